This design comes from an exercise in tuning for small area, a short achievable clock period and few clock cycles per item on the open sky130 flow, not from production work. RTL that was checked went through simulation tests only; none was proved equivalent to the original. Runs are listed by start time; runs that overlapped did not see each other's results, and the first one shown may already differ from the original design. Some runs may be left out. An edit can pass the tests and still lose a function that they never use. For runs 9, 10, 12, 14, 16, 17, 22 to 24, 29, 38, 40 and 43, only the layout was checked, not whether the RTL still works.

## flow/config.mk

```make
export PLATFORM = sky130hd
export DESIGN_NAME = dotproduct
export DESIGN_NICKNAME = dotproduct
export VERILOG_FILES = /design/flow/design.v
export SDC_FILE = /design/flow/constraint.sdc
export NUM_CORES = 4
export LEC_CHECK = 0
export CAP_MARGIN = 20
export CORE_MARGIN = 2
export CORE_UTILIZATION = 40
export SLEW_MARGIN = 20
```

## flow/constraint.sdc

```tcl
create_clock -name core_clock -period 15.0 [get_ports {clk_i}]
set_input_delay 3.0000 -clock core_clock [delete_from_list [all_inputs] [get_ports {clk_i}]]
set_output_delay 3.0000 -clock core_clock [all_outputs]
set_load 0.01 [all_outputs]
```

## flow/design.v

```verilog
module dotproduct (
    input  logic         clk_i,
    input  logic         rst_ni,    
    input  logic         start_i,
    input  logic [7:0]   nnz_i,
    input  logic [31:0]  a0_i, a1_i, a2_i, a3_i, a4_i,
                         a5_i, a6_i, a7_i, a8_i, a9_i,
    input  logic [31:0]  b0_i, b1_i, b2_i, b3_i, b4_i,
                         b5_i, b6_i, b7_i, b8_i, b9_i,
    input  logic [31:0]  c_i,
    output logic [63:0]  result_o,
    output logic         busy_o,
    output logic         result_valid_o,
    output logic [31:0]  cycle_count_o
);
    typedef enum logic [1:0] {
        IDLE,
        COMPUTE,
        DONE
    } state_t;
    state_t state;
    logic signed [63:0] acc;
    logic signed [63:0] result_reg;
    logic        [3:0]  idx;
    logic [31:0] cycle_cnt;
    logic [31:0] cycle_cnt_reg;
    logic start_d;
    wire start_pulse;
    logic signed [63:0] acc_next;
    logic signed [31:0] a [0:9];
    logic signed [31:0] b [0:9];
    always_comb begin
        a[0]=a0_i; b[0]=b0_i;
        a[1]=a1_i; b[1]=b1_i;
        a[2]=a2_i; b[2]=b2_i;
        a[3]=a3_i; b[3]=b3_i;
        a[4]=a4_i; b[4]=b4_i;
        a[5]=a5_i; b[5]=b5_i;
        a[6]=a6_i; b[6]=b6_i;
        a[7]=a7_i; b[7]=b7_i;
        a[8]=a8_i; b[8]=b8_i;
        a[9]=a9_i; b[9]=b9_i;
    end
    always_ff @(posedge clk_i or negedge rst_ni) begin
        if (!rst_ni)
            start_d <= 1'b0;
        else
            start_d <= start_i;
    end
    assign start_pulse = start_i & ~start_d;
    assign acc_next = acc + ($signed(a[idx]) * $signed(b[idx]));
    always_ff @(posedge clk_i or negedge rst_ni) begin
        if (!rst_ni) begin
            state          <= IDLE;
            acc            <= 64'sd0;
            result_reg     <= 64'sd0;
            idx            <= 4'd0;
            busy_o         <= 1'b0;
            result_valid_o <= 1'b0;
            cycle_cnt      <= 32'd0;
            cycle_cnt_reg  <= 32'd0;
        end else begin
            if (start_pulse)
                result_valid_o <= 1'b0;
            case (state)
                IDLE: begin
                    busy_o    <= 1'b0;
                    idx       <= 4'd0;
                    cycle_cnt <= 32'd0;
                    if (start_pulse && nnz_i != 0) begin
                        acc    <= 64'sd0;
                        state  <= COMPUTE;
                        busy_o <= 1'b1;
                    end
                end
                COMPUTE: begin
                    busy_o <= 1'b1;
                    acc <= acc_next;
                    cycle_cnt <= cycle_cnt + 1;
                    if (idx == nnz_i - 1) begin
                        result_reg     <= acc_next + $signed(c_i);
                        cycle_cnt_reg  <= cycle_cnt + 1;  
                        state          <= DONE;
                        result_valid_o <= 1'b1;
                    end else begin
                        idx <= idx + 1;
                    end
                end
                DONE: begin
                    busy_o <= 1'b0;
                    if (start_pulse && nnz_i != 0) begin
                        acc            <= 64'sd0;
                        idx            <= 4'd0;
                        cycle_cnt      <= 32'd0;
                        state          <= COMPUTE;
                        busy_o         <= 1'b1;
                        result_valid_o <= 1'b0;
                    end
                end
            endcase
        end
    end
    assign result_o       = result_reg;
    assign cycle_count_o  = cycle_cnt_reg;
endmodule
```

## flow/run.sh

```bash
#!/bin/bash
# synth_recipe.tcl (not shown) runs the flow's synth.tcl, then flattens the netlist and writes it again
# the make line also repeats each setting of config.mk as NAME=value (left out here)
make -C /OpenROAD-flow-scripts/flow DESIGN_CONFIG=/design/flow/config.mk WORK_HOME=/design/flow/orfs CLKGATE_MAP_FILE= SYNTH_SCRIPT=/design/flow/synth_recipe.tcl finish
```

==> results of run 1 <==
worst max-delay path: cells and delay by family:
family,cells,cell delay [ns]
compound gates,15,3.21
buf+inv,12,2.20
simple gates,7,1.52
fa+ha+maj,10,4.53
xor+xnor,1,0.13
stage by stage:
step	hold slack, ns	utilization	std cells
after floorplan	0.450	-	6177
after global placement	0.464	0.485	8695
after detailed placement	0.470	0.485	8697
after CTS	0.484	0.490	8738
after global routing	0.510	0.491	8775
final	0.480	0.491	8783
layout by cell type (no fill, tap or decap), types with 24 or more instances in the layout:
master / netlist / layout
fa_1: 1211 / 1211
nand4_1: 70 / 70
ha_1: 296 / 296
o21ai_0: 172 / 172
nand2_1: 969 / 967
buf_4: 0 / 273
nand3_1: 60 / 60
xor2_1: 69 / 69
o31ai_1: 25 / 25
a21oi_1: 141 / 140
and4_1: 54 / 53
clkdlybuf4s50_1: 0 / 779
xnor2_1: 100 / 100
a222oi_1: 39 / 39
and2_1: 43 / 36
dfrtp_1: 201 / 201
diode_2: 0 / 45
inv_1: 1268 / 1268
a22o_1: 110 / 110
a21boi_0: 25 / 24
a221oi_1: 76 / 73
a22oi_1: 80 / 80
a21o_1: 69 / 69
clkbuf_16: 0 / 25
nor2_1: 501 / 499
synth_stat cells, types with 76 or more instances:
master | count | share of area
a21oi_1 | 141 | 0.013
nand2_1 | 969 | 0.066
inv_1 | 1268 | 0.087
ha_1 | 296 | 0.068
dfrtp_1 | 201 | 0.092
a22oi_1 | 80 | 0.011
clkbuf_1 | 194 | 0.013
a221oi_1 | 76 | 0.012
o21ai_0 | 172 | 0.016
xnor2_1 | 100 | 0.016
a22o_1 | 110 | 0.018
nor2_1 | 501 | 0.034
buf_2 | 114 | 0.010
fa_1 | 1211 | 0.44
final cells by class:
class / count / area (um^2)
multi-input cells: 4383 / 43700
diodes: 45 / 113
inverters: 1268 / 4760
clock inverters: 10 / 77.6
clock buffers: 31 / 658
fillers: 13200 / 69000
well taps: 1781 / 2230
repair buffers: 1064 / 10100
flip-flops and latches: 201 / 5030
worst paths after layout:
| check | start | to | slack, ns | depth (start not counted) |
|---|---|---|---|---|
| setup / recovery | a6_i[15] | result_reg[61]$_DFFE_PN0P_ | 0.82 | 45 |
| hold / removal | result_reg[14]$_DFFE_PN0P_ | result_reg[14]$_DFFE_PN0P_ | 0.48 | 2 |
| setup reg to reg | idx[1]$_DFFE_PN0P_ | result_reg[61]$_DFFE_PN0P_ | 1.98 | 46 |
| hold reg to reg | result_reg[14]$_DFFE_PN0P_ | result_reg[14]$_DFFE_PN0P_ | 0.48 | 2 |
| max in group asynchronous | rst_ni | cycle_cnt[7]$_DFFE_PN0P_ | 11.06 | 2 |
| min in group asynchronous | rst_ni | result_reg[61]$_DFFE_PN0P_ | 2.49 | 1 |
routing by layer:
layer  GRT usage  share of wire  vias to the layer above
met5           0        0.00040                        -
met3      0.0797          0.090                      506
li1            -              -                    20800
met2       0.593           0.43                     2561
met1       0.532           0.40                    25400
met4       0.231          0.072                       16
kinds of logic after synthesis:
| group | after synthesis | synth area share |
|---|---|---|
| fa+ha+maj | 1507 | 0.510 |
| xor+xnor | 171 | 0.0277 |
| simple gates | 1807 | 0.141 |
| compound gates | 888 | 0.115 |
| buf+inv | 1593 | 0.112 |
| flops | 201 | 0.0918 |
| mux | 10 | 0.00199 |
==> summary.txt, run 1 <==
Outcome
The flow ran to the end and the layout has no timing, DRC or antenna violations.

Setup path
STA classifies the critical path endpoint as a flop. The category of the most critical setup path is in -> reg. Along the worst path, the maximum fanout reaches 11. The startpoint type of the worst setup path is an input pin. For this run, the slowest stage of the critical path takes 0.74 ns. The critical path data arrival time is 14.61 ns. The required time of the critical path is 15.43 ns. The cell that appears most often on the critical path is fa_1. The standard cell with the maximum stage delay on the critical path is nand4_1.

Drt
The average via count per standard cell is 5.61. The number of DRC violations after detailed routing is 0. The detailed router finished its first iteration with 5003 violations. The average detailed-routed wire length per instance is 31.3 um. The total length of routed wires is 275 mm. The routed layout has 49.3k vias. The number of nets with antenna violations after routing is 0. The pre-antenna-repair detailed-routing pass consisted of 7 iterations.

Placement
The placer congestion estimate is 1.05. Summed over all nets, the half-perimeter wirelength after detailed placement is 238 mm. The post-place instance area is 0.0658 mm^2.

The port buffer count is 780. The worst setup timing slack at the placement stage is 0.527 ns.

Clock network
The number of clock buffers added by TritonCTS is 24. TritonCTS built the clock tree. The CTS H-tree depth is 1. The cts-stage hold buffer count is 0. Clock latency on the worst-skew pair, taken at its later pin, is 0.55 ns.

The total setup buffers inserted after CTS is 0. Once the clock tree was built, the resizer swapped 0 gates to a different size. After clock tree synthesis, the clock-pin slew on the worst setup and hold paths is 0.07 ns. The clock passes through at most 3 buffers. The tree is rooted in a clkbuf_16. For this design, the sink count on the clock tree is 201.

Timing
Of the available clock period, the critical path in the final layout requires 0.945. Setup violations remaining at the end of the flow were counted as 0. The final number of hold-violating endpoints is 0.

The clock period could shrink to 14.18 ns. Measured against its own limit, the worst slew margin works out to 0.254. For the pin with the worst max-slew slack, the measured transition is 1.12 ns.

Between clock sinks in the finished design, the worst skew comes to 0.0224 ns. Setup repair after global routing left no endpoint under its margin. The worst-case setup margin in the final layout is 0.819 ns. The final number of max-transition violations is 0. Setup total negative slack on the finished layout was measured at 0 ns. The highest clock frequency the design can meet is 70.5 MHz.

Floorplanning
The die footprint is 0.140 mm^2. The standard-cell row count is 135. Measured along the y axis, the die boundary spans 374 um. The boundary pin count is 781. For this configuration, the core starts out at a cell density of 0.404. The core region is 0.136 mm^2. The horizontal die dimension is 374 um.

Global routing
The wire length of the first global-routing pass is 390 mm. The leftover overflow at the end of global routing is 0. Entering global routing, the biggest net connects 119 pins. The number of global-route vias before repair was 51.2k. Across every metal layer, demand over resource in global routing totals 0.396. The number of antenna violations at the first check in global routing is 90.

Synthesis
The synthesized area per cell is 8.87 um^2. The sequential share of the synthesized area is 0.0918. The synthesized design contains 0 enable-type register cells.

In the synthesized netlist, the number of instances is 6177. Yosys mapped the design onto 85 distinct sky130hd cell types. The number of warnings printed during yosys synthesis is 3.

The summed instance area of the synthesized netlist is 0.0548 mm^2. Among all flip-flop cells after synthesis, the most frequent one is dfrtp_1. The share of flip-flops with an asynchronous set or reset after synthesis is 1.00. The count of state elements after synthesis is 201.

Cells and area
The share of final-layout standard cells stronger than drive strength 1 is 0.0561. The final design instance area without fill is 0.0666 mm^2. The area growth from synthesis to layout is 21.7%. The layout net count is 9132.

Run
The tool flagged a number of max-cap violations equal to 0.

Worst hold path
The path type of the worst min-delay path is reg -> reg.
Testbench counts, summed over its fixed seeds: cycles 15,638, items 2,400.
Power of run 1 is not shown: default switching activity piles up to over one toggle a cycle in this logic, so the estimate is an artifact.
## Run 2: large edit since run 1, in outline
flow/design.v: 105 -> 1612 lines; modules unchanged: 0
  dotproduct: edited, 105 -> 1612 lines, shown in part
==> module dotproduct, changes in run 2, first 58 of 1687 lines <==
@@ -1,5 +1,5 @@
 module dotproduct (
     input  logic         clk_i,
-    input  logic         rst_ni,    
+    input  logic         rst_ni,
     input  logic         start_i,
     input  logic [7:0]   nnz_i,
@@ -14,92 +14,1599 @@
     output logic [31:0]  cycle_count_o
 );
-    typedef enum logic [1:0] {
-        IDLE,
-        COMPUTE,
-        DONE
-    } state_t;
-    state_t state;
-    logic signed [63:0] acc;
-    logic signed [63:0] result_reg;
-    logic        [3:0]  idx;
-    logic [31:0] cycle_cnt;
-    logic [31:0] cycle_cnt_reg;
-    logic start_d;
-    wire start_pulse;
-    logic signed [63:0] acc_next;
-    logic signed [31:0] a [0:9];
-    logic signed [31:0] b [0:9];
+    logic        fvalid;      
+    logic        fetching;    
+    logic        flast;       
+    logic        valid_q;
+    logic [3:0]  cnt_q;       
+    logic [3:0]  idx;         
+    logic        ch;          
+    logic [31:0] M;           
+    logic [16:0] Q;           
+    logic        sh;          
+    logic [63:0] acc;
+    wire start_ok = start_i & ~fvalid;
+    wire go       = start_ok | fetching;
+    logic [31:0] A, B;
     always_comb begin
-        a[0]=a0_i; b[0]=b0_i;
-        a[1]=a1_i; b[1]=b1_i;
-        a[2]=a2_i; b[2]=b2_i;
-        a[3]=a3_i; b[3]=b3_i;
-        a[4]=a4_i; b[4]=b4_i;
-        a[5]=a5_i; b[5]=b5_i;
-        a[6]=a6_i; b[6]=b6_i;
-        a[7]=a7_i; b[7]=b7_i;
-        a[8]=a8_i; b[8]=b8_i;
-        a[9]=a9_i; b[9]=b9_i;
+        case (idx)
+            4'd0: begin A = a0_i; B = b0_i; end
+            4'd1: begin A = a1_i; B = b1_i; end
+            4'd2: begin A = a2_i; B = b2_i; end
+            4'd3: begin A = a3_i; B = b3_i; end
+            4'd4: begin A = a4_i; B = b4_i; end
+            4'd5: begin A = a5_i; B = b5_i; end
==> summary.txt, run 2 <==
Drt
The violation count after the first detailed-route iteration came to 4557 (-8.9%). The average via count per standard cell is 6.36 (+13%). The number of DRC violations after detailed routing is 0 (unchanged). The total vias in the final route is 35.9k (-27%). The number of nets with antenna violations after routing is 0 (unchanged). The average detailed-routed wire length per instance was 30.6 um (-2.2%). The total length of routed wires is 173 mm (-37%).

The number of detailed-routing iterations run before antenna repair is 8 (+1).

Floorplanning
The standard-cell row count is 100 (-26%). The core region area is 0.0747 mm^2 (-45%). The starting density of the core is 0.405 (+0.00130).

The vertical die dimension came to 279 um (-25%). The horizontal die dimension is 279 um (-25%). The boundary pin count came to 781 (unchanged). The die footprint came to 0.0779 mm^2 (-44%).

Synthesis
The number of warnings printed during yosys synthesis was 1 (-2). In the synthesized netlist the dominant register cell turns out to be dfxtp_1. The commonest cells after synthesis are a21oi_1, nand2_1, nor2_1. The number of flops mapped to enable cells by yosys is 0 (unchanged).

The sequential share of the synthesized area is 0.0860 (-0.00583). The synthesized instance count is 4225 (-32%). The leading area contributor after synthesis is fa_1. The portion of synthesized cell area occupied by the leading cell type was 0.159 (-0.283). After synthesis, the cell types taking the most area are fa_1, dfxtp_1, a21oi_1, nand2_1, a221oi_1.

The synthesized area per cell is 7.16 um^2 (-19%). The summed instance area of the synthesized netlist is 0.0303 mm^2 (-45%). The share of flip-flops with an asynchronous set or reset after synthesis is 0.0945 (-0.906). The count of cell types in the netlist came to 88 (+3.5%). The count of state elements after synthesis is 127 (-37%).

Global routing
The number of antenna violations at the first check in global routing came to 64 (-29%). The largest net degree at the start of global routing is 93 (-22%). The leftover overflow at the end of global routing was 0 (unchanged).

The wire length of the first global-routing pass is 244 mm (-37%). The number of global-route vias before repair is 34.1k (-33%). The global-route total usage across every layer came to 0.432 (+0.0360).

Clock network
The TritonCTS sink count is 127 (-37%). The cts-stage hold buffer count is 0 (unchanged). The CTS H-tree depth is 4 (+3). The count of cells resized by post-cts repair came to 0 (unchanged). The maximum count of clock buffers along a single path is 2 (-1).

The total setup buffers inserted after CTS is 0 (unchanged). The total CTS buffers is 17 (-29%). The register clock-pin slew on the reported worst setup and hold paths is 0.08 ns (about the same). The CTS tree is built. The insertion delay to the later sink of the worst-skew pair is 0.52 ns (-0.03 ns). The cell sitting at the root of the clock tree is a clkbuf_16.

Cells and area
The fill cell total of the finished layout is 7424 (-44%). Leaving out fill and tap cells, the most frequent cells in the layout are clkdlybuf4s50_1, nand2_1, a21oi_1. The number of flip-flops in the largest register is 64. The share of final-layout standard cells stronger than drive strength 1 is 0.0566 (+0.000590). The layout net count is 5649 (-38%). The most frequent standard cell in the layout excluding fill and tap cells is clkdlybuf4s50_1. The area growth from synthesis to layout is 27.4%. The area occupied by registers was 0.00264 mm^2 (-48%). The multi-input gate area in the final layout was 0.0248 mm^2 (-43%). Counting flops per register, the top entry is acc.

Timing
The post-layout minimum cycle time is 8.97 ns (-5.22 ns). The final number of setup-violating endpoints was 0 (unchanged). The final number of max-transition violations was 0 (unchanged). The slew at the pin closest to its max-slew limit is 1.25 ns (+0.137 ns).

The total negative setup slack came to 0 ns (unchanged). The largest clock skew in the final design came to 0.0359 ns (+0.0135 ns). The relative slew slack was 0.157 (-0.0968). The final number of hold-violating endpoints is 0 (unchanged). The post-route clock period utilization was 0.598 (-0.348).

The highest clock frequency the design can meet is 112 MHz (+58%). Setup repair after global routing left no endpoint under its margin.

Setup path
The category of the most critical setup path is reg -> reg. The worst setup path is captured at a flop. The standard cell with the maximum stage delay on the critical path is and2_0. The worst setup path is launched from a flop.

The most common cell type on the critical path is fa_1. The maximum fanout encountered on the critical timing path is 32 (+21). The critical path's top delay family is compound AO/OA/AOI/OAI gates. The required time of the critical path came to 15.32 ns (-0.11 ns). The critical path data arrival time is 9.29 ns (-5.32 ns).

The delay of the slowest cell on the worst path is 1.04 ns (+0.30 ns). The buffer and inverter count on the worst path came to 2 (-10).

Placement
The port buffer count is 752 (-3.6%). The detailed placer's ending HPWL came to 135 mm (-43%). The placer congestion estimate was 0.973 (-7.2%).

Worst hold path
The path type of the worst min-delay path is reg -> reg.

Run
The max-capacitance violation count is 0 (unchanged).

Outcome
The flow ran to the end and the layout has no timing, DRC or antenna violations.
run 2: cell count changes in the layout (fill, tap and decap cells not counted), sizes merged, moves of 113 or more:
cell	before	now
a21oi	144	452
a221oi	78	191
buf	284	102
dfrtp	201	12
dfxtp	0	115
fa	1211	241
ha	296	113
inv	1268	239
nand2	969	452
o22ai	2	185
run 2: kinds of logic after synthesis:
logic type,share of synthesized area
and+or+nand+nor,0.173
xor gates and xnor gates,0.0327
other,0.000124
muxes,0.0497
DFF,0.0860
buffers and inverters,0.102
AOI/OAI and AO/OA,0.324
adders and majority gates,0.233
run 2: final cells by class:
| class | count | share of cell area |
|---|---|---|
| Inverter | 238 | 0.0232 |
| Multi-Input combinational cell | 3373 | 0.644 |
| Clock inverter | 12 | 0.00279 |
| Sequential cell | 127 | 0.0684 |
| Tap cell | 969 | 0.0315 |
| Antenna cell | 44 | 0.00286 |
| Timing Repair Buffer | 855 | 0.215 |
| Clock buffer | 20 | 0.0121 |
run 2: worst paths after layout:
kind	startpoint	endpoint	slack, ns	cells after the start
min	flast$_DFF_P_	valid_q$_DFFE_PN0P_	0.47	2
min in group asynchronous	rst_ni	idx[1]$_DFFE_PN0P_	2.94	1
max	Q[2]$_SDFF_PP0_	acc[58]$_DFF_P_	6.03	25
min reg2reg	flast$_DFF_P_	valid_q$_DFFE_PN0P_	0.47	2
max reg2reg	Q[2]$_SDFF_PP0_	acc[58]$_DFF_P_	6.03	25
max in group asynchronous	rst_ni	idx[2]$_DFFE_PN0P_	11.49	1
run 2: routing by layer:
layer  wire [um]  up-vias  track usage
met5         193        -            0
met4       14700       30        0.326
met3       18800      420        0.128
met2       73800     2238        0.643
met1       65100    17200        0.524
li1            -    16000            -
run 2: metrics by stage:
stage | util | hold slack, ns | cells | setup WS (ns) | cell area (um^2)
after global routing | 0.515 | 0.509 | 5620 | 5.68 | 38500
after floorplan | - | 0.441 | 4252 | 8.06 | 30400
after global placement | 0.506 | 0.453 | 5561 | 6.25 | 37800
after CTS | 0.514 | 0.470 | 5593 | 6.35 | 38400
after detailed placement | 0.506 | 0.455 | 5561 | 6.39 | 37800
final | 0.516 | 0.468 | 5638 | 6.03 | 38500
run 2: worst register-to-register path, stage by stage (launching register included):
cell and delay, ns:
dfxtp_2 0.77, and2_0 1.04, nand2_1 0.12, a21oi_1 0.16, nor2_1 0.05, a221oi_1 0.46, fa_1 0.53, fa_1 0.49
inv_1 0.05, fa_1 0.48, inv_1 0.05, fa_1 0.50, nor2_1 0.05, a21oi_1 0.21, fa_1 0.45, ha_1 0.44
nand2_1 0.10, o21ai_0 0.35, a32oi_1 0.20, nor3_1 0.24, a21oi_1 0.14, o21ai_0 0.54, a31oi_1 0.45, o21ai_0 0.54
mux2i_1 0.27, nand4_1 0.11
Testbench counts for the RTL of run 2, summed over its fixed seeds: cycles 18,851, items 2,400.
Power of run 2 is left out for the same reason.
==> run 3, diff against run 2 <==
--- a/flow/design.v
+++ b/flow/design.v
@@ -22,5 +22,5 @@
     logic        ch;          
     logic [31:0] M;           
-    logic [16:0] Q;           
+    logic [7:0]  bneg, bone, btwo;    
     logic        sh;          
     logic [63:0] acc;
@@ -44,8 +44,7 @@
     wire nA = (A[31:15] == {17{A[31]}});    
     wire nB = (B[31:15] == {17{B[31]}});
-    wire swap = nA & ~nB;                    
-    wire two  = ~nA & ~nB;                   
-    wire [31:0] X  = swap ? B : A;
-    wire [16:0] Qn = ch ? B[31:15] : (swap ? {A[15:0], 1'b0} : {B[15:0], 1'b0});
+    wire two  = ~nA & ~nB;
+    wire [31:0] X  = nB ? A : B;
+    wire [16:0] Qn = ch ? A[31:15] : (nB ? {B[15:0], 1'b0} : {A[15:0], 1'b0});
     wire last_chunk = ~two | ch;
     wire last_elem  = ({4'd0, idx} + 8'd1 == nnz_i);
@@ -53,5 +52,10 @@
     always_ff @(posedge clk_i) begin
         M     <= X;
-        Q     <= go ? Qn : 17'd0;    
+        for (int i = 0; i < 8; i++) begin
+            bneg[i] <= go & Qn[2*i+2];
+            bone[i] <= go & (Qn[2*i] ^ Qn[2*i+1]);
+            btwo[i] <= go & ((Qn[2*i+2] & ~Qn[2*i+1] & ~Qn[2*i]) |
+                             (~Qn[2*i+2] & Qn[2*i+1] & Qn[2*i]));
+        end
         sh    <= ch;
         flast <= last_job;
@@ -84,12 +88,4 @@
         end
     end
-    logic [7:0] bneg, bone, btwo;
-    always_comb begin
-        for (int i = 0; i < 8; i++) begin
-            bneg[i] = Q[2*i+2];
-            bone[i] = Q[2*i] ^ Q[2*i+1];
-            btwo[i] = (Q[2*i+2] & ~Q[2*i+1] & ~Q[2*i]) | (~Q[2*i+2] & Q[2*i+1] & Q[2*i]);
-        end
-    end
     wire [33:0] Xe  = {M[31], M[31], M};
     wire [33:0] Xe2 = {M[31], M, 1'b0};
@@ -104,4 +100,6 @@
     assign pp7 = (({34{bone[7]}} & Xe) | ({34{btwo[7]}} & Xe2)) ^ {34{bneg[7]}};
     wire nsh = ~sh;
+    wire s0v = ~sh;
+    wire s1v = sh;
     wire [63:0] fsum, fcar;
     wire ps1;
@@ -819,36 +817,4 @@
     wire fs713;
     wire fc714;
-    wire fs715;
-    wire fc716;
-    wire fs717;
-    wire fc718;
-    wire fs719;
-    wire fc720;
-    wire fs721;
-    wire fc722;
-    wire fs723;
-    wire fc724;
-    wire fs725;
-    wire fc726;
-    wire fs727;
-    wire fc728;
-    wire fs729;
-    wire fc730;
-    wire fs731;
-    wire fc732;
-    wire fs733;
-    wire fc734;
-    wire fs735;
-    wire fc736;
-    wire fs737;
-    wire fc738;
-    wire fs739;
-    wire fc740;
-    wire fs741;
-    wire fc742;
-    wire fs743;
-    wire fc744;
-    wire fs745;
-    wire fc746;
     assign ps1 = pp0[10] ^ pp1[8];
     assign pc2 = pp0[10] & pp1[8];
@@ -1310,293 +1276,261 @@
     assign pc458 = (~pp6[33] & pp7[31]) | (~pp6[33] & pc370) | (pp7[31] & pc370);
     assign ps459 = ~pp7[32];
-    assign ms460 = (~sh & pp0[0]);
-    assign ms461 = (~sh & pp0[1]);
-    assign ms462 = (~sh & ps371);
-    assign ms463 = (~sh & ps373);
-    assign ms464 = (~sh & ps375);
-    assign ms465 = (~sh & ps377);
-    assign ms466 = (~sh & ps379);
-    assign ms467 = (~sh & ps381);
-    assign ms468 = (~sh & ps383);
-    assign ms469 = (~sh & ps385);
-    assign ms470 = (~sh & ps387);
-    assign ms471 = (~sh & ps389);
-    assign ms472 = (~sh & ps391);
-    assign ms473 = (~sh & ps393);
-    assign ms474 = (~sh & ps395);
-    assign ms475 = (~sh & ps397);
-    assign ms476 = (sh ? pp0[0] : ps399);
-    assign ms477 = (sh ? pp0[1] : ps401);
-    assign ms478 = (sh ? ps371 : ps403);
-    assign ms479 = (sh ? ps373 : ps405);
-    assign ms480 = (sh ? ps375 : ps407);
-    assign ms481 = (sh ? ps377 : ps409);
-    assign ms482 = (sh ? ps379 : ps411);
-    assign ms483 = (sh ? ps381 : ps413);
-    assign ms484 = (sh ? ps383 : ps415);
-    assign ms485 = (sh ? ps385 : ps417);
-    assign ms486 = (sh ? ps387 : ps419);
-    assign ms487 = (sh ? ps389 : ps421);
-    assign ms488 = (sh ? ps391 : ps423);
-    assign ms489 = (sh ? ps393 : ps425);
-    assign ms490 = (sh ? ps395 : ps427);
-    assign ms491 = (sh ? ps397 : ps429);
-    assign ms492 = (sh ? ps399 : ps431);
-    assign ms493 = (sh ? ps401 : ps433);
-    assign ms494 = (sh ? ps403 : ps435);
-    assign ms495 = (sh ? ps405 : ps437);
-    assign ms496 = (sh ? ps407 : ps439);
-    assign ms497 = (sh ? ps409 : ps441);
-    assign ms498 = (sh ? ps411 : ps443);
-    assign ms499 = (sh ? ps413 : ps445);
-    assign ms500 = (sh ? ps415 : ps447);
-    assign ms501 = (sh ? ps417 : ps449);
-    assign ms502 = (sh ? ps419 : ps451);
-    assign ms503 = (sh ? ps421 : ps453);
-    assign ms504 = (sh ? ps423 : ps455);
-    assign ms505 = (sh ? ps425 : ps457);
-    assign ms506 = (sh ? ps427 : ps459);
-    assign ms507 = (sh ? ps429 : ~pp7[33]);
-    assign ms508 = (sh & ps431);
-    assign ms509 = (sh & ps433);
-    assign ms510 = (sh & ps435);
-    assign ms511 = (sh & ps437);
-    assign ms512 = (sh & ps439);
-    assign ms513 = (sh & ps441);
-    assign ms514 = (sh & ps443);
-    assign ms515 = (sh & ps445);
-    assign ms516 = (sh & ps447);
-    assign ms517 = (sh & ps449);
-    assign ms518 = (sh & ps451);
-    assign ms519 = (sh & ps453);
-    assign ms520 = (sh & ps455);
-    assign ms521 = (sh & ps457);
-    assign ms522 = (sh & ps459);
-    assign ms523 = (sh & ~pp7[33]);
-    assign mc524 = (~sh & bneg[0]);
-    assign mc525 = (~sh & bneg[1]);
-    assign mc526 = (~sh & pc372);
-    assign mc527 = (~sh & pc374);
-    assign mc528 = (~sh & pc376);
-    assign mc529 = (~sh & pc378);
-    assign mc530 = (~sh & pc380);
-    assign mc531 = (~sh & pc382);
-    assign mc532 = (~sh & pc384);
-    assign mc533 = (~sh & pc386);
-    assign mc534 = (~sh & pc388);
-    assign mc535 = (~sh & pc390);
-    assign mc536 = (~sh & pc392);
-    assign mc537 = (~sh & pc394);
-    assign mc538 = (~sh & pc396);
-    assign mc539 = (sh ? bneg[0] : pc398);
-    assign mc540 = (~sh & pc400);
-    assign mc541 = (sh ? bneg[1] : pc402);
-    assign mc542 = (sh ? pc372 : pc404);
-    assign mc543 = (sh ? pc374 : pc406);
-    assign mc544 = (sh ? pc376 : pc408);
-    assign mc545 = (sh ? pc378 : pc410);
-    assign mc546 = (sh ? pc380 : pc412);
-    assign mc547 = (sh ? pc382 : pc414);
-    assign mc548 = (sh ? pc384 : pc416);
-    assign mc549 = (sh ? pc386 : pc418);
-    assign mc550 = (sh ? pc388 : pc420);
-    assign mc551 = (sh ? pc390 : pc422);
-    assign mc552 = (sh ? pc392 : pc424);
-    assign mc553 = (sh ? pc394 : pc426);
-    assign mc554 = (sh ? pc396 : pc428);
-    assign mc555 = (sh ? pc398 : pc430);
-    assign mc556 = (sh ? pc400 : pc432);
-    assign mc557 = (sh ? pc402 : pc434);
-    assign mc558 = (sh ? pc404 : pc436);
-    assign mc559 = (sh ? pc406 : pc438);
-    assign mc560 = (sh ? pc408 : pc440);
-    assign mc561 = (sh ? pc410 : pc442);
-    assign mc562 = (sh ? pc412 : pc444);
-    assign mc563 = (sh ? pc414 : pc446);
-    assign mc564 = (sh ? pc416 : pc448);
-    assign mc565 = (sh ? pc418 : pc450);
-    assign mc566 = (sh ? pc420 : pc452);
-    assign mc567 = (sh ? pc422 : pc454);
-    assign mc568 = (sh ? pc424 : pc456);
-    assign mc569 = (sh ? pc426 : pc458);
-    assign mc570 = (sh ? pc428 : pp7[32]);
-    assign mc571 = (sh & pc430);
-    assign mc572 = (sh & pc432);
-    assign mc573 = (sh & pc434);
-    assign mc574 = (sh & pc436);
-    assign mc575 = (sh & pc438);
-    assign mc576 = (sh & pc440);
-    assign mc577 = (sh & pc442);
-    assign mc578 = (sh & pc444);
-    assign mc579 = (sh & pc446);
-    assign mc580 = (sh & pc448);
-    assign mc581 = (sh & pc450);
-    assign mc582 = (sh & pc452);
-    assign mc583 = (sh & pc454);
-    assign mc584 = (sh & pc456);
-    assign mc585 = (sh & pc458);
-    assign mc586 = (sh & pp7[32]);
-    assign fs587 = acc[48] ^ ms508;
-    assign fc588 = acc[48] & ms508;
-    assign fs589 = acc[49] ^ ms509 ^ mc572;
-    assign fc590 = (acc[49] & ms509) | (acc[49] & mc572) | (ms509 & mc572);
-    assign fs591 = acc[50] ^ ms510 ^ mc573;
-    assign fc592 = (acc[50] & ms510) | (acc[50] & mc573) | (ms510 & mc573);
-    assign fs593 = acc[51] ^ ms511 ^ mc574;
-    assign fc594 = (acc[51] & ms511) | (acc[51] & mc574) | (ms511 & mc574);
-    assign fs595 = acc[52] ^ ms512 ^ mc575;
-    assign fc596 = (acc[52] & ms512) | (acc[52] & mc575) | (ms512 & mc575);
-    assign fs597 = acc[53] ^ ms513 ^ mc576;
-    assign fc598 = (acc[53] & ms513) | (acc[53] & mc576) | (ms513 & mc576);
-    assign fs599 = acc[54] ^ ms514 ^ mc577;
-    assign fc600 = (acc[54] & ms514) | (acc[54] & mc577) | (ms514 & mc577);
-    assign fs601 = acc[55] ^ ms515 ^ mc578;
-    assign fc602 = (acc[55] & ms515) | (acc[55] & mc578) | (ms515 & mc578);
-    assign fs603 = acc[56] ^ ms516 ^ mc579;
-    assign fc604 = (acc[56] & ms516) | (acc[56] & mc579) | (ms516 & mc579);
-    assign fs605 = acc[57] ^ ms517 ^ mc580;
-    assign fc606 = (acc[57] & ms517) | (acc[57] & mc580) | (ms517 & mc580);
-    assign fs607 = acc[58] ^ ms518 ^ mc581;
-    assign fc608 = (acc[58] & ms518) | (acc[58] & mc581) | (ms518 & mc581);
-    assign fs609 = acc[59] ^ ms519 ^ mc582;
-    assign fc610 = (acc[59] & ms519) | (acc[59] & mc582) | (ms519 & mc582);
-    assign fs611 = acc[60] ^ ms520 ^ mc583;
-    assign fc612 = (acc[60] & ms520) | (acc[60] & mc583) | (ms520 & mc583);
-    assign fs613 = acc[61] ^ ms521 ^ mc584;
-    assign fc614 = (acc[61] & ms521) | (acc[61] & mc584) | (ms521 & mc584);
-    assign fs615 = acc[62] ^ ms522 ^ mc585;
-    assign fc616 = (acc[62] & ms522) | (acc[62] & mc585) | (ms522 & mc585);
-    assign fs617 = acc[63] ^ ms523 ^ mc586;
-    assign fc618 = (acc[63] & ms523) | (acc[63] & mc586) | (ms523 & mc586);
-    assign fs619 = acc[0] ^ ms460;
-    assign fc620 = acc[0] & ms460;
-    assign fs621 = acc[1] ^ ms461;
-    assign fc622 = acc[1] & ms461;
-    assign fs623 = acc[2] ^ ms462 ^ mc525;
-    assign fc624 = (acc[2] & ms462) | (acc[2] & mc525) | (ms462 & mc525);
-    assign fs625 = acc[3] ^ ms463 ^ mc526;
-    assign fc626 = (acc[3] & ms463) | (acc[3] & mc526) | (ms463 & mc526);
-    assign fs627 = acc[4] ^ ms464 ^ mc527;
-    assign fc628 = (acc[4] & ms464) | (acc[4] & mc527) | (ms464 & mc527);
-    assign fs629 = acc[5] ^ ms465 ^ mc528;
-    assign fc630 = (acc[5] & ms465) | (acc[5] & mc528) | (ms465 & mc528);
-    assign fs631 = acc[6] ^ ms466 ^ mc529;
-    assign fc632 = (acc[6] & ms466) | (acc[6] & mc529) | (ms466 & mc529);
-    assign fs633 = acc[7] ^ ms467 ^ mc530;
-    assign fc634 = (acc[7] & ms467) | (acc[7] & mc530) | (ms467 & mc530);
-    assign fs635 = acc[8] ^ ms468 ^ mc531;
-    assign fc636 = (acc[8] & ms468) | (acc[8] & mc531) | (ms468 & mc531);
-    assign fs637 = acc[9] ^ ms469 ^ mc532;
-    assign fc638 = (acc[9] & ms469) | (acc[9] & mc532) | (ms469 & mc532);
-    assign fs639 = acc[10] ^ ms470 ^ mc533;
-    assign fc640 = (acc[10] & ms470) | (acc[10] & mc533) | (ms470 & mc533);
-    assign fs641 = acc[11] ^ ms471 ^ mc534;
-    assign fc642 = (acc[11] & ms471) | (acc[11] & mc534) | (ms471 & mc534);
-    assign fs643 = acc[12] ^ ms472 ^ mc535;
-    assign fc644 = (acc[12] & ms472) | (acc[12] & mc535) | (ms472 & mc535);
-    assign fs645 = acc[13] ^ ms473 ^ mc536;
-    assign fc646 = (acc[13] & ms473) | (acc[13] & mc536) | (ms473 & mc536);
-    assign fs647 = acc[14] ^ ms474 ^ mc537;
-    assign fc648 = (acc[14] & ms474) | (acc[14] & mc537) | (ms474 & mc537);
-    assign fs649 = acc[15] ^ ms475 ^ mc538;
-    assign fc650 = (acc[15] & ms475) | (acc[15] & mc538) | (ms475 & mc538);
-    assign fs651 = acc[16] ^ ms476 ^ mc539;
-    assign fc652 = (acc[16] & ms476) | (acc[16] & mc539) | (ms476 & mc539);
-    assign fs653 = acc[17] ^ ms477 ^ mc540;
-    assign fc654 = (acc[17] & ms477) | (acc[17] & mc540) | (ms477 & mc540);
-    assign fs655 = acc[18] ^ ms478 ^ mc541;
-    assign fc656 = (acc[18] & ms478) | (acc[18] & mc541) | (ms478 & mc541);
-    assign fs657 = acc[19] ^ ms479 ^ mc542;
-    assign fc658 = (acc[19] & ms479) | (acc[19] & mc542) | (ms479 & mc542);
-    assign fs659 = acc[20] ^ ms480 ^ mc543;
-    assign fc660 = (acc[20] & ms480) | (acc[20] & mc543) | (ms480 & mc543);
-    assign fs661 = acc[21] ^ ms481 ^ mc544;
-    assign fc662 = (acc[21] & ms481) | (acc[21] & mc544) | (ms481 & mc544);
-    assign fs663 = acc[22] ^ ms482 ^ mc545;
-    assign fc664 = (acc[22] & ms482) | (acc[22] & mc545) | (ms482 & mc545);
-    assign fs665 = acc[23] ^ ms483 ^ mc546;
-    assign fc666 = (acc[23] & ms483) | (acc[23] & mc546) | (ms483 & mc546);
-    assign fs667 = acc[24] ^ ms484 ^ mc547;
-    assign fc668 = (acc[24] & ms484) | (acc[24] & mc547) | (ms484 & mc547);
-    assign fs669 = acc[25] ^ ms485 ^ mc548;
-    assign fc670 = (acc[25] & ms485) | (acc[25] & mc548) | (ms485 & mc548);
-    assign fs671 = acc[26] ^ ms486 ^ mc549;
-    assign fc672 = (acc[26] & ms486) | (acc[26] & mc549) | (ms486 & mc549);
-    assign fs673 = acc[27] ^ ms487 ^ mc550;
-    assign fc674 = (acc[27] & ms487) | (acc[27] & mc550) | (ms487 & mc550);
-    assign fs675 = acc[28] ^ ms488 ^ mc551;
-    assign fc676 = (acc[28] & ms488) | (acc[28] & mc551) | (ms488 & mc551);
-    assign fs677 = acc[29] ^ ms489 ^ mc552;
-    assign fc678 = (acc[29] & ms489) | (acc[29] & mc552) | (ms489 & mc552);
-    assign fs679 = acc[30] ^ ms490 ^ mc553;
-    assign fc680 = (acc[30] & ms490) | (acc[30] & mc553) | (ms490 & mc553);
-    assign fs681 = acc[31] ^ ms491 ^ mc554;
-    assign fc682 = (acc[31] & ms491) | (acc[31] & mc554) | (ms491 & mc554);
-    assign fs683 = acc[32] ^ ms492 ^ mc555;
-    assign fc684 = (acc[32] & ms492) | (acc[32] & mc555) | (ms492 & mc555);
-    assign fs685 = acc[33] ^ ms493 ^ mc556;
-    assign fc686 = (acc[33] & ms493) | (acc[33] & mc556) | (ms493 & mc556);
-    assign fs687 = acc[34] ^ ms494 ^ mc557;
-    assign fc688 = (acc[34] & ms494) | (acc[34] & mc557) | (ms494 & mc557);
-    assign fs689 = acc[35] ^ ms495 ^ mc558;
-    assign fc690 = (acc[35] & ms495) | (acc[35] & mc558) | (ms495 & mc558);
-    assign fs691 = acc[36] ^ ms496 ^ mc559;
-    assign fc692 = (acc[36] & ms496) | (acc[36] & mc559) | (ms496 & mc559);
-    assign fs693 = acc[37] ^ ms497 ^ mc560;
-    assign fc694 = (acc[37] & ms497) | (acc[37] & mc560) | (ms497 & mc560);
-    assign fs695 = acc[38] ^ ms498 ^ mc561;
-    assign fc696 = (acc[38] & ms498) | (acc[38] & mc561) | (ms498 & mc561);
-    assign fs697 = acc[39] ^ ms499 ^ mc562;
-    assign fc698 = (acc[39] & ms499) | (acc[39] & mc562) | (ms499 & mc562);
-    assign fs699 = acc[40] ^ ms500 ^ mc563;
-    assign fc700 = (acc[40] & ms500) | (acc[40] & mc563) | (ms500 & mc563);
-    assign fs701 = acc[41] ^ ms501 ^ mc564;
-    assign fc702 = (acc[41] & ms501) | (acc[41] & mc564) | (ms501 & mc564);
-    assign fs703 = acc[42] ^ ms502 ^ mc565;
-    assign fc704 = (acc[42] & ms502) | (acc[42] & mc565) | (ms502 & mc565);
-    assign fs705 = acc[43] ^ ms503 ^ mc566;
-    assign fc706 = (acc[43] & ms503) | (acc[43] & mc566) | (ms503 & mc566);
-    assign fs707 = acc[44] ^ ms504 ^ mc567;
-    assign fc708 = (acc[44] & ms504) | (acc[44] & mc567) | (ms504 & mc567);
-    assign fs709 = acc[45] ^ ms505 ^ mc568;
-    assign fc710 = (acc[45] & ms505) | (acc[45] & mc568) | (ms505 & mc568);
-    assign fs711 = acc[46] ^ ms506 ^ mc569;
-    assign fc712 = (acc[46] & ms506) | (acc[46] & mc569) | (ms506 & mc569);
-    assign fs713 = acc[47] ^ ms507 ^ mc570;
-    assign fc714 = (acc[47] & ms507) | (acc[47] & mc570) | (ms507 & mc570);
-    assign fs715 = fs587 ^ mc571 ^ nsh;
-    assign fc716 = (fs587 & mc571) | (fs587 & nsh) | (mc571 & nsh);
-    assign fs717 = fs589 ^ nsh ^ fc588;
-    assign fc718 = (fs589 & nsh) | (fs589 & fc588) | (nsh & fc588);
-    assign fs719 = fs591 ^ nsh ^ fc590;
-    assign fc720 = (fs591 & nsh) | (fs591 & fc590) | (nsh & fc590);
-    assign fs721 = fs593 ^ nsh ^ fc592;
-    assign fc722 = (fs593 & nsh) | (fs593 & fc592) | (nsh & fc592);
-    assign fs723 = fs595 ^ nsh ^ fc594;
-    assign fc724 = (fs595 & nsh) | (fs595 & fc594) | (nsh & fc594);
-    assign fs725 = fs597 ^ nsh ^ fc596;
-    assign fc726 = (fs597 & nsh) | (fs597 & fc596) | (nsh & fc596);
-    assign fs727 = fs599 ^ nsh ^ fc598;
-    assign fc728 = (fs599 & nsh) | (fs599 & fc598) | (nsh & fc598);
-    assign fs729 = fs601 ^ nsh ^ fc600;
-    assign fc730 = (fs601 & nsh) | (fs601 & fc600) | (nsh & fc600);
-    assign fs731 = fs603 ^ nsh ^ fc602;
-    assign fc732 = (fs603 & nsh) | (fs603 & fc602) | (nsh & fc602);
-    assign fs733 = fs605 ^ nsh ^ fc604;
-    assign fc734 = (fs605 & nsh) | (fs605 & fc604) | (nsh & fc604);
-    assign fs735 = fs607 ^ nsh ^ fc606;
-    assign fc736 = (fs607 & nsh) | (fs607 & fc606) | (nsh & fc606);
-    assign fs737 = fs609 ^ nsh ^ fc608;
-    assign fc738 = (fs609 & nsh) | (fs609 & fc608) | (nsh & fc608);
-    assign fs739 = fs611 ^ nsh ^ fc610;
-    assign fc740 = (fs611 & nsh) | (fs611 & fc610) | (nsh & fc610);
-    assign fs741 = fs613 ^ nsh ^ fc612;
-    assign fc742 = (fs613 & nsh) | (fs613 & fc612) | (nsh & fc612);
-    assign fs743 = fs615 ^ nsh ^ fc614;
-    assign fc744 = (fs615 & nsh) | (fs615 & fc614) | (nsh & fc614);
-    assign fs745 = fs617 ^ nsh ^ fc616;
-    assign fc746 = (fs617 & nsh) | (fs617 & fc616) | (nsh & fc616);
-    assign fsum = {fs745, fs743, fs741, fs739, fs737, fs735, fs733, fs731, fs729, fs727, fs725, fs723, fs721, fs719, fs717, fs715, fs713, fs711, fs709, fs707, fs705, fs703, fs701, fs699, fs697, fs695, fs693, fs691, fs689, fs687, fs685, fs683, fs681, fs679, fs677, fs675, fs673, fs671, fs669, fs667, fs665, fs663, fs661, fs659, fs657, fs655, fs653, fs651, fs649, fs647, fs645, fs643, fs641, fs639, fs637, fs635, fs633, fs631, fs629, fs627, fs625, fs623, fs621, fs619};
-    assign fcar = {fc744, fc742, fc740, fc738, fc736, fc734, fc732, fc730, fc728, fc726, fc724, fc722, fc720, fc718, fc716, fc714, fc712, fc710, fc708, fc706, fc704, fc702, fc700, fc698, fc696, fc694, fc692, fc690, fc688, fc686, fc684, fc682, fc680, fc678, fc676, fc674, fc672, fc670, fc668, fc666, fc664, fc662, fc660, fc658, fc656, fc654, fc652, fc650, fc648, fc646, fc644, fc642, fc640, fc638, fc636, fc634, fc632, fc630, fc628, fc626, fc624, fc622, fc620, mc524};
+    assign ms460 = (s0v & pp0[0]);
+    assign ms461 = (s0v & pp0[1]);
+    assign ms462 = (s0v & ps371);
+    assign ms463 = (s0v & ps373);
+    assign ms464 = (s0v & ps375);
+    assign ms465 = (s0v & ps377);
+    assign ms466 = (s0v & ps379);
+    assign ms467 = (s0v & ps381);
+    assign ms468 = (s0v & ps383);
+    assign ms469 = (s0v & ps385);
+    assign ms470 = (s0v & ps387);
+    assign ms471 = (s0v & ps389);
+    assign ms472 = (s0v & ps391);
+    assign ms473 = (s0v & ps393);
+    assign ms474 = (s0v & ps395);
+    assign ms475 = (s0v & ps397);
+    assign ms476 = ((s1v & pp0[0]) | (s0v & ps399));
+    assign ms477 = ((s1v & pp0[1]) | (s0v & ps401));
+    assign ms478 = ((s1v & ps371) | (s0v & ps403));
+    assign ms479 = ((s1v & ps373) | (s0v & ps405));
+    assign ms480 = ((s1v & ps375) | (s0v & ps407));
+    assign ms481 = ((s1v & ps377) | (s0v & ps409));
+    assign ms482 = ((s1v & ps379) | (s0v & ps411));
+    assign ms483 = ((s1v & ps381) | (s0v & ps413));
+    assign ms484 = ((s1v & ps383) | (s0v & ps415));
+    assign ms485 = ((s1v & ps385) | (s0v & ps417));
+    assign ms486 = ((s1v & ps387) | (s0v & ps419));
+    assign ms487 = ((s1v & ps389) | (s0v & ps421));
+    assign ms488 = ((s1v & ps391) | (s0v & ps423));
+    assign ms489 = ((s1v & ps393) | (s0v & ps425));
+    assign ms490 = ((s1v & ps395) | (s0v & ps427));
+    assign ms491 = ((s1v & ps397) | (s0v & ps429));
+    assign ms492 = ((s1v & ps399) | (s0v & ps431));
+    assign ms493 = ((s1v & ps401) | (s0v & ps433));
+    assign ms494 = ((s1v & ps403) | (s0v & ps435));
+    assign ms495 = ((s1v & ps405) | (s0v & ps437));
+    assign ms496 = ((s1v & ps407) | (s0v & ps439));
+    assign ms497 = ((s1v & ps409) | (s0v & ps441));
+    assign ms498 = ((s1v & ps411) | (s0v & ps443));
+    assign ms499 = ((s1v & ps413) | (s0v & ps445));
+    assign ms500 = ((s1v & ps415) | (s0v & ps447));
+    assign ms501 = ((s1v & ps417) | (s0v & ps449));
+    assign ms502 = ((s1v & ps419) | (s0v & ps451));
+    assign ms503 = ((s1v & ps421) | (s0v & ps453));
+    assign ms504 = ((s1v & ps423) | (s0v & ps455));
+    assign ms505 = ((s1v & ps425) | (s0v & ps457));
+    assign ms506 = ((s1v & ps427) | (s0v & ps459));
+    assign ms507 = ((s1v & ps429) | (s0v & ~pp7[33]));
+    assign ms508 = ((s1v & ps431) | (s0v & 1));
+    assign ms509 = ((s1v & ps433) | (s0v & 1));
+    assign ms510 = ((s1v & ps435) | (s0v & 1));
+    assign ms511 = ((s1v & ps437) | (s0v & 1));
+    assign ms512 = ((s1v & ps439) | (s0v & 1));
+    assign ms513 = ((s1v & ps441) | (s0v & 1));
+    assign ms514 = ((s1v & ps443) | (s0v & 1));
+    assign ms515 = ((s1v & ps445) | (s0v & 1));
+    assign ms516 = ((s1v & ps447) | (s0v & 1));
+    assign ms517 = ((s1v & ps449) | (s0v & 1));
+    assign ms518 = ((s1v & ps451) | (s0v & 1));
+    assign ms519 = ((s1v & ps453) | (s0v & 1));
+    assign ms520 = ((s1v & ps455) | (s0v & 1));
+    assign ms521 = ((s1v & ps457) | (s0v & 1));
+    assign ms522 = ((s1v & ps459) | (s0v & 1));
+    assign ms523 = ((s1v & ~pp7[33]) | (s0v & 1));
+    assign mc524 = (s0v & bneg[0]);
+    assign mc525 = (s0v & bneg[1]);
+    assign mc526 = (s0v & pc372);
+    assign mc527 = (s0v & pc374);
+    assign mc528 = (s0v & pc376);
+    assign mc529 = (s0v & pc378);
+    assign mc530 = (s0v & pc380);
+    assign mc531 = (s0v & pc382);
+    assign mc532 = (s0v & pc384);
+    assign mc533 = (s0v & pc386);
+    assign mc534 = (s0v & pc388);
+    assign mc535 = (s0v & pc390);
+    assign mc536 = (s0v & pc392);
+    assign mc537 = (s0v & pc394);
+    assign mc538 = (s0v & pc396);
+    assign mc539 = ((s1v & bneg[0]) | (s0v & pc398));
+    assign mc540 = (s0v & pc400);
+    assign mc541 = ((s1v & bneg[1]) | (s0v & pc402));
+    assign mc542 = ((s1v & pc372) | (s0v & pc404));
+    assign mc543 = ((s1v & pc374) | (s0v & pc406));
+    assign mc544 = ((s1v & pc376) | (s0v & pc408));
+    assign mc545 = ((s1v & pc378) | (s0v & pc410));
+    assign mc546 = ((s1v & pc380) | (s0v & pc412));
+    assign mc547 = ((s1v & pc382) | (s0v & pc414));
+    assign mc548 = ((s1v & pc384) | (s0v & pc416));
+    assign mc549 = ((s1v & pc386) | (s0v & pc418));
+    assign mc550 = ((s1v & pc388) | (s0v & pc420));
+    assign mc551 = ((s1v & pc390) | (s0v & pc422));
+    assign mc552 = ((s1v & pc392) | (s0v & pc424));
+    assign mc553 = ((s1v & pc394) | (s0v & pc426));
+    assign mc554 = ((s1v & pc396) | (s0v & pc428));
+    assign mc555 = ((s1v & pc398) | (s0v & pc430));
+    assign mc556 = ((s1v & pc400) | (s0v & pc432));
+    assign mc557 = ((s1v & pc402) | (s0v & pc434));
+    assign mc558 = ((s1v & pc404) | (s0v & pc436));
+    assign mc559 = ((s1v & pc406) | (s0v & pc438));
+    assign mc560 = ((s1v & pc408) | (s0v & pc440));
+    assign mc561 = ((s1v & pc410) | (s0v & pc442));
+    assign mc562 = ((s1v & pc412) | (s0v & pc444));
+    assign mc563 = ((s1v & pc414) | (s0v & pc446));
+    assign mc564 = ((s1v & pc416) | (s0v & pc448));
+    assign mc565 = ((s1v & pc418) | (s0v & pc450));
+    assign mc566 = ((s1v & pc420) | (s0v & pc452));
+    assign mc567 = ((s1v & pc422) | (s0v & pc454));
+    assign mc568 = ((s1v & pc424) | (s0v & pc456));
+    assign mc569 = ((s1v & pc426) | (s0v & pc458));
+    assign mc570 = ((s1v & pc428) | (s0v & pp7[32]));
+    assign mc571 = (s1v & pc430);
+    assign mc572 = (s1v & pc432);
+    assign mc573 = (s1v & pc434);
+    assign mc574 = (s1v & pc436);
+    assign mc575 = (s1v & pc438);
+    assign mc576 = (s1v & pc440);
+    assign mc577 = (s1v & pc442);
+    assign mc578 = (s1v & pc444);
+    assign mc579 = (s1v & pc446);
+    assign mc580 = (s1v & pc448);
+    assign mc581 = (s1v & pc450);
+    assign mc582 = (s1v & pc452);
+    assign mc583 = (s1v & pc454);
+    assign mc584 = (s1v & pc456);
+    assign mc585 = (s1v & pc458);
+    assign mc586 = (s1v & pp7[32]);
+    assign fs587 = acc[0] ^ ms460;
+    assign fc588 = acc[0] & ms460;
+    assign fs589 = acc[1] ^ ms461;
+    assign fc590 = acc[1] & ms461;
+    assign fs591 = acc[2] ^ ms462 ^ mc525;
+    assign fc592 = (acc[2] & ms462) | (acc[2] & mc525) | (ms462 & mc525);
+    assign fs593 = acc[3] ^ ms463 ^ mc526;
+    assign fc594 = (acc[3] & ms463) | (acc[3] & mc526) | (ms463 & mc526);
+    assign fs595 = acc[4] ^ ms464 ^ mc527;
+    assign fc596 = (acc[4] & ms464) | (acc[4] & mc527) | (ms464 & mc527);
+    assign fs597 = acc[5] ^ ms465 ^ mc528;
+    assign fc598 = (acc[5] & ms465) | (acc[5] & mc528) | (ms465 & mc528);
+    assign fs599 = acc[6] ^ ms466 ^ mc529;
+    assign fc600 = (acc[6] & ms466) | (acc[6] & mc529) | (ms466 & mc529);
+    assign fs601 = acc[7] ^ ms467 ^ mc530;
+    assign fc602 = (acc[7] & ms467) | (acc[7] & mc530) | (ms467 & mc530);
+    assign fs603 = acc[8] ^ ms468 ^ mc531;
+    assign fc604 = (acc[8] & ms468) | (acc[8] & mc531) | (ms468 & mc531);
+    assign fs605 = acc[9] ^ ms469 ^ mc532;
+    assign fc606 = (acc[9] & ms469) | (acc[9] & mc532) | (ms469 & mc532);
+    assign fs607 = acc[10] ^ ms470 ^ mc533;
+    assign fc608 = (acc[10] & ms470) | (acc[10] & mc533) | (ms470 & mc533);
+    assign fs609 = acc[11] ^ ms471 ^ mc534;
+    assign fc610 = (acc[11] & ms471) | (acc[11] & mc534) | (ms471 & mc534);
+    assign fs611 = acc[12] ^ ms472 ^ mc535;
+    assign fc612 = (acc[12] & ms472) | (acc[12] & mc535) | (ms472 & mc535);
+    assign fs613 = acc[13] ^ ms473 ^ mc536;
+    assign fc614 = (acc[13] & ms473) | (acc[13] & mc536) | (ms473 & mc536);
+    assign fs615 = acc[14] ^ ms474 ^ mc537;
+    assign fc616 = (acc[14] & ms474) | (acc[14] & mc537) | (ms474 & mc537);
+    assign fs617 = acc[15] ^ ms475 ^ mc538;
+    assign fc618 = (acc[15] & ms475) | (acc[15] & mc538) | (ms475 & mc538);
+    assign fs619 = acc[16] ^ ms476 ^ mc539;
+    assign fc620 = (acc[16] & ms476) | (acc[16] & mc539) | (ms476 & mc539);
+    assign fs621 = acc[17] ^ ms477 ^ mc540;
+    assign fc622 = (acc[17] & ms477) | (acc[17] & mc540) | (ms477 & mc540);
+    assign fs623 = acc[18] ^ ms478 ^ mc541;
+    assign fc624 = (acc[18] & ms478) | (acc[18] & mc541) | (ms478 & mc541);
+    assign fs625 = acc[19] ^ ms479 ^ mc542;
+    assign fc626 = (acc[19] & ms479) | (acc[19] & mc542) | (ms479 & mc542);
+    assign fs627 = acc[20] ^ ms480 ^ mc543;
+    assign fc628 = (acc[20] & ms480) | (acc[20] & mc543) | (ms480 & mc543);
+    assign fs629 = acc[21] ^ ms481 ^ mc544;
+    assign fc630 = (acc[21] & ms481) | (acc[21] & mc544) | (ms481 & mc544);
+    assign fs631 = acc[22] ^ ms482 ^ mc545;
+    assign fc632 = (acc[22] & ms482) | (acc[22] & mc545) | (ms482 & mc545);
+    assign fs633 = acc[23] ^ ms483 ^ mc546;
+    assign fc634 = (acc[23] & ms483) | (acc[23] & mc546) | (ms483 & mc546);
+    assign fs635 = acc[24] ^ ms484 ^ mc547;
+    assign fc636 = (acc[24] & ms484) | (acc[24] & mc547) | (ms484 & mc547);
+    assign fs637 = acc[25] ^ ms485 ^ mc548;
+    assign fc638 = (acc[25] & ms485) | (acc[25] & mc548) | (ms485 & mc548);
+    assign fs639 = acc[26] ^ ms486 ^ mc549;
+    assign fc640 = (acc[26] & ms486) | (acc[26] & mc549) | (ms486 & mc549);
+    assign fs641 = acc[27] ^ ms487 ^ mc550;
+    assign fc642 = (acc[27] & ms487) | (acc[27] & mc550) | (ms487 & mc550);
+    assign fs643 = acc[28] ^ ms488 ^ mc551;
+    assign fc644 = (acc[28] & ms488) | (acc[28] & mc551) | (ms488 & mc551);
+    assign fs645 = acc[29] ^ ms489 ^ mc552;
+    assign fc646 = (acc[29] & ms489) | (acc[29] & mc552) | (ms489 & mc552);
+    assign fs647 = acc[30] ^ ms490 ^ mc553;
+    assign fc648 = (acc[30] & ms490) | (acc[30] & mc553) | (ms490 & mc553);
+    assign fs649 = acc[31] ^ ms491 ^ mc554;
+    assign fc650 = (acc[31] & ms491) | (acc[31] & mc554) | (ms491 & mc554);
+    assign fs651 = acc[32] ^ ms492 ^ mc555;
+    assign fc652 = (acc[32] & ms492) | (acc[32] & mc555) | (ms492 & mc555);
+    assign fs653 = acc[33] ^ ms493 ^ mc556;
+    assign fc654 = (acc[33] & ms493) | (acc[33] & mc556) | (ms493 & mc556);
+    assign fs655 = acc[34] ^ ms494 ^ mc557;
+    assign fc656 = (acc[34] & ms494) | (acc[34] & mc557) | (ms494 & mc557);
+    assign fs657 = acc[35] ^ ms495 ^ mc558;
+    assign fc658 = (acc[35] & ms495) | (acc[35] & mc558) | (ms495 & mc558);
+    assign fs659 = acc[36] ^ ms496 ^ mc559;
+    assign fc660 = (acc[36] & ms496) | (acc[36] & mc559) | (ms496 & mc559);
+    assign fs661 = acc[37] ^ ms497 ^ mc560;
+    assign fc662 = (acc[37] & ms497) | (acc[37] & mc560) | (ms497 & mc560);
+    assign fs663 = acc[38] ^ ms498 ^ mc561;
+    assign fc664 = (acc[38] & ms498) | (acc[38] & mc561) | (ms498 & mc561);
+    assign fs665 = acc[39] ^ ms499 ^ mc562;
+    assign fc666 = (acc[39] & ms499) | (acc[39] & mc562) | (ms499 & mc562);
+    assign fs667 = acc[40] ^ ms500 ^ mc563;
+    assign fc668 = (acc[40] & ms500) | (acc[40] & mc563) | (ms500 & mc563);
+    assign fs669 = acc[41] ^ ms501 ^ mc564;
+    assign fc670 = (acc[41] & ms501) | (acc[41] & mc564) | (ms501 & mc564);
+    assign fs671 = acc[42] ^ ms502 ^ mc565;
+    assign fc672 = (acc[42] & ms502) | (acc[42] & mc565) | (ms502 & mc565);
+    assign fs673 = acc[43] ^ ms503 ^ mc566;
+    assign fc674 = (acc[43] & ms503) | (acc[43] & mc566) | (ms503 & mc566);
+    assign fs675 = acc[44] ^ ms504 ^ mc567;
+    assign fc676 = (acc[44] & ms504) | (acc[44] & mc567) | (ms504 & mc567);
+    assign fs677 = acc[45] ^ ms505 ^ mc568;
+    assign fc678 = (acc[45] & ms505) | (acc[45] & mc568) | (ms505 & mc568);
+    assign fs679 = acc[46] ^ ms506 ^ mc569;
+    assign fc680 = (acc[46] & ms506) | (acc[46] & mc569) | (ms506 & mc569);
+    assign fs681 = acc[47] ^ ms507 ^ mc570;
+    assign fc682 = (acc[47] & ms507) | (acc[47] & mc570) | (ms507 & mc570);
+    assign fs683 = acc[48] ^ ms508 ^ mc571;
+    assign fc684 = (acc[48] & ms508) | (acc[48] & mc571) | (ms508 & mc571);
+    assign fs685 = acc[49] ^ ms509 ^ mc572;
+    assign fc686 = (acc[49] & ms509) | (acc[49] & mc572) | (ms509 & mc572);
+    assign fs687 = acc[50] ^ ms510 ^ mc573;
+    assign fc688 = (acc[50] & ms510) | (acc[50] & mc573) | (ms510 & mc573);
+    assign fs689 = acc[51] ^ ms511 ^ mc574;
+    assign fc690 = (acc[51] & ms511) | (acc[51] & mc574) | (ms511 & mc574);
+    assign fs691 = acc[52] ^ ms512 ^ mc575;
+    assign fc692 = (acc[52] & ms512) | (acc[52] & mc575) | (ms512 & mc575);
+    assign fs693 = acc[53] ^ ms513 ^ mc576;
+    assign fc694 = (acc[53] & ms513) | (acc[53] & mc576) | (ms513 & mc576);
+    assign fs695 = acc[54] ^ ms514 ^ mc577;
+    assign fc696 = (acc[54] & ms514) | (acc[54] & mc577) | (ms514 & mc577);
+    assign fs697 = acc[55] ^ ms515 ^ mc578;
+    assign fc698 = (acc[55] & ms515) | (acc[55] & mc578) | (ms515 & mc578);
+    assign fs699 = acc[56] ^ ms516 ^ mc579;
+    assign fc700 = (acc[56] & ms516) | (acc[56] & mc579) | (ms516 & mc579);
+    assign fs701 = acc[57] ^ ms517 ^ mc580;
+    assign fc702 = (acc[57] & ms517) | (acc[57] & mc580) | (ms517 & mc580);
+    assign fs703 = acc[58] ^ ms518 ^ mc581;
+    assign fc704 = (acc[58] & ms518) | (acc[58] & mc581) | (ms518 & mc581);
+    assign fs705 = acc[59] ^ ms519 ^ mc582;
+    assign fc706 = (acc[59] & ms519) | (acc[59] & mc582) | (ms519 & mc582);
+    assign fs707 = acc[60] ^ ms520 ^ mc583;
+    assign fc708 = (acc[60] & ms520) | (acc[60] & mc583) | (ms520 & mc583);
+    assign fs709 = acc[61] ^ ms521 ^ mc584;
+    assign fc710 = (acc[61] & ms521) | (acc[61] & mc584) | (ms521 & mc584);
+    assign fs711 = acc[62] ^ ms522 ^ mc585;
+    assign fc712 = (acc[62] & ms522) | (acc[62] & mc585) | (ms522 & mc585);
+    assign fs713 = acc[63] ^ ms523 ^ mc586;
+    assign fc714 = (acc[63] & ms523) | (acc[63] & mc586) | (ms523 & mc586);
+    assign fsum = {fs713, fs711, fs709, fs707, fs705, fs703, fs701, fs699, fs697, fs695, fs693, fs691, fs689, fs687, fs685, fs683, fs681, fs679, fs677, fs675, fs673, fs671, fs669, fs667, fs665, fs663, fs661, fs659, fs657, fs655, fs653, fs651, fs649, fs647, fs645, fs643, fs641, fs639, fs637, fs635, fs633, fs631, fs629, fs627, fs625, fs623, fs621, fs619, fs617, fs615, fs613, fs611, fs609, fs607, fs605, fs603, fs601, fs599, fs597, fs595, fs593, fs591, fs589, fs587};
+    assign fcar = {fc712, fc710, fc708, fc706, fc704, fc702, fc700, fc698, fc696, fc694, fc692, fc690, fc688, fc686, fc684, fc682, fc680, fc678, fc676, fc674, fc672, fc670, fc668, fc666, fc664, fc662, fc660, fc658, fc656, fc654, fc652, fc650, fc648, fc646, fc644, fc642, fc640, fc638, fc636, fc634, fc632, fc630, fc628, fc626, fc624, fc622, fc620, fc618, fc616, fc614, fc612, fc610, fc608, fc606, fc604, fc602, fc600, fc598, fc596, fc594, fc592, fc590, fc588, mc524};
     wire [63:0] acc_next = fsum + fcar;
     always_ff @(posedge clk_i) begin
--- a/flow/config.mk
+++ b/flow/config.mk
@@ -6,4 +6,5 @@
 export NUM_CORES = 4
 export LEC_CHECK = 0
+export ABC_AREA = 1
 export CAP_MARGIN = 20
 export CORE_MARGIN = 2
==> summary.txt, run 3 <==
Timing
The final number of max-transition violations came to 0 (unchanged). The relative slew slack is 0.185 (+0.0280). The final number of hold-violating endpoints is 0 (unchanged). The total negative setup slack is 0 ns (unchanged). The slew at the pin closest to its max-slew limit came to 1.22 ns (-0.0304 ns). The post-route clock period utilization is 0.460 (-0.138). The post-layout minimum cycle time was 6.90 ns (-2.07 ns). The post-route worst hold slack is 0.495 ns (+0.0271 ns). The highest clock frequency the design can meet is 145 MHz (+30%). The final number of setup-violating endpoints was 0 (unchanged). Setup repair after global routing left no endpoint under its margin. The largest clock skew in the final design is 0.0257 ns (-0.0102 ns).

Floorplanning
The standard-cell row count is 93 (-7.0%). The horizontal die dimension came to 259 um (-7.0%). The boundary pin count is 781 (unchanged).

The vertical die dimension was 259 um (-7.0%). The core region area is 0.0645 mm^2 (-14%). The die footprint is 0.0673 mm^2 (-14%).

The starting density of the core is 0.405 (about the same).

Global routing
The global-route total usage across every layer was 0.438 (+0.00605). The largest net degree at the start of global routing is 108 (+16%). The number of antenna violations at the first check in global routing was 31 (-52%). The number of global-route vias before repair is 30.5k (-11%). The leftover overflow at the end of global routing is 0 (unchanged).

The wire length of the first global-routing pass came to 212 mm (-13%).

Setup path
The endpoint identified for the worst register-to-register timing path is acc[56]$_DFF_P_. The critical path data arrival time is 7.33 ns (-1.96 ns). The number of cell instances on the worst register-to-register path is 24 (-4.0%). The startpoint of the worst-slack reg-to-reg timing path is bneg[4]$_DFF_P_. The required time of the critical path is 15.43 ns (+0.11 ns).

The signal on the critical path passes through buf_4, clkinv_1, xor2_1, fa_1, fa_1, inv_1, fa_1, nand2_1, nand2_1, fa_1, ha_1, nand2_1, nor2_1, inv_1, nor2_1, inv_1, nor4_1, nand3_1, nand3_1, a21o_1, a21oi_1, nand2_1, nand2_1, o21ai_0. The delay of the slowest cell on the worst path came to 0.70 ns (-0.34 ns). The largest individual stage delay along the critical path comes from the cell xor2_1. The maximum fanout encountered on the critical timing path is 30 (-6.3%). The most numerous cell type found on the critical path is nand2_1. The slack of the worst reg-to-reg path is 8.10 ns (+2.07 ns).

STA classifies the critical path startpoint as a flop. The category of the most critical setup path is reg -> reg. The kind of end point of the critical path is a flop.

Synthesis
The most frequently used cell type in the post-synthesis netlist is nand2_1. The main combinational cell family by area after synthesis is simple AND/OR/NAND/NOR gates. The count of state elements after synthesis is 134 (+5.5%). The most used flip-flop cell after synthesis is dfxtp_1. The share of cell area taken by muxes after synthesis is 0.00575 (-0.0440).

Yosys attributes the largest share of cell area to fa_1, nand2_1, xor2_1, dfxtp_1, inv_1. The sequential share of the synthesized area is 0.105 (+0.0190). The adder-cell area share of the yosys netlist is 0.238 (+0.00561). The synthesized area per cell is 6.69 um^2 (-6.6%). The post-synthesis compound-gate area fraction came to 0.185 (-0.139). The share of synthesized cell area in and, or, nand and nor gates came to 0.239 (+0.0666). Summed over all instances, the cell type with the most area after synthesis is fa_1. The number of flops mapped to enable cells by yosys is 0 (unchanged).

The xor and xnor fraction of the mapped netlist area is 0.0983 (+0.0656). The portion of synthesized cell area occupied by the leading cell type is 0.186 (+0.0261). The share of flip-flops with an asynchronous set or reset after synthesis is 0.0896 (-0.00494).

After synthesis, the most frequently instantiated cells are nand2_1, inv_1, nor2_1. The synthesized instance count is 3905 (-7.6%). The number of warnings printed during yosys synthesis is 1 (unchanged). The summed instance area of the synthesized netlist is 0.0261 mm^2 (-14%). The count of cell types in the netlist was 56 (-36%).

Clock network
The CTS tree is built. The maximum count of clock buffers along a single path came to 2 (unchanged). In this run the clock root is driven by a clkbuf_16. The CTS H-tree depth is 4 (unchanged).

The total CTS buffers is 17 (unchanged). The cts-stage hold buffer count came to 0 (unchanged). The insertion delay to the later sink of the worst-skew pair is 0.51 ns (about the same). The total setup buffers inserted after CTS is 0 (unchanged). The TritonCTS sink count is 134 (+5.5%). The register clock-pin slew on the reported worst setup and hold paths is 0.07 ns (about the same). The count of cells resized by post-cts repair was 0 (unchanged).

Placement
The port buffer count is 752 (unchanged). The detailed placer's ending HPWL was 122 mm (-9.8%). The placer congestion estimate came to 1.06 (+9.1%).

Cells and area
In the layout the commonest cells are nand2_1, clkdlybuf4s50_1, inv_1. From synthesis to final layout, the design area changed by 32.7%. The number of flip-flops in the largest register was 64 (unchanged). The most frequent standard cell in the layout excluding fill and tap cells is nand2_1. The share of final-layout standard cells stronger than drive strength 1 was 0.0386 (-0.0181). The register with the most flip-flops is acc. The layout net count is 5536 (-2.0%).

Worst hold path
The worst hold path belongs to the class reg -> reg. The worst hold path startpoint is cnt_q[2]$_DFFE_PN0P_. The number of cells traversed by the worst hold path is 2 (unchanged).

For hold timing, the worst endpoint is cnt_q[2]$_DFFE_PN0P_.

Drt
The number of nets with antenna violations after routing was 0 (unchanged). The total length of routed wires is 150 mm (-13%). The violation count after the first detailed-route iteration is 3896 (-15%). The number of detailed-routing iterations run before antenna repair is 6 (-2). The number of DRC violations after detailed routing is 0 (unchanged). The total vias in the final route is 31.0k (-14%). The average detailed-routed wire length per instance is 27.8 um (-9.0%). The average via count per standard cell is 5.75 (-9.6%).

Outcome
The run finished with no timing, DRC or antenna violations.

Run
The max-capacitance violation count is 0 (unchanged).
run 3: worst max path at each step:
stage	startpoint	end	slack, ns	depth (start not counted)
final	bneg[4]$_DFF_P_	acc[56]$_DFF_P_	8.10	24
after global routing	bneg[4]$_DFF_P_	acc[61]$_DFF_P_	7.79	25
after CTS	bone[6]$_DFF_P_	acc[61]$_DFF_P_	8.08	25
after detailed placement	bone[6]$_DFF_P_	acc[61]$_DFF_P_	8.14	25
after global placement	bone[6]$_DFF_P_	acc[61]$_DFF_P_	8.10	25
after floorplan	bneg[4]$_DFF_P_	acc[51]$_DFF_P_	9.06	25
run 3: final cells by class:
cell class | count | area [um^2]
Fill cell | 6559 | 29800
Multi-Input combinational cell | 2989 | 20200
Timing Repair Buffer | 808 | 7960
Sequential cell | 134 | 2750
Inverter | 551 | 2070
Tap cell | 855 | 1070
Clock buffer | 19 | 433
Clock inverter | 12 | 155
Antenna cell | 19 | 47.5
run 3: worst max-delay path: cells and delay by family (launching register included):
family	cells	cell delay, ns
DFF	1	0.32
buffers and inverters	5	1.13
adders and majority gates	5	2.47
xor gates and xnor gates	1	0.70
and+or+nand+nor	10	1.71
AOI/OAI and AO/OA	3	0.43
run 3: logic make-up after synthesis:
logic type / Yosys count
xor+xnor: 293
buf+inv: 809
mux: 15
compound gates: 795
simple gates: 1506
other cells: 1
fa+ha+maj: 352
flops: 134
run 3: through the flow:
stage	instances	utilization	setup WS (ns)	area, um^2
finish	5387	0.538	8.10	34700
global route	5386	0.538	7.79	34700
detailed placement	5336	0.527	8.14	34000
floorplan	3932	-	9.06	26200
CTS	5367	0.536	8.08	34600
global placement	5334	0.527	8.10	34000
run 3: per-layer routing:
layer | part of all wire | GRT usage
met1 | 0.39 | 0.547
met2 | 0.42 | 0.648
met5 | 0.00080 | 0
met3 | 0.13 | 0.165
met4 | 0.061 | 0.240
Testbench counts for the RTL of run 3, summed over its fixed seeds: cycles 18,851, items 2,400.
Power of run 3 is left out for the same reason.
==> run 4, diff against run 3 <==
==> flow/flow/run.sh (new file) <==
#!/bin/bash
set -o pipefail
export BUFFER_PORTS_ARGS="-buffer_cell sky130_fd_sc_hd__buf_1"
bash standard.sh finish > standard.log 2>&1
==> flow/standard.sh (new file) <==
#!/bin/bash
# synth_recipe.tcl (not shown) runs the flow's synth.tcl, then flattens the netlist and writes it again
# the make line also repeats each setting of config.mk as NAME=value (left out here)
make -C /OpenROAD-flow-scripts/flow DESIGN_CONFIG=/design/flow/config.mk WORK_HOME=/design/flow/orfs CLKGATE_MAP_FILE= SYNTH_SCRIPT=/design/flow/synth_recipe.tcl "${@:-finish}"
removed: flow/run.sh
==> summary.txt, run 4 <==
Global routing
The leftover overflow at the end of global routing is 0 (unchanged). The number of global-route vias before repair was 30.0k (-1.6%). The number of antenna violations at the first check in global routing is 34 (+9.7%). The largest net degree at the start of global routing came to 95 (-12%). The global-route total usage across every layer is 0.446 (+0.00847). The wire length of the first global-routing pass is 213 mm (+0.82%).

Synthesis
The count of state elements after synthesis is 134 (unchanged). The number of flops mapped to enable cells by yosys was 0 (unchanged). The synthesized instance count is 3905 (unchanged). The sequential share of the synthesized area is 0.105 (unchanged). The leading area contributor after synthesis is fa_1. The count of cell types in the netlist is 56 (unchanged). The portion of synthesized cell area occupied by the leading cell type is 0.186 (unchanged). The synthesized area per cell is 6.69 um^2 (unchanged). The share of flip-flops with an asynchronous set or reset after synthesis is 0.0896 (unchanged). The dominant register cell in the synthesized netlist is dfxtp_1. Ranked by instance count, the synthesized netlist is headed by nand2_1, inv_1, nor2_1.

The summed instance area of the synthesized netlist is 0.0261 mm^2 (unchanged). The number of warnings printed during yosys synthesis is 1 (unchanged). In the post-synthesis netlist, the biggest area contributors are fa_1, nand2_1, xor2_1, dfxtp_1, inv_1. The most frequently used cell type in the post-synthesis netlist is nand2_1.

Setup path
By instance count, the cell type seen most on the critical path is fa_1. The maximum fanout encountered on the critical timing path came to 20 (-33%). The beginning of the critical path is bone[2]$_DFF_P_. The delay of the slowest cell on the worst path is 0.52 ns (-0.18 ns). The critical path data arrival time is 7.35 ns (+0.02 ns). The endpoint identified for the worst register-to-register timing path is acc[42]$_DFF_P_.

The number of cell instances on the worst register-to-register path is 25 (+4.2%). The kind of end point of the critical path is a flop. The required time of the critical path is 15.36 ns (-0.07 ns).

The startpoint type of the worst setup path is a flop. The worst setup path is of the reg -> reg kind. The number of cells on the critical path came to 25 (+4.2%).

In this run the worst setup path terminates at acc[42]$_DFF_P_. The largest individual stage delay along the critical path comes from the cell fa_1. The worst register-to-register path begins at bone[2]$_DFF_P_. The slack of the worst reg-to-reg path is 8.01 ns (-0.09 ns). The buffer and inverter count on the worst path is 5 (unchanged). The kind of cell with the highest combined delay along the critical path is adder cells.

Cells and area
The number of flip-flops in the largest register is 64 (unchanged). The final design instance area without fill is 0.0300 mm^2 (-14%). In the layout the commonest cells are nand2_1, buf_1, inv_1.

The share of final-layout standard cells stronger than drive strength 1 came to 0.0394 (+0.000860). The most frequent standard cell in the layout excluding fill and tap cells is nand2_1. The layout net count is 5538 (+0.036%). Compared with the post-synthesis result, the final layout area differs by 14.7%. More flip-flops sit in one register than any other, and that register is acc. The final cell count without fillers is 5391 (+0.074%).

Worst hold path
In this run the most critical hold path is launched from cnt_q[2]$_DFFE_PN0P_. The tightest min-delay check is of the reg -> reg type.

Floorplanning
The starting density of the core was 0.405 (unchanged). The boundary pin count is 781 (unchanged). The die footprint came to 0.0673 mm^2 (unchanged). The standard-cell row count is 93 (unchanged).

The horizontal die dimension was 259 um (unchanged). The core region area is 0.0645 mm^2 (unchanged). The vertical die dimension is 259 um (unchanged).

Clock network
The insertion delay to the later sink of the worst-skew pair is 0.50 ns (about the same). The register clock-pin slew on the reported worst setup and hold paths is 0.07 ns (about the same). The CTS H-tree depth is 4 (unchanged). The CTS tree is built. The maximum count of clock buffers along a single path came to 2 (unchanged). The count of cells resized by post-cts repair is 0 (unchanged). The TritonCTS sink count is 134 (unchanged).

The tree is rooted in a clkbuf_16. The total setup buffers inserted after CTS was 0 (unchanged). The cts-stage hold buffer count came to 0 (unchanged).

The total CTS buffers came to 17 (unchanged).

Drt
The number of DRC violations after detailed routing is 0 (unchanged). The number of nets with antenna violations after routing is 0 (unchanged). The total length of routed wires is 153 mm (+2.1%). The average via count per standard cell was 5.78 (+0.51%). The violation count after the first detailed-route iteration was 3755 (-3.6%).

The total vias in the final route is 31.2k (+0.59%). The average detailed-routed wire length per instance is 28.4 um (+2.0%). The number of detailed-routing iterations run before antenna repair is 7 (+1).

Placement
The total instance count after detailed placement is 5339 (+0.056%). The post-place instance area is 0.0293 mm^2 (-14%). The placer congestion estimate is 1.04 (-2.0%).

The port buffer count is 752 (unchanged). The detailed placer's ending HPWL is 124 mm (+1.6%).

Timing
The largest clock skew in the final design is 0.0203 ns (-0.00539 ns). The final number of setup-violating endpoints is 0 (unchanged). The post-layout minimum cycle time came to 6.99 ns (+0.0921 ns). The slew at the pin closest to its max-slew limit is 1.32 ns (+0.0938 ns). The relative slew slack came to 0.113 (-0.0718). Setup repair after global routing left no endpoint under its margin.

The final number of max-transition violations came to 0 (unchanged). The post-route clock period utilization came to 0.466 (+0.00614). The total negative setup slack is 0 ns (unchanged). The highest clock frequency the design can meet is 143 MHz (-1.3%). The final number of hold-violating endpoints is 0 (unchanged).

Run
The max-capacitance violation count is 0 (unchanged).

Outcome
The run finished with no timing, DRC or antenna violations.
[run 4: worst min-delay path by stage]
stage | endpoint | slack (ns) | cells after the start
final | cnt_q[2]$_DFFE_PN0P_ | 0.48 | 2
after global routing | cnt_q[1]$_DFFE_PN0P_ | 0.52 | 2
after CTS | cnt_q[2]$_DFFE_PN0P_ | 0.48 | 2
after detailed placement | cnt_q[2]$_DFFE_PN0P_ | 0.47 | 2
after global placement | cnt_q[2]$_DFFE_PN0P_ | 0.46 | 2
after floorplan | sh$_DFF_P_ | 0.35 | 0
[run 4: cell type report]
type                       instances  area [um^2]
fill                            7216        34500
multi-input combinational       2989        20200
timing repair buffer             810         3260
sequential                       134         2750
inverter                         551         2070
tap                              855         1070
clock buffer                      20          478
clock inverter                    12          109
antenna                           20         50.0
[run 4: kinds of logic (layout without fill, tap and decap cells)]
kind of cell / count (synthesis) / after routing / synth area share
xor gates and xnor gates: 293 / 293 / 0.0983
other: 1 / 48 / 0.000144
adders and majority gates: 352 / 352 / 0.238
DFF: 134 / 134 / 0.105
AOI/OAI and AO/OA: 795 / 795 / 0.185
and+or+nand+nor: 1506 / 1506 / 0.239
muxes: 15 / 15 / 0.00575
buffers and inverters: 809 / 1393 / 0.128
[run 4: worst min-delay path, cell delays in order, from the launching register on]
cell and delay (ns):
dfrtp_1 0.34, nand2_1 0.05, nand2_1 0.06
[run 4: stage by stage]
stage	hold slack (ns)	setup slack [ns]	utilization
floorplan	0.345	9.06	-
global placement	0.462	8.22	0.455
detailed placement	0.468	8.24	0.455
CTS	0.482	8.21	0.464
global route	0.520	7.62	0.465
finish	0.483	8.01	0.465
[run 4: metal layers]
metal,share of wire,track usage
met4,0.059,0.233
met5,0.00071,0
met2,0.42,0.662
met3,0.13,0.168
met1,0.38,0.561
Power of run 4 is left out for the same reason.
==> run 5, diff against run 4 <==
==> flow/flow/run.sh (replaced) <==
#!/bin/bash
set -o pipefail
export BUFFER_PORTS_ARGS="-buffer_cell sky130_fd_sc_hd__buf_1"
bash standard.sh SETUP_SLACK_MARGIN=8 finish > standard.log 2>&1
==> summary.txt, run 5 <==
Placement
The placer congestion estimate is 1.04 (unchanged). The total instance count after detailed placement came to 5339 (unchanged). The detailed placer's ending HPWL was 124 mm (unchanged).

The port buffer count is 752 (unchanged).

Timing
The post-route clock period utilization is 0.448 (-0.0185). Setup repair after global routing left no endpoint under its margin. The final number of max-transition violations is 0 (unchanged).

The final number of hold-violating endpoints was 0 (unchanged). The slew at the pin closest to its max-slew limit came to 1.36 ns (+0.0475 ns). The highest clock frequency the design can meet is 149 MHz (+4.1%). The post-layout minimum cycle time is 6.71 ns (-0.277 ns).

The largest clock skew in the final design came to 0.0227 ns (+0.00236 ns). The final number of setup-violating endpoints is 0 (unchanged). The total negative setup slack was 0 ns (unchanged). The relative slew slack is 0.0813 (-0.0320).

Global routing
The global-route total usage across every layer came to 0.446 (unchanged). The leftover overflow at the end of global routing was 0 (unchanged). The number of global-route vias before repair is 30.0k (unchanged). The largest net degree at the start of global routing was 95 (unchanged). The wire length of the first global-routing pass came to 213 mm (unchanged). The number of antenna violations at the first check in global routing is 34 (unchanged).

Setup path
The maximum fanout encountered on the critical timing path is 17 (-15%). The required time of the critical path is 15.35 ns (about the same). The kind of end point of the critical path is a flop. The category of the most critical setup path is reg -> reg.

The critical path data arrival time is 7.06 ns (-0.29 ns). STA classifies the critical path startpoint as a flop.

Synthesis
By area the synthesized netlist is led by fa_1, nand2_1, xor2_1, dfxtp_1, inv_1. The synthesized area per cell was 6.69 um^2 (unchanged). The most frequently used cell type in the post-synthesis netlist is nand2_1.

The sequential share of the synthesized area is 0.105 (unchanged). The share of flip-flops with an asynchronous set or reset after synthesis is 0.0896 (unchanged). The summed instance area of the synthesized netlist is 0.0261 mm^2 (unchanged).

The count of cell types in the netlist is 56 (unchanged). The synthesized instance count is 3905 (unchanged). The count of state elements after synthesis is 134 (unchanged).

The leading area contributor after synthesis is fa_1. The number of warnings printed during yosys synthesis is 1 (unchanged). The dominant register cell in the synthesized netlist is dfxtp_1. The commonest cells after synthesis are nand2_1, inv_1, nor2_1. The portion of synthesized cell area occupied by the leading cell type came to 0.186 (unchanged). The number of flops mapped to enable cells by yosys is 0 (unchanged).

Floorplanning
The vertical die dimension is 259 um (unchanged). The die footprint is 0.0673 mm^2 (unchanged). The horizontal die dimension is 259 um (unchanged). The standard-cell row count is 93 (unchanged). The core region area is 0.0645 mm^2 (unchanged).

The boundary pin count is 781 (unchanged). The starting density of the core is 0.405 (unchanged).

Drt
The violation count after the first detailed-route iteration was 3844 (+2.4%). The number of nets with antenna violations after routing was 0 (unchanged). The number of detailed-routing iterations run before antenna repair is 6 (-1). The total vias in the final route is 31.3k (+0.54%). The average via count per standard cell was 5.80 (+0.35%).

The total length of routed wires is 153 mm (about the same). The average detailed-routed wire length per instance is 28.4 um (-0.12%). The number of DRC violations after detailed routing is 0 (unchanged).

Cells and area
The share of final-layout standard cells stronger than drive strength 1 came to 0.0422 (+0.00280). Leaving out fill and tap cells, the most frequent cell in the layout is nand2_1. More flip-flops sit in one register than any other, and that register is acc. The number of flip-flops in the largest register was 64 (unchanged). The area growth from synthesis to layout is 15.1%. The final cell count without fillers is 5401 (+0.19%).

The layout net count is 5546 (+0.14%). The final core utilization is 0.466 (+0.00145). The library cells used most frequently in the layout, excluding fill and tap cells, are nand2_1, buf_1, inv_1.

Outcome
The flow ran to the end and the layout has no timing, DRC or antenna violations.

Clock network
The register clock-pin slew on the reported worst setup and hold paths is 0.07 ns (about the same). The maximum count of clock buffers along a single path is 2 (unchanged). The insertion delay to the later sink of the worst-skew pair was 0.50 ns (about the same).

The tree is rooted in a clkbuf_16. The TritonCTS sink count was 134 (unchanged). The CTS H-tree depth came to 4 (unchanged). The CTS tree is built. The total CTS buffers is 17 (unchanged).

Worst hold path
The worst hold path belongs to the class reg -> reg.

Run
The max-capacitance violation count was 0 (unchanged).
## run 5: stage by stage
step | area [um^2] | setup WS [ns] | hold WS [ns]
2_1_floorplan | 26200 | 9.06 | 0.345
4_1_cts | 29900 | 8.21 | 0.482
3_3_place_gp | 29300 | 8.22 | 0.462
3_5_place_dp | 29300 | 8.24 | 0.468
5_1_grt | 30000 | 8.00 | 0.520
6_report | 30100 | 8.29 | 0.483
## run 5: cell type report
type | count | area, um^2
antenna | 22 | 55.1
fill | 7205 | 34400
clock buffer | 20 | 478
timing repair buffer | 818 | 3330
inverter | 551 | 2090
sequential | 134 | 2750
clock inverter | 12 | 109
multi-input combinational | 2989 | 20200
tap | 855 | 1070
## run 5: routing by layer
metal,global-route usage,routed length (um)
met5,0,95
met4,0.233,9150
met2,0.662,64800
met3,0.168,20300
met1,0.561,58900
## run 5: kinds of logic after synthesis
kind of cell | synth area share
buffers and inverters | 0.128
multiplexers | 0.00575
AND/OR/NAND/NOR | 0.239
other | 0.000144
flip-flops | 0.105
AO/OA/AOI/OAI | 0.185
XOR/XNOR | 0.0983
adder cells (fa/ha/maj) | 0.238
## run 5: what timing repair did
action,4_1_cts,5_1_grt
gates resized for setup,0,8
endpoints found under the hold margin,0,0
hold buffers,0,0
setup buffers,0,8
endpoints found under the setup margin,0,16
## run 5: worst max-delay path, cell delays in order (launching register included)
cell	delay [ns]
dfxtp_1	0.36
clkinvlp_4	0.31
buf_4	0.34
a21oi_1	0.20
xor2_1	0.25
inv_1	0.09
fa_1	0.46
fa_1	0.50
inv_1	0.05
fa_1	0.48
inv_1	0.06
fa_1	0.50
inv_1	0.09
o21ai_0	0.22
fa_1	0.46
ha_1	0.39
a21oi_1	0.15
inv_1	0.07
a31oi_1	0.20
o21ai_0	0.17
a31oi_1	0.18
nand3_1	0.27
a21o_1	0.27
a21oi_1	0.25
nand2_1	0.09
nand2_1	0.06
o21ai_0	0.07
## run 5: worst paths after layout
check	from	end	slack, ns	depth (start not counted)
max in group asynchronous	rst_ni	cnt_q[1]$_DFFE_PN0P_	11.67	1
worst min-delay path	cnt_q[2]$_DFFE_PN0P_	cnt_q[2]$_DFFE_PN0P_	0.48	2
worst max register to register	btwo[0]$_DFF_P_	acc[56]$_DFF_P_	8.29	26
min in group asynchronous	rst_ni	valid_q$_DFFE_PN0P_	2.69	1
worst min register to register	cnt_q[2]$_DFFE_PN0P_	cnt_q[2]$_DFFE_PN0P_	0.48	2
worst max-delay path	btwo[0]$_DFF_P_	acc[56]$_DFF_P_	8.29	26
Power of run 5 is left out for the same reason.
==> run 6, diff against run 5 <==
==> flow/flow/run.sh (replaced) <==
#!/bin/bash
set -o pipefail
export BUFFER_PORTS_ARGS="-buffer_cell sky130_fd_sc_hd__buf_1"
bash standard.sh SETUP_SLACK_MARGIN=9.5 finish > standard.log 2>&1
==> summary.txt, run 6 <==
Outcome
The run finished with no timing, DRC or antenna violations.

Drt
The total length of routed wires was 159 mm (+3.9%). The average via count per standard cell is 5.86 (+1.0%). The total vias in the final route is 32.7k (+4.5%). The number of detailed-routing iterations run before antenna repair came to 6 (unchanged).

The number of DRC violations after detailed routing is 0 (unchanged). The number of nets with antenna violations after routing is 0 (unchanged). The average detailed-routed wire length per instance came to 28.5 um (+0.49%). The violation count after the first detailed-route iteration is 3988 (+3.7%).

Placement
The placer congestion estimate is 1.09 (+4.5%). The detailed placer's ending HPWL was 126 mm (+1.2%). The port buffer count came to 752 (unchanged).

Cells and area
In the layout the commonest cells are nand2_1, buf_1, inv_1. The number of flip-flops in the largest register is 64 (unchanged). The area occupied by registers is 0.00279 mm^2 (+1.5%).

The area growth from synthesis to layout is 33.5%. The layout net count came to 5738 (+3.5%). acc holds more flip-flops than any other register.

The multi-input gate area in the final layout is 0.0226 mm^2 (+12%). The fill cell total of the finished layout is 6529 (-9.4%). The share of final-layout standard cells stronger than drive strength 1 is 0.182 (+0.140). The library cell used most frequently in the layout, excluding fill and tap cells, is nand2_1.

Timing
The largest clock skew in the final design is 0.0237 ns (+0.00104 ns). The final number of setup-violating endpoints was 0 (unchanged). The final number of max-transition violations is 0 (unchanged). The total negative setup slack is 0 ns (unchanged).

The relative slew slack is 0.175 (+0.0936). The highest clock frequency the design can meet is 167 MHz (+12%). The slew at the pin closest to its max-slew limit is 1.24 ns (-0.126 ns).

The final number of hold-violating endpoints came to 0 (unchanged). Setup repair after global routing could not meet its margin everywhere. The post-route clock period utilization came to 0.400 (-0.0473).

The post-layout minimum cycle time came to 6.01 ns (-0.709 ns).

Clock network
The register clock-pin slew on the reported worst setup and hold paths is 0.07 ns (about the same). The insertion delay to the later sink of the worst-skew pair came to 0.51 ns (about the same). The CTS H-tree depth came to 4 (unchanged). The root buffer cell is clkbuf_16.

The TritonCTS sink count came to 134 (unchanged). The maximum count of clock buffers along a single path came to 2 (unchanged). The cts-stage hold buffer count came to 0 (unchanged). The CTS tree is built. The total CTS buffers is 17 (unchanged).

Synthesis
The post-synthesis compound-gate area fraction was 0.185 (unchanged). The sequential share of the synthesized area is 0.105 (unchanged). The number of flops mapped to enable cells by yosys came to 0 (unchanged). The share of cell area taken by muxes after synthesis is 0.00575 (unchanged). fa_1 takes more of the synthesized area than any other cell. The main combinational cell family by area after synthesis is simple AND/OR/NAND/NOR gates.

The number of warnings printed during yosys synthesis is 1 (unchanged). Yosys attributes the largest share of cell area to fa_1, nand2_1, xor2_1, dfxtp_1, inv_1. After synthesis, the most frequently instantiated cells are nand2_1, inv_1, nor2_1. Yosys instantiated no cell more often than nand2_1. The share of synthesized cell area in and, or, nand and nor gates is 0.239 (unchanged). The share of flip-flops with an asynchronous set or reset after synthesis is 0.0896 (unchanged).

For this run, the leading register cell type out of synthesis is dfxtp_1. The adder-cell area share of the yosys netlist is 0.238 (unchanged). The portion of synthesized cell area occupied by the leading cell type is 0.186 (unchanged). The count of cell types in the netlist is 56 (unchanged). The synthesized instance count was 3905 (unchanged). The xor and xnor fraction of the mapped netlist area is 0.0983 (unchanged). The synthesized area per cell is 6.69 um^2 (unchanged). The summed instance area of the synthesized netlist is 0.0261 mm^2 (unchanged). The count of state elements after synthesis came to 134 (unchanged).

Worst hold path
The number of cells traversed by the worst hold path is 2 (unchanged). The worst hold path startpoint is cnt_q[3]$_DFFE_PN0P_. The path type of the worst min-delay path is reg -> reg.

Floorplanning
The starting density of the core was 0.405 (unchanged). The boundary pin count is 781 (unchanged). The vertical die dimension is 259 um (unchanged). The standard-cell row count is 93 (unchanged). The core region area is 0.0645 mm^2 (unchanged). The die footprint was 0.0673 mm^2 (unchanged). The horizontal die dimension was 259 um (unchanged).

Run
The max-capacitance violation count is 0 (unchanged).

Setup path
The number of cell instances on the worst register-to-register path is 24 (-7.7%). The most common cell type on the critical path is fa_1. The delay of the slowest cell on the worst path is 0.59 ns (+0.09 ns).

The category of the most critical setup path is reg -> reg. For this design, the slowest cell found on the critical path is fa_1. The critical path data arrival time is 6.38 ns (-0.68 ns).

The startpoint identified for the worst register-to-register timing path is M[7]$_DFF_P_. STA classifies the critical path startpoint as a flop. The required time of the critical path is 15.37 ns (+0.02 ns). The maximum fanout encountered on the critical timing path is 5 (-12).

Walking the worst path, the cells encountered are clkinvlp_4, o22ai_1, xor2_1, fa_1, fa_1, inv_1, fa_1, inv_1, fa_1, nand2_1, nand2_2, fa_1, ha_4, a21oi_4, inv_2, a31oi_4, o21a_1, inv_2, a21oi_4, nand3_4, a31o_4, or2_2, nand3_1, nand2_1. The critical path starts at M[7]$_DFF_P_. STA classifies the critical path endpoint as a flop.

Global routing
The global-route total usage across every layer was 0.458 (+0.0114). The largest net degree at the start of global routing is 77 (-19%). The number of antenna violations at the first check in global routing is 28 (-18%). The wire length of the first global-routing pass came to 219 mm (+2.9%). The leftover overflow at the end of global routing came to 0 (unchanged). The number of global-route vias before repair is 31.2k (+4.0%).
run 6: final timing paths:
kind | endpoint | slack, ns
min reg2reg | cnt_q[3]$_DFFE_PN0P_ | 0.50
max reg2reg | acc[51]$_DFF_P_ | 8.99
max | acc[51]$_DFF_P_ | 8.99
min in group asynchronous | valid_q$_DFFE_PN0P_ | 2.47
max in group asynchronous | ch$_DFFE_PN0P_ | 12.28
min | cnt_q[3]$_DFFE_PN0P_ | 0.50
run 6: cell type report:
class	instances	area share
clock buffer	18	0.0123
tap	855	0.0307
antenna	15	0.00108
clock inverter	14	0.00546
timing repair buffer	1005	0.157
multi-input combinational	2989	0.649
sequential	134	0.0800
inverter	551	0.0639
timing repair inverter	5	0.00108
run 6: layer usage:
metal  global-route usage  wire length, um  up-vias
li1                     -                -    14300
met1                0.576            60700    15800
met2                0.666            66200     2208
met3                0.175            21500      450
met4                0.260            10800       16
met5                    0               97        -
run 6: metrics by stage:
| step | hold WS (ns) | utilization | instance area (um^2) | instances | worst slack (ns) |
|---|---|---|---|---|---|
| 5_1_grt | 0.543 | 0.541 | 34800 | 5583 | 8.82 |
| 4_1_cts | 0.496 | 0.514 | 33100 | 5511 | 9.11 |
| 3_5_place_dp | 0.474 | 0.455 | 29300 | 5334 | 7.92 |
| 6_report | 0.499 | 0.541 | 34900 | 5586 | 8.99 |
| 3_3_place_gp | 0.480 | 0.455 | 29300 | 5333 | 7.72 |
| 2_1_floorplan | 0.345 | - | 26300 | 3932 | 9.49 |
run 6: timing repair:
item	CTS	global route
pin swaps	113	125
hold endpoints to repair	0	0
setup buffers	139	56
setup endpoints to repair	96	73
gates cloned	6	3
resized for setup	455	300
run 6: worst max-delay path, delay by kind of cell, from the launching register on:
kind | cells | cell delay (ns)
DFF | 1 | 0.40
adders and majority gates | 6 | 2.80
xor gates and xnor gates | 1 | 0.24
buffers and inverters | 5 | 0.46
AOI/OAI and AO/OA | 6 | 1.16
and+or+nand+nor | 6 | 0.81
run 6: kinds of logic (layout without fill, tap and decap cells):
group           after synthesis  count (layout)
simple gates               1506            1506
flops                       134             134
xor+xnor                    293             293
compound gates              795             795
fa+ha+maj                   352             352
mux                          15              15
other cells                   1              43
buf+inv                     809            1593
Power of run 6 is left out for the same reason.
==> run 7, diff against run 6 <==
--- a/flow/design.v
+++ b/flow/design.v
@@ -19,5 +19,5 @@
     logic        valid_q;
     logic [3:0]  cnt_q;       
-    logic [3:0]  idx;         
+    logic [9:0]  sel;         
     logic        ch;          
     logic [31:0] M;           
@@ -29,16 +29,16 @@
     logic [31:0] A, B;
     always_comb begin
-        case (idx)
-            4'd0: begin A = a0_i; B = b0_i; end
-            4'd1: begin A = a1_i; B = b1_i; end
-            4'd2: begin A = a2_i; B = b2_i; end
-            4'd3: begin A = a3_i; B = b3_i; end
-            4'd4: begin A = a4_i; B = b4_i; end
-            4'd5: begin A = a5_i; B = b5_i; end
-            4'd6: begin A = a6_i; B = b6_i; end
-            4'd7: begin A = a7_i; B = b7_i; end
-            4'd8: begin A = a8_i; B = b8_i; end
-            default: begin A = a9_i; B = b9_i; end
-        endcase
+        A = ({32{sel[0]}} & a0_i) | ({32{sel[1]}} & a1_i) | ({32{sel[2]}} & a2_i) |
+            ({32{sel[3]}} & a3_i) | ({32{sel[4]}} & a4_i) | ({32{sel[5]}} & a5_i) |
+            ({32{sel[6]}} & a6_i) | ({32{sel[7]}} & a7_i) | ({32{sel[8]}} & a8_i) |
+            ({32{sel[9]}} & a9_i);
+        B = ({32{sel[0]}} & b0_i) | ({32{sel[1]}} & b1_i) | ({32{sel[2]}} & b2_i) |
+            ({32{sel[3]}} & b3_i) | ({32{sel[4]}} & b4_i) | ({32{sel[5]}} & b5_i) |
+            ({32{sel[6]}} & b6_i) | ({32{sel[7]}} & b7_i) | ({32{sel[8]}} & b8_i) |
+            ({32{sel[9]}} & b9_i);
+    end
+    logic [9:0] lastsel;
+    always_comb begin
+        for (int k = 0; k < 10; k++) lastsel[k] = (nnz_i == 8'(k + 1));
     end
     wire nA = (A[31:15] == {17{A[31]}});    
@@ -48,5 +48,5 @@
     wire [16:0] Qn = ch ? A[31:15] : (nB ? {B[15:0], 1'b0} : {A[15:0], 1'b0});
     wire last_chunk = ~two | ch;
-    wire last_elem  = ({4'd0, idx} + 8'd1 == nnz_i);
+    wire last_elem  = |(sel & lastsel);
     wire last_job   = last_chunk & last_elem;
     always_ff @(posedge clk_i) begin
@@ -67,5 +67,5 @@
             valid_q  <= 1'b0;
             cnt_q    <= 4'd0;
-            idx      <= 4'd0;
+            sel      <= 10'd1;
             ch       <= 1'b0;
         end else begin
@@ -75,5 +75,5 @@
                 if (last_chunk) begin
                     ch  <= 1'b0;
-                    idx <= last_elem ? 4'd0 : idx + 4'd1;
+                    sel <= last_elem ? 10'd1 : {sel[8:0], 1'b0};
                 end else begin
                     ch  <= 1'b1;
@@ -1533,12 +1533,32 @@
     assign fsum = {fs713, fs711, fs709, fs707, fs705, fs703, fs701, fs699, fs697, fs695, fs693, fs691, fs689, fs687, fs685, fs683, fs681, fs679, fs677, fs675, fs673, fs671, fs669, fs667, fs665, fs663, fs661, fs659, fs657, fs655, fs653, fs651, fs649, fs647, fs645, fs643, fs641, fs639, fs637, fs635, fs633, fs631, fs629, fs627, fs625, fs623, fs621, fs619, fs617, fs615, fs613, fs611, fs609, fs607, fs605, fs603, fs601, fs599, fs597, fs595, fs593, fs591, fs589, fs587};
     assign fcar = {fc712, fc710, fc708, fc706, fc704, fc702, fc700, fc698, fc696, fc694, fc692, fc690, fc688, fc686, fc684, fc682, fc680, fc678, fc676, fc674, fc672, fc670, fc668, fc666, fc664, fc662, fc660, fc658, fc656, fc654, fc652, fc650, fc648, fc646, fc644, fc642, fc640, fc638, fc636, fc634, fc632, fc630, fc628, fc626, fc624, fc622, fc620, fc618, fc616, fc614, fc612, fc610, fc608, fc606, fc604, fc602, fc600, fc598, fc596, fc594, fc592, fc590, fc588, mc524};
-    wire [63:0] acc_next = fsum + fcar;
+    localparam int BW = 8;
+    localparam int NB = 64 / BW;
+    logic [NB-2:0] bc;
+    logic [63:0]   bcw;
+    logic [63:0]   acc_next;
+    logic [NB-2:0] bc_next;
+    always_comb begin
+        bcw = 64'd0;
+        for (int k = 1; k < NB; k++) bcw[k*BW] = bc[k-1];
+    end
+    assign {bc_next[0], acc_next[BW-1:0]} = {1'b0, fsum[BW-1:0]} + {1'b0, fcar[BW-1:0]};
+    for (genvar k = 1; k < NB; k++) begin : g_blk
+        wire [BW+1:0] t = {1'b0, fsum[k*BW +: BW], 1'b1} + {1'b0, fcar[k*BW +: BW], bc[k-1]};
+        assign acc_next[k*BW +: BW] = t[BW:1];
+        if (k < NB - 1) begin : g_co
+            assign bc_next[k] = t[BW+1];
+        end
+    end
     always_ff @(posedge clk_i) begin
-        if (start_ok)
+        if (start_ok) begin
             acc <= {{32{c_i[31]}}, c_i};
-        else
+            bc  <= '0;
+        end else begin
             acc <= acc_next;
+            bc  <= bc_next;
+        end
     end
-    assign result_o       = acc;
+    assign result_o       = acc + bcw;
     assign busy_o         = fvalid;
     assign result_valid_o = valid_q;
==> flow/flow/run.sh (replaced) <==
#!/bin/bash
set -o pipefail
export BUFFER_PORTS_ARGS="-buffer_cell sky130_fd_sc_hd__buf_1"
bash standard.sh  finish > standard.log 2>&1
==> summary.txt, run 7 <==
Drt
The total vias in the final route is 30.2k (-7.6%). The violation count after the first detailed-route iteration came to 3605 (-9.6%). The total met3 wirelength after detailed routing is 14.2 mm (-34%).

The average detailed-routed wire length per instance is 26.1 um (-8.3%). The highest routing layer actually used is met5. The wire length on met1 is 57.9 mm (-4.6%). The total length of routed wires is 142 mm (-11%). The met2 wirelength from detailed routing was 61.9 mm (-6.5%).

The number of detailed-routing iterations run before antenna repair was 6 (unchanged). The number of nets with antenna violations after routing is 0 (unchanged). The average via count per standard cell was 5.55 (-5.3%). The number of DRC violations after detailed routing is 0 (unchanged).

Timing
The post-layout minimum cycle time came to 6.45 ns (+0.446 ns). The relative slew slack is 0.293 (+0.118). Setup repair after global routing left no endpoint under its margin. The worst-case setup margin in the final layout is 8.55 ns (-0.446 ns). The final number of setup-violating endpoints is 0 (unchanged). The post-route clock period utilization is 0.430 (+0.0297). The final number of hold-violating endpoints was 0 (unchanged). The slew at the pin closest to its max-slew limit is 1.06 ns (-0.179 ns). The largest clock skew in the final design was 0.00939 ns (-0.0143 ns).

The highest clock frequency the design can meet came to 155 MHz (-6.9%). The total negative setup slack came to 0 ns (unchanged). The final number of max-transition violations is 0 (unchanged).

Setup path
The buffer and inverter count on the worst path is 2 (-3). The maximum fanout encountered on the critical timing path came to 5 (unchanged). The standard cell with the maximum stage delay on the critical path is o21ai_0.

Grouping stages by cell kind, the critical path spends the most delay in compound AO/OA/AOI/OAI gates. The critical path data arrival time came to 3.45 ns (-2.93 ns). The required time of the critical path is 12.00 ns (-3.37 ns).

The critical path goes through ha_1, ha_1, nand2_1, nor2_1, nand2_1, o21ai_2, inv_1, o21ai_0, nand3_1, o2111ai_1, nand4_1, xor2_1, buf_1. The delay of the slowest cell on the worst path is 0.50 ns (-0.09 ns). The critical path is of the reg -> out type.

The startpoint type of the worst setup path is a flop. The kind of end point of the critical path is a primary output.

Synthesis
The sequential share of the synthesized area was 0.113 (+0.00833). The synthesized design spends more area on one cell type than any other, namely fa_1. The portion of synthesized cell area occupied by the leading cell type is 0.188 (+0.00220). The most frequently used cell type in the post-synthesis netlist is nand2_1. The synthesized instance count is 3984 (+2.0%). The number of warnings printed during yosys synthesis is 1 (unchanged). For this run, the leading register cell type out of synthesis is dfxtp_1. The number of flops mapped to enable cells by yosys is 0 (unchanged).

The count of state elements after synthesis is 147 (+9.7%). The summed instance area of the synthesized netlist is 0.0268 mm^2 (+2.5%). The commonest cells after synthesis are nand2_1, inv_1, xor2_1. The count of cell types in the netlist came to 55 (-1.8%). The synthesized area per cell is 6.72 um^2 (+0.47%). By area the synthesized netlist is led by fa_1, nand2_1, xor2_1, dfxtp_1, inv_1.

The share of flip-flops with an asynchronous set or reset after synthesis came to 0.122 (+0.0329).

Floorplanning
The core region area is 0.0660 mm^2 (+2.4%). The starting density of the core was 0.406 (+0.000589). The standard-cell row count is 94 (+1.1%). The horizontal die dimension came to 263 um (+1.2%). The vertical die dimension is 263 um (+1.2%). The die footprint is 0.0690 mm^2 (+2.5%).

The boundary pin count came to 781 (unchanged).

Placement
The detailed placer's ending HPWL is 116 mm (-7.9%). The worst setup timing slack at the placement stage came to 8.68 ns (+0.764 ns). The placer congestion estimate came to 1.01 (-7.4%). The port buffer count was 752 (unchanged).

Global routing
The wire length of the first global-routing pass came to 202 mm (-7.9%). The global-route total usage across every layer is 0.403 (-0.0549). The leftover overflow at the end of global routing is 0 (unchanged).

The largest net degree at the start of global routing was 95 (+23%). The number of global-route vias before repair is 29.1k (-6.8%). The number of antenna violations at the first check in global routing was 23 (-18%).

Cells and area
The number of flip-flops in the largest register is 64 (unchanged). The share of final-layout standard cells stronger than drive strength 1 was 0.0311 (-0.151). The layout net count is 5605 (-2.3%).

The register with the most flip-flops is acc. The library cell used most frequently in the layout, excluding fill and tap cells, is nand2_1. In the layout the commonest cells are nand2_1, buf_1, inv_1. The multi-input gate area in the final layout came to 0.0205 mm^2 (-9.5%). From synthesis to final layout, the design area changed by 13.4%. The area occupied by registers is 0.00307 mm^2 (+10%). The fill cell total of the finished layout is 7322 (+12%).

Clock network
The CTS tree is built. The maximum count of clock buffers along a single path was 2 (unchanged). The root buffer cell is clkbuf_16. The total CTS buffers was 17 (unchanged). The count of cells resized by post-cts repair was 0 (-100%).

The cts-stage hold buffer count was 0 (unchanged). The register clock-pin slew on the reported worst setup and hold paths was 0.07 ns (about the same). The insertion delay to the later sink of the worst-skew pair is 0.49 ns (-0.02 ns).

The total setup buffers inserted after CTS came to 0 (-100%). The TritonCTS sink count was 147 (+9.7%). The CTS H-tree depth is 4 (unchanged).

Run
The max-capacitance violation count is 0 (unchanged).

Outcome
The flow ran to the end and the layout has no timing, DRC or antenna violations.

Worst hold path
The path type of the worst min-delay path is reg -> reg.
==> run 7: cell count changes in the layout (fill, tap and decap cells not counted), moves of 53 or more <==
| cell | previous run | this run |
|---|---|---|
| nand2_1 | 859 | 1157 |
| buf_4 | 175 | 49 |
| nand3_1 | 140 | 208 |
| a221oi_1 | 67 | 0 |
| xor2_1 | 266 | 323 |
| o22ai_1 | 199 | 252 |
==> run 7: final timing paths <==
check / cells after the start / slack [ns] / startpoint / end
setup / recovery: 13 / 8.55 / bc[0]$_SDFF_PP0_ / result_o[62]
hold / removal: 2 / 0.50 / cnt_q[1]$_DFFE_PN0P_ / cnt_q[1]$_DFFE_PN0P_
setup reg to reg: 26 / 8.82 / bneg[2]$_DFF_P_ / acc[63]$_DFF_P_
hold reg to reg: 2 / 0.50 / cnt_q[1]$_DFFE_PN0P_ / cnt_q[1]$_DFFE_PN0P_
max in group asynchronous: 2 / 12.23 / rst_ni / sel[0]$_DFFE_PN1P_
min in group asynchronous: 2 / 2.48 / rst_ni / cnt_q[0]$_DFFE_PN0P_
==> run 7: per-stage QoR <==
stage,area (um^2),cells,hold slack [ns],util
after floorplan,26900,4011,0.345,-
after global placement,29700,5402,0.475,0.451
after detailed placement,29700,5402,0.483,0.451
after CTS,30300,5434,0.500,0.459
after global routing,30300,5446,0.525,0.460
final,30300,5450,0.496,0.460
==> run 7: kinds of logic (layout without fill, tap and decap cells) <==
group | count (synthesis) | after routing | share of synthesized area
mux | 4 | 4 | 0.00150
xor+xnor | 340 | 340 | 0.111
buf+inv | 787 | 1346 | 0.126
simple gates | 1738 | 1738 | 0.266
fa+ha+maj | 365 | 365 | 0.241
compound gates | 602 | 602 | 0.141
other cells | 1 | 44 | 0.000140
flops | 147 | 147 | 0.113
==> run 7: area by class of cell <==
cell class / instances / share of cell area
Tap cell: 864 / 0.0356
Sequential cell: 147 / 0.101
Timing Repair Buffer: 801 / 0.105
Multi-Input combinational cell: 3077 / 0.675
Clock buffer: 18 / 0.0145
Inverter: 513 / 0.0635
Clock inverter: 14 / 0.00429
Antenna cell: 16 / 0.00132
==> run 7: worst register-to-register path: cells and delay by family (launching register included) <==
family          cells  cell delay [ns]
xor+xnor            2             0.81
buf+inv             5             0.96
simple gates        9             1.09
fa+ha+maj           5             2.06
flops               1             0.33
compound gates      5             0.81
==> run 7: per-layer routing <==
metal,vias up,track usage
li1,13800,-
met1,14200,0.524
met2,1821,0.620
met3,305,0.0896
met4,10,0.220
met5,-,0
Testbench counts for the RTL of run 7, summed over its fixed seeds: cycles 18,851, items 2,400.
Power of run 7 is not shown: the default activity estimate is doubtful for this run.
==> run 8, diff against run 7 <==
==> flow/flow/run.sh (replaced) <==
#!/bin/bash
set -o pipefail
export BUFFER_PORTS_ARGS="-buffer_cell sky130_fd_sc_hd__buf_1"
bash standard.sh SETUP_SLACK_MARGIN=8.5 finish > standard.log 2>&1
==> summary.txt, run 8 <==
Outcome
The flow ran to the end and the layout has no timing, DRC or antenna violations.

Global routing
The number of antenna violations at the first check in global routing is 23 (unchanged). The global-route total usage across every layer is 0.403 (unchanged). The number of global-route vias before repair was 29.1k (unchanged). The leftover overflow at the end of global routing is 0 (unchanged). The largest net degree at the start of global routing is 95 (unchanged). The wire length of the first global-routing pass is 202 mm (unchanged).

Cells and area
Leaving out fill and tap cells, the most frequent cell in the layout is nand2_1. The number of flip-flops in the largest register is 64 (unchanged). The area growth from synthesis to layout is 13.4% (about the same). More flip-flops sit in one register than any other, and that register is acc. In the layout the commonest cells are nand2_1, buf_1, inv_1. The share of final-layout standard cells stronger than drive strength 1 is 0.0315 (+0.000438). The layout net count is 5605 (unchanged). The final cell count without fillers was 5450 (unchanged).

Worst hold path
The worst hold path startpoint is cnt_q[1]$_DFFE_PN0P_. The path type of the worst min-delay path is reg -> reg.

Timing
The final number of hold-violating endpoints is 0 (unchanged). The highest clock frequency the design can meet is 159 MHz (+2.4%). The largest clock skew in the final design is 0.0109 ns (+0.00156 ns). The total negative setup slack is 0 ns (unchanged). Setup repair after global routing left no endpoint under its margin. The relative slew slack is 0.283 (-0.00983). The slew at the pin closest to its max-slew limit is 1.07 ns (+0.0147 ns). The post-layout minimum cycle time was 6.30 ns (-0.150 ns).

The final number of max-transition violations is 0 (unchanged). The final number of setup-violating endpoints is 0 (unchanged). The post-route clock period utilization is 0.420 (-0.00999).

Clock network
The TritonCTS sink count is 147 (unchanged). The total setup buffers inserted after CTS was 0 (unchanged). The root buffer cell is clkbuf_16. The cts-stage hold buffer count was 0 (unchanged). The CTS tree is built.

The insertion delay to the later sink of the worst-skew pair is 0.49 ns (about the same). The register clock-pin slew on the reported worst setup and hold paths is 0.07 ns (about the same). The CTS H-tree depth is 4 (unchanged). The count of cells resized by post-cts repair was 0 (unchanged).

The maximum count of clock buffers along a single path is 2 (unchanged). The total CTS buffers came to 17 (unchanged).

Setup path
The slack of the worst reg-to-reg path came to 8.83 ns (about the same). The worst setup path is captured at a primary output. The capture point of the critical path is result_o[62]. The startpoint type of the worst setup path is a flop.

The startpoint identified for the worst register-to-register timing path is bneg[2]$_DFF_P_. By startpoint and endpoint, the worst setup path is classified as reg -> out. The required time of the critical path came to 12.00 ns (about the same). The maximum fanout encountered on the critical timing path came to 5 (unchanged). The most critical setup path has its startpoint at bc[0]$_SDFF_PP0_. The critical path data arrival time is 3.30 ns (-0.15 ns).

The number of cell instances on the worst register-to-register path is 26 (unchanged). The end of the worst register-to-register path is acc[63]$_DFF_P_.

Drt
The number of DRC violations after detailed routing is 0 (unchanged). The number of nets with antenna violations after routing was 0 (unchanged). The average detailed-routed wire length per instance is 26.1 um (-0.12%).

The number of detailed-routing iterations run before antenna repair is 6 (unchanged). The average via count per standard cell is 5.55 (about the same). The total vias in the final route came to 30.2k (+0.060%). The total length of routed wires is 142 mm (-0.12%). The violation count after the first detailed-route iteration is 3481 (-3.4%).

Synthesis
The summed instance area of the synthesized netlist is 0.0268 mm^2 (unchanged). The count of state elements after synthesis was 147 (unchanged). The count of cell types in the netlist came to 55 (unchanged). The synthesized area per cell came to 6.72 um^2 (unchanged).

The share of flip-flops with an asynchronous set or reset after synthesis came to 0.122 (unchanged). The biggest area contributor in the post-synthesis netlist is fa_1. Sorting the synthesized cells by area gives the leading types as fa_1, nand2_1, xor2_1, dfxtp_1, inv_1. The dominant register cell in the synthesized netlist is dfxtp_1. The number of flops mapped to enable cells by yosys is 0 (unchanged).

In the post-synthesis netlist, the cell with the most instances is nand2_1. The commonest cells after synthesis are nand2_1, inv_1, xor2_1. The synthesized instance count is 3984 (unchanged). The portion of synthesized cell area occupied by the leading cell type is 0.188 (unchanged). The sequential share of the synthesized area is 0.113 (unchanged). The number of warnings printed during yosys synthesis was 1 (unchanged).

Placement
The placer congestion estimate was 1.01 (unchanged). The detailed placer's ending HPWL is 116 mm (unchanged). The port buffer count came to 752 (unchanged). The total instance count after detailed placement is 5402 (unchanged).

Floorplanning
The die footprint is 0.0690 mm^2 (unchanged). The core region area is 0.0660 mm^2 (unchanged). The starting density of the core is 0.406 (unchanged). The boundary pin count is 781 (unchanged).

The horizontal die dimension is 263 um (unchanged). The vertical die dimension was 263 um (unchanged). The standard-cell row count is 94 (unchanged).

Run
The max-capacitance violation count is 0 (unchanged).
## run 8: cell types whose count changed in the layout (fill, tap and decap cells not counted)
cell     change
o31ai_1      -1
o21ai_0      -1
nor2_2       +1
o21ai_1      +1
nor2_1       -1
o31ai_2      +1
## run 8: layer usage
layer	global-route usage	vias to the layer above	share of wire
met1	0.524	14300	0.40
li1	-	13800	-
met4	0.220	10	0.059
met2	0.620	1841	0.43
met5	0	-	0.00046
met3	0.0896	298	0.10
## run 8: how the worst min path moves through the flow
stage / to / cells past startpoint / slack (ns)
5_1_grt: cnt_q[3]$_DFFE_PN0P_ / 2 / 0.52
4_1_cts: cnt_q[1]$_DFFE_PN0P_ / 2 / 0.50
3_5_place_dp: cnt_q[1]$_DFFE_PN0P_ / 2 / 0.48
2_1_floorplan: sh$_DFF_P_ / 0 / 0.35
6_report: cnt_q[1]$_DFFE_PN0P_ / 2 / 0.50
3_3_place_gp: cnt_q[0]$_DFFE_PN0P_ / 2 / 0.47
## run 8: layout make-up
class	count	area, um^2
antenna	16	40.0
clock buffer	18	439
clock inverter	14	130
fill	7321	35600
inverter	513	1930
multi-input combinational	3077	20500
sequential	147	3070
tap	864	1080
timing repair buffer	801	3190
## run 8: through the flow
stage	cell area (um^2)	utilization	hold slack (ns)	setup WS [ns]
global placement	29700	0.451	0.475	8.70
global route	30300	0.460	0.525	8.51
floorplan	26900	-	0.345	9.49
CTS	30300	0.459	0.500	8.52
detailed placement	29700	0.451	0.483	8.68
finish	30400	0.460	0.499	8.70
## run 8: logic make-up after synthesis
family,count (synthesis),share of synthesized area
fa+ha+maj,365,0.241
compound gates,602,0.141
buf+inv,787,0.126
xor+xnor,340,0.111
mux,4,0.00150
flops,147,0.113
other cells,1,0.000140
simple gates,1738,0.266
## run 8: worst max-delay path: stages, from the launching register on
cell and delay [ns]:
dfxtp_1 0.39, ha_1 0.19, ha_1 0.19, nand2_1 0.06, nor2_1 0.19, nand2_1 0.13
o21ai_2 0.34, inv_1 0.12, o21ai_1 0.36, nand3_1 0.13, o2111ai_1 0.19, nand4_1 0.16
xor2_1 0.15, buf_1 0.20
Power of run 8 is not shown: the default activity estimate is doubtful for this run.
==> run 9, diff against run 8 <==
--- a/flow/design.v
+++ b/flow/design.v
@@ -20,5 +20,7 @@
     logic [3:0]  cnt_q;       
     logic [9:0]  sel;         
-    logic        ch;          
+    logic        pend;        
+    logic        plast;       
+    logic [16:0] P;           
     logic [31:0] M;           
     logic [7:0]  bneg, bone, btwo;    
@@ -26,5 +28,6 @@
     logic [63:0] acc;
     wire start_ok = start_i & ~fvalid;
-    wire go       = start_ok | fetching;
+    wire issue0   = start_ok | (fetching & ~pend);    
+    wire go       = issue0 | pend;                     
     logic [31:0] A, B;
     always_comb begin
@@ -45,11 +48,11 @@
     wire nB = (B[31:15] == {17{B[31]}});
     wire two  = ~nA & ~nB;
-    wire [31:0] X  = nB ? A : B;
-    wire [16:0] Qn = ch ? A[31:15] : (nB ? {B[15:0], 1'b0} : {A[15:0], 1'b0});
-    wire last_chunk = ~two | ch;
+    wire [31:0] X  = pend ? M : (nB ? A : B);
+    wire [16:0] Qn = pend ? P : (nB ? {B[15:0], 1'b0} : {A[15:0], 1'b0});
     wire last_elem  = |(sel & lastsel);
-    wire last_job   = last_chunk & last_elem;
     always_ff @(posedge clk_i) begin
         M     <= X;
+        P     <= A[31:15];
+        plast <= last_elem;
         for (int i = 0; i < 8; i++) begin
             bneg[i] <= go & Qn[2*i+2];
@@ -58,6 +61,6 @@
                              (~Qn[2*i+2] & Qn[2*i+1] & Qn[2*i]));
         end
-        sh    <= ch;
-        flast <= last_job;
+        sh    <= pend;
+        flast <= pend ? plast : (last_elem & ~two);
     end
     always_ff @(posedge clk_i or negedge rst_ni) begin
@@ -65,18 +68,14 @@
             fvalid   <= 1'b0;
             fetching <= 1'b0;
+            pend     <= 1'b0;
             valid_q  <= 1'b0;
             cnt_q    <= 4'd0;
             sel      <= 10'd1;
-            ch       <= 1'b0;
         end else begin
             fvalid   <= go;
-            fetching <= go & ~last_job;
-            if (go) begin
-                if (last_chunk) begin
-                    ch  <= 1'b0;
-                    sel <= last_elem ? 10'd1 : {sel[8:0], 1'b0};
-                end else begin
-                    ch  <= 1'b1;
-                end
+            pend     <= issue0 & two;
+            if (issue0) begin
+                fetching <= ~last_elem;
+                sel      <= last_elem ? 10'd1 : {sel[8:0], 1'b0};
             end
             if (start_ok) begin
@@ -1533,5 +1532,5 @@
     assign fsum = {fs713, fs711, fs709, fs707, fs705, fs703, fs701, fs699, fs697, fs695, fs693, fs691, fs689, fs687, fs685, fs683, fs681, fs679, fs677, fs675, fs673, fs671, fs669, fs667, fs665, fs663, fs661, fs659, fs657, fs655, fs653, fs651, fs649, fs647, fs645, fs643, fs641, fs639, fs637, fs635, fs633, fs631, fs629, fs627, fs625, fs623, fs621, fs619, fs617, fs615, fs613, fs611, fs609, fs607, fs605, fs603, fs601, fs599, fs597, fs595, fs593, fs591, fs589, fs587};
     assign fcar = {fc712, fc710, fc708, fc706, fc704, fc702, fc700, fc698, fc696, fc694, fc692, fc690, fc688, fc686, fc684, fc682, fc680, fc678, fc676, fc674, fc672, fc670, fc668, fc666, fc664, fc662, fc660, fc658, fc656, fc654, fc652, fc650, fc648, fc646, fc644, fc642, fc640, fc638, fc636, fc634, fc632, fc630, fc628, fc626, fc624, fc622, fc620, fc618, fc616, fc614, fc612, fc610, fc608, fc606, fc604, fc602, fc600, fc598, fc596, fc594, fc592, fc590, fc588, mc524};
-    localparam int BW = 8;
+    localparam int BW = 16;
     localparam int NB = 64 / BW;
     logic [NB-2:0] bc;
==> summary.txt, run 9 <==
Setup path
The standard cell with the maximum stage delay on the critical path is fa_1. Grouping stages by cell kind, the critical path spends the most delay in adder cells. STA classifies the critical path endpoint as a flop. The slack of the worst reg-to-reg path was 8.80 ns (-0.03 ns). The required time of the critical path is 15.35 ns (+3.35 ns). The maximum fanout encountered on the critical timing path came to 16 (+11). The startpoint of the worst-slack reg-to-reg timing path is M[15]$_DFFE_PN_. Traced cell by cell, the critical path runs through clkinvlp_4, o22ai_1, xor2_1, fa_1, fa_1, inv_1, fa_1, inv_1, fa_1, mux2i_1, fa_1, inv_1, ha_1, nand2_1, o21ai_1, a21oi_1, o21ai_1, a21boi_0, o21ai_1, nand2_1, nand2_1, nand2_1, nand2_1, o21ai_1. The delay of the slowest cell on the worst path is 0.58 ns (+0.19 ns).

The critical path data arrival time is 6.55 ns (+3.25 ns). The buffer and inverter count on the worst path is 4 (+2). The end of the worst register-to-register path is acc[45]$_DFF_P_.

The number of cell instances on the worst register-to-register path is 24 (-7.7%). STA classifies the critical path startpoint as a flop. The category of the most critical setup path is reg -> reg.

Timing
Setup repair after global routing left no endpoint under its margin. The final number of setup-violating endpoints is 0 (unchanged). The highest clock frequency the design can meet is 161 MHz (+1.6%). The final number of hold-violating endpoints came to 0 (unchanged). The post-route clock period utilization is 0.413 (-0.00665). The final number of max-transition violations is 0 (unchanged). The post-layout minimum cycle time is 6.20 ns (-0.0997 ns). The total negative setup slack is 0 ns (unchanged). The relative slew slack is 0.247 (-0.0358). The slew at the pin closest to its max-slew limit is 1.12 ns (+0.0454 ns).

The largest clock skew in the final design is 0.0191 ns (+0.00819 ns).

Cells and area
In the layout the commonest cells are nand2_1, buf_1, inv_1. The layout net count came to 5383 (-4.0%). The number of flip-flops in the largest register is 64 (unchanged).

The area growth from synthesis to layout is 14.9%. The library cell used most frequently in the layout, excluding fill and tap cells, is nand2_1. The share of final-layout standard cells stronger than drive strength 1 was 0.0503 (+0.0187). The final core utilization is 0.463 (+0.00344). The register with the most flip-flops is acc.

Synthesis
The most frequently used cell type in the post-synthesis netlist is nand2_1. The sequential share of the synthesized area is 0.137 (+0.0236). Yosys attributes the largest share of cell area to fa_1, nand2_1, xor2_1, dfxtp_1, inv_1. The summed instance area of the synthesized netlist came to 0.0265 mm^2 (-0.88%). The number of warnings printed during yosys synthesis is 1 (unchanged).

By area, the combinational part of the netlist is dominated by adder cells. The count of state elements after synthesis was 161 (+9.5%). The adder-cell area share of the yosys netlist is 0.237 (-0.00390).

The share of synthesized cell area in and, or, nand and nor gates is 0.231 (-0.0348). The count of cell types in the netlist is 56 (+1.8%). The portion of synthesized cell area occupied by the leading cell type came to 0.185 (-0.00286).

Sorting the synthesized cells by how often they occur yields nand2_1, inv_1, xor2_1. The synthesized instance count was 3753 (-5.8%). The number of flops mapped to enable cells by yosys is 32 (+32).

The xor and xnor fraction of the mapped netlist area came to 0.111 (about the same). The post-synthesis compound-gate area fraction was 0.167 (+0.0263). The synthesized area per cell is 7.07 um^2 (+5.2%). The share of cell area taken by muxes after synthesis is 0.00113 (-0.000364). The share of flip-flops with an asynchronous set or reset after synthesis is 0.112 (-0.0106). The leading area contributor after synthesis is fa_1.

The most used flip-flop cell after synthesis is dfxtp_1.

Drt
The average via count per standard cell is 5.60 (+0.94%). The total length of routed wires is 135 mm (-5.5%). The number of detailed-routing iterations run before antenna repair is 6 (unchanged). The total vias in the final route is 29.3k (-3.1%). The average detailed-routed wire length per instance came to 25.7 um (-1.6%).

The number of nets with antenna violations after routing was 0 (unchanged). The violation count after the first detailed-route iteration is 3327 (-4.4%). The number of DRC violations after detailed routing is 0 (unchanged).

Floorplanning
The boundary pin count is 781 (unchanged). The standard-cell row count is 94 (unchanged). The horizontal die dimension is 262 um (-0.43%). The vertical die dimension came to 262 um (-0.43%). The core region area is 0.0657 mm^2 (-0.36%).

The die footprint came to 0.0684 mm^2 (-0.87%). The starting density of the core is 0.404 (-0.00213).

Placement
The detailed placer's ending HPWL was 109 mm (-6.1%). The placer congestion estimate was 1.01 (about the same). The port buffer count is 752 (unchanged).

Clock network
The total CTS buffers is 17 (unchanged). The TritonCTS sink count came to 161 (+9.5%). The cts-stage hold buffer count is 0 (unchanged).

The tree is rooted in a clkbuf_16. The CTS tree is built. The CTS H-tree depth is 4 (unchanged).

The insertion delay to the later sink of the worst-skew pair is 0.50 ns (about the same). The maximum count of clock buffers along a single path is 2 (unchanged). The register clock-pin slew on the reported worst setup and hold paths is 0.09 ns (+0.02 ns).

Worst hold path
The min-delay analysis places its worst path in the category reg -> reg. The worst hold path begins at fetching$_DFFE_PN0P_. The number of cells traversed by the worst hold path is 2 (unchanged).

For hold timing, the worst endpoint is fetching$_DFFE_PN0P_.

Run
The max-capacitance violation count came to 0 (unchanged).

Global routing
The leftover overflow at the end of global routing is 0 (unchanged). The wire length of the first global-routing pass is 189 mm (-6.4%). The global-route total usage across every layer is 0.383 (-0.0195).

The number of global-route vias before repair came to 27.4k (-5.7%). The number of antenna violations at the first check in global routing is 14 (-39%). The largest net degree at the start of global routing is 78 (-18%).

Outcome
The run finished with no timing, DRC or antenna violations.
run 9: cell count changes after synthesis, sizes merged, moves of 18 or more:
| cell | change |
|---|---|
| a221oi | +35 |
| nand4 | -22 |
| dfxtp | -18 |
| xor2 | -19 |
| edfxtp | +32 |
| a31oi | +18 |
| a22o | +29 |
| or2 | +22 |
| nand3 | -33 |
| nor2 | -40 |
| nand2 | -202 |
| inv | -46 |
run 9: layer usage:
| layer | vias to the layer above | share of wire | GRT usage |
|---|---|---|---|
| li1 | 13400 | - | - |
| met1 | 14000 | 0.40 | 0.502 |
| met3 | 269 | 0.094 | 0.0823 |
| met4 | 6 | 0.051 | 0.175 |
| met2 | 1686 | 0.45 | 0.604 |
| met5 | - | 0.00025 | 0 |
run 9: layout make-up:
cell class / instances / area [um^2]
diodes: 11 / 27.5
clock buffers: 17 / 425
clock inverters: 15 / 208
fillers: 7057 / 35300
inverters: 468 / 1830
multi-input cells: 2884 / 20000
flip-flops and latches: 161 / 3650
well taps: 864 / 1080
repair buffers: 813 / 3290
run 9: worst max path at each step:
stage | startpoint | endpoint | slack [ns] | depth (start not counted)
floorplan | bneg[4]$_DFF_P_ | acc[60]$_DFF_P_ | 9.21 | 26
global route | M[21]$_DFFE_PN_ | acc[60]$_DFF_P_ | 8.50 | 25
detailed placement | bone[2]$_DFF_P_ | acc[60]$_DFF_P_ | 8.64 | 26
CTS | bone[2]$_DFF_P_ | acc[60]$_DFF_P_ | 8.62 | 26
global placement | bone[5]$_DFF_P_ | acc[60]$_DFF_P_ | 8.50 | 25
finish | M[15]$_DFFE_PN_ | acc[45]$_DFF_P_ | 8.80 | 24
run 9: through the flow:
stage	setup slack (ns)	cell area, um^2	hold WS [ns]	cells
after floorplan	9.21	26600	0.403	3780
after global placement	8.50	29600	0.470	5178
after detailed placement	8.64	29600	0.469	5178
after CTS	8.62	30300	0.486	5210
after global routing	8.50	30500	0.524	5228
final	8.80	30500	0.484	5233
run 9: logic make-up (layout without fill, tap and decap cells):
kind of cell               Yosys count  in the layout
and+or+nand+nor                   1461           1461
buffers and inverters              735           1313
muxes                                3              3
xor gates and xnor gates           337            337
other                                1             39
adders and majority gates          356            356
DFF                                161            161
AOI/OAI and AO/OA                  699            699
run 9: repair_timing:
action | CTS | global route
setup endpoints to repair | 0 | 13
gates resized for setup | 0 | 22
setup buffers | 0 | 12
run 9: tightest hold or removal path, cell delays in order, from the launching register on:
cell and delay [ns]:
dfrtp_1 0.34, nand2_1 0.05, nand2_1 0.06
Power of run 9 is left out: the tool's default activity adds up to more than one toggle a clock period on the data nets, which glitch-free logic cannot reach.
==> run 10, diff against run 9 <==
--- a/flow/design.v
+++ b/flow/design.v
@@ -1532,5 +1532,5 @@
     assign fsum = {fs713, fs711, fs709, fs707, fs705, fs703, fs701, fs699, fs697, fs695, fs693, fs691, fs689, fs687, fs685, fs683, fs681, fs679, fs677, fs675, fs673, fs671, fs669, fs667, fs665, fs663, fs661, fs659, fs657, fs655, fs653, fs651, fs649, fs647, fs645, fs643, fs641, fs639, fs637, fs635, fs633, fs631, fs629, fs627, fs625, fs623, fs621, fs619, fs617, fs615, fs613, fs611, fs609, fs607, fs605, fs603, fs601, fs599, fs597, fs595, fs593, fs591, fs589, fs587};
     assign fcar = {fc712, fc710, fc708, fc706, fc704, fc702, fc700, fc698, fc696, fc694, fc692, fc690, fc688, fc686, fc684, fc682, fc680, fc678, fc676, fc674, fc672, fc670, fc668, fc666, fc664, fc662, fc660, fc658, fc656, fc654, fc652, fc650, fc648, fc646, fc644, fc642, fc640, fc638, fc636, fc634, fc632, fc630, fc628, fc626, fc624, fc622, fc620, fc618, fc616, fc614, fc612, fc610, fc608, fc606, fc604, fc602, fc600, fc598, fc596, fc594, fc592, fc590, fc588, mc524};
-    localparam int BW = 16;
+    localparam int BW = 8;
     localparam int NB = 64 / BW;
     logic [NB-2:0] bc;
==> summary.txt, run 10 <==
Outcome
The flow ran to the end and the layout has no timing, DRC or antenna violations.

Timing
The post-route worst hold slack is 0.441 ns (-0.0439 ns). Setup repair after global routing could not meet its margin everywhere. The highest clock frequency the design can meet is 159 MHz (-1.2%). The final number of hold-violating endpoints came to 0 (unchanged). The slew at the pin closest to its max-slew limit is 1.03 ns (-0.0900 ns).

The post-layout minimum cycle time is 6.27 ns (+0.0731 ns). The total negative setup slack is 0 ns (unchanged). The final number of setup-violating endpoints came to 0 (unchanged).

The worst-case setup margin in the final layout was 8.73 ns (-0.0731 ns). The relative slew slack came to 0.312 (+0.0655). The largest clock skew in the final design came to 0.0125 ns (-0.00663 ns).

The final number of max-transition violations is 0 (unchanged). The post-route clock period utilization is 0.418 (+0.00487).

Synthesis
The sequential share of the synthesized area is 0.139 (+0.00218). The number of warnings printed during yosys synthesis is 1 (unchanged). Among all flip-flop cells after synthesis, the most frequent one is dfxtp_1.

After synthesis, the cell types taking the most area are fa_1, nand2_1, xor2_1, dfxtp_1, inv_1. The share of flip-flops with an asynchronous set or reset after synthesis came to 0.109 (-0.00271). The number of flops mapped to enable cells by yosys is 32 (unchanged). Of all cell types, the one taking the most synthesized area is fa_1. The summed instance area of the synthesized netlist is 0.0267 mm^2 (+0.60%). The count of state elements after synthesis is 165 (+2.5%). The synthesized area per cell is 7.08 um^2 (+0.12%). The count of cell types in the netlist came to 57 (+1.8%). The synthesized instance count came to 3771 (+0.48%). The most frequently used cell type in the post-synthesis netlist is nand2_1.

Sorting the synthesized cells by how often they occur yields nand2_1, inv_1, xor2_1. The portion of synthesized cell area occupied by the leading cell type came to 0.188 (+0.00339).

Setup path
The critical path data arrival time was 3.27 ns (-3.28 ns). The maximum fanout encountered on the critical timing path was 4 (-12). The number of cell instances on the worst register-to-register path is 22 (-8.3%). By startpoint and endpoint, the worst setup path is classified as reg -> out. The kind of end point of the critical path is a primary output.

The worst setup path is launched from a flop. The required time of the critical path is 12.00 ns (-3.35 ns).

Drt
The number of detailed-routing iterations run before antenna repair is 6 (unchanged). The number of nets with antenna violations after routing is 0 (unchanged). The total vias in the final route came to 29.1k (-0.90%).

The total length of routed wires is 132 mm (-1.7%). The violation count after the first detailed-route iteration is 2954 (-11%). The average detailed-routed wire length per instance is 25.2 um (-1.8%). The average via count per standard cell is 5.54 (-1.1%). The number of DRC violations after detailed routing is 0 (unchanged).

Cells and area
The layout net count is 5407 (+0.45%). The share of final-layout standard cells stronger than drive strength 1 is 0.0421 (-0.00817). The multi-input gate area in the final layout was 0.0199 mm^2 (-0.31%). In the layout the commonest cells are nand2_1, buf_1, inv_1. Leaving out fill and tap cells, the most frequent cell in the layout is nand2_1. The final core utilization is 0.464 (about the same). The area occupied by registers is 0.00373 mm^2 (+2.2%). The area growth from synthesis to layout is 14.4%. The number of flip-flops in the largest register is 64 (unchanged). The fill cell total of the finished layout is 7040 (-0.24%).

The register with the most flip-flops is acc.

Floorplanning
The starting density of the core is 0.405 (+0.00171). The boundary pin count is 781 (unchanged). The vertical die dimension was 262 um (+0.30%). The horizontal die dimension is 262 um (+0.30%). The standard-cell row count is 94 (unchanged). The core region area came to 0.0659 mm^2 (+0.18%). The die footprint is 0.0688 mm^2 (+0.60%).

Global routing
The number of global-route vias before repair is 27.6k (+0.59%). The leftover overflow at the end of global routing was 0 (unchanged). The number of antenna violations at the first check in global routing is 8 (-6).

The wire length of the first global-routing pass came to 188 mm (-0.39%). The largest net degree at the start of global routing is 85 (+9.0%). The global-route total usage across every layer is 0.370 (-0.0131).

Worst hold path
The path type of the worst min-delay path is reg -> reg. The number of cells traversed by the worst hold path is 2 (unchanged).

Clock network
The register clock-pin slew on the reported worst setup and hold paths is 0.08 ns (about the same). The insertion delay to the later sink of the worst-skew pair is 0.50 ns (about the same). The cts-stage hold buffer count was 0 (unchanged). The TritonCTS sink count is 165 (+2.5%).

The tree is rooted in a clkbuf_16. The maximum count of clock buffers along a single path is 2 (unchanged). The total setup buffers inserted after CTS is 0 (unchanged). The total CTS buffers is 17 (unchanged).

The CTS tree is built. The CTS H-tree depth is 4 (unchanged). The count of cells resized by post-cts repair was 0 (unchanged).

Placement
The worst setup timing slack at the placement stage came to 8.83 ns (+0.185 ns). The placer congestion estimate came to 1.02 (+1.7%). The port buffer count came to 752 (unchanged). The detailed placer's ending HPWL is 108 mm (-0.81%).

Run
The max-capacitance violation count is 0 (unchanged).
## run 10: stage by stage
step                cell area [um^2]  instances
floorplan                      26800       3798
global placement               29800       5199
detailed placement             29800       5200
CTS                            30500       5232
global route                   30500       5240
finish                         30500       5243
## run 10: kinds of logic (layout without fill, tap and decap cells)
family / count (synthesis) / count (layout) / synth area share
xor gates and xnor gates: 331 / 331 / 0.109
and+or+nand+nor: 1464 / 1464 / 0.226
AOI/OAI and AO/OA: 671 / 671 / 0.163
adders and majority gates: 365 / 365 / 0.242
buffers and inverters: 771 / 1345 / 0.120
other: 1 / 35 / 0.000141
muxes: 3 / 3 / 0.00113
DFF: 165 / 165 / 0.139
## run 10: routing by layer
metal,vias to the layer above,GRT usage,share of wire
met3,237,0.0662,0.091
met4,6,0.139,0.043
met2,1591,0.599,0.46
met1,13900,0.492,0.41
met5,-,0,0.00030
li1,13300,-,-
## run 10: path summary, 6_finish.rpt
kind | start | to | slack, ns
worst max-delay path | bc[0]$_SDFF_PP0_ | result_o[48] | 8.73
worst min-delay path | plast$_DFF_P_ | flast$_DFF_P_ | 0.44
worst max register to register | bone[3]$_DFF_P_ | acc[22]$_DFF_P_ | 8.79
worst min register to register | plast$_DFF_P_ | flast$_DFF_P_ | 0.44
max in group asynchronous | rst_ni | sel[0]$_DFFE_PN1P_ | 12.03
min in group asynchronous | rst_ni | valid_q$_DFFE_PN0P_ | 2.42
## run 10: critical path, stage by stage (launching register included)
cell and delay [ns]:
dfxtp_1 0.42, ha_1 0.21, ha_1 0.19, nand2_1 0.07, nor2_2 0.16, nand2_2 0.11, o21ai_4 0.22, nand2_2 0.13
o21ai_4 0.20, nand2_2 0.07, nand2_2 0.14, inv_2 0.05, o21ai_2 0.19, nand4_1 0.13, xor2_1 0.30, buf_1 0.19
## run 10: area by class of cell
cell class	instances	share of cell area
clock buffers	17	0.0139
multi-input cells	2862	0.652
well taps	864	0.0354
clock inverters	15	0.00692
inverters	512	0.0638
flip-flops and latches	165	0.122
repair inverters	3	0.000656
repair buffers	798	0.105
diodes	7	0.000574
Power of run 10 is left out for the same reason.
==> run 11, diff against run 10 <==
--- a/flow/design.v
+++ b/flow/design.v
@@ -20,7 +20,5 @@
     logic [3:0]  cnt_q;       
     logic [9:0]  sel;         
-    logic        pend;        
-    logic        plast;       
-    logic [16:0] P;           
+    logic        ch;          
     logic [31:0] M;           
     logic [7:0]  bneg, bone, btwo;    
@@ -28,6 +26,5 @@
     logic [63:0] acc;
     wire start_ok = start_i & ~fvalid;
-    wire issue0   = start_ok | (fetching & ~pend);    
-    wire go       = issue0 | pend;                     
+    wire go       = start_ok | fetching;
     logic [31:0] A, B;
     always_comb begin
@@ -48,11 +45,11 @@
     wire nB = (B[31:15] == {17{B[31]}});
     wire two  = ~nA & ~nB;
-    wire [31:0] X  = pend ? M : (nB ? A : B);
-    wire [16:0] Qn = pend ? P : (nB ? {B[15:0], 1'b0} : {A[15:0], 1'b0});
+    wire [31:0] X  = nB ? A : B;
+    wire [16:0] Qn = ch ? A[31:15] : (nB ? {B[15:0], 1'b0} : {A[15:0], 1'b0});
+    wire last_chunk = ~two | ch;
     wire last_elem  = |(sel & lastsel);
+    wire last_job   = last_chunk & last_elem;
     always_ff @(posedge clk_i) begin
         M     <= X;
-        P     <= A[31:15];
-        plast <= last_elem;
         for (int i = 0; i < 8; i++) begin
             bneg[i] <= go & Qn[2*i+2];
@@ -61,6 +58,6 @@
                              (~Qn[2*i+2] & Qn[2*i+1] & Qn[2*i]));
         end
-        sh    <= pend;
-        flast <= pend ? plast : (last_elem & ~two);
+        sh    <= ch;
+        flast <= last_job;
     end
     always_ff @(posedge clk_i or negedge rst_ni) begin
@@ -68,14 +65,18 @@
             fvalid   <= 1'b0;
             fetching <= 1'b0;
-            pend     <= 1'b0;
             valid_q  <= 1'b0;
             cnt_q    <= 4'd0;
             sel      <= 10'd1;
+            ch       <= 1'b0;
         end else begin
             fvalid   <= go;
-            pend     <= issue0 & two;
-            if (issue0) begin
-                fetching <= ~last_elem;
-                sel      <= last_elem ? 10'd1 : {sel[8:0], 1'b0};
+            fetching <= go & ~last_job;
+            if (go) begin
+                if (last_chunk) begin
+                    ch  <= 1'b0;
+                    sel <= last_elem ? 10'd1 : {sel[8:0], 1'b0};
+                end else begin
+                    ch  <= 1'b1;
+                end
             end
             if (start_ok) begin
--- a/flow/config.mk
+++ b/flow/config.mk
@@ -9,4 +9,5 @@
 export CAP_MARGIN = 20
 export CORE_MARGIN = 2
-export CORE_UTILIZATION = 40
+export CORE_UTILIZATION = 65
+export PLACE_DENSITY = 0.75
 export SLEW_MARGIN = 20
==> summary.txt, run 11 <==
Outcome
The run stopped with a tool error. The flow halted during 3_2_place_iop. The tool reported: "[ERROR PPL-0024] Number of IO pins (781) exceeds maximum number of available positions (742). Increase the die perimeter from 827.68um to 1062.16um".

Synthesis
The summed instance area of the synthesized netlist is 0.0268 mm^2 (+0.28%). The sequential share of the synthesized area is 0.113 (-0.0258). Sorting the synthesized cells by how often they occur yields nand2_1, inv_1, xor2_1. The synthesized area per cell came to 6.72 um^2 (-5.1%).

Yosys instantiated no cell more often than nand2_1. Ranked by total cell area, the synthesized netlist is headed by fa_1, nand2_1, xor2_1, dfxtp_1, inv_1. The synthesized instance count came to 3984 (+5.6%).

The count of cell types in the netlist is 55 (-3.5%). The number of flops mapped to enable cells by yosys is 0 (-100%). The count of state elements after synthesis came to 147 (-11%). For this run, the leading register cell type out of synthesis is dfxtp_1. The portion of synthesized cell area occupied by the leading cell type is 0.188 (-0.000528). The number of warnings printed during yosys synthesis is 1 (unchanged). The share of flip-flops with an asynchronous set or reset after synthesis was 0.122 (+0.0134). The leading area contributor after synthesis is fa_1.

Floorplanning
The horizontal die dimension is 207 um (-21%). The starting density of the core was 0.657 (+0.252). The standard-cell row count was 74 (-21%). The vertical die dimension is 207 um (-21%).
-- run 11: cell types whose count changed after synthesis, sizes merged, moves of 27 or more --
cell / delta
nand2: +179
nand3: +62
a221oi: -36
a22o: -35
edfxtp: -32
nor2: +29
nand4: +27
-- run 11: cells by family after synthesis --
logic type	count (synthesis)	share of synthesized area
AOI/OAI and AO/OA	602	0.141
other	1	0.000140
and+or+nand+nor	1738	0.266
buffers and inverters	787	0.126
adders and majority gates	365	0.241
xor gates and xnor gates	340	0.111
DFF	147	0.113
muxes	4	0.00150
Testbench counts for the RTL of run 11, summed over its fixed seeds: cycles 18,851, items 2,400.
==> run 12, diff against run 11 <==
--- a/flow/design.v
+++ b/flow/design.v
@@ -20,5 +20,7 @@
     logic [3:0]  cnt_q;       
     logic [9:0]  sel;         
-    logic        ch;          
+    logic        pend;        
+    logic        plast;       
+    logic [16:0] P;           
     logic [31:0] M;           
     logic [7:0]  bneg, bone, btwo;    
@@ -26,5 +28,6 @@
     logic [63:0] acc;
     wire start_ok = start_i & ~fvalid;
-    wire go       = start_ok | fetching;
+    wire issue0   = start_ok | (fetching & ~pend);    
+    wire go       = issue0 | pend;                     
     logic [31:0] A, B;
     always_comb begin
@@ -45,11 +48,11 @@
     wire nB = (B[31:15] == {17{B[31]}});
     wire two  = ~nA & ~nB;
-    wire [31:0] X  = nB ? A : B;
-    wire [16:0] Qn = ch ? A[31:15] : (nB ? {B[15:0], 1'b0} : {A[15:0], 1'b0});
-    wire last_chunk = ~two | ch;
+    wire [31:0] X  = pend ? M : (nB ? A : B);
+    wire [16:0] Qn = pend ? P : (nB ? {B[15:0], 1'b0} : {A[15:0], 1'b0});
     wire last_elem  = |(sel & lastsel);
-    wire last_job   = last_chunk & last_elem;
     always_ff @(posedge clk_i) begin
         M     <= X;
+        P     <= A[31:15];
+        plast <= last_elem;
         for (int i = 0; i < 8; i++) begin
             bneg[i] <= go & Qn[2*i+2];
@@ -58,6 +61,6 @@
                              (~Qn[2*i+2] & Qn[2*i+1] & Qn[2*i]));
         end
-        sh    <= ch;
-        flast <= last_job;
+        sh    <= pend;
+        flast <= pend ? plast : (last_elem & ~two);
     end
     always_ff @(posedge clk_i or negedge rst_ni) begin
@@ -65,18 +68,14 @@
             fvalid   <= 1'b0;
             fetching <= 1'b0;
+            pend     <= 1'b0;
             valid_q  <= 1'b0;
             cnt_q    <= 4'd0;
             sel      <= 10'd1;
-            ch       <= 1'b0;
         end else begin
             fvalid   <= go;
-            fetching <= go & ~last_job;
-            if (go) begin
-                if (last_chunk) begin
-                    ch  <= 1'b0;
-                    sel <= last_elem ? 10'd1 : {sel[8:0], 1'b0};
-                end else begin
-                    ch  <= 1'b1;
-                end
+            pend     <= issue0 & two;
+            if (issue0) begin
+                fetching <= ~last_elem;
+                sel      <= last_elem ? 10'd1 : {sel[8:0], 1'b0};
             end
             if (start_ok) begin
@@ -1533,32 +1532,12 @@
     assign fsum = {fs713, fs711, fs709, fs707, fs705, fs703, fs701, fs699, fs697, fs695, fs693, fs691, fs689, fs687, fs685, fs683, fs681, fs679, fs677, fs675, fs673, fs671, fs669, fs667, fs665, fs663, fs661, fs659, fs657, fs655, fs653, fs651, fs649, fs647, fs645, fs643, fs641, fs639, fs637, fs635, fs633, fs631, fs629, fs627, fs625, fs623, fs621, fs619, fs617, fs615, fs613, fs611, fs609, fs607, fs605, fs603, fs601, fs599, fs597, fs595, fs593, fs591, fs589, fs587};
     assign fcar = {fc712, fc710, fc708, fc706, fc704, fc702, fc700, fc698, fc696, fc694, fc692, fc690, fc688, fc686, fc684, fc682, fc680, fc678, fc676, fc674, fc672, fc670, fc668, fc666, fc664, fc662, fc660, fc658, fc656, fc654, fc652, fc650, fc648, fc646, fc644, fc642, fc640, fc638, fc636, fc634, fc632, fc630, fc628, fc626, fc624, fc622, fc620, fc618, fc616, fc614, fc612, fc610, fc608, fc606, fc604, fc602, fc600, fc598, fc596, fc594, fc592, fc590, fc588, mc524};
-    localparam int BW = 8;
-    localparam int NB = 64 / BW;
-    logic [NB-2:0] bc;
-    logic [63:0]   bcw;
-    logic [63:0]   acc_next;
-    logic [NB-2:0] bc_next;
-    always_comb begin
-        bcw = 64'd0;
-        for (int k = 1; k < NB; k++) bcw[k*BW] = bc[k-1];
-    end
-    assign {bc_next[0], acc_next[BW-1:0]} = {1'b0, fsum[BW-1:0]} + {1'b0, fcar[BW-1:0]};
-    for (genvar k = 1; k < NB; k++) begin : g_blk
-        wire [BW+1:0] t = {1'b0, fsum[k*BW +: BW], 1'b1} + {1'b0, fcar[k*BW +: BW], bc[k-1]};
-        assign acc_next[k*BW +: BW] = t[BW:1];
-        if (k < NB - 1) begin : g_co
-            assign bc_next[k] = t[BW+1];
-        end
-    end
+    wire [63:0] acc_next = fsum + fcar;
     always_ff @(posedge clk_i) begin
-        if (start_ok) begin
+        if (start_ok)
             acc <= {{32{c_i[31]}}, c_i};
-            bc  <= '0;
-        end else begin
+        else
             acc <= acc_next;
-            bc  <= bc_next;
-        end
     end
-    assign result_o       = acc + bcw;
+    assign result_o       = acc;
     assign busy_o         = fvalid;
     assign result_valid_o = valid_q;
==> summary.txt, run 12 <==
Floorplanning
The starting density of the core is 0.654 (-0.00268). The horizontal die dimension is 209 um (+0.91%). The standard-cell row count was 75 (+1.4%). The vertical die dimension was 209 um (+0.91%).

Synthesis
By count the netlist is led by nand2_1, inv_1, nor2_1, xor2_1, o22ai_1. The share of cell area taken by muxes after synthesis was 0.000734 (-0.000762). The count of state elements after synthesis is 158 (+7.5%). The synthesized area per cell came to 6.76 um^2 (+0.62%). The main combinational cell family by area after synthesis is simple AND/OR/NAND/NOR gates. The share of synthesized cell area in and, or, nand and nor gates came to 0.257 (-0.00953). The share of flip-flops with an asynchronous set or reset after synthesis is 0.114 (-0.00852).

The number of flops mapped to enable cells by yosys is 32 (+32). nand2_1 is the most common cell in the netlist. The sequential share of the synthesized area is 0.131 (+0.0178). The adder-cell area share of the yosys netlist is 0.226 (-0.0147). The count of cell types in the netlist is 52 (-5.5%). The biggest area contributor in the post-synthesis netlist is fa_1. The dominant register cell in the synthesized netlist is dfxtp_1. The post-synthesis compound-gate area fraction was 0.172 (+0.0311). The xor and xnor fraction of the mapped netlist area is 0.0896 (-0.0216). Sorting the synthesized cells by area gives the leading types as fa_1, nand2_1, xor2_1, dfxtp_1, inv_1. The number of warnings printed during yosys synthesis is 1 (unchanged). The synthesized instance count is 4033 (+1.2%). The summed instance area of the synthesized netlist is 0.0273 mm^2 (+1.9%). The portion of synthesized cell area occupied by the leading cell type came to 0.178 (-0.0100).

Outcome
The tool reported: "[ERROR PPL-0024] Number of IO pins (781) exceeds maximum number of available positions (750). Increase the die perimeter from 835.18um to 1062.16um". The run stopped with a tool error. It got as far as 3_2_place_iop and failed there.
## run 12: cell families after synthesis
kind of cell | Yosys count
xor+xnor | 279
buf+inv | 832
fa+ha+maj | 348
flops | 158
simple gates | 1657
mux | 2
compound gates | 756
other cells | 1
==> run 13, diff against run 12 <==
==> flow/design.v: back to that of run 7 <==
--- a/flow/config.mk
+++ b/flow/config.mk
@@ -9,5 +9,5 @@
 export CAP_MARGIN = 20
 export CORE_MARGIN = 2
-export CORE_UTILIZATION = 65
-export PLACE_DENSITY = 0.75
+export CORE_UTILIZATION = 40
+export PLACE_DENSITY = 0.8
 export SLEW_MARGIN = 20
==> summary.txt, run 13 <==
Setup path
The required time of the critical path is 15.29 ns. The startpoint of the worst-slack reg-to-reg timing path is btwo[3]$_DFF_P_. The startpoint type of the worst setup path is a flop. The capture point of the critical path is acc[63]$_DFF_P_. The slack of the worst reg-to-reg path is 8.72 ns.

The end of the worst register-to-register path is acc[63]$_DFF_P_. Data arrives at the worst endpoint at 6.57 ns. The category of the most critical setup path is reg -> reg. The beginning of the critical path is btwo[3]$_DFF_P_. In this run the worst path has a maximum fanout of 3. The number of cell instances on the worst register-to-register path is 25. The worst setup path is captured at a flop.

Run
The tool flagged a number of max-cap violations equal to 0.

Floorplanning
The region available for standard cell placement spans 0.0660 mm^2. The standard-cell row count was 94 (+25%). The boundary pin count is 781. The die covers 0.0690 mm^2. The vertical die dimension was 263 um (+26%). The horizontal die dimension is 263 um (+26%). The starting density of the core came to 0.406 (-0.249).

Clock network
The insertion delay to the later sink of the worst-skew pair is 0.47 ns. CTS built an H-tree with a depth of 4. The tree is rooted in a clkbuf_16. The CTS tree is built. In this run, CTS created clock tree buffers numbering 17. The clock net in this run drives a total of 147 sinks. The total setup buffers inserted after CTS is 0.

The maximum count of clock buffers along a single path is 2. The register clock-pin slew on the reported worst setup and hold paths is 0.06 ns.

Drt
Using the TritonRoute via totals, the vias-per-cell ratio works out to 5.69. The detailed router placed 31.0k vias in this run. In this run the remaining antenna-violating nets after routing total 0. The first detailed-routing pass took 8 iterations. The total length of routed wires is 135 mm. The average detailed-routed wire length per instance is 24.7 um. The violation count after the first detailed-route iteration is 4148. The number of DRC violations after detailed routing is 0.

Synthesis
The leading area contributor after synthesis is fa_1. The sequential share of the synthesized area is 0.113 (-0.0178). The dominant register cell in the synthesized netlist is dfxtp_1. The share of synthesized cell area in and, or, nand and nor gates was 0.266 (+0.00953).

The share of cell area taken by muxes after synthesis came to 0.00150 (+0.000762). The number of flops mapped to enable cells by yosys was 0 (-100%). The synthesized instance count is 3984 (-1.2%). The post-synthesis compound-gate area fraction is 0.141 (-0.0311). The adder-cell area share of the yosys netlist is 0.241 (+0.0147). Yosys attributes the largest share of cell area to fa_1, nand2_1, xor2_1, dfxtp_1, inv_1. The main combinational cell family by area after synthesis is simple AND/OR/NAND/NOR gates. The share of flip-flops with an asynchronous set or reset after synthesis is 0.122 (+0.00852). The summed instance area of the synthesized netlist is 0.0268 mm^2 (-1.8%).

The synthesized area per cell is 6.72 um^2 (-0.61%). The count of cell types in the netlist is 55 (+5.8%). The count of state elements after synthesis came to 147 (-7.0%). The number of warnings printed during yosys synthesis is 1 (unchanged). The most frequently used cell type in the post-synthesis netlist is nand2_1. In the synthesized netlist, the cells that appear most often are nand2_1, inv_1, xor2_1. The xor and xnor fraction of the mapped netlist area is 0.111 (+0.0216). The portion of synthesized cell area occupied by the leading cell type was 0.188 (+0.0100).

Timing
The highest clock frequency the design can meet is 159 MHz. Clock skew on the completed layout was measured at 0.0132 ns. The final number of setup-violating endpoints is 0. Setup repair after global routing left no endpoint under its margin. The relative slew slack is 0.221. Dividing the final minimum period by the clock period gives 0.418. The total negative setup slack is 0 ns. Hold timing on the final database bottoms out at a slack of 0.519 ns. The post-layout minimum cycle time is 6.28 ns. The final number of hold-violating endpoints came to 0. At the pin with the least slew margin, the transition time is 1.16 ns.

The final number of max-transition violations is 0.

Global routing
The number of antenna violations at the first check in global routing is 28. The first global-routing pass estimated 194 mm of wire. The global-route total usage across every layer is 0.378. The number of global-route vias before repair came to 29.1k. Global routing finished with a remaining overflow of 0. Entering global routing, the biggest net connects 95 pins.

Placement
The post-place instance area is 0.0297 mm^2. The port buffer count is 752. The detailed placer's ending HPWL is 108 mm. After detailed placement, the design holds a cell count of 5400. The placer congestion estimate is 1.03.

Cells and area
Compared with the post-synthesis result, the final layout area differs by 13.5%. The register with the most flip-flops in the layout has 64 of them. In the layout the commonest cells are nand2_1, buf_1, inv_1. The final design instance area without fill is 0.0304 mm^2. Leaving out fill and tap cells, the most frequent cell in the layout is nand2_1. The register with the most flip-flops is acc. The share of final-layout standard cells stronger than drive strength 1 is 0.0313. At the end of the flow, the number of nets in the layout was 5604.

The fill cell total of the finished layout is 6982. The finished layout holds 5450 standard cells, fillers aside.

Worst hold path
The path type of the worst min-delay path is reg -> reg.

Outcome
The run finished with no timing, DRC or antenna violations.
-- run 13: final cells by class --
type / count / area [um^2] / area share
antenna: 17 / 42.5 / 0.00140
timing repair buffer: 799 / 3180 / 0.105
clock inverter: 9 / 103 / 0.00338
timing repair inverter: 1 / 7.51 / 0.000247
clock buffer: 23 / 488 / 0.0161
multi-input combinational: 3077 / 20500 / 0.674
inverter: 513 / 1930 / 0.0635
tap: 864 / 1080 / 0.0356
sequential: 147 / 3070 / 0.101
-- run 13: kinds of logic after synthesis --
group,Yosys count
and+or+nand+nor,1738
buffers and inverters,787
AOI/OAI and AO/OA,602
adders and majority gates,365
xor gates and xnor gates,340
DFF,147
muxes,4
other,1
-- run 13: through the flow --
stage	setup WS (ns)	util
2_1_floorplan	9.49	-
3_3_place_gp	8.56	0.450
3_5_place_dp	8.55	0.450
4_1_cts	8.55	0.459
5_1_grt	8.51	0.460
6_report	8.72	0.460
-- run 13: how the worst min path moves through the flow --
stage	startpoint	slack [ns]	to	cells past startpoint
after detailed placement	cnt_q[3]$_DFFE_PN0P_	0.50	cnt_q[3]$_DFFE_PN0P_	2
final	cnt_q[3]$_DFFE_PN0P_	0.52	cnt_q[3]$_DFFE_PN0P_	2
after global placement	cnt_q[2]$_DFFE_PN0P_	0.47	cnt_q[2]$_DFFE_PN0P_	2
after CTS	cnt_q[3]$_DFFE_PN0P_	0.51	cnt_q[3]$_DFFE_PN0P_	2
after global routing	valid_q$_DFFE_PN0P_	0.54	valid_q$_DFFE_PN0P_	2
after floorplan	ch$_DFFE_PN0P_	0.35	sh$_DFF_P_	0
-- run 13: routing by layer --
layer,share of wire,wire [um],vias to the layer above,GRT usage
met5,0.00024,33,-,0
met4,0.055,7390,6,0.176
met3,0.12,15600,411,0.0876
met2,0.45,60500,2328,0.605
met1,0.38,51400,14400,0.481
li1,-,-,13900,-
-- run 13: worst max-delay path: stages (launching register included) --
cell and delay, ns:
dfxtp_1 0.40, o21ai_0 0.93, xor2_1 0.32, ha_1 0.21
inv_1 0.05, fa_1 0.53, inv_1 0.05, fa_1 0.50
inv_1 0.05, fa_1 0.45, or2_2 0.35, fa_1 0.51
inv_1 0.06, fa_1 0.38, nand2_1 0.08, inv_1 0.05
o21ai_0 0.16, nand2_1 0.09, nand2_1 0.09, nand2_1 0.06
a21oi_1 0.17, nor2_1 0.08, o21ai_0 0.23, nand2_1 0.07
o21ai_0 0.14, o21ai_0 0.08
-- run 13: what timing repair did --
item | 4_1_cts | 5_1_grt
hold buffers | 0 | 0
endpoints found under the setup margin | 0 | 6
gates resized for setup | 0 | 4
Testbench counts for the RTL of run 13, summed over its fixed seeds: cycles 18,851, items 2,400.
Power of run 13 is not shown: the default activity estimate is doubtful for this run.
==> run 14, diff against run 13 <==
==> flow/design.v: back to that of run 12 <==
==> summary.txt, run 14 <==
Synthesis
The synthesized area per cell is 6.76 um^2 (+0.62%). Of all cell types, the one taking the most synthesized area is fa_1. The summed instance area of the synthesized netlist was 0.0273 mm^2 (+1.9%).

The count of cell types in the netlist is 52 (-5.5%). By area the synthesized netlist is led by fa_1, nand2_1, xor2_1, dfxtp_1, inv_1. The share of flip-flops with an asynchronous set or reset after synthesis is 0.114 (-0.00852). The portion of synthesized cell area occupied by the leading cell type was 0.178 (-0.0100). The synthesized instance count is 4033 (+1.2%). The number of warnings printed during yosys synthesis is 1 (unchanged). The count of state elements after synthesis is 158 (+7.5%). The dominant register cell in the synthesized netlist is dfxtp_1. The number of flops mapped to enable cells by yosys came to 32 (+32).

By instance count, the leading cell after synthesis is nand2_1. The sequential share of the synthesized area is 0.131 (+0.0178). Ranked by instance count, the synthesized netlist is headed by nand2_1, inv_1, nor2_1, xor2_1, o22ai_1.

Drt
The total vias in the final route is 32.9k (+6.1%). The average detailed-routed wire length per instance was 25.8 um (+4.3%). The total length of routed wires is 144 mm (+7.1%). The number of DRC violations after detailed routing was 0 (unchanged). The violation count after the first detailed-route iteration is 4677 (+13%).

The average via count per standard cell was 5.89 (+3.4%). The number of detailed-routing iterations run before antenna repair is 7 (-1). The number of nets with antenna violations after routing is 0 (unchanged).

Cells and area
acc holds more flip-flops than any other register. The share of final-layout standard cells stronger than drive strength 1 came to 0.0695 (+0.0382). The top cell types in the final layout, fill and taps aside, are nand2_1, buf_1, inv_1.

The area growth from synthesis to layout is 18.1%. The number of flip-flops in the largest register is 64 (unchanged). Leaving out fill and tap cells, the most frequent cell in the layout is nand2_1. The layout net count is 5735 (+2.3%). The final core utilization is 0.479 (+0.0183).

Setup path
The kind of cell with the highest combined delay along the critical path is adder cells. The buffer and inverter count on the worst path was 5 (unchanged). STA classifies the critical path startpoint as a flop. The standard cell with the maximum stage delay on the critical path is fa_1. The required time of the critical path is 15.33 ns (+0.04 ns). The maximum fanout encountered on the critical timing path came to 16 (+13). The critical path is of the reg -> reg type. The critical path data arrival time is 6.72 ns (+0.15 ns). The startpoint of the worst-slack reg-to-reg timing path is M[29]$_DFFE_PN_. STA classifies the critical path endpoint as a flop.

The beginning of the critical path is M[29]$_DFFE_PN_. The delay of the slowest cell on the worst path is 0.58 ns (-0.35 ns).

Clock network
The insertion delay to the later sink of the worst-skew pair is 0.51 ns (+0.04 ns). The register clock-pin slew on the reported worst setup and hold paths was 0.07 ns (about the same). The CTS tree is built. The CTS H-tree depth came to 4 (unchanged). The TritonCTS sink count is 158 (+7.5%). The cts-stage hold buffer count is 0 (unchanged). The maximum count of clock buffers along a single path came to 2 (unchanged). The total CTS buffers was 17 (unchanged).

The root buffer cell is clkbuf_16.

Global routing
The number of antenna violations at the first check in global routing came to 10 (-64%). The largest net degree at the start of global routing was 77 (-19%). The wire length of the first global-routing pass is 202 mm (+4.4%). The leftover overflow at the end of global routing is 0 (unchanged). The global-route total usage across every layer is 0.393 (+0.0152). The number of global-route vias before repair is 30.3k (+4.1%).

Timing
The final number of max-transition violations came to 0 (unchanged). The worst-case setup margin in the final layout is 8.61 ns (-0.113 ns). The post-route clock period utilization is 0.426 (+0.00752). The largest clock skew in the final design is 0.0196 ns (+0.00641 ns). The final number of setup-violating endpoints is 0 (unchanged). The highest clock frequency the design can meet was 157 MHz (-1.8%). Setup repair after global routing could not meet its margin everywhere. The slew at the pin closest to its max-slew limit was 1.17 ns (+0.0116 ns).

The post-layout minimum cycle time was 6.39 ns (+0.113 ns). The total negative setup slack is 0 ns (unchanged). The relative slew slack was 0.217 (-0.00430). The final number of hold-violating endpoints was 0 (unchanged). The post-route worst hold slack is 0.447 ns (-0.0716 ns).

Floorplanning
The die footprint is 0.0703 mm^2 (+1.8%). The core region area is 0.0673 mm^2 (+2.0%). The starting density of the core is 0.405 (-0.000432). The boundary pin count was 781 (unchanged). The horizontal die dimension is 265 um (+0.91%). The vertical die dimension is 265 um (+0.91%).

The standard-cell row count was 95 (+1.1%).

Placement
The port buffer count is 752 (unchanged). The worst setup timing slack at the placement stage is 8.18 ns (-0.376 ns). The placer congestion estimate is 1.09 (+5.4%). The detailed placer's ending HPWL came to 116 mm (+7.1%).

Outcome
The run finished with no timing, DRC or antenna violations.

Worst hold path
The worst hold path begins at plast$_DFF_P_. The min-delay analysis places its worst path in the category reg -> reg.

Run
The max-capacitance violation count is 0 (unchanged).
## run 14: per-layer routing
metal	wire length [um]	GRT usage	vias up
li1	-	-	14400
met1	53800	0.506	15400
met5	287	0.0222	-
met4	9060	0.193	18
met3	17900	0.107	539
met2	63300	0.605	2595
## run 14: tightest hold or removal path: cells and delay by family, from the launching register on
family / cells / cell delay (ns)
simple gates: 2 / 0.10
flops: 1 / 0.31
## run 14: per-stage QoR
step | std cells | area, um^2
floorplan | 4060 | 27400
global placement | 5475 | 30400
detailed placement | 5475 | 30400
CTS | 5524 | 31300
global route | 5591 | 32200
finish | 5593 | 32200
## run 14: logic make-up (layout without fill, tap and decap cells)
kind of cell	Yosys count	after routing	synth area share
AOI/OAI and AO/OA	756	756	0.172
xor gates and xnor gates	279	279	0.0896
adders and majority gates	348	348	0.226
buffers and inverters	832	1489	0.124
DFF	158	158	0.131
muxes	2	2	0.000734
other	1	31	0.000138
and+or+nand+nor	1657	1657	0.257
## run 14: what timing repair did
action	CTS	global route
resized for setup	13	62
setup endpoints to repair	41	45
hold endpoints to repair	0	0
pin swaps	0	0
cloned	4	1
buffers inserted	13	65
## run 14: layout make-up
cell class	instances	area, um^2
repair buffers	874	4060
flip-flops and latches	158	3590
inverters	578	2300
fillers	6862	35100
clock inverters	12	136
clock buffers	20	489
repair inverters	5	35.0
multi-input cells	3070	20500
well taps	873	1090
diodes	3	7.51
## run 14: worst paths after layout
path                                            end  slack, ns  depth (start not counted)
worst max register to register      acc[50]$_DFF_P_       8.61                         25
worst min-delay path                  flast$_DFF_P_       0.45                          2
max in group asynchronous        sel[0]$_DFFE_PN1P_      12.16                          2
worst min register to register        flast$_DFF_P_       0.45                          2
min in group asynchronous       valid_q$_DFFE_PN0P_       2.52                          2
worst max-delay path                acc[50]$_DFF_P_       8.61                         25
Power of run 14 is left out: the tool's default activity adds up to more than one toggle a clock period on the data nets, which glitch-free logic cannot reach.
==> run 15, diff against run 14 <==
==> flow/design.v: back to that of run 7 <==
==> flow/flow/run.sh (replaced) <==
#!/bin/bash
set -o pipefail
export BUFFER_PORTS_ARGS="-buffer_cell sky130_fd_sc_hd__buf_1"
bash standard.sh SETUP_SLACK_MARGIN=9.5 finish > standard.log 2>&1
--- a/flow/config.mk
+++ b/flow/config.mk
@@ -10,4 +10,3 @@
 export CORE_MARGIN = 2
 export CORE_UTILIZATION = 40
-export PLACE_DENSITY = 0.8
 export SLEW_MARGIN = 20
==> summary.txt, run 15 <==
Placement
The post-place instance area is 0.0297 mm^2 (-2.4%). The detailed placer's ending HPWL is 118 mm (+1.8%). The placer congestion estimate was 1.02 (-6.4%). The total instance count after detailed placement is 5396 (-1.4%).

The port buffer count came to 752 (unchanged).

Timing
The final number of max-transition violations was 0 (unchanged). The final number of setup-violating endpoints is 0 (unchanged). The final number of hold-violating endpoints is 0 (unchanged). The relative slew slack is 0.222 (+0.00493). The slew at the pin closest to its max-slew limit is 1.16 ns (-0.00735 ns). The post-layout minimum cycle time is 5.57 ns (-0.817 ns). The total negative setup slack was 0 ns (unchanged). The largest clock skew in the final design is 0.0300 ns (+0.0103 ns). The post-route clock period utilization is 0.371 (-0.0545). Setup repair after global routing could not meet its margin everywhere. The highest clock frequency the design can meet was 179 MHz (+15%).

Drt
The number of DRC violations after detailed routing was 0 (unchanged). The average detailed-routed wire length per instance is 26.6 um (+3.2%). The violation count after the first detailed-route iteration is 3755 (-20%). The total vias in the final route is 31.7k (-3.8%).

The number of detailed-routing iterations run before antenna repair was 7 (unchanged). The total length of routed wires is 150 mm (+3.8%). The number of nets with antenna violations after routing came to 0 (unchanged). The average via count per standard cell is 5.63 (-4.4%).

Setup path
The startpoint of the worst-slack reg-to-reg timing path is M[24]$_DFF_P_. The critical path is of the reg -> out type. The kind of end point of the critical path is a primary output. The end of the worst register-to-register path is acc[55]$_DFF_P_. The slack of the worst reg-to-reg path came to 9.46 ns (+0.85 ns).

The maximum fanout encountered on the critical timing path is 4 (-12). The number of cell instances on the worst register-to-register path was 24 (-4.0%). The critical path data arrival time is 2.57 ns (-4.15 ns). The required time of the critical path was 12.00 ns (-3.33 ns). The worst setup path is launched from a flop.

Worst hold path
For hold timing, the worst endpoint is cnt_q[3]$_DFFE_PN0P_. The worst hold path startpoint is cnt_q[3]$_DFFE_PN0P_. The worst hold path belongs to the class reg -> reg. The number of cells traversed by the worst hold path is 2 (unchanged).

Synthesis
The number of warnings printed during yosys synthesis is 1 (unchanged). The count of cell types in the netlist is 55 (+5.8%). Sorting the synthesized cells by how often they occur yields nand2_1, inv_1, xor2_1. The portion of synthesized cell area occupied by the leading cell type is 0.188 (+0.0100).

The synthesized area per cell is 6.72 um^2 (-0.61%). By instance count, the leading cell after synthesis is nand2_1. The synthesized instance count is 3984 (-1.2%). The dominant register cell in the synthesized netlist is dfxtp_1. The count of state elements after synthesis came to 147 (-7.0%). Sorting the synthesized cells by area gives the leading types as fa_1, nand2_1, xor2_1, dfxtp_1, inv_1. Of all cell types, the one taking the most synthesized area is fa_1. The sequential share of the synthesized area is 0.113 (-0.0178). The summed instance area of the synthesized netlist is 0.0268 mm^2 (-1.8%). The share of flip-flops with an asynchronous set or reset after synthesis is 0.122 (+0.00852). The number of flops mapped to enable cells by yosys is 0 (-100%).

Clock network
The cts-stage hold buffer count is 0 (unchanged). The maximum count of clock buffers along a single path was 2 (unchanged). The total CTS buffers is 17 (unchanged).

The insertion delay to the later sink of the worst-skew pair was 0.50 ns (about the same). The CTS tree is built. The register clock-pin slew on the reported worst setup and hold paths is 0.08 ns (about the same). The CTS H-tree depth is 4 (unchanged). The root buffer cell is clkbuf_16. The TritonCTS sink count came to 147 (-7.0%).

Cells and area
The number of flip-flops in the largest register is 64 (unchanged). The layout net count came to 5782 (+0.82%). The library cell used most frequently in the layout, excluding fill and tap cells, is nand2_1.

In the layout the commonest cells are nand2_1, buf_1, inv_1. Counting flops per register, the top entry is acc. The multi-input gate area in the final layout is 0.0219 mm^2 (+6.7%).

The area growth from synthesis to layout is 26.2%. The final design instance area without fill was 0.0338 mm^2 (+4.9%). The final core utilization is 0.512 (+0.0333). The share of final-layout standard cells stronger than drive strength 1 is 0.138 (+0.0684). The area occupied by registers is 0.00315 mm^2 (-12%). The fill cell total of the finished layout is 6946 (+1.2%). The final cell count without fillers came to 5627 (+0.61%).

Floorplanning
The boundary pin count is 781 (unchanged). The starting density of the core came to 0.406 (+0.000432). The vertical die dimension is 263 um (-0.90%). The horizontal die dimension is 263 um (-0.90%). The die footprint is 0.0690 mm^2 (-1.8%). The standard-cell row count is 94 (-1.1%).

The core region area is 0.0660 mm^2 (-1.9%).

Global routing
The number of global-route vias before repair is 30.3k (-0.23%). The number of antenna violations at the first check in global routing is 19 (+9). The global-route total usage across every layer was 0.417 (+0.0243).

The largest net degree at the start of global routing came to 97 (+26%). The leftover overflow at the end of global routing was 0 (unchanged). The wire length of the first global-routing pass came to 210 mm (+4.0%).

Outcome
The flow ran to the end and the layout has no timing, DRC or antenna violations.

Run
The max-capacitance violation count is 0 (unchanged).
run 15: final cells by class:
class,count,share of cell area
clock inverter,14,0.00415
timing repair buffer,976,0.148
inverter,513,0.0612
multi-input combinational,3078,0.647
sequential,147,0.0934
timing repair inverter,1,0.000222
antenna,16,0.00119
tap,864,0.0320
clock buffer,18,0.0127
run 15: critical path: stages (launching register included):
cell and delay [ns]:
dfxtp_2 0.36, ha_4 0.15, ha_4 0.14, nand2_4 0.05, nor2_4 0.09, nand2_2 0.08
o21ai_4 0.22, inv_2 0.10, buf_6 0.13, nor2_4 0.14, a21oi_2 0.11, o21ai_1 0.18
xor2_1 0.16, buf_2 0.16
run 15: per-layer routing:
layer | up-vias | GRT usage | wire length [um]
met5 | - | 0 | 13
met4 | 2 | 0.244 | 10600
met3 | 405 | 0.115 | 16100
met2 | 2012 | 0.639 | 64400
met1 | 15000 | 0.526 | 58700
li1 | 14200 | - | -
run 15: how the worst max path moves through the flow:
stage / startpoint / endpoint / slack, ns / depth (start not counted)
after floorplan: btwo[4]$_DFF_P_ / acc[39]$_DFF_P_ / 9.61 / 24
after global placement: b9_i[25] / sel[7]$_DFFE_PN0P_ / 8.72 / 15
after detailed placement: b9_i[25] / sel[1]$_DFFE_PN0P_ / 8.72 / 15
after CTS: bc[0]$_SDFF_PP0_ / result_o[62] / 9.38 / 13
after global routing: M[24]$_DFF_P_ / acc[55]$_DFF_P_ / 9.19 / 25
final: bc[0]$_SDFF_PP0_ / result_o[44] / 9.43 / 13
run 15: timing repair:
item                                    CTS  global route
endpoints found under the setup margin   89            76
endpoints found under the hold margin     0             0
gates cloned                              1             2
pin swaps                                25           105
resized for setup                       200           312
setup buffers                           130            50
run 15: kinds of logic (layout without fill, tap and decap cells):
group           Yosys count  after routing  share of synthesized area
flops                   147            147                      0.113
other cells               1             44                   0.000140
simple gates           1738           1739                      0.266
buf+inv                 787           1522                      0.126
mux                       4              4                    0.00150
xor+xnor                340            340                      0.111
compound gates          602            602                      0.141
fa+ha+maj               365            365                      0.241
run 15: stage by stage:
step / hold WS, ns / setup WS, ns
after floorplan: 0.345 / 9.61
after global placement: 0.467 / 8.72
after detailed placement: 0.476 / 8.72
after CTS: 0.493 / 9.38
after global routing: 0.517 / 9.19
final: 0.495 / 9.43
Testbench counts for the RTL of run 15, summed over its fixed seeds: cycles 18,851, items 2,400.
Power of run 15 is not shown: the default activity estimate is doubtful for this run.
==> run 16, diff against run 15 <==
--- a/flow/design.v
+++ b/flow/design.v
@@ -20,5 +20,7 @@
     logic [3:0]  cnt_q;       
     logic [9:0]  sel;         
-    logic        ch;          
+    logic        pend;        
+    logic        plast;       
+    logic [16:0] P;           
     logic [31:0] M;           
     logic [7:0]  bneg, bone, btwo;    
@@ -26,5 +28,6 @@
     logic [63:0] acc;
     wire start_ok = start_i & ~fvalid;
-    wire go       = start_ok | fetching;
+    wire issue0   = start_ok | (fetching & ~pend);    
+    wire go       = issue0 | pend;                     
     logic [31:0] A, B;
     always_comb begin
@@ -45,11 +48,11 @@
     wire nB = (B[31:15] == {17{B[31]}});
     wire two  = ~nA & ~nB;
-    wire [31:0] X  = nB ? A : B;
-    wire [16:0] Qn = ch ? A[31:15] : (nB ? {B[15:0], 1'b0} : {A[15:0], 1'b0});
-    wire last_chunk = ~two | ch;
+    wire [31:0] X  = pend ? M : (nB ? A : B);
+    wire [16:0] Qn = pend ? P : (nB ? {B[15:0], 1'b0} : {A[15:0], 1'b0});
     wire last_elem  = |(sel & lastsel);
-    wire last_job   = last_chunk & last_elem;
     always_ff @(posedge clk_i) begin
         M     <= X;
+        P     <= A[31:15];
+        plast <= last_elem;
         for (int i = 0; i < 8; i++) begin
             bneg[i] <= go & Qn[2*i+2];
@@ -58,6 +61,6 @@
                              (~Qn[2*i+2] & Qn[2*i+1] & Qn[2*i]));
         end
-        sh    <= ch;
-        flast <= last_job;
+        sh    <= pend;
+        flast <= pend ? plast : (last_elem & ~two);
     end
     always_ff @(posedge clk_i or negedge rst_ni) begin
@@ -65,18 +68,14 @@
             fvalid   <= 1'b0;
             fetching <= 1'b0;
+            pend     <= 1'b0;
             valid_q  <= 1'b0;
             cnt_q    <= 4'd0;
             sel      <= 10'd1;
-            ch       <= 1'b0;
         end else begin
             fvalid   <= go;
-            fetching <= go & ~last_job;
-            if (go) begin
-                if (last_chunk) begin
-                    ch  <= 1'b0;
-                    sel <= last_elem ? 10'd1 : {sel[8:0], 1'b0};
-                end else begin
-                    ch  <= 1'b1;
-                end
+            pend     <= issue0 & two;
+            if (issue0) begin
+                fetching <= ~last_elem;
+                sel      <= last_elem ? 10'd1 : {sel[8:0], 1'b0};
             end
             if (start_ok) begin
==> flow/flow/run.sh (replaced) <==
#!/bin/bash
set -o pipefail
export BUFFER_PORTS_ARGS="-buffer_cell sky130_fd_sc_hd__buf_1"
bash standard.sh SETUP_SLACK_MARGIN=9.0 finish > standard.log 2>&1
==> summary.txt, run 16 <==
Placement
The post-place instance area is 0.0298 mm^2 (+0.40%). The worst setup timing slack at the placement stage was 8.83 ns (+0.113 ns). The placer congestion estimate is 1.02 (+0.88%). The detailed placer's ending HPWL is 108 mm (-8.6%).

The port buffer count was 752 (unchanged).

Floorplanning
The vertical die dimension is 262 um (-0.14%). The core region area was 0.0659 mm^2 (-0.18%). The die footprint is 0.0688 mm^2 (-0.27%). The starting density of the core was 0.405 (-0.000415). The horizontal die dimension is 262 um (-0.14%). The boundary pin count is 781 (unchanged). The standard-cell row count was 94 (unchanged).

Synthesis
The count of cell types in the netlist is 57 (+3.6%). The number of flops mapped to enable cells by yosys came to 32 (+32). The synthesized instance count is 3771 (-5.3%). The count of state elements after synthesis is 165 (+12%). By area, the combinational part of the netlist is dominated by adder cells. The share of cell area taken by muxes after synthesis is 0.00113 (-0.000371).

The dominant register cell in the synthesized netlist is dfxtp_1. The sequential share of the synthesized area is 0.139 (+0.0258). Ranked by total cell area, the synthesized netlist is headed by fa_1, nand2_1, xor2_1, dfxtp_1, inv_1.

The synthesized area per cell is 7.08 um^2 (+5.4%). The most frequently used cell type in the post-synthesis netlist is nand2_1. The share of synthesized cell area in and, or, nand and nor gates was 0.226 (-0.0396). The share of flip-flops with an asynchronous set or reset after synthesis was 0.109 (-0.0134).

The adder-cell area share of the yosys netlist is 0.242 (+0.000678). The summed instance area of the synthesized netlist was 0.0267 mm^2 (-0.28%). The post-synthesis compound-gate area fraction is 0.163 (+0.0226). The portion of synthesized cell area occupied by the leading cell type is 0.188 (+0.000528). The largest total area in the synthesized netlist belongs to fa_1.

The number of warnings printed during yosys synthesis was 1 (unchanged). The xor and xnor fraction of the mapped netlist area is 0.109 (-0.00264). The commonest cells after synthesis are nand2_1, inv_1, xor2_1.

Global routing
The global-route total usage across every layer is 0.374 (-0.0436). The largest net degree at the start of global routing is 85 (-12%). The number of global-route vias before repair is 27.8k (-8.2%). The wire length of the first global-routing pass is 190 mm (-9.6%). The number of antenna violations at the first check in global routing is 8 (-11). The leftover overflow at the end of global routing came to 0 (unchanged).

Drt
The number of detailed-routing iterations run before antenna repair came to 9 (+2). The average via count per standard cell is 5.54 (-1.5%). The total length of routed wires was 135 mm (-9.6%). The average detailed-routed wire length per instance is 25.1 um (-5.8%). The total vias in the final route is 30.0k (-5.4%). The number of DRC violations after detailed routing is 0 (unchanged). The number of nets with antenna violations after routing came to 0 (unchanged). The violation count after the first detailed-route iteration came to 3466 (-7.7%).

Run
The max-capacitance violation count is 0 (unchanged).

Setup path
The worst setup path is captured at a primary output. STA classifies the critical path startpoint as a flop. The category of the most critical setup path is reg -> out. The required time of the critical path is 12.00 ns (about the same). The critical path data arrival time is 2.92 ns (+0.35 ns). The maximum fanout encountered on the critical timing path is 4 (unchanged).

Cells and area
The area growth from synthesis to layout is 21.1%. The library cell used most frequently in the layout, excluding fill and tap cells, is nand2_1. The final core utilization came to 0.491 (-0.0211). The area occupied by registers is 0.00375 mm^2 (+19%). The final design instance area without fill is 0.0323 mm^2 (-4.3%). The share of final-layout standard cells stronger than drive strength 1 came to 0.0922 (-0.0458). The multi-input gate area in the final layout is 0.0201 mm^2 (-8.2%). In the layout the commonest cells are nand2_1, buf_1, inv_1. The layout net count was 5568 (-3.7%). The number of flip-flops in the largest register was 64 (unchanged). The register with the most flip-flops is acc. The fill cell total of the finished layout was 6862 (-1.2%).

Timing
The slew at the pin closest to its max-slew limit is 1.05 ns (-0.106 ns). The worst-case setup margin in the final layout was 9.08 ns (-0.349 ns). The final number of max-transition violations was 0 (unchanged).

The total negative setup slack is 0 ns (unchanged). The post-layout minimum cycle time is 5.92 ns (+0.349 ns). The relative slew slack is 0.295 (+0.0737). The post-route clock period utilization is 0.395 (+0.0233). The largest clock skew in the final design is 0.0128 ns (-0.0172 ns). The final number of setup-violating endpoints is 0 (unchanged). The highest clock frequency the design can meet is 169 MHz (-5.9%).

The final number of hold-violating endpoints was 0 (unchanged). Setup repair after global routing could not meet its margin everywhere.

Clock network
The maximum count of clock buffers along a single path is 2 (unchanged). The root buffer cell is clkbuf_16. The CTS H-tree depth is 4 (unchanged).

The total CTS buffers is 17 (unchanged). The register clock-pin slew on the reported worst setup and hold paths came to 0.08 ns (about the same). The cts-stage hold buffer count is 0 (unchanged). TritonCTS built the clock tree. The TritonCTS sink count is 165 (+12%). The insertion delay to the later sink of the worst-skew pair was 0.50 ns (about the same).

Worst hold path
The path type of the worst min-delay path is reg -> reg.

Outcome
The flow ran to the end and the layout has no timing, DRC or antenna violations.
run 16: changes by cell type in the layout (fill, tap and decap cells not counted), moves of 22 or more:
cell | before | now
nand2_1 | 1136 | 963
nand3_1 | 199 | 143
dfxtp_2 | 51 | 3
o22ai_1 | 210 | 255
o21ai_1 | 56 | 13
o21ai_0 | 93 | 135
a221oi_1 | 0 | 36
dfxtp_1 | 70 | 106
a22o_1 | 38 | 73
edfxtp_1 | 0 | 32
o22ai_2 | 33 | 4
nand4_1 | 56 | 29
fa_1 | 226 | 248
fa_2 | 25 | 3
run 16: cell families (layout without fill, tap and decap cells):
family                     Yosys count  in the layout
other                                1             35
and+or+nand+nor                   1464           1464
DFF                                165            165
buffers and inverters              771           1506
adders and majority gates          365            365
muxes                                3              3
xor gates and xnor gates           331            331
AOI/OAI and AO/OA                  671            671
run 16: repair_timing:
item | 4_1_cts | 5_1_grt
gates resized for setup | 27 | 109
pin swaps | 5 | 15
buffers inserted | 5 | 151
cloned | 6 | 3
endpoints found under the setup margin | 20 | 30
run 16: cell type report:
type / count / area share
Antenna cell: 7 / 0.000542
Clock buffer: 17 / 0.0132
Clock inverter: 15 / 0.00654
Inverter: 512 / 0.0640
Multi-Input combinational cell: 2862 / 0.621
Sequential cell: 165 / 0.116
Tap cell: 864 / 0.0334
Timing Repair Buffer: 953 / 0.143
Timing Repair inverter: 9 / 0.00193
run 16: path summary, 6_finish.rpt:
path / startpoint / endpoint / slack [ns] / cells past startpoint
max: bc[0]$_SDFF_PP0_ / result_o[48] / 9.08 / 15
min: plast$_DFF_P_ / flast$_DFF_P_ / 0.44 / 2
max reg2reg: M[26]$_DFFE_PN_ / acc[39]$_DFF_P_ / 9.22 / 24
min reg2reg: plast$_DFF_P_ / flast$_DFF_P_ / 0.44 / 2
max in group asynchronous: rst_ni / sel[0]$_DFFE_PN1P_ / 12.02 / 2
min in group asynchronous: rst_ni / valid_q$_DFFE_PN0P_ / 2.42 / 1
run 16: routing by layer:
layer	up-vias	track usage	wire, um
met5	-	0	39
met2	1813	0.603	61300
met1	14200	0.492	54000
met3	321	0.0738	13400
met4	6	0.142	6700
li1	13700	-	-
run 16: metrics by stage:
step           instances  hold WS [ns]
6_report            5404         0.444
5_1_grt             5401         0.470
4_1_cts             5243         0.446
3_5_place_dp        5200         0.421
3_3_place_gp        5199         0.413
2_1_floorplan       3798         0.403
run 16: critical path, stage by stage, from the launching register on:
cell     delay [ns]
dfxtp_4        0.37
ha_2           0.21
ha_2           0.19
nand2_1        0.06
nor2_2         0.12
nand2_2        0.09
o21ai_4        0.19
nand2_4        0.09
o21ai_4        0.16
nand2_2        0.08
nand2_4        0.07
inv_2          0.05
o21ai_4        0.15
nand4_1        0.16
xor2_2         0.24
buf_2          0.17
Power of run 16 is left out: the tool's default activity adds up to more than one toggle a clock period on the data nets, which glitch-free logic cannot reach.
==> run 17, diff against run 16 <==
==> flow/flow/run.sh (replaced) <==
#!/bin/bash
set -o pipefail
export BUFFER_PORTS_ARGS="-buffer_cell sky130_fd_sc_hd__buf_1"
bash standard.sh SETUP_SLACK_MARGIN=9.25 finish > standard.log 2>&1
==> summary.txt, run 17 <==
Drt
The number of DRC violations after detailed routing came to 0 (unchanged). The number of nets with antenna violations after routing came to 0 (unchanged). The average detailed-routed wire length per instance came to 25.3 um (+0.71%). The average via count per standard cell is 5.56 (+0.23%). The number of detailed-routing iterations run before antenna repair is 8 (-1). The total vias in the final route is 30.2k (+0.91%). The violation count after the first detailed-route iteration is 3420 (-1.3%). The total length of routed wires is 137 mm (+1.4%).

Clock network
The root buffer cell is clkbuf_16. The cts-stage hold buffer count is 0 (unchanged). The TritonCTS sink count is 165 (unchanged).

The total CTS buffers came to 17 (unchanged). The insertion delay to the later sink of the worst-skew pair came to 0.50 ns (about the same). The CTS H-tree depth is 4 (unchanged). The maximum count of clock buffers along a single path is 2 (unchanged). The CTS tree is built. The register clock-pin slew on the reported worst setup and hold paths was 0.08 ns (about the same).

Setup path
The startpoint of the worst-slack reg-to-reg timing path is bone[3]$_DFF_P_. The maximum fanout encountered on the critical timing path was 4 (unchanged). The standard cell with the maximum stage delay on the critical path is dfxtp_4. The category of the most critical setup path is reg -> out. The startpoint type of the worst setup path is a flop. The worst setup path is captured at a primary output. The beginning of the critical path is bc[0]$_SDFF_PP0_. The required time of the critical path is 12.00 ns (about the same). The number of cell instances on the worst register-to-register path was 24 (unchanged). The worst register-to-register path ends at acc[23]$_DFF_P_. The critical path data arrival time was 2.89 ns (-0.03 ns). Walking the worst path, the cells encountered are ha_4, ha_4, nand2_4, nor2_4, nand2_2, o21ai_4, nand2_4, o21ai_4, nand2_2, nand2_4, inv_2, o21ai_4, nand4_1, xor2_2, buf_2. The slack of the worst reg-to-reg path is 9.30 ns (+0.08 ns). The delay of the slowest cell on the worst path is 0.38 ns (about the same).

Cells and area
Ranked by flip-flop count, first place goes to acc. The final cell count without fillers is 5441 (+0.68%). The share of final-layout standard cells stronger than drive strength 1 is 0.124 (+0.0319).

The number of flip-flops in the largest register is 64 (unchanged). Relative to the synthesized area, the layout overhead comes to 25.0%. The layout net count is 5604 (+0.65%).

The library cell used most frequently in the layout, excluding fill and tap cells, is nand2_1. The final core utilization is 0.507 (+0.0157). The fill cell total of the finished layout is 6707 (-2.3%). The library cells used most frequently in the layout, excluding fill and tap cells, are nand2_1, buf_1, inv_1.

Placement
The worst setup timing slack at the placement stage is 8.83 ns (unchanged). The detailed placer's ending HPWL was 108 mm (unchanged). The total instance count after detailed placement is 5200 (unchanged). The placer congestion estimate is 1.02 (unchanged). The port buffer count is 752 (unchanged).

Timing
The worst-case setup margin in the final layout came to 9.11 ns (+0.0284 ns). The largest clock skew in the final design was 0.0148 ns (+0.00204 ns). The highest clock frequency the design can meet came to 170 MHz (+0.48%). The final number of setup-violating endpoints is 0 (unchanged). The post-route clock period utilization was 0.393 (-0.00189). Setup repair after global routing could not meet its margin everywhere. The post-layout minimum cycle time is 5.89 ns (-0.0284 ns). The total negative setup slack is 0 ns (unchanged). The relative slew slack came to 0.282 (-0.0133).

The final number of hold-violating endpoints is 0 (unchanged). The slew at the pin closest to its max-slew limit is 1.07 ns (+0.0200 ns). The final number of max-transition violations is 0 (unchanged).

Synthesis
Ranked by instance count, the synthesized netlist is headed by nand2_1, inv_1, xor2_1. The number of warnings printed during yosys synthesis is 1 (unchanged). The most frequently used cell type in the post-synthesis netlist is nand2_1. The largest total area in the synthesized netlist belongs to fa_1.

The summed instance area of the synthesized netlist came to 0.0267 mm^2 (unchanged). The synthesized area per cell came to 7.08 um^2 (unchanged). Yosys attributes the largest share of cell area to fa_1, nand2_1, xor2_1, dfxtp_1, inv_1.

The portion of synthesized cell area occupied by the leading cell type came to 0.188 (unchanged). The count of cell types in the netlist was 57 (unchanged). The share of flip-flops with an asynchronous set or reset after synthesis is 0.109 (unchanged). The number of flops mapped to enable cells by yosys was 32 (unchanged). The most used flip-flop cell after synthesis is dfxtp_1. The synthesized instance count is 3771 (unchanged). The sequential share of the synthesized area is 0.139 (unchanged). The count of state elements after synthesis came to 165 (unchanged).

Global routing
The global-route total usage across every layer is 0.378 (+0.00427). The number of antenna violations at the first check in global routing is 8 (unchanged). The leftover overflow at the end of global routing is 0 (unchanged).

The largest net degree at the start of global routing is 85 (unchanged). The wire length of the first global-routing pass is 192 mm (+1.2%). The number of global-route vias before repair is 28.2k (+1.6%).

Floorplanning
The starting density of the core came to 0.405 (unchanged). The horizontal die dimension is 262 um (unchanged). The boundary pin count is 781 (unchanged). The die footprint came to 0.0688 mm^2 (unchanged). The vertical die dimension was 262 um (unchanged). The standard-cell row count was 94 (unchanged). The core region area was 0.0659 mm^2 (unchanged).

Worst hold path
The path class of the tightest hold or removal check is reg -> reg. The number of cells traversed by the worst hold path is 2 (unchanged). For hold timing, the worst endpoint is flast$_DFF_P_.

The worst hold path startpoint is plast$_DFF_P_.

Run
The max-capacitance violation count is 0 (unchanged).

Outcome
The run finished with no timing, DRC or antenna violations.
run 17: cell count changes in the layout (fill, tap and decap cells not counted), moves of 9 or more:
| cell | delta |
|---|---|
| a21oi_1 | -9 |
| buf_4 | +19 |
| buf_6 | +9 |
| dfxtp_1 | -12 |
| fa_1 | -12 |
| fa_2 | +12 |
| nand2_1 | -10 |
| nand2_2 | +9 |
| o21ai_0 | -21 |
| o21ai_1 | +10 |
| o21ai_2 | +11 |
| o22ai_1 | -25 |
| o22ai_2 | +22 |
run 17: how the worst max path moves through the flow:
| stage | end | depth (start not counted) |
|---|---|---|
| after floorplan | acc[39]$_DFF_P_ | 26 |
| after global placement | acc[39]$_DFF_P_ | 27 |
| after detailed placement | acc[23]$_DFF_P_ | 25 |
| after CTS | result_o[48] | 15 |
| after global routing | acc[23]$_DFF_P_ | 23 |
| final | result_o[48] | 15 |
run 17: metrics by stage:
| step | hold WS [ns] | instance area [um^2] |
|---|---|---|
| after detailed placement | 0.421 | 29800 |
| final | 0.443 | 33400 |
| after global routing | 0.470 | 33400 |
| after floorplan | 0.403 | 26800 |
| after CTS | 0.446 | 31500 |
| after global placement | 0.413 | 29800 |
run 17: area by class of cell:
| type | count | area [um^2] | area share |
|---|---|---|---|
| clock inverters | 15 | 211 | 0.00634 |
| repair buffers | 988 | 5030 | 0.151 |
| multi-input cells | 2862 | 20700 | 0.619 |
| repair inverters | 10 | 72.6 | 0.00218 |
| diodes | 8 | 20.0 | 0.000600 |
| flip-flops and latches | 165 | 3780 | 0.113 |
| well taps | 864 | 1080 | 0.0324 |
| clock buffers | 17 | 425 | 0.0128 |
| inverters | 512 | 2080 | 0.0624 |
run 17: cells by family after synthesis:
logic type	synth area share
AOI/OAI and AO/OA	0.163
xor gates and xnor gates	0.109
adders and majority gates	0.242
buffers and inverters	0.120
DFF	0.139
muxes	0.00113
other	0.000141
and+or+nand+nor	0.226
run 17: what timing repair did:
action / in CTS / in global routing
setup buffers: 73 / 118
pin swaps: 10 / 62
resized for setup: 91 / 225
setup endpoints to repair: 45 / 49
cloned: 6 / 4
run 17: routing by layer:
metal	track usage	wire, um	vias up
li1	-	-	13700
met1	0.494	54600	14300
met2	0.609	62000	1801
met3	0.0796	13500	365
met4	0.149	7290	6
met5	0	38	-
run 17: critical path, delay by kind of cell (launching register included):
kind | cells | cell delay [ns]
adders and majority gates | 2 | 0.29
AOI/OAI and AO/OA | 3 | 0.56
DFF | 1 | 0.38
and+or+nand+nor | 7 | 0.66
xor gates and xnor gates | 1 | 0.25
buffers and inverters | 2 | 0.23
Power of run 17 is left out for the same reason.
==> run 18, diff against run 17 <==
--- a/flow/design.v
+++ b/flow/design.v
@@ -20,7 +20,5 @@
     logic [3:0]  cnt_q;       
     logic [9:0]  sel;         
-    logic        pend;        
-    logic        plast;       
-    logic [16:0] P;           
+    logic        ch;          
     logic [31:0] M;           
     logic [7:0]  bneg, bone, btwo;    
@@ -28,6 +26,5 @@
     logic [63:0] acc;
     wire start_ok = start_i & ~fvalid;
-    wire issue0   = start_ok | (fetching & ~pend);    
-    wire go       = issue0 | pend;                     
+    wire go       = start_ok | fetching;
     logic [31:0] A, B;
     always_comb begin
@@ -48,11 +45,11 @@
     wire nB = (B[31:15] == {17{B[31]}});
     wire two  = ~nA & ~nB;
-    wire [31:0] X  = pend ? M : (nB ? A : B);
-    wire [16:0] Qn = pend ? P : (nB ? {B[15:0], 1'b0} : {A[15:0], 1'b0});
+    wire [31:0] X  = nB ? A : B;
+    wire [16:0] Qn = ch ? A[31:15] : (nB ? {B[15:0], 1'b0} : {A[15:0], 1'b0});
+    wire last_chunk = ~two | ch;
     wire last_elem  = |(sel & lastsel);
+    wire last_job   = last_chunk & last_elem;
     always_ff @(posedge clk_i) begin
         M     <= X;
-        P     <= A[31:15];
-        plast <= last_elem;
         for (int i = 0; i < 8; i++) begin
             bneg[i] <= go & Qn[2*i+2];
@@ -61,6 +58,6 @@
                              (~Qn[2*i+2] & Qn[2*i+1] & Qn[2*i]));
         end
-        sh    <= pend;
-        flast <= pend ? plast : (last_elem & ~two);
+        sh    <= ch;
+        flast <= last_job;
     end
     always_ff @(posedge clk_i or negedge rst_ni) begin
@@ -68,14 +65,18 @@
             fvalid   <= 1'b0;
             fetching <= 1'b0;
-            pend     <= 1'b0;
             valid_q  <= 1'b0;
             cnt_q    <= 4'd0;
             sel      <= 10'd1;
+            ch       <= 1'b0;
         end else begin
             fvalid   <= go;
-            pend     <= issue0 & two;
-            if (issue0) begin
-                fetching <= ~last_elem;
-                sel      <= last_elem ? 10'd1 : {sel[8:0], 1'b0};
+            fetching <= go & ~last_job;
+            if (go) begin
+                if (last_chunk) begin
+                    ch  <= 1'b0;
+                    sel <= last_elem ? 10'd1 : {sel[8:0], 1'b0};
+                end else begin
+                    ch  <= 1'b1;
+                end
             end
             if (start_ok) begin
==> flow/flow/run.sh (replaced) <==
#!/bin/bash
set -o pipefail
export BUFFER_PORTS_ARGS="-buffer_cell sky130_fd_sc_hd__buf_1"
bash standard.sh SETUP_SLACK_MARGIN=9.0 finish > standard.log 2>&1
==> summary.txt, run 18 <==
Outcome
The run finished with no timing, DRC or antenna violations.

Drt
The violation count after the first detailed-route iteration is 3698 (+8.1%). The number of nets with antenna violations after routing is 0 (unchanged). The total vias in the final route is 30.6k (+1.3%). The average detailed-routed wire length per instance is 25.9 um (+2.5%). The number of DRC violations after detailed routing is 0 (unchanged). The number of detailed-routing iterations run before antenna repair was 5 (-3). The average via count per standard cell is 5.54 (-0.27%).

The total length of routed wires was 143 mm (+4.1%).

Floorplanning
The starting density of the core came to 0.406 (+0.000415). The core region area is 0.0660 mm^2 (+0.18%). The horizontal die dimension was 263 um (+0.14%). The die footprint was 0.0690 mm^2 (+0.27%). The vertical die dimension is 263 um (+0.14%). The boundary pin count came to 781 (unchanged).

The standard-cell row count was 94 (unchanged).

Cells and area
The fill cell total of the finished layout was 7254 (+8.2%). More flip-flops sit in one register than any other, and that register is acc. The number of flip-flops in the largest register came to 64 (unchanged). The share of final-layout standard cells stronger than drive strength 1 is 0.0596 (-0.0645).

The area occupied by registers is 0.00307 mm^2 (-19%). The layout net count is 5685 (+1.4%). The multi-input gate area in the final layout is 0.0206 mm^2 (-0.18%).

The area growth from synthesis to layout is 17.3%. In the layout the commonest cells are nand2_1, buf_1, inv_1. The most frequent standard cell in the layout excluding fill and tap cells is nand2_1.

Clock network
The register clock-pin slew on the reported worst setup and hold paths is 0.07 ns (about the same). The CTS tree is built. The cts-stage hold buffer count was 0 (unchanged). The CTS H-tree depth is 4 (unchanged). The maximum count of clock buffers along a single path is 2 (unchanged). The insertion delay to the later sink of the worst-skew pair is 0.49 ns (about the same).

The total CTS buffers is 17 (unchanged). The TritonCTS sink count was 147 (-11%). The tree is rooted in a clkbuf_16.

Timing
The total negative setup slack is 0 ns (unchanged). The final number of hold-violating endpoints is 0 (unchanged). The relative slew slack is 0.248 (-0.0345).

The post-layout minimum cycle time was 5.89 ns (-0.000940 ns). The slew at the pin closest to its max-slew limit is 1.13 ns (+0.0517 ns). The final number of setup-violating endpoints is 0 (unchanged). Setup repair after global routing could not meet its margin everywhere. The post-route clock period utilization is 0.393 (about the same).

The final number of max-transition violations is 0 (unchanged). The largest clock skew in the final design is 0.0107 ns (-0.00408 ns). The highest clock frequency the design can meet is 170 MHz (about the same).

Synthesis
The synthesized area per cell is 6.72 um^2 (-5.1%). The sequential share of the synthesized area came to 0.113 (-0.0258). The share of flip-flops with an asynchronous set or reset after synthesis is 0.122 (+0.0134). The number of flops mapped to enable cells by yosys is 0 (-100%). The dominant register cell in the synthesized netlist is dfxtp_1. By area the synthesized netlist is led by fa_1, nand2_1, xor2_1, dfxtp_1, inv_1. The count of cell types in the netlist is 55 (-3.5%).

The synthesized instance count is 3984 (+5.6%). The number of warnings printed during yosys synthesis is 1 (unchanged). The most frequently used cell type in the post-synthesis netlist is nand2_1. The summed instance area of the synthesized netlist is 0.0268 mm^2 (+0.28%). The count of state elements after synthesis came to 147 (-11%). The commonest cells after synthesis are nand2_1, inv_1, xor2_1.

The portion of synthesized cell area occupied by the leading cell type is 0.188 (-0.000528). The leading area contributor after synthesis is fa_1.

Global routing
The number of antenna violations at the first check in global routing is 23 (+15). The wire length of the first global-routing pass is 202 mm (+5.2%). The number of global-route vias before repair is 29.1k (+2.9%). The largest net degree at the start of global routing is 95 (+12%). The global-route total usage across every layer came to 0.403 (+0.0252). The leftover overflow at the end of global routing is 0 (unchanged).

Setup path
The worst setup path is captured at a primary output. The critical path data arrival time is 2.89 ns (about the same). The required time of the critical path was 12.00 ns (about the same). The maximum fanout encountered on the critical timing path is 4 (unchanged). The startpoint type of the worst setup path is a flop. The critical path in this run is classified as reg -> out.

Placement
The detailed placer's ending HPWL is 116 mm (+7.4%). The port buffer count was 752 (unchanged). The placer congestion estimate came to 1.01 (-1.7%).

Run
The max-capacitance violation count was 0 (unchanged).

Worst hold path
The worst hold path belongs to the class reg -> reg.
==> run 18: metrics by stage <==
step | hold slack (ns) | utilization | cells | cell area, um^2 | setup slack [ns]
finish | 0.496 | 0.476 | 5526 | 31400 | 9.11
global route | 0.525 | 0.476 | 5526 | 31400 | 8.87
CTS | 0.500 | 0.460 | 5435 | 30400 | 9.00
detailed placement | 0.483 | 0.451 | 5402 | 29700 | 8.68
global placement | 0.475 | 0.451 | 5402 | 29700 | 8.70
floorplan | 0.345 | - | 4011 | 26900 | 9.49
==> run 18: repair_timing <==
item,in CTS,in global routing
buffers inserted,1,78
pin swaps,1,3
endpoints found under the setup margin,19,41
gates resized for setup,19,70
gates cloned,0,1
==> run 18: metal layers <==
metal / vias up / track usage / wire length (um)
met3: 327 / 0.0885 / 14200
met5: - / 0 / 104
met4: 16 / 0.212 / 8620
met2: 1858 / 0.623 / 62200
li1: 14000 / - / -
met1: 14400 / 0.526 / 58000
==> run 18: worst max-delay path: stages, from the launching register on <==
cell     delay [ns]
dfxtp_2        0.37
ha_1           0.18
ha_1           0.19
nand2_1        0.07
nor2_2         0.14
nand2_1        0.14
o21ai_4        0.21
buf_4          0.16
a21oi_1        0.12
o21ai_1        0.29
nand3_1        0.14
xor2_1         0.20
buf_1          0.17
==> run 18: kinds of logic (layout without fill, tap and decap cells) <==
group                      after synthesis  in the layout  synth area share
AOI/OAI and AO/OA                      602            602             0.141
xor gates and xnor gates               340            340             0.111
adders and majority gates              365            365             0.241
buffers and inverters                  787           1426             0.126
DFF                                    147            147             0.113
muxes                                    4              4           0.00150
other                                    1             40          0.000140
and+or+nand+nor                       1738           1738             0.266
==> run 18: cell type report <==
class,count,area share
multi-input combinational,3077,0.657
timing repair buffer,881,0.127
sequential,147,0.0978
inverter,513,0.0647
tap,864,0.0344
clock buffer,18,0.0140
clock inverter,14,0.00414
antenna,12,0.000956
==> run 18: path summary, 6_finish.rpt <==
path | end | startpoint | cells after the start | slack [ns]
setup / recovery | result_o[48] | bc[0]$_SDFF_PP0_ | 12 | 9.11
hold / removal | cnt_q[1]$_DFFE_PN0P_ | cnt_q[1]$_DFFE_PN0P_ | 2 | 0.50
setup reg to reg | acc[47]$_DFF_P_ | bone[3]$_DFF_P_ | 26 | 9.21
hold reg to reg | cnt_q[1]$_DFFE_PN0P_ | cnt_q[1]$_DFFE_PN0P_ | 2 | 0.50
max in group asynchronous | sel[0]$_DFFE_PN1P_ | rst_ni | 2 | 12.24
min in group asynchronous | cnt_q[0]$_DFFE_PN0P_ | rst_ni | 2 | 2.47
Testbench counts for the RTL of run 18, summed over its fixed seeds: cycles 18,851, items 2,400.
Power of run 18 is not shown: the default activity estimate is doubtful for this run.
==> run 19, diff against run 18 <==
--- a/flow/design.v
+++ b/flow/design.v
@@ -1533,5 +1533,5 @@
     assign fsum = {fs713, fs711, fs709, fs707, fs705, fs703, fs701, fs699, fs697, fs695, fs693, fs691, fs689, fs687, fs685, fs683, fs681, fs679, fs677, fs675, fs673, fs671, fs669, fs667, fs665, fs663, fs661, fs659, fs657, fs655, fs653, fs651, fs649, fs647, fs645, fs643, fs641, fs639, fs637, fs635, fs633, fs631, fs629, fs627, fs625, fs623, fs621, fs619, fs617, fs615, fs613, fs611, fs609, fs607, fs605, fs603, fs601, fs599, fs597, fs595, fs593, fs591, fs589, fs587};
     assign fcar = {fc712, fc710, fc708, fc706, fc704, fc702, fc700, fc698, fc696, fc694, fc692, fc690, fc688, fc686, fc684, fc682, fc680, fc678, fc676, fc674, fc672, fc670, fc668, fc666, fc664, fc662, fc660, fc658, fc656, fc654, fc652, fc650, fc648, fc646, fc644, fc642, fc640, fc638, fc636, fc634, fc632, fc630, fc628, fc626, fc624, fc622, fc620, fc618, fc616, fc614, fc612, fc610, fc608, fc606, fc604, fc602, fc600, fc598, fc596, fc594, fc592, fc590, fc588, mc524};
-    localparam int BW = 8;
+    localparam int BW = 16;
     localparam int NB = 64 / BW;
     logic [NB-2:0] bc;
--- a/flow/config.mk
+++ b/flow/config.mk
@@ -10,3 +10,4 @@
 export CORE_MARGIN = 2
 export CORE_UTILIZATION = 40
+export CTS_BUF_LIST = sky130_fd_sc_hd__clkbuf_4 sky130_fd_sc_hd__clkbuf_8
 export SLEW_MARGIN = 20
==> summary.txt, run 19 <==
Cells and area
The layout net count is 5726 (+0.72%). The final cell count without fillers is 5596 (+1.3%). The library cells used most frequently in the layout, excluding fill and tap cells, are nand2_1, buf_1, inv_1.

The most frequent standard cell in the layout excluding fill and tap cells is nand2_1. The number of flip-flops in the largest register is 64 (unchanged). The area growth from synthesis to layout is 16.8%. The register with the most flip-flops in the final layout is acc. The share of final-layout standard cells stronger than drive strength 1 came to 0.0757 (+0.0162).

Timing
The post-layout minimum cycle time is 5.83 ns (-0.0578 ns). The final number of setup-violating endpoints is 0 (unchanged). Setup repair after global routing could not meet its margin everywhere.

The post-route worst hold slack is 0.508 ns (+0.0124 ns). The highest clock frequency the design can meet is 171 MHz (+0.99%). The final number of max-transition violations came to 0 (unchanged). The worst-case setup margin in the final layout was 9.17 ns (+0.0578 ns). The total negative setup slack is 0 ns (unchanged). The final number of hold-violating endpoints is 0 (unchanged). The slew at the pin closest to its max-slew limit was 1.05 ns (-0.0730 ns). The relative slew slack is 0.296 (+0.0484). The post-route clock period utilization is 0.389 (-0.00386). The largest clock skew in the final design is 0.0342 ns (+0.0235 ns).

Clock network
The root buffer cell is clkbuf_8. The insertion delay to the later sink of the worst-skew pair is 0.55 ns (+0.06 ns). The maximum count of clock buffers along a single path was 2 (unchanged). The CTS H-tree depth is 4 (unchanged). TritonCTS built the clock tree. The register clock-pin slew on the reported worst setup and hold paths is 0.11 ns (+0.04 ns).

The cts-stage hold buffer count is 0 (unchanged). The TritonCTS sink count was 143 (-2.7%). The total CTS buffers came to 17 (unchanged).

Global routing
The leftover overflow at the end of global routing is 0 (unchanged). The global-route total usage across every layer is 0.385 (-0.0182). The number of antenna violations at the first check in global routing is 26 (+13%). The wire length of the first global-routing pass is 196 mm (-3.1%).

The largest net degree at the start of global routing was 95 (unchanged). The number of global-route vias before repair is 28.7k (-1.1%).

Placement
The detailed placer's ending HPWL is 114 mm (-1.6%). The worst setup timing slack at the placement stage is 8.73 ns (+0.0486 ns). The placer congestion estimate is 1.03 (+2.4%).

The total instance count after detailed placement came to 5458 (+1.0%). The port buffer count is 752 (unchanged).

Worst hold path
The number of cells traversed by the worst hold path is 2 (unchanged). The tightest min-delay check is of the reg -> reg type. The worst hold path begins at cnt_q[0]$_DFFE_PN0P_. The worst hold path endpoint is cnt_q[0]$_DFFE_PN0P_.

Drt
The total vias in the final route is 30.7k (+0.26%). The number of detailed-routing iterations run before antenna repair is 7 (+2). The total length of routed wires came to 139 mm (-2.8%).

The average via count per standard cell is 5.49 (-0.99%). The violation count after the first detailed-route iteration was 3558 (-3.8%). The number of nets with antenna violations after routing came to 0 (unchanged). The average detailed-routed wire length per instance was 24.9 um (-4.0%). The number of DRC violations after detailed routing is 0 (unchanged).

Synthesis
By area the synthesized netlist is led by fa_1, nand2_1, xor2_1, dfxtp_1, inv_1. The share of flip-flops with an asynchronous set or reset after synthesis is 0.126 (+0.00343). The number of flops mapped to enable cells by yosys is 0 (unchanged). The summed instance area of the synthesized netlist came to 0.0272 mm^2 (+1.6%). The count of state elements after synthesis is 143 (-2.7%). The leading area contributor after synthesis is fa_1. The most frequently used cell type in the post-synthesis netlist is nand2_1. The sequential share of the synthesized area came to 0.109 (-0.00468). By count the netlist is led by nand2_1, inv_1, xor2_1. The portion of synthesized cell area occupied by the leading cell type is 0.180 (-0.00730). The count of cell types in the netlist came to 64 (+16%).

The number of warnings printed during yosys synthesis is 1 (unchanged). The synthesized area per cell is 6.72 um^2 (about the same). The synthesized instance count came to 4042 (+1.5%). The most used flip-flop cell after synthesis is dfxtp_1.

Setup path
The required time of the critical path is 12.00 ns (about the same). The number of cell instances on the worst register-to-register path came to 21 (-19%). STA classifies the critical path endpoint as a primary output. The category of the most critical setup path is reg -> out. The maximum fanout encountered on the critical timing path came to 4 (unchanged). In this run the critical register-to-register path is captured at acc[28]$_DFF_P_. The worst setup path is launched from a flop.

The slack of the worst reg-to-reg path is 9.30 ns (+0.09 ns). The critical path data arrival time is 2.83 ns (-0.06 ns). The startpoint of the worst-slack reg-to-reg timing path is M[2]$_DFF_P_.

Floorplanning
The standard-cell row count is 95 (+1.1%). The vertical die dimension was 265 um (+0.76%). The die footprint is 0.0701 mm^2 (+1.5%). The core region area is 0.0673 mm^2 (+2.0%). The starting density of the core is 0.404 (-0.00162). The boundary pin count is 781 (unchanged). The horizontal die dimension is 265 um (+0.76%).

Run
The max-capacitance violation count is 0 (unchanged).

Outcome
The flow ran to the end and the layout has no timing, DRC or antenna violations.
==> run 19: cell count changes after synthesis, sizes merged, moves of 10 or more <==
cell / change
nor3: +10
inv: -10
o21ai: +24
a21oi: +28
xor2: -12
xnor2: +11
==> run 19: final cells by class <==
type	count	area, um^2
Multi-Input combinational cell	3139	21100
Clock inverter	14	229
Sequential cell	143	3000
Timing Repair Buffer	883	4020
Inverter	503	2010
Fill cell	7265	35500
Clock buffer	18	241
Timing Repair inverter	1	7.51
Antenna cell	22	55.1
Tap cell	873	1090
==> run 19: worst max path at each step <==
| stage | start | endpoint | slack, ns | depth (start not counted) |
|---|---|---|---|---|
| after floorplan | bneg[4]$_DFF_P_ | acc[43]$_DFF_P_ | 9.14 | 24 |
| after global placement | bone[6]$_DFF_P_ | acc[43]$_DFF_P_ | 8.74 | 26 |
| after detailed placement | bneg[1]$_DFF_P_ | acc[43]$_DFF_P_ | 8.73 | 26 |
| after CTS | bone[5]$_DFF_P_ | acc[43]$_DFF_P_ | 8.98 | 23 |
| after global routing | M[11]$_DFF_P_ | acc[43]$_DFF_P_ | 8.97 | 24 |
| final | acc[18]$_DFF_P_ | result_o[63] | 9.17 | 10 |
==> run 19: metrics by stage <==
step | instance area (um^2) | util
floorplan | 27300 | -
global placement | 30000 | 0.446
detailed placement | 30000 | 0.446
CTS | 30600 | 0.455
global route | 31700 | 0.472
finish | 31700 | 0.472
==> run 19: worst max-delay path: stages, from the launching register on <==
cell and delay [ns]:
dfxtp_1 0.43, inv_1 0.17, nor3_2 0.26, inv_1 0.07, nor2_2 0.27, inv_1 0.13, nor2_2 0.20, nand3_1 0.18
a21oi_1 0.22, xor2_1 0.17, buf_1 0.17
==> run 19: cell families after synthesis <==
| family | synth area share |
|---|---|
| AND/OR/NAND/NOR | 0.272 |
| buffers and inverters | 0.128 |
| adder cells (fa/ha/maj) | 0.231 |
| multiplexers | 0.00147 |
| flip-flops | 0.109 |
| XOR/XNOR | 0.109 |
| other | 0.000138 |
| AO/OA/AOI/OAI | 0.149 |
==> run 19: routing by layer <==
metal / part of all wire / GRT usage
met5: 0.000079 / 0
met1: 0.41 / 0.517
met2: 0.44 / 0.586
met4: 0.055 / 0.190
met3: 0.099 / 0.0806
==> run 19: timing repair <==
item                                    CTS  global route
cloned                                    0             1
pin swaps                                 3             3
buffers inserted                          7            76
hold endpoints to repair                  0             0
endpoints found under the setup margin   19            44
gates resized for setup                  21           114
Testbench counts for the RTL of run 19, summed over its fixed seeds: cycles 18,851, items 2,400.
Power of run 19 is not shown: the default activity estimate is doubtful for this run.
==> run 20, diff against run 19 <==
--- a/flow/design.v
+++ b/flow/design.v
@@ -1533,5 +1533,5 @@
     assign fsum = {fs713, fs711, fs709, fs707, fs705, fs703, fs701, fs699, fs697, fs695, fs693, fs691, fs689, fs687, fs685, fs683, fs681, fs679, fs677, fs675, fs673, fs671, fs669, fs667, fs665, fs663, fs661, fs659, fs657, fs655, fs653, fs651, fs649, fs647, fs645, fs643, fs641, fs639, fs637, fs635, fs633, fs631, fs629, fs627, fs625, fs623, fs621, fs619, fs617, fs615, fs613, fs611, fs609, fs607, fs605, fs603, fs601, fs599, fs597, fs595, fs593, fs591, fs589, fs587};
     assign fcar = {fc712, fc710, fc708, fc706, fc704, fc702, fc700, fc698, fc696, fc694, fc692, fc690, fc688, fc686, fc684, fc682, fc680, fc678, fc676, fc674, fc672, fc670, fc668, fc666, fc664, fc662, fc660, fc658, fc656, fc654, fc652, fc650, fc648, fc646, fc644, fc642, fc640, fc638, fc636, fc634, fc632, fc630, fc628, fc626, fc624, fc622, fc620, fc618, fc616, fc614, fc612, fc610, fc608, fc606, fc604, fc602, fc600, fc598, fc596, fc594, fc592, fc590, fc588, mc524};
-    localparam int BW = 16;
+    localparam int BW = 8;
     localparam int NB = 64 / BW;
     logic [NB-2:0] bc;
==> summary.txt, run 20 <==
Synthesis
The sequential share of the synthesized area came to 0.113 (+0.00468). Among all flip-flop cells after synthesis, the most frequent one is dfxtp_1. The number of warnings printed during yosys synthesis is 1 (unchanged). The summed instance area of the synthesized netlist is 0.0268 mm^2 (-1.5%). The number of flops mapped to enable cells by yosys is 0 (unchanged). The count of state elements after synthesis came to 147 (+2.8%). Ranked by instance count, the synthesized netlist is headed by nand2_1, inv_1, xor2_1. The portion of synthesized cell area occupied by the leading cell type came to 0.188 (+0.00730). The leading area contributor after synthesis is fa_1.

The share of flip-flops with an asynchronous set or reset after synthesis was 0.122 (-0.00343). By area the synthesized netlist is led by fa_1, nand2_1, xor2_1, dfxtp_1, inv_1. The most frequently used cell type in the post-synthesis netlist is nand2_1. The count of cell types in the netlist is 55 (-14%).

The synthesized area per cell is 6.72 um^2 (about the same). The synthesized instance count is 3984 (-1.4%).

Floorplanning
The horizontal die dimension is 263 um (-0.76%). The die footprint is 0.0690 mm^2 (-1.5%). The vertical die dimension is 263 um (-0.76%).

The core region area is 0.0660 mm^2 (-1.9%). The starting density of the core is 0.406 (+0.00162). The boundary pin count is 781 (unchanged). The standard-cell row count is 94 (-1.1%).

Drt
The total length of routed wires is 143 mm (+2.8%). The number of DRC violations after detailed routing is 0 (unchanged). The number of nets with antenna violations after routing came to 0 (unchanged).

The average via count per standard cell is 5.56 (+1.3%). The total vias in the final route is 30.8k (+0.20%). The number of detailed-routing iterations run before antenna repair is 6 (-1). The violation count after the first detailed-route iteration was 3546 (-0.34%). The average detailed-routed wire length per instance is 25.9 um (+4.0%).

Global routing
The global-route total usage across every layer is 0.402 (+0.0176). The number of global-route vias before repair was 29.1k (+1.3%). The number of antenna violations at the first check in global routing is 22 (-15%). The largest net degree at the start of global routing was 95 (unchanged). The wire length of the first global-routing pass came to 202 mm (+3.1%).

The leftover overflow at the end of global routing is 0 (unchanged).

Setup path
The maximum fanout encountered on the critical timing path came to 5 (+1). The signal on the critical path passes through ha_1, ha_1, nand2_1, nor2_2, nand2_2, o21ai_4, inv_2, o21ai_4, nand3_1, o2111ai_2, nand4_1, xor2_1, buf_2. The required time of the critical path is 12.00 ns (about the same).

The number of cell instances on the worst register-to-register path is 25 (+19%). The startpoint identified for the worst register-to-register timing path is btwo[2]$_DFF_P_. The end of the worst register-to-register path is acc[31]$_DFF_P_. The worst setup path is launched from a flop. The kind of end point of the critical path is a primary output.

The critical path data arrival time came to 2.88 ns (+0.05 ns). The category of the most critical setup path is reg -> out. The delay of the slowest cell on the worst path was 0.37 ns (-0.06 ns). The slack of the worst reg-to-reg path is 9.17 ns (-0.13 ns). For this design, the slowest cell found on the critical path is dfxtp_2.

Timing
Setup repair after global routing could not meet its margin everywhere. The slew at the pin closest to its max-slew limit is 1.10 ns (+0.0455 ns). The final number of hold-violating endpoints is 0 (unchanged). The final number of max-transition violations is 0 (unchanged). The post-route clock period utilization was 0.392 (+0.00281). The largest clock skew in the final design is 0.0149 ns (-0.0193 ns). The relative slew slack is 0.266 (-0.0300). The final number of setup-violating endpoints is 0 (unchanged). The highest clock frequency the design can meet is 170 MHz (-0.72%).

The total negative setup slack is 0 ns (unchanged). The post-layout minimum cycle time is 5.88 ns (+0.0422 ns).

Clock network
The maximum count of clock buffers along a single path is 2 (unchanged). The register clock-pin slew on the reported worst setup and hold paths is 0.10 ns (about the same). The insertion delay to the later sink of the worst-skew pair is 0.55 ns (about the same). The TritonCTS sink count is 147 (+2.8%).

The cts-stage hold buffer count came to 0 (unchanged). The CTS H-tree depth was 4 (unchanged). The tree is rooted in a clkbuf_8. TritonCTS built the clock tree. The total CTS buffers is 17 (unchanged).

Cells and area
The area growth from synthesis to layout is 17.0%. The register with the most flip-flops is acc. The final design instance area without fill is 0.0313 mm^2 (-1.4%). The library cell used most frequently in the layout, excluding fill and tap cells, is nand2_1. The number of flip-flops in the largest register is 64 (unchanged). The share of final-layout standard cells stronger than drive strength 1 is 0.0623 (-0.0134). In the layout the commonest cells are nand2_1, buf_1, inv_1. The layout net count is 5687 (-0.68%).

Placement
The detailed placer's ending HPWL is 116 mm (+1.6%). The placer congestion estimate came to 1.01 (-2.3%). The port buffer count is 752 (unchanged).

The post-place instance area came to 0.0297 mm^2 (-0.96%).

Run
The max-capacitance violation count came to 0 (unchanged).

Worst hold path
The worst hold path endpoint is cnt_q[1]$_DFFE_PN0P_. The path class of the tightest hold or removal check is reg -> reg. The number of cells traversed by the worst hold path was 2 (unchanged). The worst hold path begins at cnt_q[1]$_DFFE_PN0P_.

Outcome
The run finished with no timing, DRC or antenna violations.
[run 20: what timing repair did]
| action | CTS | global route |
|---|---|---|
| buffers inserted | 1 | 80 |
| pin swaps | 1 | 2 |
| gates cloned | 0 | 1 |
| setup endpoints to repair | 24 | 43 |
| resized for setup | 22 | 80 |
[run 20: through the flow]
stage / util / std cells / worst slack (ns) / hold WS, ns
floorplan: - / 4011 / 9.49 / 0.345
global placement: 0.451 / 5402 / 8.70 / 0.475
detailed placement: 0.451 / 5402 / 8.68 / 0.483
CTS: 0.458 / 5435 / 9.00 / 0.507
global route: 0.474 / 5528 / 8.88 / 0.532
finish: 0.475 / 5533 / 9.12 / 0.508
[run 20: layout make-up]
cell class	count	area [um^2]
Inverter	513	2040
Sequential cell	147	3070
Clock buffer	18	248
Timing Repair Buffer	883	4050
Fill cell	7272	34700
Clock inverter	14	130
Tap cell	864	1080
Antenna cell	17	42.5
Multi-Input combinational cell	3077	20600
[run 20: worst max-delay path by stage]
stage	start	endpoint	slack, ns	cells past startpoint
floorplan	bneg[1]$_DFF_P_	acc[39]$_DFF_P_	9.49	22
global placement	b4_i[27]	sel[3]$_DFFE_PN0P_	8.70	15
detailed placement	b4_i[27]	sel[6]$_DFFE_PN0P_	8.68	15
CTS	bc[0]$_SDFF_PP0_	result_o[62]	9.00	13
global route	bone[1]$_DFF_P_	acc[31]$_DFF_P_	8.88	25
finish	bc[0]$_SDFF_PP0_	result_o[62]	9.12	13
[run 20: cell families (layout without fill, tap and decap cells)]
| logic type | count (synthesis) | count (layout) | share of synthesized area |
|---|---|---|---|
| AO/OA/AOI/OAI | 602 | 602 | 0.141 |
| other | 1 | 45 | 0.000140 |
| multiplexers | 4 | 4 | 0.00150 |
| flip-flops | 147 | 147 | 0.113 |
| XOR/XNOR | 340 | 340 | 0.111 |
| adder cells (fa/ha/maj) | 365 | 365 | 0.241 |
| AND/OR/NAND/NOR | 1738 | 1738 | 0.266 |
| buffers and inverters | 787 | 1428 | 0.126 |
[run 20: critical path: cells and delay by family (launching register included)]
family | cells | cell delay [ns]
AND/OR/NAND/NOR | 5 | 0.61
AO/OA/AOI/OAI | 3 | 0.58
flip-flops | 1 | 0.37
adder cells (fa/ha/maj) | 2 | 0.35
buffers and inverters | 2 | 0.25
XOR/XNOR | 1 | 0.16
[run 20: metal layers]
layer | routed length [um] | track usage | up-vias | part of all wire
met3 | 14600 | 0.0883 | 350 | 0.10
met5 | 62 | 0 | - | 0.00043
li1 | - | - | 14000 | -
met4 | 9000 | 0.219 | 10 | 0.063
met1 | 57700 | 0.525 | 14500 | 0.40
met2 | 61700 | 0.620 | 1936 | 0.43
Testbench counts for the RTL of run 20, summed over its fixed seeds: cycles 18,851, items 2,400.
Power of run 20 is not shown: the default activity estimate is doubtful for this run.
==> run 21, diff against run 20 <==
--- a/flow/config.mk
+++ b/flow/config.mk
@@ -11,3 +11,4 @@
 export CORE_UTILIZATION = 40
 export CTS_BUF_LIST = sky130_fd_sc_hd__clkbuf_4 sky130_fd_sc_hd__clkbuf_8
+export GPL_TIMING_DRIVEN = 1
 export SLEW_MARGIN = 20
==> summary.txt, run 21 <==
Floorplanning
The die footprint came to 0.0690 mm^2 (unchanged). The starting density of the core is 0.406 (unchanged). The core region area is 0.0660 mm^2 (unchanged). The vertical die dimension is 263 um (unchanged). The standard-cell row count is 94 (unchanged). The horizontal die dimension came to 263 um (unchanged). The boundary pin count is 781 (unchanged).

Synthesis
The synthesized instance count came to 3984 (unchanged). Among all flip-flop cells after synthesis, the most frequent one is dfxtp_1. The leading area contributor after synthesis is fa_1.

The count of cell types in the netlist came to 55 (unchanged). The share of flip-flops with an asynchronous set or reset after synthesis was 0.122 (unchanged). The sequential share of the synthesized area is 0.113 (unchanged). The post-synthesis compound-gate area fraction is 0.141 (unchanged).

The share of synthesized cell area in and, or, nand and nor gates is 0.266 (unchanged). The number of warnings printed during yosys synthesis was 1 (unchanged). The commonest cells after synthesis are nand2_1, inv_1, xor2_1. The share of cell area taken by muxes after synthesis is 0.00150 (unchanged).

The number of flops mapped to enable cells by yosys is 0 (unchanged). The portion of synthesized cell area occupied by the leading cell type is 0.188 (unchanged). The adder-cell area share of the yosys netlist is 0.241 (unchanged). The most frequently used cell type in the post-synthesis netlist is nand2_1. The count of state elements after synthesis came to 147 (unchanged). The main combinational cell family by area after synthesis is simple AND/OR/NAND/NOR gates. The xor and xnor fraction of the mapped netlist area is 0.111 (unchanged).

The summed instance area of the synthesized netlist came to 0.0268 mm^2 (unchanged). The synthesized area per cell is 6.72 um^2 (unchanged). Sorting the synthesized cells by area gives the leading types as fa_1, nand2_1, xor2_1, dfxtp_1, inv_1.

Run
The max-capacitance violation count was 0 (unchanged).

Drt
The average via count per standard cell was 5.56 (unchanged). The total length of routed wires was 143 mm (unchanged). The total vias in the final route is 30.8k (unchanged).

The number of detailed-routing iterations run before antenna repair is 6 (unchanged). The number of nets with antenna violations after routing is 0 (unchanged). The violation count after the first detailed-route iteration is 3546 (unchanged).

The average detailed-routed wire length per instance is 25.9 um (unchanged). The number of DRC violations after detailed routing is 0 (unchanged).

Timing
The highest clock frequency the design can meet is 170 MHz (unchanged). The slew at the pin closest to its max-slew limit was 1.10 ns (unchanged). Setup repair after global routing could not meet its margin everywhere. The largest clock skew in the final design is 0.0149 ns (unchanged). The post-layout minimum cycle time came to 5.88 ns (unchanged).

The final number of setup-violating endpoints is 0 (unchanged). The final number of hold-violating endpoints is 0 (unchanged). The relative slew slack is 0.266 (unchanged). The total negative setup slack is 0 ns (unchanged). The post-route clock period utilization is 0.392 (unchanged). The final number of max-transition violations was 0 (unchanged).

Setup path
The critical path's top delay family is simple AND/OR/NAND/NOR gates. The signal on the critical path passes through ha_1, ha_1, nand2_1, nor2_2, nand2_2, o21ai_4, inv_2, o21ai_4, nand3_1, o2111ai_2, nand4_1, xor2_1, buf_2. The required time of the critical path is 12.00 ns (about the same). The maximum fanout encountered on the critical timing path is 5 (unchanged). The worst setup path is of the reg -> out kind.

The critical path data arrival time is 2.88 ns (about the same). The kind of end point of the critical path is a primary output. STA classifies the critical path startpoint as a flop.

The buffer and inverter count on the worst path is 2 (unchanged). The standard cell with the maximum stage delay on the critical path is dfxtp_2. The delay of the slowest cell on the worst path came to 0.37 ns (about the same).

Global routing
The largest net degree at the start of global routing is 95 (unchanged). The leftover overflow at the end of global routing came to 0 (unchanged). The global-route total usage across every layer is 0.402 (unchanged). The number of antenna violations at the first check in global routing is 22 (unchanged). The wire length of the first global-routing pass is 202 mm (unchanged). The number of global-route vias before repair is 29.1k (unchanged).

Clock network
The total CTS buffers was 17 (unchanged). CTS placed an instance of clkbuf_8 at the clock tree root. The insertion delay to the later sink of the worst-skew pair was 0.55 ns (about the same). The CTS tree is built. The maximum count of clock buffers along a single path was 2 (unchanged). The register clock-pin slew on the reported worst setup and hold paths is 0.10 ns (about the same). The TritonCTS sink count came to 147 (unchanged).

The CTS H-tree depth is 4 (unchanged).

Cells and area
The share of final-layout standard cells stronger than drive strength 1 is 0.0623 (unchanged). The register with the most flip-flops is acc. The area growth from synthesis to layout is 17.0% (unchanged). The fill cell total of the finished layout is 7272 (unchanged). The most frequent standard cell in the layout excluding fill and tap cells is nand2_1.

The layout net count is 5687 (unchanged). The number of flip-flops in the largest register is 64 (unchanged). Leaving out fill and tap cells, the most frequent cells in the layout are nand2_1, buf_1, inv_1.

Placement
The placer congestion estimate is 1.01 (unchanged). The detailed placer's ending HPWL was 116 mm (unchanged). The port buffer count is 752 (unchanged).

Worst hold path
The min-delay analysis places its worst path in the category reg -> reg.

Outcome
The run finished with no timing, DRC or antenna violations.
[run 21: cell counts after synthesis]
No cell type changed its count.
[run 21: worst paths after layout]
path,startpoint,end,slack (ns),depth (start not counted)
min in group asynchronous,rst_ni,cnt_q[0]$_DFFE_PN0P_,2.40,2
worst min register to register,cnt_q[1]$_DFFE_PN0P_,cnt_q[1]$_DFFE_PN0P_,0.51,2
max in group asynchronous,rst_ni,sel[0]$_DFFE_PN1P_,12.30,2
worst max register to register,btwo[2]$_DFF_P_,acc[31]$_DFF_P_,9.17,25
worst max-delay path,bc[0]$_SDFF_PP0_,result_o[62],9.12,13
worst min-delay path,cnt_q[1]$_DFFE_PN0P_,cnt_q[1]$_DFFE_PN0P_,0.51,2
[run 21: area by class of cell]
type                            count  area [um^2]  area share
Timing Repair Buffer              883         4050       0.129
Tap cell                          864         1080      0.0345
Multi-Input combinational cell   3077        20600       0.659
Sequential cell                   147         3070      0.0981
Antenna cell                       17         42.5     0.00136
Clock inverter                     14          130     0.00416
Inverter                          513         2040      0.0651
Clock buffer                       18          248     0.00791
[run 21: logic make-up (layout without fill, tap and decap cells)]
kind of cell	Yosys count	after routing
other	1	45
XOR/XNOR	340	340
AO/OA/AOI/OAI	602	602
AND/OR/NAND/NOR	1738	1738
multiplexers	4	4
adder cells (fa/ha/maj)	365	365
flip-flops	147	147
buffers and inverters	787	1428
[run 21: layer usage]
| layer | vias to the layer above | part of all wire | GRT usage |
|---|---|---|---|
| met4 | 10 | 0.063 | 0.219 |
| met1 | 14500 | 0.40 | 0.525 |
| met5 | - | 0.00043 | 0 |
| li1 | 14000 | - | - |
| met2 | 1936 | 0.43 | 0.620 |
| met3 | 350 | 0.10 | 0.0883 |
[run 21: metrics by stage]
step	util	setup slack, ns	hold slack [ns]	std cells	instance area (um^2)
after floorplan	-	9.49	0.345	4011	26900
final	0.475	9.12	0.508	5533	31300
after global placement	0.451	8.70	0.475	5402	29700
after detailed placement	0.451	8.68	0.483	5402	29700
after global routing	0.474	8.88	0.532	5528	31300
after CTS	0.458	9.00	0.507	5435	30200
[run 21: tightest hold or removal path, stage by stage (launching register included)]
cell and delay [ns]:
dfrtp_1 0.37, nand2_1 0.05, o21ai_0 0.06
[run 21: what timing repair did]
action | in CTS | in global routing
gates resized for setup | 22 | 80
hold buffers | 0 | 0
endpoints found under the hold margin | 0 | 0
pin swaps | 1 | 2
endpoints found under the setup margin | 24 | 43
cloned | 0 | 1
buffers inserted | 1 | 80
Power of run 21 is not shown: the default activity estimate is doubtful for this run.
==> run 22, diff against run 21 <==
--- a/flow/design.v
+++ b/flow/design.v
@@ -1533,5 +1533,5 @@
     assign fsum = {fs713, fs711, fs709, fs707, fs705, fs703, fs701, fs699, fs697, fs695, fs693, fs691, fs689, fs687, fs685, fs683, fs681, fs679, fs677, fs675, fs673, fs671, fs669, fs667, fs665, fs663, fs661, fs659, fs657, fs655, fs653, fs651, fs649, fs647, fs645, fs643, fs641, fs639, fs637, fs635, fs633, fs631, fs629, fs627, fs625, fs623, fs621, fs619, fs617, fs615, fs613, fs611, fs609, fs607, fs605, fs603, fs601, fs599, fs597, fs595, fs593, fs591, fs589, fs587};
     assign fcar = {fc712, fc710, fc708, fc706, fc704, fc702, fc700, fc698, fc696, fc694, fc692, fc690, fc688, fc686, fc684, fc682, fc680, fc678, fc676, fc674, fc672, fc670, fc668, fc666, fc664, fc662, fc660, fc658, fc656, fc654, fc652, fc650, fc648, fc646, fc644, fc642, fc640, fc638, fc636, fc634, fc632, fc630, fc628, fc626, fc624, fc622, fc620, fc618, fc616, fc614, fc612, fc610, fc608, fc606, fc604, fc602, fc600, fc598, fc596, fc594, fc592, fc590, fc588, mc524};
-    localparam int BW = 8;
+    localparam int BW = 4;
     localparam int NB = 64 / BW;
     logic [NB-2:0] bc;
--- a/flow/config.mk
+++ b/flow/config.mk
@@ -11,4 +11,3 @@
 export CORE_UTILIZATION = 40
 export CTS_BUF_LIST = sky130_fd_sc_hd__clkbuf_4 sky130_fd_sc_hd__clkbuf_8
-export GPL_TIMING_DRIVEN = 1
 export SLEW_MARGIN = 20
==> summary.txt, run 22 <==
Outcome
The run finished with no timing, DRC or antenna violations.

Cells and area
The layout net count came to 5714 (+0.47%). The number of flip-flops in the largest register came to 64 (unchanged). The share of final-layout standard cells stronger than drive strength 1 came to 0.0465 (-0.0158). The multi-input gate area in the final layout is 0.0212 mm^2 (+2.7%). The library cells used most frequently in the layout, excluding fill and tap cells, are nand2_1, buf_1, inv_1. The most frequent standard cell in the layout excluding fill and tap cells is nand2_1. The area growth from synthesis to layout is 14.6%. The area occupied by registers is 0.00324 mm^2 (+5.5%). Counting flops per register, the top entry is acc. The fill cell total of the finished layout is 7392 (+1.7%).

Synthesis
The sequential share of the synthesized area came to 0.116 (+0.00302). In the synthesized netlist the dominant register cell turns out to be dfxtp_1. The count of cell types in the netlist came to 58 (+5.5%).

In the synthesized netlist, the cells that appear most often are nand2_1, inv_1, xor2_1. In the post-synthesis netlist, the biggest area contributors are fa_1, nand2_1, xor2_1, dfxtp_1, inv_1. The number of flops mapped to enable cells by yosys is 0 (unchanged). The synthesized area per cell is 6.75 um^2 (+0.48%). The most frequently used cell type in the post-synthesis netlist is nand2_1. The count of state elements after synthesis came to 155 (+5.4%). The portion of synthesized cell area occupied by the leading cell type was 0.189 (+0.00117). The share of flip-flops with an asynchronous set or reset after synthesis came to 0.116 (-0.00632).

The summed instance area of the synthesized netlist was 0.0274 mm^2 (+2.5%). The number of warnings printed during yosys synthesis is 1 (unchanged). The synthesized instance count is 4066 (+2.1%).

The leading area contributor after synthesis is fa_1.

Clock network
The cts-stage hold buffer count was 0 (unchanged). The TritonCTS sink count is 155 (+5.4%). The CTS H-tree depth came to 4 (unchanged). The register clock-pin slew on the reported worst setup and hold paths is 0.09 ns (about the same). The maximum count of clock buffers along a single path is 2 (unchanged). The CTS tree is built. The root buffer cell is clkbuf_8. The total CTS buffers is 17 (unchanged). The insertion delay to the later sink of the worst-skew pair is 0.55 ns (about the same).

Timing
The largest clock skew in the final design is 0.0191 ns (+0.00412 ns). The final number of hold-violating endpoints came to 0 (unchanged). The final number of setup-violating endpoints is 0 (unchanged).

The relative slew slack is 0.197 (-0.0694). Setup repair after global routing could not meet its margin everywhere. The post-layout minimum cycle time is 5.93 ns (+0.0519 ns). The post-route clock period utilization was 0.395 (+0.00346). The highest clock frequency the design can meet was 169 MHz (-0.87%). The slew at the pin closest to its max-slew limit is 1.17 ns (+0.0758 ns). The final number of max-transition violations is 0 (unchanged). The total negative setup slack is 0 ns (unchanged).

Global routing
The leftover overflow at the end of global routing is 0 (unchanged). The largest net degree at the start of global routing came to 79 (-17%). The wire length of the first global-routing pass came to 204 mm (+1.1%). The global-route total usage across every layer is 0.402 (-0.000842).

The number of antenna violations at the first check in global routing came to 39 (+77%). The number of global-route vias before repair is 29.3k (+0.71%).

Setup path
The kind of end point of the critical path is a primary output. The critical path data arrival time came to 2.93 ns (+0.05 ns). The worst setup path is launched from a flop. The required time of the critical path came to 12.00 ns (about the same). The maximum fanout encountered on the critical timing path is 3 (-2). The category of the most critical setup path is reg -> out.

Drt
The violation count after the first detailed-route iteration came to 3824 (+7.8%). The number of DRC violations after detailed routing is 0 (unchanged). The number of nets with antenna violations after routing was 0 (unchanged). The total vias in the final route was 31.2k (+1.4%). The average via count per standard cell came to 5.59 (+0.48%). The average detailed-routed wire length per instance is 26.1 um (+0.86%). The number of detailed-routing iterations run before antenna repair is 7 (+1). The total length of routed wires is 146 mm (+1.8%).

Placement
The port buffer count is 752 (unchanged). The placer congestion estimate is 1.02 (+0.89%). The detailed placer's ending HPWL was 118 mm (+1.9%).

Run
The max-capacitance violation count is 0 (unchanged).

Floorplanning
The boundary pin count is 781 (unchanged). The starting density of the core is 0.402 (-0.00335). The die footprint is 0.0707 mm^2 (+2.5%). The core region area is 0.0682 mm^2 (+3.4%). The standard-cell row count is 96 (+2.1%). The horizontal die dimension is 266 um (+1.2%). The vertical die dimension is 266 um (+1.2%).

Worst hold path
The path type of the worst min-delay path is reg -> reg.
-- run 22: worst paths after layout --
check                                      from                    to  slack (ns)  cells after the start
max                           bc[11]$_SDFF_PP0_          result_o[59]        9.07                     11
min in group asynchronous                rst_ni   valid_q$_DFFE_PN0P_        2.40                      1
max reg2reg                     bneg[5]$_DFF_P_       acc[19]$_DFF_P_        9.21                     17
min                        cnt_q[1]$_DFFE_PN0P_  cnt_q[1]$_DFFE_PN0P_        0.50                      2
min reg2reg                cnt_q[1]$_DFFE_PN0P_  cnt_q[1]$_DFFE_PN0P_        0.50                      2
max in group asynchronous                rst_ni    sel[5]$_DFFE_PN0P_       12.22                      1
-- run 22: kinds of logic after synthesis --
family	Yosys count	synth area share
AOI/OAI and AO/OA	622	0.141
DFF	155	0.116
and+or+nand+nor	1713	0.258
muxes	18	0.00656
xor gates and xnor gates	338	0.108
other	1	0.000137
adders and majority gates	381	0.245
buffers and inverters	838	0.126
-- run 22: repair_timing --
item                       in CTS  in global routing
setup endpoints to repair      21                 60
resized for setup              23                 56
setup buffers                   3                  7
pin swaps                       2                  9
-- run 22: final cells by class --
| cell class | instances | share of cell area |
|---|---|---|
| clock buffer | 18 | 0.00768 |
| inverter | 569 | 0.0681 |
| sequential | 155 | 0.103 |
| timing repair buffer | 807 | 0.103 |
| antenna | 38 | 0.00302 |
| tap | 882 | 0.0351 |
| clock inverter | 14 | 0.00521 |
| multi-input combinational | 3100 | 0.675 |
-- run 22: routing by layer --
| layer | GRT usage | wire (um) | vias up |
|---|---|---|---|
| met5 | 0 | 0 | - |
| met2 | 0.611 | 63300 | 1881 |
| met3 | 0.100 | 15300 | 302 |
| met4 | 0.220 | 8500 | 0 |
| li1 | - | - | 14200 |
| met1 | 0.521 | 58500 | 14800 |
-- run 22: critical path, stage by stage (launching register included) --
cell     delay [ns]
dfxtp_1        0.36
ha_1           0.37
inv_1          0.09
nor3_1         0.23
inv_1          0.11
o22ai_1        0.26
a22oi_1        0.11
o21ai_0        0.28
a21oi_1        0.07
o21ai_1        0.18
xor2_1         0.17
buf_1          0.16
-- run 22: through the flow --
step / std cells / instance area, um^2 / util / hold slack, ns / setup WS [ns]
floorplan: 4093 / 27500 / - / 0.384 / 9.90
global placement: 5503 / 30600 / 0.448 / 0.474 / 8.69
detailed placement: 5503 / 30600 / 0.448 / 0.478 / 8.63
CTS: 5538 / 31100 / 0.455 / 0.500 / 8.91
global route: 5572 / 31400 / 0.460 / 0.519 / 8.96
finish: 5583 / 31400 / 0.461 / 0.498 / 9.07
Power of run 22 is not shown: the default activity estimate is doubtful for this run.
==> run 23, diff against run 22 <==
--- a/flow/design.v
+++ b/flow/design.v
@@ -1533,5 +1533,5 @@
     assign fsum = {fs713, fs711, fs709, fs707, fs705, fs703, fs701, fs699, fs697, fs695, fs693, fs691, fs689, fs687, fs685, fs683, fs681, fs679, fs677, fs675, fs673, fs671, fs669, fs667, fs665, fs663, fs661, fs659, fs657, fs655, fs653, fs651, fs649, fs647, fs645, fs643, fs641, fs639, fs637, fs635, fs633, fs631, fs629, fs627, fs625, fs623, fs621, fs619, fs617, fs615, fs613, fs611, fs609, fs607, fs605, fs603, fs601, fs599, fs597, fs595, fs593, fs591, fs589, fs587};
     assign fcar = {fc712, fc710, fc708, fc706, fc704, fc702, fc700, fc698, fc696, fc694, fc692, fc690, fc688, fc686, fc684, fc682, fc680, fc678, fc676, fc674, fc672, fc670, fc668, fc666, fc664, fc662, fc660, fc658, fc656, fc654, fc652, fc650, fc648, fc646, fc644, fc642, fc640, fc638, fc636, fc634, fc632, fc630, fc628, fc626, fc624, fc622, fc620, fc618, fc616, fc614, fc612, fc610, fc608, fc606, fc604, fc602, fc600, fc598, fc596, fc594, fc592, fc590, fc588, mc524};
-    localparam int BW = 4;
+    localparam int BW = 32;
     localparam int NB = 64 / BW;
     logic [NB-2:0] bc;
==> summary.txt, run 23 <==
Floorplanning
The boundary pin count is 781 (unchanged). The horizontal die dimension is 262 um (-1.6%). The die footprint is 0.0685 mm^2 (-3.1%). The starting density of the core is 0.404 (+0.00202).

The core region area is 0.0657 mm^2 (-3.6%). The vertical die dimension is 262 um (-1.6%). The standard-cell row count was 94 (-2.1%).

Cells and area
The final design instance area without fill came to 0.0323 mm^2 (+2.8%). The most frequent standard cell in the layout excluding fill and tap cells is nand2_1. From synthesis to final layout, the design area changed by 21.6%. The number of flip-flops in the largest register was 64 (unchanged). The top cell types in the final layout, fill and taps aside, are nand2_1, buf_1, inv_1. The share of final-layout standard cells stronger than drive strength 1 came to 0.106 (+0.0594). The layout net count is 5703 (-0.19%).

The final cell count without fillers is 5564 (-0.34%). The fill cell total of the finished layout is 6888 (-6.8%). The register with the most flip-flops is acc.

Clock network
The root buffer cell is clkbuf_8. The maximum count of clock buffers along a single path is 2 (unchanged). The insertion delay to the later sink of the worst-skew pair is 0.56 ns (about the same). The cts-stage hold buffer count is 0 (unchanged). The total CTS buffers is 17 (unchanged). The register clock-pin slew on the reported worst setup and hold paths is 0.09 ns (about the same). The CTS H-tree depth is 4 (unchanged).

The CTS tree is built. The TritonCTS sink count is 141 (-9.0%).

Synthesis
The synthesized area per cell is 6.72 um^2 (-0.51%). The count of state elements after synthesis is 141 (-9.0%). The synthesized instance count is 3958 (-2.7%). The number of warnings printed during yosys synthesis is 1 (unchanged). The count of cell types in the netlist came to 57 (-1.7%). By instance count, the leading cell after synthesis is nand2_1.

The summed instance area of the synthesized netlist is 0.0266 mm^2 (-3.2%). The share of flip-flops with an asynchronous set or reset after synthesis was 0.128 (+0.0115). Ranked by instance count, the synthesized netlist is headed by nand2_1, inv_1, xor2_1.

The sequential share of the synthesized area is 0.110 (-0.00676). The number of flops mapped to enable cells by yosys is 0 (unchanged). The most used flip-flop cell after synthesis is dfxtp_1. Of all cell types, the one taking the most synthesized area is fa_1. Ranked by total cell area, the synthesized netlist is headed by fa_1, nand2_1, xor2_1, dfxtp_1, inv_1. The portion of synthesized cell area occupied by the leading cell type is 0.183 (-0.00591).

Drt
The number of nets with antenna violations after routing was 0 (unchanged). The average via count per standard cell is 5.61 (+0.46%). The total length of routed wires is 141 mm (-3.2%). The average detailed-routed wire length per instance is 25.3 um (-2.9%). The total vias in the final route was 31.2k (+0.12%). The number of detailed-routing iterations run before antenna repair was 6 (-1).

The violation count after the first detailed-route iteration is 3786 (-0.99%). The number of DRC violations after detailed routing was 0 (unchanged).

Global routing
The number of global-route vias before repair was 28.9k (-1.5%). The largest net degree at the start of global routing is 94 (+19%). The global-route total usage across every layer came to 0.395 (-0.00682). The wire length of the first global-routing pass is 195 mm (-4.4%).

The leftover overflow at the end of global routing came to 0 (unchanged). The number of antenna violations at the first check in global routing came to 24 (-38%).

Timing
The final number of max-transition violations came to 0 (unchanged). The post-layout minimum cycle time is 5.96 ns (+0.0288 ns). The largest clock skew in the final design is 0.0260 ns (+0.00696 ns). The final number of hold-violating endpoints is 0 (unchanged). The post-route worst hold slack is 0.490 ns (-0.00716 ns). Setup repair after global routing could not meet its margin everywhere. The highest clock frequency the design can meet is 168 MHz (-0.48%). The total negative setup slack is 0 ns (unchanged). The post-route clock period utilization is 0.397 (+0.00192). The relative slew slack came to 0.186 (-0.0108). The slew at the pin closest to its max-slew limit was 1.19 ns (+0.0157 ns). The final number of setup-violating endpoints came to 0 (unchanged).

Placement
The detailed placer's ending HPWL is 111 mm (-5.9%). The total instance count after detailed placement was 5370 (-2.4%). The post-place instance area is 0.0295 mm^2 (-3.5%). The port buffer count came to 752 (unchanged). The placer congestion estimate is 1.03 (+1.6%).

Setup path
In this run the worst setup path begins at acc[32]$_DFF_P_. The slack of the worst reg-to-reg path is 9.14 ns (-0.07 ns). The maximum fanout encountered on the critical timing path is 3 (unchanged). The required time of the critical path came to 12.00 ns (about the same).

The startpoint identified for the worst register-to-register timing path is M[7]$_DFF_P_. The worst setup path is launched from a flop. The critical path data arrival time is 2.96 ns (+0.03 ns). In this run the critical register-to-register path is captured at acc[59]$_DFF_P_. The number of cell instances on the worst register-to-register path was 24 (+7). The category of the most critical setup path is reg -> out.

The kind of end point of the critical path is a primary output. The capture point of the critical path is result_o[59].

Outcome
The flow ran to the end and the layout has no timing, DRC or antenna violations.

Worst hold path
The path type of the worst min-delay path is reg -> reg.

Run
The max-capacitance violation count is 0 (unchanged).
-- run 23: cell count changes after synthesis, sizes merged, moves of 14 or more --
cell | before | now
inv | 567 | 472
buf | 123 | 153
xor2 | 326 | 297
nor2 | 230 | 253
a21oi | 83 | 103
nand2 | 1160 | 1141
nor3 | 45 | 26
or2 | 11 | 28
fa | 259 | 243
dfxtp | 137 | 123
ha | 122 | 108
-- run 23: stage by stage --
stage	setup WS, ns	util
5_1_grt	8.84	0.491
6_report	9.04	0.492
3_5_place_dp	8.46	0.449
4_1_cts	8.93	0.473
2_1_floorplan	9.27	-
3_3_place_gp	8.53	0.449
-- run 23: area by class of cell --
type | count | area (um^2) | area share
inverter | 474 | 1920 | 0.0595
timing repair inverter | 1 | 5.00 | 0.000155
clock inverter | 10 | 139 | 0.00430
antenna | 19 | 47.5 | 0.00147
timing repair buffer | 953 | 4730 | 0.146
clock buffer | 21 | 277 | 0.00856
sequential | 141 | 2970 | 0.0919
multi-input combinational | 3081 | 21100 | 0.654
tap | 864 | 1080 | 0.0335
-- run 23: cell families after synthesis --
group	count (synthesis)	synth area share
flip-flops	141	0.110
buffers and inverters	763	0.126
adder cells (fa/ha/maj)	352	0.234
XOR/XNOR	319	0.105
AO/OA/AOI/OAI	647	0.150
multiplexers	14	0.00527
other	1	0.000141
AND/OR/NAND/NOR	1721	0.270
-- run 23: worst max-delay path: stages (launching register included) --
cell     delay [ns]
dfxtp_2        0.36
ha_4           0.16
nand3_4        0.09
nor2_4         0.15
nand3_4        0.09
nor2_4         0.16
nand3_4        0.09
nor2_4         0.15
nand2_2        0.09
nor2_4         0.13
nand2_2        0.09
nor2_4         0.15
nand2_4        0.09
nor2_4         0.15
nand2_2        0.08
xor2_2         0.21
buf_4          0.16
-- run 23: layer usage --
layer	GRT usage	share of wire	vias up
met5	0	0.00028	-
li1	-	-	14200
met2	0.613	0.44	2076
met1	0.513	0.39	14600
met3	0.0856	0.10	429
met4	0.209	0.063	6
-- run 23: repair_timing --
item                       4_1_cts  5_1_grt
pin swaps                        5       39
gates cloned                     0        1
setup endpoints to repair       51       49
buffers inserted                99       44
hold endpoints to repair         0        0
resized for setup               75      205
-- run 23: worst min-delay path by stage --
stage	from	endpoint	depth (start not counted)	slack [ns]
4_1_cts	cnt_q[1]$_DFFE_PN0P_	cnt_q[1]$_DFFE_PN0P_	2	0.50
3_5_place_dp	cnt_q[1]$_DFFE_PN0P_	cnt_q[1]$_DFFE_PN0P_	2	0.47
2_1_floorplan	ch$_DFFE_PN0P_	sh$_DFF_P_	0	0.38
5_1_grt	cnt_q[3]$_DFFE_PN0P_	cnt_q[3]$_DFFE_PN0P_	2	0.54
3_3_place_gp	cnt_q[1]$_DFFE_PN0P_	cnt_q[1]$_DFFE_PN0P_	2	0.47
6_report	cnt_q[1]$_DFFE_PN0P_	cnt_q[1]$_DFFE_PN0P_	2	0.49
Power of run 23 is not shown: the default activity estimate is doubtful for this run.
==> run 24: too many edits to list; what changed since run 23 <==
flow/design.v: 1566 -> 1256 lines; modules unchanged: 0
  dotproduct: edited, 1566 -> 1256 lines, shown in part
==> module dotproduct, changes in run 24, first 52 of 2681 lines <==
@@ -20,5 +20,7 @@
     logic [3:0]  cnt_q;       
     logic [9:0]  sel;         
-    logic        ch;          
+    logic        pend;        
+    logic        plast;       
+    logic [16:0] P;           
     logic [31:0] M;           
     logic [7:0]  bneg, bone, btwo;    
@@ -26,5 +28,6 @@
     logic [63:0] acc;
     wire start_ok = start_i & ~fvalid;
-    wire go       = start_ok | fetching;
+    wire issue0   = start_ok | (fetching & ~pend);    
+    wire go       = issue0 | pend;                     
     logic [31:0] A, B;
     always_comb begin
@@ -45,11 +48,11 @@
     wire nB = (B[31:15] == {17{B[31]}});
     wire two  = ~nA & ~nB;
-    wire [31:0] X  = nB ? A : B;
-    wire [16:0] Qn = ch ? A[31:15] : (nB ? {B[15:0], 1'b0} : {A[15:0], 1'b0});
-    wire last_chunk = ~two | ch;
+    wire [31:0] X  = pend ? M : (nB ? A : B);
+    wire [16:0] Qn = pend ? P : (nB ? {B[15:0], 1'b0} : {A[15:0], 1'b0});
     wire last_elem  = |(sel & lastsel);
-    wire last_job   = last_chunk & last_elem;
     always_ff @(posedge clk_i) begin
         M     <= X;
+        P     <= A[31:15];
+        plast <= last_elem;
         for (int i = 0; i < 8; i++) begin
             bneg[i] <= go & Qn[2*i+2];
@@ -58,6 +61,6 @@
                              (~Qn[2*i+2] & Qn[2*i+1] & Qn[2*i]));
         end
-        sh    <= ch;
-        flast <= last_job;
+        sh    <= pend;
+        flast <= pend ? plast : (last_elem & ~two);
     end
     always_ff @(posedge clk_i or negedge rst_ni) begin
@@ -65,18 +68,14 @@
             fvalid   <= 1'b0;
             fetching <= 1'b0;
+            pend     <= 1'b0;
             valid_q  <= 1'b0;
             cnt_q    <= 4'd0;
             sel      <= 10'd1;
-            ch       <= 1'b0;
         end else begin
             fvalid   <= go;
==> summary.txt, run 24 <==
Timing
The final number of hold-violating endpoints is 0 (unchanged). The highest clock frequency the design can meet is 168 MHz (about the same). The total negative setup slack is 0 ns (unchanged). The post-route clock period utilization is 0.397 (about the same). Setup repair after global routing could not meet its margin everywhere. The post-layout minimum cycle time came to 5.96 ns (+0.00386 ns). The largest clock skew in the final design is 0.0304 ns (+0.00440 ns). The final number of setup-violating endpoints came to 0 (unchanged). The slew at the pin closest to its max-slew limit came to 1.23 ns (+0.0415 ns). The relative slew slack is 0.174 (-0.0121). The worst-case setup margin in the final layout is 9.04 ns (-0.00386 ns).

The final number of max-transition violations came to 0 (unchanged).

Cells and area
The fill cell total of the finished layout was 7232 (+5.0%). The share of final-layout standard cells stronger than drive strength 1 is 0.0589 (-0.0470). The library cell used most frequently in the layout, excluding fill and tap cells, is nand2_1. From synthesis to final layout, the design area changed by 16.1%.

The final core utilization is 0.468 (-0.0238). The register with the most flip-flops is acc. Leaving out fill and tap cells, the most frequent cells in the layout are nand2_1, buf_1, inv_1. The final design instance area without fill is 0.0314 mm^2 (-3.0%).

The number of flip-flops in the largest register is 64 (unchanged). The layout net count came to 5573 (-2.3%).

Drt
The number of DRC violations after detailed routing is 0 (unchanged). The number of detailed-routing iterations run before antenna repair is 7 (+1). The average via count per standard cell is 5.80 (+3.4%).

The violation count after the first detailed-route iteration was 3884 (+2.6%). The total length of routed wires is 154 mm (+9.5%). The number of nets with antenna violations after routing is 0 (unchanged). The average detailed-routed wire length per instance is 28.3 um (+12%). The total vias in the final route is 31.6k (+1.3%).

Clock network
The root buffer cell is clkbuf_8. The total CTS buffers was 17 (unchanged). The cts-stage hold buffer count is 0 (unchanged). TritonCTS built the clock tree. The insertion delay to the later sink of the worst-skew pair came to 0.61 ns (+0.05 ns). The register clock-pin slew on the reported worst setup and hold paths is 0.12 ns (+0.03 ns).

The maximum count of clock buffers along a single path is 2 (unchanged). The CTS H-tree depth is 4 (unchanged). The TritonCTS sink count is 158 (+12%).

Synthesis
The portion of synthesized cell area occupied by the leading cell type came to 0.175 (-0.00806). The synthesized instance count is 3907 (-1.3%). The synthesized area per cell was 6.91 um^2 (+2.9%).

The post-synthesis compound-gate area fraction is 0.180 (+0.0304). The dominant register cell in the synthesized netlist is dfxtp_1. The summed instance area of the synthesized netlist came to 0.0270 mm^2 (+1.6%). The count of state elements after synthesis is 158 (+12%). The most frequently used cell type in the post-synthesis netlist is nand2_1. After synthesis, the largest family of logic cells by area is simple AND/OR/NAND/NOR gates. The xor and xnor fraction of the mapped netlist area came to 0.0957 (-0.00943).

The number of flops mapped to enable cells by yosys is 48 (+48). The share of flip-flops with an asynchronous set or reset after synthesis is 0.114 (-0.0137). The commonest cells after synthesis are nand2_1, inv_1, xor2_1.

The count of cell types in the netlist is 60 (+5.3%). The adder-cell area share of the yosys netlist came to 0.223 (-0.0115). The sequential share of the synthesized area is 0.138 (+0.0287). The share of cell area taken by muxes after synthesis came to 0 (-0.00527). The number of warnings printed during yosys synthesis was 1 (unchanged). The share of synthesized cell area in and, or, nand and nor gates is 0.235 (-0.0345). Summed over all instances, the cell type with the most area after synthesis is fa_1. Sorting the synthesized cells by area gives the leading types as fa_1, nand2_1, xor2_1, inv_1, dfxtp_1.

Setup path
The standard cell with the maximum stage delay on the critical path is o21ai_0. The delay of the slowest cell on the worst path is 0.75 ns (+0.39 ns). The required time of the critical path was 15.45 ns (+3.45 ns). The worst setup path is launched from a flop. The critical path data arrival time is 6.41 ns (+3.45 ns). The critical path goes through buf_12, o21ai_0, ha_1, inv_1, fa_1, fa_1, inv_1, fa_1, fa_1, ha_1, inv_1, o21bai_1, a21oi_1, o21ai_0, a21oi_1, nand3_1, a21oi_1, nand2_1, nand2_1, nor2_1, o21ai_0. The most common cell type on the critical path is fa_1.

The maximum fanout encountered on the critical timing path is 32 (+29). The category of the most critical setup path is reg -> reg. The kind of end point of the critical path is a flop.

Global routing
The largest net degree at the start of global routing is 73 (-22%). The number of global-route vias before repair is 29.6k (+2.4%). The global-route total usage across every layer is 0.431 (+0.0367). The number of antenna violations at the first check in global routing is 20 (-17%). The wire length of the first global-routing pass is 214 mm (+9.6%). The leftover overflow at the end of global routing is 0 (unchanged).

Floorplanning
The standard-cell row count is 95 (+1.1%). The horizontal die dimension is 264 um (+0.78%). The starting density of the core is 0.403 (-0.00149). The die footprint is 0.0696 mm^2 (+1.6%). The core region area came to 0.0670 mm^2 (+2.0%). The boundary pin count is 781 (unchanged). The vertical die dimension is 264 um (+0.78%).

Placement
The placer congestion estimate is 1.11 (+7.6%). The port buffer count came to 752 (unchanged). The worst setup timing slack at the placement stage is 8.30 ns (-0.162 ns). The detailed placer's ending HPWL is 127 mm (+15%).

The post-place instance area is 0.0302 mm^2 (+2.4%).

Worst hold path
The path type of the worst min-delay path is reg -> reg.

Outcome
The flow ran to the end and the layout has no timing, DRC or antenna violations.

Run
The max-capacitance violation count is 0 (unchanged).
run 24: stage by stage:
| stage | cells | hold slack, ns |
|---|---|---|
| floorplan | 3934 | 0.403 |
| global placement | 5359 | 0.467 |
| detailed placement | 5359 | 0.473 |
| CTS | 5391 | 0.501 |
| global route | 5448 | 0.538 |
| finish | 5453 | 0.498 |
run 24: repair_timing:
item | in CTS | in global routing
pin swaps | 0 | 1
gates cloned | 0 | 1
endpoints found under the setup margin | 44 | 39
gates resized for setup | 21 | 57
endpoints found under the hold margin | 0 | 0
buffers inserted | 0 | 43
run 24: kinds of logic after synthesis:
logic type	count (synthesis)
AO/OA/AOI/OAI	765
XOR/XNOR	295
adder cells (fa/ha/maj)	339
buffers and inverters	853
flip-flops	158
other	1
AND/OR/NAND/NOR	1496
run 24: layout make-up:
class	count	area (um^2)	area share
diodes	16	40.0	0.00128
clock buffers	18	248	0.00790
clock inverters	14	136	0.00435
inverters	611	2390	0.0763
multi-input cells	2923	20100	0.640
flip-flops and latches	158	3760	0.120
well taps	873	1090	0.0348
repair buffers	840	3620	0.115
run 24: worst paths after layout:
kind / start / to / slack [ns] / depth (start not counted)
worst max-delay path: sh$_DFF_P_ / acc[61]$_DFF_P_ / 9.04 / 21
worst min-delay path: cnt_q[0]$_DFFE_PN0P_ / cnt_q[0]$_DFFE_PN0P_ / 0.50 / 2
worst max register to register: sh$_DFF_P_ / acc[61]$_DFF_P_ / 9.04 / 21
worst min register to register: cnt_q[0]$_DFFE_PN0P_ / cnt_q[0]$_DFFE_PN0P_ / 0.50 / 2
max in group asynchronous: rst_ni / sel[0]$_DFFE_PN1P_ / 12.23 / 2
min in group asynchronous: rst_ni / valid_q$_DFFE_PN0P_ / 2.39 / 2
run 24: critical path, delay by kind of cell, from the launching register on:
kind | cells | cell delay [ns]
AO/OA/AOI/OAI | 7 | 1.90
adder cells (fa/ha/maj) | 6 | 2.64
buffers and inverters | 4 | 0.47
flip-flops | 1 | 0.40
AND/OR/NAND/NOR | 4 | 0.37
run 24: per-layer routing:
layer | track usage | routed length [um] | vias to the layer above
met2 | 0.653 | 66500 | 2105
met5 | 0 | 23 | -
met4 | 0.206 | 8620 | 4
met3 | 0.144 | 19200 | 311
met1 | 0.553 | 60000 | 15200
li1 | - | - | 14000
Power of run 24 is not shown: default switching activity piles up to over one toggle a cycle in this logic, so the estimate is an artifact.
==> run 25, diff against run 24 <==
==> flow/design.v: back to that of run 7 <==
--- a/flow/config.mk
+++ b/flow/config.mk
@@ -7,7 +7,7 @@
 export LEC_CHECK = 0
 export ABC_AREA = 1
-export CAP_MARGIN = 20
+export CAP_MARGIN = 50
 export CORE_MARGIN = 2
 export CORE_UTILIZATION = 40
 export CTS_BUF_LIST = sky130_fd_sc_hd__clkbuf_4 sky130_fd_sc_hd__clkbuf_8
-export SLEW_MARGIN = 20
+export SLEW_MARGIN = 60
==> summary.txt, run 25 <==
Outcome
The flow ran to the end and the layout has no timing, DRC or antenna violations.

Floorplanning
The die footprint came to 0.0690 mm^2 (-0.88%). The core region area is 0.0660 mm^2 (-1.6%). The vertical die dimension is 263 um (-0.44%).

The starting density of the core is 0.406 (+0.00282). The horizontal die dimension is 263 um (-0.44%). The boundary pin count is 781 (unchanged).

The standard-cell row count was 94 (-1.1%).

Clock network
The maximum count of clock buffers along a single path is 2 (unchanged). The cts-stage hold buffer count is 0 (unchanged). The TritonCTS sink count is 147 (-7.0%). TritonCTS built the clock tree. The register clock-pin slew on the reported worst setup and hold paths was 0.09 ns (-0.03 ns). The insertion delay to the later sink of the worst-skew pair is 0.55 ns (-0.06 ns).

The total CTS buffers was 17 (unchanged). CTS placed an instance of clkbuf_8 at the clock tree root. The CTS H-tree depth is 4 (unchanged).

Drt
The violation count after the first detailed-route iteration is 3403 (-12%). The number of detailed-routing iterations run before antenna repair is 6 (-1). The number of DRC violations after detailed routing is 0 (unchanged). The average via count per standard cell is 5.57 (-4.0%). The total length of routed wires was 143 mm (-7.5%).

The number of nets with antenna violations after routing is 0 (unchanged). The total vias in the final route is 30.4k (-3.9%). The average detailed-routed wire length per instance came to 26.1 um (-7.7%).

Synthesis
By count the netlist is led by nand2_1, inv_1, xor2_1. The portion of synthesized cell area occupied by the leading cell type is 0.188 (+0.0128). The summed instance area of the synthesized netlist came to 0.0268 mm^2 (-0.89%). The share of flip-flops with an asynchronous set or reset after synthesis is 0.122 (+0.00852). The synthesized design spends more area on one cell type than any other, namely fa_1. The dominant register cell in the synthesized netlist is dfxtp_1. The count of cell types in the netlist is 55 (-8.3%). The count of state elements after synthesis is 147 (-7.0%). The number of flops mapped to enable cells by yosys is 0 (-100%).

The sequential share of the synthesized area is 0.113 (-0.0249). nand2_1 is the most common cell in the netlist. The number of warnings printed during yosys synthesis is 1 (unchanged).

The synthesized instance count is 3984 (+2.0%). In the post-synthesis netlist, the biggest area contributors are fa_1, nand2_1, xor2_1, dfxtp_1, inv_1. The synthesized area per cell is 6.72 um^2 (-2.8%).

Global routing
The busiest metal layer after global routing is met2. The wire length of the first global-routing pass is 202 mm (-5.5%). The leftover overflow at the end of global routing was 0 (unchanged).

The number of antenna violations at the first check in global routing was 22 (+10%). The global-route total usage across every layer is 0.403 (-0.0283). The met3 global-route usage is 0.0980 (-0.0464). The routing usage on met1 is 0.524 (-0.0285). The met2 global-route usage is 0.620 (-0.0330). The number of global-route vias before repair was 29.0k (-1.9%). The largest net degree at the start of global routing is 95 (+30%).

Setup path
The maximum fanout encountered on the critical timing path came to 4 (-88%). The slack of the worst reg-to-reg path was 9.30 ns (+0.26 ns). The end of the worst register-to-register path is acc[31]$_DFF_P_. The startpoint identified for the worst register-to-register timing path is bone[0]$_DFF_P_. In this run the worst setup path begins at bc[0]$_SDFF_PP0_. The kind of end point of the critical path is a primary output. The required time of the critical path is 12.00 ns (-3.45 ns). The category of the most critical setup path is reg -> out. The startpoint type of the worst setup path is a flop. The critical path data arrival time is 2.86 ns (-3.55 ns). The number of cell instances on the worst register-to-register path is 25 (+19%). In this run the worst setup path terminates at result_o[54].

Cells and area
The register with the most flip-flops is acc. The multi-input gate area in the final layout is 0.0208 mm^2 (+3.7%). The area occupied by registers is 0.00308 mm^2 (-18%). Leaving out fill and tap cells, the most frequent cells in the layout are nand2_1, buf_1, inv_1.

The area growth from synthesis to layout is 15.3%. The most frequent standard cell in the layout excluding fill and tap cells is nand2_1. The final design instance area without fill is 0.0309 mm^2 (-1.6%). The fill cell total of the finished layout is 7220 (-0.17%). The layout net count is 5620 (+0.84%). The share of final-layout standard cells stronger than drive strength 1 is 0.0519 (-0.00703).

The number of flip-flops in the largest register was 64 (unchanged).

Timing
The relative slew slack came to 0.596 (+0.422). The final number of setup-violating endpoints is 0 (unchanged). The final number of hold-violating endpoints is 0 (unchanged). The slew at the pin closest to its max-slew limit is 0.600 ns (-0.632 ns). The post-route clock period utilization is 0.391 (-0.00665). The total negative setup slack is 0 ns (unchanged). Setup repair after global routing could not meet its margin everywhere.

The final number of max-transition violations came to 0 (unchanged). The largest clock skew in the final design is 0.0124 ns (-0.0181 ns). The post-layout minimum cycle time came to 5.86 ns (-0.0998 ns). The highest clock frequency the design can meet is 171 MHz (+1.7%).

Worst hold path
The path class of the tightest hold or removal check is reg -> reg.

Placement
The detailed placer's ending HPWL is 116 mm (-8.9%). The placer congestion estimate was 1.01 (-9.3%). The port buffer count is 752 (unchanged). The post-place instance area is 0.0299 mm^2 (-1.1%).

Run
The max-capacitance violation count is 0 (unchanged).
==> run 25: area by class of cell <==
cell class,instances,share of cell area
sequential,147,0.0997
clock inverter,13,0.00673
clock buffer,19,0.00827
timing repair buffer,816,0.112
antenna,15,0.00122
inverter,513,0.0630
tap,864,0.0350
multi-input combinational,3077,0.674
==> run 25: cell families after synthesis <==
kind of cell    count (synthesis)  synth area share
mux                             4           0.00150
buf+inv                       787             0.126
other cells                     1          0.000140
simple gates                 1738             0.266
fa+ha+maj                     365             0.241
xor+xnor                      340             0.111
compound gates                602             0.141
flops                         147             0.113
==> run 25: stage by stage <==
step | instances | setup WS, ns | util | hold WS, ns
global route | 5460 | 8.99 | 0.468 | 0.539
CTS | 5439 | 8.92 | 0.462 | 0.506
finish | 5464 | 9.14 | 0.468 | 0.501
detailed placement | 5404 | 9.02 | 0.453 | 0.482
floorplan | 4011 | 9.49 | - | 0.345
global placement | 5402 | 8.70 | 0.451 | 0.475
==> run 25: worst max-delay path, cell delays in order (launching register included) <==
cell and delay [ns]:
dfxtp_2 0.37, ha_1 0.17, ha_1 0.18, nand2_1 0.07, nor2_2 0.15, nand2_1 0.14
o21ai_4 0.22, buf_4 0.17, buf_4 0.10, nand3_1 0.08, o2111ai_2 0.14, nand4_1 0.17
xnor2_1 0.18, buf_1 0.17
==> run 25: worst min path at each step <==
stage	from	cells past startpoint	slack, ns	endpoint
after global routing	cnt_q[0]$_DFFE_PN0P_	2	0.54	cnt_q[0]$_DFFE_PN0P_
after global placement	cnt_q[0]$_DFFE_PN0P_	2	0.47	cnt_q[0]$_DFFE_PN0P_
after CTS	cnt_q[0]$_DFFE_PN0P_	2	0.51	cnt_q[0]$_DFFE_PN0P_
after detailed placement	cnt_q[0]$_DFFE_PN0P_	2	0.48	cnt_q[0]$_DFFE_PN0P_
final	cnt_q[1]$_DFFE_PN0P_	2	0.50	cnt_q[1]$_DFFE_PN0P_
after floorplan	ch$_DFFE_PN0P_	0	0.35	sh$_DFF_P_
==> run 25: metal layers <==
layer  vias to the layer above  wire (um)
li1                      13900          -
met1                     14400      57900
met2                      1809      62200
met3                       308      14500
met4                        12       8140
met5                         -         79
==> run 25: repair_timing <==
action	in CTS	in global routing
pin swaps	3	2
setup buffers	3	5
setup endpoints to repair	19	36
gates resized for setup	20	50
Testbench counts for the RTL of run 25, summed over its fixed seeds: cycles 18,851, items 2,400.
Power of run 25 is not shown: the default activity estimate is doubtful for this run.
==> run 26, diff against run 25 <==
==> flow/flow/run.sh (replaced) <==
#!/bin/bash
set -o pipefail
export BUFFER_PORTS_ARGS="-buffer_cell sky130_fd_sc_hd__buf_1"
bash standard.sh finish > standard.log 2>&1
--- a/flow/config.mk
+++ b/flow/config.mk
@@ -7,7 +7,6 @@
 export LEC_CHECK = 0
 export ABC_AREA = 1
-export CAP_MARGIN = 50
+export CAP_MARGIN = 20
 export CORE_MARGIN = 2
 export CORE_UTILIZATION = 40
-export CTS_BUF_LIST = sky130_fd_sc_hd__clkbuf_4 sky130_fd_sc_hd__clkbuf_8
-export SLEW_MARGIN = 60
+export SLEW_MARGIN = 20
==> summary.txt, run 26 <==
Placement
The detailed placer's ending HPWL came to 116 mm (-0.16%). The port buffer count is 752 (unchanged). The post-place instance area is 0.0297 mm^2 (-0.53%). The total instance count after detailed placement came to 5402 (-0.037%).

The placer congestion estimate is 1.01 (unchanged). The worst setup timing slack at the placement stage was 8.68 ns (-0.336 ns).

Cells and area
The final cell count without fillers is 5450 (-0.26%). The register with the most flip-flops is acc. The share of final-layout standard cells stronger than drive strength 1 was 0.0311 (-0.0208). In the layout the commonest cells are nand2_1, buf_1, inv_1.

The most frequent standard cell in the layout excluding fill and tap cells is nand2_1. The layout net count is 5605 (-0.27%). The number of flip-flops in the largest register is 64 (unchanged). The final design instance area without fill is 0.0303 mm^2 (-1.7%). The fill cell total of the finished layout is 7322 (+1.4%). Relative to the synthesized area, the layout overhead comes to 13.4%.

Floorplanning
The standard-cell row count came to 94 (unchanged). The vertical die dimension came to 263 um (unchanged). The starting density of the core is 0.406 (unchanged). The core region area is 0.0660 mm^2 (unchanged). The boundary pin count is 781 (unchanged). The horizontal die dimension is 263 um (unchanged). The die footprint is 0.0690 mm^2 (unchanged).

Synthesis
The number of flops mapped to enable cells by yosys came to 0 (unchanged). The most used flip-flop cell after synthesis is dfxtp_1. The synthesized design spends more area on one cell type than any other, namely fa_1. Yosys instantiated no cell more often than nand2_1. The share of flip-flops with an asynchronous set or reset after synthesis was 0.122 (unchanged). The summed instance area of the synthesized netlist is 0.0268 mm^2 (unchanged).

The synthesized instance count is 3984 (unchanged). The synthesized area per cell is 6.72 um^2 (unchanged). The portion of synthesized cell area occupied by the leading cell type is 0.188 (unchanged).

Ranked by total cell area, the synthesized netlist is headed by fa_1, nand2_1, xor2_1, dfxtp_1, inv_1. The number of warnings printed during yosys synthesis is 1 (unchanged). The count of state elements after synthesis was 147 (unchanged). The sequential share of the synthesized area came to 0.113 (unchanged).

The count of cell types in the netlist came to 55 (unchanged). Ranked by instance count, the synthesized netlist is headed by nand2_1, inv_1, xor2_1.

Clock network
The maximum count of clock buffers along a single path is 2 (unchanged). The CTS H-tree depth is 4 (unchanged). The total setup buffers inserted after CTS is 0 (-3). The cts-stage hold buffer count came to 0 (unchanged). The count of cells resized by post-cts repair is 0 (-100%).

The register clock-pin slew on the reported worst setup and hold paths came to 0.07 ns (-0.02 ns). The insertion delay to the later sink of the worst-skew pair is 0.49 ns (-0.06 ns). The root buffer cell is clkbuf_16. TritonCTS built the clock tree.

The total CTS buffers is 17 (unchanged). The TritonCTS sink count was 147 (unchanged).

Global routing
The number of antenna violations at the first check in global routing was 23 (+4.5%). The met2 global-route usage came to 0.620 (about the same). The routing usage on met1 is 0.524 (about the same).

The number of global-route vias before repair was 29.1k (+0.22%). The leftover overflow at the end of global routing is 0 (unchanged). The wire length of the first global-routing pass is 202 mm (-0.11%). The global-route total usage across every layer was 0.403 (-0.000501).

The layer flagged by global routing as most heavily used is met2. The met3 global-route usage is 0.0896 (-0.00843). The largest net degree at the start of global routing was 95 (unchanged).

Drt
The number of DRC violations after detailed routing is 0 (unchanged). The number of detailed-routing iterations run before antenna repair is 6 (unchanged). The average detailed-routed wire length per instance is 26.1 um (about the same). The total vias in the final route is 30.2k (-0.61%). The total length of routed wires is 142 mm (-0.24%).

The average via count per standard cell is 5.55 (-0.36%). The number of nets with antenna violations after routing is 0 (unchanged). The violation count after the first detailed-route iteration is 3605 (+5.9%).

Setup path
The required time of the critical path is 12.00 ns (about the same). The delay of the slowest cell on the worst path is 0.50 ns (+0.13 ns). Among all stages on the critical path, the largest delay is contributed by o21ai_0. The kind of end point of the critical path is a primary output.

The critical path data arrival time came to 3.45 ns (+0.59 ns). By startpoint and endpoint, the worst setup path is classified as reg -> out. The signal on the critical path passes through ha_1, ha_1, nand2_1, nor2_1, nand2_1, o21ai_2, inv_1, o21ai_0, nand3_1, o2111ai_1, nand4_1, xor2_1, buf_1.

The maximum fanout encountered on the critical timing path is 5 (+1). STA classifies the critical path startpoint as a flop.

Timing
The largest clock skew in the final design was 0.00939 ns (-0.00298 ns). The total negative setup slack came to 0 ns (unchanged). The relative slew slack is 0.293 (-0.303).

The final number of setup-violating endpoints is 0 (unchanged). The worst-case setup margin in the final layout is 8.55 ns (-0.591 ns). The post-layout minimum cycle time was 6.45 ns (+0.591 ns). The highest clock frequency the design can meet came to 155 MHz (-9.2%).

The final number of max-transition violations is 0 (unchanged). The final number of hold-violating endpoints is 0 (unchanged). Setup repair after global routing left no endpoint under its margin. The slew at the pin closest to its max-slew limit is 1.06 ns (+0.460 ns). The post-route clock period utilization is 0.430 (+0.0394).

Outcome
The flow ran to the end and the layout has no timing, DRC or antenna violations.

Run
The max-capacitance violation count is 0 (unchanged).

Worst hold path
The min-delay analysis places its worst path in the category reg -> reg.
-- run 26: critical path, delay by kind of cell, from the launching register on --
family                   cells  cell delay [ns]
AO/OA/AOI/OAI                3             1.04
XOR/XNOR                     1             0.15
adder cells (fa/ha/maj)      2             0.38
buffers and inverters        2             0.30
flip-flops                   1             0.39
AND/OR/NAND/NOR              5             0.68
-- run 26: logic make-up after synthesis --
kind of cell    synth area share
fa+ha+maj                  0.241
xor+xnor                   0.111
compound gates             0.141
mux                      0.00150
simple gates               0.266
flops                      0.113
buf+inv                    0.126
other cells             0.000140
-- run 26: layout make-up --
cell class	instances	area, um^2	share of cell area
multi-input combinational	3077	20500	0.675
timing repair buffer	801	3190	0.105
sequential	147	3070	0.101
inverter	513	1930	0.0635
tap	864	1080	0.0356
clock buffer	18	439	0.0145
clock inverter	14	130	0.00429
antenna	16	40.0	0.00132
-- run 26: worst paths after layout --
path | from | to | slack [ns] | cells past startpoint
max in group asynchronous | rst_ni | sel[0]$_DFFE_PN1P_ | 12.23 | 2
setup reg to reg | bneg[2]$_DFF_P_ | acc[63]$_DFF_P_ | 8.82 | 26
hold / removal | cnt_q[1]$_DFFE_PN0P_ | cnt_q[1]$_DFFE_PN0P_ | 0.50 | 2
setup / recovery | bc[0]$_SDFF_PP0_ | result_o[62] | 8.55 | 13
min in group asynchronous | rst_ni | cnt_q[0]$_DFFE_PN0P_ | 2.48 | 2
hold reg to reg | cnt_q[1]$_DFFE_PN0P_ | cnt_q[1]$_DFFE_PN0P_ | 0.50 | 2
-- run 26: layer usage --
layer | routed length (um) | share of wire
met1 | 57900 | 0.41
met2 | 61900 | 0.43
met3 | 14200 | 0.10
met4 | 8350 | 0.059
met5 | 64 | 0.00045
-- run 26: per-stage QoR --
step	hold WS, ns	util
detailed placement	0.483	0.451
CTS	0.500	0.459
global placement	0.475	0.451
floorplan	0.345	-
global route	0.525	0.460
finish	0.496	0.460
Power of run 26 is not shown: the default activity estimate is doubtful for this run.
==> run 27, diff against run 26 <==
==> flow/flow/run.sh (replaced) <==
#!/bin/bash
set -o pipefail
export BUFFER_PORTS_ARGS="-buffer_cell sky130_fd_sc_hd__buf_1"
bash standard.sh SETUP_SLACK_MARGIN=9.0 finish > standard.log 2>&1
--- a/flow/config.mk
+++ b/flow/config.mk
@@ -7,6 +7,7 @@
 export LEC_CHECK = 0
 export ABC_AREA = 1
-export CAP_MARGIN = 20
+export CAP_MARGIN = 70
 export CORE_MARGIN = 2
 export CORE_UTILIZATION = 40
-export SLEW_MARGIN = 20
+export CTS_BUF_LIST = sky130_fd_sc_hd__clkbuf_4 sky130_fd_sc_hd__clkbuf_8
+export SLEW_MARGIN = 80
==> summary.txt, run 27 <==
Synthesis
The share of flip-flops with an asynchronous set or reset after synthesis was 0.122 (unchanged). The number of flops mapped to enable cells by yosys came to 0 (unchanged). By area the synthesized netlist is led by fa_1, nand2_1, xor2_1, dfxtp_1, inv_1.

The synthesized area per cell came to 6.72 um^2 (unchanged). The sequential share of the synthesized area is 0.113 (unchanged). The dominant register cell in the synthesized netlist is dfxtp_1.

The portion of synthesized cell area occupied by the leading cell type is 0.188 (unchanged). The summed instance area of the synthesized netlist was 0.0268 mm^2 (unchanged). The count of state elements after synthesis is 147 (unchanged). The number of warnings printed during yosys synthesis is 1 (unchanged). The largest total area in the synthesized netlist belongs to fa_1. Yosys instantiated no cell more often than nand2_1. The count of cell types in the netlist is 55 (unchanged). Ranked by instance count, the synthesized netlist is headed by nand2_1, inv_1, xor2_1. The synthesized instance count is 3984 (unchanged).

Timing
The total negative setup slack came to 0 ns (unchanged). The largest clock skew in the final design was 0.0190 ns (+0.00960 ns). The final number of hold-violating endpoints is 0 (unchanged). The highest clock frequency the design can meet came to 170 MHz (+9.4%). The final number of setup-violating endpoints is 0 (unchanged). The post-route clock period utilization is 0.393 (-0.0369). Setup repair after global routing could not meet its margin everywhere.

The post-layout minimum cycle time was 5.90 ns (-0.553 ns). The final number of max-transition violations was 0 (unchanged).

Clock network
The CTS H-tree depth is 4 (unchanged). The insertion delay to the later sink of the worst-skew pair was 0.57 ns (+0.08 ns). The maximum count of clock buffers along a single path was 2 (unchanged). The cts-stage hold buffer count is 0 (unchanged).

The total CTS buffers came to 17 (unchanged). The TritonCTS sink count came to 147 (unchanged). TritonCTS built the clock tree. The tree is rooted in a clkbuf_8. The register clock-pin slew on the reported worst setup and hold paths is 0.10 ns (+0.03 ns).

Setup path
The worst setup path is captured at a primary output. The required time of the critical path is 12.00 ns (about the same). The startpoint type of the worst setup path is a flop. The maximum fanout encountered on the critical timing path is 3 (-2).

The delay of the slowest cell on the worst path was 0.37 ns (-0.13 ns). Traced cell by cell, the critical path runs through ha_1, ha_1, nand2_1, nor2_4, nand2_2, o21ai_4, buf_4, nand2_1, o31ai_4, nand2_1, xnor2_2, buf_1. By instance count, the cell type seen most on the critical path is nand2_1. The critical path data arrival time is 2.90 ns (-0.55 ns). The slowest stage of the critical path is the dfxtp_2 cell.

By startpoint and endpoint, the worst setup path is classified as reg -> out.

Global routing
The largest net degree at the start of global routing is 40 (-58%). The global routing stage identified its most utilized layer as met2. The met3 global-route usage was 0.0981 (+0.00853).

The number of antenna violations at the first check in global routing is 18 (-22%). The leftover overflow at the end of global routing is 0 (unchanged). The routing usage on met1 is 0.521 (-0.00360). The number of global-route vias before repair is 29.8k (+2.6%). The met2 global-route usage is 0.623 (+0.00337).

The global-route total usage across every layer is 0.405 (+0.00230). The wire length of the first global-routing pass is 204 mm (+0.89%).

Placement
The placer congestion estimate is 1.01 (unchanged). The detailed placer's ending HPWL is 119 mm (+3.3%). The port buffer count is 752 (unchanged).

Run
The max-capacitance violation count is 0 (unchanged).

Drt
The average via count per standard cell is 5.51 (-0.60%). The violation count after the first detailed-route iteration was 3294 (-8.6%). The total vias in the final route came to 30.5k (+1.0%). The number of detailed-routing iterations run before antenna repair came to 6 (unchanged). The average detailed-routed wire length per instance is 25.8 um (-1.4%). The total length of routed wires is 143 mm (+0.23%). The number of DRC violations after detailed routing came to 0 (unchanged).

The number of nets with antenna violations after routing came to 0 (unchanged).

Floorplanning
The horizontal die dimension is 263 um (unchanged). The standard-cell row count was 94 (unchanged). The core region area is 0.0660 mm^2 (unchanged).

The vertical die dimension came to 263 um (unchanged). The die footprint is 0.0690 mm^2 (unchanged). The boundary pin count is 781 (unchanged).

The starting density of the core is 0.406 (unchanged).

Cells and area
Leaving out fill and tap cells, the most frequent cell in the layout is nand2_1. The share of final-layout standard cells stronger than drive strength 1 was 0.0871 (+0.0560). The number of flip-flops in the largest register came to 64 (unchanged).

The layout net count was 5696 (+1.6%). acc holds more flip-flops than any other register. The library cells used most frequently in the layout, excluding fill and tap cells, are nand2_1, buf_1, inv_1. The area growth from synthesis to layout is 22.3%.

Worst hold path
The worst hold path belongs to the class reg -> reg.

Outcome
The flow ran to the end and the layout has no timing, DRC or antenna violations.
## run 27: per-stage QoR
step | setup WS (ns) | cell area, um^2 | hold WS, ns | util | instances
after floorplan | 9.49 | 26900 | 0.345 | - | 4011
after global placement | 8.70 | 29700 | 0.475 | 0.451 | 5402
after detailed placement | 8.33 | 32000 | 0.478 | 0.485 | 5488
after CTS | 9.01 | 32400 | 0.501 | 0.491 | 5521
after global routing | 8.97 | 32700 | 0.541 | 0.496 | 5536
final | 9.10 | 32700 | 0.507 | 0.496 | 5540
## run 27: layout make-up
cell class	instances	area [um^2]
Antenna cell	15	37.5
Clock buffer	18	241
Clock inverter	14	164
Fill cell	6975	33200
Inverter	513	2020
Multi-Input combinational cell	3077	21400
Sequential cell	147	3110
Tap cell	864	1080
Timing Repair Buffer	892	4690
## run 27: routing by layer
metal / up-vias / part of all wire
li1: 14000 / -
met1: 14400 / 0.41
met2: 1783 / 0.43
met3: 288 / 0.10
met4: 4 / 0.061
met5: - / 0.00018
## run 27: final timing paths
path / cells past startpoint / start / endpoint / slack [ns]
worst max-delay path: 12 / bc[0]$_SDFF_PP0_ / result_o[30] / 9.10
max in group asynchronous: 2 / rst_ni / sel[0]$_DFFE_PN1P_ / 12.34
worst min-delay path: 2 / cnt_q[0]$_DFFE_PN0P_ / cnt_q[0]$_DFFE_PN0P_ / 0.51
worst min register to register: 2 / cnt_q[0]$_DFFE_PN0P_ / cnt_q[0]$_DFFE_PN0P_ / 0.51
min in group asynchronous: 2 / rst_ni / cnt_q[2]$_DFFE_PN0P_ / 2.38
worst max register to register: 25 / bone[4]$_DFF_P_ / acc[47]$_DFF_P_ / 9.33
## run 27: timing repair
action / CTS / global route
resized for setup: 13 / 9
pin swaps: 3 / 4
setup buffers: 1 / 1
endpoints found under the hold margin: 0 / 0
setup endpoints to repair: 11 / 11
## run 27: worst max-delay path: cells and delay by family (launching register included)
family          cells  cell delay (ns)
fa+ha+maj           2             0.35
xor+xnor            1             0.23
compound gates      2             0.45
simple gates        5             0.57
buf+inv             2             0.36
flops               1             0.37
## run 27: logic make-up after synthesis
group | after synthesis | synth area share
XOR/XNOR | 340 | 0.111
adder cells (fa/ha/maj) | 365 | 0.241
AO/OA/AOI/OAI | 602 | 0.141
other | 1 | 0.000140
AND/OR/NAND/NOR | 1738 | 0.266
flip-flops | 147 | 0.113
multiplexers | 4 | 0.00150
buffers and inverters | 787 | 0.126
Power of run 27 is not shown: the default activity estimate is doubtful for this run.
==> run 28, diff against run 27 <==
==> flow/flow/run.sh (replaced) <==
#!/bin/bash
set -o pipefail
export BUFFER_PORTS_ARGS="-buffer_cell sky130_fd_sc_hd__buf_1"
bash standard.sh SETUP_SLACK_MARGIN=9.25 finish > standard.log 2>&1
--- a/flow/config.mk
+++ b/flow/config.mk
@@ -7,7 +7,7 @@
 export LEC_CHECK = 0
 export ABC_AREA = 1
-export CAP_MARGIN = 70
+export CAP_MARGIN = 40
 export CORE_MARGIN = 2
 export CORE_UTILIZATION = 40
 export CTS_BUF_LIST = sky130_fd_sc_hd__clkbuf_4 sky130_fd_sc_hd__clkbuf_8
-export SLEW_MARGIN = 80
+export SLEW_MARGIN = 50
==> summary.txt, run 28 <==
Synthesis
The count of cell types in the netlist came to 55 (unchanged). The most frequently used cell type in the post-synthesis netlist is nand2_1. The number of warnings printed during yosys synthesis is 1 (unchanged). The leading area contributor after synthesis is fa_1. The summed instance area of the synthesized netlist is 0.0268 mm^2 (unchanged).

The count of state elements after synthesis is 147 (unchanged). The synthesized area per cell is 6.72 um^2 (unchanged). The number of flops mapped to enable cells by yosys is 0 (unchanged). By area the synthesized netlist is led by fa_1, nand2_1, xor2_1, dfxtp_1, inv_1. The sequential share of the synthesized area was 0.113 (unchanged). The portion of synthesized cell area occupied by the leading cell type is 0.188 (unchanged). Among all flip-flop cells after synthesis, the most frequent one is dfxtp_1. By count the netlist is led by nand2_1, inv_1, xor2_1. The synthesized instance count is 3984 (unchanged). The share of flip-flops with an asynchronous set or reset after synthesis is 0.122 (unchanged).

Drt
The average detailed-routed wire length per instance is 26.0 um (+0.99%). The number of detailed-routing iterations run before antenna repair was 6 (unchanged). The average via count per standard cell came to 5.54 (+0.50%). The number of DRC violations after detailed routing was 0 (unchanged). The total vias in the final route was 30.8k (+0.68%).

The highest metal layer carrying signal wires in the routed design is met5. The met2 wirelength from detailed routing was 63.0 mm (+1.9%). The total length of routed wires is 144 mm (+1.2%). The total met3 wirelength after detailed routing came to 14.0 mm (-2.3%). The number of nets with antenna violations after routing was 0 (unchanged). The violation count after the first detailed-route iteration came to 3515 (+6.7%).

The wire length on met1 came to 58.8 mm (+1.7%).

Clock network
The CTS H-tree depth was 4 (unchanged). The root buffer cell is clkbuf_8. The register clock-pin slew on the reported worst setup and hold paths is 0.10 ns (about the same). The TritonCTS sink count is 147 (unchanged). The maximum count of clock buffers along a single path is 2 (unchanged). TritonCTS built the clock tree. The total CTS buffers was 17 (unchanged).

The insertion delay to the later sink of the worst-skew pair is 0.56 ns (about the same).

Placement
The placer congestion estimate is 1.01 (unchanged). The port buffer count is 752 (unchanged). The worst setup timing slack at the placement stage is 8.92 ns (+0.586 ns). The detailed placer's ending HPWL was 116 mm (-3.1%).

Global routing
The largest net degree at the start of global routing was 95 (+140%). The leftover overflow at the end of global routing is 0 (unchanged). The number of global-route vias before repair is 29.2k (-2.1%). The number of antenna violations at the first check in global routing is 22 (+4). The wire length of the first global-routing pass is 204 mm (-0.15%). The global-route total usage across every layer is 0.405 (about the same).

Floorplanning
The horizontal die dimension came to 263 um (unchanged). The die footprint was 0.0690 mm^2 (unchanged). The standard-cell row count is 94 (unchanged).

The boundary pin count is 781 (unchanged). The starting density of the core is 0.406 (unchanged). The vertical die dimension is 263 um (unchanged). The core region area is 0.0660 mm^2 (unchanged).

Cells and area
The area growth from synthesis to layout is 20.0%. In the layout the commonest cells are nand2_1, buf_1, inv_1. The final core utilization was 0.487 (-0.00948).

The layout net count is 5704 (+0.14%). The share of final-layout standard cells stronger than drive strength 1 is 0.0895 (+0.00242). The area occupied by registers was 0.00311 mm^2 (about the same). The fill cell total of the finished layout was 7116 (+2.0%). The multi-input gate area in the final layout is 0.0212 mm^2 (-0.86%). The most frequent standard cell in the layout excluding fill and tap cells is nand2_1. The number of flip-flops in the largest register was 64 (unchanged).

The register with the most flip-flops is acc.

Timing
The final number of hold-violating endpoints was 0 (unchanged). Setup repair after global routing could not meet its margin everywhere. The post-route clock period utilization is 0.378 (-0.0157).

The worst-case setup margin in the final layout is 9.34 ns (+0.235 ns). The slew at the pin closest to its max-slew limit is 0.738 ns. The final number of max-transition violations is 0 (unchanged). The highest clock frequency the design can meet is 177 MHz (+4.1%). Measured against its own limit, the worst slew margin works out to 0.507.

The largest clock skew in the final design is 0.0208 ns (+0.00178 ns). The post-layout minimum cycle time came to 5.66 ns (-0.235 ns). The total negative setup slack is 0 ns (unchanged). The final number of setup-violating endpoints is 0 (unchanged).

Setup path
The startpoint type of the worst setup path is a flop. The slack of the worst reg-to-reg path is 9.36 ns (+0.03 ns). The worst setup path is of the reg -> out kind. The critical path data arrival time was 2.66 ns (-0.24 ns). The largest individual stage delay along the critical path comes from the cell dfxtp_2.

Walking the worst path, the cells encountered are ha_4, ha_4, nand2_4, nor2_4, nand2_2, o21ai_4, inv_2, o21ai_4, nand3_2, o2111ai_4, nand4_1, xor2_1, buf_2. The required time of the critical path is 12.00 ns (about the same). The worst setup path is captured at a primary output.

The maximum fanout encountered on the critical timing path is 4 (+1). The delay of the slowest cell on the worst path came to 0.37 ns (about the same).

Outcome
The flow ran to the end and the layout has no timing, DRC or antenna violations.

Run
The max-capacitance violation count is 0 (unchanged).

Worst hold path
The path type of the worst min-delay path is reg -> reg.
==> run 28: layout make-up <==
cell class / count / share of cell area
clock inverters: 14 / 0.00483
multi-input cells: 3077 / 0.660
well taps: 864 / 0.0337
diodes: 17 / 0.00132
repair buffers: 898 / 0.132
flip-flops and latches: 147 / 0.0969
repair inverters: 2 / 0.000390
inverters: 513 / 0.0629
clock buffers: 18 / 0.00772
==> run 28: final timing paths <==
kind	from	endpoint	cells after the start
setup reg to reg	M[27]$_DFF_P_	acc[31]$_DFF_P_	22
hold reg to reg	cnt_q[1]$_DFFE_PN0P_	cnt_q[1]$_DFFE_PN0P_	2
setup / recovery	bc[0]$_SDFF_PP0_	result_o[62]	13
min in group asynchronous	rst_ni	cnt_q[3]$_DFFE_PN0P_	2
max in group asynchronous	rst_ni	sel[0]$_DFFE_PN1P_	2
hold / removal	cnt_q[1]$_DFFE_PN0P_	cnt_q[1]$_DFFE_PN0P_	2
==> run 28: cells by family after synthesis <==
kind of cell	count (synthesis)	share of synthesized area
mux	4	0.00150
flops	147	0.113
other cells	1	0.000140
xor+xnor	340	0.111
buf+inv	787	0.126
fa+ha+maj	365	0.241
compound gates	602	0.141
simple gates	1738	0.266
==> run 28: metrics by stage <==
stage	instances	area (um^2)	hold WS, ns
detailed placement	5403	29800	0.487
floorplan	4011	26900	0.345
global route	5548	32100	0.547
global placement	5402	29700	0.475
finish	5550	32100	0.507
CTS	5478	30800	0.510
==> run 28: timing repair <==
action,4_1_cts,5_1_grt
endpoints found under the setup margin,47,51
pin swaps,13,38
hold buffers,0,0
gates resized for setup,80,205
gates cloned,0,2
buffers inserted,43,53
==> run 28: layer usage <==
| layer | up-vias | GRT usage |
|---|---|---|
| met2 | 1772 | 0.628 |
| met3 | 335 | 0.0945 |
| met5 | - | 0 |
| met4 | 8 | 0.206 |
| met1 | 14600 | 0.527 |
| li1 | 14000 | - |
==> run 28: worst max-delay path, delay by kind of cell (launching register included) <==
| kind | cells | cell delay, ns |
|---|---|---|
| compound gates | 3 | 0.51 |
| simple gates | 5 | 0.48 |
| flops | 1 | 0.37 |
| fa+ha+maj | 2 | 0.30 |
| buf+inv | 2 | 0.25 |
| xor+xnor | 1 | 0.19 |
Power of run 28 is not shown: the default activity estimate is doubtful for this run.
==> run 29, diff against run 28 <==
--- a/flow/design.v
+++ b/flow/design.v
@@ -20,5 +20,7 @@
     logic [3:0]  cnt_q;       
     logic [9:0]  sel;         
-    logic        ch;          
+    logic        pend;        
+    logic        plast;       
+    logic [16:0] P;           
     logic [31:0] M;           
     logic [7:0]  bneg, bone, btwo;    
@@ -26,5 +28,6 @@
     logic [63:0] acc;
     wire start_ok = start_i & ~fvalid;
-    wire go       = start_ok | fetching;
+    wire issue0   = start_ok | (fetching & ~pend);    
+    wire go       = issue0 | pend;                     
     logic [31:0] A, B;
     always_comb begin
@@ -45,11 +48,11 @@
     wire nB = (B[31:15] == {17{B[31]}});
     wire two  = ~nA & ~nB;
-    wire [31:0] X  = nB ? A : B;
-    wire [16:0] Qn = ch ? A[31:15] : (nB ? {B[15:0], 1'b0} : {A[15:0], 1'b0});
-    wire last_chunk = ~two | ch;
+    wire [31:0] X  = pend ? M : (nB ? A : B);
+    wire [16:0] Qn = pend ? P : (nB ? {B[15:0], 1'b0} : {A[15:0], 1'b0});
     wire last_elem  = |(sel & lastsel);
-    wire last_job   = last_chunk & last_elem;
     always_ff @(posedge clk_i) begin
         M     <= X;
+        P     <= A[31:15];
+        plast <= last_elem;
         for (int i = 0; i < 8; i++) begin
             bneg[i] <= go & Qn[2*i+2];
@@ -58,6 +61,6 @@
                              (~Qn[2*i+2] & Qn[2*i+1] & Qn[2*i]));
         end
-        sh    <= ch;
-        flast <= last_job;
+        sh    <= pend;
+        flast <= pend ? plast : (last_elem & ~two);
     end
     always_ff @(posedge clk_i or negedge rst_ni) begin
@@ -65,18 +68,14 @@
             fvalid   <= 1'b0;
             fetching <= 1'b0;
+            pend     <= 1'b0;
             valid_q  <= 1'b0;
             cnt_q    <= 4'd0;
             sel      <= 10'd1;
-            ch       <= 1'b0;
         end else begin
             fvalid   <= go;
-            fetching <= go & ~last_job;
-            if (go) begin
-                if (last_chunk) begin
-                    ch  <= 1'b0;
-                    sel <= last_elem ? 10'd1 : {sel[8:0], 1'b0};
-                end else begin
-                    ch  <= 1'b1;
-                end
+            pend     <= issue0 & two;
+            if (issue0) begin
+                fetching <= ~last_elem;
+                sel      <= last_elem ? 10'd1 : {sel[8:0], 1'b0};
             end
             if (start_ok) begin
--- a/flow/config.mk
+++ b/flow/config.mk
@@ -7,7 +7,7 @@
 export LEC_CHECK = 0
 export ABC_AREA = 1
-export CAP_MARGIN = 40
+export CAP_MARGIN = 50
 export CORE_MARGIN = 2
 export CORE_UTILIZATION = 40
 export CTS_BUF_LIST = sky130_fd_sc_hd__clkbuf_4 sky130_fd_sc_hd__clkbuf_8
-export SLEW_MARGIN = 50
+export SLEW_MARGIN = 60
==> summary.txt, run 29 <==
Run
The max-capacitance violation count was 0 (unchanged).

Synthesis
The portion of synthesized cell area occupied by the leading cell type is 0.188 (+0.000528). The number of warnings printed during yosys synthesis is 1 (unchanged). Sorting the synthesized cells by area gives the leading types as fa_1, nand2_1, xor2_1, dfxtp_1, inv_1.

The commonest cells after synthesis are nand2_1, inv_1, xor2_1. Among all cell types in the netlist, the one instantiated most often is nand2_1. The count of cell types in the netlist is 57 (+3.6%).

The number of flops mapped to enable cells by yosys came to 32 (+32). The sequential share of the synthesized area is 0.139 (+0.0258). The share of flip-flops with an asynchronous set or reset after synthesis is 0.109 (-0.0134). The summed instance area of the synthesized netlist came to 0.0267 mm^2 (-0.28%). The synthesized area per cell is 7.08 um^2 (+5.4%). The largest total area in the synthesized netlist belongs to fa_1. The synthesized instance count is 3771 (-5.3%).

The dominant register cell in the synthesized netlist is dfxtp_1. The count of state elements after synthesis is 165 (+12%).

Clock network
The CTS H-tree depth is 4 (unchanged). The insertion delay to the later sink of the worst-skew pair is 0.59 ns (+0.03 ns). The cts-stage hold buffer count is 0 (unchanged).

The total CTS buffers came to 17 (unchanged). The TritonCTS sink count was 165 (+12%). The CTS tree is built. The register clock-pin slew on the reported worst setup and hold paths is 0.11 ns (about the same). The maximum count of clock buffers along a single path is 2 (unchanged). The root buffer cell is clkbuf_8.

Cells and area
The register with the most flip-flops in the final layout is acc. The fill cell total of the finished layout came to 6890 (-3.2%). The final design instance area without fill is 0.0320 mm^2 (-0.19%). The number of flip-flops in the largest register is 64 (unchanged).

The area growth from synthesis to layout is 20.1% (about the same). The final core utilization is 0.487 (about the same). The layout net count is 5476 (-4.0%). In the layout the commonest cells are nand2_1, buf_1, inv_1. The share of final-layout standard cells stronger than drive strength 1 is 0.0971 (+0.00752). The most frequent standard cell in the layout excluding fill and tap cells is nand2_1.

Floorplanning
The horizontal die dimension is 262 um (-0.14%). The standard-cell row count is 94 (unchanged). The boundary pin count was 781 (unchanged).

The starting density of the core is 0.405 (-0.000415). The vertical die dimension came to 262 um (-0.14%). The core region area is 0.0659 mm^2 (-0.18%). The die footprint came to 0.0688 mm^2 (-0.27%).

Setup path
The category of the most critical setup path is reg -> out. The critical path data arrival time was 2.89 ns (+0.23 ns). The kind of end point of the critical path is a primary output. The maximum fanout encountered on the critical timing path is 4 (unchanged).

The required time of the critical path was 12.00 ns (about the same). STA classifies the critical path startpoint as a flop.

Global routing
The wire length of the first global-routing pass was 190 mm (-6.9%). The leftover overflow at the end of global routing is 0 (unchanged). The number of antenna violations at the first check in global routing is 13 (-41%). The number of global-route vias before repair is 27.7k (-5.1%).

The largest net degree at the start of global routing is 85 (-11%). The global-route total usage across every layer was 0.372 (-0.0329).

Drt
The average detailed-routed wire length per instance is 25.1 um (-3.5%). The total length of routed wires came to 134 mm (-7.5%). The violation count after the first detailed-route iteration was 3217 (-8.5%). The number of detailed-routing iterations run before antenna repair came to 8 (+2).

The number of DRC violations after detailed routing came to 0 (unchanged). The average via count per standard cell is 5.52 (-0.46%). The number of nets with antenna violations after routing was 0 (unchanged). The total vias in the final route is 29.3k (-4.7%).

Timing
The final number of hold-violating endpoints is 0 (unchanged). The post-layout minimum cycle time is 5.89 ns (+0.227 ns). The relative slew slack came to 0.584 (+0.0772). The slew at the pin closest to its max-slew limit came to 0.620 ns (-0.118 ns).

The total negative setup slack is 0 ns (unchanged). The final number of max-transition violations is 0 (unchanged). The final number of setup-violating endpoints is 0 (unchanged). Setup repair after global routing could not meet its margin everywhere.

The largest clock skew in the final design came to 0.0244 ns (+0.00365 ns). The post-route clock period utilization is 0.393 (+0.0152). The highest clock frequency the design can meet is 170 MHz (-3.9%).

Placement
The post-place instance area is 0.0300 mm^2 (+0.57%). The port buffer count is 752 (unchanged). The placer congestion estimate was 1.02 (+1.7%). The detailed placer's ending HPWL is 108 mm (-6.9%).

Outcome
The flow ran to the end and the layout has no timing, DRC or antenna violations.

Worst hold path
The path class of the tightest hold or removal check is reg -> reg.
[run 29: area by class of cell]
cell class,instances,area [um^2],area share
clock inverters,15,183,0.00570
diodes,11,27.5,0.000859
well taps,864,1080,0.0337
flip-flops and latches,165,3780,0.118
repair buffers,870,4050,0.127
inverters,512,2060,0.0643
multi-input cells,2862,20600,0.644
clock buffers,17,234,0.00730
[run 29: path summary, 6_finish.rpt]
check | start | end | slack [ns] | cells after the start
min in group asynchronous | rst_ni | fetching$_DFFE_PN0P_ | 2.36 | 1
setup / recovery | bc[0]$_SDFF_PP0_ | result_o[48] | 9.11 | 15
hold / removal | plast$_DFF_P_ | flast$_DFF_P_ | 0.45 | 2
setup reg to reg | bneg[6]$_DFF_P_ | acc[39]$_DFF_P_ | 9.38 | 23
hold reg to reg | plast$_DFF_P_ | flast$_DFF_P_ | 0.45 | 2
max in group asynchronous | rst_ni | sel[1]$_DFFE_PN0P_ | 12.29 | 1
[run 29: cell families (layout without fill, tap and decap cells)]
logic type                 after synthesis  count (layout)  share of synthesized area
DFF                                    165             165                      0.139
muxes                                    3               3                    0.00113
other                                    1              39                   0.000141
xor gates and xnor gates               331             331                      0.109
adders and majority gates              365             365                      0.242
and+or+nand+nor                       1464            1464                      0.226
AOI/OAI and AO/OA                      671             671                      0.163
buffers and inverters                  771            1414                      0.120
[run 29: layer usage]
metal	GRT usage	vias to the layer above	routed length (um)
met1	0.487	14000	53600
met5	0	-	38
li1	-	13500	-
met2	0.590	1603	61000
met4	0.156	6	6260
met3	0.0856	260	12600
[run 29: what timing repair did]
| action | 4_1_cts | 5_1_grt |
|---|---|---|
| endpoints found under the setup margin | 41 | 54 |
| cloned | 0 | 2 |
| gates resized for setup | 83 | 245 |
| pin swaps | 13 | 43 |
| buffers inserted | 24 | 36 |
[run 29: metrics by stage]
step / instances / hold WS [ns] / worst slack [ns]
5_1_grt: 5312 / 0.490 / 9.04
6_report: 5316 / 0.450 / 9.11
4_1_cts: 5262 / 0.452 / 9.01
3_3_place_gp: 5199 / 0.413 / 8.90
3_5_place_dp: 5206 / 0.420 / 8.96
2_1_floorplan: 3798 / 0.403 / 9.40
[run 29: critical path, stage by stage, from the launching register on]
cell     delay (ns)
dfxtp_4        0.40
ha_4           0.15
ha_4           0.14
nand2_4        0.05
nor2_4         0.09
nand2_2        0.08
o21ai_4        0.18
nand2_4        0.08
o21ai_4        0.15
nand2_2        0.09
nand2_4        0.08
inv_2          0.05
o21ai_4        0.18
nand4_1        0.16
xor2_2         0.25
buf_2          0.18
Power of run 29 is left out: the tool's default activity adds up to more than one toggle a clock period on the data nets, which glitch-free logic cannot reach.
==> run 30, diff against run 29 <==
--- a/flow/design.v
+++ b/flow/design.v
@@ -20,7 +20,5 @@
     logic [3:0]  cnt_q;       
     logic [9:0]  sel;         
-    logic        pend;        
-    logic        plast;       
-    logic [16:0] P;           
+    logic        ch;          
     logic [31:0] M;           
     logic [7:0]  bneg, bone, btwo;    
@@ -28,6 +26,5 @@
     logic [63:0] acc;
     wire start_ok = start_i & ~fvalid;
-    wire issue0   = start_ok | (fetching & ~pend);    
-    wire go       = issue0 | pend;                     
+    wire go       = start_ok | fetching;
     logic [31:0] A, B;
     always_comb begin
@@ -48,11 +45,11 @@
     wire nB = (B[31:15] == {17{B[31]}});
     wire two  = ~nA & ~nB;
-    wire [31:0] X  = pend ? M : (nB ? A : B);
-    wire [16:0] Qn = pend ? P : (nB ? {B[15:0], 1'b0} : {A[15:0], 1'b0});
+    wire [31:0] X  = nB ? A : B;
+    wire [16:0] Qn = ch ? A[31:15] : (nB ? {B[15:0], 1'b0} : {A[15:0], 1'b0});
+    wire last_chunk = ~two | ch;
     wire last_elem  = |(sel & lastsel);
+    wire last_job   = last_chunk & last_elem;
     always_ff @(posedge clk_i) begin
         M     <= X;
-        P     <= A[31:15];
-        plast <= last_elem;
         for (int i = 0; i < 8; i++) begin
             bneg[i] <= go & Qn[2*i+2];
@@ -61,6 +58,6 @@
                              (~Qn[2*i+2] & Qn[2*i+1] & Qn[2*i]));
         end
-        sh    <= pend;
-        flast <= pend ? plast : (last_elem & ~two);
+        sh    <= ch;
+        flast <= last_job;
     end
     always_ff @(posedge clk_i or negedge rst_ni) begin
@@ -68,14 +65,18 @@
             fvalid   <= 1'b0;
             fetching <= 1'b0;
-            pend     <= 1'b0;
             valid_q  <= 1'b0;
             cnt_q    <= 4'd0;
             sel      <= 10'd1;
+            ch       <= 1'b0;
         end else begin
             fvalid   <= go;
-            pend     <= issue0 & two;
-            if (issue0) begin
-                fetching <= ~last_elem;
-                sel      <= last_elem ? 10'd1 : {sel[8:0], 1'b0};
+            fetching <= go & ~last_job;
+            if (go) begin
+                if (last_chunk) begin
+                    ch  <= 1'b0;
+                    sel <= last_elem ? 10'd1 : {sel[8:0], 1'b0};
+                end else begin
+                    ch  <= 1'b1;
+                end
             end
             if (start_ok) begin
==> summary.txt, run 30 <==
Timing
Setup repair after global routing could not meet its margin everywhere. The post-route clock period utilization is 0.379 (-0.0135). The final number of hold-violating endpoints came to 0 (unchanged). The post-layout minimum cycle time is 5.69 ns (-0.202 ns).

The final number of setup-violating endpoints is 0 (unchanged). The largest clock skew in the final design is 0.0191 ns (-0.00531 ns). The final number of max-transition violations is 0 (unchanged). The slew at the pin closest to its max-slew limit is 0.629 ns (+0.00955 ns). The total negative setup slack is 0 ns (unchanged). The highest clock frequency the design can meet came to 176 MHz (+3.6%).

The relative slew slack came to 0.576 (-0.00831).

Global routing
The global-route total usage across every layer is 0.403 (+0.0312). The number of antenna violations at the first check in global routing came to 22 (+9). The wire length of the first global-routing pass was 202 mm (+6.8%). The number of global-route vias before repair is 29.1k (+5.1%). The largest net degree at the start of global routing is 95 (+12%). The leftover overflow at the end of global routing is 0 (unchanged).

Worst hold path
The number of cells traversed by the worst hold path came to 2 (unchanged). The path type of the worst min-delay path is reg -> reg. The startpoint identified for the worst hold timing path is cnt_q[1]$_DFFE_PN0P_. The worst hold path endpoint is cnt_q[1]$_DFFE_PN0P_.

Drt
The number of nets with antenna violations after routing is 0 (unchanged). The average via count per standard cell is 5.57 (+1.1%). The number of detailed-routing iterations run before antenna repair was 8 (unchanged). The total length of routed wires is 144 mm (+7.7%). The number of DRC violations after detailed routing is 0 (unchanged). The violation count after the first detailed-route iteration is 3682 (+14%). The total vias in the final route came to 30.6k (+4.2%).

The average detailed-routed wire length per instance was 26.2 um (+4.4%).

Placement
The port buffer count came to 752 (unchanged). The placer congestion estimate was 1.01 (-1.7%). The detailed placer's ending HPWL is 116 mm (+7.6%).

The post-place instance area is 0.0299 mm^2 (-0.25%). The total instance count after detailed placement was 5404 (+3.8%).

Synthesis
The commonest cells after synthesis are nand2_1, inv_1, xor2_1. The leading area contributor after synthesis is fa_1. The number of flops mapped to enable cells by yosys was 0 (-100%). The synthesized instance count is 3984 (+5.6%). The count of cell types in the netlist is 55 (-3.5%). In the post-synthesis netlist, the cell with the most instances is nand2_1. The sequential share of the synthesized area is 0.113 (-0.0258).

Ranked by total cell area, the synthesized netlist is headed by fa_1, nand2_1, xor2_1, dfxtp_1, inv_1. The share of flip-flops with an asynchronous set or reset after synthesis is 0.122 (+0.0134). The dominant register cell in the synthesized netlist is dfxtp_1. The summed instance area of the synthesized netlist is 0.0268 mm^2 (+0.28%).

The count of state elements after synthesis was 147 (-11%). The portion of synthesized cell area occupied by the leading cell type came to 0.188 (-0.000528). The synthesized area per cell was 6.72 um^2 (-5.1%). The number of warnings printed during yosys synthesis is 1 (unchanged).

Setup path
The critical path data arrival time was 2.69 ns (-0.20 ns). The end of the worst register-to-register path is acc[31]$_DFF_P_. Broken down by cell family, the worst path's largest delay share belongs to compound AO/OA/AOI/OAI gates. The critical path is of the reg -> out type. The maximum fanout encountered on the critical timing path is 5 (+1). The standard cell with the maximum stage delay on the critical path is dfxtp_2. The slack of the worst reg-to-reg path is 9.45 ns (+0.07 ns). The number of cell instances on the worst register-to-register path is 24 (+4.3%). The buffer and inverter count on the worst path is 2 (unchanged). The critical path goes through ha_4, ha_4, nand2_4, nor2_4, nand2_2, o21ai_4, inv_2, o21ai_4, nand3_2, o2111ai_4, nand4_1, xor2_1, buf_2.

The required time of the critical path is 12.00 ns (about the same). The delay of the slowest cell on the worst path is 0.36 ns (-0.04 ns). The startpoint type of the worst setup path is a flop. The worst register-to-register path begins at M[20]$_DFF_P_. The kind of end point of the critical path is a primary output.

Cells and area
The final cell count without fillers was 5483 (+3.1%). The share of final-layout standard cells stronger than drive strength 1 is 0.0743 (-0.0228). Leaving out fill and tap cells, the most frequent cell in the layout is nand2_1. Compared with the post-synthesis result, the final layout area differs by 18.3%.

Counting flops per register, the top entry is acc. The layout net count is 5638 (+3.0%). In the layout the commonest cells are nand2_1, buf_1, inv_1. The fill cell total of the finished layout is 7124 (+3.4%). The final design instance area without fill is 0.0317 mm^2 (-1.2%). The number of flip-flops in the largest register is 64 (unchanged).

The final core utilization was 0.480 (-0.00661).

Clock network
The maximum count of clock buffers along a single path is 2 (unchanged). The root buffer cell is clkbuf_8. The total CTS buffers is 17 (unchanged).

The TritonCTS sink count is 147 (-11%). The cts-stage hold buffer count is 0 (unchanged). The register clock-pin slew on the reported worst setup and hold paths is 0.09 ns (-0.02 ns). The CTS tree is built. The insertion delay to the later sink of the worst-skew pair came to 0.55 ns (-0.04 ns). The CTS H-tree depth is 4 (unchanged).

Floorplanning
The horizontal die dimension came to 263 um (+0.14%). The core region area is 0.0660 mm^2 (+0.18%). The vertical die dimension is 263 um (+0.14%). The standard-cell row count came to 94 (unchanged). The starting density of the core is 0.406 (+0.000415).

The die footprint is 0.0690 mm^2 (+0.27%). The boundary pin count is 781 (unchanged).

Run
The max-capacitance violation count is 0 (unchanged).

Outcome
The run finished with no timing, DRC or antenna violations.
-- run 30: cell count changes after synthesis, sizes merged, moves of 15 or more --
cell,before,now
a21oi,61,83
nand2,984,1163
edfxtp,32,0
or2,27,8
nor3,30,15
a211oi,35,15
a221oi,36,0
buf,124,145
nand4,29,56
nand3,149,211
nor2,228,257
a22o,73,38
-- run 30: cell type report --
type | instances | area [um^2] | share of cell area
diodes | 16 | 40.0 | 0.00126
clock buffers | 19 | 255 | 0.00806
clock inverters | 13 | 208 | 0.00656
inverters | 513 | 1970 | 0.0622
multi-input cells | 3077 | 21200 | 0.671
flip-flops and latches | 147 | 3100 | 0.0979
well taps | 864 | 1080 | 0.0341
repair buffers | 834 | 3770 | 0.119
-- run 30: routing by layer --
| metal | vias up | global-route usage | wire [um] |
|---|---|---|---|
| met5 | - | 0 | 106 |
| met4 | 16 | 0.205 | 8070 |
| met1 | 14500 | 0.522 | 58200 |
| met2 | 1840 | 0.623 | 63000 |
| met3 | 319 | 0.102 | 14400 |
| li1 | 13900 | - | - |
-- run 30: timing repair --
action,in CTS,in global routing
setup endpoints to repair,47,44
gates resized for setup,64,181
pin swaps,11,31
setup buffers,9,18
gates cloned,0,1
-- run 30: worst max-delay path by stage --
stage	cells after the start	startpoint	to	slack (ns)
4_1_cts	15	acc[16]$_DFF_P_	result_o[53]	9.18
3_3_place_gp	15	b4_i[27]	sel[3]$_DFFE_PN0P_	8.70
6_report	13	bc[0]$_SDFF_PP0_	result_o[62]	9.31
5_1_grt	13	bc[0]$_SDFF_PP0_	result_o[62]	9.22
2_1_floorplan	22	bneg[1]$_DFF_P_	acc[39]$_DFF_P_	9.49
3_5_place_dp	22	bone[5]$_DFF_P_	acc[23]$_DFF_P_	9.02
-- run 30: cell families (layout without fill, tap and decap cells) --
kind of cell | count (synthesis) | count (layout) | share of synthesized area
DFF | 147 | 147 | 0.113
and+or+nand+nor | 1738 | 1738 | 0.266
buffers and inverters | 787 | 1379 | 0.126
xor gates and xnor gates | 340 | 340 | 0.111
adders and majority gates | 365 | 365 | 0.241
other | 1 | 44 | 0.000140
AOI/OAI and AO/OA | 602 | 602 | 0.141
muxes | 4 | 4 | 0.00150
-- run 30: tightest hold or removal path, cell delays in order, from the launching register on --
cell and delay [ns]:
dfrtp_1 0.36, nand2_1 0.05, o21ai_0 0.06
-- run 30: through the flow --
stage                     setup slack [ns]  hold WS [ns]
after floorplan                       9.49         0.345
after global placement                8.70         0.475
after detailed placement              9.02         0.482
after CTS                             9.18         0.506
after global routing                  9.22         0.539
final                                 9.31         0.502
Testbench counts for the RTL of run 30, summed over its fixed seeds: cycles 18,851, items 2,400.
Power of run 30 is not shown: the default activity estimate is doubtful for this run.
==> run 31, diff against run 30 <==
==> flow/flow/run.sh (replaced) <==
#!/bin/bash
set -o pipefail
export BUFFER_PORTS_ARGS="-buffer_cell sky130_fd_sc_hd__buf_1"
bash standard.sh SETUP_SLACK_MARGIN=9.1 finish > standard.log 2>&1
--- a/flow/config.mk
+++ b/flow/config.mk
@@ -10,4 +10,3 @@
 export CORE_MARGIN = 2
 export CORE_UTILIZATION = 40
-export CTS_BUF_LIST = sky130_fd_sc_hd__clkbuf_4 sky130_fd_sc_hd__clkbuf_8
 export SLEW_MARGIN = 60
==> summary.txt, run 31 <==
Floorplanning
The horizontal die dimension is 263 um (unchanged). The starting density of the core came to 0.406 (unchanged). The core region area is 0.0660 mm^2 (unchanged). The boundary pin count is 781 (unchanged).

The vertical die dimension is 263 um (unchanged). The die footprint is 0.0690 mm^2 (unchanged). The standard-cell row count was 94 (unchanged).

Drt
The number of detailed-routing iterations run before antenna repair came to 6 (-2). The total length of routed wires is 143 mm (-0.64%). The number of DRC violations after detailed routing was 0 (unchanged). The wire length on met1 came to 57.8 mm (-0.60%).

The average via count per standard cell was 5.56 (-0.31%). The number of nets with antenna violations after routing is 0 (unchanged). The violation count after the first detailed-route iteration was 3596 (-2.3%). The met2 wirelength from detailed routing is 62.1 mm (-1.4%). The total met3 wirelength after detailed routing was 14.6 mm (+1.4%). The highest routing layer actually used is met5.

The average detailed-routed wire length per instance is 26.1 um (-0.46%). The total vias in the final route is 30.4k (-0.49%).

Global routing
The wire length of the first global-routing pass is 202 mm (about the same). The largest net degree at the start of global routing is 95 (unchanged). The number of global-route vias before repair was 29.1k (-0.034%).

The number of antenna violations at the first check in global routing is 23 (+4.5%). The global-route total usage across every layer is 0.404 (about the same). The leftover overflow at the end of global routing came to 0 (unchanged).

Clock network
The cts-stage hold buffer count is 0 (unchanged). The root buffer cell is clkbuf_16. The register clock-pin slew on the reported worst setup and hold paths is 0.07 ns (-0.02 ns). The maximum count of clock buffers along a single path was 2 (unchanged). The total CTS buffers was 17 (unchanged). The TritonCTS sink count is 147 (unchanged).

The insertion delay to the later sink of the worst-skew pair is 0.49 ns (-0.06 ns). The CTS tree is built. The CTS H-tree depth is 4 (unchanged).

Setup path
STA classifies the critical path startpoint as a flop. The required time of the critical path is 12.00 ns (about the same). The beginning of the critical path is bc[0]$_SDFF_PP0_. The critical path data arrival time is 2.79 ns (+0.10 ns). The category of the most critical setup path is reg -> out. In this run the critical register-to-register path is launched from btwo[3]$_DFF_P_.

STA classifies the critical path endpoint as a primary output. The maximum fanout encountered on the critical timing path is 5 (unchanged).

Cells and area
From synthesis to final layout, the design area changed by 16.5%. The number of flip-flops in the largest register is 64 (unchanged). In the layout the commonest cells are nand2_1, buf_1, inv_1. The layout net count is 5625 (-0.23%). The share of final-layout standard cells stronger than drive strength 1 is 0.0553 (-0.0190).

Leaving out fill and tap cells, the most frequent cell in the layout is nand2_1. The final design instance area without fill is 0.0312 mm^2 (-1.5%). The final core utilization is 0.473 (-0.00736). The register with the most flip-flops in the final layout is acc.

Synthesis
The synthesized area per cell is 6.72 um^2 (unchanged). The largest total area in the synthesized netlist belongs to fa_1. The share of flip-flops with an asynchronous set or reset after synthesis came to 0.122 (unchanged). nand2_1 is the most common cell in the netlist. The count of cell types in the netlist is 55 (unchanged).

The sequential share of the synthesized area was 0.113 (unchanged). The commonest cells after synthesis are nand2_1, inv_1, xor2_1. The number of warnings printed during yosys synthesis was 1 (unchanged). The number of flops mapped to enable cells by yosys is 0 (unchanged).

The count of state elements after synthesis came to 147 (unchanged). The synthesized instance count is 3984 (unchanged). The summed instance area of the synthesized netlist is 0.0268 mm^2 (unchanged). The dominant register cell in the synthesized netlist is dfxtp_1. Sorting the synthesized cells by area gives the leading types as fa_1, nand2_1, xor2_1, dfxtp_1, inv_1.

The portion of synthesized cell area occupied by the leading cell type is 0.188 (unchanged).

Placement
The post-place instance area is 0.0299 mm^2 (unchanged). The port buffer count was 752 (unchanged). The detailed placer's ending HPWL came to 116 mm (unchanged). The placer congestion estimate is 1.01 (unchanged).

Timing
The final number of setup-violating endpoints is 0 (unchanged). Setup repair after global routing could not meet its margin everywhere. The slew at the pin closest to its max-slew limit was 0.617 ns (-0.0125 ns). The largest clock skew in the final design is 0.0113 ns (-0.00778 ns). The relative slew slack was 0.584 (+0.00842).

The post-route clock period utilization was 0.386 (+0.00672). The highest clock frequency the design can meet is 173 MHz (-1.7%). The total negative setup slack is 0 ns (unchanged). The final number of max-transition violations is 0 (unchanged). The final number of hold-violating endpoints is 0 (unchanged). The post-layout minimum cycle time is 5.79 ns (+0.101 ns).

Worst hold path
In this run the most critical hold path is launched from cnt_q[1]$_DFFE_PN0P_. The path type of the worst min-delay path is reg -> reg.

Outcome
The flow ran to the end and the layout has no timing, DRC or antenna violations.

Run
The max-capacitance violation count is 0 (unchanged).
[run 31: worst paths after layout]
kind,endpoint,cells past startpoint,slack [ns]
min,cnt_q[1]$_DFFE_PN0P_,2,0.50
max,result_o[62],13,9.21
max reg2reg,bc[4]$_SDFF_PP0_,23,9.36
min reg2reg,cnt_q[1]$_DFFE_PN0P_,2,0.50
max in group asynchronous,sel[0]$_DFFE_PN1P_,2,12.23
min in group asynchronous,cnt_q[3]$_DFFE_PN0P_,2,2.48
[run 31: stage by stage]
| stage | cells | setup WS (ns) | hold slack, ns |
|---|---|---|---|
| floorplan | 4011 | 9.49 | 0.345 |
| finish | 5473 | 9.21 | 0.503 |
| global placement | 5402 | 8.70 | 0.475 |
| global route | 5465 | 9.07 | 0.532 |
| detailed placement | 5404 | 9.02 | 0.482 |
| CTS | 5439 | 9.08 | 0.499 |
[run 31: timing repair]
action	4_1_cts	5_1_grt
buffers inserted	3	12
setup endpoints to repair	26	41
pin swaps	3	4
gates resized for setup	26	79
[run 31: cell families (layout without fill, tap and decap cells)]
logic type               Yosys count  count (layout)  synth area share
AO/OA/AOI/OAI                    602             602             0.141
XOR/XNOR                         340             340             0.111
adder cells (fa/ha/maj)          365             365             0.241
buffers and inverters            787            1366             0.126
flip-flops                       147             147             0.113
multiplexers                       4               4           0.00150
other                              1              47          0.000140
AND/OR/NAND/NOR                 1738            1738             0.266
[run 31: critical path, stage by stage (launching register included)]
cell	delay (ns)
dfxtp_2	0.36
ha_1	0.17
ha_1	0.18
nand2_1	0.09
nor2_4	0.13
nand2_2	0.10
o21ai_4	0.25
inv_2	0.11
o21ai_4	0.20
nand3_1	0.12
o2111ai_2	0.13
nand4_1	0.14
xor2_1	0.16
buf_2	0.15
[run 31: final cells by class]
| class | count | area (um^2) |
|---|---|---|
| tap | 864 | 1080 |
| fill | 7189 | 34800 |
| inverter | 513 | 1950 |
| timing repair buffer | 821 | 3520 |
| sequential | 147 | 3080 |
| multi-input combinational | 3077 | 20900 |
| antenna | 19 | 47.5 |
| clock buffer | 21 | 493 |
| clock inverter | 11 | 148 |
[run 31: metal layers]
layer / vias up / global-route usage
met1: 14400 / 0.520
met3: 299 / 0.105
met5: - / 0
li1: 13900 / -
met2: 1792 / 0.620
met4: 10 / 0.212
Power of run 31 is not shown: the default activity estimate is doubtful for this run.
==> run 32, diff against run 31 <==
==> flow/flow/run.sh (replaced) <==
#!/bin/bash
set -o pipefail
export BUFFER_PORTS_ARGS="-buffer_cell sky130_fd_sc_hd__buf_1"
bash standard.sh SETUP_SLACK_MARGIN=9.4 finish > standard.log 2>&1
==> summary.txt, run 32 <==
Outcome
The flow ran to the end and the layout has no timing, DRC or antenna violations.

Timing
The highest clock frequency the design can meet is 179 MHz (+3.4%). The final number of max-transition violations is 0 (unchanged). The largest clock skew in the final design came to 0.0114 ns (+0.0000165 ns). The post-layout minimum cycle time is 5.60 ns (-0.191 ns).

The slew at the pin closest to its max-slew limit was 0.576 ns (-0.0408 ns). The final number of setup-violating endpoints is 0 (unchanged). The relative slew slack is 0.616 (+0.0316). The post-route worst hold slack is 0.495 ns (-0.00767 ns).

The final number of hold-violating endpoints was 0 (unchanged). Setup repair after global routing could not meet its margin everywhere. The post-route clock period utilization is 0.373 (-0.0127). The total negative setup slack came to 0 ns (unchanged). The worst-case setup margin in the final layout is 9.40 ns (+0.191 ns).

Cells and area
The layout net count came to 5661 (+0.64%). The area growth from synthesis to layout is 21.7%. The share of final-layout standard cells stronger than drive strength 1 was 0.0960 (+0.0406). Leaving out fill and tap cells, the most frequent cells in the layout are nand2_1, buf_1, inv_1.

The register with the most flip-flops is acc. The number of flip-flops in the largest register was 64 (unchanged). The fill cell total of the finished layout is 7042 (-2.0%). The most frequent standard cell in the layout excluding fill and tap cells is nand2_1.

The final design instance area without fill is 0.0326 mm^2 (+4.4%).

Floorplanning
The die footprint is 0.0690 mm^2 (unchanged). The standard-cell row count is 94 (unchanged). The vertical die dimension is 263 um (unchanged).

The boundary pin count is 781 (unchanged). The core region area is 0.0660 mm^2 (unchanged). The horizontal die dimension was 263 um (unchanged). The starting density of the core is 0.406 (unchanged).

Placement
The worst setup timing slack at the placement stage was 9.02 ns (unchanged). The detailed placer's ending HPWL came to 116 mm (unchanged). The placer congestion estimate was 1.01 (unchanged). The port buffer count is 752 (unchanged). The post-place instance area is 0.0299 mm^2 (unchanged).

Worst hold path
The worst hold path belongs to the class reg -> reg. The worst hold path begins at cnt_q[1]$_DFFE_PN0P_. The worst hold path endpoint is cnt_q[1]$_DFFE_PN0P_. The number of cells traversed by the worst hold path came to 2 (unchanged).

Synthesis
The summed instance area of the synthesized netlist is 0.0268 mm^2 (unchanged). The post-synthesis compound-gate area fraction came to 0.141 (unchanged). The share of flip-flops with an asynchronous set or reset after synthesis is 0.122 (unchanged). The number of flops mapped to enable cells by yosys came to 0 (unchanged). The number of warnings printed during yosys synthesis is 1 (unchanged). The share of cell area taken by muxes after synthesis is 0.00150 (unchanged).

The portion of synthesized cell area occupied by the leading cell type is 0.188 (unchanged). The synthesized instance count is 3984 (unchanged). The share of synthesized cell area in and, or, nand and nor gates is 0.266 (unchanged). The most frequently used cell type in the post-synthesis netlist is nand2_1. The leading area contributor after synthesis is fa_1.

The sequential share of the synthesized area is 0.113 (unchanged). Ranked by instance count, the synthesized netlist is headed by nand2_1, inv_1, xor2_1. The xor and xnor fraction of the mapped netlist area is 0.111 (unchanged). By area, the combinational part of the netlist is dominated by simple AND/OR/NAND/NOR gates. The count of cell types in the netlist was 55 (unchanged).

The synthesized area per cell was 6.72 um^2 (unchanged). The adder-cell area share of the yosys netlist is 0.241 (unchanged). Ranked by total cell area, the synthesized netlist is headed by fa_1, nand2_1, xor2_1, dfxtp_1, inv_1. The most used flip-flop cell after synthesis is dfxtp_1. The count of state elements after synthesis came to 147 (unchanged).

Setup path
The maximum fanout encountered on the critical timing path is 4 (-1). The required time of the critical path is 12.00 ns (about the same). The slack of the worst reg-to-reg path came to 9.50 ns (+0.14 ns).

The end of the worst register-to-register path is acc[31]$_DFF_P_. The category of the most critical setup path is reg -> out. The critical path data arrival time is 2.60 ns (-0.19 ns). The number of cell instances on the worst register-to-register path is 24 (+4.3%). STA classifies the critical path startpoint as a flop. STA classifies the critical path endpoint as a primary output. The startpoint of the worst-slack reg-to-reg timing path is M[21]$_DFF_P_.

Run
The max-capacitance violation count came to 0 (unchanged).

Clock network
TritonCTS built the clock tree. The total CTS buffers came to 17 (unchanged). The TritonCTS sink count is 147 (unchanged). The CTS H-tree depth is 4 (unchanged). The register clock-pin slew on the reported worst setup and hold paths is 0.07 ns (about the same). The maximum count of clock buffers along a single path was 2 (unchanged). The insertion delay to the later sink of the worst-skew pair is 0.50 ns (about the same). The root buffer cell is clkbuf_16.

Drt
The total vias in the final route is 30.9k (+1.5%). The violation count after the first detailed-route iteration came to 3629 (+0.92%). The number of DRC violations after detailed routing is 0 (unchanged). The average detailed-routed wire length per instance is 26.4 um (+1.2%).

The number of detailed-routing iterations run before antenna repair was 6 (unchanged). The number of nets with antenna violations after routing came to 0 (unchanged). The average via count per standard cell is 5.60 (+0.84%).

The total length of routed wires is 146 mm (+1.8%).

Global routing
The leftover overflow at the end of global routing is 0 (unchanged). The number of global-route vias before repair is 29.2k (+0.39%). The largest net degree at the start of global routing is 95 (unchanged). The wire length of the first global-routing pass was 203 mm (+0.31%). The global-route total usage across every layer is 0.405 (+0.00139).

The number of antenna violations at the first check in global routing is 23 (unchanged).
## run 32: kinds of logic (layout without fill, tap and decap cells)
group                    Yosys count  in the layout
AO/OA/AOI/OAI                    602            602
XOR/XNOR                         340            340
adder cells (fa/ha/maj)          365            365
buffers and inverters            787           1402
flip-flops                       147            147
multiplexers                       4              4
other                              1             48
AND/OR/NAND/NOR                 1738           1738
## run 32: worst max path at each step
| stage | startpoint | endpoint | cells past startpoint |
|---|---|---|---|
| after floorplan | bneg[1]$_DFF_P_ | acc[39]$_DFF_P_ | 22 |
| after global placement | b4_i[27] | sel[3]$_DFFE_PN0P_ | 15 |
| after CTS | acc[8]$_DFF_P_ | result_o[62] | 13 |
| after detailed placement | bone[5]$_DFF_P_ | acc[23]$_DFF_P_ | 22 |
| final | bc[0]$_SDFF_PP0_ | result_o[62] | 13 |
| after global routing | btwo[0]$_DFF_P_ | acc[47]$_DFF_P_ | 26 |
## run 32: layout make-up
cell class | count | area (um^2) | area share
multi-input combinational | 3077 | 21600 | 0.665
timing repair buffer | 857 | 4050 | 0.124
sequential | 147 | 3120 | 0.0958
inverter | 513 | 1980 | 0.0609
tap | 864 | 1080 | 0.0332
clock buffer | 21 | 493 | 0.0151
clock inverter | 11 | 148 | 0.00453
antenna | 20 | 50.0 | 0.00154
## run 32: layer usage
| metal | global-route usage | share of wire |
|---|---|---|
| met5 | 0 | 0.00056 |
| met4 | 0.212 | 0.059 |
| met3 | 0.103 | 0.11 |
| met2 | 0.623 | 0.43 |
| met1 | 0.523 | 0.40 |
## run 32: through the flow
stage,util,std cells
CTS,0.470,5452
floorplan,-,4011
global route,0.493,5502
global placement,0.451,5402
finish,0.494,5510
detailed placement,0.453,5404
## run 32: what timing repair did
item	CTS	global route
gates cloned	0	5
hold buffers	0	0
buffers inserted	16	30
resized for setup	96	270
pin swaps	15	67
setup endpoints to repair	55	50
endpoints found under the hold margin	0	0
## run 32: critical path, stage by stage, from the launching register on
cell and delay (ns):
dfxtp_2 0.35, ha_4 0.16, ha_4 0.15, nand2_4 0.05, nor2_4 0.09, nand2_2 0.09, o21ai_4 0.22, inv_2 0.10
o21ai_4 0.20, nand3_2 0.12, o2111ai_4 0.11, nand4_1 0.14, xor2_1 0.18, buf_2 0.15
Power of run 32 is not shown: the default activity estimate is doubtful for this run.
==> run 33, diff against run 32 <==
==> flow/flow/run.sh (replaced) <==
#!/bin/bash
set -o pipefail
export BUFFER_PORTS_ARGS="-buffer_cell sky130_fd_sc_hd__buf_1"
bash standard.sh SETUP_SLACK_MARGIN=9.25 finish > standard.log 2>&1
==> summary.txt, run 33 <==
Cells and area
The most frequent standard cell in the layout excluding fill and tap cells is nand2_1. The area growth from synthesis to layout is 18.5%. The final design instance area without fill is 0.0317 mm^2 (-2.6%). The fill cell total of the finished layout is 7139 (+1.4%). The final cell count without fillers is 5475 (-0.64%).

In the layout the commonest cells are nand2_1, buf_1, inv_1. The register with the most flip-flops is acc. The layout net count was 5628 (-0.58%). The share of final-layout standard cells stronger than drive strength 1 is 0.0697 (-0.0263).

The number of flip-flops in the largest register was 64 (unchanged).

Setup path
The critical path data arrival time is 2.64 ns (+0.04 ns). The required time of the critical path is 12.00 ns (about the same). The buffer and inverter count on the worst path is 2 (unchanged). By startpoint and endpoint, the worst setup path is classified as reg -> out. The startpoint identified for the worst register-to-register timing path is bone[4]$_DFF_P_. In this run the critical register-to-register path is captured at acc[31]$_DFF_P_. The slowest stage of the critical path is the dfxtp_2 cell.

The slack of the worst reg-to-reg path came to 9.46 ns (-0.04 ns). The number of cell instances on the worst register-to-register path was 25 (+4.2%). The delay of the slowest cell on the worst path is 0.36 ns (about the same). The worst setup path is launched from a flop. The critical path's top delay family is compound AO/OA/AOI/OAI gates. The number of cells on the critical path came to 13 (unchanged). The signal on the critical path passes through ha_4, ha_4, nand2_1, nor2_4, nand2_2, o21ai_4, inv_2, o21ai_4, nand3_2, o2111ai_4, nand4_1, xor2_1, buf_2. STA classifies the critical path endpoint as a primary output.

The maximum fanout encountered on the critical timing path is 5 (+1).

Timing
The total negative setup slack is 0 ns (unchanged). The final number of setup-violating endpoints was 0 (unchanged). The highest clock frequency the design can meet was 177 MHz (-0.72%). The largest clock skew in the final design is 0.0105 ns (-0.000851 ns).

The post-layout minimum cycle time was 5.64 ns (+0.0406 ns). The relative slew slack is 0.562 (-0.0539). The post-route worst hold slack is 0.503 ns (+0.00843 ns). The final number of max-transition violations is 0 (unchanged). The post-route clock period utilization is 0.376 (+0.00271). The final number of hold-violating endpoints was 0 (unchanged). Setup repair after global routing could not meet its margin everywhere. The slew at the pin closest to its max-slew limit is 0.650 ns (+0.0739 ns).

Floorplanning
The starting density of the core came to 0.406 (unchanged). The vertical die dimension was 263 um (unchanged). The core region area is 0.0660 mm^2 (unchanged). The die footprint was 0.0690 mm^2 (unchanged). The boundary pin count is 781 (unchanged). The standard-cell row count came to 94 (unchanged). The horizontal die dimension is 263 um (unchanged).

Worst hold path
The number of cells traversed by the worst hold path came to 2 (unchanged). The worst hold path startpoint is cnt_q[1]$_DFFE_PN0P_. The worst hold path endpoint is cnt_q[1]$_DFFE_PN0P_. The path type of the worst min-delay path is reg -> reg.

Clock network
TritonCTS built the clock tree. The insertion delay to the later sink of the worst-skew pair is 0.49 ns (about the same). The CTS H-tree depth came to 4 (unchanged). The TritonCTS sink count is 147 (unchanged). The total CTS buffers is 17 (unchanged).

The register clock-pin slew on the reported worst setup and hold paths came to 0.07 ns (about the same). The maximum count of clock buffers along a single path is 2 (unchanged). The root buffer cell is clkbuf_16.

Synthesis
Yosys instantiated no cell more often than nand2_1. Sorting the synthesized cells by area gives the leading types as fa_1, nand2_1, xor2_1, dfxtp_1, inv_1. The synthesized design spends more area on one cell type than any other, namely fa_1. Counting instances in the post-synthesis netlist gives the leading cell types as nand2_1, inv_1, xor2_1.

The synthesized instance count is 3984 (unchanged). The share of cell area taken by muxes after synthesis is 0.00150 (unchanged). The count of state elements after synthesis is 147 (unchanged). By area, the combinational part of the netlist is dominated by simple AND/OR/NAND/NOR gates. The dominant register cell in the synthesized netlist is dfxtp_1.

The xor and xnor fraction of the mapped netlist area was 0.111 (unchanged). The synthesized area per cell was 6.72 um^2 (unchanged). The share of flip-flops with an asynchronous set or reset after synthesis is 0.122 (unchanged). The portion of synthesized cell area occupied by the leading cell type was 0.188 (unchanged). The summed instance area of the synthesized netlist came to 0.0268 mm^2 (unchanged). The number of warnings printed during yosys synthesis is 1 (unchanged). The share of synthesized cell area in and, or, nand and nor gates is 0.266 (unchanged). The post-synthesis compound-gate area fraction is 0.141 (unchanged). The adder-cell area share of the yosys netlist came to 0.241 (unchanged). The number of flops mapped to enable cells by yosys came to 0 (unchanged). The sequential share of the synthesized area is 0.113 (unchanged).

The count of cell types in the netlist is 55 (unchanged).

Drt
The number of DRC violations after detailed routing was 0 (unchanged). The number of nets with antenna violations after routing is 0 (unchanged). The average via count per standard cell is 5.58 (-0.35%).

The total length of routed wires is 144 mm (-1.4%). The total vias in the final route came to 30.6k (-0.99%). The number of detailed-routing iterations run before antenna repair is 8 (+2). The violation count after the first detailed-route iteration is 3597 (-0.88%). The average detailed-routed wire length per instance was 26.2 um (-0.76%).

Placement
The total instance count after detailed placement is 5404 (unchanged). The placer congestion estimate is 1.01 (unchanged). The post-place instance area was 0.0299 mm^2 (unchanged). The port buffer count is 752 (unchanged). The detailed placer's ending HPWL is 116 mm (unchanged).

Outcome
The run finished with no timing, DRC or antenna violations.

Global routing
The number of antenna violations at the first check in global routing came to 24 (+4.3%). The global-route total usage across every layer is 0.404 (-0.00111). The number of global-route vias before repair is 29.2k (-0.072%). The leftover overflow at the end of global routing was 0 (unchanged).

The largest net degree at the start of global routing is 95 (unchanged). The wire length of the first global-routing pass is 202 mm (-0.29%).

Run
The max-capacitance violation count is 0 (unchanged).
==> run 33: cell families after synthesis <==
logic type      after synthesis
buf+inv                     787
xor+xnor                    340
fa+ha+maj                   365
simple gates               1738
compound gates              602
flops                       147
other cells                   1
mux                           4
==> run 33: layout make-up <==
type / instances / area, um^2 / share of cell area
flip-flops and latches: 147 / 3100 / 0.0976
diodes: 18 / 45.0 / 0.00142
well taps: 864 / 1080 / 0.0341
clock inverters: 11 / 148 / 0.00466
clock buffers: 21 / 493 / 0.0155
multi-input cells: 3077 / 21200 / 0.669
inverters: 513 / 1970 / 0.0620
repair buffers: 824 / 3680 / 0.116
==> run 33: through the flow <==
step	setup WS, ns	util
global route	9.22	0.480
finish	9.36	0.481
floorplan	9.49	-
global placement	8.70	0.451
CTS	9.19	0.467
detailed placement	9.02	0.453
==> run 33: repair_timing <==
item                       4_1_cts  5_1_grt
hold buffers                     0        0
gates resized for setup         52      178
setup endpoints to repair       43       43
setup buffers                    8        9
cloned                           0        1
pin swaps                        7       22
==> run 33: worst max path at each step <==
stage	startpoint	endpoint	slack, ns
2_1_floorplan	bneg[1]$_DFF_P_	acc[39]$_DFF_P_	9.49
3_3_place_gp	b4_i[27]	sel[3]$_DFFE_PN0P_	8.70
3_5_place_dp	bone[5]$_DFF_P_	acc[23]$_DFF_P_	9.02
4_1_cts	acc[8]$_DFF_P_	result_o[62]	9.19
5_1_grt	bone[1]$_DFF_P_	acc[31]$_DFF_P_	9.22
6_report	bc[0]$_SDFF_PP0_	result_o[62]	9.36
==> run 33: metal layers <==
metal | wire, um | up-vias | GRT usage
met3 | 15200 | 297 | 0.108
li1 | - | 13900 | -
met1 | 57500 | 14500 | 0.518
met2 | 62600 | 1871 | 0.620
met5 | 78 | - | 0
met4 | 8060 | 12 | 0.213
==> run 33: tightest hold or removal path, stage by stage (launching register included) <==
cell and delay [ns]:
dfrtp_1 0.35, nand2_1 0.06, o21ai_0 0.06
Power of run 33 is not shown: the default activity estimate is doubtful for this run.
==> run 34, diff against run 33 <==
--- a/flow/config.mk
+++ b/flow/config.mk
@@ -10,3 +10,5 @@
 export CORE_MARGIN = 2
 export CORE_UTILIZATION = 40
+export CTS_CLUSTER_DIAMETER = 150
+export CTS_CLUSTER_SIZE = 40
 export SLEW_MARGIN = 60
==> summary.txt, run 34 <==
Global routing
The number of antenna violations at the first check in global routing was 24 (unchanged). The wire length of the first global-routing pass is 202 mm (unchanged). The global-route total usage across every layer is 0.404 (unchanged).

The largest net degree at the start of global routing is 95 (unchanged). The number of global-route vias before repair is 29.2k (unchanged). The leftover overflow at the end of global routing came to 0 (unchanged).

Clock network
The register clock-pin slew on the reported worst setup and hold paths is 0.07 ns (about the same). The total CTS buffers is 17 (unchanged). The root buffer cell is clkbuf_16. The TritonCTS sink count is 147 (unchanged). The maximum count of clock buffers along a single path is 2 (unchanged). The insertion delay to the later sink of the worst-skew pair is 0.49 ns (about the same).

The cts-stage hold buffer count is 0 (unchanged). The CTS tree is built. The CTS H-tree depth is 4 (unchanged).

Setup path
The worst setup path is of the reg -> out kind. The maximum fanout encountered on the critical timing path came to 5 (unchanged). The worst setup path is launched from a flop.

The required time of the critical path was 12.00 ns (about the same). The number of cell instances on the worst register-to-register path is 25 (unchanged). The critical path data arrival time is 2.64 ns (about the same). The kind of end point of the critical path is a primary output.

Drt
The number of DRC violations after detailed routing is 0 (unchanged). The average via count per standard cell is 5.58 (unchanged). The violation count after the first detailed-route iteration is 3597 (unchanged).

The total vias in the final route is 30.6k (unchanged). The total length of routed wires is 144 mm (unchanged). The number of detailed-routing iterations run before antenna repair is 8 (unchanged). The number of nets with antenna violations after routing is 0 (unchanged).

The average detailed-routed wire length per instance is 26.2 um (unchanged).

Timing
The final number of hold-violating endpoints is 0 (unchanged). The final number of max-transition violations is 0 (unchanged). The final number of setup-violating endpoints is 0 (unchanged).

The post-layout minimum cycle time is 5.64 ns (unchanged). The total negative setup slack is 0 ns (unchanged). The largest clock skew in the final design is 0.0105 ns (unchanged). The post-route clock period utilization is 0.376 (unchanged). The relative slew slack is 0.562 (unchanged).

The highest clock frequency the design can meet is 177 MHz (unchanged). The slew at the pin closest to its max-slew limit was 0.650 ns (unchanged). Setup repair after global routing could not meet its margin everywhere.

Cells and area
The share of final-layout standard cells stronger than drive strength 1 is 0.0697 (unchanged). The layout net count came to 5628 (unchanged). Leaving out fill and tap cells, the most frequent cell in the layout is nand2_1. The number of flip-flops in the largest register is 64 (unchanged). In the layout the commonest cells are nand2_1, buf_1, inv_1. The area growth from synthesis to layout is 18.5% (unchanged). The register with the most flip-flops is acc.

The final cell count without fillers is 5475 (unchanged).

Floorplanning
The vertical die dimension is 263 um (unchanged). The die footprint was 0.0690 mm^2 (unchanged). The standard-cell row count is 94 (unchanged). The boundary pin count is 781 (unchanged). The starting density of the core is 0.406 (unchanged). The core region area was 0.0660 mm^2 (unchanged). The horizontal die dimension was 263 um (unchanged).

Synthesis
The adder-cell area share of the yosys netlist is 0.241 (unchanged). After synthesis, the largest family of logic cells by area is simple AND/OR/NAND/NOR gates. The most used flip-flop cell after synthesis is dfxtp_1.

The synthesized area per cell is 6.72 um^2 (unchanged). The number of flops mapped to enable cells by yosys is 0 (unchanged). Yosys instantiated no cell more often than nand2_1. The synthesized design spends more area on one cell type than any other, namely fa_1.

The share of cell area taken by muxes after synthesis is 0.00150 (unchanged). The count of state elements after synthesis is 147 (unchanged). The summed instance area of the synthesized netlist is 0.0268 mm^2 (unchanged).

Ranked by instance count, the synthesized netlist is headed by nand2_1, inv_1, xor2_1. In the post-synthesis netlist, the biggest area contributors are fa_1, nand2_1, xor2_1, dfxtp_1, inv_1. The sequential share of the synthesized area is 0.113 (unchanged). The xor and xnor fraction of the mapped netlist area was 0.111 (unchanged). The share of synthesized cell area in and, or, nand and nor gates is 0.266 (unchanged). The number of warnings printed during yosys synthesis is 1 (unchanged). The synthesized instance count is 3984 (unchanged). The share of flip-flops with an asynchronous set or reset after synthesis is 0.122 (unchanged).

The portion of synthesized cell area occupied by the leading cell type is 0.188 (unchanged). The count of cell types in the netlist is 55 (unchanged). The post-synthesis compound-gate area fraction is 0.141 (unchanged).

Worst hold path
The path class of the tightest hold or removal check is reg -> reg. The number of cells traversed by the worst hold path is 2 (unchanged).

Placement
The placer congestion estimate is 1.01 (unchanged). The detailed placer's ending HPWL is 116 mm (unchanged). The port buffer count is 752 (unchanged). The total instance count after detailed placement is 5404 (unchanged).

Run
The max-capacitance violation count is 0 (unchanged).

Outcome
The run finished with no timing, DRC or antenna violations.
run 34: cell counts after synthesis:
No cell type changed its count.
run 34: critical path: stages (launching register included):
cell,delay [ns]
dfxtp_2,0.36
ha_4,0.15
ha_4,0.12
nand2_1,0.07
nor2_4,0.10
nand2_2,0.09
o21ai_4,0.24
inv_2,0.10
o21ai_4,0.20
nand3_2,0.12
o2111ai_4,0.11
nand4_1,0.14
xor2_1,0.18
buf_2,0.15
run 34: cell families after synthesis:
| logic type | after synthesis |
|---|---|
| adder cells (fa/ha/maj) | 365 |
| buffers and inverters | 787 |
| other | 1 |
| flip-flops | 147 |
| AND/OR/NAND/NOR | 1738 |
| AO/OA/AOI/OAI | 602 |
| XOR/XNOR | 340 |
| multiplexers | 4 |
run 34: metrics by stage:
step                      utilization  instance area, um^2  hold WS [ns]  worst slack [ns]
final                           0.481                31700         0.503              9.36
after global routing            0.480                31700         0.532              9.22
after CTS                       0.467                30800         0.499              9.19
after detailed placement        0.453                29900         0.482              9.02
after global placement          0.451                29700         0.475              8.70
after floorplan                     -                26900         0.345              9.49
run 34: final cells by class:
cell class / instances / area [um^2]
Antenna cell: 18 / 45.0
Clock buffer: 21 / 493
Clock inverter: 11 / 148
Fill cell: 7139 / 34300
Inverter: 513 / 1970
Multi-Input combinational cell: 3077 / 21200
Sequential cell: 147 / 3100
Tap cell: 864 / 1080
Timing Repair Buffer: 824 / 3680
run 34: timing repair:
action / in CTS / in global routing
setup buffers: 8 / 9
gates resized for setup: 52 / 178
pin swaps: 7 / 22
cloned: 0 / 1
endpoints found under the setup margin: 43 / 43
run 34: per-layer routing:
metal	up-vias	track usage	part of all wire
met4	12	0.213	0.056
met1	14500	0.518	0.40
met3	297	0.108	0.11
met2	1871	0.620	0.44
li1	13900	-	-
met5	-	0	0.00054
run 34: final timing paths:
check	startpoint	end	slack [ns]
setup / recovery	bc[0]$_SDFF_PP0_	result_o[62]	9.36
hold / removal	cnt_q[1]$_DFFE_PN0P_	cnt_q[1]$_DFFE_PN0P_	0.50
setup reg to reg	bone[4]$_DFF_P_	acc[31]$_DFF_P_	9.46
hold reg to reg	cnt_q[1]$_DFFE_PN0P_	cnt_q[1]$_DFFE_PN0P_	0.50
max in group asynchronous	rst_ni	sel[0]$_DFFE_PN1P_	12.23
min in group asynchronous	rst_ni	cnt_q[3]$_DFFE_PN0P_	2.48
Power of run 34 is not shown: the default activity estimate is doubtful for this run.
==> run 35, diff against run 34 <==
==> flow/flow/run.sh (replaced) <==
#!/bin/bash
set -o pipefail
export BUFFER_PORTS_ARGS="-buffer_cell sky130_fd_sc_hd__buf_1"
bash standard.sh SYNTH_ARGS=-noabc SETUP_SLACK_MARGIN=9.5 finish > standard.log 2>&1
--- a/flow/config.mk
+++ b/flow/config.mk
@@ -10,5 +10,3 @@
 export CORE_MARGIN = 2
 export CORE_UTILIZATION = 40
-export CTS_CLUSTER_DIAMETER = 150
-export CTS_CLUSTER_SIZE = 40
 export SLEW_MARGIN = 60
==> summary.txt, run 35 <==
Outcome
The run finished with no timing, DRC or antenna violations.

Synthesis
The number of warnings printed during yosys synthesis is 1 (unchanged). In the post-synthesis netlist, the cell with the most instances is nand2_1. Yosys attributes the largest share of cell area to fa_1, nand2_1, xor2_1, dfxtp_1, o22ai_1. The synthesized instance count is 3678 (-7.7%). The count of cell types in the netlist came to 55 (unchanged).

The biggest area contributor in the post-synthesis netlist is fa_1. The dominant register cell in the synthesized netlist is dfxtp_1. By count the netlist is led by nand2_1, inv_1, xor2_1. The count of state elements after synthesis came to 147 (unchanged). The portion of synthesized cell area occupied by the leading cell type is 0.200 (+0.0119). The number of flops mapped to enable cells by yosys is 0 (unchanged). The summed instance area of the synthesized netlist is 0.0258 mm^2 (-3.7%). The sequential share of the synthesized area is 0.118 (+0.00438). The share of flip-flops with an asynchronous set or reset after synthesis is 0.122 (unchanged). The synthesized area per cell is 7.01 um^2 (+4.3%).

Clock network
The TritonCTS sink count is 147 (unchanged). The root buffer cell is clkbuf_16. The CTS H-tree depth came to 4 (unchanged). The CTS tree is built. The maximum count of clock buffers along a single path is 2 (unchanged). The register clock-pin slew on the reported worst setup and hold paths is 0.07 ns (about the same). The insertion delay to the later sink of the worst-skew pair is 0.50 ns (about the same). The total CTS buffers is 17 (unchanged).

Placement
The port buffer count is 752 (unchanged). The placer congestion estimate was 0.978 (-2.9%). The detailed placer's ending HPWL is 108 mm (-6.6%). The post-place instance area was 0.0291 mm^2 (-2.7%).

Drt
The number of DRC violations after detailed routing is 0 (unchanged). The average detailed-routed wire length per instance was 26.3 um (+0.48%). The total length of routed wires is 138 mm (-3.7%). The total met3 wirelength after detailed routing came to 14.5 mm (-4.5%). The violation count after the first detailed-route iteration is 3373 (-6.2%). The highest layer touched by signal routing is met5.

The wire length on met1 is 55.3 mm (-3.9%). The number of nets with antenna violations after routing is 0 (unchanged). The met2 wirelength from detailed routing is 60.8 mm (-2.9%). The total vias in the final route is 29.6k (-3.1%). The average via count per standard cell came to 5.65 (+1.1%). The number of detailed-routing iterations run before antenna repair was 6 (-2).

Floorplanning
The die footprint was 0.0665 mm^2 (-3.7%). The horizontal die dimension is 258 um (-1.8%). The vertical die dimension was 258 um (-1.8%).

The boundary pin count is 781 (unchanged). The standard-cell row count is 93 (-1.1%). The core region area is 0.0641 mm^2 (-2.8%).

The starting density of the core is 0.402 (-0.00373).

Setup path
The worst setup path is of the reg -> out kind. The kind of end point of the critical path is a primary output. STA classifies the critical path startpoint as a flop.

The signal on the critical path passes through ha_4, ha_4, nand3_4, nor2_4, a21oi_4, o21ai_2, nand2_2, o21ai_4, nand3_2, nand2_2, nand2_4, o21ai_4, xor2_1, buf_2. The required time of the critical path is 12.00 ns (about the same). The buffer and inverter count on the worst path is 1 (-1).

The maximum fanout encountered on the critical timing path was 3 (-2). The critical path data arrival time is 2.58 ns (-0.06 ns). The standard cell with the maximum stage delay on the critical path is dfxtp_4. Grouping stages by cell kind, the critical path spends the most delay in simple AND/OR/NAND/NOR gates. The delay of the slowest cell on the worst path is 0.37 ns (about the same).

Timing
The final number of hold-violating endpoints is 0 (unchanged). The highest clock frequency the design can meet is 179 MHz (+0.99%). The slew at the pin closest to its max-slew limit was 0.676 ns (+0.0264 ns). The final number of max-transition violations came to 0 (unchanged). The post-route clock period utilization is 0.372 (-0.00368). The total negative setup slack was 0 ns (unchanged). The relative slew slack is 0.544 (-0.0178). The largest clock skew in the final design was 0.0245 ns (+0.0140 ns). Setup repair after global routing could not meet its margin everywhere. The final number of setup-violating endpoints is 0 (unchanged).

The post-layout minimum cycle time is 5.58 ns (-0.0552 ns).

Cells and area
The area occupied by registers is 0.00318 mm^2 (+2.7%). The register with the most flip-flops is acc. The multi-input gate area in the final layout is 0.0215 mm^2 (+1.6%). The number of flip-flops in the largest register is 64 (unchanged). In the layout the commonest cells are nand2_1, buf_1, xor2_1. The share of final-layout standard cells stronger than drive strength 1 is 0.138 (+0.0684). The most frequent standard cell in the layout excluding fill and tap cells is nand2_1. The layout net count is 5426 (-3.6%).

The final design instance area without fill is 0.0322 mm^2 (+1.5%). Relative to the synthesized area, the layout overhead comes to 24.9%. The fill cell total of the finished layout was 6615 (-7.3%).

Global routing
The number of antenna violations at the first check in global routing is 15 (-38%). The global-route total usage across every layer was 0.398 (-0.00612). The wire length of the first global-routing pass is 192 mm (-5.0%). The leftover overflow at the end of global routing is 0 (unchanged). The largest net degree at the start of global routing is 89 (-6.3%). The number of global-route vias before repair is 27.6k (-5.5%).

Worst hold path
The path type of the worst min-delay path is reg -> reg.

Run
The max-capacitance violation count was 0 (unchanged).
## run 35: changes by cell type after synthesis, sizes merged, moves of 11 or more
cell    change
nor4       +17
xor2       -20
inv       -181
clkbuf     +12
buf        -19
nand3      -54
a211oi     -12
mux2i      +11
a21oi      -28
nand2      -44
## run 35: cell families (layout without fill, tap and decap cells)
logic type	after synthesis	in the layout	synth area share
AOI/OAI and AO/OA	571	571	0.138
DFF	147	147	0.118
xor gates and xnor gates	325	325	0.110
and+or+nand+nor	1648	1648	0.267
other	1	37	0.000146
buffers and inverters	598	1275	0.104
muxes	15	15	0.00583
adders and majority gates	373	373	0.256
## run 35: per-stage QoR
stage,utilization,cells,hold WS [ns],setup slack (ns)
finish,0.502,5246,0.499,9.42
global route,0.502,5242,0.539,9.21
CTS,0.475,5172,0.498,9.24
detailed placement,0.454,5103,0.480,8.90
global placement,0.449,5095,0.467,8.92
floorplan,-,3705,0.345,9.58
## run 35: per-layer routing
layer,global-route usage,up-vias
met4,0.179,8
met1,0.524,14100
met2,0.619,1898
met3,0.0946,308
li1,-,13300
met5,0,-
## run 35: what timing repair did
item	4_1_cts	5_1_grt
hold buffers	0	0
setup endpoints to repair	61	52
cloned	0	7
pin swaps	39	133
gates resized for setup	147	282
setup buffers	38	56
## run 35: cell type report
type,instances,share of cell area
multi-input cells,2960,0.669
repair inverters,1,0.000155
clock buffers,18,0.0133
repair buffers,912,0.140
clock inverters,13,0.00369
well taps,855,0.0332
inverters,331,0.0412
diodes,9,0.000700
flip-flops and latches,147,0.0987
## run 35: worst min-delay path, cell delays in order, from the launching register on
cell and delay (ns):
dfrtp_1 0.36, nand2_1 0.05, o21ai_0 0.06
## run 35: final timing paths
check / from / end / slack (ns) / cells past startpoint
max: acc[8]$_DFF_P_ / result_o[52] / 9.42 / 14
min: cnt_q[0]$_DFFE_PN0P_ / cnt_q[0]$_DFFE_PN0P_ / 0.50 / 2
max reg2reg: M[6]$_DFF_P_ / acc[23]$_DFF_P_ / 9.55 / 22
min reg2reg: cnt_q[0]$_DFFE_PN0P_ / cnt_q[0]$_DFFE_PN0P_ / 0.50 / 2
max in group asynchronous: rst_ni / sel[0]$_DFFE_PN1P_ / 12.24 / 2
min in group asynchronous: rst_ni / cnt_q[3]$_DFFE_PN0P_ / 2.47 / 2
Power of run 35 is not shown: the default activity estimate is doubtful for this run.
==> run 36, diff against run 35 <==
==> flow/flow/run.sh (replaced) <==
#!/bin/bash
set -o pipefail
export BUFFER_PORTS_ARGS="-buffer_cell sky130_fd_sc_hd__buf_1"
bash standard.sh SYNTH_ARGS=-noabc SETUP_SLACK_MARGIN=9.0 finish > standard.log 2>&1
==> summary.txt, run 36 <==
Synthesis
The synthesized instance count is 3678 (unchanged). By area the synthesized netlist is led by fa_1, nand2_1, xor2_1, dfxtp_1, o22ai_1. The summed instance area of the synthesized netlist was 0.0258 mm^2 (unchanged). The count of state elements after synthesis is 147 (unchanged). The synthesized area per cell came to 7.01 um^2 (unchanged). The portion of synthesized cell area occupied by the leading cell type came to 0.200 (unchanged).

The number of flops mapped to enable cells by yosys is 0 (unchanged). The dominant register cell in the synthesized netlist is dfxtp_1. The number of warnings printed during yosys synthesis is 1 (unchanged). The sequential share of the synthesized area is 0.118 (unchanged).

The largest total area in the synthesized netlist belongs to fa_1. The count of cell types in the netlist was 55 (unchanged). In the synthesized netlist, the cells that appear most often are nand2_1, inv_1, xor2_1. The share of flip-flops with an asynchronous set or reset after synthesis came to 0.122 (unchanged). The most common cell in the synthesized netlist is nand2_1.

Setup path
The critical path data arrival time is 2.81 ns (+0.23 ns). The worst setup path is launched from a flop. The kind of end point of the critical path is a primary output. The category of the most critical setup path is reg -> out. The required time of the critical path is 12.00 ns (about the same). The maximum fanout encountered on the critical timing path is 5 (+2).

Floorplanning
The vertical die dimension is 258 um (unchanged). The boundary pin count came to 781 (unchanged). The core region area was 0.0641 mm^2 (unchanged). The die footprint is 0.0665 mm^2 (unchanged).

The starting density of the core is 0.402 (unchanged). The standard-cell row count is 93 (unchanged). The horizontal die dimension is 258 um (unchanged).

Outcome
The run finished with no timing, DRC or antenna violations.

Drt
The number of DRC violations after detailed routing is 0 (unchanged). The violation count after the first detailed-route iteration is 3356 (-0.50%). The number of nets with antenna violations after routing is 0 (unchanged). The average detailed-routed wire length per instance was 25.9 um (-1.5%). The total length of routed wires is 134 mm (-3.3%). The number of detailed-routing iterations run before antenna repair is 5 (-1).

The total vias in the final route came to 28.7k (-3.2%). The average via count per standard cell is 5.56 (-1.5%).

Global routing
The largest net degree at the start of global routing is 89 (unchanged). The global-route total usage across every layer is 0.394 (-0.00380). The wire length of the first global-routing pass is 190 mm (-0.95%). The leftover overflow at the end of global routing is 0 (unchanged). The number of global-route vias before repair is 27.3k (-1.1%).

The number of antenna violations at the first check in global routing came to 16 (+1).

Timing
The final number of setup-violating endpoints is 0 (unchanged). The slew at the pin closest to its max-slew limit is 0.714 ns (+0.0377 ns). The post-route worst hold slack is 0.502 ns (+0.00303 ns). The final number of max-transition violations is 0 (unchanged). The post-layout minimum cycle time is 5.81 ns (+0.222 ns).

The relative slew slack is 0.519 (-0.0254). The highest clock frequency the design can meet is 172 MHz (-3.8%). The largest clock skew in the final design is 0.0234 ns (-0.00103 ns).

The total negative setup slack is 0 ns (unchanged). Setup repair after global routing could not meet its margin everywhere. The post-route clock period utilization is 0.387 (+0.0148).

The final number of hold-violating endpoints is 0 (unchanged).

Clock network
The TritonCTS sink count is 147 (unchanged). The CTS tree is built. The maximum count of clock buffers along a single path is 2 (unchanged). The total CTS buffers is 17 (unchanged). In this run the clock root is driven by a clkbuf_16. The register clock-pin slew on the reported worst setup and hold paths is 0.07 ns (about the same). The insertion delay to the later sink of the worst-skew pair is 0.50 ns (about the same).

The cts-stage hold buffer count is 0 (unchanged). The CTS H-tree depth is 4 (unchanged).

Placement
The detailed placer's ending HPWL is 108 mm (unchanged). The port buffer count is 752 (unchanged). The placer congestion estimate is 0.978 (unchanged).

Cells and area
The multi-input gate area in the final layout is 0.0206 mm^2 (-4.5%). The share of final-layout standard cells stronger than drive strength 1 is 0.0651 (-0.0730). In the layout the commonest cells are nand2_1, buf_1, xor2_1. The area occupied by registers came to 0.00309 mm^2 (-2.9%). The layout net count is 5331 (-1.8%). The fill cell total of the finished layout is 6879 (+4.0%). The number of flip-flops in the largest register is 64 (unchanged).

Leaving out fill and tap cells, the most frequent cell in the layout is nand2_1. The area growth from synthesis to layout is 16.5%. The register with the most flip-flops is acc.

Worst hold path
The path type of the worst min-delay path is reg -> reg.

Run
The max-capacitance violation count is 0 (unchanged).
## run 36: cell counts after synthesis
No cell type changed its count.
## run 36: cell type report
class                      count  share of cell area
timing repair buffer         818               0.116
tap                          855              0.0356
antenna                        9            0.000750
clock inverter                13             0.00396
sequential                   147               0.103
multi-input combinational   2960               0.685
clock buffer                  18              0.0143
inverter                     331              0.0418
## run 36: path summary, 6_finish.rpt
kind	from	endpoint	cells after the start	slack, ns
max	bc[0]$_SDFF_PP0_	result_o[52]	14	9.19
min	cnt_q[0]$_DFFE_PN0P_	cnt_q[0]$_DFFE_PN0P_	2	0.50
max reg2reg	bneg[0]$_DFF_P_	bc[4]$_SDFF_PP0_	24	9.29
min reg2reg	cnt_q[0]$_DFFE_PN0P_	cnt_q[0]$_DFFE_PN0P_	2	0.50
max in group asynchronous	rst_ni	sel[0]$_DFFE_PN1P_	2	12.24
min in group asynchronous	rst_ni	cnt_q[0]$_DFFE_PN0P_	2	2.47
## run 36: repair_timing
action / CTS / global route
setup endpoints to repair: 4 / 23
gates resized for setup: 7 / 54
pin swaps: 3 / 5
setup buffers: 2 / 4
## run 36: critical path, stage by stage (launching register included)
cell	delay (ns)
dfxtp_4	0.38
ha_4	0.15
ha_4	0.14
nand3_4	0.10
nor2_4	0.15
a21oi_4	0.10
o21ai_2	0.19
nand2_2	0.12
o21ai_4	0.18
nand3_2	0.09
nand2_2	0.10
nand2_1	0.09
o21ai_2	0.20
xor2_1	0.18
buf_2	0.15
## run 36: cells by family (layout without fill, tap and decap cells)
kind of cell	after synthesis	count (layout)	synth area share
AO/OA/AOI/OAI	571	571	0.138
XOR/XNOR	325	325	0.110
adder cells (fa/ha/maj)	373	373	0.256
buffers and inverters	598	1180	0.104
flip-flops	147	147	0.118
multiplexers	15	15	0.00583
other	1	37	0.000146
AND/OR/NAND/NOR	1648	1648	0.267
## run 36: layer usage
| metal | track usage | vias to the layer above | share of wire |
|---|---|---|---|
| met4 | 0.181 | 12 | 0.052 |
| met1 | 0.523 | 13600 | 0.41 |
| met2 | 0.611 | 1693 | 0.44 |
| li1 | - | 13100 | - |
| met3 | 0.0879 | 248 | 0.096 |
| met5 | 0 | - | 0.00051 |
## run 36: through the flow
step                       util  instance area (um^2)  instances  setup WS, ns
after floorplan               -                 25900       3705          9.58
after global placement    0.449                 28800       5095          8.92
after detailed placement  0.454                 29100       5103          8.90
after CTS                 0.463                 29700       5136          8.96
after global routing      0.468                 30000       5149          8.93
final                     0.468                 30000       5151          9.19
Power of run 36 is not shown: the default activity estimate is doubtful for this run.
==> run 37, diff against run 36 <==
==> flow/flow/run.sh (replaced) <==
#!/bin/bash
set -o pipefail
export BUFFER_PORTS_ARGS="-buffer_cell sky130_fd_sc_hd__buf_1"
bash standard.sh SYNTH_ARGS=-noabc SETUP_SLACK_MARGIN=9.35 finish > standard.log 2>&1
==> summary.txt, run 37 <==
Synthesis
The share of flip-flops with an asynchronous set or reset after synthesis is 0.122 (unchanged). The synthesized area per cell is 7.01 um^2 (unchanged). Yosys instantiated no cell more often than nand2_1. The number of warnings printed during yosys synthesis came to 1 (unchanged). The count of cell types in the netlist is 55 (unchanged).

The summed instance area of the synthesized netlist is 0.0258 mm^2 (unchanged). The leading area contributor after synthesis is fa_1. The number of flops mapped to enable cells by yosys is 0 (unchanged). The sequential share of the synthesized area was 0.118 (unchanged). The count of state elements after synthesis is 147 (unchanged).

The portion of synthesized cell area occupied by the leading cell type is 0.200 (unchanged). The synthesized instance count is 3678 (unchanged). Ranked by total cell area, the synthesized netlist is headed by fa_1, nand2_1, xor2_1, dfxtp_1, o22ai_1. Among all flip-flop cells after synthesis, the most frequent one is dfxtp_1.

Sorting the synthesized cells by how often they occur yields nand2_1, inv_1, xor2_1.

Global routing
The met2 global-route usage is 0.617 (+0.00597). The wire length of the first global-routing pass is 192 mm (+0.68%). The global-route total usage across every layer is 0.397 (+0.00252). The leftover overflow at the end of global routing is 0 (unchanged). The number of global-route vias before repair came to 27.5k (+0.73%). The met3 global-route usage was 0.0829 (-0.00501). The largest net degree at the start of global routing is 89 (unchanged).

In this run the most used layer during global routing was met2. The number of antenna violations at the first check in global routing was 14 (-2). The routing usage on met1 is 0.529 (+0.00632).

Clock network
The cts-stage hold buffer count came to 0 (unchanged). The root buffer cell is clkbuf_16. The CTS tree is built. The insertion delay to the later sink of the worst-skew pair is 0.50 ns (about the same). The TritonCTS sink count is 147 (unchanged). The maximum count of clock buffers along a single path is 2 (unchanged). The total CTS buffers is 17 (unchanged). The register clock-pin slew on the reported worst setup and hold paths is 0.08 ns (about the same). The CTS H-tree depth is 4 (unchanged).

Floorplanning
The core region area was 0.0641 mm^2 (unchanged). The vertical die dimension came to 258 um (unchanged). The standard-cell row count came to 93 (unchanged). The boundary pin count was 781 (unchanged). The horizontal die dimension is 258 um (unchanged). The starting density of the core is 0.402 (unchanged). The die footprint is 0.0665 mm^2 (unchanged).

Setup path
The startpoint type of the worst setup path is a flop. The required time of the critical path is 12.00 ns (about the same). The critical path data arrival time is 2.60 ns (-0.21 ns). STA classifies the critical path endpoint as a primary output. The startpoint of the worst-slack reg-to-reg timing path is M[15]$_DFF_P_.

The beginning of the critical path is bc[1]$_SDFF_PP0_. The end of the worst register-to-register path is acc[23]$_DFF_P_. The number of cell instances on the worst register-to-register path was 22 (-8.3%). The maximum fanout encountered on the critical timing path was 3 (-2). The slack of the worst reg-to-reg path is 9.50 ns (+0.21 ns).

The critical path ends at result_o[23]. The category of the most critical setup path is reg -> out.

Drt
The total length of routed wires is 136 mm (+2.2%). The number of DRC violations after detailed routing is 0 (unchanged). The average via count per standard cell was 5.62 (+1.0%). The number of nets with antenna violations after routing was 0 (unchanged).

The total vias in the final route was 29.2k (+2.0%). The number of detailed-routing iterations run before antenna repair is 8 (+3). The average detailed-routed wire length per instance is 26.2 um (+1.2%). The violation count after the first detailed-route iteration is 3578 (+6.6%).

Timing
The relative slew slack is 0.546 (+0.0266). The post-layout minimum cycle time is 5.60 ns (-0.203 ns). The post-route worst hold slack is 0.500 ns (-0.00198 ns). The final number of hold-violating endpoints is 0 (unchanged). The largest clock skew in the final design is 0.0254 ns (+0.00195 ns). The final number of setup-violating endpoints is 0 (unchanged). The highest clock frequency the design can meet is 178 MHz (+3.6%). The final number of max-transition violations is 0 (unchanged). The total negative setup slack was 0 ns (unchanged). Setup repair after global routing could not meet its margin everywhere. The post-route clock period utilization is 0.374 (-0.0135). The slew at the pin closest to its max-slew limit is 0.680 ns (-0.0344 ns).

Cells and area
The layout net count is 5379 (+0.90%). The number of flip-flops in the largest register came to 64 (unchanged). The fill cell total of the finished layout is 6770 (-1.6%). The final core utilization came to 0.485 (+0.0170). In the layout the commonest cells are nand2_1, buf_1, xor2_1.

The share of final-layout standard cells stronger than drive strength 1 is 0.103 (+0.0380). The library cell used most frequently in the layout, excluding fill and tap cells, is nand2_1. Relative to the synthesized area, the layout overhead comes to 20.7%.

Counting flops per register, the top entry is acc.

Placement
The detailed placer's ending HPWL is 108 mm (unchanged). The port buffer count is 752 (unchanged). The placer congestion estimate is 0.978 (unchanged).

Worst hold path
In this run the worst hold path is classified as reg -> reg.

Run
The max-capacitance violation count is 0 (unchanged).

Outcome
The flow ran to the end and the layout has no timing, DRC or antenna violations.
## run 37: changes by cell type in the layout (fill, tap and decap cells not counted), sizes merged
cell      before  now
buf          813  858
clkinvlp       3    9
inv          337  331
clkbuf        22   25
diode          9   10
## run 37: routing by layer
layer	wire (um)	vias up
li1	-	13200
met1	54800	13800
met2	60000	1845
met3	13900	305
met4	7490	10
met5	221	-
## run 37: cell type report
class / instances / area, um^2 / area share
diodes: 10 / 25.0 / 0.000804
clock buffers: 18 / 429 / 0.0138
flip-flops and latches: 147 / 3130 / 0.101
inverters: 331 / 1310 / 0.0420
clock inverters: 13 / 119 / 0.00382
multi-input cells: 2960 / 21000 / 0.675
repair buffers: 866 / 4030 / 0.129
well taps: 855 / 1070 / 0.0344
## run 37: worst max-delay path, stage by stage (launching register included)
cell	delay [ns]
dfxtp_2	0.35
ha_4	0.30
inv_1	0.06
nor3_1	0.17
nand2_1	0.14
o21ai_4	0.26
buf_6	0.14
nand3_1	0.09
nand3b_1	0.23
xnor2_2	0.21
buf_2	0.16
## run 37: how the worst min path moves through the flow
| stage | from | endpoint | slack (ns) | depth (start not counted) |
|---|---|---|---|---|
| 2_1_floorplan | ch$_DFFE_PN0P_ | sh$_DFF_P_ | 0.35 | 0 |
| 3_3_place_gp | cnt_q[2]$_DFFE_PN0P_ | cnt_q[2]$_DFFE_PN0P_ | 0.47 | 2 |
| 3_5_place_dp | cnt_q[0]$_DFFE_PN0P_ | cnt_q[0]$_DFFE_PN0P_ | 0.48 | 2 |
| 4_1_cts | cnt_q[0]$_DFFE_PN0P_ | cnt_q[0]$_DFFE_PN0P_ | 0.50 | 2 |
| 5_1_grt | cnt_q[2]$_DFFE_PN0P_ | cnt_q[2]$_DFFE_PN0P_ | 0.54 | 2 |
| 6_report | cnt_q[0]$_DFFE_PN0P_ | cnt_q[0]$_DFFE_PN0P_ | 0.50 | 2 |
## run 37: metrics by stage
stage          cells  instance area (um^2)  setup WS (ns)
2_1_floorplan   3705                 25900           9.58
3_3_place_gp    5095                 28800           8.92
3_5_place_dp    5103                 29100           8.90
4_1_cts         5159                 30100           9.24
5_1_grt         5196                 31100           9.22
6_report        5200                 31100           9.40
## run 37: kinds of logic after synthesis
kind of cell               share of synthesized area
AOI/OAI and AO/OA                              0.138
and+or+nand+nor                                0.267
muxes                                        0.00583
buffers and inverters                          0.104
DFF                                            0.118
other                                       0.000146
xor gates and xnor gates                       0.110
adders and majority gates                      0.256
## run 37: repair_timing
item,CTS,global route
endpoints found under the setup margin,43,42
gates resized for setup,65,196
pin swaps,19,61
cloned,0,4
buffers inserted,25,25
hold endpoints to repair,0,0
Power of run 37 is not shown: the default activity estimate is doubtful for this run.
--- run 38: outline of the changes from run 37 ---
flow/design.v: 1566 -> 1258 lines; modules unchanged: 0
  dotproduct: edited, 1566 -> 1258 lines, shown in part
==> module dotproduct, changes in run 38, first 51 of 2686 lines <==
@@ -20,11 +20,15 @@
     logic [3:0]  cnt_q;       
     logic [9:0]  sel;         
-    logic        ch;          
+    logic        pend;        
+    logic        plast;       
+    logic [16:0] P;           
     logic [31:0] M;           
     logic [7:0]  bneg, bone, btwo;    
     logic        sh;          
-    logic [63:0] acc;
+    logic [63:0] accv;        
+    logic [15:0] acclo;       
     wire start_ok = start_i & ~fvalid;
-    wire go       = start_ok | fetching;
+    wire issue0   = start_ok | (fetching & ~pend);    
+    wire go       = issue0 | pend;                     
     logic [31:0] A, B;
     always_comb begin
@@ -45,11 +49,11 @@
     wire nB = (B[31:15] == {17{B[31]}});
     wire two  = ~nA & ~nB;
-    wire [31:0] X  = nB ? A : B;
-    wire [16:0] Qn = ch ? A[31:15] : (nB ? {B[15:0], 1'b0} : {A[15:0], 1'b0});
-    wire last_chunk = ~two | ch;
+    wire [31:0] X  = pend ? M : (nB ? A : B);
+    wire [16:0] Qn = pend ? P : (nB ? {B[15:0], 1'b0} : {A[15:0], 1'b0});
     wire last_elem  = |(sel & lastsel);
-    wire last_job   = last_chunk & last_elem;
     always_ff @(posedge clk_i) begin
         M     <= X;
+        P     <= A[31:15];
+        plast <= last_elem;
         for (int i = 0; i < 8; i++) begin
             bneg[i] <= go & Qn[2*i+2];
@@ -58,6 +62,6 @@
                              (~Qn[2*i+2] & Qn[2*i+1] & Qn[2*i]));
         end
-        sh    <= ch;
-        flast <= last_job;
+        sh    <= pend;
+        flast <= pend ? plast : (last_elem & ~two);
     end
     always_ff @(posedge clk_i or negedge rst_ni) begin
@@ -65,18 +69,14 @@
             fvalid   <= 1'b0;
             fetching <= 1'b0;
+            pend     <= 1'b0;
             valid_q  <= 1'b0;
             cnt_q    <= 4'd0;
             sel      <= 10'd1;
==> flow/flow/run.sh (replaced) <==
#!/bin/bash
set -o pipefail
export BUFFER_PORTS_ARGS="-buffer_cell sky130_fd_sc_hd__buf_1"
bash standard.sh SYNTH_ARGS=-noabc SETUP_SLACK_MARGIN=9.25 finish > standard.log 2>&1
==> summary.txt, run 38 <==
Clock network
The insertion delay to the later sink of the worst-skew pair is 0.54 ns (+0.04 ns). The CTS H-tree depth is 4 (unchanged). The CTS tree is built.

Clock tree synthesis selected as its root buffer the cell clkbuf_16. The maximum count of clock buffers along a single path is 2 (unchanged). The cts-stage hold buffer count is 0 (unchanged). The total CTS buffers was 17 (unchanged).

The TritonCTS sink count was 174 (+18%). The register clock-pin slew on the reported worst setup and hold paths is 0.09 ns (about the same).

Synthesis
The number of flops mapped to enable cells by yosys is 32 (+32). The number of warnings printed during yosys synthesis is 1 (unchanged). The sequential share of the synthesized area is 0.142 (+0.0243).

The count of cell types in the netlist was 47 (-15%). The dominant register cell in the synthesized netlist is dfxtp_1. The most frequently used cell type in the post-synthesis netlist is nand2_1. The leading area contributor after synthesis is fa_1. The synthesized instance count came to 4046 (+10%).

The summed instance area of the synthesized netlist is 0.0274 mm^2 (+6.4%). The synthesized area per cell is 6.78 um^2 (-3.3%). The portion of synthesized cell area occupied by the leading cell type is 0.172 (-0.0274). Ranked by instance count, the synthesized netlist is headed by nand2_1, inv_1, nand3_1.

The count of state elements after synthesis came to 174 (+18%). After synthesis, the cell types taking the most area are fa_1, nand2_1, xor2_1, dfxtp_1, nand3_1. The share of flip-flops with an asynchronous set or reset after synthesis is 0.103 (-0.0190).

Placement
The placer congestion estimate is 1.02 (+4.1%). The detailed placer's ending HPWL is 127 mm (+18%). The port buffer count was 752 (unchanged).

Timing
The highest clock frequency the design can meet came to 178 MHz (-0.29%). The largest clock skew in the final design is 0.0176 ns (-0.00778 ns). The relative slew slack is 0.540 (-0.00508). The post-layout minimum cycle time came to 5.62 ns (+0.0163 ns). Setup repair after global routing could not meet its margin everywhere. The slew at the pin closest to its max-slew limit is 0.684 ns (+0.00396 ns). The total negative setup slack is 0 ns (unchanged). The post-route worst hold slack is 0.450 ns (-0.0503 ns). The final number of max-transition violations is 0 (unchanged). The post-route clock period utilization is 0.375 (+0.00109).

The final number of hold-violating endpoints is 0 (unchanged). The final number of setup-violating endpoints is 0 (unchanged).

Setup path
The end of the worst register-to-register path is accv[36]$_DFF_P_. The maximum fanout encountered on the critical timing path is 26 (+23). The worst setup path is captured at a flop.

The worst setup path is launched from a flop. The delay of the slowest cell on the worst path is 0.58 ns (+0.23 ns). The critical path data arrival time is 6.03 ns (+3.43 ns).

The number of cell instances on the worst register-to-register path is 24 (+9.1%). Traced cell by cell, the critical path runs through clkinvlp_4, buf_8, o22ai_1, xor2_1, fa_1, fa_1, fa_1, fa_1, ha_2, nand2_1, nor2_4, inv_1, nor2_1, inv_1, nor2_1, nand2_1, nand2_1, nand2_1, nand2_1, nand2_1, nand3_2, nand3_2, nand3_2, nand2_1. The slack of the worst reg-to-reg path came to 9.38 ns (-0.12 ns). The most common cell type on the critical path is nand2_1. The standard cell with the maximum stage delay on the critical path is fa_1. The critical path in this run is classified as reg -> reg. The startpoint of the worst-slack reg-to-reg timing path is btwo[3]$_DFF_P_. The required time of the critical path was 15.41 ns (+3.41 ns).

Worst hold path
The number of cells traversed by the worst hold path was 2 (unchanged). The worst hold path endpoint is flast$_DFF_P_. In this run the most critical hold path is launched from plast$_DFF_P_. The path type of the worst min-delay path is reg -> reg.

Cells and area
The share of final-layout standard cells stronger than drive strength 1 is 0.0654 (-0.0377). The layout net count is 5654 (+5.1%). The number of flip-flops in the largest register came to 64 (unchanged). The most frequent standard cell in the layout excluding fill and tap cells is nand2_1. Relative to the synthesized area, the layout overhead comes to 16.5%. The top cell types in the final layout, fill and taps aside, are nand2_1, buf_1, inv_1.

Ranked by flip-flop count, first place goes to accv.

Drt
The average detailed-routed wire length per instance came to 28.0 um (+6.8%). The number of detailed-routing iterations run before antenna repair is 9 (+1). The total length of routed wires is 155 mm (+14%). The total vias in the final route was 32.4k (+11%). The number of nets with antenna violations after routing is 0 (unchanged). The violation count after the first detailed-route iteration was 3733 (+4.3%). The number of DRC violations after detailed routing is 0 (unchanged). The average via count per standard cell was 5.84 (+3.9%).

Global routing
The leftover overflow at the end of global routing is 0 (unchanged). The largest net degree at the start of global routing was 70 (-21%). The global-route total usage across every layer is 0.430 (+0.0338). The number of global-route vias before repair was 30.5k (+11%). The wire length of the first global-routing pass came to 218 mm (+14%). The number of antenna violations at the first check in global routing is 27 (+13).

Outcome
The run finished with no timing, DRC or antenna violations.

Floorplanning
The standard-cell row count came to 95 (+2.2%). The horizontal die dimension is 266 um (+3.1%). The starting density of the core is 0.406 (+0.00421). The core region area came to 0.0675 mm^2 (+5.3%). The boundary pin count is 781 (unchanged). The die footprint is 0.0707 mm^2 (+6.3%). The vertical die dimension came to 266 um (+3.1%).

Run
The max-capacitance violation count came to 0 (unchanged).
-- run 38: changes by cell type in the layout (fill, tap and decap cells not counted), sizes merged, moves of 19 or more --
cell / change
nand3: +191
fa: -21
nand2: +126
buf: -43
xnor2: -21
inv: +64
o21ai: -79
a21oi: +59
edfxtp: +32
xor2: -19
-- run 38: worst max path at each step --
| stage | cells after the start | slack [ns] | to | startpoint |
|---|---|---|---|---|
| floorplan | 24 | 10.23 | accv[36]$_DFF_P_ | bneg[0]$_DFF_P_ |
| global placement | 21 | 8.77 | accv[36]$_DFF_P_ | M[20]$_DFFE_PN_ |
| detailed placement | 24 | 8.86 | accv[39]$_DFF_P_ | bone[4]$_DFF_P_ |
| CTS | 25 | 9.27 | accv[36]$_DFF_P_ | bone[0]$_DFF_P_ |
| global route | 25 | 9.20 | accv[36]$_DFF_P_ | bone[0]$_DFF_P_ |
| finish | 24 | 9.38 | accv[36]$_DFF_P_ | btwo[3]$_DFF_P_ |
-- run 38: cells by family after synthesis --
family                   count (synthesis)  synth area share
AO/OA/AOI/OAI                          584             0.133
XOR/XNOR                               285            0.0910
adder cells (fa/ha/maj)                339             0.219
buffers and inverters                  667             0.104
flip-flops                             174             0.142
multiplexers                            16           0.00584
other                                    1          0.000137
AND/OR/NAND/NOR                       1980             0.305
-- run 38: through the flow --
step	setup WS (ns)	std cells	instance area, um^2	util
global route	9.20	5529	31900	0.472
finish	9.38	5543	31900	0.473
detailed placement	8.86	5478	30800	0.456
floorplan	10.23	4073	27500	-
global placement	8.77	5474	30500	0.452
CTS	9.27	5512	31500	0.467
-- run 38: area by class of cell --
type	count	area, um^2
antenna	25	62.6
clock buffer	17	425
clock inverter	15	230
fill	7448	35600
inverter	389	1510
multi-input combinational	3232	21200
sequential	174	3940
tap	873	1090
timing repair buffer	818	3480
-- run 38: timing repair --
action | in CTS | in global routing
hold endpoints to repair | 0 | 0
gates cloned | 0 | 0
resized for setup | 34 | 58
buffers inserted | 2 | 2
setup endpoints to repair | 35 | 39
-- run 38: layer usage --
layer / share of wire / global-route usage / routed length, um / vias to the layer above
met1: 0.39 / 0.546 / 61300 / 15500
met4: 0.066 / 0.251 / 10300 / 10
met2: 0.42 / 0.638 / 65300 / 2132
met3: 0.12 / 0.140 / 18400 / 331
li1: - / - / - / 14400
met5: 0.00073 / 0 / 114 / -
-- run 38: critical path, delay by kind of cell, from the launching register on --
kind	cells	cell delay, ns
buffers and inverters	4	0.64
xor gates and xnor gates	1	0.22
AOI/OAI and AO/OA	1	0.16
DFF	1	0.36
adders and majority gates	5	2.38
and+or+nand+nor	13	1.69
Power of run 38 is left out: the tool's default activity adds up to more than one toggle a clock period on the data nets, which glitch-free logic cannot reach.
==> run 39, diff against run 38 <==
==> flow/design.v: back to that of run 7 <==
==> summary.txt, run 39 <==
Clock network
The insertion delay to the later sink of the worst-skew pair is 0.51 ns (-0.03 ns). The CTS H-tree depth came to 4 (unchanged). The cts-stage hold buffer count is 0 (unchanged).

CTS placed an instance of clkbuf_16 at the clock tree root. TritonCTS built the clock tree. The total CTS buffers is 17 (unchanged). The register clock-pin slew on the reported worst setup and hold paths was 0.08 ns (about the same). The maximum count of clock buffers along a single path is 2 (unchanged). The TritonCTS sink count came to 147 (-16%).

Synthesis
The synthesized instance count is 3678 (-9.1%). By area the synthesized netlist is led by fa_1, nand2_1, xor2_1, dfxtp_1, o22ai_1. The share of flip-flops with an asynchronous set or reset after synthesis was 0.122 (+0.0190). The post-synthesis compound-gate area fraction is 0.138 (+0.00507).

The xor and xnor fraction of the mapped netlist area is 0.110 (+0.0194). The number of flops mapped to enable cells by yosys is 0 (-100%). The leading area contributor after synthesis is fa_1. The share of synthesized cell area in and, or, nand and nor gates is 0.267 (-0.0377). The number of warnings printed during yosys synthesis is 1 (unchanged).

The count of state elements after synthesis is 147 (-16%). By count the netlist is led by nand2_1, inv_1, xor2_1. The portion of synthesized cell area occupied by the leading cell type is 0.200 (+0.0274). The dominant register cell in the synthesized netlist is dfxtp_1. The synthesized area per cell is 7.01 um^2 (+3.4%). The sequential share of the synthesized area is 0.118 (-0.0243). Yosys instantiated no cell more often than nand2_1. The adder-cell area share of the yosys netlist is 0.256 (+0.0367). After synthesis, the largest family of logic cells by area is simple AND/OR/NAND/NOR gates. The count of cell types in the netlist came to 55 (+17%). The share of cell area taken by muxes after synthesis is 0.00583 (-0.0000144).

The summed instance area of the synthesized netlist is 0.0258 mm^2 (-6.0%).

Global routing
The leftover overflow at the end of global routing is 0 (unchanged). The wire length of the first global-routing pass is 191 mm (-12%). The number of global-route vias before repair is 27.4k (-10%). The global-route total usage across every layer is 0.396 (-0.0345). The largest net degree at the start of global routing came to 89 (+27%). The number of antenna violations at the first check in global routing is 15 (-44%).

Setup path
The startpoint of the worst-slack reg-to-reg timing path is M[15]$_DFF_P_. Walking the worst path, the cells encountered are ha_4, inv_1, nor3_1, a21o_1, a21oi_4, o21ai_2, inv_2, o21ai_4, inv_1, o21bai_4, xor2_1, buf_1. The startpoint type of the worst setup path is a flop. The critical path data arrival time is 2.66 ns (-3.37 ns).

The maximum fanout encountered on the critical timing path is 4 (-85%). The category of the most critical setup path is reg -> out. The slack of the worst reg-to-reg path is 9.42 ns (+0.04 ns). The end of the worst register-to-register path is acc[23]$_DFF_P_.

The required time of the critical path is 12.00 ns (-3.41 ns). The number of cell instances on the worst register-to-register path is 22 (-8.3%). On the critical path, the stage with the largest delay is an instance of dfxtp_2. The worst setup path is captured at a primary output. The cell that appears most often on the critical path is inv_1. The delay of the slowest cell on the worst path came to 0.36 ns (-0.22 ns).

Cells and area
The register with the most flip-flops is acc. The share of final-layout standard cells stronger than drive strength 1 is 0.0895 (+0.0241). The area growth from synthesis to layout is 19.5%.

The layout net count is 5367 (-5.1%). In the layout the commonest cells are nand2_1, buf_1, xor2_1. The number of flip-flops in the largest register is 64 (unchanged). The library cell used most frequently in the layout, excluding fill and tap cells, is nand2_1.

Timing
The relative slew slack was 0.547 (+0.00625). The post-route clock period utilization came to 0.377 (+0.00261). The final number of setup-violating endpoints came to 0 (unchanged). The largest clock skew in the final design is 0.0262 ns (+0.00855 ns). The final number of hold-violating endpoints is 0 (unchanged). The slew at the pin closest to its max-slew limit is 0.673 ns (-0.0108 ns). The highest clock frequency the design can meet is 177 MHz (-0.69%). Setup repair after global routing could not meet its margin everywhere. The total negative setup slack came to 0 ns (unchanged).

The post-layout minimum cycle time is 5.66 ns (+0.0392 ns). The final number of max-transition violations is 0 (unchanged).

Drt
The average via count per standard cell is 5.59 (-4.2%). The violation count after the first detailed-route iteration is 3640 (-2.5%). The total length of routed wires is 135 mm (-13%). The number of detailed-routing iterations run before antenna repair is 6 (-3). The number of DRC violations after detailed routing came to 0 (unchanged). The average detailed-routed wire length per instance is 26.0 um (-7.2%). The number of nets with antenna violations after routing is 0 (unchanged).

The total vias in the final route came to 29.0k (-10%).

Outcome
The run finished with no timing, DRC or antenna violations.

Floorplanning
The horizontal die dimension is 258 um (-3.0%). The core region area is 0.0641 mm^2 (-5.0%). The vertical die dimension was 258 um (-3.0%). The standard-cell row count is 93 (-2.1%). The boundary pin count is 781 (unchanged).

The starting density of the core is 0.402 (-0.00421). The die footprint is 0.0665 mm^2 (-5.9%).

Worst hold path
The number of cells traversed by the worst hold path is 2 (unchanged). The worst hold path startpoint is cnt_q[0]$_DFFE_PN0P_. For hold timing, the worst endpoint is cnt_q[0]$_DFFE_PN0P_. The path type of the worst min-delay path is reg -> reg.

Placement
The placer congestion estimate is 0.978 (-3.9%). The port buffer count is 752 (unchanged). The detailed placer's ending HPWL is 108 mm (-15%).

Run
The max-capacitance violation count is 0 (unchanged).
run 39: cell count changes in the layout (fill, tap and decap cells not counted), sizes merged, moves of 32 or more:
cell,previous run,this run
o21ai,89,168
a21oi,114,55
edfxtp,32,0
nand3,348,157
buf,815,848
inv,395,332
nand2,1245,1119
run 39: cell type report:
class,count,area [um^2]
Antenna cell,10,25.0
Inverter,331,1300
Clock buffer,18,429
Tap cell,855,1070
Clock inverter,13,119
Multi-Input combinational cell,2960,20800
Sequential cell,147,3120
Timing Repair Buffer,854,3900
Fill cell,6786,33300
run 39: layer usage:
metal / part of all wire / track usage / vias to the layer above
met4: 0.051 / 0.182 / 10
met2: 0.44 / 0.614 / 1763
li1: - / - / 13200
met3: 0.096 / 0.0797 / 258
met1: 0.41 / 0.530 / 13800
met5: 0.00040 / 0 / -
run 39: worst max-delay path: cells and delay by family, from the launching register on:
family,cells,cell delay [ns]
adder cells (fa/ha/maj),1,0.30
AO/OA/AOI/OAI,5,0.82
AND/OR/NAND/NOR,1,0.18
XOR/XNOR,1,0.15
buffers and inverters,4,0.36
flip-flops,1,0.36
run 39: cell families after synthesis:
family	count (synthesis)
AO/OA/AOI/OAI	571
XOR/XNOR	325
adder cells (fa/ha/maj)	373
buffers and inverters	598
flip-flops	147
multiplexers	15
other	1
AND/OR/NAND/NOR	1648
run 39: repair_timing:
action,in CTS,in global routing
pin swaps,8,49
setup endpoints to repair,33,29
cloned,0,2
gates resized for setup,34,158
buffers inserted,16,23
run 39: metrics by stage:
step | instances | instance area [um^2] | util | hold slack (ns) | setup slack, ns
6_report | 5188 | 30800 | 0.480 | 0.501 | 9.34
5_1_grt | 5185 | 30800 | 0.480 | 0.539 | 9.11
4_1_cts | 5150 | 29900 | 0.467 | 0.498 | 9.22
3_5_place_dp | 5103 | 29100 | 0.454 | 0.480 | 8.90
3_3_place_gp | 5095 | 28800 | 0.449 | 0.467 | 8.92
2_1_floorplan | 3705 | 25900 | - | 0.345 | 9.58
run 39: worst max path at each step:
| stage | depth (start not counted) | startpoint | slack, ns | to |
|---|---|---|---|---|
| detailed placement | 17 | b2_i[23] | 8.90 | btwo[0]$_DFF_P_ |
| finish | 12 | bc[1]$_SDFF_PP0_ | 9.34 | result_o[49] |
| global placement | 17 | b2_i[23] | 8.92 | btwo[0]$_DFF_P_ |
| floorplan | 25 | bneg[2]$_DFF_P_ | 9.58 | bc[4]$_SDFF_PP0_ |
| CTS | 12 | acc[18]$_DFF_P_ | 9.22 | result_o[52] |
| global route | 22 | bone[2]$_DFF_P_ | 9.11 | acc[63]$_DFF_P_ |
Testbench counts for the RTL of run 39, summed over its fixed seeds: cycles 18,851, items 2,400.
Power of run 39 is not shown: the default activity estimate is doubtful for this run.
==> run 40, diff against run 39 <==
--- a/flow/design.v
+++ b/flow/design.v
@@ -1533,5 +1533,5 @@
     assign fsum = {fs713, fs711, fs709, fs707, fs705, fs703, fs701, fs699, fs697, fs695, fs693, fs691, fs689, fs687, fs685, fs683, fs681, fs679, fs677, fs675, fs673, fs671, fs669, fs667, fs665, fs663, fs661, fs659, fs657, fs655, fs653, fs651, fs649, fs647, fs645, fs643, fs641, fs639, fs637, fs635, fs633, fs631, fs629, fs627, fs625, fs623, fs621, fs619, fs617, fs615, fs613, fs611, fs609, fs607, fs605, fs603, fs601, fs599, fs597, fs595, fs593, fs591, fs589, fs587};
     assign fcar = {fc712, fc710, fc708, fc706, fc704, fc702, fc700, fc698, fc696, fc694, fc692, fc690, fc688, fc686, fc684, fc682, fc680, fc678, fc676, fc674, fc672, fc670, fc668, fc666, fc664, fc662, fc660, fc658, fc656, fc654, fc652, fc650, fc648, fc646, fc644, fc642, fc640, fc638, fc636, fc634, fc632, fc630, fc628, fc626, fc624, fc622, fc620, fc618, fc616, fc614, fc612, fc610, fc608, fc606, fc604, fc602, fc600, fc598, fc596, fc594, fc592, fc590, fc588, mc524};
-    localparam int BW = 8;
+    localparam int BW = 4;
     localparam int NB = 64 / BW;
     logic [NB-2:0] bc;
==> summary.txt, run 40 <==
Cells and area
The library cell used most frequently in the layout, excluding fill and tap cells, is nand2_1. Compared with the post-synthesis result, the final layout area differs by 18.4%. The layout net count was 5498 (+2.4%). The register with the most flip-flops in the final layout is acc. In the layout the commonest cells are nand2_1, buf_1, xor2_1. The number of flip-flops in the largest register is 64 (unchanged). The share of final-layout standard cells stronger than drive strength 1 was 0.0766 (-0.0129).

Synthesis
The count of state elements after synthesis was 155 (+5.4%). The number of flops mapped to enable cells by yosys is 0 (unchanged). Yosys instantiated no cell more often than nand2_1. The share of synthesized cell area in and, or, nand and nor gates is 0.261 (-0.00673). The number of warnings printed during yosys synthesis is 1 (unchanged). The share of flip-flops with an asynchronous set or reset after synthesis was 0.116 (-0.00632). The portion of synthesized cell area occupied by the leading cell type is 0.200 (+0.000519).

Ranked by total cell area, the synthesized netlist is headed by fa_1, nand2_1, xor2_1, dfxtp_1, o22ai_1. The sequential share of the synthesized area is 0.121 (+0.00279). Summed over all instances, the cell type with the most area after synthesis is fa_1.

The summed instance area of the synthesized netlist came to 0.0265 mm^2 (+2.8%). The share of cell area taken by muxes after synthesis is 0.00567 (-0.000161). By count the netlist is led by nand2_1, inv_1, xor2_1. The synthesized area per cell came to 6.96 um^2 (-0.61%). The synthesized instance count came to 3806 (+3.5%). The xor and xnor fraction of the mapped netlist area is 0.110 (-0.000412). By area, the combinational part of the netlist is dominated by simple AND/OR/NAND/NOR gates. The adder-cell area share of the yosys netlist is 0.259 (+0.00274).

The count of cell types in the netlist is 51 (-7.3%). The post-synthesis compound-gate area fraction is 0.141 (+0.00312). The most used flip-flop cell after synthesis is dfxtp_1.

Timing
The final number of hold-violating endpoints is 0 (unchanged). The highest clock frequency the design can meet is 175 MHz (-0.70%). The relative slew slack is 0.567 (+0.0206). The final number of max-transition violations is 0 (unchanged). The total negative setup slack is 0 ns (unchanged). The slew at the pin closest to its max-slew limit was 0.647 ns (-0.0255 ns). The post-layout minimum cycle time is 5.70 ns (+0.0398 ns). The final number of setup-violating endpoints is 0 (unchanged). Setup repair after global routing could not meet its margin everywhere. The largest clock skew in the final design was 0.0256 ns (-0.000606 ns). The post-route worst hold slack is 0.494 ns (-0.00761 ns). The post-route clock period utilization is 0.380 (+0.00265).

Clock network
The maximum count of clock buffers along a single path is 2 (unchanged). The CTS H-tree depth is 4 (unchanged). TritonCTS built the clock tree. The TritonCTS sink count is 155 (+5.4%).

The insertion delay to the later sink of the worst-skew pair came to 0.49 ns (-0.02 ns). The total CTS buffers is 17 (unchanged). The root buffer cell chosen for the clock tree is clkbuf_16. The register clock-pin slew on the reported worst setup and hold paths is 0.08 ns (about the same).

Setup path
The number of cell instances on the worst register-to-register path came to 16 (-27%). The slack of the worst reg-to-reg path is 9.51 ns (+0.09 ns). The startpoint of the worst-slack reg-to-reg timing path is bneg[0]$_DFF_P_.

In this run the worst setup path terminates at result_o[47]. In this run the critical register-to-register path is captured at acc[35]$_DFF_P_. The critical path starts at bc[1]$_SDFF_PP0_. The required time of the critical path is 12.00 ns (about the same). The maximum fanout encountered on the critical timing path is 3 (-1). The kind of end point of the critical path is a primary output.

The critical path data arrival time is 2.70 ns (+0.04 ns). The critical path in this run is classified as reg -> out. STA classifies the critical path startpoint as a flop.

Outcome
The run finished with no timing, DRC or antenna violations.

Worst hold path
The startpoint identified for the worst hold timing path is cnt_q[3]$_DFFE_PN0P_. The path type of the worst min-delay path is reg -> reg.

Drt
The total vias in the final route was 30.2k (+4.0%). The number of DRC violations after detailed routing is 0 (unchanged). The number of detailed-routing iterations run before antenna repair came to 8 (+2). The average via count per standard cell is 5.67 (+1.5%). The number of nets with antenna violations after routing came to 0 (unchanged). The violation count after the first detailed-route iteration is 3490 (-4.1%). The total length of routed wires came to 141 mm (+4.6%).

The average detailed-routed wire length per instance came to 26.6 um (+2.0%).

Placement
The port buffer count is 752 (unchanged). The placer congestion estimate is 1.08 (+10%). The detailed placer's ending HPWL came to 115 mm (+6.0%).

Global routing
The number of global-route vias before repair is 28.6k (+4.4%). The global-route total usage across every layer is 0.403 (+0.00696). The wire length of the first global-routing pass came to 198 mm (+3.4%). The number of antenna violations at the first check in global routing is 25 (+10). The largest net degree at the start of global routing came to 78 (-12%). The leftover overflow at the end of global routing is 0 (unchanged).

Floorplanning
The starting density of the core is 0.404 (+0.00191). The vertical die dimension is 261 um (+1.4%). The standard-cell row count is 94 (+1.1%). The die footprint was 0.0683 mm^2 (+2.8%). The horizontal die dimension is 261 um (+1.4%). The core region area is 0.0656 mm^2 (+2.4%). The boundary pin count was 781 (unchanged).

Run
The max-capacitance violation count came to 0 (unchanged).
==> run 40: timing repair <==
item | 4_1_cts | 5_1_grt
setup buffers | 9 | 14
resized for setup | 73 | 93
pin swaps | 11 | 22
endpoints found under the setup margin | 41 | 30
hold buffers | 0 | 0
==> run 40: per-layer routing <==
metal | wire, um | track usage
met2 | 60600 | 0.606
met1 | 57500 | 0.534
met3 | 16400 | 0.115
met4 | 6630 | 0.186
met5 | 58 | 0
==> run 40: worst min path at each step <==
stage | endpoint | cells after the start
floorplan | sh$_DFF_P_ | 0
global placement | cnt_q[3]$_DFFE_PN0P_ | 2
detailed placement | cnt_q[3]$_DFFE_PN0P_ | 2
CTS | cnt_q[3]$_DFFE_PN0P_ | 2
global route | cnt_q[3]$_DFFE_PN0P_ | 2
finish | cnt_q[3]$_DFFE_PN0P_ | 2
==> run 40: kinds of logic (layout without fill, tap and decap cells) <==
logic type               count (synthesis)  count (layout)
AO/OA/AOI/OAI                          609             609
XOR/XNOR                               333             333
adder cells (fa/ha/maj)                389             389
buffers and inverters                  622            1228
flip-flops                             155             155
multiplexers                            15              15
other                                    1              42
AND/OR/NAND/NOR                       1682            1682
==> run 40: metrics by stage <==
stage	worst slack [ns]	area, um^2	instances	utilization
global route	9.20	31400	5314	0.478
CTS	9.24	30800	5287	0.469
global placement	8.88	29600	5242	0.451
detailed placement	9.06	29800	5246	0.454
finish	9.30	31400	5317	0.478
floorplan	9.81	26600	3833	-
==> run 40: cell type report <==
class | instances | area [um^2]
sequential | 155 | 3260
fill | 7004 | 34200
multi-input combinational | 3056 | 21400
inverter | 358 | 1350
antenna | 14 | 35.0
clock inverter | 15 | 196
tap | 864 | 1080
timing repair buffer | 838 | 3600
clock buffer | 17 | 425
==> run 40: worst max-delay path: stages (launching register included) <==
cell	delay, ns
dfxtp_4	0.37
ha_4	0.31
nand2_8	0.07
o31ai_4	0.29
nand2_2	0.10
o21ai_4	0.09
nand2_2	0.09
o21ai_4	0.10
nand2_1	0.11
nand2_2	0.09
nand2_1	0.07
nand2_2	0.08
nand2_1	0.05
nand2_1	0.07
xor2_1	0.15
buf_2	0.15
Power of run 40 is not shown: the default activity estimate is doubtful for this run.
==> run 41, diff against run 40 <==
--- a/flow/design.v
+++ b/flow/design.v
@@ -1533,5 +1533,5 @@
     assign fsum = {fs713, fs711, fs709, fs707, fs705, fs703, fs701, fs699, fs697, fs695, fs693, fs691, fs689, fs687, fs685, fs683, fs681, fs679, fs677, fs675, fs673, fs671, fs669, fs667, fs665, fs663, fs661, fs659, fs657, fs655, fs653, fs651, fs649, fs647, fs645, fs643, fs641, fs639, fs637, fs635, fs633, fs631, fs629, fs627, fs625, fs623, fs621, fs619, fs617, fs615, fs613, fs611, fs609, fs607, fs605, fs603, fs601, fs599, fs597, fs595, fs593, fs591, fs589, fs587};
     assign fcar = {fc712, fc710, fc708, fc706, fc704, fc702, fc700, fc698, fc696, fc694, fc692, fc690, fc688, fc686, fc684, fc682, fc680, fc678, fc676, fc674, fc672, fc670, fc668, fc666, fc664, fc662, fc660, fc658, fc656, fc654, fc652, fc650, fc648, fc646, fc644, fc642, fc640, fc638, fc636, fc634, fc632, fc630, fc628, fc626, fc624, fc622, fc620, fc618, fc616, fc614, fc612, fc610, fc608, fc606, fc604, fc602, fc600, fc598, fc596, fc594, fc592, fc590, fc588, mc524};
-    localparam int BW = 4;
+    localparam int BW = 16;
     localparam int NB = 64 / BW;
     logic [NB-2:0] bc;
==> summary.txt, run 41 <==
Clock network
The cts-stage hold buffer count came to 0 (unchanged). The maximum count of clock buffers along a single path is 2 (unchanged). The TritonCTS sink count came to 143 (-7.7%).

The CTS tree is built. The cell sitting at the root of the clock tree is a clkbuf_16. The register clock-pin slew on the reported worst setup and hold paths was 0.07 ns (about the same). The CTS H-tree depth was 4 (unchanged). The insertion delay to the later sink of the worst-skew pair is 0.50 ns (about the same). The total CTS buffers is 17 (unchanged).

Floorplanning
The die footprint is 0.0661 mm^2 (-3.3%). The horizontal die dimension is 257 um (-1.6%). The starting density of the core is 0.405 (+0.00166). The boundary pin count came to 781 (unchanged). The standard-cell row count is 92 (-2.1%). The vertical die dimension is 257 um (-1.6%). The core region area came to 0.0632 mm^2 (-3.7%).

Synthesis
The number of warnings printed during yosys synthesis came to 1 (unchanged). Counting instances in the post-synthesis netlist gives the leading cell types as nand2_1, xor2_1, inv_1. The portion of synthesized cell area occupied by the leading cell type came to 0.198 (-0.00252).

The sequential share of the synthesized area is 0.115 (-0.00525). The synthesized area per cell is 6.94 um^2 (-0.30%). By area the synthesized netlist is led by fa_1, nand2_1, xor2_1, dfxtp_1, o22ai_1.

The most frequently used cell type in the post-synthesis netlist is nand2_1. The dominant register cell in the synthesized netlist is dfxtp_1. The leading area contributor after synthesis is fa_1. The count of cell types in the netlist came to 55 (+7.8%). The synthesized instance count is 3691 (-3.0%). The share of flip-flops with an asynchronous set or reset after synthesis is 0.126 (+0.00975). The count of state elements after synthesis was 143 (-7.7%). The summed instance area of the synthesized netlist is 0.0256 mm^2 (-3.3%).

The number of flops mapped to enable cells by yosys is 0 (unchanged).

Cells and area
Counting flops per register, the top entry is acc. The share of final-layout standard cells stronger than drive strength 1 came to 0.0789 (+0.00229). The area growth from synthesis to layout is 18.5% (about the same). Leaving out fill and tap cells, the most frequent cell in the layout is nand2_1. The layout net count was 5345 (-2.8%).

Leaving out fill and tap cells, the most frequent cells in the layout are nand2_1, buf_1, xor2_1. The final design instance area without fill is 0.0304 mm^2 (-3.2%). The final core utilization is 0.481 (+0.00227). The number of flip-flops in the largest register came to 64 (unchanged).

Timing
Setup repair after global routing could not meet its margin everywhere. The final number of hold-violating endpoints came to 0 (unchanged). The highest clock frequency the design can meet was 177 MHz (+1.0%). The final number of setup-violating endpoints is 0 (unchanged).

The post-route clock period utilization came to 0.376 (-0.00389). The relative slew slack is 0.531 (-0.0361). The largest clock skew in the final design is 0.0229 ns (-0.00269 ns). The post-layout minimum cycle time is 5.64 ns (-0.0584 ns). The final number of max-transition violations is 0 (unchanged). The total negative setup slack is 0 ns (unchanged). The slew at the pin closest to its max-slew limit is 0.696 ns (+0.0485 ns).

Setup path
The required time of the critical path is 12.00 ns (about the same). The worst setup path is of the reg -> out kind. STA classifies the critical path startpoint as a flop. The kind of end point of the critical path is a primary output. The maximum fanout encountered on the critical timing path was 4 (+1). The critical path data arrival time is 2.64 ns (-0.06 ns).

Placement
The detailed placer's ending HPWL is 108 mm (-6.1%). The placer congestion estimate was 1.01 (-5.7%). The port buffer count is 752 (unchanged).

The post-place instance area came to 0.0288 mm^2 (-3.4%).

Global routing
The wire length of the first global-routing pass came to 190 mm (-3.9%). The global-route total usage across every layer is 0.394 (-0.00872). The largest net degree at the start of global routing was 83 (+6.4%).

The number of antenna violations at the first check in global routing is 10 (-60%). The leftover overflow at the end of global routing came to 0 (unchanged). The number of global-route vias before repair is 27.7k (-3.2%).

Worst hold path
The path class of the tightest hold or removal check is reg -> reg.

Drt
The met2 wirelength from detailed routing is 56.6 mm (-6.7%). The detailed router used layers up to and including met5. The average detailed-routed wire length per instance came to 26.1 um (-1.8%). The total length of routed wires came to 135 mm (-4.7%).

The total met3 wirelength after detailed routing is 15.2 mm (-7.4%). The number of detailed-routing iterations run before antenna repair came to 7 (-1). The number of nets with antenna violations after routing is 0 (unchanged). The violation count after the first detailed-route iteration is 3310 (-5.2%). The average via count per standard cell is 5.67 (about the same). The wire length on met1 is 52.8 mm (-8.1%). The number of DRC violations after detailed routing came to 0 (unchanged). The total vias in the final route came to 29.3k (-3.0%).

Outcome
The run finished with no timing, DRC or antenna violations.

Run
The max-capacitance violation count was 0 (unchanged).
-- run 41: critical path, stage by stage, from the launching register on --
cell,delay (ns)
dfxtp_4,0.37
ha_4,0.15
buf_4,0.10
nand4_1,0.20
nor2_2,0.20
nand2_1,0.10
nand2_4,0.10
nand3_4,0.10
nor3_4,0.18
a21oi_4,0.11
nor2_2,0.12
nand2_1,0.08
xnor2_1,0.17
clkbuf_2,0.16
-- run 41: final cells by class --
| cell class | instances | area [um^2] |
|---|---|---|
| Multi-Input combinational cell | 2988 | 20700 |
| Clock buffer | 17 | 425 |
| Tap cell | 846 | 1060 |
| Inverter | 313 | 1220 |
| Timing Repair Buffer | 834 | 3700 |
| Sequential cell | 143 | 3000 |
| Fill cell | 6716 | 32800 |
| Clock inverter | 15 | 194 |
| Antenna cell | 7 | 17.5 |
-- run 41: worst paths after layout --
path | endpoint | slack [ns] | from | cells past startpoint
max in group asynchronous | sel[0]$_DFFE_PN1P_ | 12.22 | rst_ni | 2
setup / recovery | result_o[59] | 9.36 | bc[0]$_SDFF_PP0_ | 13
hold reg to reg | cnt_q[3]$_DFFE_PN0P_ | 0.49 | cnt_q[3]$_DFFE_PN0P_ | 2
setup reg to reg | acc[45]$_DFF_P_ | 9.37 | M[23]$_DFF_P_ | 19
hold / removal | cnt_q[3]$_DFFE_PN0P_ | 0.49 | cnt_q[3]$_DFFE_PN0P_ | 2
min in group asynchronous | valid_q$_DFFE_PN0P_ | 2.48 | rst_ni | 2
-- run 41: layer usage --
layer	global-route usage	up-vias
li1	-	13200
met1	0.509	13800
met2	0.587	1963
met3	0.102	314
met4	0.244	2
met5	0	-
-- run 41: cell families (layout without fill, tap and decap cells) --
kind of cell,after synthesis,in the layout,synth area share
buffers and inverters,587,1179,0.103
muxes,15,15,0.00586
xor gates and xnor gates,329,329,0.112
other,1,35,0.000146
AOI/OAI and AO/OA,593,593,0.142
adders and majority gates,365,365,0.252
DFF,143,143,0.115
and+or+nand+nor,1658,1658,0.269
-- run 41: through the flow --
stage | setup WS (ns) | instances | hold WS [ns]
4_1_cts | 9.21 | 5136 | 0.486
6_report | 9.36 | 5163 | 0.488
3_3_place_gp | 8.80 | 5081 | 0.465
3_5_place_dp | 8.78 | 5088 | 0.473
5_1_grt | 9.18 | 5159 | 0.499
2_1_floorplan | 9.27 | 3718 | 0.345
-- run 41: timing repair --
action	in CTS	in global routing
setup buffers	16	15
gates resized for setup	53	104
pin swaps	8	23
gates cloned	0	4
endpoints found under the setup margin	33	28
Testbench counts for the RTL of run 41, summed over its fixed seeds: cycles 18,851, items 2,400.
Power of run 41 is not shown: the default activity estimate is doubtful for this run.
==> run 42, diff against run 41 <==
--- a/flow/config.mk
+++ b/flow/config.mk
@@ -7,6 +7,6 @@
 export LEC_CHECK = 0
 export ABC_AREA = 1
-export CAP_MARGIN = 50
+export CAP_MARGIN = 60
 export CORE_MARGIN = 2
 export CORE_UTILIZATION = 40
-export SLEW_MARGIN = 60
+export SLEW_MARGIN = 70
==> summary.txt, run 42 <==
Outcome
The flow ran to the end and the layout has no timing, DRC or antenna violations.

Clock network
The total CTS buffers is 17 (unchanged). The insertion delay to the later sink of the worst-skew pair is 0.51 ns (about the same). The cts-stage hold buffer count is 0 (unchanged).

The maximum count of clock buffers along a single path was 2 (unchanged). TritonCTS built the clock tree. The register clock-pin slew on the reported worst setup and hold paths came to 0.07 ns (about the same). The TritonCTS sink count is 143 (unchanged). The root buffer cell is clkbuf_16.

The CTS H-tree depth is 4 (unchanged).

Synthesis
The dominant register cell in the synthesized netlist is dfxtp_1. The synthesized area per cell is 6.94 um^2 (unchanged). The number of flops mapped to enable cells by yosys came to 0 (unchanged).

The number of warnings printed during yosys synthesis is 1 (unchanged). The count of cell types in the netlist is 55 (unchanged). The share of flip-flops with an asynchronous set or reset after synthesis is 0.126 (unchanged). The synthesized instance count is 3691 (unchanged). The portion of synthesized cell area occupied by the leading cell type came to 0.198 (unchanged). The count of state elements after synthesis is 143 (unchanged). The summed instance area of the synthesized netlist is 0.0256 mm^2 (unchanged). The most frequently used cell type in the post-synthesis netlist is nand2_1. Ranked by instance count, the synthesized netlist is headed by nand2_1, xor2_1, inv_1. The sequential share of the synthesized area came to 0.115 (unchanged). The largest total area in the synthesized netlist belongs to fa_1. After synthesis, the cell types taking the most area are fa_1, nand2_1, xor2_1, dfxtp_1, o22ai_1.

Placement
The placer congestion estimate is 1.01 (unchanged). The detailed placer's ending HPWL is 108 mm (+0.13%). The port buffer count came to 752 (unchanged).

Timing
The highest clock frequency the design can meet is 177 MHz (-0.40%). The post-layout minimum cycle time is 5.66 ns (+0.0227 ns). The post-route worst hold slack is 0.492 ns (+0.00400 ns).

The total negative setup slack came to 0 ns (unchanged). The largest clock skew in the final design is 0.0350 ns (+0.0121 ns). The slew at the pin closest to its max-slew limit is 0.496 ns (-0.200 ns). Setup repair after global routing could not meet its margin everywhere. The relative slew slack was 0.667 (+0.136). The post-route clock period utilization is 0.378 (+0.00151). The final number of setup-violating endpoints is 0 (unchanged).

The final number of hold-violating endpoints is 0 (unchanged). The final number of max-transition violations came to 0 (unchanged).

Drt
The average detailed-routed wire length per instance is 25.8 um (-0.96%). The total length of routed wires is 134 mm (-0.31%). The average via count per standard cell is 5.67 (about the same). The number of DRC violations after detailed routing is 0 (unchanged). The total vias in the final route came to 29.5k (+0.66%).

The violation count after the first detailed-route iteration is 3134 (-5.3%). The number of nets with antenna violations after routing is 0 (unchanged). The number of detailed-routing iterations run before antenna repair is 6 (-1).

Global routing
The number of antenna violations at the first check in global routing is 12 (+2). The global-route total usage across every layer is 0.396 (+0.00232). The leftover overflow at the end of global routing is 0 (unchanged). The wire length of the first global-routing pass was 191 mm (+0.74%).

The largest net degree at the start of global routing is 83 (unchanged). The number of global-route vias before repair is 28.1k (+1.7%).

Run
The max-capacitance violation count came to 0 (unchanged).

Floorplanning
The core region area is 0.0632 mm^2 (unchanged). The vertical die dimension is 257 um (unchanged). The die footprint is 0.0661 mm^2 (unchanged). The horizontal die dimension is 257 um (unchanged). The boundary pin count is 781 (unchanged). The starting density of the core is 0.405 (unchanged). The standard-cell row count is 92 (unchanged).

Cells and area
The fill cell total of the finished layout was 6661 (-0.82%). Counting flops per register, the top entry is acc. The multi-input gate area in the final layout is 0.0208 mm^2 (+0.37%). The area growth from synthesis to layout is 20.2%.

The layout net count came to 5377 (+0.60%). Leaving out fill and tap cells, the most frequent cells in the layout are nand2_1, buf_1, xor2_1. The library cell used most frequently in the layout, excluding fill and tap cells, is nand2_1.

The number of flip-flops in the largest register came to 64 (unchanged). The area occupied by registers is 0.00302 mm^2 (+0.58%). The share of final-layout standard cells stronger than drive strength 1 came to 0.0894 (+0.0105).

Setup path
The maximum fanout encountered on the critical timing path is 4 (unchanged). The worst setup path is launched from a flop. The beginning of the critical path is bc[0]$_SDFF_PP0_.

The category of the most critical setup path is reg -> out. The critical path data arrival time was 2.66 ns (+0.02 ns). The startpoint of the worst-slack reg-to-reg timing path is bone[0]$_DFF_P_. STA classifies the critical path endpoint as a primary output. The required time of the critical path is 12.00 ns (about the same).

Worst hold path
The worst hold path startpoint is cnt_q[3]$_DFFE_PN0P_. The path type of the worst min-delay path is reg -> reg.
run 42: cell types whose count changed in the layout (fill, tap and decap cells not counted), sizes merged:
cell	previous run	this run
buf	828	853
clkbuf	23	29
diode	7	9
bufbuf	0	1
clkinv	11	10
inv	312	313
run 42: final timing paths:
kind                                        end  cells after the start  slack [ns]
setup / recovery                   result_o[58]                     15        9.34
hold / removal             cnt_q[3]$_DFFE_PN0P_                      2        0.49
setup reg to reg                acc[47]$_DFF_P_                     18        9.44
hold reg to reg            cnt_q[3]$_DFFE_PN0P_                      2        0.49
max in group asynchronous    sel[0]$_DFFE_PN1P_                      2       12.23
min in group asynchronous   valid_q$_DFFE_PN0P_                      2        2.49
run 42: area by class of cell:
type                    count  share of cell area
repair buffers            866               0.130
clock buffers              17              0.0138
multi-input cells        2988               0.676
diodes                      9            0.000731
inverters                 313              0.0404
flip-flops and latches    143              0.0981
clock inverters            15             0.00605
well taps                 846              0.0344
run 42: cells by family after synthesis:
family | after synthesis | share of synthesized area
compound gates | 593 | 0.142
mux | 15 | 0.00586
flops | 143 | 0.115
other cells | 1 | 0.000146
fa+ha+maj | 365 | 0.252
xor+xnor | 329 | 0.112
simple gates | 1658 | 0.269
buf+inv | 587 | 0.103
run 42: timing repair:
action,in CTS,in global routing
pin swaps,9,40
cloned,1,3
setup endpoints to repair,24,28
buffers inserted,10,25
resized for setup,41,122
run 42: stage by stage:
step	std cells	area (um^2)	worst slack [ns]	util
finish	5197	30800	9.34	0.487
global route	5191	30800	9.19	0.487
detailed placement	5110	29100	9.07	0.460
global placement	5081	28500	8.80	0.451
floorplan	3718	25700	9.27	-
CTS	5153	29900	9.15	0.473
run 42: critical path, stage by stage, from the launching register on:
cell and delay [ns]:
dfxtp_4 0.37, ha_4 0.15, ha_4 0.15, nand3_4 0.09
nor2_4 0.14, nand4_4 0.12, o21ai_4 0.16, nand2_2 0.10
nor2_4 0.13, nand4_1 0.12, nand2_2 0.12, nand2_4 0.06
nor2_4 0.11, nand2_2 0.06, xnor2_1 0.13, buf_2 0.15
run 42: routing by layer:
| metal | vias to the layer above | global-route usage | part of all wire |
|---|---|---|---|
| met2 | 1961 | 0.597 | 0.43 |
| met3 | 322 | 0.103 | 0.11 |
| met5 | - | 0 | 0.00025 |
| met4 | 6 | 0.223 | 0.066 |
| li1 | 13300 | - | - |
| met1 | 13900 | 0.515 | 0.39 |
Power of run 42 is not shown: the default activity estimate is doubtful for this run.
==> run 43, diff against run 42 <==
--- a/flow/design.v
+++ b/flow/design.v
@@ -1533,5 +1533,5 @@
     assign fsum = {fs713, fs711, fs709, fs707, fs705, fs703, fs701, fs699, fs697, fs695, fs693, fs691, fs689, fs687, fs685, fs683, fs681, fs679, fs677, fs675, fs673, fs671, fs669, fs667, fs665, fs663, fs661, fs659, fs657, fs655, fs653, fs651, fs649, fs647, fs645, fs643, fs641, fs639, fs637, fs635, fs633, fs631, fs629, fs627, fs625, fs623, fs621, fs619, fs617, fs615, fs613, fs611, fs609, fs607, fs605, fs603, fs601, fs599, fs597, fs595, fs593, fs591, fs589, fs587};
     assign fcar = {fc712, fc710, fc708, fc706, fc704, fc702, fc700, fc698, fc696, fc694, fc692, fc690, fc688, fc686, fc684, fc682, fc680, fc678, fc676, fc674, fc672, fc670, fc668, fc666, fc664, fc662, fc660, fc658, fc656, fc654, fc652, fc650, fc648, fc646, fc644, fc642, fc640, fc638, fc636, fc634, fc632, fc630, fc628, fc626, fc624, fc622, fc620, fc618, fc616, fc614, fc612, fc610, fc608, fc606, fc604, fc602, fc600, fc598, fc596, fc594, fc592, fc590, fc588, mc524};
-    localparam int BW = 16;
+    localparam int BW = 32;
     localparam int NB = 64 / BW;
     logic [NB-2:0] bc;
--- a/flow/config.mk
+++ b/flow/config.mk
@@ -7,6 +7,6 @@
 export LEC_CHECK = 0
 export ABC_AREA = 1
-export CAP_MARGIN = 60
+export CAP_MARGIN = 50
 export CORE_MARGIN = 2
 export CORE_UTILIZATION = 40
-export SLEW_MARGIN = 70
+export SLEW_MARGIN = 60
==> summary.txt, run 43 <==
Cells and area
The most frequent standard cell in the layout excluding fill and tap cells is nand2_1. Compared with the post-synthesis result, the final layout area differs by 21.4%. The fill cell total of the finished layout was 6764 (+1.5%). The multi-input gate area in the final layout was 0.0214 mm^2 (+3.0%).

The register with the most flip-flops in the final layout is acc. The share of final-layout standard cells stronger than drive strength 1 is 0.113 (+0.0237). The library cells used most frequently in the layout, excluding fill and tap cells, are nand2_1, buf_1, inv_1. The area occupied by registers came to 0.00298 mm^2 (-1.3%). The layout net count is 5462 (+1.6%). The number of flip-flops in the largest register came to 64 (unchanged).

Synthesis
The sequential share of the synthesized area is 0.112 (-0.00355). The number of warnings printed during yosys synthesis came to 1 (unchanged). The portion of synthesized cell area occupied by the leading cell type is 0.193 (-0.00500). Yosys instantiated no cell more often than nand2_1.

The most used flip-flop cell after synthesis is dfxtp_1. The count of state elements after synthesis is 141 (-1.4%). Of all cell types, the one taking the most synthesized area is fa_1. In the post-synthesis netlist, the biggest area contributors are fa_1, nand2_1, xor2_1, dfxtp_1, o22ai_1. The synthesized area per cell is 6.88 um^2 (-0.85%). The number of flops mapped to enable cells by yosys came to 0 (unchanged). The share of flip-flops with an asynchronous set or reset after synthesis is 0.128 (+0.00179). The count of cell types in the netlist is 56 (+1.8%). The synthesized instance count is 3789 (+2.7%). Ranked by instance count, the synthesized netlist is headed by nand2_1, inv_1, xor2_1. The summed instance area of the synthesized netlist came to 0.0261 mm^2 (+1.8%).

Drt
The number of detailed-routing iterations run before antenna repair is 6 (unchanged). The number of DRC violations after detailed routing is 0 (unchanged). The total length of routed wires is 137 mm (+2.3%).

The average via count per standard cell is 5.74 (+1.3%). The violation count after the first detailed-route iteration is 3765 (+20%). The number of nets with antenna violations after routing is 0 (unchanged). The average detailed-routed wire length per instance was 26.0 um (+0.48%).

The total vias in the final route is 30.4k (+3.1%).

Floorplanning
The vertical die dimension was 259 um (+0.87%). The boundary pin count came to 781 (unchanged). The horizontal die dimension is 259 um (+0.87%). The standard-cell row count came to 93 (+1.1%). The core region area is 0.0645 mm^2 (+2.0%). The die footprint is 0.0673 mm^2 (+1.8%).

The starting density of the core is 0.405 (-0.000896).

Run
The max-capacitance violation count came to 0 (unchanged).

Setup path
The worst setup path is of the reg -> reg kind. The maximum fanout encountered on the critical timing path is 11 (+7). The critical path data arrival time is 6.25 ns (+3.59 ns). The required time of the critical path is 15.44 ns (+3.44 ns). The startpoint type of the worst setup path is a flop. The worst setup path is captured at a flop. The slack of the worst reg-to-reg path is 9.18 ns (-0.26 ns).

Clock network
The TritonCTS sink count is 141 (-1.4%). The total CTS buffers is 17 (unchanged). The cts-stage hold buffer count is 0 (unchanged).

The CTS H-tree depth is 4 (unchanged). The insertion delay to the later sink of the worst-skew pair came to 0.51 ns (about the same). The maximum count of clock buffers along a single path was 2 (unchanged).

The root buffer cell is clkbuf_16. The register clock-pin slew on the reported worst setup and hold paths is 0.07 ns (about the same). The CTS tree is built.

Timing
The total negative setup slack is 0 ns (unchanged). The highest clock frequency the design can meet came to 172 MHz (-2.6%). The relative slew slack is 0.584 (-0.0829).

Setup repair after global routing could not meet its margin everywhere. The largest clock skew in the final design is 0.0206 ns (-0.0144 ns). The post-route worst hold slack is 0.490 ns (-0.00239 ns). The post-layout minimum cycle time is 5.82 ns (+0.153 ns).

The slew at the pin closest to its max-slew limit was 0.621 ns (+0.125 ns). The final number of setup-violating endpoints is 0 (unchanged). The final number of max-transition violations is 0 (unchanged).

The worst-case setup margin in the final layout is 9.18 ns (-0.153 ns). The post-route clock period utilization was 0.388 (+0.0102). The final number of hold-violating endpoints is 0 (unchanged).

Global routing
The wire length of the first global-routing pass is 192 mm (+0.42%). The number of global-route vias before repair is 28.5k (+1.2%). The routing usage on met1 was 0.517 (+0.00233). The met2 global-route usage came to 0.594 (-0.00304). The global-route total usage across every layer is 0.390 (-0.00588). The largest net degree at the start of global routing was 79 (-4.8%). The met3 global-route usage is 0.115 (+0.0120). The number of antenna violations at the first check in global routing is 17 (+5). The busiest metal layer after global routing is met2. The leftover overflow at the end of global routing came to 0 (unchanged).

Placement
The port buffer count is 752 (unchanged). The detailed placer's ending HPWL is 107 mm (-0.41%). The placer congestion estimate is 1.01 (-0.31%). The worst setup timing slack at the placement stage is 8.21 ns (-0.856 ns).

Worst hold path
The path class of the tightest hold or removal check is reg -> reg.

Outcome
The flow ran to the end and the layout has no timing, DRC or antenna violations.
==> run 43: cells by family (layout without fill, tap and decap cells) <==
family / Yosys count / after routing / synth area share
muxes: 15 / 15 / 0.00576
buffers and inverters: 640 / 1255 / 0.113
xor gates and xnor gates: 306 / 306 / 0.103
AOI/OAI and AO/OA: 641 / 641 / 0.151
other: 1 / 34 / 0.000144
DFF: 141 / 141 / 0.112
and+or+nand+nor: 1684 / 1684 / 0.271
adders and majority gates: 361 / 361 / 0.245
==> run 43: per-stage QoR <==
step / area, um^2 / instances / util
2_1_floorplan: 26200 / 3816 / -
3_3_place_gp: 28900 / 5182 / 0.448
3_5_place_dp: 29200 / 5189 / 0.453
4_1_cts: 30600 / 5257 / 0.475
5_1_grt: 31700 / 5289 / 0.491
6_report: 31700 / 5292 / 0.491
==> run 43: worst max-delay path, cell delays in order, from the launching register on <==
cell,delay (ns)
dfxtp_4,0.36
clkinvlp_4,0.19
buf_6,0.21
o22ai_1,0.19
xor2_1,0.22
fa_1,0.49
fa_1,0.58
fa_1,0.47
fa_2,0.66
buf_4,0.15
nand2_1,0.06
o21ai_2,0.11
fa_2,0.48
ha_4,0.33
nand2_2,0.12
nor4_4,0.27
nand3_1,0.14
nand3_2,0.18
a21o_1,0.17
xor2_2,0.19
nand2_1,0.08
nand2_1,0.07
==> run 43: cell type report <==
| type | instances | share of cell area |
|---|---|---|
| Antenna cell | 6 | 0.000474 |
| Clock buffer | 21 | 0.0152 |
| Clock inverter | 11 | 0.00565 |
| Inverter | 350 | 0.0447 |
| Multi-Input combinational cell | 3035 | 0.677 |
| Sequential cell | 141 | 0.0942 |
| Tap cell | 855 | 0.0338 |
| Timing Repair Buffer | 873 | 0.129 |
==> run 43: worst paths after layout <==
check	start	to	cells after the start
max reg2reg	bone[4]$_DFF_P_	acc[27]$_DFF_P_	21
min in group asynchronous	rst_ni	valid_q$_DFFE_PN0P_	2
max	bone[4]$_DFF_P_	acc[27]$_DFF_P_	21
max in group asynchronous	rst_ni	sel[0]$_DFFE_PN1P_	2
min reg2reg	cnt_q[1]$_DFFE_PN0P_	cnt_q[1]$_DFFE_PN0P_	2
min	cnt_q[1]$_DFFE_PN0P_	cnt_q[1]$_DFFE_PN0P_	2
==> run 43: per-layer routing <==
metal | part of all wire | routed length [um]
met3 | 0.11 | 15700
met5 | 0.0027 | 376
met1 | 0.40 | 55000
met4 | 0.046 | 6330
met2 | 0.44 | 59900
==> run 43: repair_timing <==
action	in CTS	in global routing
pin swaps	19	48
setup endpoints to repair	50	44
gates cloned	3	3
resized for setup	121	195
setup buffers	33	25
Power of run 43 is not shown: the default activity estimate is doubtful for this run.
==> run 44, diff against run 43 <==
--- a/flow/design.v
+++ b/flow/design.v
@@ -1533,5 +1533,5 @@
     assign fsum = {fs713, fs711, fs709, fs707, fs705, fs703, fs701, fs699, fs697, fs695, fs693, fs691, fs689, fs687, fs685, fs683, fs681, fs679, fs677, fs675, fs673, fs671, fs669, fs667, fs665, fs663, fs661, fs659, fs657, fs655, fs653, fs651, fs649, fs647, fs645, fs643, fs641, fs639, fs637, fs635, fs633, fs631, fs629, fs627, fs625, fs623, fs621, fs619, fs617, fs615, fs613, fs611, fs609, fs607, fs605, fs603, fs601, fs599, fs597, fs595, fs593, fs591, fs589, fs587};
     assign fcar = {fc712, fc710, fc708, fc706, fc704, fc702, fc700, fc698, fc696, fc694, fc692, fc690, fc688, fc686, fc684, fc682, fc680, fc678, fc676, fc674, fc672, fc670, fc668, fc666, fc664, fc662, fc660, fc658, fc656, fc654, fc652, fc650, fc648, fc646, fc644, fc642, fc640, fc638, fc636, fc634, fc632, fc630, fc628, fc626, fc624, fc622, fc620, fc618, fc616, fc614, fc612, fc610, fc608, fc606, fc604, fc602, fc600, fc598, fc596, fc594, fc592, fc590, fc588, mc524};
-    localparam int BW = 32;
+    localparam int BW = 16;
     localparam int NB = 64 / BW;
     logic [NB-2:0] bc;
==> flow/flow/run.sh (replaced) <==
#!/bin/bash
set -o pipefail
export BUFFER_PORTS_ARGS="-buffer_cell sky130_fd_sc_hd__buf_1"
bash standard.sh SYNTH_ARGS=-noabc SETUP_SLACK_MARGIN=9.4 finish > standard.log 2>&1
==> summary.txt, run 44 <==
Timing
The post-layout minimum cycle time is 5.62 ns (-0.195 ns). The post-route clock period utilization is 0.375 (-0.0130). The final number of setup-violating endpoints is 0 (unchanged). The final number of hold-violating endpoints is 0 (unchanged).

Setup repair after global routing could not meet its margin everywhere. The largest clock skew in the final design was 0.0222 ns (+0.00162 ns). The slew at the pin closest to its max-slew limit is 0.658 ns (+0.0371 ns). The highest clock frequency the design can meet is 178 MHz (+3.5%).

The relative slew slack is 0.556 (-0.0279). The total negative setup slack is 0 ns (unchanged). The final number of max-transition violations is 0 (unchanged).

Run
The max-capacitance violation count is 0 (unchanged).

Drt
The total length of routed wires was 136 mm (-1.1%). The total vias in the final route is 29.4k (-3.3%). The violation count after the first detailed-route iteration is 3340 (-11%).

The number of DRC violations after detailed routing is 0 (unchanged). The average via count per standard cell is 5.67 (-1.3%). The number of nets with antenna violations after routing is 0 (unchanged). The average detailed-routed wire length per instance is 26.2 um (+0.97%). The number of detailed-routing iterations run before antenna repair is 6 (unchanged).

Setup path
The slack of the worst reg-to-reg path came to 9.43 ns (+0.25 ns). The most common cell type on the critical path is nor2_4. The signal on the critical path passes through ha_4, ha_4, nand3_4, nor2_4, nand4_4, o21ai_4, nand2_2, nor2_4, buf_4, buf_6, buf_6, nand2_4, nor2_4, xor2_1, buf_2. The worst register-to-register path begins at M[15]$_DFF_P_. The kind of end point of the critical path is a primary output. The delay of the slowest cell on the worst path was 0.37 ns (-0.29 ns). The worst register-to-register path ends at acc[45]$_DFF_P_. The worst setup path is of the reg -> out kind. The required time of the critical path is 12.00 ns (-3.44 ns). The number of cell instances on the worst register-to-register path was 19 (-9.5%). The standard cell with the maximum stage delay on the critical path is dfxtp_4. The startpoint type of the worst setup path is a flop. The critical path data arrival time came to 2.62 ns (-3.63 ns). The maximum fanout encountered on the critical timing path is 3 (-8).

Cells and area
In the layout the commonest cells are nand2_1, buf_1, xor2_1. The library cell used most frequently in the layout, excluding fill and tap cells, is nand2_1. The layout net count is 5357 (-1.9%). The share of final-layout standard cells stronger than drive strength 1 is 0.0976 (-0.0154).

The fill cell total of the finished layout is 6671 (-1.4%). The area growth from synthesis to layout is 20.3%. acc holds more flip-flops than any other register. The number of flip-flops in the largest register was 64 (unchanged).

Synthesis
The count of cell types in the netlist is 55 (-1.8%). The count of state elements after synthesis came to 143 (+1.4%). The number of warnings printed during yosys synthesis is 1 (unchanged). The summed instance area of the synthesized netlist was 0.0256 mm^2 (-1.8%). The sequential share of the synthesized area is 0.115 (+0.00355). The synthesized area per cell is 6.94 um^2 (+0.86%). After synthesis, the cell types taking the most area are fa_1, nand2_1, xor2_1, dfxtp_1, o22ai_1.

The portion of synthesized cell area occupied by the leading cell type is 0.198 (+0.00500). The commonest cells after synthesis are nand2_1, xor2_1, inv_1. The share of flip-flops with an asynchronous set or reset after synthesis is 0.126 (-0.00179). The most frequently used cell type in the post-synthesis netlist is nand2_1.

fa_1 takes more of the synthesized area than any other cell. The dominant register cell in the synthesized netlist is dfxtp_1. The number of flops mapped to enable cells by yosys is 0 (unchanged). The synthesized instance count came to 3691 (-2.6%).

Clock network
The total CTS buffers is 17 (unchanged). The cts-stage hold buffer count is 0 (unchanged). The CTS H-tree depth came to 4 (unchanged). The maximum count of clock buffers along a single path is 2 (unchanged). The register clock-pin slew on the reported worst setup and hold paths is 0.07 ns (about the same).

TritonCTS built the clock tree. The TritonCTS sink count is 143 (+1.4%). The insertion delay to the later sink of the worst-skew pair is 0.50 ns (about the same). The root buffer cell is clkbuf_16.

Floorplanning
The standard-cell row count is 92 (-1.1%). The core region area is 0.0632 mm^2 (-2.0%). The horizontal die dimension is 257 um (-0.87%).

The vertical die dimension is 257 um (-0.87%). The starting density of the core came to 0.405 (+0.000896). The boundary pin count came to 781 (unchanged).

The die footprint is 0.0661 mm^2 (-1.7%).

Global routing
The leftover overflow at the end of global routing was 0 (unchanged). The number of antenna violations at the first check in global routing is 17 (unchanged). The largest net degree at the start of global routing is 88 (+11%).

The wire length of the first global-routing pass is 190 mm (-1.2%). The global-route total usage across every layer is 0.395 (+0.00440). The number of global-route vias before repair is 27.9k (-2.0%).

Placement
The placer congestion estimate was 0.993 (-1.8%). The detailed placer's ending HPWL is 108 mm (+0.25%). The port buffer count was 752 (unchanged).

Worst hold path
The worst hold path terminates at cnt_q[2]$_DFFE_PN0P_. The worst hold path startpoint is cnt_q[2]$_DFFE_PN0P_. The number of cells traversed by the worst hold path is 2 (unchanged).

The min-delay analysis places its worst path in the category reg -> reg.

Outcome
The run finished with no timing, DRC or antenna violations.
[run 44: changes by cell type after synthesis, moves of 8 or more]
| cell | change |
|---|---|
| a21oi_1 | -14 |
| buf_2 | +13 |
| buf_4 | -21 |
| inv_1 | -39 |
| nor2_1 | -10 |
| o21ai_0 | -11 |
| o21bai_1 | -9 |
| or2_2 | -8 |
| xor2_1 | +16 |
[run 44: worst max-delay path, delay by kind of cell, from the launching register on]
kind,cells,cell delay (ns)
xor+xnor,1,0.18
buf+inv,4,0.46
compound gates,1,0.17
fa+ha+maj,2,0.28
simple gates,7,0.67
flops,1,0.37
[run 44: per-layer routing]
layer	vias to the layer above	global-route usage	wire [um]
met5	-	0	49
met4	8	0.229	8740
met2	1870	0.599	58500
met3	308	0.102	14700
met1	13900	0.507	53800
li1	13200	-	-
[run 44: logic make-up (layout without fill, tap and decap cells)]
family                   count (synthesis)  count (layout)  share of synthesized area
adder cells (fa/ha/maj)                365             365                      0.252
XOR/XNOR                               329             329                      0.112
other                                    1              42                   0.000146
AO/OA/AOI/OAI                          593             593                      0.142
buffers and inverters                  587            1191                      0.103
flip-flops                             143             143                      0.115
multiplexers                            15              15                    0.00586
AND/OR/NAND/NOR                       1658            1658                      0.269
[run 44: what timing repair did]
item | CTS | global route
setup buffers | 20 | 22
setup endpoints to repair | 48 | 39
pin swaps | 11 | 64
hold endpoints to repair | 0 | 0
cloned | 2 | 3
gates resized for setup | 92 | 161
[run 44: layout make-up]
| cell class | count | area, um^2 | share of cell area |
|---|---|---|---|
| clock inverters | 14 | 170 | 0.00552 |
| clock buffers | 18 | 429 | 0.0139 |
| repair buffers | 846 | 3870 | 0.126 |
| well taps | 846 | 1060 | 0.0343 |
| flip-flops and latches | 143 | 3020 | 0.0980 |
| inverters | 313 | 1260 | 0.0409 |
| diodes | 14 | 35.0 | 0.00114 |
| multi-input cells | 2988 | 21000 | 0.680 |
[run 44: worst max path at each step]
stage / slack, ns / start / to / cells after the start
2_1_floorplan: 9.47 / bneg[3]$_DFF_P_ / acc[46]$_DFF_P_ / 23
3_3_place_gp: 8.78 / bone[4]$_DFF_P_ / acc[44]$_DFF_P_ / 24
3_5_place_dp: 8.79 / bneg[0]$_DFF_P_ / acc[61]$_DFF_P_ / 22
4_1_cts: 9.26 / bc[0]$_SDFF_PP0_ / result_o[58] / 15
5_1_grt: 9.27 / bc[0]$_SDFF_PP0_ / result_o[58] / 15
6_report: 9.38 / bc[0]$_SDFF_PP0_ / result_o[44] / 15
[run 44: stage by stage]
stage | hold WS (ns) | worst slack (ns) | cells | area [um^2] | utilization
after global placement | 0.482 | 8.78 | 5076 | 28500 | 0.450
after floorplan | 0.345 | 9.47 | 3718 | 25700 | -
after detailed placement | 0.494 | 8.79 | 5087 | 28800 | 0.455
after global routing | 0.532 | 9.27 | 5177 | 30800 | 0.488
final | 0.513 | 9.38 | 5182 | 30800 | 0.488
after CTS | 0.510 | 9.26 | 5141 | 29900 | 0.474
Testbench counts for the RTL of run 44, summed over its fixed seeds: cycles 18,851, items 2,400.
Power of run 44 is not shown: the default activity estimate is doubtful for this run.
==> run 45, diff against run 44 <==
==> flow/flow/run.sh (replaced) <==
#!/bin/bash
set -o pipefail
export BUFFER_PORTS_ARGS="-buffer_cell sky130_fd_sc_hd__buf_1"
bash standard.sh SYNTH_ARGS=-noabc finish > standard.log 2>&1
==> summary.txt, run 45 <==
Outcome
The run finished with no timing, DRC or antenna violations.

Worst hold path
The path type of the worst min-delay path is reg -> reg.

Synthesis
Sorting the synthesized cells by how often they occur yields nand2_1, xor2_1, inv_1. The synthesized instance count was 3691 (unchanged). Yosys attributes the largest share of cell area to fa_1, nand2_1, xor2_1, dfxtp_1, o22ai_1. In the post-synthesis netlist, the cell with the most instances is nand2_1. The dominant register cell in the synthesized netlist is dfxtp_1. The share of flip-flops with an asynchronous set or reset after synthesis came to 0.126 (unchanged). The number of warnings printed during yosys synthesis is 1 (unchanged). The leading area contributor after synthesis is fa_1.

The sequential share of the synthesized area is 0.115 (unchanged). The count of state elements after synthesis is 143 (unchanged). The number of flops mapped to enable cells by yosys is 0 (unchanged). The summed instance area of the synthesized netlist is 0.0256 mm^2 (unchanged). The portion of synthesized cell area occupied by the leading cell type is 0.198 (unchanged).

The synthesized area per cell is 6.94 um^2 (unchanged). The count of cell types in the netlist is 55 (unchanged).

Cells and area
The number of flip-flops in the largest register was 64 (unchanged). From synthesis to final layout, the design area changed by 15.2%. In the layout the commonest cells are nand2_1, buf_1, xor2_1.

The most frequent standard cell in the layout excluding fill and tap cells is nand2_1. The share of final-layout standard cells stronger than drive strength 1 is 0.0526 (-0.0450). The layout net count is 5312 (-0.84%).

Ranked by flip-flop count, first place goes to acc.

Setup path
On the critical path, the stage with the largest delay is an instance of fa_1. STA classifies the critical path startpoint as a flop. Following the worst setup path forward leads to its endpoint at acc[61]$_DFF_P_. The slack of the worst reg-to-reg path came to 8.77 ns (-0.66 ns). The number of cells on the critical path is 22 (+7).

The worst register-to-register path ends at acc[61]$_DFF_P_. The required time of the critical path came to 15.42 ns (+3.42 ns). The number of cell instances on the worst register-to-register path was 22 (+3). The buffer and inverter count on the worst path is 3 (-1). Traced cell by cell, the critical path runs through buf_4, inv_1, xor2_1, fa_1, fa_1, fa_1, fa_1, inv_1, nand2_1, fa_1, fa_1, nand2_1, o21ai_1, a21oi_1, o21ai_1, a21boi_0, o21ai_0, nand2_1, nand2_1, nand2_1, nand2_1, o21ai_0. The critical path data arrival time is 6.65 ns (+4.03 ns). The delay of the slowest cell on the worst path is 0.54 ns (+0.17 ns). The critical path's top delay family is adder cells. STA classifies the critical path endpoint as a flop.

The maximum fanout encountered on the critical timing path came to 31 (+28). By startpoint and endpoint, the worst setup path is classified as reg -> reg. The startpoint of the worst-slack reg-to-reg timing path is bneg[0]$_DFF_P_.

The beginning of the critical path is bneg[0]$_DFF_P_.

Drt
The number of detailed-routing iterations run before antenna repair is 9 (+3). The average via count per standard cell is 5.62 (-0.86%). The violation count after the first detailed-route iteration came to 3252 (-2.6%).

The average detailed-routed wire length per instance was 25.8 um (-1.5%). The total vias in the final route is 28.8k (-1.8%). The number of nets with antenna violations after routing was 0 (unchanged).

The total length of routed wires is 132 mm (-2.5%). The number of DRC violations after detailed routing is 0 (unchanged).

Timing
The total negative setup slack is 0 ns (unchanged). The post-route clock period utilization is 0.415 (+0.0405). The relative slew slack is 0.587 (+0.0302). The final number of setup-violating endpoints is 0 (unchanged). The final number of max-transition violations came to 0 (unchanged). The final number of hold-violating endpoints was 0 (unchanged). The post-layout minimum cycle time is 6.23 ns (+0.608 ns). The largest clock skew in the final design is 0.0261 ns (+0.00393 ns). The worst-case setup margin in the final layout came to 8.77 ns (-0.608 ns).

Setup repair after global routing left no endpoint under its margin. The highest clock frequency the design can meet is 161 MHz (-9.8%). The slew at the pin closest to its max-slew limit is 0.620 ns (-0.0383 ns).

Clock network
The TritonCTS sink count is 143 (unchanged). The insertion delay to the later sink of the worst-skew pair is 0.50 ns (about the same). TritonCTS built the clock tree. The count of cells resized by post-cts repair was 0 (-100%). The CTS H-tree depth came to 4 (unchanged). The total setup buffers inserted after CTS is 0 (-100%). The root buffer cell is clkbuf_16. The cts-stage hold buffer count is 0 (unchanged). The total CTS buffers came to 17 (unchanged).

The maximum count of clock buffers along a single path is 2 (unchanged). The register clock-pin slew on the reported worst setup and hold paths is 0.07 ns (about the same).

Global routing
The wire length of the first global-routing pass is 189 mm (-0.44%). The number of global-route vias before repair is 27.5k (-1.4%). The number of antenna violations at the first check in global routing is 11 (-6).

The leftover overflow at the end of global routing was 0 (unchanged). The global-route total usage across every layer is 0.392 (-0.00253). The largest net degree at the start of global routing is 83 (-5.7%).

Floorplanning
The vertical die dimension is 257 um (unchanged). The boundary pin count is 781 (unchanged). The standard-cell row count is 92 (unchanged). The die footprint is 0.0661 mm^2 (unchanged).

The horizontal die dimension came to 257 um (unchanged). The starting density of the core is 0.405 (unchanged). The core region area was 0.0632 mm^2 (unchanged).

Placement
The worst setup timing slack at the placement stage was 8.78 ns (-0.0117 ns). The placer congestion estimate is 1.01 (+2.1%). The port buffer count is 752 (unchanged).

The detailed placer's ending HPWL is 108 mm (about the same).

Run
The max-capacitance violation count came to 0 (unchanged).
run 45: cell counts after synthesis:
No cell type changed its count.
run 45: area by class of cell:
class                      instances  area, um^2
tap                              846        1060
inverter                         313        1190
sequential                       143        2980
clock inverter                    15         194
fill                            6819       33700
antenna                            8        20.0
timing repair buffer             801        3270
clock buffer                      17         425
multi-input combinational       2988       20400
run 45: worst reg2reg max path, delay by kind of cell (launching register included):
kind	cells	cell delay, ns
AOI/OAI and AO/OA	6	1.12
xor gates and xnor gates	1	0.51
adders and majority gates	6	2.93
buffers and inverters	3	0.83
DFF	1	0.31
and+or+nand+nor	6	0.45
run 45: through the flow:
stage | util | hold slack (ns) | std cells | area, um^2
floorplan | - | 0.345 | 3718 | 25700
global route | 0.467 | 0.499 | 5126 | 29500
CTS | 0.465 | 0.486 | 5120 | 29400
detailed placement | 0.455 | 0.473 | 5088 | 28800
global placement | 0.451 | 0.465 | 5081 | 28500
finish | 0.467 | 0.483 | 5131 | 29500
run 45: cells by family after synthesis:
kind of cell | count (synthesis) | share of synthesized area
and+or+nand+nor | 1658 | 0.269
AOI/OAI and AO/OA | 593 | 0.142
buffers and inverters | 587 | 0.103
adders and majority gates | 365 | 0.252
xor gates and xnor gates | 329 | 0.112
DFF | 143 | 0.115
muxes | 15 | 0.00586
other | 1 | 0.000146
run 45: per-layer routing:
layer,share of wire,GRT usage,vias to the layer above
li1,-,-,13200
met1,0.39,0.507,13500
met2,0.42,0.583,1854
met3,0.11,0.103,265
met4,0.072,0.243,6
met5,0.00023,0,-
run 45: worst min path at each step:
stage,start,end,slack (ns),cells past startpoint
finish,sel[0]$_DFFE_PN1P_,sel[0]$_DFFE_PN1P_,0.48,2
floorplan,ch$_DFFE_PN0P_,sh$_DFF_P_,0.35,0
detailed placement,cnt_q[1]$_DFFE_PN0P_,cnt_q[1]$_DFFE_PN0P_,0.47,2
global placement,sel[0]$_DFFE_PN1P_,sel[0]$_DFFE_PN1P_,0.47,2
CTS,sel[0]$_DFFE_PN1P_,sel[0]$_DFFE_PN1P_,0.49,2
global route,sel[0]$_DFFE_PN1P_,sel[0]$_DFFE_PN1P_,0.50,2
Power of run 45 is not shown: the default activity estimate is doubtful for this run.

-- what the ideal ports hide --
How much do the figures lean on ideal ports? The routed layouts below were timed once more, with nothing changed but the port constraints.
Step 1 (the two cells are an assumption about what drives the block):
set clk [get_ports {clk_i}]
set_driving_cell -lib_cell sky130_fd_sc_hd__clkbuf_16 $clk
set_driving_cell -lib_cell sky130_fd_sc_hd__buf_2 [delete_from_list [all_inputs] $clk]
Step 2, shift: input delay + t, output delay - t, t = (earliest + latest rising clock arrival at the registers) / 2. This alone moves slack from input paths to output paths.
Slacks: ideal ports / drivers / drivers and shift; pairs: ideal ports / drivers.
| run | shift t [ns] | setup slack, ns | slew at the worst register clock pin (ns) |
|---|---|---|---|
| run 1 | 0.604 | 0.819 / 0.818 / 0.214 | 0.07 / 0.07 |
| run 2 | 0.549 | 6.034 / 6.034 / 6.034 | 0.08 / 0.08 |
| run 3 | 0.560 | 8.100 / 8.100 / 8.100 | 0.08 / 0.08 |
| run 4 | 0.552 | 8.008 / 8.008 / 8.008 | 0.07 / 0.07 |
| run 5 | 0.552 | 8.285 / 8.285 / 8.285 | 0.07 / 0.07 |
| run 6 | 0.550 | 8.995 / 8.995 / 8.995 | 0.08 / 0.08 |
| run 7 | 0.544 | 8.549 / 8.487 / 8.564 | 0.07 / 0.07 |
| run 8 | 0.542 | 8.699 / 8.639 / 8.587 | 0.07 / 0.07 |
| run 9 | 0.559 | 8.799 / 8.799 / 8.716 | 0.09 / 0.09 |
| run 10 | 0.559 | 8.725 / 8.660 / 8.790 | 0.08 / 0.08 |
| run 13 | 0.526 | 8.724 / 8.665 / 8.343 | 0.06 / 0.06 |
| run 14 | 0.546 | 8.611 / 8.611 / 8.611 | 0.09 / 0.09 |
| run 15 | 0.542 | 9.428 / 9.372 / 9.089 | 0.09 / 0.09 |
| run 16 | 0.557 | 9.079 / 9.016 / 9.121 | 0.08 / 0.08 |
| run 17 | 0.564 | 9.108 / 9.041 / 9.111 | 0.08 / 0.08 |
| run 18 | 0.548 | 9.109 / 9.045 / 8.823 | 0.07 / 0.07 |
| run 19 | 0.597 | 9.166 / 9.106 / 8.693 | 0.11 / 0.11 |
| run 20 | 0.597 | 9.124 / 9.068 / 8.818 | 0.10 / 0.10 |
| run 21 | 0.597 | 9.124 / 9.068 / 8.818 | 0.10 / 0.10 |
| run 22 | 0.597 | 9.072 / 9.017 / 8.755 | 0.10 / 0.10 |
| run 23 | 0.607 | 9.044 / 8.983 / 9.056 | 0.10 / 0.10 |
| run 24 | 0.650 | 9.040 / 9.040 / 8.577 | 0.13 / 0.13 |
| run 25 | 0.605 | 9.139 / 9.082 / 9.282 | 0.09 / 0.09 |
| run 26 | 0.544 | 8.549 / 8.487 / 8.564 | 0.07 / 0.07 |
| run 27 | 0.615 | 9.102 / 9.042 / 8.651 | 0.10 / 0.10 |
| run 28 | 0.606 | 9.337 / 9.281 / 9.067 | 0.10 / 0.10 |
| run 29 | 0.642 | 9.110 / 9.040 / 9.286 | 0.12 / 0.12 |
| run 30 | 0.605 | 9.312 / 9.250 / 9.323 | 0.09 / 0.09 |
| run 31 | 0.546 | 9.211 / 9.151 / 9.112 | 0.07 / 0.07 |
| run 32 | 0.550 | 9.402 / 9.343 / 9.098 | 0.07 / 0.07 |
| run 33 | 0.544 | 9.361 / 9.301 / 9.117 | 0.07 / 0.07 |
| run 34 | 0.544 | 9.361 / 9.301 / 9.117 | 0.07 / 0.07 |
| run 35 | 0.554 | 9.416 / 9.353 / 9.261 | 0.09 / 0.09 |
| run 36 | 0.553 | 9.194 / 9.130 / 9.277 | 0.09 / 0.09 |
| run 37 | 0.551 | 9.397 / 9.336 / 9.229 | 0.09 / 0.09 |
| run 38 | 0.591 | 9.381 / 9.381 / 9.114 | 0.10 / 0.10 |
| run 39 | 0.555 | 9.341 / 9.279 / 9.262 | 0.09 / 0.09 |
| run 40 | 0.532 | 9.302 / 9.243 / 9.356 | 0.08 / 0.08 |
| run 41 | 0.550 | 9.360 / 9.301 / 9.226 | 0.09 / 0.09 |
| run 42 | 0.559 | 9.337 / 9.275 / 9.205 | 0.10 / 0.10 |
| run 43 | 0.567 | 9.184 / 9.184 / 9.184 | 0.08 / 0.08 |
| run 44 | 0.547 | 9.379 / 9.322 / 9.262 | 0.08 / 0.08 |
| run 45 | 0.549 | 8.771 / 8.766 / 8.771 | 0.09 / 0.09 |
After both steps setup and hold are still met in every run listed. The setup slack of run 1, which loses most, moves by -0.001 ns with the drivers and by -0.605 ns with both steps.
